Source: an optimization exercise on an open RTL-to-GDS flow (aim: small area, a short achievable clock period and few clock cycles). Production flows keep margins and buffers that such runs may drop.
Where RTL was checked, it was by simulation tests only, not by an equivalence proof against the original.
Runs are listed by start time; runs that overlapped did not see each other's results, and the first one shown may already differ from the original design.
Some runs may be left out. An edit can pass the tests and still lose a function that they never use.
The RTL of runs 3 to 8, 11, 15, 16, 19 and 22 to 25 was laid out without a check of its function.
The flow treats the clock pin as an ideal source, which a real chip does not have.

[design/flow/config.mk]
export PLATFORM = sky130hd
export DESIGN_NAME = median_fliter
export DESIGN_NICKNAME = median_fliter
export VERILOG_FILES = /design/flow/design.v
export SDC_FILE = /design/flow/constraint.sdc
export NUM_CORES = 4
export LEC_CHECK = 0
export CAP_MARGIN = 20
export CORE_MARGIN = 2
export CORE_UTILIZATION = 40
export SLEW_MARGIN = 20
[design/flow/constraint.sdc]
create_clock -name core_clock -period 10.0 [get_ports {clk}]
set_input_delay 2.0000 -clock core_clock [delete_from_list [all_inputs] [get_ports {clk}]]
set_output_delay 2.0000 -clock core_clock [all_outputs]
set_load 0.01 [all_outputs]
[design/flow/design.v]
module median_fliter(
  input                  clk,
  input                  rst,
  input               enable,
  input  [7:0]     RAM_IMG_Q,
  input  [7:0]     RAM_OUT_Q,
  output          RAM_IMG_OE,
  output          RAM_IMG_WE,
  output [15:0]    RAM_IMG_A,
  output [7:0]     RAM_IMG_D,
  output          RAM_OUT_OE,
  output          RAM_OUT_WE,
  output [15:0]    RAM_OUT_A,
  output [7:0]     RAM_OUT_D,
  output                done
);
  parameter INITIAL  = 2'd0;
  parameter READ     = 2'd1;
  parameter SORT     = 2'd2;
  parameter WRITE    = 2'd3;
  parameter WIDTH    = 8;
  parameter DEPTH    = 515;
  reg  [15:0] p0_addr;
  wire [15:0] p1_addr;
  wire [15:0] p2_addr;
  wire [15:0] p3_addr;
  wire [15:0] p4_addr;
  wire [15:0] p5_addr;
  wire [15:0] p6_addr;
  wire [15:0] p7_addr;
  wire [15:0] p8_addr;
  wire [15:0] p0_addr_cnt_up;
  reg  [7:0]  reg0;
  reg  [7:0]  reg1;
  reg  [7:0]  reg2;
  reg  [7:0]  reg3;
  reg  [7:0]  reg4;
  reg  [7:0]  reg5;
  reg  [7:0]  reg6;
  reg  [7:0]  reg7;
  reg  [7:0]  reg8;
  reg  [7:0]  pad0;
  reg  [7:0]  pad1;
  reg  [7:0]  pad2;
  reg  [7:0]  pad3;
  reg  [7:0]  pad4;
  reg  [7:0]  pad5;
  reg  [7:0]  pad6;
  reg  [7:0]  pad7;
  reg  [7:0]  pad8;
  reg  [7:0]  sortNum1;
  reg  [7:0]  sortNum2;
  reg  [7:0]  sortNum3;
  reg  [7:0]  sortNum4;
  reg  [7:0]  sortNum5;
  reg  [7:0]  sortNum6;
  reg  [7:0]  sortNum7;
  reg  [7:0]  sortNum8;
  reg  [7:0]  sortNum9;
  reg  [7:0]  sort1_o;
  reg  [7:0]  sort2_o;
  reg  [7:0]  sort3_o;
  reg  [7:0]  sort4_o;
  reg  [7:0]  sort5_o;
  reg  [7:0]  sort6_o;
  reg  [7:0]  sort7_o;
  reg  [7:0]  sort8_o;
  reg  [1:0]  cs;
  reg  [1:0]  ns;
  reg  [15:0] RAM_IMG_A_reg;
  reg  [15:0] RAM_OUT_A_reg;
  wire [15:0] RAM_IMG_A_cnt_up;
  wire [15:0] RAM_OUT_A_cnt_up;
  reg         RAM_IMG_OE_reg;
  reg         RAM_OUT_WE_reg;
  reg  [8:0]  column_cnt;
  wire [8:0]  column_cnt_up;
  reg  [8:0]  row_cnt;
  wire [8:0]  row_cnt_up;
  reg  [3:0]  read_cnt;
  wire [3:0]  read_cnt_up;
  wire        read_done;
  reg  [2:0]  sort_cnt;
  wire [2:0]  sort_cnt_up;
  wire        sort_done;
  wire        write_done;
  reg         done_reg;
  assign p1_addr = p0_addr-16'h0101;
  assign p2_addr = p0_addr-16'h0100;
  assign p3_addr = p0_addr-16'h00ff;
  assign p4_addr = p0_addr-16'h0001;
  assign p5_addr = p0_addr+16'h0001;
  assign p6_addr = p0_addr+16'h00ff;
  assign p7_addr = p0_addr+16'h0100;
  assign p8_addr = p0_addr+16'h0101;
  assign RAM_IMG_A = RAM_IMG_A_reg;
  assign RAM_OUT_A = RAM_OUT_A_reg;
  assign RAM_IMG_A_cnt_up = RAM_IMG_A+1'd1;
  assign RAM_OUT_A_cnt_up = RAM_OUT_A+1'd1;
  assign column_cnt_up = column_cnt+1'd1;
  assign row_cnt_up = row_cnt+1'd1;
  assign read_cnt_up = read_cnt+1'd1;
  assign sort_cnt_up = sort_cnt+1'd1;
  assign p0_addr_cnt_up = p0_addr+1'd1;
  assign RAM_IMG_OE = RAM_IMG_OE_reg;
  assign RAM_OUT_WE = RAM_OUT_WE_reg;
  assign RAM_IMG_WE = 1'b0;
  assign RAM_IMG_D  = 8'd0;
  assign RAM_OUT_OE = 1'b0;
  assign RAM_OUT_D = sort5_o;
  assign read_done = (read_cnt==4'd10);
  assign sort_done = (sort_cnt==3'd7);
  assign done = done_reg;
  assign write_done = (RAM_OUT_A==16'd65535);
  always @(posedge clk, posedge rst) begin
    if (rst) begin
      cs <= INITIAL;
    end else cs <= ns;
  end
  always @(*) begin
    ns = cs;
    case (cs)
      INITIAL:
        begin
          if (enable) begin
            ns = READ;
          end
        end
      READ:
        begin
          if (!read_done) begin
            ns = READ;
          end else ns = SORT;
        end
      SORT:
        begin
          if (!sort_done) begin
            ns = SORT;
          end else ns = WRITE;
        end
      WRITE:
        begin
          if (write_done) begin
            ns = INITIAL;
          end else ns = READ;
        end
    endcase
  end
  always @(*) begin
    RAM_IMG_OE_reg=0;
    RAM_OUT_WE_reg=0;
    case (cs)
      INITIAL:
        begin
        end
      READ:
        begin
          RAM_IMG_OE_reg=1;
        end
      SORT:
        begin
        end
      WRITE:
        begin
          RAM_OUT_WE_reg=1;
        end
    endcase
  end
  always @(posedge clk, posedge rst) begin
    if (rst) begin
      column_cnt <= 0;
    end else if (column_cnt!=9'd255 && RAM_OUT_WE) begin
      column_cnt <= column_cnt_up;
    end else if (column_cnt==9'd255 && RAM_OUT_WE) begin
      column_cnt <= 0;
    end
  end
  always @(posedge clk, posedge rst) begin
    if (rst) begin
      row_cnt <= 0;
    end else if (column_cnt==9'd255 && row_cnt==9'd255 && RAM_OUT_WE) begin
      row_cnt <= 0;
    end else if (column_cnt==9'd255 && RAM_OUT_WE) begin
      row_cnt <= row_cnt_up;
    end
  end
  always @(posedge clk, posedge rst) begin
    if (rst) begin
      p0_addr <= 0;
    end else if (RAM_OUT_WE) begin
      p0_addr <= p0_addr_cnt_up;
    end 
  end
  always @(posedge clk, posedge rst) begin
    if (rst) begin
      read_cnt <= 0;
    end else if (!read_done && RAM_IMG_OE) begin
      read_cnt <= read_cnt_up;
    end else if (read_done && RAM_IMG_OE) begin
      read_cnt <= 0;
    end
  end
  always @(posedge clk, posedge rst) begin
    if (rst) begin
      RAM_IMG_A_reg <= 0;
    end else if (RAM_IMG_OE) begin
      case (read_cnt)
        4'd0:
          begin
            RAM_IMG_A_reg <= p1_addr;
          end
        4'd1:
          begin
            RAM_IMG_A_reg <= p2_addr;
          end
        4'd2:
          begin
            RAM_IMG_A_reg <= p3_addr;
          end
        4'd3:
          begin
            RAM_IMG_A_reg <= p4_addr;
          end
        4'd4:
          begin
            RAM_IMG_A_reg <= p0_addr;
          end
        4'd5:
          begin
            RAM_IMG_A_reg <= p5_addr;
          end
        4'd6:
          begin
            RAM_IMG_A_reg <= p6_addr;
          end
        4'd7:
          begin
            RAM_IMG_A_reg <= p7_addr;
          end
        4'd8:
          begin
            RAM_IMG_A_reg <= p8_addr;
          end   
      endcase
    end
  end
  always @(posedge clk, posedge rst) begin
    if (rst) begin
      reg0 <=0;
      reg1 <=0;
      reg2 <=0;
      reg3 <=0;
      reg4 <=0;
      reg5 <=0;
      reg6 <=0;
      reg7 <=0;
      reg8 <=0;
    end else if (RAM_IMG_OE) begin
      case (read_cnt)
        4'd2:
          begin
            reg0 <= RAM_IMG_Q;
          end
        4'd3:
          begin
            reg1 <= RAM_IMG_Q;
          end
        4'd4:
          begin
            reg2 <= RAM_IMG_Q;
          end
        4'd5:
          begin
            reg3 <= RAM_IMG_Q;
          end
        4'd6:
          begin
            reg4 <= RAM_IMG_Q;
          end
        4'd7:
          begin
            reg5 <= RAM_IMG_Q;
          end
        4'd8:
          begin
            reg6 <= RAM_IMG_Q;
          end
        4'd9:
          begin
            reg7 <= RAM_IMG_Q;
          end
        4'd10:
          begin
            reg8 <= RAM_IMG_Q;
          end   
      endcase
    end
  end
  always @(*) begin
    pad0 = reg0;
    pad1 = reg1;
    pad2 = reg2;
    pad3 = reg3;
    pad4 = reg4;
    pad5 = reg5;
    pad6 = reg6;
    pad7 = reg7;
    pad8 = reg8;
    if (cs==SORT) begin
      if (row_cnt!=9'd0 && row_cnt!=9'd255 && column_cnt!=9'd0 && column_cnt!=9'd255) begin
        pad0 = reg0;
        pad1 = reg1;
        pad2 = reg2;
        pad3 = reg3;
        pad4 = reg4;
        pad5 = reg5;
        pad6 = reg6;
        pad7 = reg7;
        pad8 = reg8;
      end else begin
        if (row_cnt==9'd0) begin  
          pad0 = 0;
          pad1 = 0;
          pad2 = 0;
        end
        if (row_cnt==9'd255) begin  
          pad6 = 0;
          pad7 = 0;
          pad8 = 0;
        end
        if (column_cnt==9'd0) begin  
          pad0 = 0;
          pad3 = 0;
          pad6 = 0;
        end 
        if (column_cnt==9'd255) begin  
          pad2 = 0;
          pad5 = 0;
          pad8 = 0;
        end
      end
    end
  end
  always @(*) begin  
    sortNum1 = pad0;
    sortNum2 = pad1;
    sortNum3 = pad2;
    sortNum4 = pad3;
    sortNum5 = pad4;
    sortNum6 = pad5;
    sortNum7 = pad6;
    sortNum8 = pad7;
    sortNum9 = pad8;
    if (cs==SORT) begin
      if (pad0>=pad1 && pad0>=pad2 && pad0>=pad3 && pad0>=pad4 && pad0>=pad5 && pad0>=pad6 && pad0>=pad7 && pad0>=pad8) begin
        sortNum9 = pad0;
        sortNum1 = pad1;
        sortNum2 = pad2;
        sortNum3 = pad3;
        sortNum4 = pad4;
        sortNum5 = pad5;
        sortNum6 = pad6;
        sortNum7 = pad7;
        sortNum8 = pad8;
      end else if (pad1>=pad0 && pad1>=pad2 && pad1>=pad3 && pad1>=pad4 && pad1>=pad5 && pad1>=pad6 && pad1>=pad7 && pad1>=pad8) begin
        sortNum9 = pad1;
        sortNum1 = pad0;
        sortNum2 = pad2;
        sortNum3 = pad3;
        sortNum4 = pad4;
        sortNum5 = pad5;
        sortNum6 = pad6;
        sortNum7 = pad7;
        sortNum8 = pad8;
      end else if (pad2>=pad1 && pad2>=pad0 && pad2>=pad3 && pad2>=pad4 && pad2>=pad5 && pad2>=pad6 && pad2>=pad7 && pad2>=pad8) begin
        sortNum9 = pad2;
        sortNum1 = pad0;
        sortNum2 = pad1;
        sortNum3 = pad3;
        sortNum4 = pad4;
        sortNum5 = pad5;
        sortNum6 = pad6;
        sortNum7 = pad7;
        sortNum8 = pad8;
      end else if (pad3>=pad1 && pad3>=pad2 && pad3>=pad0 && pad3>=pad4 && pad3>=pad5 && pad3>=pad6 && pad3>=pad7 && pad3>=pad8) begin
        sortNum9 = pad3;
        sortNum1 = pad0;
        sortNum2 = pad1;
        sortNum3 = pad2;
        sortNum4 = pad4;
        sortNum5 = pad5;
        sortNum6 = pad6;
        sortNum7 = pad7;
        sortNum8 = pad8;
      end else if (pad4>=pad1 && pad4>=pad2 && pad4>=pad3 && pad4>=pad0 && pad4>=pad5 && pad4>=pad6 && pad4>=pad7 && pad4>=pad8) begin
        sortNum9 = pad4;
        sortNum1 = pad0;
        sortNum2 = pad1;
        sortNum3 = pad2;
        sortNum4 = pad3;
        sortNum5 = pad5;
        sortNum6 = pad6;
        sortNum7 = pad7;
        sortNum8 = pad8;
      end else if (pad5>=pad1 && pad5>=pad2 && pad5>=pad3 && pad5>=pad4 && pad5>=pad0 && pad5>=pad6 && pad5>=pad7 && pad5>=pad8) begin
        sortNum9 = pad5;
        sortNum1 = pad0;
        sortNum2 = pad1;
        sortNum3 = pad2;
        sortNum4 = pad3;
        sortNum5 = pad4;
        sortNum6 = pad6;
        sortNum7 = pad7;
        sortNum8 = pad8;
      end else if (pad6>=pad1 && pad6>=pad2 && pad6>=pad3 && pad6>=pad4 && pad6>=pad5 && pad6>=pad0 && pad6>=pad7 && pad6>=pad8) begin
        sortNum9 = pad6;
        sortNum1 = pad0;
        sortNum2 = pad1;
        sortNum3 = pad2;
        sortNum4 = pad3;
        sortNum5 = pad4;
        sortNum6 = pad5;
        sortNum7 = pad7;
        sortNum8 = pad8;
      end else if (pad7>=pad1 && pad7>=pad2 && pad7>=pad3 && pad7>=pad4 && pad7>=pad5 && pad7>=pad6 && pad7>=pad0 && pad7>=pad8) begin
        sortNum9 = pad7;
        sortNum1 = pad0;
        sortNum2 = pad1;
        sortNum3 = pad2;
        sortNum4 = pad3;
        sortNum5 = pad4;
        sortNum6 = pad5;
        sortNum7 = pad6;
        sortNum8 = pad8;
      end else if (pad8>=pad1 && pad8>=pad2 && pad8>=pad3 && pad8>=pad4 && pad8>=pad5 && pad8>=pad6 && pad8>=pad7 && pad8>=pad0) begin
        sortNum9 = pad8;
        sortNum1 = pad0;
        sortNum2 = pad1;
        sortNum3 = pad2;
        sortNum4 = pad3;
        sortNum5 = pad4;
        sortNum6 = pad5;
        sortNum7 = pad6;
        sortNum8 = pad7;
      end
    end
  end
  always @(posedge clk, posedge rst) begin 
    if (rst) begin
      sort1_o <= 0;
      sort2_o <= 0;
      sort3_o <= 0;
      sort4_o <= 0;
      sort5_o <= 0;
      sort6_o <= 0;
      sort7_o <= 0;
      sort8_o <= 0;
    end else if (cs==SORT) begin
      case (sort_cnt)
        3'd0:
          begin 
            sort1_o <= sortNum1;
            sort2_o <= sortNum2;
            sort3_o <= sortNum3;
            sort4_o <= sortNum4;
            sort5_o <= sortNum5;
            sort6_o <= sortNum6;
            sort7_o <= sortNum7;
            sort8_o <= sortNum8;
          end
        3'd1:  
          begin 
            if (sort1_o>=sort2_o) begin
              sort1_o <= sort2_o;
              sort2_o <= sort1_o;
            end
            if (sort3_o>=sort4_o) begin
              sort3_o <= sort4_o;
              sort4_o <= sort3_o;
            end 
            if (sort5_o>=sort6_o) begin
              sort5_o <= sort6_o;
              sort6_o <= sort5_o;
            end
            if (sort7_o>=sort8_o) begin
              sort7_o <= sort8_o;
              sort8_o <= sort7_o;
            end
          end
        3'd2:  
          begin
            if (sort1_o>=sort4_o) begin
              sort1_o <= sort4_o;
              sort4_o <= sort1_o;
            end
            if (sort2_o>=sort3_o) begin
              sort2_o <= sort3_o;
              sort3_o <= sort2_o;
            end
            if (sort5_o>=sort8_o) begin
              sort5_o <= sort8_o;
              sort8_o <= sort5_o;
            end
            if (sort6_o>=sort7_o) begin
              sort6_o <= sort7_o;
              sort7_o <= sort6_o;
            end
          end
        3'd3:  
          begin 
            if (sort1_o>=sort2_o) begin
              sort1_o <= sort2_o;
              sort2_o <= sort1_o;
            end
            if (sort3_o>=sort4_o) begin
              sort3_o <= sort4_o;
              sort4_o <= sort3_o;
            end 
            if (sort5_o>=sort6_o) begin
              sort5_o <= sort6_o;
              sort6_o <= sort5_o;
            end
            if (sort7_o>=sort8_o) begin
              sort7_o <= sort8_o;
              sort8_o <= sort7_o;
            end
          end
        3'd4:  
          begin 
            if (sort1_o>=sort8_o) begin
              sort1_o <= sort8_o;
              sort8_o <= sort1_o;
            end
            if (sort2_o>=sort7_o) begin
              sort2_o <= sort7_o;
              sort7_o <= sort2_o;
            end 
            if (sort3_o>=sort6_o) begin
              sort3_o <= sort6_o;
              sort6_o <= sort3_o;
            end
            if (sort4_o>=sort5_o) begin
              sort4_o <= sort5_o;
              sort5_o <= sort4_o;
            end
          end
        3'd5:  
          begin 
            if (sort1_o>=sort2_o) begin
              sort1_o <= sort2_o;
              sort2_o <= sort1_o;
            end
            if (sort3_o>=sort4_o) begin
              sort3_o <= sort4_o;
              sort4_o <= sort3_o;
            end 
            if (sort5_o>=sort6_o) begin
              sort5_o <= sort6_o;
              sort6_o <= sort5_o;
            end
            if (sort7_o>=sort8_o) begin
              sort7_o <= sort8_o;
              sort8_o <= sort7_o;
            end
          end
        3'd6:  
          begin 
            if (sort1_o>=sort4_o) begin
              sort1_o <= sort4_o;
              sort4_o <= sort1_o;
            end
            if (sort2_o>=sort3_o) begin
              sort2_o <= sort3_o;
              sort3_o <= sort2_o;
            end
            if (sort5_o>=sort8_o) begin
              sort5_o <= sort8_o;
              sort8_o <= sort5_o;
            end
            if (sort6_o>=sort7_o) begin
              sort6_o <= sort7_o;
              sort7_o <= sort6_o;
            end
          end
        3'd7:  
          begin 
            if (sort1_o>=sort2_o) begin
              sort1_o <= sort2_o;
              sort2_o <= sort1_o;
            end
            if (sort3_o>=sort4_o) begin
              sort3_o <= sort4_o;
              sort4_o <= sort3_o;
            end 
            if (sort5_o>=sort6_o) begin
              sort5_o <= sort6_o;
              sort6_o <= sort5_o;
            end
            if (sort7_o>=sort8_o) begin
              sort7_o <= sort8_o;
              sort8_o <= sort7_o;
            end
          end
      endcase
    end
  end
  always @(posedge clk, posedge rst) begin
    if (rst) begin
      sort_cnt <= 0;
    end else if (!sort_done && cs==SORT) begin
      sort_cnt <= sort_cnt_up; 
    end else if (sort_done && cs==SORT) begin
      sort_cnt <= 0;
    end
  end
  always @(posedge clk, posedge rst) begin
    if (rst) begin
      RAM_OUT_A_reg <= 0;
    end else if (RAM_OUT_WE) begin
      RAM_OUT_A_reg <= RAM_OUT_A_cnt_up;
    end
  end
  always @(posedge clk, posedge rst) begin
    if (rst) begin
      done_reg <= 0;
    end else if (RAM_OUT_WE && write_done) begin
      done_reg <= 1;
    end else if (cs==INITIAL && enable) begin
      done_reg <= 0;
    end
  end
endmodule
[design/flow/run.sh]
#!/bin/bash
# synth_recipe.tcl (not shown) runs the flow's synth.tcl, then flattens the netlist and writes it again
# the make line also repeats each setting of config.mk as NAME=value (left out here)
make -C /OpenROAD-flow-scripts/flow DESIGN_CONFIG=/design/flow/config.mk WORK_HOME=/design/flow/orfs CLKGATE_MAP_FILE= SYNTH_SCRIPT=/design/flow/synth_recipe.tcl finish
==> flow_results.xml, run 1 <==
<?xml version="1.0" encoding="UTF-8"?>
<metrics>
  <group name="clock_tree">
    <metric name="clk_pin_slew_worst_paths" unit="ps">70</metric>
    <metric name="num_cts_buffers" unit="">24</metric>
    <metric name="cts.repair.resized" unit="">0</metric>
    <metric name="clock-sinks" unit="">212</metric>
    <metric name="ctsRootBufferMaster" unit="">clkbuf_16</metric>
    <metric name="h_tree_depth_reported_by_cts" unit="">1</metric>
    <metric name="max_clock_buf_depth" unit="">3</metric>
    <metric name="post_cts_hold_buffer_count" unit="">0</metric>
    <metric name="cts_setup_buffers" unit="">0</metric>
    <metric name="clk-insertion-delay-late" unit="ps">560</metric>
    <metric name="tritoncts" unit="">yes</metric>
  </group>
  <group name="global_route">
    <metric name="grt_overflow_total" unit="">0</metric>
    <metric name="wire_length_of_the_first_global_routing_pass" unit="um">112000</metric>
    <metric name="antenna_violations_before_repair" unit="">1</metric>
    <metric name="grt_util_all_layers" unit="%">25.9</metric>
    <metric name="grt_pass1_vias" unit="">18900</metric>
    <metric name="grt_max_degree" unit="">136</metric>
  </group>
  <group name="synth">
    <metric name="synth_warnings" unit="">1</metric>
    <metric name="synth_cell_types" unit="">81</metric>
    <metric name="synth.avg_cell_area" unit="sq um">8.93</metric>
    <metric name="syn_inst" unit="">2389</metric>
    <metric name="number_of_enable_type_register_cells_in_the_synthesized_netlist" unit="">0</metric>
    <metric name="synth.cell_area" unit="sq um">21300</metric>
    <metric name="yosysSeqAreaShare" unit="%">24.9</metric>
    <metric name="synth_area_leaders" unit="">dfrtp_1, ha_1, mux2_2, a21oi_1, o21ai_0</metric>
    <metric name="async_flop_share" unit="%">100</metric>
    <metric name="share_of_yosys_cell_area_claimed_by_the_top_area_cell_type" unit="%">24.9</metric>
    <metric name="ys_dominant_reg_cell" unit="">dfrtp_1</metric>
    <metric name="synth_seq_cells" unit="">212</metric>
    <metric name="yosys.area.top_type" unit="">dfrtp_1</metric>
  </group>
  <group name="hold_path">
    <metric name="hold_removal_path_class" unit="">reg -&gt; reg</metric>
    <metric name="worstHoldEndpoint" unit="">RAM_IMG_A_reg[12]</metric>
    <metric name="min_path_cells" unit="">2</metric>
    <metric name="holdCritStartpoint" unit="">RAM_IMG_A_reg[12]</metric>
  </group>
  <group name="timing">
    <metric name="rsz0062_at_grt" unit="">no</metric>
    <metric name="min_period_over_period" unit="%">67.9</metric>
    <metric name="setup_total_negative_slack" unit="ps">0</metric>
    <metric name="final_period_minus_worst_setup_slack" unit="ps">6790</metric>
    <metric name="timing_max_transition_violations_final" unit="">0</metric>
    <metric name="fmax" unit="MHz">147</metric>
    <metric name="setup_violations" unit="">0</metric>
    <metric name="finClkSkew" unit="ps">41.1</metric>
    <metric name="timing_worst_slew_pin_value" unit="ps">1130</metric>
    <metric name="max-slew-margin-rel" unit="%">24.3</metric>
    <metric name="final_hold_viol_count" unit="">0</metric>
  </group>
  <group name="layout">
    <metric name="area.growth.synth_to_final" unit="%">9.61</metric>
    <metric name="instances_no_fill" unit="">3116</metric>
    <metric name="final_layout_size_suffix_gt1_share" unit="%">7.96</metric>
    <metric name="final_net_count" unit="">2846</metric>
    <metric name="layout.cells.most_common_list" unit="">ha_1, dfrtp_1, nand2_1</metric>
    <metric name="final_common_cell" unit="">ha_1</metric>
  </group>
  <group name="worst_setup_path">
    <metric name="worst_path_most_repeated_cell" unit="">and3_1</metric>
    <metric name="cp.required" unit="ps">10370</metric>
    <metric name="worst-path-buf-inv" unit="">2</metric>
    <metric name="regToRegEndpoint" unit="">sort8_o[2]</metric>
    <metric name="ff2ff_setup_slack" unit="ps">3210</metric>
    <metric name="ff2ff_path_depth" unit="">20</metric>
    <metric name="crit-reg2reg-launch" unit="">row_cnt[4]</metric>
    <metric name="slowest_delay" unit="ps">840</metric>
    <metric name="worstPathMaxFanout" unit="">33</metric>
    <metric name="setup_cp_type" unit="">reg -&gt; reg</metric>
    <metric name="cp_top_family" unit="">simple AND/OR/NAND/NOR gates</metric>
    <metric name="cp.arrival" unit="ps">7160</metric>
    <metric name="worst_setup_path_end_kind" unit="">register</metric>
    <metric name="crit_path_cell_trace" unit="">and3_1, and3_1, and3_1, ha_1, nand3b_1, and2_1, nand2_1, inv_1, ha_1, nand4_1, nand2b_1, a21oi_1, a2111oi_0, o2111ai_1, nor4_4, nor3_4, buf_4, nand4_1, mux2i_1, a31oi_1</metric>
    <metric name="crit_start_category" unit="">register</metric>
    <metric name="cpMaxStageDelayCell" unit="">nor4_4</metric>
  </group>
  <group name="drt">
    <metric name="postRouteAntennaNets" unit="">0</metric>
    <metric name="via_per_inst" unit="">6.28</metric>
    <metric name="drt_pre_antenna_iters" unit="">12</metric>
    <metric name="postRouteWirelength" unit="um">74300</metric>
    <metric name="drc_errors" unit="">0</metric>
    <metric name="drt-wirelength-per-cell" unit="um">23.8</metric>
    <metric name="initialDrtViolationCount" unit="">2390</metric>
    <metric name="routed-via-count" unit="">19600</metric>
  </group>
  <group name="run">
    <metric name="number_of_maximum_capacitance_violations" unit="">0</metric>
  </group>
  <group name="floorplan">
    <metric name="starting_density_of_the_core" unit="%">40.5</metric>
    <metric name="fp.dieH" unit="um">235</metric>
    <metric name="die_area" unit="sq um">55200</metric>
    <metric name="placement_rows" unit="">84</metric>
    <metric name="placeableCoreArea" unit="sq um">52700</metric>
    <metric name="dieWidth" unit="um">235</metric>
    <metric name="design.portCount" unit="">72</metric>
  </group>
  <group name="place">
    <metric name="place.detailed.hpwl" unit="um">54300</metric>
    <metric name="portBuffers" unit="">53</metric>
    <metric name="numPlacedInstances" unit="">3071</metric>
    <metric name="place_congestion" unit="">0.954</metric>
  </group>
  <group name="status">
    <metric name="run_status" unit="">complete, no violations</metric>
  </group>
</metrics>
-- layer usage --
layer	track usage, %	wire length [um]	vias up
met4	11.2	3590	0
met5	0	0	-
li1	-	-	9052
met3	5.82	6570	189
met2	41.0	33000	827
met1	33.8	31100	9509
-- worst max-delay path by stage --
| stage | start | end | slack (ps) | cells after the start |
|---|---|---|---|---|
| floorplan | rst | RAM_IMG_A_reg[0] | 2210 | 1 |
| global placement | row_cnt[0] | sort8_o[2] | 3530 | 19 |
| detailed placement | row_cnt[0] | sort8_o[2] | 3370 | 20 |
| CTS | row_cnt[4] | sort8_o[2] | 3360 | 20 |
| global route | row_cnt[4] | sort8_o[2] | 2750 | 20 |
| finish | row_cnt[4] | sort8_o[2] | 3210 | 20 |
-- tightest hold or removal path: stages (launching register included) --
cell	delay, ps
dfrtp_1	350
nand2_1	50
nand2_1	50
-- per-stage QoR --
step	setup slack, ps	utilization, %	hold slack [ps]	cell area, sq um
after CTS	3360	44.4	491	23400
after global routing	2750	44.4	515	23400
after detailed placement	3370	42.9	469	22600
after global placement	3530	42.9	463	22600
final	3210	44.4	485	23400
after floorplan	2210	-	472	21400
-- area by class of cell --
class,instances,area [sq um]
tap,688,861
clock buffer,33,674
fill,5067,29300
sequential,212,5310
timing repair buffer,71,666
clock inverter,10,123
inverter,150,571
antenna,2,5.00
multi-input combinational,1950,15200
-- synth_stat cells (all sizes together) (8+ instances only) --
library cell and count:
a222oi 64, nand4 64, dfrtp 212, a21o 76, nand3 29, ha 416, o21ai 178, a21oi 181
o31ai 9, nor2b 35, buf 24, mux2i 36, nor4 11, o211a 9, or3 11, and2 25
nand2b 34, and3 43, nand2 192, a31oi 40, a211oi 20, nor3 22, mux2 107, nor2 109
o21a 14, inv 148, o22ai 14, xor2 16, xnor2 42, o211ai 28, o22a 10, clkbuf 62
nand3b 8
-- kinds of logic (layout without fill, tap and decap cells) --
kind of cell / after synthesis / after routing / share of synthesized area [%]
compound gates: 705 / 705 / 21.6
buf+inv: 236 / 264 / 4.39
simple gates: 615 / 615 / 14.7
flops: 212 / 212 / 24.9
xor+xnor: 58 / 58 / 2.38
other cells: 1 / 12 / 0.0176
mux: 143 / 143 / 7.44
fa+ha+maj: 419 / 419 / 24.6
Testbench counts, summed over its fixed seeds: cycles 5,242,884.
Power of run 1 is not shown: the default activity estimate is doubtful for this run.
==> run 2: changes to the inputs <==
==> design/flow/design.v (replaced) <==
module median_fliter(
  input                  clk,
  input                  rst,
  input               enable,
  input  [7:0]     RAM_IMG_Q,
  input  [7:0]     RAM_OUT_Q,
  output          RAM_IMG_OE,
  output          RAM_IMG_WE,
  output [15:0]    RAM_IMG_A,
  output [7:0]     RAM_IMG_D,
  output          RAM_OUT_OE,
  output          RAM_OUT_WE,
  output [15:0]    RAM_OUT_A,
  output [7:0]     RAM_OUT_D,
  output                done
);
  localparam LK = 3;             
  localparam K  = 1 << LK;       
  localparam L  = K + 2;         
  localparam [3:0] RI_LAST = L - 1;
  reg        running;    
  reg        first;      
  reg        flush;      
  reg  [7:0] rrow;       
  reg  [7:0] rcol;       
  reg  [3:0] ri;         
  reg        done_reg;
  reg  [4:0] vp;         
  wire       busy = |vp;
  wire start    = enable & ~running & ~busy;
  wire ri_last  = (ri == RI_LAST);
  wire row_pad  = ((ri == 4'd0) & (rrow == 8'd255)) | (ri_last & (rrow == 8'd0));
  always @(posedge clk, posedge rst) begin
    if (rst) begin
      running <= 1'b0;
      first   <= 1'b0;
      flush   <= 1'b0;
      rrow    <= 8'd0;
      rcol    <= 8'd0;
      ri      <= 4'd0;
    end else if (start) begin
      running <= 1'b1;
      first   <= 1'b1;
      flush   <= 1'b0;
      rrow    <= 8'd255;
      rcol    <= 8'd0;
      ri      <= 4'd0;
    end else if (running) begin
      if (!ri_last) begin
        ri   <= ri + 4'd1;
        rrow <= rrow + 8'd1;
      end else begin
        ri    <= 4'd0;
        first <= 1'b0;
        rcol  <= rcol + 8'd1;
        if (rcol == 8'd255) begin
          rrow <= rrow - 8'd1;
          if (rrow == 8'd0) flush <= 1'b1;    
        end else begin
          rrow <= rrow - RI_LAST;
        end
        if (flush) running <= 1'b0;
      end
    end
  end
  wire v0 = running & ~first & (ri >= 4'd2);    
  wire mn0 = (rcol == 8'd0);                    
  wire mo0 = (rcol == 8'd1);                    
  reg       pad1;
  reg [1:0] mn, mo;
  always @(posedge clk, posedge rst) begin
    if (rst) vp <= 5'd0;
    else     vp <= {vp[3:0], v0};
  end
  always @(posedge clk) begin
    pad1 <= row_pad;
    mn   <= {mn[0], mn0};
    mo   <= {mo[0], mo0};
  end
  reg [7:0] din;
  reg [7:0] dl [1:2*L];
  integer k;
  always @(posedge clk) begin
    din   <= RAM_IMG_Q & {8{~pad1}};
    dl[1] <= din;
    for (k = 2; k <= 2*L; k = k + 1) dl[k] <= dl[k-1];
  end
  wire [7:0] ta = dl[2*L] & {8{~mo[1]}};    
  wire [7:0] tb = dl[L];                    
  wire [7:0] tc = din & {8{~mn[1]}};        
  wire ab = ta > tb;
  wire bc = tb > tc;
  wire ac = ta > tc;
  wire [7:0] s_lo = (!ab && !ac) ? ta : (ab && !bc) ? tb : tc;
  wire [7:0] s_hi = (ab && ac) ? ta : (!ab && bc) ? tb : tc;
  wire [7:0] s_md = (ab ^ ac) ? ta : (ab ^ bc) ? tc : tb;
  reg [7:0] lo0, md0, hi0, lo1, md1, hi1, lo2, md2, hi2;
  always @(posedge clk) begin
    lo0 <= s_lo; md0 <= s_md; hi0 <= s_hi;
    lo1 <= lo0;  md1 <= md0;  hi1 <= hi0;
    lo2 <= lo1;  md2 <= md1;  hi2 <= hi1;
  end
  function [7:0] max3(input [7:0] a, input [7:0] b, input [7:0] c);
    reg [7:0] m;
    begin
      m = (a > b) ? a : b;
      max3 = (m > c) ? m : c;
    end
  endfunction
  function [7:0] min3(input [7:0] a, input [7:0] b, input [7:0] c);
    reg [7:0] m;
    begin
      m = (a < b) ? a : b;
      min3 = (m < c) ? m : c;
    end
  endfunction
  function [7:0] med3(input [7:0] a, input [7:0] b, input [7:0] c);
    reg x, y, z;
    begin
      x = a > b;
      y = b > c;
      z = a > c;
      med3 = (x ^ z) ? a : (x ^ y) ? c : b;
    end
  endfunction
  reg [7:0] mxlo, mdmd, mnhi, dout;
  always @(posedge clk) begin
    mxlo <= max3(lo0, lo1, lo2);
    mdmd <= med3(md0, md1, md2);
    mnhi <= min3(hi0, hi1, hi2);
    dout <= med3(mxlo, mdmd, mnhi);
  end
  wire we = vp[4];
  reg [15:0] wcnt;    
  always @(posedge clk, posedge rst) begin
    if (rst) begin
      wcnt     <= 16'd0;
      done_reg <= 1'b0;
    end else begin
      if (we) wcnt <= wcnt + 16'd1;
      if (start) done_reg <= 1'b0;
      else if (we && wcnt == 16'hffff) done_reg <= 1'b1;
    end
  end
  assign RAM_IMG_OE = running;
  assign RAM_IMG_WE = 1'b0;
  assign RAM_IMG_A  = {rrow, rcol};
  assign RAM_IMG_D  = 8'd0;
  assign RAM_OUT_OE = 1'b0;
  assign RAM_OUT_WE = we;
  assign RAM_OUT_A  = {wcnt[15:8+LK], wcnt[LK-1:0], wcnt[7+LK:LK]};
  assign RAM_OUT_D  = dout;
  assign done       = done_reg;
endmodule
==> flow_results.xml, run 2 <==
<?xml version="1.0" encoding="UTF-8"?>
<metrics>
  <group name="drt">
    <metric name="via_per_inst" unit="">4.83</metric>
    <metric name="routed-via-count" unit="">7393</metric>
    <metric name="initialDrtViolationCount" unit="">392</metric>
    <metric name="postRouteWirelength" unit="um">21200</metric>
    <metric name="drc_errors" unit="">0</metric>
    <metric name="drt_pre_antenna_iters" unit="">5</metric>
    <metric name="postRouteAntennaNets" unit="">0</metric>
    <metric name="drt-wirelength-per-cell" unit="um">13.9</metric>
  </group>
  <group name="global_route">
    <metric name="grt_pass1_vias" unit="">7388</metric>
    <metric name="grt_max_degree" unit="">46</metric>
    <metric name="wire_length_of_the_first_global_routing_pass" unit="um">35900</metric>
    <metric name="grt_overflow_total" unit="">0</metric>
    <metric name="grt_util_all_layers" unit="%">14.2</metric>
    <metric name="antenna_violations_before_repair" unit="">0</metric>
  </group>
  <group name="clock_tree">
    <metric name="num_cts_buffers" unit="">34</metric>
    <metric name="post_cts_hold_buffer_count" unit="">0</metric>
    <metric name="h_tree_depth_reported_by_cts" unit="">2</metric>
    <metric name="ctsRootBufferMaster" unit="">clkbuf_16</metric>
    <metric name="clk_pin_slew_worst_paths" unit="ps">60</metric>
    <metric name="clock-sinks" unit="">322</metric>
    <metric name="clk-insertion-delay-late" unit="ps">510</metric>
    <metric name="tritoncts" unit="">yes</metric>
    <metric name="max_clock_buf_depth" unit="">3</metric>
    <metric name="cts_setup_buffers" unit="">0</metric>
    <metric name="cts.repair.resized" unit="">0</metric>
  </group>
  <group name="place">
    <metric name="post_place_instance_area" unit="sq um">12700</metric>
    <metric name="numPlacedInstances" unit="">1470</metric>
    <metric name="place_congestion" unit="">0.800</metric>
    <metric name="portBuffers" unit="">53</metric>
    <metric name="place.detailed.hpwl" unit="um">15100</metric>
  </group>
  <group name="layout">
    <metric name="instances_no_fill" unit="">1531</metric>
    <metric name="largest_register" unit="">dl</metric>
    <metric name="largest_register_ffs" unit="">160</metric>
    <metric name="stdcell_area" unit="sq um">13800</metric>
    <metric name="layout.cells.most_common_list" unit="">dfxtp_1, ha_1, inv_1</metric>
    <metric name="final_layout_size_suffix_gt1_share" unit="%">7.32</metric>
    <metric name="area.growth.synth_to_final" unit="%">17.3</metric>
    <metric name="final_net_count" unit="">1258</metric>
    <metric name="post-route-util" unit="%">47.9</metric>
    <metric name="final_common_cell" unit="">dfxtp_1</metric>
    <metric name="num_antenna_cells" unit="">0</metric>
    <metric name="filler_cell_count" unit="">2646</metric>
  </group>
  <group name="timing">
    <metric name="setup_total_negative_slack" unit="ps">0</metric>
    <metric name="final_hold_viol_count" unit="">0</metric>
    <metric name="setup_violations" unit="">0</metric>
    <metric name="rsz0062_at_grt" unit="">no</metric>
    <metric name="finClkSkew" unit="ps">24.2</metric>
    <metric name="max-slew-margin-rel" unit="%">32.8</metric>
    <metric name="timing_max_transition_violations_final" unit="">0</metric>
    <metric name="timing_worst_slew_pin_value" unit="ps">1000</metric>
    <metric name="fmax" unit="MHz">244</metric>
    <metric name="min_period_over_period" unit="%">41.0</metric>
    <metric name="final_period_minus_worst_setup_slack" unit="ps">4100</metric>
  </group>
  <group name="synth">
    <metric name="yosys.area.top_type" unit="">dfxtp_1</metric>
    <metric name="most_frequent_cells_after_synthesis" unit="">dfxtp_1, ha_1, inv_1</metric>
    <metric name="yosysSeqAreaShare" unit="%">56.6</metric>
    <metric name="synth_cell_types" unit="">62</metric>
    <metric name="synth.most_common_cell" unit="">dfxtp_1</metric>
    <metric name="synth_warnings" unit="">2</metric>
    <metric name="async_flop_share" unit="%">14.0</metric>
    <metric name="share_of_yosys_cell_area_claimed_by_the_top_area_cell_type" unit="%">47.1</metric>
    <metric name="synth.avg_cell_area" unit="sq um">11.2</metric>
    <metric name="synth_seq_cells" unit="">322</metric>
    <metric name="ys_dominant_reg_cell" unit="">dfxtp_1</metric>
    <metric name="synth_area_leaders" unit="">dfxtp_1, ha_1, dfrtp_1, inv_1, a21oi_1</metric>
    <metric name="syn_inst" unit="">1055</metric>
    <metric name="synth.cell_area" unit="sq um">11800</metric>
    <metric name="number_of_enable_type_register_cells_in_the_synthesized_netlist" unit="">0</metric>
  </group>
  <group name="floorplan">
    <metric name="placement_rows" unit="">62</metric>
    <metric name="die_area" unit="sq um">30800</metric>
    <metric name="dieWidth" unit="um">176</metric>
    <metric name="starting_density_of_the_core" unit="%">40.8</metric>
    <metric name="fp.dieH" unit="um">176</metric>
    <metric name="placeableCoreArea" unit="sq um">28900</metric>
    <metric name="design.portCount" unit="">72</metric>
  </group>
  <group name="worst_setup_path">
    <metric name="ff2ff_path_depth" unit="">14</metric>
    <metric name="crit-reg2reg-launch" unit="">lo1[3]</metric>
    <metric name="regToRegEndpoint" unit="">mxlo[7]</metric>
    <metric name="ff2ff_setup_slack" unit="ps">5900</metric>
    <metric name="crit_start_category" unit="">register</metric>
    <metric name="setup_cp_type" unit="">reg -&gt; reg</metric>
    <metric name="worstPathMaxFanout" unit="">9</metric>
    <metric name="cp.arrival" unit="ps">4480</metric>
    <metric name="timing.critical_path.from" unit="">lo1[3]</metric>
    <metric name="cp.required" unit="ps">10380</metric>
    <metric name="timing.critical_path.to" unit="">mxlo[7]</metric>
    <metric name="worst_setup_path_end_kind" unit="">register</metric>
  </group>
  <group name="status">
    <metric name="run_status" unit="">complete, no violations</metric>
  </group>
  <group name="run">
    <metric name="number_of_maximum_capacitance_violations" unit="">0</metric>
  </group>
  <group name="hold_path">
    <metric name="hold_removal_path_class" unit="">reg -&gt; reg</metric>
  </group>
</metrics>
## run 2: stage by stage
stage | setup slack, ps | hold slack, ps
2_1_floorplan | 6440 | 310
3_3_place_gp | 5880 | 310
3_5_place_dp | 5880 | 312
4_1_cts | 5860 | 319
5_1_grt | 5540 | 328
6_report | 5900 | 322
## run 2: metal layers
layer / wire length (um) / global-route usage, % / up-vias
li1: - / - / 3764
met1: 10200 / 18.8 / 3456
met2: 9840 / 23.5 / 141
met3: 759 / 2.77 / 32
met4: 452 / 4.65 / 0
met5: 0 / 0 / -
## run 2: cell type report
| class | instances | area, sq um | area share, % |
|---|---|---|---|
| timing repair buffer | 54 | 538 | 3.89 |
| inverter | 105 | 394 | 2.85 |
| sequential | 322 | 6670 | 48.3 |
| clock inverter | 13 | 128 | 0.924 |
| multi-input combinational | 605 | 4580 | 33.1 |
| clock buffer | 48 | 1030 | 7.43 |
| tap | 384 | 480 | 3.48 |
## run 2: cell families after synthesis
group	after synthesis	synth area share, %
AOI/OAI and AO/OA	208	11.7
xor gates and xnor gates	27	2.07
adders and majority gates	117	12.5
buffers and inverters	137	4.79
DFF	322	56.6
muxes	27	2.78
other	1	0.0318
and+or+nand+nor	216	9.53
## run 2: how the worst min path moves through the flow
stage                         start   endpoint  slack, ps  depth (start not counted)
final                      dl[6][3]   dl[7][3]        320                          0
after global routing       dl[9][1]  dl[10][1]        330                          0
after CTS                 dl[16][6]  dl[17][6]        320                          0
after detailed placement   dl[9][1]  dl[10][1]        310                          0
after global placement        mn[0]      mn[1]        310                          0
after floorplan            dl[9][0]  dl[10][0]        310                          0
## run 2: critical path: stages, from the launching register on
cell      delay, ps
dfxtp_1         350
inv_1            50
ha_1            280
and3_1          200
a221o_1         340
a221oi_2        220
a41o_1          370
mux2_1          400
ha_1            290
nor2b_1         120
o21a_1          120
o21a_1          110
o21ai_0          70
a21oi_1         640
mux2_2          440
Testbench counts for the RTL of run 2, summed over its fixed seeds: cycles 327,744.
Power of run 2 is not shown: the default activity estimate is doubtful for this run.
==> run 3: changes to the inputs <==
--- a/design/flow/design.v
+++ b/design/flow/design.v
@@ -27,3 +27,3 @@
   reg        done_reg;
-  reg  [4:0] vp;         
+  reg  [3:0] vp;         
   wire       busy = |vp;
@@ -72,3 +72,3 @@
     if (rst) vp <= 5'd0;
-    else     vp <= {vp[3:0], v0};
+    else     vp <= {vp[2:0], v0};
   end
@@ -90,5 +90,15 @@
   wire [7:0] tc = din & {8{~mn[1]}};        
-  wire ab = ta > tb;
-  wire bc = tb > tc;
-  wire ac = ta > tc;
+  function gt8(input [7:0] a, input [7:0] b);
+    integer i;
+    reg g;
+    begin
+      g = 1'b0;
+      for (i = 0; i < 8; i = i + 1)
+        g = (a[i] & ~b[i]) | (~(a[i] ^ b[i]) & g);
+      gt8 = g;
+    end
+  endfunction
+  wire ab = gt8(ta, tb);
+  wire bc = gt8(tb, tc);
+  wire ac = gt8(ta, tc);
   wire [7:0] s_lo = (!ab && !ac) ? ta : (ab && !bc) ? tb : tc;
@@ -105,4 +115,4 @@
     begin
-      m = (a > b) ? a : b;
-      max3 = (m > c) ? m : c;
+      m = gt8(a, b) ? a : b;
+      max3 = gt8(m, c) ? m : c;
     end
@@ -112,4 +122,4 @@
     begin
-      m = (a < b) ? a : b;
-      min3 = (m < c) ? m : c;
+      m = gt8(b, a) ? a : b;
+      min3 = gt8(c, m) ? m : c;
     end
@@ -119,5 +129,5 @@
     begin
-      x = a > b;
-      y = b > c;
-      z = a > c;
+      x = gt8(a, b);
+      y = gt8(b, c);
+      z = gt8(a, c);
       med3 = (x ^ z) ? a : (x ^ y) ? c : b;
@@ -125,10 +135,6 @@
   endfunction
-  reg [7:0] mxlo, mdmd, mnhi, dout;
-  always @(posedge clk) begin
-    mxlo <= max3(lo0, lo1, lo2);
-    mdmd <= med3(md0, md1, md2);
-    mnhi <= min3(hi0, hi1, hi2);
-    dout <= med3(mxlo, mdmd, mnhi);
-  end
-  wire we = vp[4];
+  reg [7:0] dout;
+  always @(posedge clk)
+    dout <= med3(max3(lo0, lo1, lo2), med3(md0, md1, md2), min3(hi0, hi1, hi2));
+  wire we = vp[3];
   reg [15:0] wcnt;    
==> flow_results.xml, run 3 <==
<?xml version="1.0" encoding="UTF-8"?>
<metrics>
  <group name="layout">
    <metric name="instances_no_fill" unit="">1475</metric>
    <metric name="final_common_cell" unit="">dfxtp_1</metric>
    <metric name="largest_register" unit="">dl</metric>
    <metric name="final_net_count" unit="">1209</metric>
    <metric name="area.growth.synth_to_final" unit="%">17.3</metric>
    <metric name="largest_register_ffs" unit="">160</metric>
    <metric name="num_antenna_cells" unit="">0</metric>
    <metric name="layout.cells.most_common_list" unit="">dfxtp_1, ha_1, inv_1</metric>
    <metric name="final_layout_size_suffix_gt1_share" unit="%">6.98</metric>
  </group>
  <group name="drt">
    <metric name="initialDrtViolationCount" unit="">455</metric>
    <metric name="postRouteAntennaNets" unit="">0</metric>
    <metric name="via_per_inst" unit="">4.80</metric>
    <metric name="drt-wirelength-per-cell" unit="um">13.8</metric>
    <metric name="postRouteWirelength" unit="um">20300</metric>
    <metric name="drt_pre_antenna_iters" unit="">6</metric>
    <metric name="routed-via-count" unit="">7080</metric>
    <metric name="drc_errors" unit="">0</metric>
  </group>
  <group name="synth">
    <metric name="synth_warnings" unit="">2</metric>
    <metric name="synth.avg_cell_area" unit="sq um">10.9</metric>
    <metric name="synth_seq_cells" unit="">297</metric>
    <metric name="async_flop_share" unit="%">14.8</metric>
    <metric name="yosys.area.top_type" unit="">dfxtp_1</metric>
    <metric name="most_frequent_cells_after_synthesis" unit="">dfxtp_1, ha_1, inv_1</metric>
    <metric name="synth.most_common_cell" unit="">dfxtp_1</metric>
    <metric name="share_of_yosys_cell_area_claimed_by_the_top_area_cell_type" unit="%">45.6</metric>
    <metric name="synth_area_leaders" unit="">dfxtp_1, ha_1, dfrtp_1, a21oi_1, inv_1</metric>
    <metric name="yosysSeqAreaShare" unit="%">55.5</metric>
    <metric name="ys_dominant_reg_cell" unit="">dfxtp_1</metric>
    <metric name="syn_inst" unit="">1019</metric>
    <metric name="synth_cell_types" unit="">69</metric>
    <metric name="synth.cell_area" unit="sq um">11100</metric>
    <metric name="number_of_enable_type_register_cells_in_the_synthesized_netlist" unit="">0</metric>
  </group>
  <group name="place">
    <metric name="place_congestion" unit="">0.845</metric>
    <metric name="portBuffers" unit="">53</metric>
    <metric name="numPlacedInstances" unit="">1421</metric>
    <metric name="dp_slack" unit="ps">3100</metric>
    <metric name="place.detailed.hpwl" unit="um">14700</metric>
  </group>
  <group name="worst_setup_path">
    <metric name="cp.arrival" unit="ps">6990</metric>
    <metric name="regToRegEndpoint" unit="">dout[2]</metric>
    <metric name="worstPathMaxFanout" unit="">8</metric>
    <metric name="crit-reg2reg-launch" unit="">lo1[5]</metric>
    <metric name="worst_setup_path_end_kind" unit="">register</metric>
    <metric name="setup_cp_type" unit="">reg -&gt; reg</metric>
    <metric name="ff2ff_path_depth" unit="">21</metric>
    <metric name="crit_start_category" unit="">register</metric>
    <metric name="ff2ff_setup_slack" unit="ps">3410</metric>
    <metric name="cp.required" unit="ps">10390</metric>
  </group>
  <group name="floorplan">
    <metric name="die_area" unit="sq um">29100</metric>
    <metric name="placeableCoreArea" unit="sq um">27100</metric>
    <metric name="starting_density_of_the_core" unit="%">41.0</metric>
    <metric name="design.portCount" unit="">72</metric>
    <metric name="placement_rows" unit="">60</metric>
    <metric name="dieWidth" unit="um">171</metric>
    <metric name="fp.dieH" unit="um">171</metric>
  </group>
  <group name="timing">
    <metric name="max-slew-margin-rel" unit="%">51.8</metric>
    <metric name="final.hold.worst_slack" unit="ps">322</metric>
    <metric name="finClkSkew" unit="ps">9.28</metric>
    <metric name="timing_worst_slew_pin_value" unit="ps">719</metric>
    <metric name="fmax" unit="MHz">152</metric>
    <metric name="min_period_over_period" unit="%">65.9</metric>
    <metric name="final_period_minus_worst_setup_slack" unit="ps">6590</metric>
    <metric name="final_hold_viol_count" unit="">0</metric>
    <metric name="setup_violations" unit="">0</metric>
    <metric name="rsz0062_at_grt" unit="">no</metric>
    <metric name="timing_max_transition_violations_final" unit="">0</metric>
    <metric name="setup_total_negative_slack" unit="ps">0</metric>
    <metric name="setup_slack" unit="ps">3410</metric>
  </group>
  <group name="global_route">
    <metric name="grt_pass1_vias" unit="">6993</metric>
    <metric name="wire_length_of_the_first_global_routing_pass" unit="um">34500</metric>
    <metric name="grt_overflow_total" unit="">0</metric>
    <metric name="grt_max_degree" unit="">45</metric>
    <metric name="grt_util_all_layers" unit="%">14.6</metric>
    <metric name="antenna_violations_before_repair" unit="">0</metric>
  </group>
  <group name="clock_tree">
    <metric name="clk_pin_slew_worst_paths" unit="ps">70</metric>
    <metric name="clock-sinks" unit="">297</metric>
    <metric name="cts.repair.resized" unit="">0</metric>
    <metric name="num_cts_buffers" unit="">29</metric>
    <metric name="post_cts_hold_buffer_count" unit="">0</metric>
    <metric name="max_clock_buf_depth" unit="">3</metric>
    <metric name="ctsRootBufferMaster" unit="">clkbuf_16</metric>
    <metric name="cts_setup_buffers" unit="">0</metric>
    <metric name="clk-insertion-delay-late" unit="ps">550</metric>
    <metric name="h_tree_depth_reported_by_cts" unit="">1</metric>
    <metric name="tritoncts" unit="">yes</metric>
  </group>
  <group name="hold_path">
    <metric name="worstHoldEndpoint" unit="">dl[18][0]</metric>
    <metric name="hold_removal_path_class" unit="">reg -&gt; reg</metric>
    <metric name="min_path_cells" unit="">0</metric>
    <metric name="holdCritStartpoint" unit="">dl[17][0]</metric>
  </group>
  <group name="run">
    <metric name="number_of_maximum_capacitance_violations" unit="">0</metric>
  </group>
  <group name="status">
    <metric name="run_status" unit="">complete, no violations</metric>
  </group>
</metrics>
run 3: how the worst max path moves through the flow:
stage / from / end / slack (ps) / depth (start not counted)
after global placement: hi0[5] / dout[3] / 3240 / 24
after detailed placement: hi0[5] / dout[2] / 3100 / 23
final: lo1[5] / dout[2] / 3410 / 21
after global routing: hi0[5] / dout[2] / 2450 / 24
after floorplan: hi0[5] / dout[1] / 4380 / 26
after CTS: hi0[5] / dout[3] / 3040 / 23
run 3: routing by layer:
metal	track usage, %	part of all wire [%]	vias up
li1	-	-	3635
met1	19.7	48	3274
met2	23.6	45	138
met3	2.68	4.1	33
met4	4.91	2.9	0
met5	0	0	-
run 3: stage by stage:
| step | util, % | instance area (sq um) |
|---|---|---|
| final | 48.0 | 13000 |
| after detailed placement | 44.2 | 12000 |
| after floorplan | - | 11100 |
| after CTS | 48.0 | 13000 |
| after global routing | 48.0 | 13000 |
| after global placement | 44.2 | 12000 |
run 3: final cells by class:
type | instances | area (sq um)
Clock buffer | 38 | 820
Timing Repair Buffer | 55 | 546
Sequential cell | 297 | 6170
Fill cell | 2493 | 14100
Tap cell | 372 | 465
Multi-Input combinational cell | 609 | 4470
Clock inverter | 16 | 221
Inverter | 88 | 330
run 3: cells by family (layout without fill, tap and decap cells):
family | Yosys count | after routing | share of synthesized area (%)
adders and majority gates | 110 | 110 | 12.5
DFF | 297 | 297 | 55.5
xor gates and xnor gates | 32 | 32 | 2.59
and+or+nand+nor | 231 | 231 | 10.1
other | 1 | 10 | 0.0338
muxes | 15 | 15 | 1.43
buffers and inverters | 122 | 197 | 4.51
AOI/OAI and AO/OA | 211 | 211 | 13.3
run 3: critical path, stage by stage, from the launching register on:
cell and delay, ps:
dfxtp_1 350, inv_1 50, ha_1 310, a2111oi_0 520
nand2_1 130, o21a_1 330, mux2_2 360, ha_1 300
a21o_1 180, a211oi_1 290, nand2_1 140, o21ai_1 590
mux2i_1 390, inv_1 140, ha_1 330, a21oi_1 150
o21ai_0 90, a221oi_1 360, o21ai_1 230, or4_1 740
a221oi_1 360, a221oi_1 90
Power of run 3 is not shown: default switching activity piles up to over one toggle a cycle in this logic, so the estimate is an artifact.
==> run 4: changes to the inputs <==
--- a/design/flow/design.v
+++ b/design/flow/design.v
@@ -27,3 +27,3 @@
   reg        done_reg;
-  reg  [3:0] vp;         
+  reg  [4:0] vp;         
   wire       busy = |vp;
@@ -72,3 +72,3 @@
     if (rst) vp <= 5'd0;
-    else     vp <= {vp[2:0], v0};
+    else     vp <= {vp[3:0], v0};
   end
@@ -135,6 +135,10 @@
   endfunction
-  reg [7:0] dout;
-  always @(posedge clk)
-    dout <= med3(max3(lo0, lo1, lo2), med3(md0, md1, md2), min3(hi0, hi1, hi2));
-  wire we = vp[3];
+  reg [7:0] mxlo, mdmd, mnhi, dout;
+  always @(posedge clk) begin
+    mxlo <= max3(lo0, lo1, lo2);
+    mdmd <= med3(md0, md1, md2);
+    mnhi <= min3(hi0, hi1, hi2);
+    dout <= med3(mxlo, mdmd, mnhi);
+  end
+  wire we = vp[4];
   reg [15:0] wcnt;    
==> flow_results.xml, run 4 <==
<?xml version="1.0" encoding="UTF-8"?>
<metrics>
  <group name="floorplan">
    <metric name="design.portCount" unit="">72</metric>
    <metric name="placeableCoreArea" unit="sq um">28000</metric>
    <metric name="fp.dieH" unit="um">173</metric>
    <metric name="placement_rows" unit="">61</metric>
    <metric name="die_area" unit="sq um">30000</metric>
    <metric name="starting_density_of_the_core" unit="%">40.8</metric>
    <metric name="dieWidth" unit="um">173</metric>
  </group>
  <group name="drt">
    <metric name="postRouteAntennaNets" unit="">0</metric>
    <metric name="drt-wirelength-per-cell" unit="um">13.4</metric>
    <metric name="postRouteWirelength" unit="um">19600</metric>
    <metric name="initialDrtViolationCount" unit="">295</metric>
    <metric name="routed-via-count" unit="">6940</metric>
    <metric name="drc_errors" unit="">0</metric>
    <metric name="via_per_inst" unit="">4.72</metric>
    <metric name="drt_pre_antenna_iters" unit="">4</metric>
  </group>
  <group name="clock_tree">
    <metric name="tritoncts" unit="">yes</metric>
    <metric name="post_cts_hold_buffer_count" unit="">0</metric>
    <metric name="clk_pin_slew_worst_paths" unit="ps">60</metric>
    <metric name="ctsRootBufferMaster" unit="">clkbuf_16</metric>
    <metric name="h_tree_depth_reported_by_cts" unit="">2</metric>
    <metric name="clock-sinks" unit="">322</metric>
    <metric name="clk-insertion-delay-late" unit="ps">510</metric>
    <metric name="max_clock_buf_depth" unit="">3</metric>
    <metric name="cts.repair.resized" unit="">0</metric>
    <metric name="num_cts_buffers" unit="">34</metric>
    <metric name="cts_setup_buffers" unit="">0</metric>
  </group>
  <group name="layout">
    <metric name="num_antenna_cells" unit="">0</metric>
    <metric name="layout.cells.most_common_list" unit="">dfxtp_1, ha_1, inv_1</metric>
    <metric name="largest_register" unit="">dl</metric>
    <metric name="area.growth.synth_to_final" unit="%">18.7</metric>
    <metric name="final_common_cell" unit="">dfxtp_1</metric>
    <metric name="largest_register_ffs" unit="">160</metric>
    <metric name="final_layout_size_suffix_gt1_share" unit="%">8.24</metric>
    <metric name="final_net_count" unit="">1195</metric>
  </group>
  <group name="hold_path">
    <metric name="hold_removal_path_class" unit="">reg -&gt; reg</metric>
    <metric name="holdCritStartpoint" unit="">dl[9][4]</metric>
    <metric name="worstHoldEndpoint" unit="">dl[10][4]</metric>
    <metric name="min_path_cells" unit="">0</metric>
  </group>
  <group name="global_route">
    <metric name="antenna_violations_before_repair" unit="">0</metric>
    <metric name="grt_overflow_total" unit="">0</metric>
    <metric name="grt_max_degree" unit="">46</metric>
    <metric name="wire_length_of_the_first_global_routing_pass" unit="um">33200</metric>
    <metric name="grt_pass1_vias" unit="">6868</metric>
    <metric name="grt_util_all_layers" unit="%">13.4</metric>
  </group>
  <group name="synth">
    <metric name="share_of_yosys_cell_area_claimed_by_the_top_area_cell_type" unit="%">48.5</metric>
    <metric name="async_flop_share" unit="%">14.0</metric>
    <metric name="synth_area_leaders" unit="">dfxtp_1, ha_1, dfrtp_1, inv_1, a21oi_1</metric>
    <metric name="synth_warnings" unit="">2</metric>
    <metric name="ys_dominant_reg_cell" unit="">dfxtp_1</metric>
    <metric name="syn_inst" unit="">995</metric>
    <metric name="synth_seq_cells" unit="">322</metric>
    <metric name="synth.most_common_cell" unit="">dfxtp_1</metric>
    <metric name="yosys.area.top_type" unit="">dfxtp_1</metric>
    <metric name="most_frequent_cells_after_synthesis" unit="">dfxtp_1, ha_1, inv_1</metric>
    <metric name="number_of_enable_type_register_cells_in_the_synthesized_netlist" unit="">0</metric>
    <metric name="synth_cell_types" unit="">64</metric>
    <metric name="synth.cell_area" unit="sq um">11400</metric>
    <metric name="yosysSeqAreaShare" unit="%">58.3</metric>
    <metric name="synth.avg_cell_area" unit="sq um">11.5</metric>
  </group>
  <group name="place">
    <metric name="place.detailed.hpwl" unit="um">14100</metric>
    <metric name="place_congestion" unit="">0.775</metric>
    <metric name="portBuffers" unit="">53</metric>
  </group>
  <group name="worst_setup_path">
    <metric name="slowest_delay" unit="ps">740</metric>
    <metric name="cp_top_family" unit="">flip-flops</metric>
    <metric name="cp.required" unit="ps">8000</metric>
    <metric name="worstPathMaxFanout" unit="">19</metric>
    <metric name="crit_start_category" unit="">register</metric>
    <metric name="ff2ff_path_depth" unit="">14</metric>
    <metric name="setup_cp_type" unit="">reg -&gt; out</metric>
    <metric name="regToRegEndpoint" unit="">mnhi[0]</metric>
    <metric name="cp.arrival" unit="ps">1910</metric>
    <metric name="cpMaxStageDelayCell" unit="">dfrtp_1</metric>
    <metric name="worst-path-buf-inv" unit="">1</metric>
    <metric name="ff2ff_setup_slack" unit="ps">6270</metric>
    <metric name="crit-reg2reg-launch" unit="">hi0[5]</metric>
    <metric name="crit_path_cell_trace" unit="">clkdlybuf4s50_1</metric>
    <metric name="worst_setup_path_end_kind" unit="">output port</metric>
  </group>
  <group name="timing">
    <metric name="final_hold_viol_count" unit="">0</metric>
    <metric name="max-slew-margin-rel" unit="%">41.6</metric>
    <metric name="final_period_minus_worst_setup_slack" unit="ps">3910</metric>
    <metric name="min_period_over_period" unit="%">39.1</metric>
    <metric name="finClkSkew" unit="ps">19.4</metric>
    <metric name="timing_max_transition_violations_final" unit="">0</metric>
    <metric name="rsz0062_at_grt" unit="">no</metric>
    <metric name="timing_worst_slew_pin_value" unit="ps">876</metric>
    <metric name="setup_total_negative_slack" unit="ps">0</metric>
    <metric name="fmax" unit="MHz">256</metric>
    <metric name="setup_violations" unit="">0</metric>
  </group>
  <group name="run">
    <metric name="number_of_maximum_capacitance_violations" unit="">0</metric>
  </group>
  <group name="status">
    <metric name="run_status" unit="">complete, no violations</metric>
  </group>
</metrics>
[run 4: cell types whose count changed after synthesis, moves of 9 or more]
cell      previous run  this run
a221oi_1            14         0
a21oi_1             79        61
nor2_1              86        71
o21ai_0             17         8
nand2_1             42        31
nand3_1             25        14
dfxtp_1            253       277
[run 4: cells by family after synthesis]
kind of cell    after synthesis  share of synthesized area (%)
simple gates                215                           9.56
buf+inv                     115                           4.10
flops                       322                           58.3
xor+xnor                     30                           2.30
fa+ha+maj                   110                           12.1
mux                          24                           2.46
compound gates              178                           11.2
other cells                   1                         0.0328
[run 4: per-stage QoR]
stage / std cells / util, % / setup WS [ps] / hold slack, ps / instance area [sq um]
5_1_grt: 1470 / 48.5 / 5890 / 324 / 13600
2_1_floorplan: 1004 / - / 6600 / 310 / 11500
6_report: 1470 / 48.5 / 6090 / 314 / 13600
3_5_place_dp: 1408 / 44.1 / 6200 / 312 / 12300
4_1_cts: 1470 / 48.5 / 6070 / 319 / 13600
3_3_place_gp: 1408 / 44.1 / 6210 / 309 / 12300
[run 4: worst max-delay path by stage]
stage,startpoint,to,slack [ps],cells after the start
after floorplan,hi0[5],mnhi[0],6600,15
after global placement,enable,rcol[7],6210,7
after detailed placement,enable,rcol[7],6200,7
after CTS,running,RAM_IMG_OE,6070,1
after global routing,hi0[5],mnhi[0],5890,14
final,running,RAM_IMG_OE,6090,1
[run 4: layer usage]
layer / GRT usage, % / vias to the layer above / part of all wire [%]
met1: 17.2 / 3242 / 47
met5: 0 / - / 0
li1: - / 3546 / -
met4: 4.94 / 0 / 2.1
met3: 3.06 / 26 / 4.4
met2: 22.1 / 126 / 46
[run 4: layout make-up]
type / instances / area [sq um]
Clock buffer: 44 / 981
Clock inverter: 18 / 259
Fill cell: 2548 / 14400
Inverter: 87 / 327
Multi-Input combinational cell: 567 / 4340
Sequential cell: 322 / 6670
Tap cell: 378 / 473
Timing Repair Buffer: 54 / 538
Power of run 4 is not shown: the default activity estimate is doubtful for this run.
==> run 5: changes to the inputs <==
==> design/flow/design.v (replaced) <==
module median_fliter(
  input                  clk,
  input                  rst,
  input               enable,
  input  [7:0]     RAM_IMG_Q,
  input  [7:0]     RAM_OUT_Q,
  output          RAM_IMG_OE,
  output          RAM_IMG_WE,
  output [15:0]    RAM_IMG_A,
  output [7:0]     RAM_IMG_D,
  output          RAM_OUT_OE,
  output          RAM_OUT_WE,
  output [15:0]    RAM_OUT_A,
  output [7:0]     RAM_OUT_D,
  output                done
);
  localparam LK = 3;             
  localparam K  = 1 << LK;       
  localparam L  = K + 2;         
  localparam [3:0] RI_LAST = L - 1;
  reg        go;         
  reg        running;    
  reg        oe;         
  reg        first;      
  reg        flush;      
  reg  [7:0] rrow;       
  reg  [7:0] rcol;       
  reg  [3:0] ri;         
  reg        done_reg;
  reg  [4:0] vp;         
  wire ri_last  = (ri == RI_LAST);
  wire row_pad  = ((ri == 4'd0) & (rrow == 8'd255)) | (ri_last & (rrow == 8'd0));
  always @(posedge clk, posedge rst) begin
    if (rst) begin
      go      <= 1'b0;
      running <= 1'b0;
      oe      <= 1'b0;
    end else begin
      go <= enable & ~running & ~go;
      if (go) begin
        running <= 1'b1;
        oe      <= 1'b1;
      end else if (ri_last) begin
        if (rcol == 8'd255 && rrow == 8'd0) oe <= 1'b0;    
        if (flush) running <= 1'b0;
      end
    end
  end
  always @(posedge clk) begin
    if (go) begin
      first <= 1'b1;
      flush <= 1'b0;
      rrow  <= 8'd255;
      rcol  <= 8'd0;
      ri    <= 4'd0;
    end else if (!ri_last) begin
      ri   <= ri + 4'd1;
      rrow <= rrow + 8'd1;
    end else begin
      ri    <= 4'd0;
      first <= 1'b0;
      rcol  <= rcol + 8'd1;
      if (rcol == 8'd255) begin
        rrow <= rrow - 8'd1;
        if (rrow == 8'd0) flush <= 1'b1;
      end else begin
        rrow <= rrow - RI_LAST;
      end
    end
  end
  wire v0  = running & ~first & (ri >= 4'd2);   
  wire mn0 = (rcol == 8'd0);                    
  reg       pad1;
  reg [1:0] mn;
  always @(posedge clk, posedge rst) begin
    if (rst) vp <= 5'd0;
    else     vp <= {vp[3:0], v0};
  end
  always @(posedge clk) begin
    pad1 <= row_pad;
    mn   <= {mn[0], mn0};
  end
  reg [7:0] din;
  reg [7:0] dl [1:2*L];
  integer k;
  always @(posedge clk) begin
    din     <= RAM_IMG_Q & {8{~pad1}};
    dl[1]   <= din;
    for (k = 2; k <= 2*L; k = k + 1) dl[k] <= dl[k-1];
    dl[L+1] <= dl[L] & {8{~mn[1]}};
  end
  wire [7:0] ta = dl[2*L];                  
  wire [7:0] tb = dl[L];                    
  wire [7:0] tc = din & {8{~mn[1]}};        
  function gt8(input [7:0] a, input [7:0] b);
    integer i;
    reg g;
    begin
      g = 1'b0;
      for (i = 0; i < 8; i = i + 1)
        g = (a[i] & ~b[i]) | (~(a[i] ^ b[i]) & g);
      gt8 = g;
    end
  endfunction
  function [7:0] max3(input [7:0] a, input [7:0] b, input [7:0] c);
    reg x, y, z;
    begin
      x = gt8(a, b);
      y = gt8(b, c);
      z = gt8(a, c);
      max3 = (x & z) ? a : (~x & y) ? b : c;
    end
  endfunction
  function [7:0] min3(input [7:0] a, input [7:0] b, input [7:0] c);
    reg x, y, z;
    begin
      x = gt8(a, b);
      y = gt8(b, c);
      z = gt8(a, c);
      min3 = (~x & ~z) ? a : (x & ~y) ? b : c;
    end
  endfunction
  function [7:0] med3(input [7:0] a, input [7:0] b, input [7:0] c);
    reg x, y, z;
    begin
      x = gt8(a, b);
      y = gt8(b, c);
      z = gt8(a, c);
      med3 = (x ^ z) ? a : (x ^ y) ? c : b;
    end
  endfunction
  reg [7:0] lo0, md0, hi0, lo1, md1, hi1, lo2, md2, hi2;
  always @(posedge clk) begin
    lo0 <= min3(ta, tb, tc);
    md0 <= med3(ta, tb, tc);
    hi0 <= max3(ta, tb, tc);
    lo1 <= lo0;  md1 <= md0;  hi1 <= hi0;
    lo2 <= lo1;  md2 <= md1;  hi2 <= hi1;
  end
  reg [7:0] mxlo, mdmd, mnhi, dout;
  always @(posedge clk) begin
    mxlo <= max3(lo0, lo1, lo2);
    mdmd <= med3(md0, md1, md2);
    mnhi <= min3(hi0, hi1, hi2);
    dout <= med3(mxlo, mdmd, mnhi);
  end
  wire we = vp[4];
  reg [15:0] wcnt;    
  always @(posedge clk, posedge rst) begin
    if (rst) begin
      wcnt     <= 16'd0;
      done_reg <= 1'b0;
    end else begin
      if (we) wcnt <= wcnt + 16'd1;
      if (enable && !running) done_reg <= 1'b0;
      else if (we && wcnt == 16'hffff) done_reg <= 1'b1;
    end
  end
  assign RAM_IMG_OE = oe;
  assign RAM_IMG_WE = 1'b0;
  assign RAM_IMG_A  = {rrow, rcol};
  assign RAM_IMG_D  = 8'd0;
  assign RAM_OUT_OE = 1'b0;
  assign RAM_OUT_WE = we;
  assign RAM_OUT_A  = {wcnt[15:8+LK], wcnt[LK-1:0], wcnt[7+LK:LK]};
  assign RAM_OUT_D  = dout;
  assign done       = done_reg;
endmodule
==> design/flow/flow/run.sh (new file) <==
#!/bin/bash
# The standard layout (standard.sh, standard synthesis), with the
# ports buffered by a stronger buffer than the default choice.
set -euo pipefail
bash standard.sh BUFFER_PORTS_ARGS="-buffer_cell sky130_fd_sc_hd__buf_4" finish > standard.log 2>&1
==> design/flow/standard.sh (new file) <==
#!/bin/bash
# synth_recipe.tcl (not shown) runs the flow's synth.tcl, then flattens the netlist and writes it again
# the make line also repeats each setting of config.mk as NAME=value (left out here)
make -C /OpenROAD-flow-scripts/flow DESIGN_CONFIG=/design/flow/config.mk WORK_HOME=/design/flow/orfs CLKGATE_MAP_FILE= SYNTH_SCRIPT=/design/flow/synth_recipe.tcl "${@:-finish}"
removed: design/flow/run.sh
==> flow_results.xml, run 5 <==
<?xml version="1.0" encoding="UTF-8"?>
<metrics>
  <group name="drt">
    <metric name="drc_errors" unit="">0</metric>
    <metric name="initialDrtViolationCount" unit="">360</metric>
    <metric name="postRouteWirelength" unit="um">20100</metric>
    <metric name="routed-via-count" unit="">7152</metric>
    <metric name="postRouteAntennaNets" unit="">0</metric>
    <metric name="drt_pre_antenna_iters" unit="">4</metric>
    <metric name="drt-wirelength-per-cell" unit="um">13.6</metric>
    <metric name="via_per_inst" unit="">4.84</metric>
  </group>
  <group name="worst_setup_path">
    <metric name="cp.required" unit="ps">8000</metric>
    <metric name="worst_setup_path_end_kind" unit="">output port</metric>
    <metric name="setup_cp_type" unit="">reg -&gt; out</metric>
    <metric name="cp_top_family" unit="">flip-flops</metric>
    <metric name="cp.arrival" unit="ps">1140</metric>
    <metric name="slowest_delay" unit="ps">480</metric>
    <metric name="worstPathMaxFanout" unit="">7</metric>
    <metric name="worst-path-buf-inv" unit="">1</metric>
    <metric name="crit_path_cell_trace" unit="">buf_4</metric>
    <metric name="cpMaxStageDelayCell" unit="">dfrtp_1</metric>
    <metric name="crit_start_category" unit="">register</metric>
  </group>
  <group name="clock_tree">
    <metric name="ctsRootBufferMaster" unit="">clkbuf_16</metric>
    <metric name="max_clock_buf_depth" unit="">3</metric>
    <metric name="cts.repair.resized" unit="">0</metric>
    <metric name="tritoncts" unit="">yes</metric>
    <metric name="clk_pin_slew_worst_paths" unit="ps">60</metric>
    <metric name="clk-insertion-delay-late" unit="ps">510</metric>
    <metric name="cts_setup_buffers" unit="">0</metric>
    <metric name="post_cts_hold_buffer_count" unit="">0</metric>
    <metric name="h_tree_depth_reported_by_cts" unit="">2</metric>
    <metric name="clock-sinks" unit="">322</metric>
    <metric name="num_cts_buffers" unit="">34</metric>
  </group>
  <group name="floorplan">
    <metric name="starting_density_of_the_core" unit="%">40.9</metric>
    <metric name="fp.dieH" unit="um">173</metric>
    <metric name="design.portCount" unit="">72</metric>
    <metric name="dieWidth" unit="um">173</metric>
    <metric name="placement_rows" unit="">61</metric>
    <metric name="die_area" unit="sq um">29900</metric>
    <metric name="placeableCoreArea" unit="sq um">27900</metric>
  </group>
  <group name="global_route">
    <metric name="grt_overflow_total" unit="">0</metric>
    <metric name="wire_length_of_the_first_global_routing_pass" unit="um">33800</metric>
    <metric name="antenna_violations_before_repair" unit="">0</metric>
    <metric name="grt_pass1_vias" unit="">6978</metric>
    <metric name="grt_util_all_layers" unit="%">13.6</metric>
    <metric name="grt_max_degree" unit="">26</metric>
  </group>
  <group name="synth">
    <metric name="synth.cell_area" unit="sq um">11400</metric>
    <metric name="yosys.area.top_type" unit="">dfxtp_1</metric>
    <metric name="async_flop_share" unit="%">7.76</metric>
    <metric name="synth.avg_cell_area" unit="sq um">11.5</metric>
    <metric name="ys_dominant_reg_cell" unit="">dfxtp_1</metric>
    <metric name="synth_area_leaders" unit="">dfxtp_1, ha_1, dfrtp_1, inv_1, a21oi_1</metric>
    <metric name="synth_cell_types" unit="">72</metric>
    <metric name="synth.most_common_cell" unit="">dfxtp_1</metric>
    <metric name="number_of_enable_type_register_cells_in_the_synthesized_netlist" unit="">0</metric>
    <metric name="most_frequent_cells_after_synthesis" unit="">dfxtp_1, ha_1, inv_1</metric>
    <metric name="share_of_yosys_cell_area_claimed_by_the_top_area_cell_type" unit="%">52.0</metric>
    <metric name="synth_seq_cells" unit="">322</metric>
    <metric name="synth_warnings" unit="">2</metric>
    <metric name="yosysSeqAreaShare" unit="%">57.5</metric>
    <metric name="syn_inst" unit="">996</metric>
  </group>
  <group name="layout">
    <metric name="final_layout_size_suffix_gt1_share" unit="%">12.7</metric>
    <metric name="largest_register_ffs" unit="">160</metric>
    <metric name="layout.cells.most_common_list" unit="">dfxtp_1, ha_1, inv_1</metric>
    <metric name="final_common_cell" unit="">dfxtp_1</metric>
    <metric name="filler_cell_count" unit="">2574</metric>
    <metric name="largest_register" unit="">dl</metric>
    <metric name="num_antenna_cells" unit="">0</metric>
    <metric name="area.growth.synth_to_final" unit="%">16.6</metric>
    <metric name="final_net_count" unit="">1214</metric>
  </group>
  <group name="timing">
    <metric name="setup_violations" unit="">0</metric>
    <metric name="final_hold_viol_count" unit="">0</metric>
    <metric name="final_period_minus_worst_setup_slack" unit="ps">3140</metric>
    <metric name="timing_max_transition_violations_final" unit="">0</metric>
    <metric name="timing_worst_slew_pin_value" unit="ps">1050</metric>
    <metric name="rsz0062_at_grt" unit="">no</metric>
    <metric name="min_period_over_period" unit="%">31.4</metric>
    <metric name="setup_total_negative_slack" unit="ps">0</metric>
    <metric name="fmax" unit="MHz">319</metric>
    <metric name="finClkSkew" unit="ps">22.5</metric>
    <metric name="max-slew-margin-rel" unit="%">29.7</metric>
  </group>
  <group name="run">
    <metric name="number_of_maximum_capacitance_violations" unit="">0</metric>
  </group>
  <group name="status">
    <metric name="run_status" unit="">complete, no violations</metric>
  </group>
  <group name="place">
    <metric name="place.detailed.hpwl" unit="um">14700</metric>
    <metric name="portBuffers" unit="">53</metric>
    <metric name="place_congestion" unit="">0.843</metric>
  </group>
  <group name="hold_path">
    <metric name="hold_removal_path_class" unit="">reg -&gt; reg</metric>
  </group>
</metrics>
[run 5: cell types whose count changed after synthesis, moves of 17 or more]
cell	previous run	this run
a21oi_1	61	42
dfrtp_1	45	25
dfxtp_1	277	297
nor2_1	71	52
nand3_1	14	31
a211oi_1	25	6
a221oi_1	0	23
[run 5: worst register-to-register path, cell delays in order (launching register included)]
cell and delay, ps:
dfxtp_1 470, nand2b_1 360, ha_1 250, or3_1 360, a31o_1 220, a311oi_4 440
and2_1 410, or2_2 260, o21ai_1 80
[run 5: per-stage QoR]
step	util [%]	cell area [sq um]	hold WS, ps	worst slack (ps)	instances
5_1_grt	47.7	13300	320	6790	1478
6_report	47.7	13300	316	6860	1478
4_1_cts	47.7	13300	317	6830	1478
2_1_floorplan	-	11500	310	7430	1005
3_5_place_dp	43.8	12200	312	6880	1418
3_3_place_gp	43.8	12200	310	6940	1418
[run 5: layout make-up]
type | instances | area [sq um] | area share (%)
clock buffer | 45 | 942 | 7.07
clock inverter | 15 | 158 | 1.18
inverter | 94 | 353 | 2.65
multi-input combinational | 571 | 4430 | 33.3
sequential | 322 | 6570 | 49.3
tap | 378 | 473 | 3.55
timing repair buffer | 53 | 398 | 2.99
[run 5: metal layers]
layer | track usage [%] | vias up | part of all wire [%]
met5 | 0 | - | 0
met4 | 4.87 | 0 | 2.6
met3 | 2.29 | 40 | 3.9
met2 | 21.3 | 123 | 43
met1 | 18.9 | 3324 | 50
li1 | - | 3665 | -
[run 5: path summary, 6_finish.rpt]
path	startpoint	end	slack, ps	cells past startpoint
max reg2reg	mn[1]	lo0[1]	7000	8
max	vp[4]	RAM_OUT_WE	6860	1
min	dl[14][4]	dl[15][4]	320	0
min in group asynchronous	rst	wcnt[12]	1680	2
max in group asynchronous	rst	wcnt[0]	7760	2
min reg2reg	dl[14][4]	dl[15][4]	320	0
[run 5: logic make-up (layout without fill, tap and decap cells)]
family / count (synthesis) / in the layout / synth area share, %
flops: 322 / 322 / 57.5
simple gates: 220 / 220 / 9.99
compound gates: 189 / 189 / 12.6
fa+ha+maj: 119 / 119 / 13.1
buf+inv: 112 / 207 / 4.03
xor+xnor: 27 / 27 / 2.07
mux: 6 / 6 / 0.657
other cells: 1 / 10 / 0.0328
Power of run 5 is not shown: the default activity estimate is doubtful for this run.
==> run 6: changes to the inputs <==
==> design/flow/run.sh (new file) <==
#!/bin/bash
# synth_recipe.tcl (not shown) runs the flow's synth.tcl, then flattens the netlist and writes it again
# the make line also repeats each setting of config.mk as NAME=value (left out here)
make -C /OpenROAD-flow-scripts/flow DESIGN_CONFIG=/design/flow/config.mk WORK_HOME=/design/flow/orfs CLKGATE_MAP_FILE= SYNTH_SCRIPT=/design/flow/synth_recipe.tcl finish
removed: design/flow/flow/run.sh
removed: design/flow/standard.sh
==> flow_results.xml, run 6 <==
<?xml version="1.0" encoding="UTF-8"?>
<metrics>
  <group name="status">
    <metric name="run_status" unit="">complete, no violations</metric>
  </group>
  <group name="worst_setup_path">
    <metric name="cp.required" unit="ps">8000</metric>
    <metric name="cpMaxStageDelayCell" unit="">clkdlybuf4s50_1</metric>
    <metric name="worstPathMaxFanout" unit="">7</metric>
    <metric name="worst_setup_path_end_kind" unit="">output port</metric>
    <metric name="setup_cp_type" unit="">reg -&gt; out</metric>
    <metric name="cp.arrival" unit="ps">1610</metric>
    <metric name="crit_start_category" unit="">register</metric>
    <metric name="slowest_delay" unit="ps">590</metric>
    <metric name="cp_top_family" unit="">buffers and inverters</metric>
    <metric name="worst-path-buf-inv" unit="">1</metric>
    <metric name="crit_path_cell_trace" unit="">clkdlybuf4s50_1</metric>
  </group>
  <group name="timing">
    <metric name="max-slew-margin-rel" unit="%">33.3</metric>
    <metric name="timing_worst_slew_pin_value" unit="ps">992</metric>
    <metric name="timing_max_transition_violations_final" unit="">0</metric>
    <metric name="setup_violations" unit="">0</metric>
    <metric name="rsz0062_at_grt" unit="">no</metric>
    <metric name="finClkSkew" unit="ps">13.0</metric>
    <metric name="fmax" unit="MHz">277</metric>
    <metric name="final_period_minus_worst_setup_slack" unit="ps">3610</metric>
    <metric name="setup_total_negative_slack" unit="ps">0</metric>
    <metric name="min_period_over_period" unit="%">36.1</metric>
    <metric name="final_hold_viol_count" unit="">0</metric>
  </group>
  <group name="layout">
    <metric name="num_antenna_cells" unit="">0</metric>
    <metric name="stdcell_area" unit="sq um">13400</metric>
    <metric name="filler_cell_count" unit="">2637</metric>
    <metric name="layout.cells.most_common_list" unit="">dfxtp_1, ha_1, inv_1</metric>
    <metric name="final_common_cell" unit="">dfxtp_1</metric>
    <metric name="largest_register_ffs" unit="">160</metric>
    <metric name="final_net_count" unit="">1211</metric>
    <metric name="largest_register" unit="">dl</metric>
    <metric name="area.growth.synth_to_final" unit="%">17.4</metric>
    <metric name="final_layout_size_suffix_gt1_share" unit="%">7.67</metric>
  </group>
  <group name="floorplan">
    <metric name="placement_rows" unit="">61</metric>
    <metric name="fp.dieH" unit="um">173</metric>
    <metric name="dieWidth" unit="um">173</metric>
    <metric name="die_area" unit="sq um">29900</metric>
    <metric name="placeableCoreArea" unit="sq um">27900</metric>
    <metric name="starting_density_of_the_core" unit="%">40.9</metric>
    <metric name="design.portCount" unit="">72</metric>
  </group>
  <group name="synth">
    <metric name="number_of_enable_type_register_cells_in_the_synthesized_netlist" unit="">0</metric>
    <metric name="combinational_family_with_the_most_area_after_synthesis" unit="">adder cells</metric>
    <metric name="yosysSeqAreaShare" unit="%">57.5</metric>
    <metric name="yosys.area.top_type" unit="">dfxtp_1</metric>
    <metric name="synth.avg_cell_area" unit="sq um">11.5</metric>
    <metric name="synth.most_common_cell" unit="">dfxtp_1</metric>
    <metric name="synth_seq_cells" unit="">322</metric>
    <metric name="syn_inst" unit="">996</metric>
    <metric name="synth_cell_types" unit="">72</metric>
    <metric name="synth.area.mux_share" unit="%">0.657</metric>
    <metric name="synth.cell_area" unit="sq um">11400</metric>
    <metric name="synth-adder-area-share" unit="%">13.1</metric>
    <metric name="synth_compound_gate_area_share" unit="%">12.6</metric>
    <metric name="most_frequent_cells_after_synthesis" unit="">dfxtp_1, ha_1, inv_1</metric>
    <metric name="synth_area_leaders" unit="">dfxtp_1, ha_1, dfrtp_1, inv_1, a21oi_1</metric>
    <metric name="synth_warnings" unit="">2</metric>
    <metric name="synth_simple_gate_area_share" unit="%">9.99</metric>
    <metric name="ys_dominant_reg_cell" unit="">dfxtp_1</metric>
    <metric name="async_flop_share" unit="%">7.76</metric>
    <metric name="share_of_yosys_cell_area_claimed_by_the_top_area_cell_type" unit="%">52.0</metric>
    <metric name="synthesized_area_fraction_occupied_by_xor_and_xnor_cells" unit="%">2.07</metric>
  </group>
  <group name="global_route">
    <metric name="wire_length_of_the_first_global_routing_pass" unit="um">33600</metric>
    <metric name="grt_use_met3" unit="%">2.26</metric>
    <metric name="grt_pass1_vias" unit="">6873</metric>
    <metric name="grt_util_all_layers" unit="%">13.4</metric>
    <metric name="grt_overflow_total" unit="">0</metric>
    <metric name="grt_max_degree" unit="">26</metric>
    <metric name="grt_util_met2" unit="%">20.5</metric>
    <metric name="globalRouteMet1Util" unit="%">19.1</metric>
    <metric name="top_usage_layer" unit="">met2</metric>
    <metric name="antenna_violations_before_repair" unit="">0</metric>
  </group>
  <group name="clock_tree">
    <metric name="max_clock_buf_depth" unit="">3</metric>
    <metric name="clk-insertion-delay-late" unit="ps">540</metric>
    <metric name="cts_setup_buffers" unit="">0</metric>
    <metric name="tritoncts" unit="">yes</metric>
    <metric name="post_cts_hold_buffer_count" unit="">0</metric>
    <metric name="clock-sinks" unit="">322</metric>
    <metric name="clk_pin_slew_worst_paths" unit="ps">60</metric>
    <metric name="num_cts_buffers" unit="">31</metric>
    <metric name="cts.repair.resized" unit="">0</metric>
    <metric name="h_tree_depth_reported_by_cts" unit="">1</metric>
    <metric name="ctsRootBufferMaster" unit="">clkbuf_16</metric>
  </group>
  <group name="place">
    <metric name="place.detailed.hpwl" unit="um">14500</metric>
    <metric name="place_congestion" unit="">0.820</metric>
    <metric name="post_place_instance_area" unit="sq um">12400</metric>
    <metric name="portBuffers" unit="">53</metric>
  </group>
  <group name="drt">
    <metric name="routed-via-count" unit="">7141</metric>
    <metric name="postRouteWirelength" unit="um">19900</metric>
    <metric name="drt_pre_antenna_iters" unit="">5</metric>
    <metric name="via_per_inst" unit="">4.85</metric>
    <metric name="drt-wirelength-per-cell" unit="um">13.5</metric>
    <metric name="initialDrtViolationCount" unit="">381</metric>
    <metric name="drc_errors" unit="">0</metric>
    <metric name="postRouteAntennaNets" unit="">0</metric>
  </group>
  <group name="hold_path">
    <metric name="hold_removal_path_class" unit="">reg -&gt; reg</metric>
  </group>
  <group name="run">
    <metric name="number_of_maximum_capacitance_violations" unit="">0</metric>
  </group>
</metrics>
-- run 6: final cells by class --
class | count | area, sq um | area share, %
Tap cell | 378 | 473 | 3.52
Inverter | 94 | 353 | 2.63
Multi-Input combinational cell | 571 | 4430 | 33.0
Timing Repair Buffer | 53 | 531 | 3.95
Clock buffer | 46 | 953 | 7.11
Clock inverter | 9 | 105 | 0.783
Sequential cell | 322 | 6570 | 49.0
-- run 6: path summary, 6_finish.rpt --
kind                                    to  slack (ps)       from  depth (start not counted)
worst max-delay path            RAM_OUT_WE        6390      vp[4]                          1
worst min-delay path             dl[12][0]         320  dl[11][0]                          0
worst max register to register      md0[7]        6960      mn[1]                          8
worst min register to register   dl[12][0]         320  dl[11][0]                          0
max in group asynchronous          wcnt[7]        7460        rst                          2
min in group asynchronous         wcnt[12]        1960        rst                          2
-- run 6: kinds of logic (layout without fill, tap and decap cells) --
| group | after synthesis | in the layout |
|---|---|---|
| compound gates | 189 | 189 |
| xor+xnor | 27 | 27 |
| fa+ha+maj | 119 | 119 |
| buf+inv | 112 | 202 |
| flops | 322 | 322 |
| mux | 6 | 6 |
| other cells | 1 | 10 |
| simple gates | 220 | 220 |
-- run 6: layer usage --
| layer | vias to the layer above | wire length (um) |
|---|---|---|
| met4 | 0 | 610 |
| met1 | 3332 | 9930 |
| li1 | 3646 | - |
| met2 | 118 | 8690 |
| met3 | 45 | 706 |
| met5 | - | 0 |
-- run 6: metrics by stage --
stage                     setup slack, ps  utilization [%]  hold slack [ps]  std cells
after global placement               6810             44.2              310       1418
final                                6390             48.0              322       1473
after CTS                            6350             48.0              324       1473
after detailed placement             6810             44.2              312       1418
after floorplan                      7430                -              310       1005
after global routing                 6330             48.0              328       1473
Power of run 6 is not shown: the default activity estimate is doubtful for this run.
==> run 7: changes to the inputs <==
==> design/flow/flow/run.sh (new file) <==
#!/bin/bash
set -euo pipefail
bash standard.sh BUFFER_PORTS_ARGS="-buffer_cell sky130_fd_sc_hd__buf_4" SETUP_SLACK_MARGIN=7.2 finish > standard.log 2>&1
==> design/flow/standard.sh (new file) <==
#!/bin/bash
# synth_recipe.tcl (not shown) runs the flow's synth.tcl, then flattens the netlist and writes it again
# the make line also repeats each setting of config.mk as NAME=value (left out here)
make -C /OpenROAD-flow-scripts/flow DESIGN_CONFIG=/design/flow/config.mk WORK_HOME=/design/flow/orfs CLKGATE_MAP_FILE= SYNTH_SCRIPT=/design/flow/synth_recipe.tcl "${@:-finish}"
removed: design/flow/run.sh
==> flow_results.xml, run 7 <==
<?xml version="1.0" encoding="UTF-8"?>
<metrics>
  <group name="worst_setup_path">
    <metric name="crit_start_category" unit="">register</metric>
    <metric name="crit_path_cell_trace" unit="">buf_6</metric>
    <metric name="worst-path-buf-inv" unit="">1</metric>
    <metric name="cp.arrival" unit="ps">1040</metric>
    <metric name="slowest_delay" unit="ps">410</metric>
    <metric name="setup_cp_type" unit="">reg -&gt; out</metric>
    <metric name="cp.required" unit="ps">8000</metric>
    <metric name="worstPathMaxFanout" unit="">3</metric>
    <metric name="cpMaxStageDelayCell" unit="">dfrtp_1</metric>
    <metric name="worst_setup_path_end_kind" unit="">output port</metric>
    <metric name="cp_top_family" unit="">flip-flops</metric>
  </group>
  <group name="clock_tree">
    <metric name="clk-insertion-delay-late" unit="ps">510</metric>
    <metric name="tritoncts" unit="">yes</metric>
    <metric name="h_tree_depth_reported_by_cts" unit="">2</metric>
    <metric name="num_cts_buffers" unit="">34</metric>
    <metric name="clock-sinks" unit="">322</metric>
    <metric name="clk_pin_slew_worst_paths" unit="ps">60</metric>
    <metric name="max_clock_buf_depth" unit="">3</metric>
    <metric name="ctsRootBufferMaster" unit="">clkbuf_16</metric>
    <metric name="post_cts_hold_buffer_count" unit="">0</metric>
  </group>
  <group name="synth">
    <metric name="yosys.area.top_type" unit="">dfxtp_1</metric>
    <metric name="synth.avg_cell_area" unit="sq um">11.5</metric>
    <metric name="ys_dominant_reg_cell" unit="">dfxtp_1</metric>
    <metric name="synth_warnings" unit="">2</metric>
    <metric name="synth.most_common_cell" unit="">dfxtp_1</metric>
    <metric name="most_frequent_cells_after_synthesis" unit="">dfxtp_1, ha_1, inv_1</metric>
    <metric name="synth_area_leaders" unit="">dfxtp_1, ha_1, dfrtp_1, inv_1, a21oi_1</metric>
    <metric name="share_of_yosys_cell_area_claimed_by_the_top_area_cell_type" unit="%">52.0</metric>
    <metric name="synth.cell_area" unit="sq um">11400</metric>
    <metric name="yosysSeqAreaShare" unit="%">57.5</metric>
    <metric name="number_of_enable_type_register_cells_in_the_synthesized_netlist" unit="">0</metric>
    <metric name="async_flop_share" unit="%">7.76</metric>
    <metric name="synth_cell_types" unit="">72</metric>
    <metric name="synth_seq_cells" unit="">322</metric>
    <metric name="syn_inst" unit="">996</metric>
  </group>
  <group name="timing">
    <metric name="setup_violations" unit="">0</metric>
    <metric name="timing_max_transition_violations_final" unit="">0</metric>
    <metric name="setup_total_negative_slack" unit="ps">0</metric>
    <metric name="min_period_over_period" unit="%">30.4</metric>
    <metric name="timing_worst_slew_pin_value" unit="ps">1020</metric>
    <metric name="fmax" unit="MHz">329</metric>
    <metric name="finClkSkew" unit="ps">22.3</metric>
    <metric name="final_hold_viol_count" unit="">0</metric>
    <metric name="final_period_minus_worst_setup_slack" unit="ps">3040</metric>
    <metric name="max-slew-margin-rel" unit="%">31.3</metric>
    <metric name="rsz0062_at_grt" unit="">yes</metric>
  </group>
  <group name="floorplan">
    <metric name="placeableCoreArea" unit="sq um">27900</metric>
    <metric name="dieWidth" unit="um">173</metric>
    <metric name="design.portCount" unit="">72</metric>
    <metric name="placement_rows" unit="">61</metric>
    <metric name="die_area" unit="sq um">29900</metric>
    <metric name="starting_density_of_the_core" unit="%">40.9</metric>
    <metric name="fp.dieH" unit="um">173</metric>
  </group>
  <group name="layout">
    <metric name="largest_register_ffs" unit="">160</metric>
    <metric name="area.growth.synth_to_final" unit="%">22.3</metric>
    <metric name="largest_register" unit="">dl</metric>
    <metric name="final_layout_size_suffix_gt1_share" unit="%">19.7</metric>
    <metric name="final_common_cell" unit="">dfxtp_1</metric>
    <metric name="layout.cells.most_common_list" unit="">dfxtp_1, ha_1, inv_1</metric>
    <metric name="final_net_count" unit="">1263</metric>
    <metric name="num_antenna_cells" unit="">0</metric>
  </group>
  <group name="global_route">
    <metric name="grt_util_all_layers" unit="%">14.0</metric>
    <metric name="grt_overflow_total" unit="">0</metric>
    <metric name="grt_max_degree" unit="">26</metric>
    <metric name="grt_pass1_vias" unit="">7248</metric>
    <metric name="wire_length_of_the_first_global_routing_pass" unit="um">34800</metric>
    <metric name="antenna_violations_before_repair" unit="">0</metric>
  </group>
  <group name="drt">
    <metric name="via_per_inst" unit="">4.85</metric>
    <metric name="drt-wirelength-per-cell" unit="um">13.6</metric>
    <metric name="postRouteAntennaNets" unit="">0</metric>
    <metric name="routed-via-count" unit="">7403</metric>
    <metric name="drt_pre_antenna_iters" unit="">4</metric>
    <metric name="drc_errors" unit="">0</metric>
    <metric name="postRouteWirelength" unit="um">20800</metric>
    <metric name="initialDrtViolationCount" unit="">370</metric>
  </group>
  <group name="place">
    <metric name="place_congestion" unit="">0.843</metric>
    <metric name="portBuffers" unit="">53</metric>
    <metric name="place.detailed.hpwl" unit="um">14700</metric>
  </group>
  <group name="run">
    <metric name="number_of_maximum_capacitance_violations" unit="">0</metric>
  </group>
  <group name="status">
    <metric name="run_status" unit="">complete, no violations</metric>
  </group>
  <group name="hold_path">
    <metric name="hold_removal_path_class" unit="">reg -&gt; reg</metric>
  </group>
</metrics>
-- run 7: cell counts after synthesis --
Identical to the previous run, type by type.
-- run 7: path summary, 6_finish.rpt --
kind,start,to,slack [ps],cells after the start
max,wcnt[4],RAM_OUT_A[1],6960,1
min,dl[14][4],dl[15][4],320,0
max reg2reg,mn[1],md0[4],7330,10
min reg2reg,dl[14][4],dl[15][4],320,0
max in group asynchronous,rst,wcnt[0],7700,2
min in group asynchronous,rst,wcnt[12],1690,2
-- run 7: cell families (layout without fill, tap and decap cells) --
family                     Yosys count  count (layout)  share of synthesized area [%]
AOI/OAI and AO/OA                  189             189                           12.6
xor gates and xnor gates            27              27                           2.07
adders and majority gates          119             119                           13.1
buffers and inverters              112             256                           4.03
DFF                                322             322                           57.5
muxes                                6               6                          0.657
other                                1              10                         0.0328
and+or+nand+nor                    220             220                           9.99
-- run 7: stage by stage --
| stage | area (sq um) | cells | utilization (%) | setup WS, ps | hold WS, ps |
|---|---|---|---|---|---|
| global route | 14000 | 1527 | 50.0 | 6930 | 320 |
| global placement | 12200 | 1418 | 43.8 | 6940 | 310 |
| finish | 14000 | 1527 | 50.0 | 6960 | 316 |
| detailed placement | 12200 | 1418 | 43.8 | 6880 | 312 |
| floorplan | 11500 | 1005 | - | 7430 | 310 |
| CTS | 13800 | 1513 | 49.4 | 6940 | 317 |
-- run 7: final cells by class --
cell class | count | area (sq um)
Fill cell | 2514 | 14000
Sequential cell | 322 | 6620
Multi-Input combinational cell | 571 | 4470
Timing Repair Buffer | 102 | 952
Clock buffer | 45 | 942
Tap cell | 378 | 473
Inverter | 94 | 355
Clock inverter | 15 | 158
-- run 7: routing by layer --
layer / up-vias / track usage, % / wire (um)
met5: - / 0 / 0
li1: 3766 / - / -
met4: 0 / 4.87 / 524
met2: 128 / 22.4 / 9240
met1: 3467 / 19.1 / 10300
met3: 42 / 2.29 / 796
-- run 7: repair_timing --
action / CTS / global route
setup buffers: 35 / 14
pin swaps: 1 / 1
gates resized for setup: 70 / 20
gates cloned: 0 / 0
endpoints found under the setup margin: 66 / 69
Power of run 7 is not shown: the default activity estimate is doubtful for this run.
==> run 8: changes to the inputs <==
--- a/design/flow/design.v
+++ b/design/flow/design.v
@@ -100,3 +100,3 @@
       for (i = 0; i < 8; i = i + 1)
-        g = (a[i] & ~b[i]) | (~(a[i] ^ b[i]) & g);
+        g = (a[i] & ~b[i]) | ((a[i] | ~b[i]) & g);
       gt8 = g;
==> design/flow/flow/run.sh (replaced) <==
#!/bin/bash
# The standard layout (standard.sh, standard synthesis), with the
# ports buffered by a stronger buffer than the default choice.
set -euo pipefail
bash standard.sh BUFFER_PORTS_ARGS="-buffer_cell sky130_fd_sc_hd__buf_4" finish > standard.log 2>&1
--- a/design/flow/config.mk
+++ b/design/flow/config.mk
@@ -10,2 +10,4 @@
 export CORE_UTILIZATION = 40
+export CTS_BUF_LIST = sky130_fd_sc_hd__clkbuf_8
+export CTS_CLUSTER_SIZE = 20
 export SLEW_MARGIN = 20
==> flow_results.xml, run 8 <==
<?xml version="1.0" encoding="UTF-8"?>
<metrics>
  <group name="timing">
    <metric name="finClkSkew" unit="ps">29.2</metric>
    <metric name="final_hold_viol_count" unit="">0</metric>
    <metric name="fmax" unit="MHz">250</metric>
    <metric name="max-slew-margin-rel" unit="%">36.3</metric>
    <metric name="timing_worst_slew_pin_value" unit="ps">948</metric>
    <metric name="min_period_over_period" unit="%">40.0</metric>
    <metric name="final_period_minus_worst_setup_slack" unit="ps">4000</metric>
    <metric name="rsz0062_at_grt" unit="">no</metric>
    <metric name="timing_max_transition_violations_final" unit="">0</metric>
    <metric name="setup_total_negative_slack" unit="ps">0</metric>
    <metric name="setup_violations" unit="">0</metric>
  </group>
  <group name="synth">
    <metric name="synth.avg_cell_area" unit="sq um">11.3</metric>
    <metric name="yosysSeqAreaShare" unit="%">61.0</metric>
    <metric name="number_of_enable_type_register_cells_in_the_synthesized_netlist" unit="">0</metric>
    <metric name="synth.most_common_cell" unit="">dfxtp_1</metric>
    <metric name="synth_area_leaders" unit="">dfxtp_1, dfrtp_1, mux2i_1, inv_1, maj3_1</metric>
    <metric name="synth_warnings" unit="">2</metric>
    <metric name="syn_inst" unit="">954</metric>
    <metric name="yosys.area.top_type" unit="">dfxtp_1</metric>
    <metric name="most_frequent_cells_after_synthesis" unit="">dfxtp_1, inv_1, nor2_1</metric>
    <metric name="async_flop_share" unit="%">7.76</metric>
    <metric name="share_of_yosys_cell_area_claimed_by_the_top_area_cell_type" unit="%">55.2</metric>
    <metric name="synth_cell_types" unit="">70</metric>
    <metric name="synth.cell_area" unit="sq um">10800</metric>
    <metric name="ys_dominant_reg_cell" unit="">dfxtp_1</metric>
    <metric name="synth_seq_cells" unit="">322</metric>
  </group>
  <group name="worst_setup_path">
    <metric name="ff2ff_path_depth" unit="">8</metric>
    <metric name="worstPathMaxFanout" unit="">17</metric>
    <metric name="setup_cp_type" unit="">reg -&gt; reg</metric>
    <metric name="regToRegEndpoint" unit="">md0[4]</metric>
    <metric name="crit_start_category" unit="">register</metric>
    <metric name="ff2ff_setup_slack" unit="ps">6000</metric>
    <metric name="worst_setup_path_end_kind" unit="">register</metric>
    <metric name="crit_path_cell_trace" unit="">inv_1, nand2_1, o21ai_0, a221oi_2, a2111oi_1, nor4_4, xor2_1, a222oi_1</metric>
    <metric name="crit-reg2reg-launch" unit="">mn[1]</metric>
    <metric name="cp.arrival" unit="ps">4380</metric>
    <metric name="cpMaxStageDelayCell" unit="">nor4_4</metric>
    <metric name="slowest_delay" unit="ps">890</metric>
    <metric name="cp.required" unit="ps">10380</metric>
  </group>
  <group name="floorplan">
    <metric name="design.portCount" unit="">72</metric>
    <metric name="starting_density_of_the_core" unit="%">40.4</metric>
    <metric name="fp.dieH" unit="um">168</metric>
    <metric name="placeableCoreArea" unit="sq um">26700</metric>
    <metric name="placement_rows" unit="">60</metric>
    <metric name="dieWidth" unit="um">168</metric>
    <metric name="die_area" unit="sq um">28200</metric>
  </group>
  <group name="drt">
    <metric name="via_per_inst" unit="">4.73</metric>
    <metric name="routed-via-count" unit="">6718</metric>
    <metric name="drc_errors" unit="">0</metric>
    <metric name="postRouteWirelength" unit="um">18500</metric>
    <metric name="drt-wirelength-per-cell" unit="um">13.0</metric>
    <metric name="initialDrtViolationCount" unit="">376</metric>
    <metric name="drt_pre_antenna_iters" unit="">5</metric>
    <metric name="postRouteAntennaNets" unit="">0</metric>
  </group>
  <group name="clock_tree">
    <metric name="cts.repair.resized" unit="">0</metric>
    <metric name="h_tree_depth_reported_by_cts" unit="">2</metric>
    <metric name="cts_setup_buffers" unit="">0</metric>
    <metric name="clock-sinks" unit="">322</metric>
    <metric name="max_clock_buf_depth" unit="">3</metric>
    <metric name="clk-insertion-delay-late" unit="ps">570</metric>
    <metric name="tritoncts" unit="">yes</metric>
    <metric name="post_cts_hold_buffer_count" unit="">0</metric>
    <metric name="ctsRootBufferMaster" unit="">clkbuf_8</metric>
    <metric name="clk_pin_slew_worst_paths" unit="ps">60</metric>
    <metric name="num_cts_buffers" unit="">49</metric>
  </group>
  <group name="layout">
    <metric name="filler_cell_count" unit="">2381</metric>
    <metric name="final_layout_size_suffix_gt1_share" unit="%">14.6</metric>
    <metric name="final_net_count" unit="">1082</metric>
    <metric name="layout.cells.most_common_list" unit="">dfxtp_1, inv_1, nor2_1</metric>
    <metric name="instances_no_fill" unit="">1421</metric>
    <metric name="area.growth.synth_to_final" unit="%">15.7</metric>
    <metric name="stdcell_area" unit="sq um">12500</metric>
    <metric name="final_common_cell" unit="">dfxtp_1</metric>
    <metric name="num_antenna_cells" unit="">0</metric>
    <metric name="largest_register" unit="">dl</metric>
    <metric name="largest_register_ffs" unit="">160</metric>
  </group>
  <group name="place">
    <metric name="post_place_instance_area" unit="sq um">11500</metric>
    <metric name="numPlacedInstances" unit="">1339</metric>
    <metric name="portBuffers" unit="">53</metric>
    <metric name="place.detailed.hpwl" unit="um">12900</metric>
    <metric name="place_congestion" unit="">0.790</metric>
  </group>
  <group name="hold_path">
    <metric name="hold_removal_path_class" unit="">reg -&gt; reg</metric>
    <metric name="min_path_cells" unit="">0</metric>
    <metric name="holdCritStartpoint" unit="">dl[8][3]</metric>
    <metric name="worstHoldEndpoint" unit="">dl[9][3]</metric>
  </group>
  <group name="run">
    <metric name="number_of_maximum_capacitance_violations" unit="">0</metric>
  </group>
  <group name="global_route">
    <metric name="grt_pass1_vias" unit="">6462</metric>
    <metric name="antenna_violations_before_repair" unit="">0</metric>
    <metric name="grt_overflow_total" unit="">0</metric>
    <metric name="grt_util_all_layers" unit="%">13.4</metric>
    <metric name="wire_length_of_the_first_global_routing_pass" unit="um">31200</metric>
    <metric name="grt_max_degree" unit="">26</metric>
  </group>
  <group name="status">
    <metric name="run_status" unit="">complete, no violations</metric>
  </group>
</metrics>
run 8: kinds of logic (layout without fill, tap and decap cells):
logic type	count (synthesis)	count (layout)	share of synthesized area [%]
buf+inv	111	228	4.28
xor+xnor	36	36	3.24
simple gates	232	232	11.1
flops	322	322	61.0
fa+ha+maj	59	59	6.03
compound gates	139	139	9.15
other cells	1	10	0.0348
mux	54	54	5.17
run 8: worst max path at each step:
| stage | from | end | slack [ps] | cells after the start |
|---|---|---|---|---|
| global route | mn[1] | md0[4] | 5620 | 8 |
| global placement | dl[10][0] | md0[4] | 5950 | 9 |
| detailed placement | dl[10][0] | md0[4] | 5980 | 9 |
| CTS | dl[10][0] | md0[4] | 5960 | 9 |
| floorplan | ri[1] | rrow[7] | 6990 | 15 |
| finish | mn[1] | md0[4] | 6000 | 8 |
run 8: per-stage QoR:
| step | worst slack [ps] | util [%] | hold slack, ps |
|---|---|---|---|
| after detailed placement | 5980 | 43.2 | 312 |
| after global placement | 5950 | 43.2 | 310 |
| after floorplan | 6990 | - | 310 |
| final | 6000 | 46.7 | 307 |
| after CTS | 5960 | 46.7 | 306 |
| after global routing | 5620 | 46.7 | 311 |
run 8: area by class of cell:
type	count	area (sq um)	share of cell area, %
Sequential cell	322	6570	52.8
Clock inverter	26	159	1.28
Clock buffer	56	771	6.19
Inverter	91	342	2.74
Multi-Input combinational cell	530	3770	30.3
Tap cell	341	427	3.43
Timing Repair Buffer	55	413	3.32
run 8: routing by layer:
metal / GRT usage, % / vias to the layer above / wire length [um]
li1: - / 3438 / -
met1: 18.0 / 3145 / 9010
met4: 4.24 / 0 / 348
met5: 0 / - / 0
met2: 21.4 / 101 / 8350
met3: 3.15 / 34 / 783
run 8: worst max-delay path: cells and delay by family, from the launching register on:
family / cells / cell delay (ps)
compound gates: 4 / 1170
simple gates: 2 / 1150
buf+inv: 1 / 320
flops: 1 / 760
xor+xnor: 1 / 410
Power of run 8 is not shown: the default activity estimate is doubtful for this run.
==> run 9: changes to the inputs <==
--- a/design/flow/design.v
+++ b/design/flow/design.v
@@ -95,9 +95,18 @@
   function gt8(input [7:0] a, input [7:0] b);
+    reg [7:0] g, p;
+    reg [3:0] g1, p1;
+    reg [1:0] g2, p2;
     integer i;
-    reg g;
     begin
-      g = 1'b0;
-      for (i = 0; i < 8; i = i + 1)
-        g = (a[i] & ~b[i]) | ((a[i] | ~b[i]) & g);
-      gt8 = g;
+      g = a & ~b;
+      p = a | ~b;
+      for (i = 0; i < 4; i = i + 1) begin
+        g1[i] = g[2*i+1] | (p[2*i+1] & g[2*i]);
+        p1[i] = p[2*i+1] & p[2*i];
+      end
+      for (i = 0; i < 2; i = i + 1) begin
+        g2[i] = g1[2*i+1] | (p1[2*i+1] & g1[2*i]);
+        p2[i] = p1[2*i+1] & p1[2*i];
+      end
+      gt8 = g2[1] | (p2[1] & g2[0]);
     end
@@ -147,12 +156,17 @@
   wire we = vp[4];
-  reg [15:0] wcnt;    
+  reg [15:0] wa;      
+  reg        wlast;   
+  always @(posedge clk) begin
+    if (go) begin
+      wa    <= 16'hffff;
+      wlast <= 1'b0;
+    end else if (vp[3]) begin
+      wa    <= wa + 16'd1;
+      wlast <= (wa == 16'hfffe);
+    end
+  end
   always @(posedge clk, posedge rst) begin
-    if (rst) begin
-      wcnt     <= 16'd0;
-      done_reg <= 1'b0;
-    end else begin
-      if (we) wcnt <= wcnt + 16'd1;
-      if (enable && !running) done_reg <= 1'b0;
-      else if (we && wcnt == 16'hffff) done_reg <= 1'b1;
-    end
+    if (rst) done_reg <= 1'b0;
+    else if (enable && !running) done_reg <= 1'b0;
+    else if (we && wlast) done_reg <= 1'b1;
   end
@@ -164,3 +178,3 @@
   assign RAM_OUT_WE = we;
-  assign RAM_OUT_A  = {wcnt[15:8+LK], wcnt[LK-1:0], wcnt[7+LK:LK]};
+  assign RAM_OUT_A  = {wa[15:8+LK], wa[LK-1:0], wa[7+LK:LK]};
   assign RAM_OUT_D  = dout;
--- a/design/flow/config.mk
+++ b/design/flow/config.mk
@@ -10,4 +10,4 @@
 export CORE_UTILIZATION = 40
-export CTS_BUF_LIST = sky130_fd_sc_hd__clkbuf_8
-export CTS_CLUSTER_SIZE = 20
+export CTS_CLUSTER_DIAMETER = 100
+export CTS_CLUSTER_SIZE = 30
 export SLEW_MARGIN = 20
==> flow_results.xml, run 9 <==
<?xml version="1.0" encoding="UTF-8"?>
<metrics>
  <group name="status">
    <metric name="run_status" unit="">complete, no violations</metric>
  </group>
  <group name="synth">
    <metric name="most_frequent_cells_after_synthesis" unit="">dfxtp_1, inv_1, mux2i_1</metric>
    <metric name="yosys.area.top_type" unit="">dfxtp_1</metric>
    <metric name="synth_warnings" unit="">2</metric>
    <metric name="yosysSeqAreaShare" unit="%">59.0</metric>
    <metric name="synth.avg_cell_area" unit="sq um">11.3</metric>
    <metric name="syn_inst" unit="">975</metric>
    <metric name="async_flop_share" unit="%">2.79</metric>
    <metric name="synth_area_leaders" unit="">dfxtp_1, mux2i_1, inv_1, nand2b_1, dfrtp_1</metric>
    <metric name="share_of_yosys_cell_area_claimed_by_the_top_area_cell_type" unit="%">57.0</metric>
    <metric name="number_of_enable_type_register_cells_in_the_synthesized_netlist" unit="">0</metric>
    <metric name="synth.cell_area" unit="sq um">11000</metric>
    <metric name="synth_cell_types" unit="">67</metric>
    <metric name="ys_dominant_reg_cell" unit="">dfxtp_1</metric>
    <metric name="synth_seq_cells" unit="">323</metric>
    <metric name="synth.most_common_cell" unit="">dfxtp_1</metric>
  </group>
  <group name="worst_setup_path">
    <metric name="crit_path_cell_trace" unit="">buf_4</metric>
    <metric name="worst-path-buf-inv" unit="">1</metric>
    <metric name="cp_top_family" unit="">flip-flops</metric>
    <metric name="cp.arrival" unit="ps">1150</metric>
    <metric name="cpMaxStageDelayCell" unit="">dfxtp_1</metric>
    <metric name="crit-reg2reg-launch" unit="">ri[1]</metric>
    <metric name="ff2ff_path_depth" unit="">13</metric>
    <metric name="worst-path-stages" unit="">1</metric>
    <metric name="slowest_delay" unit="ps">470</metric>
    <metric name="regToRegEndpoint" unit="">rrow[6]</metric>
    <metric name="setup_cp_type" unit="">reg -&gt; out</metric>
    <metric name="crit_start_category" unit="">register</metric>
    <metric name="worst_setup_path_end_kind" unit="">output port</metric>
    <metric name="ff2ff_setup_slack" unit="ps">7040</metric>
    <metric name="worstPathMaxFanout" unit="">6</metric>
    <metric name="cp.required" unit="ps">8000</metric>
  </group>
  <group name="timing">
    <metric name="timing_max_transition_violations_final" unit="">0</metric>
    <metric name="rsz0062_at_grt" unit="">no</metric>
    <metric name="max-slew-margin-rel" unit="%">43.4</metric>
    <metric name="min_period_over_period" unit="%">31.5</metric>
    <metric name="final_period_minus_worst_setup_slack" unit="ps">3150</metric>
    <metric name="setup_violations" unit="">0</metric>
    <metric name="finClkSkew" unit="ps">27.4</metric>
    <metric name="fmax" unit="MHz">318</metric>
    <metric name="final_hold_viol_count" unit="">0</metric>
    <metric name="setup_total_negative_slack" unit="ps">0</metric>
    <metric name="timing_worst_slew_pin_value" unit="ps">848</metric>
  </group>
  <group name="place">
    <metric name="place_congestion" unit="">0.854</metric>
    <metric name="place.detailed.hpwl" unit="um">13900</metric>
    <metric name="portBuffers" unit="">53</metric>
  </group>
  <group name="layout">
    <metric name="largest_register" unit="">dl</metric>
    <metric name="filler_cell_count" unit="">2534</metric>
    <metric name="final_common_cell" unit="">dfxtp_1</metric>
    <metric name="num_antenna_cells" unit="">0</metric>
    <metric name="largest_register_ffs" unit="">160</metric>
    <metric name="layout.cells.most_common_list" unit="">dfxtp_1, inv_1, mux2i_1</metric>
    <metric name="final_net_count" unit="">1066</metric>
    <metric name="final_layout_size_suffix_gt1_share" unit="%">12.7</metric>
    <metric name="area.growth.synth_to_final" unit="%">10.6</metric>
  </group>
  <group name="floorplan">
    <metric name="design.portCount" unit="">72</metric>
    <metric name="placement_rows" unit="">60</metric>
    <metric name="die_area" unit="sq um">28900</metric>
    <metric name="dieWidth" unit="um">170</metric>
    <metric name="placeableCoreArea" unit="sq um">27000</metric>
    <metric name="starting_density_of_the_core" unit="%">40.8</metric>
    <metric name="fp.dieH" unit="um">170</metric>
  </group>
  <group name="clock_tree">
    <metric name="max_clock_buf_depth" unit="">3</metric>
    <metric name="clk_pin_slew_worst_paths" unit="ps">110</metric>
    <metric name="post_cts_hold_buffer_count" unit="">0</metric>
    <metric name="clk-insertion-delay-late" unit="ps">510</metric>
    <metric name="ctsRootBufferMaster" unit="">clkbuf_16</metric>
    <metric name="clock-sinks" unit="">323</metric>
    <metric name="cts.repair.resized" unit="">0</metric>
    <metric name="cts_setup_buffers" unit="">0</metric>
    <metric name="h_tree_depth_reported_by_cts" unit="">1</metric>
    <metric name="num_cts_buffers" unit="">15</metric>
    <metric name="tritoncts" unit="">yes</metric>
  </group>
  <group name="global_route">
    <metric name="grt_util_all_layers" unit="%">13.2</metric>
    <metric name="grt_overflow_total" unit="">0</metric>
    <metric name="grt_pass1_vias" unit="">6372</metric>
    <metric name="grt_max_degree" unit="">32</metric>
    <metric name="antenna_violations_before_repair" unit="">0</metric>
    <metric name="wire_length_of_the_first_global_routing_pass" unit="um">31200</metric>
  </group>
  <group name="drt">
    <metric name="via_per_inst" unit="">4.93</metric>
    <metric name="drt_pre_antenna_iters" unit="">6</metric>
    <metric name="postRouteAntennaNets" unit="">0</metric>
    <metric name="routed-via-count" unit="">6781</metric>
    <metric name="drc_errors" unit="">0</metric>
    <metric name="initialDrtViolationCount" unit="">456</metric>
    <metric name="drt-wirelength-per-cell" unit="um">13.9</metric>
    <metric name="postRouteWirelength" unit="um">19200</metric>
  </group>
  <group name="hold_path">
    <metric name="worstHoldEndpoint" unit="">dl[2][7]</metric>
    <metric name="hold_removal_path_class" unit="">reg -&gt; reg</metric>
    <metric name="holdCritStartpoint" unit="">dl[1][7]</metric>
    <metric name="min_path_cells" unit="">0</metric>
  </group>
  <group name="run">
    <metric name="number_of_maximum_capacitance_violations" unit="">0</metric>
  </group>
</metrics>
[run 9: cells by family (layout without fill, tap and decap cells)]
family / after synthesis / count (layout) / synth area share (%)
compound gates: 183 / 183 / 11.9
xor+xnor: 22 / 22 / 2.56
fa+ha+maj: 48 / 48 / 4.89
buf+inv: 114 / 165 / 4.30
flops: 323 / 323 / 59.0
mux: 77 / 77 / 7.16
other cells: 1 / 10 / 0.0340
simple gates: 207 / 207 / 10.1
[run 9: through the flow]
stage	area (sq um)	utilization, %	setup slack, ps	hold slack, ps	cells
4_1_cts	12200	45.1	6830	301	1376
2_1_floorplan	11100	-	7450	310	984
3_5_place_dp	11800	43.5	7020	312	1356
6_report	12200	45.1	6850	302	1376
3_3_place_gp	11800	43.5	7040	309	1356
5_1_grt	12200	45.1	6710	302	1376
[run 9: worst max-delay path by stage]
stage	startpoint	end	slack [ps]
2_1_floorplan	ri[1]	rrow[7]	7450
3_3_place_gp	ri[1]	rrow[6]	7040
3_5_place_dp	ri[1]	rrow[7]	7020
4_1_cts	rrow[0]	RAM_IMG_A[8]	6830
5_1_grt	ri[1]	rrow[6]	6710
6_report	rrow[0]	RAM_IMG_A[8]	6850
[run 9: metal layers]
layer	up-vias	GRT usage, %	wire (um)
met5	-	0	0
met4	0	3.86	386
met3	23	2.07	687
met2	109	21.4	8580
met1	3189	18.2	9500
li1	3460	-	-
[run 9: cell type report]
| class | count | area, sq um | area share, % |
|---|---|---|---|
| sequential | 323 | 6510 | 53.4 |
| timing repair buffer | 54 | 405 | 3.32 |
| inverter | 91 | 342 | 2.80 |
| clock inverter | 3 | 48.8 | 0.400 |
| multi-input combinational | 547 | 4080 | 33.4 |
| tap | 341 | 427 | 3.50 |
| clock buffer | 17 | 383 | 3.14 |
Testbench counts for the RTL of run 9, summed over its fixed seeds: cycles 327,748.
Power of run 9 is not shown: the default activity estimate is doubtful for this run.
==> run 10: changes to the inputs <==
--- a/design/flow/config.mk
+++ b/design/flow/config.mk
@@ -7,2 +7,3 @@
 export LEC_CHECK = 0
+export ABC_AREA = 1
 export CAP_MARGIN = 20
==> flow_results.xml, run 10 <==
<?xml version="1.0" encoding="UTF-8"?>
<metrics>
  <group name="synth">
    <metric name="async_flop_share" unit="%">2.79</metric>
    <metric name="synth_cell_types" unit="">42</metric>
    <metric name="synth.most_common_cell" unit="">nand2_1</metric>
    <metric name="synth_warnings" unit="">2</metric>
    <metric name="syn_inst" unit="">1335</metric>
    <metric name="yosys.area.top_type" unit="">dfxtp_1</metric>
    <metric name="synth.cell_area" unit="sq um">11200</metric>
    <metric name="synth_seq_cells" unit="">323</metric>
    <metric name="most_frequent_cells_after_synthesis" unit="">nand2_1, dfxtp_1, inv_1</metric>
    <metric name="number_of_enable_type_register_cells_in_the_synthesized_netlist" unit="">0</metric>
    <metric name="synth.avg_cell_area" unit="sq um">8.41</metric>
    <metric name="share_of_yosys_cell_area_claimed_by_the_top_area_cell_type" unit="%">56.0</metric>
    <metric name="synth_area_leaders" unit="">dfxtp_1, nand2_1, nand3_1, inv_1, o21ai_0</metric>
    <metric name="ys_dominant_reg_cell" unit="">dfxtp_1</metric>
    <metric name="yosysSeqAreaShare" unit="%">58.0</metric>
  </group>
  <group name="clock_tree">
    <metric name="post_cts_hold_buffer_count" unit="">0</metric>
    <metric name="clk_pin_slew_worst_paths" unit="ps">110</metric>
    <metric name="num_cts_buffers" unit="">14</metric>
    <metric name="max_clock_buf_depth" unit="">3</metric>
    <metric name="cts_setup_buffers" unit="">0</metric>
    <metric name="clock-sinks" unit="">323</metric>
    <metric name="ctsRootBufferMaster" unit="">clkbuf_16</metric>
    <metric name="clk-insertion-delay-late" unit="ps">510</metric>
    <metric name="h_tree_depth_reported_by_cts" unit="">1</metric>
    <metric name="tritoncts" unit="">yes</metric>
    <metric name="cts.repair.resized" unit="">0</metric>
  </group>
  <group name="floorplan">
    <metric name="design.portCount" unit="">72</metric>
    <metric name="starting_density_of_the_core" unit="%">40.5</metric>
    <metric name="placement_rows" unit="">61</metric>
    <metric name="placeableCoreArea" unit="sq um">27700</metric>
    <metric name="fp.dieH" unit="um">172</metric>
    <metric name="dieWidth" unit="um">172</metric>
    <metric name="die_area" unit="sq um">29400</metric>
  </group>
  <group name="worst_setup_path">
    <metric name="regToRegEndpoint" unit="">rrow[6]</metric>
    <metric name="cp.arrival" unit="ps">3560</metric>
    <metric name="ff2ff_path_depth" unit="">14</metric>
    <metric name="timing.critical_path.to" unit="">rrow[6]</metric>
    <metric name="worstPathMaxFanout" unit="">12</metric>
    <metric name="crit-reg2reg-launch" unit="">ri[1]</metric>
    <metric name="ff2ff_setup_slack" unit="ps">6840</metric>
    <metric name="crit_start_category" unit="">register</metric>
    <metric name="worst_setup_path_end_kind" unit="">register</metric>
    <metric name="setup_cp_type" unit="">reg -&gt; reg</metric>
    <metric name="cp.required" unit="ps">10400</metric>
    <metric name="timing.critical_path.from" unit="">ri[1]</metric>
  </group>
  <group name="timing">
    <metric name="finClkSkew" unit="ps">15.6</metric>
    <metric name="final_period_minus_worst_setup_slack" unit="ps">3160</metric>
    <metric name="min_period_over_period" unit="%">31.6</metric>
    <metric name="fmax" unit="MHz">317</metric>
    <metric name="setup_total_negative_slack" unit="ps">0</metric>
    <metric name="rsz0062_at_grt" unit="">no</metric>
    <metric name="timing_max_transition_violations_final" unit="">0</metric>
    <metric name="final_hold_viol_count" unit="">0</metric>
    <metric name="setup_violations" unit="">0</metric>
    <metric name="max-slew-margin-rel" unit="%">40.8</metric>
    <metric name="timing_worst_slew_pin_value" unit="ps">887</metric>
  </group>
  <group name="layout">
    <metric name="regArea" unit="sq um">6510</metric>
    <metric name="layout.cells.most_common_list" unit="">nand2_1, dfxtp_1, inv_1</metric>
    <metric name="filler_cell_count" unit="">2725</metric>
    <metric name="final_common_cell" unit="">nand2_1</metric>
    <metric name="final_layout_size_suffix_gt1_share" unit="%">6.89</metric>
    <metric name="final_net_count" unit="">1425</metric>
    <metric name="num_antenna_cells" unit="">0</metric>
    <metric name="area.growth.synth_to_final" unit="%">10.2</metric>
    <metric name="largest_register" unit="">dl</metric>
    <metric name="instances_no_fill" unit="">1771</metric>
    <metric name="multi_input_area" unit="sq um">3910</metric>
    <metric name="largest_register_ffs" unit="">160</metric>
  </group>
  <group name="run">
    <metric name="number_of_maximum_capacitance_violations" unit="">0</metric>
  </group>
  <group name="global_route">
    <metric name="grt_pass1_vias" unit="">7364</metric>
    <metric name="grt_util_all_layers" unit="%">14.6</metric>
    <metric name="grt_overflow_total" unit="">0</metric>
    <metric name="grt_max_degree" unit="">32</metric>
    <metric name="antenna_violations_before_repair" unit="">0</metric>
    <metric name="wire_length_of_the_first_global_routing_pass" unit="um">35300</metric>
  </group>
  <group name="drt">
    <metric name="postRouteWirelength" unit="um">21600</metric>
    <metric name="initialDrtViolationCount" unit="">490</metric>
    <metric name="drt_pre_antenna_iters" unit="">7</metric>
    <metric name="postRouteAntennaNets" unit="">0</metric>
    <metric name="drc_errors" unit="">0</metric>
    <metric name="via_per_inst" unit="">4.71</metric>
    <metric name="drt-wirelength-per-cell" unit="um">12.2</metric>
    <metric name="routed-via-count" unit="">8349</metric>
  </group>
  <group name="place">
    <metric name="place_congestion" unit="">0.931</metric>
    <metric name="place.detailed.hpwl" unit="um">15700</metric>
    <metric name="portBuffers" unit="">53</metric>
    <metric name="numPlacedInstances" unit="">1753</metric>
  </group>
  <group name="hold_path">
    <metric name="hold_removal_path_class" unit="">reg -&gt; reg</metric>
  </group>
  <group name="status">
    <metric name="run_status" unit="">complete, no violations</metric>
  </group>
</metrics>
-- run 10: cell count changes in the layout (fill, tap and decap cells not counted), sizes merged, moves of 44 or more --
cell	before	now
nor2	34	85
nand3	4	157
inv	94	186
nand2	44	329
mux2i	62	0
nand2b	44	0
-- run 10: per-stage QoR --
stage / area (sq um) / worst slack, ps / hold slack (ps) / utilization (%)
2_1_floorplan: 11300 / 7580 / 310 / -
3_3_place_gp: 12000 / 6940 / 310 / 43.3
3_5_place_dp: 12000 / 6860 / 312 / 43.3
4_1_cts: 12400 / 6830 / 335 / 44.7
5_1_grt: 12400 / 6510 / 341 / 44.7
6_report: 12400 / 6840 / 331 / 44.7
-- run 10: logic make-up after synthesis --
group                    Yosys count  synth area share (%)
AND/OR/NAND/NOR                  601                  23.1
flip-flops                       323                  58.0
buffers and inverters            208                  7.57
AO/OA/AOI/OAI                    179                  9.00
adder cells (fa/ha/maj)           15                  1.74
XOR/XNOR                           8                 0.624
other                              1                0.0334
-- run 10: critical path, stage by stage (launching register included) --
cell and delay [ps]:
dfxtp_1 350, inv_1 100, ha_1 150, nand3_1 360, inv_1 440, and3_1 260
nand3_1 100, nor2_1 160, ha_1 300, a21oi_1 130, o21ai_0 150, a21oi_1 170
o21ai_0 120, a21oi_1 140, o21ai_0 110
-- run 10: how the worst min path moves through the flow --
stage          slack, ps   endpoint      start  cells past startpoint
2_1_floorplan        310  dl[10][0]   dl[9][0]                      0
3_3_place_gp         310   dl[8][2]   dl[7][2]                      0
3_5_place_dp         310  dl[12][6]  dl[11][6]                      0
4_1_cts              330  dl[13][7]  dl[12][7]                      0
5_1_grt              340  dl[16][4]  dl[15][4]                      0
6_report             330  dl[18][5]  dl[17][5]                      0
-- run 10: final cells by class --
type                       count  area share (%)
sequential                   323            52.6
inverter                     186            5.64
multi-input combinational    813            31.6
clock buffer                  16            2.97
tap                          378            3.82
clock inverter                 2           0.192
timing repair buffer          53            3.21
-- run 10: routing by layer --
metal	routed length, um	share of wire [%]	track usage [%]
met5	0	0	0
met3	987	4.6	2.21
met1	10300	48	20.0
met2	9730	45	24.0
met4	545	2.5	4.09
Power of run 10 is not shown: the default activity estimate is doubtful for this run.
==> run 11: changes to the inputs <==
--- a/design/flow/design.v
+++ b/design/flow/design.v
@@ -19,3 +19,2 @@
   localparam L  = K + 2;         
-  localparam [3:0] RI_LAST = L - 1;
   reg        go;         
@@ -27,7 +26,16 @@
   reg  [7:0] rcol;       
-  reg  [3:0] ri;         
+  reg  [4:0] sm1;        
+  reg  [4:0] jc;         
+  reg        col_last;   
+  reg        col_zero;   
+  reg        strip_top;  
+  reg        strip_bot;  
   reg        done_reg;
   reg  [4:0] vp;         
-  wire ri_last  = (ri == RI_LAST);
-  wire row_pad  = ((ri == 4'd0) & (rrow == 8'd255)) | (ri_last & (rrow == 8'd0));
+  wire ri_first = ~jc[0] & ~jc[4];          
+  wire ri_last  = jc[4] & ~jc[3];           
+  wire ri_ge2   = jc[1] | jc[4];            
+  wire row_pad  = (ri_first & strip_top) | (ri_last & strip_bot);
+  wire step_end = ri_last;
+  wire [4:0] sm1_next = col_last ? sm1 + 5'd1 : sm1;
   always @(posedge clk, posedge rst) begin
@@ -42,4 +50,4 @@
         oe      <= 1'b1;
-      end else if (ri_last) begin
-        if (rcol == 8'd255 && rrow == 8'd0) oe <= 1'b0;    
+      end else if (step_end) begin
+        if (col_last && strip_bot) oe <= 1'b0;    
         if (flush) running <= 1'b0;
@@ -49,25 +57,29 @@
   always @(posedge clk) begin
+    jc <= go ? 5'd0 : {jc[3:0], ~jc[4]};
     if (go) begin
-      first <= 1'b1;
-      flush <= 1'b0;
-      rrow  <= 8'd255;
-      rcol  <= 8'd0;
-      ri    <= 4'd0;
-    end else if (!ri_last) begin
-      ri   <= ri + 4'd1;
+      first     <= 1'b1;
+      flush     <= 1'b0;
+      rrow      <= 8'd255;
+      rcol      <= 8'd0;
+      sm1       <= 5'd31;
+      col_last  <= 1'b0;
+      col_zero  <= 1'b1;
+      strip_top <= 1'b1;
+      strip_bot <= 1'b0;
+    end else if (!step_end) begin
       rrow <= rrow + 8'd1;
     end else begin
-      ri    <= 4'd0;
-      first <= 1'b0;
-      rcol  <= rcol + 8'd1;
-      if (rcol == 8'd255) begin
-        rrow <= rrow - 8'd1;
-        if (rrow == 8'd0) flush <= 1'b1;
-      end else begin
-        rrow <= rrow - RI_LAST;
-      end
+      first     <= 1'b0;
+      rcol      <= rcol + 8'd1;
+      col_last  <= (rcol == 8'd254);
+      col_zero  <= col_last;
+      rrow      <= {sm1_next, 3'b111};
+      sm1       <= sm1_next;
+      strip_top <= (sm1_next == 5'd31);
+      strip_bot <= (sm1_next == 5'd30);
+      if (col_last && strip_bot) flush <= 1'b1;
     end
   end
-  wire v0  = running & ~first & (ri >= 4'd2);   
-  wire mn0 = (rcol == 8'd0);                    
+  wire v0  = running & ~first & ri_ge2;   
+  wire mn0 = col_zero;                    
   reg       pad1;
--- a/design/flow/config.mk
+++ b/design/flow/config.mk
@@ -7,3 +7,2 @@
 export LEC_CHECK = 0
-export ABC_AREA = 1
 export CAP_MARGIN = 20
==> flow_results.xml, run 11 <==
<?xml version="1.0" encoding="UTF-8"?>
<metrics>
  <group name="clock_tree">
    <metric name="h_tree_depth_reported_by_cts" unit="">1</metric>
    <metric name="post_cts_hold_buffer_count" unit="">0</metric>
    <metric name="clk_pin_slew_worst_paths" unit="ps">100</metric>
    <metric name="max_clock_buf_depth" unit="">3</metric>
    <metric name="num_cts_buffers" unit="">15</metric>
    <metric name="clk-insertion-delay-late" unit="ps">500</metric>
    <metric name="ctsRootBufferMaster" unit="">clkbuf_16</metric>
    <metric name="tritoncts" unit="">yes</metric>
    <metric name="clock-sinks" unit="">333</metric>
    <metric name="cts_setup_buffers" unit="">0</metric>
    <metric name="cts.repair.resized" unit="">0</metric>
  </group>
  <group name="worst_setup_path">
    <metric name="slowest_delay" unit="ps">470</metric>
    <metric name="worstPathMaxFanout" unit="">6</metric>
    <metric name="cpMaxStageDelayCell" unit="">dfxtp_1</metric>
    <metric name="cp.required" unit="ps">8000</metric>
    <metric name="cp.arrival" unit="ps">1130</metric>
    <metric name="crit_start_category" unit="">register</metric>
    <metric name="worst-path-buf-inv" unit="">1</metric>
    <metric name="setup_cp_type" unit="">reg -&gt; out</metric>
    <metric name="crit_path_cell_trace" unit="">buf_4</metric>
    <metric name="cp_top_family" unit="">flip-flops</metric>
    <metric name="worst_setup_path_end_kind" unit="">output port</metric>
  </group>
  <group name="drt">
    <metric name="initialDrtViolationCount" unit="">474</metric>
    <metric name="postRouteWirelength" unit="um">20300</metric>
    <metric name="drt_pre_antenna_iters" unit="">5</metric>
    <metric name="drt-wirelength-per-cell" unit="um">14.0</metric>
    <metric name="routed-via-count" unit="">7163</metric>
    <metric name="drc_errors" unit="">0</metric>
    <metric name="via_per_inst" unit="">4.95</metric>
    <metric name="postRouteAntennaNets" unit="">0</metric>
  </group>
  <group name="global_route">
    <metric name="grt_util_met2" unit="%">22.8</metric>
    <metric name="wire_length_of_the_first_global_routing_pass" unit="um">33300</metric>
    <metric name="grt_use_met3" unit="%">1.96</metric>
    <metric name="grt_pass1_vias" unit="">6685</metric>
    <metric name="antenna_violations_before_repair" unit="">0</metric>
    <metric name="top_usage_layer" unit="">met2</metric>
    <metric name="grt_max_degree" unit="">34</metric>
    <metric name="grt_overflow_total" unit="">0</metric>
    <metric name="grt_util_all_layers" unit="%">13.9</metric>
    <metric name="globalRouteMet1Util" unit="%">19.4</metric>
  </group>
  <group name="timing">
    <metric name="final_hold_viol_count" unit="">0</metric>
    <metric name="final.hold.worst_slack" unit="ps">322</metric>
    <metric name="setup_total_negative_slack" unit="ps">0</metric>
    <metric name="final_period_minus_worst_setup_slack" unit="ps">3130</metric>
    <metric name="max-slew-margin-rel" unit="%">46.0</metric>
    <metric name="rsz0062_at_grt" unit="">no</metric>
    <metric name="finClkSkew" unit="ps">23.6</metric>
    <metric name="fmax" unit="MHz">319</metric>
    <metric name="min_period_over_period" unit="%">31.3</metric>
    <metric name="setup_violations" unit="">0</metric>
    <metric name="timing_worst_slew_pin_value" unit="ps">805</metric>
    <metric name="timing_max_transition_violations_final" unit="">0</metric>
  </group>
  <group name="place">
    <metric name="place.detailed.hpwl" unit="um">14100</metric>
    <metric name="numPlacedInstances" unit="">1428</metric>
    <metric name="place_congestion" unit="">0.873</metric>
    <metric name="portBuffers" unit="">53</metric>
  </group>
  <group name="run">
    <metric name="number_of_maximum_capacitance_violations" unit="">0</metric>
  </group>
  <group name="layout">
    <metric name="num_antenna_cells" unit="">0</metric>
    <metric name="final_layout_size_suffix_gt1_share" unit="%">10.8</metric>
    <metric name="final_net_count" unit="">1092</metric>
    <metric name="instances_no_fill" unit="">1448</metric>
    <metric name="filler_cell_count" unit="">2577</metric>
    <metric name="final_common_cell" unit="">dfxtp_1</metric>
    <metric name="area.growth.synth_to_final" unit="%">10.5</metric>
    <metric name="largest_register_ffs" unit="">160</metric>
    <metric name="largest_register" unit="">dl</metric>
    <metric name="layout.cells.most_common_list" unit="">dfxtp_1, inv_1, buf_4</metric>
  </group>
  <group name="synth">
    <metric name="yosysSeqAreaShare" unit="%">59.8</metric>
    <metric name="synth_warnings" unit="">2</metric>
    <metric name="synth.most_common_cell" unit="">dfxtp_1</metric>
    <metric name="synth_seq_cells" unit="">333</metric>
    <metric name="number_of_enable_type_register_cells_in_the_synthesized_netlist" unit="">0</metric>
    <metric name="synth_cell_types" unit="">77</metric>
    <metric name="synth.avg_cell_area" unit="sq um">11.1</metric>
    <metric name="most_frequent_cells_after_synthesis" unit="">dfxtp_1, inv_1, mux2i_1</metric>
    <metric name="synth_area_leaders" unit="">dfxtp_1, mux2i_1, inv_1, nand2b_1, nor2b_1</metric>
    <metric name="share_of_yosys_cell_area_claimed_by_the_top_area_cell_type" unit="%">57.8</metric>
    <metric name="syn_inst" unit="">1016</metric>
    <metric name="synth.cell_area" unit="sq um">11200</metric>
    <metric name="ys_dominant_reg_cell" unit="">dfxtp_1</metric>
    <metric name="async_flop_share" unit="%">2.70</metric>
    <metric name="yosys.area.top_type" unit="">dfxtp_1</metric>
  </group>
  <group name="floorplan">
    <metric name="design.portCount" unit="">72</metric>
    <metric name="dieWidth" unit="um">172</metric>
    <metric name="fp.dieH" unit="um">172</metric>
    <metric name="starting_density_of_the_core" unit="%">40.5</metric>
    <metric name="placeableCoreArea" unit="sq um">27700</metric>
    <metric name="placement_rows" unit="">61</metric>
    <metric name="die_area" unit="sq um">29400</metric>
  </group>
  <group name="status">
    <metric name="run_status" unit="">complete, no violations</metric>
  </group>
  <group name="hold_path">
    <metric name="hold_removal_path_class" unit="">reg -&gt; reg</metric>
  </group>
</metrics>
-- run 11: cell count changes in the layout (fill, tap and decap cells not counted), moves of 12 or more --
cell	before	now
o211ai_1	20	2
o21ai_1	3	22
maj3_1	0	17
nor2_1	79	39
nor2b_1	0	37
nand2_1	319	38
a22oi_1	1	23
o21ai_0	77	31
mux2i_1	0	50
xor2_1	5	17
nand3_1	155	17
nand2b_1	0	38
inv_1	180	79
-- run 11: path summary, 6_finish.rpt --
kind / start / to / slack, ps / cells past startpoint
worst min-delay path: dl[8][2] / dl[9][2] / 320 / 0
worst max register to register: mn[1] / md0[7] / 7140 / 7
worst max-delay path: wa[0] / RAM_OUT_A[8] / 6870 / 1
worst min register to register: dl[8][2] / dl[9][2] / 320 / 0
min in group asynchronous: rst / oe / 1450 / 2
max in group asynchronous: rst / vp[2] / 8300 / 2
-- run 11: stage by stage --
step / utilization (%) / instance area [sq um] / setup slack, ps
after floorplan: - / 11300 / 7570
after global placement: 43.3 / 12000 / 7210
after detailed placement: 43.3 / 12000 / 7170
after CTS: 44.8 / 12400 / 6830
after global routing: 44.8 / 12400 / 6780
final: 44.8 / 12400 / 6870
-- run 11: cell families after synthesis --
| kind of cell | count (synthesis) | share of synthesized area (%) |
|---|---|---|
| AO/OA/AOI/OAI | 235 | 14.8 |
| AND/OR/NAND/NOR | 219 | 10.4 |
| multiplexers | 60 | 5.53 |
| buffers and inverters | 113 | 4.22 |
| flip-flops | 333 | 59.8 |
| adder cells (fa/ha/maj) | 27 | 2.58 |
| XOR/XNOR | 28 | 2.65 |
| other | 1 | 0.0334 |
-- run 11: layout make-up --
class,instances,area [sq um],share of cell area [%]
Clock buffer,17,383,3.09
Clock inverter,3,36.3,0.292
Inverter,83,312,2.51
Multi-Input combinational cell,579,4080,32.9
Sequential cell,333,6710,54.1
Tap cell,378,473,3.81
Timing Repair Buffer,55,413,3.33
-- run 11: layer usage --
layer / part of all wire [%] / wire length [um]
met3: 4.5 / 920
met4: 1.4 / 274
met2: 45 / 9150
met5: 0 / 0
met1: 49 / 9930
Power of run 11 is not shown: the default activity estimate is doubtful for this run.
==> run 12: changes to the inputs <==
==> design/flow/design.v: back to that of run 9 <==
==> design/flow/flow/run.sh (replaced) <==
#!/bin/bash
set -euo pipefail
bash standard.sh BUFFER_PORTS_ARGS="-buffer_cell sky130_fd_sc_hd__buf_4" CTS_ARGS="-sink_clustering_enable -repair_clock_nets -sink_clustering_size 30 -sink_clustering_max_diameter 100 -dont_use_dummy_load -sink_clustering_levels 1" finish > standard.log 2>&1
==> flow_results.xml, run 12 <==
<?xml version="1.0" encoding="UTF-8"?>
<metrics>
  <group name="drt">
    <metric name="initialDrtViolationCount" unit="">457</metric>
    <metric name="drt-wirelength-per-cell" unit="um">14.0</metric>
    <metric name="postRouteAntennaNets" unit="">0</metric>
    <metric name="drc_errors" unit="">0</metric>
    <metric name="via_per_inst" unit="">4.96</metric>
    <metric name="postRouteWirelength" unit="um">19200</metric>
    <metric name="routed-via-count" unit="">6801</metric>
    <metric name="drt_pre_antenna_iters" unit="">6</metric>
  </group>
  <group name="worst_setup_path">
    <metric name="cp.arrival" unit="ps">1140</metric>
    <metric name="slowest_delay" unit="ps">460</metric>
    <metric name="worst_setup_path_end_kind" unit="">output port</metric>
    <metric name="crit_start_category" unit="">register</metric>
    <metric name="cpMaxStageDelayCell" unit="">dfxtp_1</metric>
    <metric name="crit_path_cell_trace" unit="">buf_4</metric>
    <metric name="cp.required" unit="ps">8000</metric>
    <metric name="worstPathMaxFanout" unit="">6</metric>
    <metric name="worst-path-buf-inv" unit="">1</metric>
    <metric name="setup_cp_type" unit="">reg -&gt; out</metric>
    <metric name="cp_top_family" unit="">flip-flops</metric>
  </group>
  <group name="clock_tree">
    <metric name="cts_setup_buffers" unit="">0</metric>
    <metric name="cts.repair.resized" unit="">0</metric>
    <metric name="ctsRootBufferMaster" unit="">clkbuf_16</metric>
    <metric name="post_cts_hold_buffer_count" unit="">0</metric>
    <metric name="clock-sinks" unit="">323</metric>
    <metric name="num_cts_buffers" unit="">15</metric>
    <metric name="max_clock_buf_depth" unit="">3</metric>
    <metric name="h_tree_depth_reported_by_cts" unit="">1</metric>
    <metric name="clk-insertion-delay-late" unit="ps">500</metric>
    <metric name="tritoncts" unit="">yes</metric>
    <metric name="clk_pin_slew_worst_paths" unit="ps">110</metric>
  </group>
  <group name="synth">
    <metric name="synth.most_common_cell" unit="">dfxtp_1</metric>
    <metric name="synth.avg_cell_area" unit="sq um">11.3</metric>
    <metric name="syn_inst" unit="">975</metric>
    <metric name="synth_seq_cells" unit="">323</metric>
    <metric name="async_flop_share" unit="%">2.79</metric>
    <metric name="most_frequent_cells_after_synthesis" unit="">dfxtp_1, inv_1, mux2i_1</metric>
    <metric name="synth_warnings" unit="">2</metric>
    <metric name="number_of_enable_type_register_cells_in_the_synthesized_netlist" unit="">0</metric>
    <metric name="synth_area_leaders" unit="">dfxtp_1, mux2i_1, inv_1, nand2b_1, dfrtp_1</metric>
    <metric name="share_of_yosys_cell_area_claimed_by_the_top_area_cell_type" unit="%">57.0</metric>
    <metric name="yosys.area.top_type" unit="">dfxtp_1</metric>
    <metric name="ys_dominant_reg_cell" unit="">dfxtp_1</metric>
    <metric name="synth.cell_area" unit="sq um">11000</metric>
    <metric name="synth_cell_types" unit="">67</metric>
    <metric name="yosysSeqAreaShare" unit="%">59.0</metric>
  </group>
  <group name="floorplan">
    <metric name="starting_density_of_the_core" unit="%">40.8</metric>
    <metric name="placement_rows" unit="">60</metric>
    <metric name="die_area" unit="sq um">28900</metric>
    <metric name="fp.dieH" unit="um">170</metric>
    <metric name="dieWidth" unit="um">170</metric>
    <metric name="design.portCount" unit="">72</metric>
    <metric name="placeableCoreArea" unit="sq um">27000</metric>
  </group>
  <group name="global_route">
    <metric name="wire_length_of_the_first_global_routing_pass" unit="um">31200</metric>
    <metric name="grt_overflow_total" unit="">0</metric>
    <metric name="grt_max_degree" unit="">31</metric>
    <metric name="antenna_violations_before_repair" unit="">0</metric>
    <metric name="grt_util_all_layers" unit="%">13.2</metric>
    <metric name="grt_pass1_vias" unit="">6362</metric>
  </group>
  <group name="timing">
    <metric name="max-slew-margin-rel" unit="%">42.9</metric>
    <metric name="final_hold_viol_count" unit="">0</metric>
    <metric name="final_period_minus_worst_setup_slack" unit="ps">3140</metric>
    <metric name="timing_worst_slew_pin_value" unit="ps">856</metric>
    <metric name="finClkSkew" unit="ps">59.6</metric>
    <metric name="fmax" unit="MHz">318</metric>
    <metric name="timing_max_transition_violations_final" unit="">0</metric>
    <metric name="setup_total_negative_slack" unit="ps">0</metric>
    <metric name="min_period_over_period" unit="%">31.4</metric>
    <metric name="setup_violations" unit="">0</metric>
    <metric name="rsz0062_at_grt" unit="">no</metric>
  </group>
  <group name="layout">
    <metric name="final_common_cell" unit="">dfxtp_1</metric>
    <metric name="final_layout_size_suffix_gt1_share" unit="%">12.4</metric>
    <metric name="area.growth.synth_to_final" unit="%">10.1</metric>
    <metric name="largest_register" unit="">dl</metric>
    <metric name="final_net_count" unit="">1066</metric>
    <metric name="num_antenna_cells" unit="">0</metric>
    <metric name="layout.cells.most_common_list" unit="">dfxtp_1, inv_1, mux2i_1</metric>
    <metric name="largest_register_ffs" unit="">160</metric>
  </group>
  <group name="run">
    <metric name="number_of_maximum_capacitance_violations" unit="">0</metric>
  </group>
  <group name="place">
    <metric name="place_congestion" unit="">0.854</metric>
    <metric name="portBuffers" unit="">53</metric>
    <metric name="place.detailed.hpwl" unit="um">13900</metric>
  </group>
  <group name="status">
    <metric name="run_status" unit="">complete, no violations</metric>
  </group>
  <group name="hold_path">
    <metric name="hold_removal_path_class" unit="">reg -&gt; reg</metric>
  </group>
</metrics>
run 12: cell families after synthesis:
| logic type | share of synthesized area, % |
|---|---|
| buffers and inverters | 4.30 |
| XOR/XNOR | 2.56 |
| adder cells (fa/ha/maj) | 4.89 |
| other | 0.0340 |
| AND/OR/NAND/NOR | 10.1 |
| AO/OA/AOI/OAI | 11.9 |
| flip-flops | 59.0 |
| multiplexers | 7.16 |
run 12: final timing paths:
path / from / endpoint / slack [ps] / cells after the start
setup / recovery: rrow[0] / RAM_IMG_A[8] / 6860 / 1
min in group asynchronous: rst / running / 1440 / 2
hold / removal: dl[1][7] / dl[2][7] / 260 / 0
setup reg to reg: ri[1] / rrow[6] / 7060 / 13
max in group asynchronous: rst / vp[3] / 8300 / 2
hold reg to reg: dl[1][7] / dl[2][7] / 260 / 0
run 12: area by class of cell:
class,instances,area [sq um]
Sequential cell,323,6510
Timing Repair Buffer,54,405
Tap cell,341,427
Inverter,91,342
Clock buffer,15,375
Fill cell,2539,14900
Multi-Input combinational cell,547,4080
run 12: per-stage QoR:
step	setup WS [ps]	area, sq um	hold WS [ps]	utilization (%)	std cells
final	6860	12100	263	44.9	1371
after global routing	6710	12100	265	44.9	1371
after CTS	6830	12100	263	44.9	1371
after detailed placement	7020	11800	312	43.5	1356
after global placement	7040	11800	309	43.5	1356
after floorplan	7450	11100	310	-	984
run 12: routing by layer:
metal  up-vias  wire length (um)  GRT usage (%)  share of wire, %
li1       3450                 -              -                 -
met1      3209              9380           18.2                49
met2       116              8610           21.3                45
met3        26               735           2.05               3.8
met4         0               424           3.90               2.2
met5         -                 0              0                 0
Testbench counts for the RTL of run 12, summed over its fixed seeds: cycles 327,748.
Power of run 12 is not shown: the default activity estimate is doubtful for this run.
==> run 13: changes to the inputs <==
--- a/design/flow/config.mk
+++ b/design/flow/config.mk
@@ -9,5 +9,4 @@
 export CORE_MARGIN = 2
-export CORE_UTILIZATION = 40
-export CTS_CLUSTER_DIAMETER = 100
-export CTS_CLUSTER_SIZE = 30
+export CORE_UTILIZATION = 65
+export PLACE_DENSITY = 0.75
 export SLEW_MARGIN = 20
==> flow_results.xml, run 13 <==
<?xml version="1.0" encoding="UTF-8"?>
<metrics>
  <group name="synth">
    <metric name="most_frequent_cells_after_synthesis" unit="">dfxtp_1, inv_1, mux2i_1</metric>
    <metric name="synth_simple_gate_area_share" unit="%">10.1</metric>
    <metric name="yosysSeqAreaShare" unit="%">59.0</metric>
    <metric name="yosys.area.top_type" unit="">dfxtp_1</metric>
    <metric name="share_of_yosys_cell_area_claimed_by_the_top_area_cell_type" unit="%">57.0</metric>
    <metric name="number_of_enable_type_register_cells_in_the_synthesized_netlist" unit="">0</metric>
    <metric name="async_flop_share" unit="%">2.79</metric>
    <metric name="synth_cell_types" unit="">67</metric>
    <metric name="synth-adder-area-share" unit="%">4.89</metric>
    <metric name="synth_warnings" unit="">2</metric>
    <metric name="synthesized_area_fraction_occupied_by_xor_and_xnor_cells" unit="%">2.56</metric>
    <metric name="synth_seq_cells" unit="">323</metric>
    <metric name="synth.most_common_cell" unit="">dfxtp_1</metric>
    <metric name="ys_dominant_reg_cell" unit="">dfxtp_1</metric>
    <metric name="syn_inst" unit="">975</metric>
    <metric name="combinational_family_with_the_most_area_after_synthesis" unit="">compound AO/OA/AOI/OAI gates</metric>
    <metric name="synth_area_leaders" unit="">dfxtp_1, mux2i_1, inv_1, nand2b_1, dfrtp_1</metric>
    <metric name="synth.area.mux_share" unit="%">7.16</metric>
    <metric name="synth_compound_gate_area_share" unit="%">11.9</metric>
    <metric name="synth.cell_area" unit="sq um">11000</metric>
    <metric name="synth.avg_cell_area" unit="sq um">11.3</metric>
  </group>
  <group name="timing">
    <metric name="fmax" unit="MHz">323</metric>
    <metric name="setup_violations" unit="">0</metric>
    <metric name="max-slew-margin-rel" unit="%">44.7</metric>
    <metric name="final_period_minus_worst_setup_slack" unit="ps">3100</metric>
    <metric name="timing_worst_slew_pin_value" unit="ps">828</metric>
    <metric name="rsz0062_at_grt" unit="">no</metric>
    <metric name="final_hold_viol_count" unit="">0</metric>
    <metric name="min_period_over_period" unit="%">31.0</metric>
    <metric name="finClkSkew" unit="ps">28.6</metric>
    <metric name="setup_total_negative_slack" unit="ps">0</metric>
    <metric name="timing_max_transition_violations_final" unit="">0</metric>
  </group>
  <group name="global_route">
    <metric name="wire_length_of_the_first_global_routing_pass" unit="um">31500</metric>
    <metric name="grt_max_degree" unit="">32</metric>
    <metric name="grt_util_all_layers" unit="%">21.4</metric>
    <metric name="antenna_violations_before_repair" unit="">0</metric>
    <metric name="grt_overflow_total" unit="">0</metric>
    <metric name="grt_pass1_vias" unit="">6554</metric>
  </group>
  <group name="layout">
    <metric name="stdcell_area" unit="sq um">12000</metric>
    <metric name="final_layout_size_suffix_gt1_share" unit="%">12.3</metric>
    <metric name="area.growth.synth_to_final" unit="%">8.45</metric>
    <metric name="layout.cells.most_common_list" unit="">dfxtp_1, inv_1, mux2i_1</metric>
    <metric name="final_common_cell" unit="">dfxtp_1</metric>
    <metric name="final_net_count" unit="">1065</metric>
    <metric name="largest_register" unit="">dl</metric>
    <metric name="largest_register_ffs" unit="">160</metric>
    <metric name="num_antenna_cells" unit="">0</metric>
  </group>
  <group name="drt">
    <metric name="via_per_inst" unit="">5.54</metric>
    <metric name="routed-via-count" unit="">6914</metric>
    <metric name="postRouteAntennaNets" unit="">0</metric>
    <metric name="drt_pre_antenna_iters" unit="">6</metric>
    <metric name="drc_errors" unit="">0</metric>
    <metric name="dr.max_layer_used" unit="">met4</metric>
    <metric name="initialDrtViolationCount" unit="">416</metric>
    <metric name="drt-wirelength-per-cell" unit="um">15.5</metric>
    <metric name="wl_met2" unit="um">9460</metric>
    <metric name="wirelength_met1" unit="um">8850</metric>
    <metric name="postRouteWirelength" unit="um">19400</metric>
    <metric name="met3WireLength" unit="um">688</metric>
  </group>
  <group name="status">
    <metric name="run_status" unit="">complete, no violations</metric>
  </group>
  <group name="clock_tree">
    <metric name="clk-insertion-delay-late" unit="ps">490</metric>
    <metric name="h_tree_depth_reported_by_cts" unit="">1</metric>
    <metric name="max_clock_buf_depth" unit="">3</metric>
    <metric name="tritoncts" unit="">yes</metric>
    <metric name="cts.repair.resized" unit="">0</metric>
    <metric name="clock-sinks" unit="">323</metric>
    <metric name="clk_pin_slew_worst_paths" unit="ps">100</metric>
    <metric name="cts_setup_buffers" unit="">0</metric>
    <metric name="num_cts_buffers" unit="">14</metric>
    <metric name="ctsRootBufferMaster" unit="">clkbuf_16</metric>
    <metric name="post_cts_hold_buffer_count" unit="">0</metric>
  </group>
  <group name="worst_setup_path">
    <metric name="worst_setup_path_end_kind" unit="">output port</metric>
    <metric name="crit-reg2reg-launch" unit="">ri[1]</metric>
    <metric name="cp.required" unit="ps">8000</metric>
    <metric name="worst-path-buf-inv" unit="">1</metric>
    <metric name="slowest_delay" unit="ps">460</metric>
    <metric name="ff2ff_setup_slack" unit="ps">7030</metric>
    <metric name="cpMaxStageDelayCell" unit="">dfxtp_1</metric>
    <metric name="setup_cp_type" unit="">reg -&gt; out</metric>
    <metric name="crit_start_category" unit="">register</metric>
    <metric name="crit_path_cell_trace" unit="">buf_4</metric>
    <metric name="cp.arrival" unit="ps">1100</metric>
    <metric name="ff2ff_path_depth" unit="">13</metric>
    <metric name="cp_top_family" unit="">flip-flops</metric>
    <metric name="worstPathMaxFanout" unit="">6</metric>
    <metric name="regToRegEndpoint" unit="">rrow[6]</metric>
  </group>
  <group name="floorplan">
    <metric name="die_area" unit="sq um">18000</metric>
    <metric name="design.portCount" unit="">72</metric>
    <metric name="placeableCoreArea" unit="sq um">16600</metric>
    <metric name="starting_density_of_the_core" unit="%">66.5</metric>
    <metric name="placement_rows" unit="">47</metric>
    <metric name="dieWidth" unit="um">134</metric>
    <metric name="fp.dieH" unit="um">134</metric>
  </group>
  <group name="hold_path">
    <metric name="hold_removal_path_class" unit="">reg -&gt; reg</metric>
    <metric name="worstHoldEndpoint" unit="">dl[13][3]</metric>
    <metric name="holdCritStartpoint" unit="">dl[12][3]</metric>
    <metric name="min_path_cells" unit="">0</metric>
  </group>
  <group name="run">
    <metric name="number_of_maximum_capacitance_violations" unit="">0</metric>
  </group>
  <group name="place">
    <metric name="place_congestion" unit="">0.959</metric>
    <metric name="portBuffers" unit="">53</metric>
    <metric name="post_place_instance_area" unit="sq um">11600</metric>
    <metric name="place.detailed.hpwl" unit="um">13800</metric>
  </group>
</metrics>
-- run 13: cell count changes in the layout (fill, tap and decap cells not counted), sizes merged --
cell and change:
clkbuf -1
-- run 13: how the worst max path moves through the flow --
stage / slack [ps] / to / from / cells past startpoint
6_report: 6900 / RAM_IMG_A[3] / rcol[3] / 1
5_1_grt: 6760 / rrow[7] / ri[1] / 13
4_1_cts: 6890 / RAM_IMG_A[3] / rcol[3] / 1
3_5_place_dp: 7020 / rrow[6] / ri[1] / 13
3_3_place_gp: 7060 / rrow[6] / ri[1] / 13
2_1_floorplan: 7450 / rrow[7] / ri[1] / 13
-- run 13: stage by stage --
step / setup slack, ps / utilization, % / hold WS, ps / cells
after floorplan: 7450 / - / 310 / 984
after detailed placement: 7020 / 70.0 / 312 / 1235
after global placement: 7060 / 70.0 / 310 / 1235
after global routing: 6760 / 72.1 / 330 / 1249
final: 6900 / 72.1 / 321 / 1249
after CTS: 6890 / 72.1 / 322 / 1249
-- run 13: cells by family (layout without fill, tap and decap cells) --
kind of cell | count (synthesis) | count (layout)
buffers and inverters | 114 | 159
adder cells (fa/ha/maj) | 48 | 48
AND/OR/NAND/NOR | 207 | 207
flip-flops | 323 | 323
multiplexers | 77 | 77
other | 1 | 10
XOR/XNOR | 22 | 22
AO/OA/AOI/OAI | 183 | 183
-- run 13: cell type report --
type                       instances  area, sq um
clock buffer                      14          350
sequential                       323         6510
fill                            1236         4620
inverter                          91          342
multi-input combinational        547         4080
tap                              220          275
timing repair buffer              54          405
-- run 13: layer usage --
layer | vias to the layer above | track usage [%]
li1 | 3450 | -
met1 | 3261 | 28.3
met2 | 161 | 37.3
met3 | 42 | 2.49
met4 | 0 | 5.61
met5 | - | 0
Power of run 13 is not shown: the default activity estimate is doubtful for this run.
==> run 14: changes to the inputs <==
--- a/design/flow/config.mk
+++ b/design/flow/config.mk
@@ -9,4 +9,4 @@
 export CORE_MARGIN = 2
-export CORE_UTILIZATION = 65
-export PLACE_DENSITY = 0.75
+export CORE_UTILIZATION = 55
+export PLACE_DENSITY = 0.65
 export SLEW_MARGIN = 20
==> flow_results.xml, run 14 <==
<?xml version="1.0" encoding="UTF-8"?>
<metrics>
  <group name="status">
    <metric name="run_status" unit="">complete, no violations</metric>
  </group>
  <group name="hold_path">
    <metric name="hold_removal_path_class" unit="">reg -&gt; reg</metric>
    <metric name="min_path_cells" unit="">0</metric>
  </group>
  <group name="place">
    <metric name="place_congestion" unit="">0.883</metric>
    <metric name="dp_slack" unit="ps">7050</metric>
    <metric name="portBuffers" unit="">53</metric>
    <metric name="place.detailed.hpwl" unit="um">13500</metric>
  </group>
  <group name="global_route">
    <metric name="antenna_violations_before_repair" unit="">0</metric>
    <metric name="grt_util_all_layers" unit="%">17.4</metric>
    <metric name="grt_max_degree" unit="">36</metric>
    <metric name="grt_overflow_total" unit="">0</metric>
    <metric name="grt_pass1_vias" unit="">6354</metric>
    <metric name="wire_length_of_the_first_global_routing_pass" unit="um">31100</metric>
  </group>
  <group name="drt">
    <metric name="drt_pre_antenna_iters" unit="">5</metric>
    <metric name="drt-wirelength-per-cell" unit="um">14.6</metric>
    <metric name="initialDrtViolationCount" unit="">407</metric>
    <metric name="postRouteAntennaNets" unit="">0</metric>
    <metric name="via_per_inst" unit="">5.26</metric>
    <metric name="routed-via-count" unit="">6806</metric>
    <metric name="postRouteWirelength" unit="um">18900</metric>
    <metric name="drc_errors" unit="">0</metric>
  </group>
  <group name="synth">
    <metric name="share_of_yosys_cell_area_claimed_by_the_top_area_cell_type" unit="%">57.0</metric>
    <metric name="synth_seq_cells" unit="">323</metric>
    <metric name="synth_area_leaders" unit="">dfxtp_1, mux2i_1, inv_1, nand2b_1, dfrtp_1</metric>
    <metric name="synth.cell_area" unit="sq um">11000</metric>
    <metric name="most_frequent_cells_after_synthesis" unit="">dfxtp_1, inv_1, mux2i_1</metric>
    <metric name="async_flop_share" unit="%">2.79</metric>
    <metric name="yosys.area.top_type" unit="">dfxtp_1</metric>
    <metric name="synth.avg_cell_area" unit="sq um">11.3</metric>
    <metric name="number_of_enable_type_register_cells_in_the_synthesized_netlist" unit="">0</metric>
    <metric name="synth.most_common_cell" unit="">dfxtp_1</metric>
    <metric name="syn_inst" unit="">975</metric>
    <metric name="yosysSeqAreaShare" unit="%">59.0</metric>
    <metric name="ys_dominant_reg_cell" unit="">dfxtp_1</metric>
    <metric name="synth_warnings" unit="">2</metric>
    <metric name="synth_cell_types" unit="">67</metric>
  </group>
  <group name="timing">
    <metric name="timing_max_transition_violations_final" unit="">0</metric>
    <metric name="setup_violations" unit="">0</metric>
    <metric name="rsz0062_at_grt" unit="">no</metric>
    <metric name="final_hold_viol_count" unit="">0</metric>
    <metric name="timing_worst_slew_pin_value" unit="ps">827</metric>
    <metric name="setup_slack" unit="ps">6890</metric>
    <metric name="fmax" unit="MHz">322</metric>
    <metric name="min_period_over_period" unit="%">31.1</metric>
    <metric name="setup_total_negative_slack" unit="ps">0</metric>
    <metric name="max-slew-margin-rel" unit="%">44.8</metric>
    <metric name="final.hold.worst_slack" unit="ps">316</metric>
    <metric name="final_period_minus_worst_setup_slack" unit="ps">3110</metric>
    <metric name="finClkSkew" unit="ps">28.3</metric>
  </group>
  <group name="floorplan">
    <metric name="design.portCount" unit="">72</metric>
    <metric name="placement_rows" unit="">51</metric>
    <metric name="die_area" unit="sq um">21200</metric>
    <metric name="fp.dieH" unit="um">146</metric>
    <metric name="dieWidth" unit="um">146</metric>
    <metric name="placeableCoreArea" unit="sq um">19600</metric>
    <metric name="starting_density_of_the_core" unit="%">56.3</metric>
  </group>
  <group name="clock_tree">
    <metric name="ctsRootBufferMaster" unit="">clkbuf_16</metric>
    <metric name="clk-insertion-delay-late" unit="ps">490</metric>
    <metric name="clock-sinks" unit="">323</metric>
    <metric name="max_clock_buf_depth" unit="">3</metric>
    <metric name="cts.repair.resized" unit="">0</metric>
    <metric name="num_cts_buffers" unit="">14</metric>
    <metric name="tritoncts" unit="">yes</metric>
    <metric name="clk_pin_slew_worst_paths" unit="ps">110</metric>
    <metric name="post_cts_hold_buffer_count" unit="">0</metric>
    <metric name="h_tree_depth_reported_by_cts" unit="">1</metric>
    <metric name="cts_setup_buffers" unit="">0</metric>
  </group>
  <group name="worst_setup_path">
    <metric name="setup_cp_type" unit="">reg -&gt; out</metric>
    <metric name="cp.arrival" unit="ps">1110</metric>
    <metric name="ff2ff_setup_slack" unit="ps">7030</metric>
    <metric name="worst-path-buf-inv" unit="">1</metric>
    <metric name="worst_setup_path_end_kind" unit="">output port</metric>
    <metric name="crit_start_category" unit="">register</metric>
    <metric name="cpMaxStageDelayCell" unit="">dfxtp_1</metric>
    <metric name="cp.required" unit="ps">8000</metric>
    <metric name="slowest_delay" unit="ps">460</metric>
    <metric name="worstPathMaxFanout" unit="">6</metric>
    <metric name="worst-path-stages" unit="">1</metric>
    <metric name="ff2ff_path_depth" unit="">13</metric>
    <metric name="cp_top_family" unit="">flip-flops</metric>
    <metric name="crit_path_cell_trace" unit="">buf_4</metric>
  </group>
  <group name="layout">
    <metric name="final_common_cell" unit="">dfxtp_1</metric>
    <metric name="area.growth.synth_to_final" unit="%">8.96</metric>
    <metric name="final_layout_size_suffix_gt1_share" unit="%">12.3</metric>
    <metric name="layout.cells.most_common_list" unit="">dfxtp_1, inv_1, mux2i_1</metric>
    <metric name="post-route-util" unit="%">61.3</metric>
    <metric name="largest_register" unit="">dl</metric>
    <metric name="largest_register_ffs" unit="">160</metric>
    <metric name="num_antenna_cells" unit="">0</metric>
    <metric name="final_net_count" unit="">1065</metric>
  </group>
  <group name="run">
    <metric name="number_of_maximum_capacitance_violations" unit="">0</metric>
  </group>
</metrics>
## run 14: cell counts in the layout (fill, tap and decap cells not counted)
No cell type changed its count.
## run 14: stage by stage
step,cells,instance area [sq um]
after CTS,1294,12000
after detailed placement,1280,11700
after floorplan,984,11100
after global placement,1280,11700
final,1294,12000
after global routing,1294,12000
## run 14: layout make-up
type,count,area [sq um]
Fill cell,1639,7570
Sequential cell,323,6510
Multi-Input combinational cell,547,4080
Timing Repair Buffer,54,405
Clock buffer,14,350
Inverter,91,342
Tap cell,265,332
## run 14: layer usage
layer	GRT usage (%)	wire length, um
met5	0	0
met4	3.53	245
met3	2.38	683
met2	29.4	8820
met1	24.2	9110
## run 14: kinds of logic (layout without fill, tap and decap cells)
kind of cell | count (synthesis) | count (layout) | share of synthesized area [%]
AOI/OAI and AO/OA | 183 | 183 | 11.9
xor gates and xnor gates | 22 | 22 | 2.56
adders and majority gates | 48 | 48 | 4.89
buffers and inverters | 114 | 159 | 4.30
DFF | 323 | 323 | 59.0
muxes | 77 | 77 | 7.16
other | 1 | 10 | 0.0340
and+or+nand+nor | 207 | 207 | 10.1
## run 14: path summary, 6_finish.rpt
kind | start | end
worst min register to register | dl[4][6] | dl[5][6]
max in group asynchronous | rst | vp[2]
worst max register to register | ri[1] | rrow[6]
min in group asynchronous | rst | vp[0]
worst min-delay path | dl[4][6] | dl[5][6]
worst max-delay path | wa[0] | RAM_OUT_A[8]
Power of run 14 is not shown: the default activity estimate is doubtful for this run.
==> run 15: changes to the inputs <==
--- a/design/flow/design.v
+++ b/design/flow/design.v
@@ -140,9 +140,11 @@
   endfunction
-  reg [7:0] lo0, md0, hi0, lo1, md1, hi1, lo2, md2, hi2;
+  reg [7:0] lo0, md0, hi0, lo1, md1, hi1, md2, lo12, hi12;
   always @(posedge clk) begin
-    lo0 <= min3(ta, tb, tc);
-    md0 <= med3(ta, tb, tc);
-    hi0 <= max3(ta, tb, tc);
-    lo1 <= lo0;  md1 <= md0;  hi1 <= hi0;
-    lo2 <= lo1;  md2 <= md1;  hi2 <= hi1;
+    lo0  <= min3(ta, tb, tc);
+    md0  <= med3(ta, tb, tc);
+    hi0  <= max3(ta, tb, tc);
+    lo1  <= lo0;  md1 <= md0;  hi1 <= hi0;
+    md2  <= md1;
+    lo12 <= gt8(lo0, lo1) ? lo0 : lo1;
+    hi12 <= gt8(hi0, hi1) ? hi1 : hi0;
   end
@@ -150,5 +152,5 @@
   always @(posedge clk) begin
-    mxlo <= max3(lo0, lo1, lo2);
+    mxlo <= gt8(lo12, lo0) ? lo12 : lo0;
     mdmd <= med3(md0, md1, md2);
-    mnhi <= min3(hi0, hi1, hi2);
+    mnhi <= gt8(hi12, hi0) ? hi0 : hi12;
     dout <= med3(mxlo, mdmd, mnhi);
--- a/design/flow/config.mk
+++ b/design/flow/config.mk
@@ -9,4 +9,4 @@
 export CORE_MARGIN = 2
-export CORE_UTILIZATION = 55
-export PLACE_DENSITY = 0.65
+export CORE_UTILIZATION = 65
+export PLACE_DENSITY = 0.75
 export SLEW_MARGIN = 20
==> flow_results.xml, run 15 <==
<?xml version="1.0" encoding="UTF-8"?>
<metrics>
  <group name="layout">
    <metric name="final_net_count" unit="">1056</metric>
    <metric name="num_antenna_cells" unit="">0</metric>
    <metric name="area.growth.synth_to_final" unit="%">8.76</metric>
    <metric name="post-route-util" unit="%">72.1</metric>
    <metric name="layout.cells.most_common_list" unit="">dfxtp_1, inv_1, mux2i_1</metric>
    <metric name="largest_register" unit="">dl</metric>
    <metric name="stdcell_area" unit="sq um">11900</metric>
    <metric name="final_common_cell" unit="">dfxtp_1</metric>
    <metric name="final_layout_size_suffix_gt1_share" unit="%">11.1</metric>
    <metric name="largest_register_ffs" unit="">160</metric>
  </group>
  <group name="place">
    <metric name="post_place_instance_area" unit="sq um">11600</metric>
    <metric name="portBuffers" unit="">53</metric>
    <metric name="place.detailed.hpwl" unit="um">13100</metric>
    <metric name="place_congestion" unit="">0.876</metric>
  </group>
  <group name="clock_tree">
    <metric name="clk_pin_slew_worst_paths" unit="ps">110</metric>
    <metric name="cts_setup_buffers" unit="">0</metric>
    <metric name="tritoncts" unit="">yes</metric>
    <metric name="cts.repair.resized" unit="">0</metric>
    <metric name="ctsRootBufferMaster" unit="">clkbuf_16</metric>
    <metric name="clock-sinks" unit="">323</metric>
    <metric name="post_cts_hold_buffer_count" unit="">0</metric>
    <metric name="clk-insertion-delay-late" unit="ps">490</metric>
    <metric name="num_cts_buffers" unit="">14</metric>
    <metric name="max_clock_buf_depth" unit="">3</metric>
    <metric name="h_tree_depth_reported_by_cts" unit="">1</metric>
  </group>
  <group name="synth">
    <metric name="ys_dominant_reg_cell" unit="">dfxtp_1</metric>
    <metric name="syn_inst" unit="">966</metric>
    <metric name="synth_seq_cells" unit="">323</metric>
    <metric name="yosysSeqAreaShare" unit="%">59.4</metric>
    <metric name="async_flop_share" unit="%">2.79</metric>
    <metric name="synth.most_common_cell" unit="">dfxtp_1</metric>
    <metric name="synth_warnings" unit="">2</metric>
    <metric name="synth.avg_cell_area" unit="sq um">11.3</metric>
    <metric name="number_of_enable_type_register_cells_in_the_synthesized_netlist" unit="">0</metric>
    <metric name="synth.cell_area" unit="sq um">11000</metric>
    <metric name="synth_cell_types" unit="">68</metric>
    <metric name="most_frequent_cells_after_synthesis" unit="">dfxtp_1, inv_1, mux2i_1</metric>
    <metric name="yosys.area.top_type" unit="">dfxtp_1</metric>
    <metric name="share_of_yosys_cell_area_claimed_by_the_top_area_cell_type" unit="%">57.4</metric>
    <metric name="synth_area_leaders" unit="">dfxtp_1, mux2i_1, inv_1, maj3_1, a222oi_1</metric>
  </group>
  <group name="worst_setup_path">
    <metric name="worst-path-stages" unit="">1</metric>
    <metric name="cp.required" unit="ps">8000</metric>
    <metric name="worst-path-buf-inv" unit="">1</metric>
    <metric name="regToRegEndpoint" unit="">rrow[7]</metric>
    <metric name="cpMaxStageDelayCell" unit="">dfxtp_1</metric>
    <metric name="slowest_delay" unit="ps">460</metric>
    <metric name="cp_top_family" unit="">flip-flops</metric>
    <metric name="worst_setup_path_end_kind" unit="">output port</metric>
    <metric name="ff2ff_setup_slack" unit="ps">6900</metric>
    <metric name="crit-reg2reg-launch" unit="">ri[0]</metric>
    <metric name="worstPathMaxFanout" unit="">5</metric>
    <metric name="ff2ff_path_depth" unit="">11</metric>
    <metric name="crit_start_category" unit="">register</metric>
    <metric name="setup_cp_type" unit="">reg -&gt; out</metric>
    <metric name="cp.arrival" unit="ps">1120</metric>
    <metric name="crit_path_cell_trace" unit="">buf_4</metric>
  </group>
  <group name="floorplan">
    <metric name="dieWidth" unit="um">134</metric>
    <metric name="starting_density_of_the_core" unit="%">66.3</metric>
    <metric name="die_area" unit="sq um">17900</metric>
    <metric name="fp.dieH" unit="um">134</metric>
    <metric name="placement_rows" unit="">47</metric>
    <metric name="placeableCoreArea" unit="sq um">16500</metric>
    <metric name="design.portCount" unit="">72</metric>
  </group>
  <group name="hold_path">
    <metric name="holdCritStartpoint" unit="">dl[17][2]</metric>
    <metric name="worstHoldEndpoint" unit="">dl[18][2]</metric>
    <metric name="min_path_cells" unit="">0</metric>
    <metric name="hold_removal_path_class" unit="">reg -&gt; reg</metric>
  </group>
  <group name="global_route">
    <metric name="grt_max_degree" unit="">43</metric>
    <metric name="grt_pass1_vias" unit="">6411</metric>
    <metric name="wire_length_of_the_first_global_routing_pass" unit="um">30600</metric>
    <metric name="grt_overflow_total" unit="">0</metric>
    <metric name="antenna_violations_before_repair" unit="">0</metric>
    <metric name="grt_util_all_layers" unit="%">20.8</metric>
  </group>
  <group name="drt">
    <metric name="drc_errors" unit="">0</metric>
    <metric name="drt-wirelength-per-cell" unit="um">14.8</metric>
    <metric name="initialDrtViolationCount" unit="">441</metric>
    <metric name="postRouteWirelength" unit="um">18400</metric>
    <metric name="via_per_inst" unit="">5.40</metric>
    <metric name="postRouteAntennaNets" unit="">0</metric>
    <metric name="routed-via-count" unit="">6700</metric>
    <metric name="drt_pre_antenna_iters" unit="">5</metric>
  </group>
  <group name="run">
    <metric name="number_of_maximum_capacitance_violations" unit="">0</metric>
  </group>
  <group name="timing">
    <metric name="max-slew-margin-rel" unit="%">55.6</metric>
    <metric name="final_period_minus_worst_setup_slack" unit="ps">3120</metric>
    <metric name="min_period_over_period" unit="%">31.2</metric>
    <metric name="final_hold_viol_count" unit="">0</metric>
    <metric name="finClkSkew" unit="ps">46.2</metric>
    <metric name="fmax" unit="MHz">321</metric>
    <metric name="setup_total_negative_slack" unit="ps">0</metric>
    <metric name="rsz0062_at_grt" unit="">no</metric>
    <metric name="timing_worst_slew_pin_value" unit="ps">661</metric>
    <metric name="timing_max_transition_violations_final" unit="">0</metric>
    <metric name="setup_violations" unit="">0</metric>
  </group>
  <group name="status">
    <metric name="run_status" unit="">complete, no violations</metric>
  </group>
</metrics>
## run 15: final cells by class
cell class | count | area (sq um)
inverters | 101 | 379
repair buffers | 58 | 435
flip-flops and latches | 323 | 6510
clock buffers | 14 | 350
well taps | 220 | 275
multi-input cells | 524 | 3960
fillers | 1213 | 4610
## run 15: per-layer routing
| metal | global-route usage (%) | vias to the layer above | part of all wire (%) |
|---|---|---|---|
| met5 | 0 | - | 0 |
| met4 | 5.26 | 0 | 1.9 |
| met3 | 2.53 | 27 | 3.2 |
| met2 | 37.1 | 126 | 49 |
| met1 | 27.0 | 3157 | 45 |
| li1 | - | 3390 | - |
## run 15: worst max-delay path by stage
stage,startpoint,endpoint,slack (ps)
final,wa[0],RAM_OUT_A[8],6880
after global routing,ri[1],rrow[7],6510
after global placement,ri[0],rrow[6],6920
after floorplan,ri[1],rrow[6],7350
after CTS,ri[0],rrow[7],6840
after detailed placement,ri[0],rrow[7],6860
## run 15: metrics by stage
stage,hold WS (ps),worst slack [ps],cells
after global routing,322,6510,1240
after detailed placement,312,6860,1226
final,319,6880,1240
after CTS,317,6840,1240
after floorplan,310,7350,975
after global placement,310,6920,1226
## run 15: kinds of logic after synthesis
group           count (synthesis)  share of synthesized area [%]
compound gates                153                           9.89
other cells                     1                         0.0342
fa+ha+maj                      50                           5.05
simple gates                  196                           9.79
flops                         323                           59.4
buf+inv                       128                           4.90
xor+xnor                       27                           2.40
mux                            88                           8.49
Power of run 15 is not shown: the default activity estimate is doubtful for this run.
==> run 16: changes to the inputs <==
==> design/flow/flow/run.sh (replaced) <==
#!/bin/bash
# The standard layout (standard.sh, standard synthesis) with: ports
# buffered by buf_4, clock tree sinks clustered by 30 without dummy loads, and
# after CTS the flip-flops that drive output ports given drive strength 2.
set -euo pipefail
bash standard.sh BUFFER_PORTS_ARGS="-buffer_cell sky130_fd_sc_hd__buf_4" \
  CTS_ARGS="-sink_clustering_enable -repair_clock_nets -sink_clustering_size 30 -sink_clustering_max_diameter 100 -dont_use_dummy_load -sink_clustering_levels 1" \
  POST_CTS_TCL="$PWD/flow/post_cts.tcl" finish > standard.log 2>&1
==> design/flow/flow/post_cts.tcl (new file) <==
# Give each flip-flop that drives an output port's buffer a stronger drive.
proc upsize_output_flops {strength} {
  set db [ord::get_db]
  set block [ord::get_db_block]
  set n 0
  foreach bt [$block getBTerms] {
    if {[$bt getIoType] != "OUTPUT"} { continue }
    set net [$bt getNet]
    if {$net == "NULL"} { continue }
    foreach it [$net getITerms] {
      if {![$it isOutputSignal]} { continue }
      set buf [$it getInst]
      foreach bit [$buf getITerms] {
        if {![$bit isInputSignal]} { continue }
        set bnet [$bit getNet]
        if {$bnet == "NULL"} { continue }
        foreach dit [$bnet getITerms] {
          if {![$dit isOutputSignal]} { continue }
          set inst [$dit getInst]
          set master [[$inst getMaster] getName]
          if {[regexp {^(sky130_fd_sc_hd__df\w+)_1$} $master -> base]} {
            set new [$db findMaster ${base}_$strength]
            if {$new != "NULL"} {
              $inst swapMaster $new
              incr n
            }
          }
        }
      }
    }
  }
  puts "upsize: $n output flip-flops to drive $strength"
}

upsize_output_flops 2
==> flow_results.xml, run 16 <==
<?xml version="1.0" encoding="UTF-8"?>
<metrics>
  <group name="floorplan">
    <metric name="design.portCount" unit="">72</metric>
    <metric name="placement_rows" unit="">47</metric>
    <metric name="dieWidth" unit="um">134</metric>
    <metric name="fp.dieH" unit="um">134</metric>
    <metric name="placeableCoreArea" unit="sq um">16500</metric>
    <metric name="starting_density_of_the_core" unit="%">66.3</metric>
    <metric name="die_area" unit="sq um">17900</metric>
  </group>
  <group name="layout">
    <metric name="final_layout_size_suffix_gt1_share" unit="%">15.3</metric>
    <metric name="area.growth.synth_to_final" unit="%">9.25</metric>
    <metric name="layout.cells.most_common_list" unit="">dfxtp_1, inv_1, mux2i_1</metric>
    <metric name="multi_input_area" unit="sq um">3960</metric>
    <metric name="regArea" unit="sq um">6570</metric>
    <metric name="num_antenna_cells" unit="">0</metric>
    <metric name="final_net_count" unit="">1056</metric>
    <metric name="filler_cell_count" unit="">1206</metric>
    <metric name="final_common_cell" unit="">dfxtp_1</metric>
    <metric name="largest_register_ffs" unit="">160</metric>
    <metric name="largest_register" unit="">dl</metric>
  </group>
  <group name="synth">
    <metric name="share_of_yosys_cell_area_claimed_by_the_top_area_cell_type" unit="%">57.4</metric>
    <metric name="synth.cell_area" unit="sq um">11000</metric>
    <metric name="ys_dominant_reg_cell" unit="">dfxtp_1</metric>
    <metric name="synth_warnings" unit="">2</metric>
    <metric name="number_of_enable_type_register_cells_in_the_synthesized_netlist" unit="">0</metric>
    <metric name="synth_seq_cells" unit="">323</metric>
    <metric name="async_flop_share" unit="%">2.79</metric>
    <metric name="yosysSeqAreaShare" unit="%">59.4</metric>
    <metric name="synth_cell_types" unit="">68</metric>
    <metric name="synth.avg_cell_area" unit="sq um">11.3</metric>
    <metric name="syn_inst" unit="">966</metric>
    <metric name="yosys.area.top_type" unit="">dfxtp_1</metric>
    <metric name="synth.most_common_cell" unit="">dfxtp_1</metric>
    <metric name="synth_area_leaders" unit="">dfxtp_1, mux2i_1, inv_1, maj3_1, a222oi_1</metric>
    <metric name="most_frequent_cells_after_synthesis" unit="">dfxtp_1, inv_1, mux2i_1</metric>
  </group>
  <group name="drt">
    <metric name="via_per_inst" unit="">5.43</metric>
    <metric name="postRouteAntennaNets" unit="">0</metric>
    <metric name="drt-wirelength-per-cell" unit="um">14.9</metric>
    <metric name="postRouteWirelength" unit="um">18500</metric>
    <metric name="initialDrtViolationCount" unit="">523</metric>
    <metric name="drc_errors" unit="">0</metric>
    <metric name="routed-via-count" unit="">6729</metric>
    <metric name="drt_pre_antenna_iters" unit="">6</metric>
  </group>
  <group name="worst_setup_path">
    <metric name="cpMaxStageDelayCell" unit="">and3b_1</metric>
    <metric name="crit_start_category" unit="">register</metric>
    <metric name="worst_setup_path_end_kind" unit="">register</metric>
    <metric name="setup_cp_type" unit="">reg -&gt; reg</metric>
    <metric name="worst_path_most_repeated_cell" unit="">ha_1</metric>
    <metric name="cp.arrival" unit="ps">3490</metric>
    <metric name="slowest_delay" unit="ps">550</metric>
    <metric name="worstPathMaxFanout" unit="">14</metric>
    <metric name="cp.required" unit="ps">10400</metric>
    <metric name="crit_path_cell_trace" unit="">ha_1, and3b_1, clkinv_1, nor3_1, ha_1, inv_1, o21bai_1, a21oi_1, o21ai_0, xnor2_1, nand2b_1</metric>
  </group>
  <group name="place">
    <metric name="place_congestion" unit="">0.876</metric>
    <metric name="portBuffers" unit="">53</metric>
    <metric name="place.detailed.hpwl" unit="um">13100</metric>
  </group>
  <group name="run">
    <metric name="number_of_maximum_capacitance_violations" unit="">0</metric>
  </group>
  <group name="timing">
    <metric name="final_hold_viol_count" unit="">0</metric>
    <metric name="max-slew-margin-rel" unit="%">55.9</metric>
    <metric name="final_period_minus_worst_setup_slack" unit="ps">3080</metric>
    <metric name="finClkSkew" unit="ps">46.4</metric>
    <metric name="min_period_over_period" unit="%">30.8</metric>
    <metric name="timing_worst_slew_pin_value" unit="ps">657</metric>
    <metric name="rsz0062_at_grt" unit="">no</metric>
    <metric name="fmax" unit="MHz">324</metric>
    <metric name="setup_total_negative_slack" unit="ps">0</metric>
    <metric name="timing_max_transition_violations_final" unit="">0</metric>
    <metric name="setup_violations" unit="">0</metric>
  </group>
  <group name="global_route">
    <metric name="antenna_violations_before_repair" unit="">0</metric>
    <metric name="wire_length_of_the_first_global_routing_pass" unit="um">30600</metric>
    <metric name="grt_max_degree" unit="">43</metric>
    <metric name="grt_overflow_total" unit="">0</metric>
    <metric name="grt_pass1_vias" unit="">6411</metric>
    <metric name="grt_util_all_layers" unit="%">20.8</metric>
  </group>
  <group name="hold_path">
    <metric name="hold_removal_path_class" unit="">reg -&gt; reg</metric>
  </group>
  <group name="clock_tree">
    <metric name="clk_pin_slew_worst_paths" unit="ps">110</metric>
    <metric name="clock-sinks" unit="">323</metric>
    <metric name="clk-insertion-delay-late" unit="ps">500</metric>
    <metric name="tritoncts" unit="">yes</metric>
  </group>
  <group name="status">
    <metric name="run_status" unit="">complete, no violations</metric>
  </group>
</metrics>
run 16: cell counts after synthesis:
No cell type changed its count.
run 16: cell families (layout without fill, tap and decap cells):
family                   after synthesis  in the layout  share of synthesized area (%)
AND/OR/NAND/NOR                      196            196                           9.79
adder cells (fa/ha/maj)               50             50                           5.05
flip-flops                           323            323                           59.4
AO/OA/AOI/OAI                        153            153                           9.89
other                                  1             10                         0.0342
buffers and inverters                128            173                           4.90
multiplexers                          88             88                           8.49
XOR/XNOR                              27             27                           2.40
run 16: critical path: cells and delay by family, from the launching register on:
kind	cells	cell delay, ps
AND/OR/NAND/NOR	3	960
buffers and inverters	2	500
adder cells (fa/ha/maj)	2	480
AO/OA/AOI/OAI	3	450
flip-flops	1	420
XOR/XNOR	1	180
run 16: layer usage:
layer,up-vias,track usage (%),wire (um)
met2,129,37.1,9110
met4,0,5.26,351
met3,27,2.53,610
li1,3389,-,-
met5,-,0,0
met1,3184,27.0,8430
run 16: final cells by class:
type / count / share of cell area (%)
sequential: 323 / 54.9
multi-input combinational: 524 / 33.1
timing repair buffer: 58 / 3.64
inverter: 101 / 3.17
clock buffer: 14 / 2.93
tap: 220 / 2.30
run 16: final timing paths:
kind                             end  cells past startpoint       from  slack, ps
setup reg to reg             rrow[7]                     11      ri[0]       6920
setup / recovery             rrow[7]                     11      ri[0]       6920
min in group asynchronous         oe                      2        rst       1450
max in group asynchronous   done_reg                      2        rst       8260
hold reg to reg            dl[18][2]                      0  dl[17][2]        320
hold / removal             dl[18][2]                      0  dl[17][2]        320
run 16: through the flow:
| stage | utilization (%) | cells | setup WS [ps] | instance area, sq um | hold slack, ps |
|---|---|---|---|---|---|
| after floorplan | - | 975 | 7350 | 11000 | 310 |
| after global placement | 70.0 | 1226 | 6920 | 11600 | 310 |
| after detailed placement | 70.0 | 1226 | 6860 | 11600 | 312 |
| after global routing | 72.4 | 1240 | 6510 | 12000 | 323 |
| final | 72.4 | 1240 | 6920 | 12000 | 319 |
Power of run 16 is not shown: the default activity estimate is doubtful for this run.
==> run 17: changes to the inputs <==
--- a/design/flow/design.v
+++ b/design/flow/design.v
@@ -28,5 +28,5 @@
   reg  [3:0] ri;         
+  reg        ri_last;    
   reg        done_reg;
   reg  [4:0] vp;         
-  wire ri_last  = (ri == RI_LAST);
   wire row_pad  = ((ri == 4'd0) & (rrow == 8'd255)) | (ri_last & (rrow == 8'd0));
@@ -54,9 +54,12 @@
       rcol  <= 8'd0;
-      ri    <= 4'd0;
+      ri      <= 4'd0;
+      ri_last <= 1'b0;
     end else if (!ri_last) begin
-      ri   <= ri + 4'd1;
+      ri      <= ri + 4'd1;
+      ri_last <= (ri == RI_LAST - 4'd1);
       rrow <= rrow + 8'd1;
     end else begin
-      ri    <= 4'd0;
-      first <= 1'b0;
+      ri      <= 4'd0;
+      ri_last <= 1'b0;
+      first   <= 1'b0;
       rcol  <= rcol + 8'd1;
==> flow_results.xml, run 17 <==
<?xml version="1.0" encoding="UTF-8"?>
<metrics>
  <group name="worst_setup_path">
    <metric name="worst_setup_path_end_kind" unit="">register</metric>
    <metric name="setup_cp_type" unit="">reg -&gt; reg</metric>
    <metric name="timing.critical_path.from" unit="">mn[1]</metric>
    <metric name="crit_start_category" unit="">register</metric>
    <metric name="worst_path_most_repeated_cell" unit="">o22ai_1</metric>
    <metric name="worstPathMaxFanout" unit="">32</metric>
    <metric name="cpMaxStageDelayCell" unit="">dfxtp_1</metric>
    <metric name="worst-path-buf-inv" unit="">0</metric>
    <metric name="crit_path_cell_trace" unit="">nor2b_1, a21boi_0, a2111oi_0, o22ai_1, and2_1, xnor2_1, o22ai_1, a21oi_1</metric>
    <metric name="crit-reg2reg-launch" unit="">mn[1]</metric>
    <metric name="slowest_delay" unit="ps">960</metric>
    <metric name="regToRegEndpoint" unit="">md0[5]</metric>
    <metric name="worst-path-stages" unit="">8</metric>
    <metric name="cp_top_family" unit="">compound AO/OA/AOI/OAI gates</metric>
    <metric name="ff2ff_setup_slack" unit="ps">6680</metric>
    <metric name="timing.critical_path.to" unit="">md0[5]</metric>
    <metric name="cp.arrival" unit="ps">3710</metric>
    <metric name="ff2ff_path_depth" unit="">8</metric>
    <metric name="cp.required" unit="ps">10380</metric>
  </group>
  <group name="drt">
    <metric name="postRouteWirelength" unit="um">17500</metric>
    <metric name="routed-via-count" unit="">6583</metric>
    <metric name="postRouteAntennaNets" unit="">0</metric>
    <metric name="drt-wirelength-per-cell" unit="um">14.3</metric>
    <metric name="drc_errors" unit="">0</metric>
    <metric name="drt_pre_antenna_iters" unit="">5</metric>
    <metric name="via_per_inst" unit="">5.37</metric>
    <metric name="initialDrtViolationCount" unit="">450</metric>
  </group>
  <group name="timing">
    <metric name="final_period_minus_worst_setup_slack" unit="ps">3320</metric>
    <metric name="min_period_over_period" unit="%">33.2</metric>
    <metric name="setup_total_negative_slack" unit="ps">0</metric>
    <metric name="rsz0062_at_grt" unit="">no</metric>
    <metric name="max-slew-margin-rel" unit="%">36.1</metric>
    <metric name="finClkSkew" unit="ps">25.4</metric>
    <metric name="fmax" unit="MHz">301</metric>
    <metric name="timing_worst_slew_pin_value" unit="ps">957</metric>
    <metric name="timing_max_transition_violations_final" unit="">0</metric>
    <metric name="setup_violations" unit="">0</metric>
    <metric name="final_hold_viol_count" unit="">0</metric>
  </group>
  <group name="layout">
    <metric name="instances_no_fill" unit="">1226</metric>
    <metric name="final_layout_size_suffix_gt1_share" unit="%">14.5</metric>
    <metric name="area.growth.synth_to_final" unit="%">9.11</metric>
    <metric name="final_common_cell" unit="">dfxtp_1</metric>
    <metric name="final_net_count" unit="">1045</metric>
    <metric name="layout.cells.most_common_list" unit="">dfxtp_1, inv_1, buf_4</metric>
    <metric name="num_antenna_cells" unit="">0</metric>
    <metric name="filler_cell_count" unit="">1152</metric>
    <metric name="largest_register_ffs" unit="">160</metric>
    <metric name="largest_register" unit="">dl</metric>
  </group>
  <group name="floorplan">
    <metric name="placeableCoreArea" unit="sq um">15900</metric>
    <metric name="dieWidth" unit="um">132</metric>
    <metric name="die_area" unit="sq um">17400</metric>
    <metric name="starting_density_of_the_core" unit="%">66.8</metric>
    <metric name="placement_rows" unit="">46</metric>
    <metric name="design.portCount" unit="">72</metric>
    <metric name="fp.dieH" unit="um">132</metric>
  </group>
  <group name="synth">
    <metric name="synth_cell_types" unit="">72</metric>
    <metric name="synth.most_common_cell" unit="">dfxtp_1</metric>
    <metric name="synth.avg_cell_area" unit="sq um">11.1</metric>
    <metric name="synth_compound_gate_area_share" unit="%">12.3</metric>
    <metric name="yosysSeqAreaShare" unit="%">61.3</metric>
    <metric name="synth-adder-area-share" unit="%">4.94</metric>
    <metric name="syn_inst" unit="">960</metric>
    <metric name="synth_seq_cells" unit="">324</metric>
    <metric name="synth.area.mux_share" unit="%">3.37</metric>
    <metric name="synthesized_area_fraction_occupied_by_xor_and_xnor_cells" unit="%">2.44</metric>
    <metric name="ys_dominant_reg_cell" unit="">dfxtp_1</metric>
    <metric name="synth.cell_area" unit="sq um">10700</metric>
    <metric name="combinational_family_with_the_most_area_after_synthesis" unit="">compound AO/OA/AOI/OAI gates</metric>
    <metric name="share_of_yosys_cell_area_claimed_by_the_top_area_cell_type" unit="%">59.2</metric>
    <metric name="number_of_enable_type_register_cells_in_the_synthesized_netlist" unit="">0</metric>
    <metric name="most_frequent_cells_after_synthesis" unit="">dfxtp_1, inv_1, nand2b_1</metric>
    <metric name="synth_area_leaders" unit="">dfxtp_1, inv_1, nand2b_1, dfrtp_1, maj3_1</metric>
    <metric name="synth_warnings" unit="">2</metric>
    <metric name="synth_simple_gate_area_share" unit="%">11.3</metric>
    <metric name="yosys.area.top_type" unit="">dfxtp_1</metric>
    <metric name="async_flop_share" unit="%">2.78</metric>
  </group>
  <group name="clock_tree">
    <metric name="tritoncts" unit="">yes</metric>
    <metric name="clk_pin_slew_worst_paths" unit="ps">100</metric>
    <metric name="clock-sinks" unit="">324</metric>
    <metric name="clk-insertion-delay-late" unit="ps">480</metric>
  </group>
  <group name="global_route">
    <metric name="grt_use_met3" unit="%">2.77</metric>
    <metric name="globalRouteMet1Util" unit="%">28.1</metric>
    <metric name="antenna_violations_before_repair" unit="">0</metric>
    <metric name="grt_util_all_layers" unit="%">19.7</metric>
    <metric name="grt_overflow_total" unit="">0</metric>
    <metric name="grt_util_met2" unit="%">32.3</metric>
    <metric name="grt_pass1_vias" unit="">6070</metric>
    <metric name="wire_length_of_the_first_global_routing_pass" unit="um">28900</metric>
    <metric name="top_usage_layer" unit="">met2</metric>
    <metric name="grt_max_degree" unit="">44</metric>
  </group>
  <group name="place">
    <metric name="portBuffers" unit="">53</metric>
    <metric name="place_congestion" unit="">0.856</metric>
    <metric name="place.detailed.hpwl" unit="um">12300</metric>
    <metric name="numPlacedInstances" unit="">1212</metric>
  </group>
  <group name="status">
    <metric name="run_status" unit="">complete, no violations</metric>
  </group>
  <group name="hold_path">
    <metric name="hold_removal_path_class" unit="">reg -&gt; reg</metric>
    <metric name="holdCritStartpoint" unit="">dl[17][1]</metric>
  </group>
  <group name="run">
    <metric name="number_of_maximum_capacitance_violations" unit="">0</metric>
  </group>
</metrics>
[run 17: area by class of cell]
cell class | count | area (sq um) | area share [%]
Sequential cell | 324 | 6590 | 56.6
Multi-Input combinational cell | 532 | 3690 | 31.7
Timing Repair Buffer | 55 | 413 | 3.55
Clock buffer | 14 | 350 | 3.01
Inverter | 85 | 319 | 2.74
Tap cell | 216 | 270 | 2.32
[run 17: logic make-up (layout without fill, tap and decap cells)]
kind of cell / count (synthesis) / after routing
flops: 324 / 324
simple gates: 224 / 224
compound gates: 190 / 190
buf+inv: 113 / 154
fa+ha+maj: 47 / 47
mux: 33 / 33
xor+xnor: 28 / 28
other cells: 1 / 10
[run 17: stage by stage]
step,util [%],setup WS [ps],instance area [sq um],hold slack [ps]
global route,72.9,6340,11600,330
global placement,70.4,6870,11200,310
finish,72.9,6680,11600,329
floorplan,-,7520,10700,310
detailed placement,70.4,6830,11200,312
[run 17: worst min path at each step]
stage | end | slack, ps | cells past startpoint
floorplan | dl[10][0] | 310 | 0
detailed placement | dl[12][7] | 310 | 0
global route | dl[15][3] | 330 | 0
global placement | dl[2][5] | 310 | 0
finish | dl[18][1] | 330 | 0
[run 17: layer usage]
metal  part of all wire [%]  up-vias  wire length (um)
met4                    1.5        0               265
met5                      0        -                 0
met3                    3.6       19               632
li1                       -     3366                 -
met1                     49     3069              8500
met2                     46      129              8080
Testbench counts for the RTL of run 17, summed over its fixed seeds: cycles 327,748.
Power of run 17 is not shown: the default activity estimate is doubtful for this run.
==> run 18: changes to the inputs <==
--- a/design/flow/flow/run.sh
+++ b/design/flow/flow/run.sh
@@ -7,2 +7,2 @@
   CTS_ARGS="-sink_clustering_enable -repair_clock_nets -sink_clustering_size 30 -sink_clustering_max_diameter 100 -dont_use_dummy_load -sink_clustering_levels 1" \
-  POST_CTS_TCL="$PWD/flow/post_cts.tcl" finish > standard.log 2>&1
+  SETUP_SLACK_MARGIN=6.95 POST_CTS_TCL="$PWD/flow/post_cts.tcl" finish > standard.log 2>&1
==> flow_results.xml, run 18 <==
<?xml version="1.0" encoding="UTF-8"?>
<metrics>
  <group name="status">
    <metric name="run_status" unit="">complete, no violations</metric>
  </group>
  <group name="floorplan">
    <metric name="die_area" unit="sq um">17400</metric>
    <metric name="placeableCoreArea" unit="sq um">15900</metric>
    <metric name="fp.dieH" unit="um">132</metric>
    <metric name="design.portCount" unit="">72</metric>
    <metric name="placement_rows" unit="">46</metric>
    <metric name="starting_density_of_the_core" unit="%">66.8</metric>
    <metric name="dieWidth" unit="um">132</metric>
  </group>
  <group name="timing">
    <metric name="fmax" unit="MHz">331</metric>
    <metric name="final_hold_viol_count" unit="">0</metric>
    <metric name="timing_max_transition_violations_final" unit="">0</metric>
    <metric name="min_period_over_period" unit="%">30.2</metric>
    <metric name="final_period_minus_worst_setup_slack" unit="ps">3020</metric>
    <metric name="finClkSkew" unit="ps">24.7</metric>
    <metric name="setup_total_negative_slack" unit="ps">0</metric>
    <metric name="max-slew-margin-rel" unit="%">48.8</metric>
    <metric name="setup_violations" unit="">0</metric>
    <metric name="rsz0062_at_grt" unit="">yes</metric>
    <metric name="timing_worst_slew_pin_value" unit="ps">766</metric>
  </group>
  <group name="synth">
    <metric name="async_flop_share" unit="%">2.78</metric>
    <metric name="number_of_enable_type_register_cells_in_the_synthesized_netlist" unit="">0</metric>
    <metric name="share_of_yosys_cell_area_claimed_by_the_top_area_cell_type" unit="%">59.2</metric>
    <metric name="synth_warnings" unit="">2</metric>
    <metric name="ys_dominant_reg_cell" unit="">dfxtp_1</metric>
    <metric name="synth_cell_types" unit="">72</metric>
    <metric name="yosysSeqAreaShare" unit="%">61.3</metric>
    <metric name="synth_seq_cells" unit="">324</metric>
    <metric name="most_frequent_cells_after_synthesis" unit="">dfxtp_1, inv_1, nand2b_1</metric>
    <metric name="syn_inst" unit="">960</metric>
    <metric name="synth.avg_cell_area" unit="sq um">11.1</metric>
    <metric name="synth.cell_area" unit="sq um">10700</metric>
    <metric name="yosys.area.top_type" unit="">dfxtp_1</metric>
    <metric name="synth_area_leaders" unit="">dfxtp_1, inv_1, nand2b_1, dfrtp_1, maj3_1</metric>
    <metric name="synth.most_common_cell" unit="">dfxtp_1</metric>
  </group>
  <group name="hold_path">
    <metric name="holdCritStartpoint" unit="">dl[14][3]</metric>
    <metric name="worstHoldEndpoint" unit="">dl[15][3]</metric>
    <metric name="min_path_cells" unit="">0</metric>
    <metric name="hold_removal_path_class" unit="">reg -&gt; reg</metric>
  </group>
  <group name="drt">
    <metric name="postRouteAntennaNets" unit="">0</metric>
    <metric name="drc_errors" unit="">0</metric>
    <metric name="routed-via-count" unit="">6589</metric>
    <metric name="via_per_inst" unit="">5.37</metric>
    <metric name="drt-wirelength-per-cell" unit="um">14.3</metric>
    <metric name="drt_pre_antenna_iters" unit="">5</metric>
    <metric name="initialDrtViolationCount" unit="">475</metric>
    <metric name="postRouteWirelength" unit="um">17600</metric>
  </group>
  <group name="layout">
    <metric name="filler_cell_count" unit="">1144</metric>
    <metric name="final_net_count" unit="">1046</metric>
    <metric name="final_layout_size_suffix_gt1_share" unit="%">14.7</metric>
    <metric name="final_common_cell" unit="">dfxtp_1</metric>
    <metric name="area.growth.synth_to_final" unit="%">9.44</metric>
    <metric name="largest_register_ffs" unit="">160</metric>
    <metric name="num_antenna_cells" unit="">0</metric>
    <metric name="largest_register" unit="">dl</metric>
    <metric name="layout.cells.most_common_list" unit="">dfxtp_1, inv_1, buf_4</metric>
  </group>
  <group name="run">
    <metric name="number_of_maximum_capacitance_violations" unit="">0</metric>
  </group>
  <group name="worst_setup_path">
    <metric name="crit-reg2reg-launch" unit="">dl[20][2]</metric>
    <metric name="cp_top_family" unit="">flip-flops</metric>
    <metric name="setup_cp_type" unit="">reg -&gt; out</metric>
    <metric name="worstPathMaxFanout" unit="">2</metric>
    <metric name="crit_start_category" unit="">register</metric>
    <metric name="ff2ff_path_depth" unit="">8</metric>
    <metric name="cp.arrival" unit="ps">1020</metric>
    <metric name="slowest_delay" unit="ps">420</metric>
    <metric name="worst-path-stages" unit="">1</metric>
    <metric name="cp.required" unit="ps">8000</metric>
    <metric name="regToRegEndpoint" unit="">hi0[3]</metric>
    <metric name="worst_setup_path_end_kind" unit="">output port</metric>
    <metric name="ff2ff_setup_slack" unit="ps">7200</metric>
    <metric name="worst-path-buf-inv" unit="">1</metric>
    <metric name="cpMaxStageDelayCell" unit="">dfrtp_2</metric>
    <metric name="crit_path_cell_trace" unit="">buf_6</metric>
  </group>
  <group name="place">
    <metric name="place.detailed.hpwl" unit="um">12300</metric>
    <metric name="place_congestion" unit="">0.856</metric>
    <metric name="portBuffers" unit="">53</metric>
  </group>
  <group name="clock_tree">
    <metric name="tritoncts" unit="">yes</metric>
    <metric name="clk-insertion-delay-late" unit="ps">480</metric>
    <metric name="clock-sinks" unit="">324</metric>
    <metric name="clk_pin_slew_worst_paths" unit="ps">100</metric>
  </group>
  <group name="global_route">
    <metric name="antenna_violations_before_repair" unit="">0</metric>
    <metric name="grt_util_all_layers" unit="%">19.8</metric>
    <metric name="grt_max_degree" unit="">44</metric>
    <metric name="grt_overflow_total" unit="">0</metric>
    <metric name="wire_length_of_the_first_global_routing_pass" unit="um">28900</metric>
    <metric name="grt_pass1_vias" unit="">6073</metric>
  </group>
</metrics>
[run 18: per-stage QoR]
step	hold slack (ps)	std cells	util, %	cell area, sq um	worst slack, ps
final	327	1227	73.2	11700	6980
after detailed placement	312	1212	70.4	11200	6830
after global routing	330	1227	73.2	11700	6930
after floorplan	310	969	-	10700	7520
after global placement	310	1212	70.4	11200	6870
[run 18: kinds of logic after synthesis]
| family | synth area share [%] |
|---|---|
| muxes | 3.37 |
| and+or+nand+nor | 11.3 |
| adders and majority gates | 4.94 |
| AOI/OAI and AO/OA | 12.3 |
| buffers and inverters | 4.40 |
| xor gates and xnor gates | 2.44 |
| other | 0.0352 |
| DFF | 61.3 |
[run 18: worst max path at each step]
stage	slack, ps	from	to
5_1_grt	6930	oe	RAM_IMG_OE
6_report	6980	oe	RAM_IMG_OE
3_5_place_dp	6830	mn[1]	md0[5]
3_3_place_gp	6870	mn[1]	md0[5]
2_1_floorplan	7520	mnhi[0]	dout[0]
[run 18: routing by layer]
| layer | wire length (um) | global-route usage (%) |
|---|---|---|
| met5 | 0 | 0 |
| met4 | 311 | 4.65 |
| met3 | 674 | 2.77 |
| met2 | 8110 | 32.3 |
| met1 | 8480 | 28.1 |
[run 18: area by class of cell]
type,instances,area (sq um),area share [%]
Sequential cell,324,6600,56.6
Timing Repair Buffer,56,428,3.67
Inverter,85,319,2.74
Multi-Input combinational cell,532,3700,31.7
Clock buffer,14,350,3.00
Tap cell,216,270,2.32
Power of run 18 is not shown: the default activity estimate is doubtful for this run.
==> run 19: changes to the inputs <==
--- a/design/flow/design.v
+++ b/design/flow/design.v
@@ -144,2 +144,5 @@
   reg [7:0] lo0, md0, hi0, lo1, md1, hi1, md2, lo12, hi12;
+  reg       md12;    
+  wire      md01 = gt8(md0, md1);
+  wire      md02 = gt8(md0, md2);
   always @(posedge clk) begin
@@ -150,2 +153,3 @@
     md2  <= md1;
+    md12 <= md01;
     lo12 <= gt8(lo0, lo1) ? lo0 : lo1;
@@ -156,3 +160,3 @@
     mxlo <= gt8(lo12, lo0) ? lo12 : lo0;
-    mdmd <= med3(md0, md1, md2);
+    mdmd <= (md01 ^ md02) ? md0 : (md01 ^ md12) ? md2 : md1;
     mnhi <= gt8(hi12, hi0) ? hi0 : hi12;
==> flow_results.xml, run 19 <==
<?xml version="1.0" encoding="UTF-8"?>
<metrics>
  <group name="layout">
    <metric name="final_layout_size_suffix_gt1_share" unit="%">16.6</metric>
    <metric name="num_antenna_cells" unit="">0</metric>
    <metric name="area.growth.synth_to_final" unit="%">10.8</metric>
    <metric name="stdcell_area" unit="sq um">12100</metric>
    <metric name="final_net_count" unit="">1106</metric>
    <metric name="final_common_cell" unit="">dfxtp_1</metric>
    <metric name="layout.cells.most_common_list" unit="">dfxtp_1, inv_1, buf_4</metric>
    <metric name="multi_input_area" unit="sq um">3970</metric>
    <metric name="largest_register" unit="">dl</metric>
    <metric name="filler_cell_count" unit="">1191</metric>
    <metric name="largest_register_ffs" unit="">160</metric>
    <metric name="regArea" unit="sq um">6640</metric>
  </group>
  <group name="drt">
    <metric name="via_per_inst" unit="">5.58</metric>
    <metric name="initialDrtViolationCount" unit="">464</metric>
    <metric name="postRouteAntennaNets" unit="">0</metric>
    <metric name="postRouteWirelength" unit="um">19600</metric>
    <metric name="drt_pre_antenna_iters" unit="">5</metric>
    <metric name="routed-via-count" unit="">7209</metric>
    <metric name="drt-wirelength-per-cell" unit="um">15.2</metric>
    <metric name="drc_errors" unit="">0</metric>
  </group>
  <group name="timing">
    <metric name="timing_worst_slew_pin_value" unit="ps">768</metric>
    <metric name="setup_violations" unit="">0</metric>
    <metric name="min_period_over_period" unit="%">30.4</metric>
    <metric name="rsz0062_at_grt" unit="">yes</metric>
    <metric name="final.hold.worst_slack" unit="ps">308</metric>
    <metric name="setup_total_negative_slack" unit="ps">0</metric>
    <metric name="setup_slack" unit="ps">6960</metric>
    <metric name="max-slew-margin-rel" unit="%">48.4</metric>
    <metric name="final_period_minus_worst_setup_slack" unit="ps">3040</metric>
    <metric name="final_hold_viol_count" unit="">0</metric>
    <metric name="timing_max_transition_violations_final" unit="">0</metric>
    <metric name="finClkSkew" unit="ps">41.1</metric>
    <metric name="fmax" unit="MHz">329</metric>
  </group>
  <group name="synth">
    <metric name="synth.most_common_cell" unit="">dfxtp_1</metric>
    <metric name="synth_warnings" unit="">2</metric>
    <metric name="synth_area_leaders" unit="">dfxtp_1, inv_1, mux2i_1, nor2b_1, dfrtp_1</metric>
    <metric name="share_of_yosys_cell_area_claimed_by_the_top_area_cell_type" unit="%">58.0</metric>
    <metric name="yosys.area.top_type" unit="">dfxtp_1</metric>
    <metric name="number_of_enable_type_register_cells_in_the_synthesized_netlist" unit="">0</metric>
    <metric name="synth_cell_types" unit="">69</metric>
    <metric name="yosysSeqAreaShare" unit="%">60.1</metric>
    <metric name="synth.avg_cell_area" unit="sq um">10.8</metric>
    <metric name="most_frequent_cells_after_synthesis" unit="">dfxtp_1, inv_1, nand2_1</metric>
    <metric name="async_flop_share" unit="%">2.77</metric>
    <metric name="synth.cell_area" unit="sq um">10900</metric>
    <metric name="synth_seq_cells" unit="">325</metric>
    <metric name="syn_inst" unit="">1009</metric>
    <metric name="ys_dominant_reg_cell" unit="">dfxtp_1</metric>
  </group>
  <group name="clock_tree">
    <metric name="clk_pin_slew_worst_paths" unit="ps">100</metric>
    <metric name="clock-sinks" unit="">325</metric>
    <metric name="clk-insertion-delay-late" unit="ps">500</metric>
    <metric name="tritoncts" unit="">yes</metric>
  </group>
  <group name="worst_setup_path">
    <metric name="setup_cp_type" unit="">reg -&gt; out</metric>
    <metric name="worstPathMaxFanout" unit="">2</metric>
    <metric name="cp.required" unit="ps">8000</metric>
    <metric name="ff2ff_path_depth" unit="">7</metric>
    <metric name="worst-path-buf-inv" unit="">1</metric>
    <metric name="crit_path_cell_trace" unit="">buf_6</metric>
    <metric name="crit_start_category" unit="">register</metric>
    <metric name="worst_setup_path_end_kind" unit="">output port</metric>
    <metric name="slowest_delay" unit="ps">430</metric>
    <metric name="cp_top_family" unit="">flip-flops</metric>
    <metric name="cpMaxStageDelayCell" unit="">dfrtp_2</metric>
    <metric name="cp.arrival" unit="ps">1040</metric>
    <metric name="worst-path-stages" unit="">1</metric>
  </group>
  <group name="global_route">
    <metric name="globalRouteMet1Util" unit="%">28.8</metric>
    <metric name="grt_pass1_vias" unit="">6518</metric>
    <metric name="top_usage_layer" unit="">met2</metric>
    <metric name="grt_overflow_total" unit="">0</metric>
    <metric name="grt_use_met3" unit="%">2.40</metric>
    <metric name="antenna_violations_before_repair" unit="">0</metric>
    <metric name="grt_util_all_layers" unit="%">21.4</metric>
    <metric name="wire_length_of_the_first_global_routing_pass" unit="um">31500</metric>
    <metric name="grt_max_degree" unit="">31</metric>
    <metric name="grt_util_met2" unit="%">37.3</metric>
  </group>
  <group name="status">
    <metric name="run_status" unit="">complete, no violations</metric>
  </group>
  <group name="run">
    <metric name="number_of_maximum_capacitance_violations" unit="">0</metric>
  </group>
  <group name="floorplan">
    <metric name="die_area" unit="sq um">17800</metric>
    <metric name="placeableCoreArea" unit="sq um">16500</metric>
    <metric name="design.portCount" unit="">72</metric>
    <metric name="starting_density_of_the_core" unit="%">66.3</metric>
    <metric name="fp.dieH" unit="um">134</metric>
    <metric name="dieWidth" unit="um">134</metric>
    <metric name="placement_rows" unit="">47</metric>
  </group>
  <group name="place">
    <metric name="place_congestion" unit="">0.841</metric>
    <metric name="portBuffers" unit="">53</metric>
    <metric name="place.detailed.hpwl" unit="um">13100</metric>
    <metric name="post_place_instance_area" unit="sq um">11500</metric>
    <metric name="dp_slack" unit="ps">6430</metric>
  </group>
  <group name="hold_path">
    <metric name="min_path_cells" unit="">0</metric>
    <metric name="hold_removal_path_class" unit="">reg -&gt; reg</metric>
  </group>
</metrics>
run 19: changes by cell type in the layout (fill, tap and decap cells not counted), sizes merged, moves of 9 or more:
| cell | delta |
|---|---|
| buf | +14 |
| o21ai | -12 |
| nor2 | +13 |
| nand2b | -13 |
| maj3 | -10 |
| nand2 | +19 |
| mux2i | +9 |
run 19: cell type report:
type | instances | area share, %
inverters | 83 | 2.58
well taps | 220 | 2.28
flip-flops and latches | 325 | 54.9
clock buffers | 14 | 2.90
multi-input cells | 579 | 32.8
repair buffers | 70 | 4.47
run 19: logic make-up (layout without fill, tap and decap cells):
group	after synthesis	in the layout	synth area share (%)
other	1	10	0.0344
flip-flops	325	325	60.1
XOR/XNOR	26	26	2.09
AO/OA/AOI/OAI	187	187	12.2
adder cells (fa/ha/maj)	37	37	3.89
AND/OR/NAND/NOR	277	277	13.5
multiplexers	42	42	4.01
buffers and inverters	114	167	4.29
run 19: final timing paths:
check,to,slack [ps],startpoint
worst max register to register,md0[1],7080,dl[10][0]
worst min-delay path,dl[10][7],310,dl[9][7]
worst max-delay path,done,6960,done_reg
min in group asynchronous,vp[3],1440,rst
max in group asynchronous,vp[4],8280,rst
worst min register to register,dl[10][7],310,dl[9][7]
run 19: routing by layer:
metal  part of all wire (%)  vias to the layer above
met1                     46                     3433
met5                      0                        -
met3                    3.7                       25
met4                    1.5                        0
met2                     49                      140
li1                       -                     3611
run 19: stage by stage:
stage          utilization, %  cells
2_1_floorplan               -   1018
3_3_place_gp             69.8   1263
3_5_place_dp             69.8   1263
5_1_grt                  73.4   1291
6_report                 73.4   1291
Power of run 19 is not shown: the default activity estimate is doubtful for this run.
==> run 20: changes to the inputs <==
--- a/design/flow/design.v
+++ b/design/flow/design.v
@@ -144,5 +144,2 @@
   reg [7:0] lo0, md0, hi0, lo1, md1, hi1, md2, lo12, hi12;
-  reg       md12;    
-  wire      md01 = gt8(md0, md1);
-  wire      md02 = gt8(md0, md2);
   always @(posedge clk) begin
@@ -153,3 +150,2 @@
     md2  <= md1;
-    md12 <= md01;
     lo12 <= gt8(lo0, lo1) ? lo0 : lo1;
@@ -160,3 +156,3 @@
     mxlo <= gt8(lo12, lo0) ? lo12 : lo0;
-    mdmd <= (md01 ^ md02) ? md0 : (md01 ^ md12) ? md2 : md1;
+    mdmd <= med3(md0, md1, md2);
     mnhi <= gt8(hi12, hi0) ? hi0 : hi12;
--- a/design/flow/flow/run.sh
+++ b/design/flow/flow/run.sh
@@ -6,3 +6,3 @@
 bash standard.sh BUFFER_PORTS_ARGS="-buffer_cell sky130_fd_sc_hd__buf_4" \
-  CTS_ARGS="-sink_clustering_enable -repair_clock_nets -sink_clustering_size 30 -sink_clustering_max_diameter 100 -dont_use_dummy_load -sink_clustering_levels 1" \
+  CTS_ARGS="-sink_clustering_enable -repair_clock_nets -sink_clustering_size 20 -sink_clustering_max_diameter 100 -dont_use_dummy_load -sink_clustering_levels 1" \
   SETUP_SLACK_MARGIN=6.95 POST_CTS_TCL="$PWD/flow/post_cts.tcl" finish > standard.log 2>&1
==> flow_results.xml, run 20 <==
<?xml version="1.0" encoding="UTF-8"?>
<metrics>
  <group name="status">
    <metric name="run_status" unit="">complete, no violations</metric>
  </group>
  <group name="clock_tree">
    <metric name="clk-insertion-delay-late" unit="ps">510</metric>
    <metric name="clock-sinks" unit="">324</metric>
    <metric name="tritoncts" unit="">yes</metric>
    <metric name="clk_pin_slew_worst_paths" unit="ps">80</metric>
  </group>
  <group name="timing">
    <metric name="final_period_minus_worst_setup_slack" unit="ps">3040</metric>
    <metric name="rsz0062_at_grt" unit="">yes</metric>
    <metric name="min_period_over_period" unit="%">30.4</metric>
    <metric name="max-slew-margin-rel" unit="%">49.3</metric>
    <metric name="finClkSkew" unit="ps">44.9</metric>
    <metric name="timing_worst_slew_pin_value" unit="ps">755</metric>
    <metric name="timing_max_transition_violations_final" unit="">0</metric>
    <metric name="setup_violations" unit="">0</metric>
    <metric name="fmax" unit="MHz">329</metric>
    <metric name="final_hold_viol_count" unit="">0</metric>
    <metric name="setup_total_negative_slack" unit="ps">0</metric>
  </group>
  <group name="global_route">
    <metric name="antenna_violations_before_repair" unit="">0</metric>
    <metric name="grt_util_all_layers" unit="%">20.4</metric>
    <metric name="wire_length_of_the_first_global_routing_pass" unit="um">29800</metric>
    <metric name="grt_overflow_total" unit="">0</metric>
    <metric name="grt_pass1_vias" unit="">6246</metric>
    <metric name="grt_max_degree" unit="">44</metric>
  </group>
  <group name="hold_path">
    <metric name="hold_removal_path_class" unit="">reg -&gt; reg</metric>
    <metric name="min_path_cells" unit="">0</metric>
  </group>
  <group name="drt">
    <metric name="initialDrtViolationCount" unit="">369</metric>
    <metric name="drt-wirelength-per-cell" unit="um">14.5</metric>
    <metric name="postRouteWirelength" unit="um">18000</metric>
    <metric name="routed-via-count" unit="">6652</metric>
    <metric name="drt_pre_antenna_iters" unit="">5</metric>
    <metric name="drc_errors" unit="">0</metric>
    <metric name="postRouteAntennaNets" unit="">0</metric>
    <metric name="via_per_inst" unit="">5.36</metric>
  </group>
  <group name="layout">
    <metric name="final_common_cell" unit="">dfxtp_1</metric>
    <metric name="final_layout_size_suffix_gt1_share" unit="%">15.8</metric>
    <metric name="final_net_count" unit="">1059</metric>
    <metric name="num_antenna_cells" unit="">0</metric>
    <metric name="layout.cells.most_common_list" unit="">dfxtp_1, inv_1, buf_4</metric>
    <metric name="stdcell_area" unit="sq um">11900</metric>
    <metric name="area.growth.synth_to_final" unit="%">11.4</metric>
    <metric name="largest_register" unit="">dl</metric>
    <metric name="largest_register_ffs" unit="">160</metric>
    <metric name="filler_cell_count" unit="">1099</metric>
  </group>
  <group name="synth">
    <metric name="synth.cell_area" unit="sq um">10700</metric>
    <metric name="synth.area.mux_share" unit="%">3.37</metric>
    <metric name="async_flop_share" unit="%">2.78</metric>
    <metric name="number_of_enable_type_register_cells_in_the_synthesized_netlist" unit="">0</metric>
    <metric name="syn_inst" unit="">960</metric>
    <metric name="synth.most_common_cell" unit="">dfxtp_1</metric>
    <metric name="combinational_family_with_the_most_area_after_synthesis" unit="">compound AO/OA/AOI/OAI gates</metric>
    <metric name="yosysSeqAreaShare" unit="%">61.3</metric>
    <metric name="synthesized_area_fraction_occupied_by_xor_and_xnor_cells" unit="%">2.44</metric>
    <metric name="synth_cell_types" unit="">72</metric>
    <metric name="synth_warnings" unit="">2</metric>
    <metric name="most_frequent_cells_after_synthesis" unit="">dfxtp_1, inv_1, nand2b_1</metric>
    <metric name="synth.avg_cell_area" unit="sq um">11.1</metric>
    <metric name="synth_simple_gate_area_share" unit="%">11.3</metric>
    <metric name="ys_dominant_reg_cell" unit="">dfxtp_1</metric>
    <metric name="synth_compound_gate_area_share" unit="%">12.3</metric>
    <metric name="yosys.area.top_type" unit="">dfxtp_1</metric>
    <metric name="synth-adder-area-share" unit="%">4.94</metric>
    <metric name="synth_seq_cells" unit="">324</metric>
    <metric name="share_of_yosys_cell_area_claimed_by_the_top_area_cell_type" unit="%">59.2</metric>
    <metric name="synth_area_leaders" unit="">dfxtp_1, inv_1, nand2b_1, dfrtp_1, maj3_1</metric>
  </group>
  <group name="worst_setup_path">
    <metric name="setup_cp_type" unit="">reg -&gt; out</metric>
    <metric name="cpMaxStageDelayCell" unit="">dfrtp_2</metric>
    <metric name="worst-path-stages" unit="">1</metric>
    <metric name="crit_start_category" unit="">register</metric>
    <metric name="worstPathMaxFanout" unit="">2</metric>
    <metric name="worst_setup_path_end_kind" unit="">output port</metric>
    <metric name="ff2ff_path_depth" unit="">8</metric>
    <metric name="worst-path-buf-inv" unit="">1</metric>
    <metric name="crit_path_cell_trace" unit="">buf_6</metric>
    <metric name="slowest_delay" unit="ps">410</metric>
    <metric name="cp.required" unit="ps">8000</metric>
    <metric name="cp_top_family" unit="">flip-flops</metric>
    <metric name="cp.arrival" unit="ps">1040</metric>
  </group>
  <group name="place">
    <metric name="portBuffers" unit="">53</metric>
    <metric name="place_congestion" unit="">0.856</metric>
    <metric name="place.detailed.hpwl" unit="um">12300</metric>
    <metric name="post_place_instance_area" unit="sq um">11200</metric>
  </group>
  <group name="floorplan">
    <metric name="fp.dieH" unit="um">132</metric>
    <metric name="dieWidth" unit="um">132</metric>
    <metric name="design.portCount" unit="">72</metric>
    <metric name="die_area" unit="sq um">17400</metric>
    <metric name="starting_density_of_the_core" unit="%">66.8</metric>
    <metric name="placement_rows" unit="">46</metric>
    <metric name="placeableCoreArea" unit="sq um">15900</metric>
  </group>
  <group name="run">
    <metric name="number_of_maximum_capacitance_violations" unit="">0</metric>
  </group>
</metrics>
==> run 20: metal layers <==
layer	up-vias	share of wire, %	GRT usage [%]
li1	3398	-	-
met1	3081	47	28.3
met2	135	46	33.5
met3	38	4.1	3.00
met4	0	2.5	6.28
met5	-	0	0
==> run 20: final timing paths <==
kind,from,endpoint,slack (ps)
worst max-delay path,oe,RAM_IMG_OE,6960
worst min-delay path,mn[0],mn[1],270
worst max register to register,dl[20][2],hi0[3],7160
worst min register to register,mn[0],mn[1],270
max in group asynchronous,rst,vp[4],8250
min in group asynchronous,rst,vp[1],1440
==> run 20: logic make-up after synthesis <==
group	Yosys count
XOR/XNOR	28
flip-flops	324
AND/OR/NAND/NOR	224
buffers and inverters	113
AO/OA/AOI/OAI	190
other	1
multiplexers	33
adder cells (fa/ha/maj)	47
==> run 20: through the flow <==
stage	worst slack [ps]	utilization (%)	hold WS, ps	std cells
2_1_floorplan	7520	-	310	969
3_3_place_gp	6870	70.4	310	1212
3_5_place_dp	6830	70.4	312	1212
5_1_grt	6930	74.5	268	1240
6_report	6960	74.5	272	1240
==> run 20: final cells by class <==
class	instances	area, sq um	share of cell area (%)
Sequential cell	324	6600	55.6
Multi-Input combinational cell	532	3700	31.2
Clock buffer	20	500	4.21
Timing Repair Buffer	63	480	4.05
Inverter	85	319	2.69
Tap cell	216	270	2.28
Testbench counts for the RTL of run 20, summed over its fixed seeds: cycles 327,748.
Power of run 20 is not shown: the default activity estimate is doubtful for this run.
==> run 21: changes to the inputs <==
==> design/flow/flow/run.sh (replaced) <==
#!/bin/bash
# The standard layout (standard.sh, standard synthesis) with: ports
# buffered by buf_4, clock tree sinks clustered by 30 without dummy loads, and
# after CTS the flip-flops that drive output ports given drive strength 2.
set -euo pipefail
bash standard.sh BUFFER_PORTS_ARGS="-buffer_cell sky130_fd_sc_hd__buf_2" \
  CTS_ARGS="-sink_clustering_enable -repair_clock_nets -sink_clustering_size 30 -sink_clustering_max_diameter 100 -dont_use_dummy_load -sink_clustering_levels 1" \
  SETUP_SLACK_MARGIN=6.95 POST_CTS_TCL="$PWD/flow/post_cts.tcl" finish > standard.log 2>&1
==> flow_results.xml, run 21 <==
<?xml version="1.0" encoding="UTF-8"?>
<metrics>
  <group name="status">
    <metric name="run_status" unit="">complete, no violations</metric>
  </group>
  <group name="worst_setup_path">
    <metric name="cp.required" unit="ps">8000</metric>
    <metric name="worstPathMaxFanout" unit="">2</metric>
    <metric name="cp.arrival" unit="ps">1040</metric>
    <metric name="slowest_delay" unit="ps">420</metric>
    <metric name="cp_top_family" unit="">flip-flops</metric>
    <metric name="crit_path_cell_trace" unit="">buf_6</metric>
    <metric name="cpMaxStageDelayCell" unit="">dfrtp_2</metric>
    <metric name="setup_cp_type" unit="">reg -&gt; out</metric>
    <metric name="worst-path-buf-inv" unit="">1</metric>
    <metric name="crit_start_category" unit="">register</metric>
    <metric name="worst_setup_path_end_kind" unit="">output port</metric>
  </group>
  <group name="timing">
    <metric name="setup_total_negative_slack" unit="ps">0</metric>
    <metric name="setup_violations" unit="">0</metric>
    <metric name="final_hold_viol_count" unit="">0</metric>
    <metric name="max-slew-margin-rel" unit="%">48.6</metric>
    <metric name="timing_max_transition_violations_final" unit="">0</metric>
    <metric name="finClkSkew" unit="ps">49.1</metric>
    <metric name="fmax" unit="MHz">329</metric>
    <metric name="final_period_minus_worst_setup_slack" unit="ps">3040</metric>
    <metric name="rsz0062_at_grt" unit="">yes</metric>
    <metric name="timing_worst_slew_pin_value" unit="ps">770</metric>
    <metric name="min_period_over_period" unit="%">30.4</metric>
  </group>
  <group name="global_route">
    <metric name="grt_pass1_vias" unit="">6039</metric>
    <metric name="wire_length_of_the_first_global_routing_pass" unit="um">28600</metric>
    <metric name="grt_use_met3" unit="%">2.54</metric>
    <metric name="grt_util_all_layers" unit="%">19.8</metric>
    <metric name="grt_overflow_total" unit="">0</metric>
    <metric name="top_usage_layer" unit="">met2</metric>
    <metric name="grt_max_degree" unit="">33</metric>
    <metric name="antenna_violations_before_repair" unit="">0</metric>
    <metric name="grt_util_met2" unit="%">32.6</metric>
    <metric name="globalRouteMet1Util" unit="%">28.1</metric>
  </group>
  <group name="drt">
    <metric name="postRouteWirelength" unit="um">17500</metric>
    <metric name="drt-wirelength-per-cell" unit="um">14.3</metric>
    <metric name="via_per_inst" unit="">5.34</metric>
    <metric name="drc_errors" unit="">0</metric>
    <metric name="postRouteAntennaNets" unit="">0</metric>
    <metric name="initialDrtViolationCount" unit="">436</metric>
    <metric name="routed-via-count" unit="">6547</metric>
    <metric name="drt_pre_antenna_iters" unit="">5</metric>
  </group>
  <group name="floorplan">
    <metric name="starting_density_of_the_core" unit="%">66.8</metric>
    <metric name="dieWidth" unit="um">132</metric>
    <metric name="die_area" unit="sq um">17400</metric>
    <metric name="fp.dieH" unit="um">132</metric>
    <metric name="placeableCoreArea" unit="sq um">15900</metric>
    <metric name="placement_rows" unit="">46</metric>
    <metric name="design.portCount" unit="">72</metric>
  </group>
  <group name="clock_tree">
    <metric name="clk-insertion-delay-late" unit="ps">500</metric>
    <metric name="clk_pin_slew_worst_paths" unit="ps">100</metric>
    <metric name="tritoncts" unit="">yes</metric>
    <metric name="clock-sinks" unit="">324</metric>
  </group>
  <group name="layout">
    <metric name="area.growth.synth_to_final" unit="%">8.15</metric>
    <metric name="layout.cells.most_common_list" unit="">dfxtp_1, inv_1, buf_2</metric>
    <metric name="filler_cell_count" unit="">1178</metric>
    <metric name="largest_register_ffs" unit="">160</metric>
    <metric name="final_common_cell" unit="">dfxtp_1</metric>
    <metric name="largest_register" unit="">dl</metric>
    <metric name="final_net_count" unit="">1045</metric>
    <metric name="num_antenna_cells" unit="">0</metric>
    <metric name="final_layout_size_suffix_gt1_share" unit="%">14.7</metric>
  </group>
  <group name="synth">
    <metric name="yosys.area.top_type" unit="">dfxtp_1</metric>
    <metric name="synth.avg_cell_area" unit="sq um">11.1</metric>
    <metric name="synth_area_leaders" unit="">dfxtp_1, inv_1, nand2b_1, dfrtp_1, maj3_1</metric>
    <metric name="ys_dominant_reg_cell" unit="">dfxtp_1</metric>
    <metric name="number_of_enable_type_register_cells_in_the_synthesized_netlist" unit="">0</metric>
    <metric name="share_of_yosys_cell_area_claimed_by_the_top_area_cell_type" unit="%">59.2</metric>
    <metric name="most_frequent_cells_after_synthesis" unit="">dfxtp_1, inv_1, nand2b_1</metric>
    <metric name="synth_warnings" unit="">2</metric>
    <metric name="synth_cell_types" unit="">72</metric>
    <metric name="async_flop_share" unit="%">2.78</metric>
    <metric name="synth_seq_cells" unit="">324</metric>
    <metric name="synth.cell_area" unit="sq um">10700</metric>
    <metric name="yosysSeqAreaShare" unit="%">61.3</metric>
    <metric name="synth.most_common_cell" unit="">dfxtp_1</metric>
    <metric name="syn_inst" unit="">960</metric>
  </group>
  <group name="place">
    <metric name="portBuffers" unit="">53</metric>
    <metric name="place.detailed.hpwl" unit="um">12500</metric>
    <metric name="place_congestion" unit="">0.845</metric>
  </group>
  <group name="hold_path">
    <metric name="hold_removal_path_class" unit="">reg -&gt; reg</metric>
  </group>
  <group name="run">
    <metric name="number_of_maximum_capacitance_violations" unit="">0</metric>
  </group>
</metrics>
-- run 21: cell count changes in the layout (fill, tap and decap cells not counted) --
cell	delta
buf_2	+52
a2111oi_1	-1
a2111oi_0	+1
clkbuf_16	-6
buf_4	-59
dfxtp_2	+1
dfxtp_4	-1
buf_6	-1
-- run 21: stage by stage --
| stage | std cells | utilization (%) | worst slack, ps | hold WS [ps] | area, sq um |
|---|---|---|---|---|---|
| after floorplan | 969 | - | 7520 | 310 | 10700 |
| after global placement | 1212 | 69.6 | 6850 | 310 | 11100 |
| after detailed placement | 1212 | 69.6 | 6810 | 312 | 11100 |
| after global routing | 1226 | 72.3 | 6930 | 317 | 11500 |
| final | 1226 | 72.3 | 6960 | 304 | 11500 |
-- run 21: layout make-up --
cell class	count	area, sq um	area share [%]
flip-flops and latches	324	6600	57.3
multi-input cells	532	3700	32.1
clock buffers	14	350	3.04
inverters	85	319	2.77
repair buffers	55	287	2.49
well taps	216	270	2.34
-- run 21: metal layers --
layer  part of all wire, %  wire (um)  up-vias
met5                     0          0        -
met4                   2.0        346        0
li1                      -          -     3358
met3                   4.0        705       22
met2                    45       7950      126
met1                    49       8520     3041
-- run 21: kinds of logic (layout without fill, tap and decap cells) --
logic type / count (synthesis) / count (layout) / synth area share (%)
AOI/OAI and AO/OA: 190 / 190 / 12.3
xor gates and xnor gates: 28 / 28 / 2.44
adders and majority gates: 47 / 47 / 4.94
buffers and inverters: 113 / 154 / 4.40
DFF: 324 / 324 / 61.3
muxes: 33 / 33 / 3.37
other: 1 / 10 / 0.0352
and+or+nand+nor: 224 / 224 / 11.3
-- run 21: final timing paths --
path                           start         end  slack (ps)  cells past startpoint
setup / recovery                  oe  RAM_IMG_OE        6960                      1
hold / removal              dl[3][7]    dl[4][7]         300                      0
setup reg to reg           dl[20][0]      hi0[7]        7180                      8
hold reg to reg             dl[3][7]    dl[4][7]         300                      0
max in group asynchronous        rst       vp[4]        8240                      2
min in group asynchronous        rst     running        1440                      2
-- run 21: worst register-to-register path, delay by kind of cell, from the launching register on --
family	cells	cell delay [ps]
simple gates	3	1200
fa+ha+maj	2	520
compound gates	3	520
flops	1	470
Power of run 21 is not shown: the default activity estimate is doubtful for this run.
==> run 22: changes to the inputs <==
--- a/design/flow/design.v
+++ b/design/flow/design.v
@@ -30,3 +30,3 @@
   reg        done_reg;
-  reg  [4:0] vp;         
+  reg  [3:0] vp;         
   wire row_pad  = ((ri == 4'd0) & (rrow == 8'd255)) | (ri_last & (rrow == 8'd0));
@@ -78,4 +78,4 @@
   always @(posedge clk, posedge rst) begin
-    if (rst) vp <= 5'd0;
-    else     vp <= {vp[3:0], v0};
+    if (rst) vp <= 4'd0;
+    else     vp <= {vp[2:0], v0};
   end
@@ -94,5 +94,2 @@
   end
-  wire [7:0] ta = dl[2*L];                  
-  wire [7:0] tb = dl[L];                    
-  wire [7:0] tc = din & {8{~mn[1]}};        
   function gt8(input [7:0] a, input [7:0] b);
@@ -116,20 +113,2 @@
   endfunction
-  function [7:0] max3(input [7:0] a, input [7:0] b, input [7:0] c);
-    reg x, y, z;
-    begin
-      x = gt8(a, b);
-      y = gt8(b, c);
-      z = gt8(a, c);
-      max3 = (x & z) ? a : (~x & y) ? b : c;
-    end
-  endfunction
-  function [7:0] min3(input [7:0] a, input [7:0] b, input [7:0] c);
-    reg x, y, z;
-    begin
-      x = gt8(a, b);
-      y = gt8(b, c);
-      z = gt8(a, c);
-      min3 = (~x & ~z) ? a : (x & ~y) ? b : c;
-    end
-  endfunction
   function [7:0] med3(input [7:0] a, input [7:0] b, input [7:0] c);
@@ -143,11 +122,21 @@
   endfunction
-  reg [7:0] lo0, md0, hi0, lo1, md1, hi1, md2, lo12, hi12;
+  wire [7:0] ta = dl[2*L];
+  wire [7:0] tb = dl[L];
+  wire [7:0] tc = din & {8{~mn[1]}};
+  wire [7:0] nc = RAM_IMG_Q & {8{~pad1 & ~mn[0]}};    
+  reg        ab, bc, ac;                              
   always @(posedge clk) begin
-    lo0  <= min3(ta, tb, tc);
-    md0  <= med3(ta, tb, tc);
-    hi0  <= max3(ta, tb, tc);
-    lo1  <= lo0;  md1 <= md0;  hi1 <= hi0;
+    ab <= gt8(dl[2*L-1], dl[L-1]);
+    bc <= gt8(dl[L-1], nc);
+    ac <= gt8(dl[2*L-1], nc);
+  end
+  wire [7:0] s_lo = (~ab & ~ac) ? ta : (ab & ~bc) ? tb : tc;
+  wire [7:0] s_md = (ab ^ ac) ? ta : (ab ^ bc) ? tc : tb;
+  wire [7:0] s_hi = (ab & ac) ? ta : (~ab & bc) ? tb : tc;
+  reg [7:0] lo1, md1, hi1, md2, lo12, hi12;
+  always @(posedge clk) begin
+    lo1  <= s_lo;  md1 <= s_md;  hi1 <= s_hi;
     md2  <= md1;
-    lo12 <= gt8(lo0, lo1) ? lo0 : lo1;
-    hi12 <= gt8(hi0, hi1) ? hi1 : hi0;
+    lo12 <= gt8(s_lo, lo1) ? s_lo : lo1;
+    hi12 <= gt8(s_hi, hi1) ? hi1 : s_hi;
   end
@@ -155,8 +144,8 @@
   always @(posedge clk) begin
-    mxlo <= gt8(lo12, lo0) ? lo12 : lo0;
-    mdmd <= med3(md0, md1, md2);
-    mnhi <= gt8(hi12, hi0) ? hi0 : hi12;
+    mxlo <= gt8(lo12, s_lo) ? lo12 : s_lo;
+    mdmd <= med3(s_md, md1, md2);
+    mnhi <= gt8(hi12, s_hi) ? s_hi : hi12;
     dout <= med3(mxlo, mdmd, mnhi);
   end
-  wire we = vp[4];
+  wire we = vp[3];
   reg [15:0] wa;      
@@ -167,3 +156,3 @@
       wlast <= 1'b0;
-    end else if (vp[3]) begin
+    end else if (vp[2]) begin
       wa    <= wa + 16'd1;
==> flow_results.xml, run 22 <==
<?xml version="1.0" encoding="UTF-8"?>
<metrics>
  <group name="clock_tree">
    <metric name="tritoncts" unit="">yes</metric>
    <metric name="clk-insertion-delay-late" unit="ps">490</metric>
    <metric name="clock-sinks" unit="">302</metric>
    <metric name="clk_pin_slew_worst_paths" unit="ps">110</metric>
  </group>
  <group name="synth">
    <metric name="number_of_enable_type_register_cells_in_the_synthesized_netlist" unit="">0</metric>
    <metric name="syn_inst" unit="">1031</metric>
    <metric name="synth_cell_types" unit="">83</metric>
    <metric name="combinational_family_with_the_most_area_after_synthesis" unit="">compound AO/OA/AOI/OAI gates</metric>
    <metric name="async_flop_share" unit="%">2.65</metric>
    <metric name="synth_simple_gate_area_share" unit="%">14.1</metric>
    <metric name="synth-adder-area-share" unit="%">4.71</metric>
    <metric name="synth_seq_cells" unit="">302</metric>
    <metric name="most_frequent_cells_after_synthesis" unit="">dfxtp_1, inv_1, nor2_1</metric>
    <metric name="yosys.area.top_type" unit="">dfxtp_1</metric>
    <metric name="synth.cell_area" unit="sq um">10800</metric>
    <metric name="ys_dominant_reg_cell" unit="">dfxtp_1</metric>
    <metric name="synth_area_leaders" unit="">dfxtp_1, inv_1, nor2_1, a21oi_1, nand2b_1</metric>
    <metric name="share_of_yosys_cell_area_claimed_by_the_top_area_cell_type" unit="%">54.6</metric>
    <metric name="synth_warnings" unit="">2</metric>
    <metric name="synthesized_area_fraction_occupied_by_xor_and_xnor_cells" unit="%">2.18</metric>
    <metric name="synth.most_common_cell" unit="">dfxtp_1</metric>
    <metric name="yosysSeqAreaShare" unit="%">56.4</metric>
    <metric name="synth.area.mux_share" unit="%">3.02</metric>
    <metric name="synth_compound_gate_area_share" unit="%">14.6</metric>
    <metric name="synth.avg_cell_area" unit="sq um">10.5</metric>
  </group>
  <group name="drt">
    <metric name="drc_errors" unit="">0</metric>
    <metric name="initialDrtViolationCount" unit="">403</metric>
    <metric name="drt_pre_antenna_iters" unit="">5</metric>
    <metric name="routed-via-count" unit="">7477</metric>
    <metric name="via_per_inst" unit="">5.58</metric>
    <metric name="postRouteWirelength" unit="um">21200</metric>
    <metric name="drt-wirelength-per-cell" unit="um">15.8</metric>
    <metric name="postRouteAntennaNets" unit="">0</metric>
  </group>
  <group name="hold_path">
    <metric name="holdCritStartpoint" unit="">vp[1]</metric>
    <metric name="hold_removal_path_class" unit="">reg -&gt; reg</metric>
  </group>
  <group name="timing">
    <metric name="rsz0062_at_grt" unit="">yes</metric>
    <metric name="final_hold_viol_count" unit="">0</metric>
    <metric name="final_period_minus_worst_setup_slack" unit="ps">3310</metric>
    <metric name="setup_violations" unit="">0</metric>
    <metric name="min_period_over_period" unit="%">33.1</metric>
    <metric name="final.hold.worst_slack" unit="ps">303</metric>
    <metric name="max-slew-margin-rel" unit="%">44.6</metric>
    <metric name="setup_total_negative_slack" unit="ps">0</metric>
    <metric name="timing_worst_slew_pin_value" unit="ps">823</metric>
    <metric name="timing_max_transition_violations_final" unit="">0</metric>
    <metric name="fmax" unit="MHz">302</metric>
    <metric name="finClkSkew" unit="ps">57.2</metric>
  </group>
  <group name="worst_setup_path">
    <metric name="cp.arrival" unit="ps">3700</metric>
    <metric name="crit-reg2reg-launch" unit="">ab</metric>
    <metric name="worstPathMaxFanout" unit="">4</metric>
    <metric name="slowest_delay" unit="ps">340</metric>
    <metric name="timing.critical_path.from" unit="">RAM_IMG_Q[1]</metric>
    <metric name="setup_cp_type" unit="">in -&gt; reg</metric>
    <metric name="worst_setup_path_end_kind" unit="">register</metric>
    <metric name="ff2ff_setup_slack" unit="ps">6860</metric>
    <metric name="cp.required" unit="ps">10390</metric>
    <metric name="worst_path_most_repeated_cell" unit="">o21ai_1</metric>
    <metric name="crit_path_cell_trace" unit="">buf_6, nor2b_4, o21ai_1, a221o_1, o21ai_2, a21oi_2, maj3_2, a211o_1, a32oi_1, o21ai_1</metric>
    <metric name="cpMaxStageDelayCell" unit="">a221o_1</metric>
    <metric name="crit_start_category" unit="">input port</metric>
  </group>
  <group name="layout">
    <metric name="filler_cell_count" unit="">1160</metric>
    <metric name="largest_register_ffs" unit="">160</metric>
    <metric name="largest_register" unit="">dl</metric>
    <metric name="final_layout_size_suffix_gt1_share" unit="%">22.9</metric>
    <metric name="final_common_cell" unit="">dfxtp_1</metric>
    <metric name="area.growth.synth_to_final" unit="%">15.0</metric>
    <metric name="layout.cells.most_common_list" unit="">dfxtp_1, inv_1, nor2_1</metric>
    <metric name="final_net_count" unit="">1159</metric>
    <metric name="num_antenna_cells" unit="">0</metric>
  </group>
  <group name="floorplan">
    <metric name="design.portCount" unit="">72</metric>
    <metric name="placeableCoreArea" unit="sq um">16400</metric>
    <metric name="fp.dieH" unit="um">133</metric>
    <metric name="starting_density_of_the_core" unit="%">65.7</metric>
    <metric name="dieWidth" unit="um">133</metric>
    <metric name="die_area" unit="sq um">17600</metric>
    <metric name="placement_rows" unit="">47</metric>
  </group>
  <group name="place">
    <metric name="place.detailed.hpwl" unit="um">14100</metric>
    <metric name="portBuffers" unit="">53</metric>
    <metric name="place_congestion" unit="">0.880</metric>
  </group>
  <group name="status">
    <metric name="run_status" unit="">complete, no violations</metric>
  </group>
  <group name="global_route">
    <metric name="grt_pass1_vias" unit="">7002</metric>
    <metric name="grt_overflow_total" unit="">0</metric>
    <metric name="wire_length_of_the_first_global_routing_pass" unit="um">33900</metric>
    <metric name="antenna_violations_before_repair" unit="">0</metric>
    <metric name="grt_max_degree" unit="">33</metric>
    <metric name="grt_util_all_layers" unit="%">23.4</metric>
  </group>
  <group name="run">
    <metric name="number_of_maximum_capacitance_violations" unit="">0</metric>
  </group>
</metrics>
[run 22: worst paths after layout]
| check | cells after the start | endpoint |
|---|---|---|
| setup / recovery | 10 | bc |
| hold / removal | 0 | vp[2] |
| setup reg to reg | 12 | mnhi[3] |
| hold reg to reg | 0 | vp[2] |
| max in group asynchronous | 2 | oe |
| min in group asynchronous | 2 | running |
[run 22: routing by layer]
layer	up-vias	part of all wire, %	global-route usage [%]
li1	3724	-	-
met1	3544	46	31.1
met2	175	47	39.1
met3	34	4.7	3.91
met4	0	2.2	7.89
met5	-	0	0
[run 22: stage by stage]
stage	cell area, sq um	util [%]	setup WS [ps]	cells
5_1_grt	12400	75.6	6640	1340
3_5_place_dp	11200	68.4	6150	1285
3_3_place_gp	11200	68.4	6170	1285
6_report	12400	75.6	6690	1340
2_1_floorplan	10800	-	6380	1040
[run 22: cell type report]
class | instances | area [sq um] | share of cell area [%]
clock buffer | 14 | 350 | 2.82
multi-input combinational | 612 | 4610 | 37.2
sequential | 302 | 6170 | 49.7
tap | 220 | 275 | 2.22
timing repair buffer | 95 | 626 | 5.04
inverter | 97 | 368 | 2.97
[run 22: logic make-up after synthesis]
family,after synthesis
adder cells (fa/ha/maj),44
AO/OA/AOI/OAI,219
buffers and inverters,126
XOR/XNOR,26
flip-flops,302
AND/OR/NAND/NOR,286
other,1
multiplexers,27
[run 22: worst max-delay path: cells and delay by family]
| kind | cells | cell delay (ps) |
|---|---|---|
| AO/OA/AOI/OAI | 7 | 1180 |
| AND/OR/NAND/NOR | 1 | 150 |
| adder cells (fa/ha/maj) | 1 | 310 |
| buffers and inverters | 1 | 60 |
Power of run 22 is not shown: the default activity estimate is doubtful for this run.
==> run 23: changes to the inputs <==
--- a/design/flow/flow/run.sh
+++ b/design/flow/flow/run.sh
@@ -5,3 +5,3 @@
 set -euo pipefail
-bash standard.sh BUFFER_PORTS_ARGS="-buffer_cell sky130_fd_sc_hd__buf_2" \
+bash standard.sh BUFFER_PORTS_ARGS="-buffer_cell sky130_fd_sc_hd__buf_4" \
   CTS_ARGS="-sink_clustering_enable -repair_clock_nets -sink_clustering_size 30 -sink_clustering_max_diameter 100 -dont_use_dummy_load -sink_clustering_levels 1" \
==> flow_results.xml, run 23 <==
<?xml version="1.0" encoding="UTF-8"?>
<metrics>
  <group name="drt">
    <metric name="initialDrtViolationCount" unit="">491</metric>
    <metric name="postRouteAntennaNets" unit="">0</metric>
    <metric name="drc_errors" unit="">0</metric>
    <metric name="postRouteWirelength" unit="um">21000</metric>
    <metric name="drt-wirelength-per-cell" unit="um">15.8</metric>
    <metric name="via_per_inst" unit="">5.57</metric>
    <metric name="drt_pre_antenna_iters" unit="">5</metric>
    <metric name="routed-via-count" unit="">7398</metric>
  </group>
  <group name="synth">
    <metric name="yosysSeqAreaShare" unit="%">56.4</metric>
    <metric name="synth_seq_cells" unit="">302</metric>
    <metric name="synth_cell_types" unit="">83</metric>
    <metric name="async_flop_share" unit="%">2.65</metric>
    <metric name="share_of_yosys_cell_area_claimed_by_the_top_area_cell_type" unit="%">54.6</metric>
    <metric name="yosys.area.top_type" unit="">dfxtp_1</metric>
    <metric name="most_frequent_cells_after_synthesis" unit="">dfxtp_1, inv_1, nor2_1</metric>
    <metric name="number_of_enable_type_register_cells_in_the_synthesized_netlist" unit="">0</metric>
    <metric name="syn_inst" unit="">1031</metric>
    <metric name="synth_warnings" unit="">2</metric>
    <metric name="synth_area_leaders" unit="">dfxtp_1, inv_1, nor2_1, a21oi_1, nand2b_1</metric>
    <metric name="synth.cell_area" unit="sq um">10800</metric>
    <metric name="synth.most_common_cell" unit="">dfxtp_1</metric>
    <metric name="ys_dominant_reg_cell" unit="">dfxtp_1</metric>
    <metric name="synth.avg_cell_area" unit="sq um">10.5</metric>
  </group>
  <group name="layout">
    <metric name="final_net_count" unit="">1147</metric>
    <metric name="largest_register" unit="">dl</metric>
    <metric name="final_layout_size_suffix_gt1_share" unit="%">21.8</metric>
    <metric name="num_antenna_cells" unit="">0</metric>
    <metric name="filler_cell_count" unit="">1111</metric>
    <metric name="area.growth.synth_to_final" unit="%">15.2</metric>
    <metric name="final_common_cell" unit="">dfxtp_1</metric>
    <metric name="stdcell_area" unit="sq um">12400</metric>
    <metric name="layout.cells.most_common_list" unit="">dfxtp_1, inv_1, buf_4</metric>
    <metric name="largest_register_ffs" unit="">160</metric>
  </group>
  <group name="global_route">
    <metric name="wire_length_of_the_first_global_routing_pass" unit="um">34700</metric>
    <metric name="grt_util_all_layers" unit="%">24.0</metric>
    <metric name="grt_max_degree" unit="">33</metric>
    <metric name="antenna_violations_before_repair" unit="">0</metric>
    <metric name="grt_overflow_total" unit="">0</metric>
    <metric name="grt_pass1_vias" unit="">7064</metric>
  </group>
  <group name="timing">
    <metric name="finClkSkew" unit="ps">54.8</metric>
    <metric name="timing_max_transition_violations_final" unit="">0</metric>
    <metric name="max-slew-margin-rel" unit="%">49.1</metric>
    <metric name="final_period_minus_worst_setup_slack" unit="ps">3330</metric>
    <metric name="setup_total_negative_slack" unit="ps">0</metric>
    <metric name="timing_worst_slew_pin_value" unit="ps">762</metric>
    <metric name="rsz0062_at_grt" unit="">yes</metric>
    <metric name="setup_violations" unit="">0</metric>
    <metric name="fmax" unit="MHz">301</metric>
    <metric name="final_hold_viol_count" unit="">0</metric>
    <metric name="min_period_over_period" unit="%">33.3</metric>
  </group>
  <group name="worst_setup_path">
    <metric name="ff2ff_path_depth" unit="">12</metric>
    <metric name="crit_path_cell_trace" unit="">buf_6, nor2b_4, o21ai_1, a221o_1, o21ai_2, a21oi_2, maj3_2, a211o_1, a32oi_1, o21ai_1</metric>
    <metric name="crit-reg2reg-launch" unit="">ab</metric>
    <metric name="crit_start_category" unit="">input port</metric>
    <metric name="cp_top_family" unit="">compound AO/OA/AOI/OAI gates</metric>
    <metric name="ff2ff_setup_slack" unit="ps">6880</metric>
    <metric name="slowest_delay" unit="ps">370</metric>
    <metric name="worst_setup_path_end_kind" unit="">register</metric>
    <metric name="worst_path_most_repeated_cell" unit="">o21ai_1</metric>
    <metric name="setup_cp_type" unit="">in -&gt; reg</metric>
    <metric name="worst-path-buf-inv" unit="">1</metric>
    <metric name="cpMaxStageDelayCell" unit="">a221o_1</metric>
    <metric name="cp.required" unit="ps">10370</metric>
    <metric name="regToRegEndpoint" unit="">mnhi[3]</metric>
    <metric name="worstPathMaxFanout" unit="">3</metric>
    <metric name="cp.arrival" unit="ps">3700</metric>
  </group>
  <group name="hold_path">
    <metric name="min_path_cells" unit="">0</metric>
    <metric name="holdCritStartpoint" unit="">dl[14][4]</metric>
    <metric name="hold_removal_path_class" unit="">reg -&gt; reg</metric>
    <metric name="worstHoldEndpoint" unit="">dl[15][4]</metric>
  </group>
  <group name="floorplan">
    <metric name="placeableCoreArea" unit="sq um">16400</metric>
    <metric name="fp.dieH" unit="um">133</metric>
    <metric name="starting_density_of_the_core" unit="%">65.7</metric>
    <metric name="die_area" unit="sq um">17600</metric>
    <metric name="placement_rows" unit="">47</metric>
    <metric name="design.portCount" unit="">72</metric>
    <metric name="dieWidth" unit="um">133</metric>
  </group>
  <group name="clock_tree">
    <metric name="clock-sinks" unit="">302</metric>
    <metric name="clk-insertion-delay-late" unit="ps">490</metric>
    <metric name="clk_pin_slew_worst_paths" unit="ps">100</metric>
    <metric name="tritoncts" unit="">yes</metric>
  </group>
  <group name="place">
    <metric name="portBuffers" unit="">53</metric>
    <metric name="place.detailed.hpwl" unit="um">14200</metric>
    <metric name="post_place_instance_area" unit="sq um">11400</metric>
    <metric name="place_congestion" unit="">0.873</metric>
  </group>
  <group name="run">
    <metric name="number_of_maximum_capacitance_violations" unit="">0</metric>
  </group>
  <group name="status">
    <metric name="run_status" unit="">complete, no violations</metric>
  </group>
</metrics>
==> run 23: metal layers <==
| layer | wire (um) | GRT usage (%) | vias up | share of wire, % |
|---|---|---|---|---|
| met5 | 0 | 0 | - | 0 |
| met4 | 425 | 6.57 | 0 | 2.0 |
| met3 | 881 | 3.45 | 30 | 4.2 |
| met2 | 10100 | 40.5 | 168 | 48 |
| met1 | 9660 | 32.5 | 3505 | 46 |
| li1 | - | - | 3695 | - |
==> run 23: kinds of logic (layout without fill, tap and decap cells) <==
| group | count (synthesis) | after routing | synth area share (%) |
|---|---|---|---|
| DFF | 302 | 302 | 56.4 |
| and+or+nand+nor | 286 | 286 | 14.1 |
| AOI/OAI and AO/OA | 219 | 219 | 14.6 |
| buffers and inverters | 126 | 194 | 4.88 |
| adders and majority gates | 44 | 44 | 4.71 |
| muxes | 27 | 27 | 3.02 |
| xor gates and xnor gates | 26 | 26 | 2.18 |
| other | 1 | 10 | 0.0348 |
==> run 23: worst reg2reg max path: stages, from the launching register on <==
cell      delay (ps)
dfxtp_2          400
inv_2             80
ha_4             200
or3b_1           370
a21o_1           210
a21oi_1          160
o21ai_1          140
o31ai_2          270
nor2_1            90
maj3_2           330
a221oi_4         310
buf_12           160
mux2_4           290
==> run 23: final cells by class <==
cell class / instances / area, sq um / share of cell area (%)
clock buffer: 14 / 350 / 2.82
timing repair buffer: 83 / 676 / 5.44
inverter: 97 / 370 / 2.98
tap: 220 / 275 / 2.22
sequential: 302 / 6160 / 49.6
multi-input combinational: 612 / 4590 / 37.0
==> run 23: worst max path at each step <==
stage	startpoint	end	slack [ps]	cells past startpoint
after floorplan	RAM_IMG_Q[1]	bc	6380	9
after global placement	RAM_IMG_Q[1]	bc	6180	10
after detailed placement	RAM_IMG_Q[1]	bc	6140	10
after global routing	RAM_IMG_Q[1]	bc	6610	10
final	RAM_IMG_Q[1]	bc	6670	10
==> run 23: per-stage QoR <==
stage,cells,hold WS [ps],setup WS (ps),utilization [%]
detailed placement,1285,312,6140,69.2
finish,1328,277,6670,75.7
floorplan,1040,310,6380,-
global placement,1285,310,6180,69.2
global route,1328,275,6610,75.7
Power of run 23 is not shown: the default activity estimate is doubtful for this run.
==> run 24: changes to the inputs <==
--- a/design/flow/design.v
+++ b/design/flow/design.v
@@ -30,3 +30,3 @@
   reg        done_reg;
-  reg  [3:0] vp;         
+  reg  [4:0] vp;         
   wire row_pad  = ((ri == 4'd0) & (rrow == 8'd255)) | (ri_last & (rrow == 8'd0));
@@ -78,4 +78,4 @@
   always @(posedge clk, posedge rst) begin
-    if (rst) vp <= 4'd0;
-    else     vp <= {vp[2:0], v0};
+    if (rst) vp <= 5'd0;
+    else     vp <= {vp[3:0], v0};
   end
@@ -94,2 +94,5 @@
   end
+  wire [7:0] ta = dl[2*L];                  
+  wire [7:0] tb = dl[L];                    
+  wire [7:0] tc = din & {8{~mn[1]}};        
   function gt8(input [7:0] a, input [7:0] b);
@@ -113,2 +116,20 @@
   endfunction
+  function [7:0] max3(input [7:0] a, input [7:0] b, input [7:0] c);
+    reg x, y, z;
+    begin
+      x = gt8(a, b);
+      y = gt8(b, c);
+      z = gt8(a, c);
+      max3 = (x & z) ? a : (~x & y) ? b : c;
+    end
+  endfunction
+  function [7:0] min3(input [7:0] a, input [7:0] b, input [7:0] c);
+    reg x, y, z;
+    begin
+      x = gt8(a, b);
+      y = gt8(b, c);
+      z = gt8(a, c);
+      min3 = (~x & ~z) ? a : (x & ~y) ? b : c;
+    end
+  endfunction
   function [7:0] med3(input [7:0] a, input [7:0] b, input [7:0] c);
@@ -122,21 +143,11 @@
   endfunction
-  wire [7:0] ta = dl[2*L];
-  wire [7:0] tb = dl[L];
-  wire [7:0] tc = din & {8{~mn[1]}};
-  wire [7:0] nc = RAM_IMG_Q & {8{~pad1 & ~mn[0]}};    
-  reg        ab, bc, ac;                              
+  reg [7:0] lo0, md0, hi0, lo1, md1, hi1, md2, lo12, hi12;
   always @(posedge clk) begin
-    ab <= gt8(dl[2*L-1], dl[L-1]);
-    bc <= gt8(dl[L-1], nc);
-    ac <= gt8(dl[2*L-1], nc);
-  end
-  wire [7:0] s_lo = (~ab & ~ac) ? ta : (ab & ~bc) ? tb : tc;
-  wire [7:0] s_md = (ab ^ ac) ? ta : (ab ^ bc) ? tc : tb;
-  wire [7:0] s_hi = (ab & ac) ? ta : (~ab & bc) ? tb : tc;
-  reg [7:0] lo1, md1, hi1, md2, lo12, hi12;
-  always @(posedge clk) begin
-    lo1  <= s_lo;  md1 <= s_md;  hi1 <= s_hi;
+    lo0  <= min3(ta, tb, tc);
+    md0  <= med3(ta, tb, tc);
+    hi0  <= max3(ta, tb, tc);
+    lo1  <= lo0;  md1 <= md0;  hi1 <= hi0;
     md2  <= md1;
-    lo12 <= gt8(s_lo, lo1) ? s_lo : lo1;
-    hi12 <= gt8(s_hi, hi1) ? hi1 : s_hi;
+    lo12 <= gt8(lo0, lo1) ? lo0 : lo1;
+    hi12 <= gt8(hi0, hi1) ? hi1 : hi0;
   end
@@ -144,18 +155,14 @@
   always @(posedge clk) begin
-    mxlo <= gt8(lo12, s_lo) ? lo12 : s_lo;
-    mdmd <= med3(s_md, md1, md2);
-    mnhi <= gt8(hi12, s_hi) ? s_hi : hi12;
+    mxlo <= gt8(lo12, lo0) ? lo12 : lo0;
+    mdmd <= med3(md0, md1, md2);
+    mnhi <= gt8(hi12, hi0) ? hi0 : hi12;
     dout <= med3(mxlo, mdmd, mnhi);
   end
-  wire we = vp[3];
+  wire we = vp[4];
   reg [15:0] wa;      
-  reg        wlast;   
   always @(posedge clk) begin
-    if (go) begin
-      wa    <= 16'hffff;
-      wlast <= 1'b0;
-    end else if (vp[2]) begin
-      wa    <= wa + 16'd1;
-      wlast <= (wa == 16'hfffe);
-    end
+    if (go)
+      wa <= 16'hffff;
+    else if (vp[3])
+      wa <= wa + 16'd1;
   end
@@ -164,3 +171,3 @@
     else if (enable && !running) done_reg <= 1'b0;
-    else if (we && wlast) done_reg <= 1'b1;
+    else if (we && (&wa)) done_reg <= 1'b1;
   end
--- a/design/flow/flow/run.sh
+++ b/design/flow/flow/run.sh
@@ -5,3 +5,3 @@
 set -euo pipefail
-bash standard.sh BUFFER_PORTS_ARGS="-buffer_cell sky130_fd_sc_hd__buf_4" \
+bash standard.sh BUFFER_PORTS_ARGS="-buffer_cell sky130_fd_sc_hd__buf_2" \
   CTS_ARGS="-sink_clustering_enable -repair_clock_nets -sink_clustering_size 30 -sink_clustering_max_diameter 100 -dont_use_dummy_load -sink_clustering_levels 1" \
==> flow_results.xml, run 24 <==
<?xml version="1.0" encoding="UTF-8"?>
<metrics>
  <group name="status">
    <metric name="run_status" unit="">complete, no violations</metric>
  </group>
  <group name="worst_setup_path">
    <metric name="setup_cp_type" unit="">reg -&gt; out</metric>
    <metric name="cp.arrival" unit="ps">1040</metric>
    <metric name="slowest_delay" unit="ps">430</metric>
    <metric name="ff2ff_setup_slack" unit="ps">7190</metric>
    <metric name="worstPathMaxFanout" unit="">2</metric>
    <metric name="crit_path_cell_trace" unit="">buf_6</metric>
    <metric name="worst-path-buf-inv" unit="">1</metric>
    <metric name="worst_setup_path_end_kind" unit="">output port</metric>
    <metric name="crit_start_category" unit="">register</metric>
    <metric name="cp.required" unit="ps">8000</metric>
    <metric name="cpMaxStageDelayCell" unit="">dfrtp_2</metric>
    <metric name="cp_top_family" unit="">flip-flops</metric>
  </group>
  <group name="synth">
    <metric name="ys_dominant_reg_cell" unit="">dfxtp_1</metric>
    <metric name="synth.avg_cell_area" unit="sq um">11.2</metric>
    <metric name="synth_area_leaders" unit="">dfxtp_1, inv_1, mux2i_1, nand2b_1, nor2b_1</metric>
    <metric name="synth.most_common_cell" unit="">dfxtp_1</metric>
    <metric name="synth.cell_area" unit="sq um">11500</metric>
    <metric name="yosys.area.top_type" unit="">dfxtp_1</metric>
    <metric name="synth_seq_cells" unit="">323</metric>
    <metric name="syn_inst" unit="">1029</metric>
    <metric name="number_of_enable_type_register_cells_in_the_synthesized_netlist" unit="">0</metric>
    <metric name="yosysSeqAreaShare" unit="%">56.4</metric>
    <metric name="synth_cell_types" unit="">80</metric>
    <metric name="async_flop_share" unit="%">2.79</metric>
    <metric name="most_frequent_cells_after_synthesis" unit="">dfxtp_1, inv_1, nand2b_1</metric>
    <metric name="synth_warnings" unit="">2</metric>
    <metric name="share_of_yosys_cell_area_claimed_by_the_top_area_cell_type" unit="%">54.5</metric>
  </group>
  <group name="timing">
    <metric name="max-slew-margin-rel" unit="%">43.8</metric>
    <metric name="rsz0062_at_grt" unit="">yes</metric>
    <metric name="finClkSkew" unit="ps">17.4</metric>
    <metric name="timing_max_transition_violations_final" unit="">0</metric>
    <metric name="timing_worst_slew_pin_value" unit="ps">843</metric>
    <metric name="fmax" unit="MHz">329</metric>
    <metric name="final_hold_viol_count" unit="">0</metric>
    <metric name="final_period_minus_worst_setup_slack" unit="ps">3040</metric>
    <metric name="setup_violations" unit="">0</metric>
    <metric name="min_period_over_period" unit="%">30.4</metric>
    <metric name="setup_total_negative_slack" unit="ps">0</metric>
  </group>
  <group name="layout">
    <metric name="multi_input_area" unit="sq um">4540</metric>
    <metric name="final_common_cell" unit="">dfxtp_1</metric>
    <metric name="area.growth.synth_to_final" unit="%">7.39</metric>
    <metric name="largest_register_ffs" unit="">160</metric>
    <metric name="largest_register" unit="">dl</metric>
    <metric name="regArea" unit="sq um">6590</metric>
    <metric name="num_antenna_cells" unit="">0</metric>
    <metric name="final_net_count" unit="">1106</metric>
    <metric name="layout.cells.most_common_list" unit="">dfxtp_1, inv_1, buf_2</metric>
    <metric name="filler_cell_count" unit="">1309</metric>
    <metric name="final_layout_size_suffix_gt1_share" unit="%">18.1</metric>
  </group>
  <group name="place">
    <metric name="place.detailed.hpwl" unit="um">14000</metric>
    <metric name="place_congestion" unit="">0.865</metric>
    <metric name="portBuffers" unit="">53</metric>
  </group>
  <group name="clock_tree">
    <metric name="clk-insertion-delay-late" unit="ps">490</metric>
    <metric name="tritoncts" unit="">yes</metric>
    <metric name="clock-sinks" unit="">323</metric>
    <metric name="clk_pin_slew_worst_paths" unit="ps">110</metric>
  </group>
  <group name="floorplan">
    <metric name="placement_rows" unit="">48</metric>
    <metric name="placeableCoreArea" unit="sq um">17400</metric>
    <metric name="starting_density_of_the_core" unit="%">66.5</metric>
    <metric name="design.portCount" unit="">72</metric>
    <metric name="dieWidth" unit="um">137</metric>
    <metric name="fp.dieH" unit="um">137</metric>
    <metric name="die_area" unit="sq um">18800</metric>
  </group>
  <group name="drt">
    <metric name="wl_met2" unit="um">9480</metric>
    <metric name="drc_errors" unit="">0</metric>
    <metric name="met3WireLength" unit="um">829</metric>
    <metric name="via_per_inst" unit="">5.78</metric>
    <metric name="dr.max_layer_used" unit="">met4</metric>
    <metric name="postRouteWirelength" unit="um">20300</metric>
    <metric name="drt-wirelength-per-cell" unit="um">15.6</metric>
    <metric name="routed-via-count" unit="">7494</metric>
    <metric name="drt_pre_antenna_iters" unit="">7</metric>
    <metric name="wirelength_met1" unit="um">9470</metric>
    <metric name="postRouteAntennaNets" unit="">0</metric>
    <metric name="initialDrtViolationCount" unit="">645</metric>
  </group>
  <group name="global_route">
    <metric name="grt_pass1_vias" unit="">6678</metric>
    <metric name="grt_util_all_layers" unit="%">21.5</metric>
    <metric name="grt_overflow_total" unit="">0</metric>
    <metric name="antenna_violations_before_repair" unit="">0</metric>
    <metric name="grt_max_degree" unit="">43</metric>
    <metric name="wire_length_of_the_first_global_routing_pass" unit="um">32800</metric>
  </group>
  <group name="run">
    <metric name="number_of_maximum_capacitance_violations" unit="">0</metric>
  </group>
  <group name="hold_path">
    <metric name="hold_removal_path_class" unit="">reg -&gt; reg</metric>
  </group>
</metrics>
run 24: cell types whose count changed in the layout (fill, tap and decap cells not counted), moves of 16 or more:
| cell | delta |
|---|---|
| buf_2 | +50 |
| buf_4 | -73 |
| dfxtp_1 | +22 |
| mux2i_1 | +19 |
| nand2_1 | -16 |
| nor2_1 | -37 |
run 24: area by class of cell:
type	count	area share [%]
Clock buffer	14	2.83
Inverter	86	2.60
Multi-Input combinational cell	593	36.6
Sequential cell	323	53.2
Tap cell	225	2.27
Timing Repair Buffer	56	2.47
run 24: cell families (layout without fill, tap and decap cells):
logic type      Yosys count  count (layout)  share of synthesized area (%)
simple gates            237             237                           11.8
buf+inv                 122             156                           4.66
xor+xnor                 23              23                           2.20
fa+ha+maj                43              43                           4.15
compound gates          218             218                           14.5
other cells               1              10                         0.0325
mux                      62              62                           6.19
flops                   323             323                           56.4
run 24: per-layer routing:
metal / GRT usage, % / up-vias
li1: - / 3725
met5: 0 / -
met4: 6.87 / 0
met2: 35.1 / 198
met1: 30.3 / 3537
met3: 2.17 / 34
run 24: worst paths after layout:
path	from	to	cells after the start
max	vp[4]	RAM_OUT_WE	1
min	dl[17][4]	dl[18][4]	0
max reg2reg	mn[1]	md0[4]	7
min reg2reg	dl[17][4]	dl[18][4]	0
max in group asynchronous	rst	oe	2
min in group asynchronous	rst	vp[4]	2
run 24: stage by stage:
| stage | cells | hold slack (ps) | cell area [sq um] | util (%) | setup WS [ps] |
|---|---|---|---|---|---|
| after detailed placement | 1280 | 312 | 11900 | 68.6 | 6670 |
| after global routing | 1297 | 325 | 12400 | 71.4 | 6930 |
| after global placement | 1280 | 310 | 11900 | 68.6 | 6700 |
| after floorplan | 1038 | 310 | 11600 | - | 7560 |
| final | 1297 | 319 | 12400 | 71.4 | 6960 |
Power of run 24 is not shown: the default activity estimate is doubtful for this run.
==> run 25: changes to the inputs <==
--- a/design/flow/design.v
+++ b/design/flow/design.v
@@ -98,18 +98,9 @@
   function gt8(input [7:0] a, input [7:0] b);
-    reg [7:0] g, p;
-    reg [3:0] g1, p1;
-    reg [1:0] g2, p2;
     integer i;
+    reg g;
     begin
-      g = a & ~b;
-      p = a | ~b;
-      for (i = 0; i < 4; i = i + 1) begin
-        g1[i] = g[2*i+1] | (p[2*i+1] & g[2*i]);
-        p1[i] = p[2*i+1] & p[2*i];
-      end
-      for (i = 0; i < 2; i = i + 1) begin
-        g2[i] = g1[2*i+1] | (p1[2*i+1] & g1[2*i]);
-        p2[i] = p1[2*i+1] & p1[2*i];
-      end
-      gt8 = g2[1] | (p2[1] & g2[0]);
+      g = 1'b0;
+      for (i = 0; i < 8; i = i + 1)
+        g = (a[i] & ~b[i]) | ((a[i] | ~b[i]) & g);
+      gt8 = g;
     end
@@ -162,7 +153,11 @@
   reg [15:0] wa;      
+  reg        wlast;   
   always @(posedge clk) begin
-    if (go)
-      wa <= 16'hffff;
-    else if (vp[3])
-      wa <= wa + 16'd1;
+    if (go) begin
+      wa    <= 16'hffff;
+      wlast <= 1'b0;
+    end else if (vp[3]) begin
+      wa    <= wa + 16'd1;
+      wlast <= (wa == 16'hfffe);
+    end
   end
@@ -171,3 +166,3 @@
     else if (enable && !running) done_reg <= 1'b0;
-    else if (we && (&wa)) done_reg <= 1'b1;
+    else if (we && wlast) done_reg <= 1'b1;
   end
==> flow_results.xml, run 25 <==
<?xml version="1.0" encoding="UTF-8"?>
<metrics>
  <group name="synth">
    <metric name="async_flop_share" unit="%">2.78</metric>
    <metric name="ys_dominant_reg_cell" unit="">dfxtp_1</metric>
    <metric name="synth_area_leaders" unit="">dfxtp_1, inv_1, maj3_1, dfrtp_1, a21oi_1</metric>
    <metric name="share_of_yosys_cell_area_claimed_by_the_top_area_cell_type" unit="%">60.4</metric>
    <metric name="syn_inst" unit="">938</metric>
    <metric name="synth.cell_area" unit="sq um">10400</metric>
    <metric name="yosys.area.top_type" unit="">dfxtp_1</metric>
    <metric name="synth.avg_cell_area" unit="sq um">11.1</metric>
    <metric name="synth_cell_types" unit="">67</metric>
    <metric name="synth_warnings" unit="">2</metric>
    <metric name="synth_seq_cells" unit="">324</metric>
    <metric name="number_of_enable_type_register_cells_in_the_synthesized_netlist" unit="">0</metric>
    <metric name="most_frequent_cells_after_synthesis" unit="">dfxtp_1, inv_1, nor2_1</metric>
    <metric name="synth.most_common_cell" unit="">dfxtp_1</metric>
    <metric name="yosysSeqAreaShare" unit="%">62.5</metric>
  </group>
  <group name="place">
    <metric name="portBuffers" unit="">53</metric>
    <metric name="place.detailed.hpwl" unit="um">11900</metric>
    <metric name="numPlacedInstances" unit="">1191</metric>
    <metric name="place_congestion" unit="">0.907</metric>
  </group>
  <group name="drt">
    <metric name="drt_pre_antenna_iters" unit="">5</metric>
    <metric name="postRouteWirelength" unit="um">17400</metric>
    <metric name="drc_errors" unit="">0</metric>
    <metric name="postRouteAntennaNets" unit="">0</metric>
    <metric name="routed-via-count" unit="">6462</metric>
    <metric name="drt-wirelength-per-cell" unit="um">14.4</metric>
    <metric name="initialDrtViolationCount" unit="">520</metric>
    <metric name="via_per_inst" unit="">5.34</metric>
  </group>
  <group name="layout">
    <metric name="largest_register_ffs" unit="">160</metric>
    <metric name="final_common_cell" unit="">dfxtp_1</metric>
    <metric name="area.growth.synth_to_final" unit="%">10.0</metric>
    <metric name="final_net_count" unit="">1029</metric>
    <metric name="layout.cells.most_common_list" unit="">dfxtp_1, inv_1, buf_2</metric>
    <metric name="num_antenna_cells" unit="">0</metric>
    <metric name="filler_cell_count" unit="">1129</metric>
    <metric name="largest_register" unit="">dl</metric>
    <metric name="final_layout_size_suffix_gt1_share" unit="%">18.0</metric>
    <metric name="instances_no_fill" unit="">1210</metric>
  </group>
  <group name="worst_setup_path">
    <metric name="cp.required" unit="ps">10390</metric>
    <metric name="worst_setup_path_end_kind" unit="">register</metric>
    <metric name="crit-reg2reg-launch" unit="">lo1[0]</metric>
    <metric name="crit_start_category" unit="">register</metric>
    <metric name="setup_cp_type" unit="">reg -&gt; reg</metric>
    <metric name="worstPathMaxFanout" unit="">3</metric>
    <metric name="ff2ff_setup_slack" unit="ps">6900</metric>
    <metric name="cp.arrival" unit="ps">3490</metric>
    <metric name="ff2ff_path_depth" unit="">9</metric>
    <metric name="regToRegEndpoint" unit="">lo12[0]</metric>
  </group>
  <group name="hold_path">
    <metric name="min_path_cells" unit="">0</metric>
    <metric name="worstHoldEndpoint" unit="">dl[16][5]</metric>
    <metric name="holdCritStartpoint" unit="">dl[15][5]</metric>
    <metric name="hold_removal_path_class" unit="">reg -&gt; reg</metric>
  </group>
  <group name="global_route">
    <metric name="grt_pass1_vias" unit="">6113</metric>
    <metric name="globalRouteMet1Util" unit="%">27.5</metric>
    <metric name="grt_util_all_layers" unit="%">20.6</metric>
    <metric name="grt_overflow_total" unit="">0</metric>
    <metric name="wire_length_of_the_first_global_routing_pass" unit="um">28400</metric>
    <metric name="antenna_violations_before_repair" unit="">0</metric>
    <metric name="grt_util_met2" unit="%">36.0</metric>
    <metric name="top_usage_layer" unit="">met2</metric>
    <metric name="grt_max_degree" unit="">31</metric>
    <metric name="grt_use_met3" unit="%">2.36</metric>
  </group>
  <group name="clock_tree">
    <metric name="clk-insertion-delay-late" unit="ps">490</metric>
    <metric name="tritoncts" unit="">yes</metric>
    <metric name="clock-sinks" unit="">324</metric>
    <metric name="clk_pin_slew_worst_paths" unit="ps">100</metric>
  </group>
  <group name="timing">
    <metric name="rsz0062_at_grt" unit="">yes</metric>
    <metric name="fmax" unit="MHz">322</metric>
    <metric name="final_period_minus_worst_setup_slack" unit="ps">3100</metric>
    <metric name="final.hold.worst_slack" unit="ps">317</metric>
    <metric name="timing_max_transition_violations_final" unit="">0</metric>
    <metric name="max-slew-margin-rel" unit="%">47.4</metric>
    <metric name="setup_total_negative_slack" unit="ps">0</metric>
    <metric name="final_hold_viol_count" unit="">0</metric>
    <metric name="timing_worst_slew_pin_value" unit="ps">782</metric>
    <metric name="min_period_over_period" unit="%">31.0</metric>
    <metric name="finClkSkew" unit="ps">27.2</metric>
    <metric name="setup_violations" unit="">0</metric>
  </group>
  <group name="floorplan">
    <metric name="fp.dieH" unit="um">131</metric>
    <metric name="placement_rows" unit="">46</metric>
    <metric name="die_area" unit="sq um">17100</metric>
    <metric name="design.portCount" unit="">72</metric>
    <metric name="starting_density_of_the_core" unit="%">66.2</metric>
    <metric name="placeableCoreArea" unit="sq um">15800</metric>
    <metric name="dieWidth" unit="um">131</metric>
  </group>
  <group name="status">
    <metric name="run_status" unit="">complete, no violations</metric>
  </group>
  <group name="run">
    <metric name="number_of_maximum_capacitance_violations" unit="">0</metric>
  </group>
</metrics>
==> run 25: changes by cell type after synthesis, moves of 15 or more <==
cell	change
mux2_1	+16
nand2_1	+16
nand3_1	-22
mux2_2	-18
mux2i_1	-20
a211o_1	-15
nor2_1	+25
==> run 25: cell families (layout without fill, tap and decap cells) <==
logic type	count (synthesis)	in the layout	synth area share (%)
and+or+nand+nor	219	219	10.7
buffers and inverters	108	155	4.64
DFF	324	324	62.5
other	1	10	0.0359
adders and majority gates	58	58	6.21
xor gates and xnor gates	23	23	1.93
muxes	27	27	2.84
AOI/OAI and AO/OA	178	178	11.1
==> run 25: area by class of cell <==
| class | instances | area [sq um] | area share, % |
|---|---|---|---|
| Timing Repair Buffer | 59 | 333 | 2.90 |
| Multi-Input combinational cell | 515 | 3570 | 31.0 |
| Tap cell | 216 | 270 | 2.35 |
| Sequential cell | 324 | 6620 | 57.6 |
| Inverter | 82 | 349 | 3.04 |
| Clock buffer | 14 | 350 | 3.05 |
==> run 25: layer usage <==
| layer | part of all wire, % | wire [um] | up-vias |
|---|---|---|---|
| met4 | 1.3 | 229 | 0 |
| met3 | 3.4 | 597 | 21 |
| li1 | - | - | 3278 |
| met1 | 46 | 8070 | 3036 |
| met5 | 0 | 0 | - |
| met2 | 49 | 8510 | 127 |
==> run 25: worst max-delay path: stages (launching register included) <==
cell and delay [ps]:
dfxtp_2 340, and2b_1 190, maj3_2 310, maj3_2 310, maj3_2 290, maj3_2 290, maj3_2 300, maj3_2 310
maj3_4 360, mux2_4 300
==> run 25: worst max-delay path by stage <==
stage	endpoint	start	depth (start not counted)
2_1_floorplan	hi12[0]	hi1[0]	9
3_3_place_gp	hi12[0]	hi0[0]	9
3_5_place_dp	hi12[4]	hi0[0]	9
5_1_grt	lo12[0]	lo1[0]	9
6_report	lo12[0]	lo1[0]	9
==> run 25: stage by stage <==
step	utilization [%]	area (sq um)	setup slack, ps
6_report	72.9	11500	6900
5_1_grt	72.9	11500	6830
2_1_floorplan	-	10500	6950
3_3_place_gp	69.0	10900	6790
3_5_place_dp	69.0	10900	6760
Power of run 25 is not shown: the default activity estimate is doubtful for this run.
==> run 26: changes to the inputs <==
--- a/design/flow/design.v
+++ b/design/flow/design.v
@@ -98,9 +98,18 @@
   function gt8(input [7:0] a, input [7:0] b);
+    reg [7:0] g, p;
+    reg [3:0] g1, p1;
+    reg [1:0] g2, p2;
     integer i;
-    reg g;
     begin
-      g = 1'b0;
-      for (i = 0; i < 8; i = i + 1)
-        g = (a[i] & ~b[i]) | ((a[i] | ~b[i]) & g);
-      gt8 = g;
+      g = a & ~b;
+      p = a | ~b;
+      for (i = 0; i < 4; i = i + 1) begin
+        g1[i] = g[2*i+1] | (p[2*i+1] & g[2*i]);
+        p1[i] = p[2*i+1] & p[2*i];
+      end
+      for (i = 0; i < 2; i = i + 1) begin
+        g2[i] = g1[2*i+1] | (p1[2*i+1] & g1[2*i]);
+        p2[i] = p1[2*i+1] & p1[2*i];
+      end
+      gt8 = g2[1] | (p2[1] & g2[0]);
     end
--- a/design/flow/flow/run.sh
+++ b/design/flow/flow/run.sh
@@ -1,5 +1,9 @@
 #!/bin/bash
-# The standard layout (standard.sh, standard synthesis) with: ports
-# buffered by buf_4, clock tree sinks clustered by 30 without dummy loads, and
-# after CTS the flip-flops that drive output ports given drive strength 2.
+# The standard layout (standard.sh, with the standard synthesis), changed
+# only in how hard and with what it optimises:
+#  - ports buffered with buf_2,
+#  - clock tree sinks clustered by up to 30 within 100 um, no dummy loads,
+#  - timing repair aiming for 6.95 ns of setup slack,
+#  - after CTS, the flip-flops that drive output ports get drive strength 2.
+# The tools' full output goes to standard.log here and to orfs/logs/.
 set -euo pipefail
==> flow_results.xml, run 26 <==
<?xml version="1.0" encoding="UTF-8"?>
<metrics>
  <group name="run">
    <metric name="number_of_maximum_capacitance_violations" unit="">0</metric>
  </group>
  <group name="worst_setup_path">
    <metric name="setup_cp_type" unit="">reg -&gt; out</metric>
    <metric name="slowest_delay" unit="ps">420</metric>
    <metric name="regToRegEndpoint" unit="">hi0[7]</metric>
    <metric name="cpMaxStageDelayCell" unit="">dfrtp_2</metric>
    <metric name="worst_setup_path_end_kind" unit="">output port</metric>
    <metric name="ff2ff_path_depth" unit="">8</metric>
    <metric name="timing.critical_path.from" unit="">oe</metric>
    <metric name="ff2ff_setup_slack" unit="ps">7180</metric>
    <metric name="cp.arrival" unit="ps">1040</metric>
    <metric name="timing.critical_path.to" unit="">RAM_IMG_OE</metric>
    <metric name="crit_path_cell_trace" unit="">buf_6</metric>
    <metric name="cp.required" unit="ps">8000</metric>
    <metric name="worst-path-stages" unit="">1</metric>
    <metric name="crit_start_category" unit="">register</metric>
    <metric name="worst-path-buf-inv" unit="">1</metric>
    <metric name="worstPathMaxFanout" unit="">2</metric>
    <metric name="cp_top_family" unit="">flip-flops</metric>
    <metric name="crit-reg2reg-launch" unit="">dl[20][0]</metric>
  </group>
  <group name="synth">
    <metric name="ys_dominant_reg_cell" unit="">dfxtp_1</metric>
    <metric name="synth_warnings" unit="">2</metric>
    <metric name="most_frequent_cells_after_synthesis" unit="">dfxtp_1, inv_1, nand2b_1</metric>
    <metric name="synth.avg_cell_area" unit="sq um">11.1</metric>
    <metric name="async_flop_share" unit="%">2.78</metric>
    <metric name="synth.most_common_cell" unit="">dfxtp_1</metric>
    <metric name="syn_inst" unit="">960</metric>
    <metric name="yosys.area.top_type" unit="">dfxtp_1</metric>
    <metric name="synth_seq_cells" unit="">324</metric>
    <metric name="number_of_enable_type_register_cells_in_the_synthesized_netlist" unit="">0</metric>
    <metric name="synth.cell_area" unit="sq um">10700</metric>
    <metric name="yosysSeqAreaShare" unit="%">61.3</metric>
    <metric name="synth_cell_types" unit="">72</metric>
    <metric name="share_of_yosys_cell_area_claimed_by_the_top_area_cell_type" unit="%">59.2</metric>
    <metric name="synth_area_leaders" unit="">dfxtp_1, inv_1, nand2b_1, dfrtp_1, maj3_1</metric>
  </group>
  <group name="timing">
    <metric name="setup_violations" unit="">0</metric>
    <metric name="min_period_over_period" unit="%">30.4</metric>
    <metric name="max-slew-margin-rel" unit="%">48.6</metric>
    <metric name="final_hold_viol_count" unit="">0</metric>
    <metric name="finClkSkew" unit="ps">49.1</metric>
    <metric name="timing_worst_slew_pin_value" unit="ps">770</metric>
    <metric name="setup_total_negative_slack" unit="ps">0</metric>
    <metric name="final_period_minus_worst_setup_slack" unit="ps">3040</metric>
    <metric name="fmax" unit="MHz">329</metric>
    <metric name="timing_max_transition_violations_final" unit="">0</metric>
    <metric name="rsz0062_at_grt" unit="">yes</metric>
  </group>
  <group name="global_route">
    <metric name="antenna_violations_before_repair" unit="">0</metric>
    <metric name="grt_util_met2" unit="%">32.6</metric>
    <metric name="grt_pass1_vias" unit="">6039</metric>
    <metric name="grt_util_all_layers" unit="%">19.8</metric>
    <metric name="wire_length_of_the_first_global_routing_pass" unit="um">28600</metric>
    <metric name="grt_use_met3" unit="%">2.54</metric>
    <metric name="top_usage_layer" unit="">met2</metric>
    <metric name="grt_max_degree" unit="">33</metric>
    <metric name="globalRouteMet1Util" unit="%">28.1</metric>
    <metric name="grt_overflow_total" unit="">0</metric>
  </group>
  <group name="layout">
    <metric name="area.growth.synth_to_final" unit="%">8.15</metric>
    <metric name="layout.cells.most_common_list" unit="">dfxtp_1, inv_1, buf_2</metric>
    <metric name="largest_register" unit="">dl</metric>
    <metric name="stdcell_area" unit="sq um">11500</metric>
    <metric name="final_net_count" unit="">1045</metric>
    <metric name="final_layout_size_suffix_gt1_share" unit="%">14.7</metric>
    <metric name="final_common_cell" unit="">dfxtp_1</metric>
    <metric name="post-route-util" unit="%">72.3</metric>
    <metric name="num_antenna_cells" unit="">0</metric>
    <metric name="largest_register_ffs" unit="">160</metric>
    <metric name="filler_cell_count" unit="">1178</metric>
  </group>
  <group name="place">
    <metric name="place_congestion" unit="">0.845</metric>
    <metric name="portBuffers" unit="">53</metric>
    <metric name="post_place_instance_area" unit="sq um">11100</metric>
    <metric name="place.detailed.hpwl" unit="um">12500</metric>
  </group>
  <group name="clock_tree">
    <metric name="tritoncts" unit="">yes</metric>
    <metric name="clock-sinks" unit="">324</metric>
    <metric name="clk-insertion-delay-late" unit="ps">500</metric>
    <metric name="clk_pin_slew_worst_paths" unit="ps">100</metric>
  </group>
  <group name="hold_path">
    <metric name="min_path_cells" unit="">0</metric>
    <metric name="hold_removal_path_class" unit="">reg -&gt; reg</metric>
  </group>
  <group name="drt">
    <metric name="postRouteAntennaNets" unit="">0</metric>
    <metric name="drt_pre_antenna_iters" unit="">5</metric>
    <metric name="initialDrtViolationCount" unit="">436</metric>
    <metric name="routed-via-count" unit="">6547</metric>
    <metric name="postRouteWirelength" unit="um">17500</metric>
    <metric name="drc_errors" unit="">0</metric>
    <metric name="drt-wirelength-per-cell" unit="um">14.3</metric>
    <metric name="via_per_inst" unit="">5.34</metric>
  </group>
  <group name="status">
    <metric name="run_status" unit="">complete, no violations</metric>
  </group>
  <group name="floorplan">
    <metric name="starting_density_of_the_core" unit="%">66.8</metric>
    <metric name="die_area" unit="sq um">17400</metric>
    <metric name="dieWidth" unit="um">132</metric>
    <metric name="fp.dieH" unit="um">132</metric>
    <metric name="placeableCoreArea" unit="sq um">15900</metric>
    <metric name="design.portCount" unit="">72</metric>
    <metric name="placement_rows" unit="">46</metric>
  </group>
</metrics>
==> run 26: cell count changes after synthesis, sizes merged, moves of 6 or more <==
cell	previous run	this run
nor2	52	40
nand3	4	10
a22oi	18	11
nand2b	28	48
maj3	44	33
a221o	2	8
nand2	49	35
mux2i	9	19
==> run 26: worst min-delay path by stage <==
stage                   start   endpoint  slack (ps)
floorplan            dl[9][0]  dl[10][0]         310
global placement     dl[7][5]   dl[8][5]         310
detailed placement  dl[12][7]  dl[13][7]         310
global route         dl[3][7]   dl[4][7]         320
finish               dl[3][7]   dl[4][7]         300
==> run 26: per-layer routing <==
layer / wire, um / part of all wire, % / up-vias
li1: - / - / 3358
met1: 8520 / 49 / 3041
met2: 7950 / 45 / 126
met3: 705 / 4.0 / 22
met4: 346 / 2.0 / 0
met5: 0 / 0 / -
==> run 26: logic make-up (layout without fill, tap and decap cells) <==
group,Yosys count,count (layout),synth area share (%)
AOI/OAI and AO/OA,190,190,12.3
xor gates and xnor gates,28,28,2.44
adders and majority gates,47,47,4.94
buffers and inverters,113,154,4.40
DFF,324,324,61.3
muxes,33,33,3.37
other,1,10,0.0352
and+or+nand+nor,224,224,11.3
==> run 26: layout make-up <==
class	instances	area [sq um]	share of cell area, %
repair buffers	55	287	2.49
flip-flops and latches	324	6600	57.3
well taps	216	270	2.34
inverters	85	319	2.77
multi-input cells	532	3700	32.1
clock buffers	14	350	3.04
==> run 26: worst reg2reg max path: stages, from the launching register on <==
cell and delay (ps):
dfxtp_1 470, nor2b_1 180, maj3_1 190, a31oi_1 100
maj3_2 330, a2bb2oi_2 280, nor2b_1 650, or2_1 370
o21ai_1 140
==> run 26: metrics by stage <==
stage,std cells,setup WS [ps],hold slack (ps)
2_1_floorplan,969,7520,310
3_3_place_gp,1212,6850,310
3_5_place_dp,1212,6810,312
5_1_grt,1226,6930,317
6_report,1226,6960,304
Testbench counts for the RTL of run 26, summed over its fixed seeds: cycles 327,748.
Power of run 26 is not shown: the default activity estimate is doubtful for this run.
==> run 27: changes to the inputs <==
--- a/design/flow/flow/run.sh
+++ b/design/flow/flow/run.sh
@@ -11,2 +11,2 @@
   CTS_ARGS="-sink_clustering_enable -repair_clock_nets -sink_clustering_size 30 -sink_clustering_max_diameter 100 -dont_use_dummy_load -sink_clustering_levels 1" \
-  SETUP_SLACK_MARGIN=6.95 POST_CTS_TCL="$PWD/flow/post_cts.tcl" finish > standard.log 2>&1
+  SETUP_SLACK_MARGIN=7.05 POST_CTS_TCL="$PWD/flow/post_cts.tcl" finish > standard.log 2>&1
==> flow_results.xml, run 27 <==
<?xml version="1.0" encoding="UTF-8"?>
<metrics>
  <group name="status">
    <metric name="run_status" unit="">complete, no violations</metric>
  </group>
  <group name="layout">
    <metric name="filler_cell_count" unit="">1098</metric>
    <metric name="final_layout_size_suffix_gt1_share" unit="%">18.0</metric>
    <metric name="layout.cells.most_common_list" unit="">dfxtp_1, inv_1, nand2b_1</metric>
    <metric name="final_net_count" unit="">1084</metric>
    <metric name="largest_register" unit="">dl</metric>
    <metric name="final_common_cell" unit="">dfxtp_1</metric>
    <metric name="num_antenna_cells" unit="">0</metric>
    <metric name="area.growth.synth_to_final" unit="%">12.8</metric>
    <metric name="largest_register_ffs" unit="">160</metric>
  </group>
  <group name="synth">
    <metric name="yosysSeqAreaShare" unit="%">61.3</metric>
    <metric name="async_flop_share" unit="%">2.78</metric>
    <metric name="share_of_yosys_cell_area_claimed_by_the_top_area_cell_type" unit="%">59.2</metric>
    <metric name="syn_inst" unit="">960</metric>
    <metric name="number_of_enable_type_register_cells_in_the_synthesized_netlist" unit="">0</metric>
    <metric name="yosys.area.top_type" unit="">dfxtp_1</metric>
    <metric name="synth.avg_cell_area" unit="sq um">11.1</metric>
    <metric name="most_frequent_cells_after_synthesis" unit="">dfxtp_1, inv_1, nand2b_1</metric>
    <metric name="synth_area_leaders" unit="">dfxtp_1, inv_1, nand2b_1, dfrtp_1, maj3_1</metric>
    <metric name="synth.most_common_cell" unit="">dfxtp_1</metric>
    <metric name="synth_seq_cells" unit="">324</metric>
    <metric name="synth_warnings" unit="">2</metric>
    <metric name="ys_dominant_reg_cell" unit="">dfxtp_1</metric>
    <metric name="synth_cell_types" unit="">72</metric>
    <metric name="synth.cell_area" unit="sq um">10700</metric>
  </group>
  <group name="drt">
    <metric name="wirelength_met1" unit="um">8770</metric>
    <metric name="drt-wirelength-per-cell" unit="um">14.8</metric>
    <metric name="initialDrtViolationCount" unit="">398</metric>
    <metric name="postRouteAntennaNets" unit="">0</metric>
    <metric name="wl_met2" unit="um">8820</metric>
    <metric name="dr.max_layer_used" unit="">met4</metric>
    <metric name="postRouteWirelength" unit="um">18700</metric>
    <metric name="met3WireLength" unit="um">708</metric>
    <metric name="via_per_inst" unit="">5.37</metric>
    <metric name="drc_errors" unit="">0</metric>
    <metric name="drt_pre_antenna_iters" unit="">5</metric>
    <metric name="routed-via-count" unit="">6791</metric>
  </group>
  <group name="timing">
    <metric name="final_hold_viol_count" unit="">0</metric>
    <metric name="max-slew-margin-rel" unit="%">50.3</metric>
    <metric name="min_period_over_period" unit="%">30.3</metric>
    <metric name="setup_total_negative_slack" unit="ps">0</metric>
    <metric name="rsz0062_at_grt" unit="">yes</metric>
    <metric name="fmax" unit="MHz">330</metric>
    <metric name="finClkSkew" unit="ps">48.2</metric>
    <metric name="setup_violations" unit="">0</metric>
    <metric name="final_period_minus_worst_setup_slack" unit="ps">3030</metric>
    <metric name="timing_max_transition_violations_final" unit="">0</metric>
    <metric name="timing_worst_slew_pin_value" unit="ps">740</metric>
  </group>
  <group name="place">
    <metric name="place.detailed.hpwl" unit="um">12500</metric>
    <metric name="place_congestion" unit="">0.845</metric>
    <metric name="portBuffers" unit="">53</metric>
  </group>
  <group name="floorplan">
    <metric name="placement_rows" unit="">46</metric>
    <metric name="starting_density_of_the_core" unit="%">66.8</metric>
    <metric name="placeableCoreArea" unit="sq um">15900</metric>
    <metric name="die_area" unit="sq um">17400</metric>
    <metric name="fp.dieH" unit="um">132</metric>
    <metric name="design.portCount" unit="">72</metric>
    <metric name="dieWidth" unit="um">132</metric>
  </group>
  <group name="worst_setup_path">
    <metric name="cp.required" unit="ps">8000</metric>
    <metric name="cp_top_family" unit="">flip-flops</metric>
    <metric name="crit_path_cell_trace" unit="">buf_6</metric>
    <metric name="cp.arrival" unit="ps">1030</metric>
    <metric name="worst-path-buf-inv" unit="">1</metric>
    <metric name="crit_start_category" unit="">register</metric>
    <metric name="slowest_delay" unit="ps">420</metric>
    <metric name="setup_cp_type" unit="">reg -&gt; out</metric>
    <metric name="worst_setup_path_end_kind" unit="">output port</metric>
    <metric name="worstPathMaxFanout" unit="">2</metric>
    <metric name="cpMaxStageDelayCell" unit="">dfrtp_2</metric>
  </group>
  <group name="run">
    <metric name="number_of_maximum_capacitance_violations" unit="">0</metric>
  </group>
  <group name="global_route">
    <metric name="wire_length_of_the_first_global_routing_pass" unit="um">30500</metric>
    <metric name="grt_pass1_vias" unit="">6380</metric>
    <metric name="grt_overflow_total" unit="">0</metric>
    <metric name="grt_util_all_layers" unit="%">21.1</metric>
    <metric name="grt_max_degree" unit="">33</metric>
    <metric name="antenna_violations_before_repair" unit="">0</metric>
  </group>
  <group name="clock_tree">
    <metric name="clock-sinks" unit="">324</metric>
    <metric name="tritoncts" unit="">yes</metric>
    <metric name="clk_pin_slew_worst_paths" unit="ps">100</metric>
    <metric name="clk-insertion-delay-late" unit="ps">500</metric>
  </group>
  <group name="hold_path">
    <metric name="hold_removal_path_class" unit="">reg -&gt; reg</metric>
  </group>
</metrics>
==> run 27: cell counts after synthesis <==
No cell type changed its count.
==> run 27: final cells by class <==
type	count	area [sq um]	share of cell area [%]
Sequential cell	324	6610	55.0
Multi-Input combinational cell	532	3700	30.8
Timing Repair Buffer	94	767	6.38
Clock buffer	14	350	2.91
Inverter	85	319	2.65
Tap cell	216	270	2.25
==> run 27: layer usage <==
layer	vias up	track usage, %
met4	0	4.59
met3	26	2.65
li1	3438	-
met5	-	0
met2	141	35.9
met1	3186	29.3
==> run 27: cell families (layout without fill, tap and decap cells) <==
kind of cell,after synthesis,count (layout),share of synthesized area [%]
AOI/OAI and AO/OA,190,190,12.3
xor gates and xnor gates,28,28,2.44
adders and majority gates,47,47,4.94
buffers and inverters,113,193,4.40
DFF,324,324,61.3
muxes,33,33,3.37
other,1,10,0.0352
and+or+nand+nor,224,224,11.3
==> run 27: final timing paths <==
path / startpoint / endpoint / slack [ps] / cells after the start
worst min-delay path: dl[3][7] / dl[4][7] / 310 / 0
worst max register to register: mnhi[0] / dout[0] / 7310 / 8
max in group asynchronous: rst / done_reg / 8250 / 2
worst max-delay path: oe / RAM_IMG_OE / 6970 / 1
min in group asynchronous: rst / oe / 1440 / 2
worst min register to register: dl[3][7] / dl[4][7] / 310 / 0
==> run 27: metrics by stage <==
step / hold slack [ps] / worst slack, ps / instances / util, % / cell area (sq um)
6_report: 305 / 6970 / 1265 / 75.4 / 12000
5_1_grt: 317 / 6930 / 1265 / 75.4 / 12000
2_1_floorplan: 310 / 7520 / 969 / - / 10700
3_3_place_gp: 310 / 6850 / 1212 / 69.6 / 11100
3_5_place_dp: 312 / 6810 / 1212 / 69.6 / 11100
Power of run 27 is not shown: the default activity estimate is doubtful for this run.
==> run 28: changes to the inputs <==
--- a/design/flow/flow/run.sh
+++ b/design/flow/flow/run.sh
@@ -10,3 +10,3 @@
 bash standard.sh BUFFER_PORTS_ARGS="-buffer_cell sky130_fd_sc_hd__buf_2" \
-  CTS_ARGS="-sink_clustering_enable -repair_clock_nets -sink_clustering_size 30 -sink_clustering_max_diameter 100 -dont_use_dummy_load -sink_clustering_levels 1" \
-  SETUP_SLACK_MARGIN=7.05 POST_CTS_TCL="$PWD/flow/post_cts.tcl" finish > standard.log 2>&1
+  CTS_ARGS="-sink_clustering_enable -repair_clock_nets -sink_clustering_size 25 -sink_clustering_max_diameter 100 -dont_use_dummy_load -sink_clustering_levels 1" \
+  SETUP_SLACK_MARGIN=6.95 POST_CTS_TCL="$PWD/flow/post_cts.tcl" finish > standard.log 2>&1
==> flow_results.xml, run 28 <==
<?xml version="1.0" encoding="UTF-8"?>
<metrics>
  <group name="clock_tree">
    <metric name="clock-sinks" unit="">324</metric>
    <metric name="tritoncts" unit="">yes</metric>
    <metric name="clk_pin_slew_worst_paths" unit="ps">90</metric>
    <metric name="clk-insertion-delay-late" unit="ps">500</metric>
  </group>
  <group name="worst_setup_path">
    <metric name="timing.critical_path.from" unit="">oe</metric>
    <metric name="worst_setup_path_end_kind" unit="">output port</metric>
    <metric name="cpMaxStageDelayCell" unit="">dfrtp_2</metric>
    <metric name="cp_top_family" unit="">flip-flops</metric>
    <metric name="crit_start_category" unit="">register</metric>
    <metric name="slowest_delay" unit="ps">420</metric>
    <metric name="cp.arrival" unit="ps">1050</metric>
    <metric name="cp.required" unit="ps">8000</metric>
    <metric name="crit_path_cell_trace" unit="">buf_6</metric>
    <metric name="worst-path-buf-inv" unit="">1</metric>
    <metric name="setup_cp_type" unit="">reg -&gt; out</metric>
    <metric name="crit-reg2reg-launch" unit="">dl[20][0]</metric>
    <metric name="worstPathMaxFanout" unit="">2</metric>
  </group>
  <group name="synth">
    <metric name="synth.cell_area" unit="sq um">10700</metric>
    <metric name="synth.most_common_cell" unit="">dfxtp_1</metric>
    <metric name="yosys.area.top_type" unit="">dfxtp_1</metric>
    <metric name="combinational_family_with_the_most_area_after_synthesis" unit="">compound AO/OA/AOI/OAI gates</metric>
    <metric name="synth.area.mux_share" unit="%">3.37</metric>
    <metric name="synth.avg_cell_area" unit="sq um">11.1</metric>
    <metric name="synthesized_area_fraction_occupied_by_xor_and_xnor_cells" unit="%">2.44</metric>
    <metric name="ys_dominant_reg_cell" unit="">dfxtp_1</metric>
    <metric name="syn_inst" unit="">960</metric>
    <metric name="most_frequent_cells_after_synthesis" unit="">dfxtp_1, inv_1, nand2b_1</metric>
    <metric name="synth-adder-area-share" unit="%">4.94</metric>
    <metric name="number_of_enable_type_register_cells_in_the_synthesized_netlist" unit="">0</metric>
    <metric name="yosysSeqAreaShare" unit="%">61.3</metric>
    <metric name="synth_cell_types" unit="">72</metric>
    <metric name="synth_seq_cells" unit="">324</metric>
    <metric name="async_flop_share" unit="%">2.78</metric>
    <metric name="synth_simple_gate_area_share" unit="%">11.3</metric>
    <metric name="synth_compound_gate_area_share" unit="%">12.3</metric>
    <metric name="synth_area_leaders" unit="">dfxtp_1, inv_1, nand2b_1, dfrtp_1, maj3_1</metric>
    <metric name="synth_warnings" unit="">2</metric>
    <metric name="share_of_yosys_cell_area_claimed_by_the_top_area_cell_type" unit="%">59.2</metric>
  </group>
  <group name="floorplan">
    <metric name="design.portCount" unit="">72</metric>
    <metric name="fp.dieH" unit="um">132</metric>
    <metric name="die_area" unit="sq um">17400</metric>
    <metric name="starting_density_of_the_core" unit="%">66.8</metric>
    <metric name="dieWidth" unit="um">132</metric>
    <metric name="placeableCoreArea" unit="sq um">15900</metric>
    <metric name="placement_rows" unit="">46</metric>
  </group>
  <group name="timing">
    <metric name="rsz0062_at_grt" unit="">yes</metric>
    <metric name="finClkSkew" unit="ps">49.5</metric>
    <metric name="timing_worst_slew_pin_value" unit="ps">779</metric>
    <metric name="final_hold_viol_count" unit="">0</metric>
    <metric name="final_period_minus_worst_setup_slack" unit="ps">3050</metric>
    <metric name="setup_total_negative_slack" unit="ps">0</metric>
    <metric name="max-slew-margin-rel" unit="%">48.0</metric>
    <metric name="min_period_over_period" unit="%">30.5</metric>
    <metric name="setup_slack" unit="ps">6950</metric>
    <metric name="fmax" unit="MHz">328</metric>
    <metric name="setup_violations" unit="">0</metric>
    <metric name="timing_max_transition_violations_final" unit="">0</metric>
  </group>
  <group name="place">
    <metric name="place.detailed.hpwl" unit="um">12500</metric>
    <metric name="numPlacedInstances" unit="">1212</metric>
    <metric name="place_congestion" unit="">0.845</metric>
    <metric name="portBuffers" unit="">53</metric>
    <metric name="dp_slack" unit="ps">6810</metric>
  </group>
  <group name="hold_path">
    <metric name="hold_removal_path_class" unit="">reg -&gt; reg</metric>
    <metric name="holdCritStartpoint" unit="">dl[12][5]</metric>
  </group>
  <group name="drt">
    <metric name="via_per_inst" unit="">5.32</metric>
    <metric name="drt_pre_antenna_iters" unit="">7</metric>
    <metric name="drc_errors" unit="">0</metric>
    <metric name="postRouteWirelength" unit="um">17800</metric>
    <metric name="initialDrtViolationCount" unit="">409</metric>
    <metric name="routed-via-count" unit="">6590</metric>
    <metric name="drt-wirelength-per-cell" unit="um">14.4</metric>
    <metric name="postRouteAntennaNets" unit="">0</metric>
  </group>
  <group name="layout">
    <metric name="final_common_cell" unit="">dfxtp_1</metric>
    <metric name="largest_register" unit="">dl</metric>
    <metric name="instances_no_fill" unit="">1238</metric>
    <metric name="num_antenna_cells" unit="">0</metric>
    <metric name="post-route-util" unit="%">73.1</metric>
    <metric name="filler_cell_count" unit="">1149</metric>
    <metric name="area.growth.synth_to_final" unit="%">9.37</metric>
    <metric name="multi_input_area" unit="sq um">3700</metric>
    <metric name="layout.cells.most_common_list" unit="">dfxtp_1, inv_1, buf_2</metric>
    <metric name="final_net_count" unit="">1057</metric>
    <metric name="regArea" unit="sq um">6610</metric>
    <metric name="final_layout_size_suffix_gt1_share" unit="%">15.7</metric>
    <metric name="largest_register_ffs" unit="">160</metric>
  </group>
  <group name="global_route">
    <metric name="grt_max_degree" unit="">33</metric>
    <metric name="wire_length_of_the_first_global_routing_pass" unit="um">29100</metric>
    <metric name="grt_pass1_vias" unit="">6102</metric>
    <metric name="antenna_violations_before_repair" unit="">0</metric>
    <metric name="grt_util_all_layers" unit="%">20.1</metric>
    <metric name="grt_overflow_total" unit="">0</metric>
  </group>
  <group name="status">
    <metric name="run_status" unit="">complete, no violations</metric>
  </group>
  <group name="run">
    <metric name="number_of_maximum_capacitance_violations" unit="">0</metric>
  </group>
</metrics>
-- run 28: path summary, 6_finish.rpt --
path / endpoint / slack, ps / depth (start not counted)
setup reg to reg: hi0[7] / 7120 / 8
setup / recovery: RAM_IMG_OE / 6950 / 1
hold / removal: dl[13][5] / 300 / 0
max in group asynchronous: vp[4] / 8250 / 2
min in group asynchronous: oe / 1430 / 2
hold reg to reg: dl[13][5] / 300 / 0
-- run 28: cell type report --
class / instances / share of cell area, %
multi-input combinational: 532 / 31.7
clock buffer: 16 / 3.43
sequential: 324 / 56.7
inverter: 85 / 2.74
tap: 216 / 2.32
timing repair buffer: 65 / 3.10
-- run 28: logic make-up after synthesis --
logic type                 Yosys count
DFF                                324
and+or+nand+nor                    224
AOI/OAI and AO/OA                  190
buffers and inverters              113
adders and majority gates           47
muxes                               33
xor gates and xnor gates            28
other                                1
-- run 28: through the flow --
step	hold slack (ps)	instance area, sq um
after detailed placement	312	11100
after global placement	310	11100
final	299	11700
after global routing	306	11700
after floorplan	310	10700
-- run 28: layer usage --
metal	GRT usage, %	part of all wire (%)	wire length [um]	up-vias
met5	0	0	0	-
met4	4.83	1.9	345	0
met3	2.88	3.9	696	29
met2	33.2	46	8160	128
met1	28.2	48	8630	3050
li1	-	-	-	3383
Power of run 28 is not shown: the default activity estimate is doubtful for this run.
==> run 29: changes to the inputs <==
--- a/design/flow/flow/run.sh
+++ b/design/flow/flow/run.sh
@@ -10,3 +10,3 @@
 bash standard.sh BUFFER_PORTS_ARGS="-buffer_cell sky130_fd_sc_hd__buf_2" \
-  CTS_ARGS="-sink_clustering_enable -repair_clock_nets -sink_clustering_size 25 -sink_clustering_max_diameter 100 -dont_use_dummy_load -sink_clustering_levels 1" \
-  SETUP_SLACK_MARGIN=6.95 POST_CTS_TCL="$PWD/flow/post_cts.tcl" finish > standard.log 2>&1
+  CTS_ARGS="-sink_clustering_enable -repair_clock_nets -sink_clustering_size 30 -sink_clustering_max_diameter 100 -dont_use_dummy_load -sink_clustering_levels 1" \
+  SETUP_SLACK_MARGIN=6.95 RECOVER_POWER=100 MATCH_CELL_FOOTPRINT=0 POST_CTS_TCL="$PWD/flow/post_cts.tcl" finish > standard.log 2>&1
==> flow_results.xml, run 29 <==
<?xml version="1.0" encoding="UTF-8"?>
<metrics>
  <group name="synth">
    <metric name="synth_warnings" unit="">2</metric>
    <metric name="number_of_enable_type_register_cells_in_the_synthesized_netlist" unit="">0</metric>
    <metric name="synth_seq_cells" unit="">324</metric>
    <metric name="yosysSeqAreaShare" unit="%">61.3</metric>
    <metric name="synth.cell_area" unit="sq um">10700</metric>
    <metric name="synth.most_common_cell" unit="">dfxtp_1</metric>
    <metric name="most_frequent_cells_after_synthesis" unit="">dfxtp_1, inv_1, nand2b_1</metric>
    <metric name="synth_cell_types" unit="">72</metric>
    <metric name="syn_inst" unit="">960</metric>
    <metric name="async_flop_share" unit="%">2.78</metric>
    <metric name="synth.avg_cell_area" unit="sq um">11.1</metric>
    <metric name="synth_area_leaders" unit="">dfxtp_1, inv_1, nand2b_1, dfrtp_1, maj3_1</metric>
    <metric name="share_of_yosys_cell_area_claimed_by_the_top_area_cell_type" unit="%">59.2</metric>
    <metric name="yosys.area.top_type" unit="">dfxtp_1</metric>
    <metric name="ys_dominant_reg_cell" unit="">dfxtp_1</metric>
  </group>
  <group name="layout">
    <metric name="final_common_cell" unit="">dfxtp_1</metric>
    <metric name="layout.cells.most_common_list" unit="">dfxtp_1, inv_1, nand2b_1</metric>
    <metric name="final_net_count" unit="">1045</metric>
    <metric name="final_layout_size_suffix_gt1_share" unit="%">8.22</metric>
    <metric name="regArea" unit="sq um">6540</metric>
    <metric name="largest_register" unit="">dl</metric>
    <metric name="multi_input_area" unit="sq um">3630</metric>
    <metric name="num_antenna_cells" unit="">0</metric>
    <metric name="area.growth.synth_to_final" unit="%">6.73</metric>
    <metric name="largest_register_ffs" unit="">160</metric>
    <metric name="filler_cell_count" unit="">1236</metric>
  </group>
  <group name="worst_setup_path">
    <metric name="cp.required" unit="ps">10350</metric>
    <metric name="cp.arrival" unit="ps">3870</metric>
    <metric name="ff2ff_path_depth" unit="">8</metric>
    <metric name="worstPathMaxFanout" unit="">32</metric>
    <metric name="worst_setup_path_end_kind" unit="">register</metric>
    <metric name="setup_cp_type" unit="">reg -&gt; reg</metric>
    <metric name="ff2ff_setup_slack" unit="ps">6480</metric>
    <metric name="crit_start_category" unit="">register</metric>
  </group>
  <group name="global_route">
    <metric name="wire_length_of_the_first_global_routing_pass" unit="um">28600</metric>
    <metric name="grt_max_degree" unit="">33</metric>
    <metric name="antenna_violations_before_repair" unit="">0</metric>
    <metric name="grt_overflow_total" unit="">0</metric>
    <metric name="grt_pass1_vias" unit="">6039</metric>
    <metric name="grt_util_all_layers" unit="%">19.8</metric>
  </group>
  <group name="status">
    <metric name="run_status" unit="">complete, no violations</metric>
  </group>
  <group name="clock_tree">
    <metric name="clk_pin_slew_worst_paths" unit="ps">100</metric>
    <metric name="tritoncts" unit="">yes</metric>
    <metric name="clock-sinks" unit="">324</metric>
    <metric name="clk-insertion-delay-late" unit="ps">500</metric>
  </group>
  <group name="timing">
    <metric name="final_hold_viol_count" unit="">0</metric>
    <metric name="finClkSkew" unit="ps">48.8</metric>
    <metric name="fmax" unit="MHz">284</metric>
    <metric name="setup_violations" unit="">0</metric>
    <metric name="timing_worst_slew_pin_value" unit="ps">1150</metric>
    <metric name="timing_max_transition_violations_final" unit="">0</metric>
    <metric name="rsz0062_at_grt" unit="">yes</metric>
    <metric name="final_period_minus_worst_setup_slack" unit="ps">3520</metric>
    <metric name="max-slew-margin-rel" unit="%">23.6</metric>
    <metric name="setup_total_negative_slack" unit="ps">0</metric>
    <metric name="min_period_over_period" unit="%">35.2</metric>
  </group>
  <group name="floorplan">
    <metric name="die_area" unit="sq um">17400</metric>
    <metric name="placement_rows" unit="">46</metric>
    <metric name="placeableCoreArea" unit="sq um">15900</metric>
    <metric name="dieWidth" unit="um">132</metric>
    <metric name="fp.dieH" unit="um">132</metric>
    <metric name="starting_density_of_the_core" unit="%">66.8</metric>
    <metric name="design.portCount" unit="">72</metric>
  </group>
  <group name="hold_path">
    <metric name="hold_removal_path_class" unit="">reg -&gt; reg</metric>
    <metric name="min_path_cells" unit="">0</metric>
  </group>
  <group name="place">
    <metric name="portBuffers" unit="">53</metric>
    <metric name="place_congestion" unit="">0.845</metric>
    <metric name="place.detailed.hpwl" unit="um">12500</metric>
  </group>
  <group name="run">
    <metric name="number_of_maximum_capacitance_violations" unit="">0</metric>
  </group>
  <group name="drt">
    <metric name="drt_pre_antenna_iters" unit="">5</metric>
    <metric name="postRouteAntennaNets" unit="">0</metric>
    <metric name="via_per_inst" unit="">5.34</metric>
    <metric name="initialDrtViolationCount" unit="">417</metric>
    <metric name="routed-via-count" unit="">6545</metric>
    <metric name="postRouteWirelength" unit="um">17600</metric>
    <metric name="drt-wirelength-per-cell" unit="um">14.3</metric>
    <metric name="drc_errors" unit="">0</metric>
  </group>
</metrics>
run 29: cell counts after synthesis:
Identical to the previous run, type by type.
run 29: routing by layer:
| layer | routed length (um) | GRT usage [%] | vias up | share of wire (%) |
|---|---|---|---|---|
| met4 | 348 | 4.59 | 0 | 2.0 |
| met5 | 0 | 0 | - | 0 |
| met2 | 7930 | 32.6 | 129 | 45 |
| met3 | 694 | 2.54 | 22 | 3.9 |
| met1 | 8610 | 28.1 | 3037 | 49 |
| li1 | - | - | 3357 | - |
run 29: worst paths after layout:
| path | start | end |
|---|---|---|
| hold / removal | dl[3][7] | dl[4][7] |
| hold reg to reg | dl[3][7] | dl[4][7] |
| max in group asynchronous | rst | vp[4] |
| setup / recovery | mn[1] | hi0[7] |
| setup reg to reg | mn[1] | hi0[7] |
| min in group asynchronous | rst | oe |
run 29: layout make-up:
class / instances / area share (%)
tap: 216 / 2.38
clock buffer: 14 / 3.08
timing repair buffer: 55 / 2.28
multi-input combinational: 532 / 31.9
inverter: 85 / 2.80
sequential: 324 / 57.5
run 29: kinds of logic (layout without fill, tap and decap cells):
group	count (synthesis)	after routing	share of synthesized area, %
compound gates	190	190	12.3
simple gates	224	224	11.3
mux	33	33	3.37
other cells	1	10	0.0352
fa+ha+maj	47	47	4.94
flops	324	324	61.3
buf+inv	113	154	4.40
xor+xnor	28	28	2.44
run 29: critical path, cell delays in order (launching register included):
cell and delay (ps):
dfxtp_1 970, nor2b_1 220, a21boi_0 190, a2111oi_0 280, o22ai_1 140, and2_0 400, nor2_1 550, or2_0 410
o21ai_0 200
run 29: through the flow:
| step | hold WS (ps) | worst slack [ps] | util, % | instances | instance area (sq um) |
|---|---|---|---|---|---|
| finish | 304 | 6480 | 71.3 | 1226 | 11400 |
| global route | 317 | 6040 | 71.3 | 1226 | 11400 |
| detailed placement | 312 | 6810 | 69.6 | 1212 | 11100 |
| global placement | 310 | 6850 | 69.6 | 1212 | 11100 |
| floorplan | 310 | 7520 | - | 969 | 10700 |
Power of run 29 is not shown: the default activity estimate is doubtful for this run.
==> run 30: changes to the inputs <==
--- a/design/flow/flow/run.sh
+++ b/design/flow/flow/run.sh
@@ -11,2 +11,2 @@
   CTS_ARGS="-sink_clustering_enable -repair_clock_nets -sink_clustering_size 30 -sink_clustering_max_diameter 100 -dont_use_dummy_load -sink_clustering_levels 1" \
-  SETUP_SLACK_MARGIN=6.95 RECOVER_POWER=100 MATCH_CELL_FOOTPRINT=0 POST_CTS_TCL="$PWD/flow/post_cts.tcl" finish > standard.log 2>&1
+  SETUP_SLACK_MARGIN=6.95 POST_CTS_TCL="$PWD/flow/post_cts.tcl" finish > standard.log 2>&1
--- a/design/flow/flow/post_cts.tcl
+++ b/design/flow/flow/post_cts.tcl
@@ -35 +35,6 @@
 upsize_output_flops 2
+
+# Downsize gates off the critical paths, keeping the setup margin the flow aims for.
+estimate_parasitics -placement
+repair_timing -recover_power 100 -setup_margin $::env(SETUP_SLACK_MARGIN) -verbose
+detailed_placement
==> flow_results.xml, run 30 <==
<?xml version="1.0" encoding="UTF-8"?>
<metrics>
  <group name="floorplan">
    <metric name="fp.dieH" unit="um">132</metric>
    <metric name="starting_density_of_the_core" unit="%">66.8</metric>
    <metric name="dieWidth" unit="um">132</metric>
    <metric name="placeableCoreArea" unit="sq um">15900</metric>
    <metric name="placement_rows" unit="">46</metric>
    <metric name="design.portCount" unit="">72</metric>
    <metric name="die_area" unit="sq um">17400</metric>
  </group>
  <group name="layout">
    <metric name="final_layout_size_suffix_gt1_share" unit="%">11.9</metric>
    <metric name="filler_cell_count" unit="">1197</metric>
    <metric name="final_net_count" unit="">1045</metric>
    <metric name="num_antenna_cells" unit="">0</metric>
    <metric name="largest_register" unit="">dl</metric>
    <metric name="instances_no_fill" unit="">1226</metric>
    <metric name="final_common_cell" unit="">dfxtp_1</metric>
    <metric name="area.growth.synth_to_final" unit="%">7.65</metric>
    <metric name="layout.cells.most_common_list" unit="">dfxtp_1, inv_1, nand2b_1</metric>
    <metric name="largest_register_ffs" unit="">160</metric>
  </group>
  <group name="worst_setup_path">
    <metric name="crit-reg2reg-launch" unit="">mnhi[0]</metric>
    <metric name="crit_start_category" unit="">register</metric>
    <metric name="timing.critical_path.from" unit="">oe</metric>
    <metric name="cp.required" unit="ps">8000</metric>
    <metric name="cp.arrival" unit="ps">1040</metric>
    <metric name="worstPathMaxFanout" unit="">2</metric>
    <metric name="worst-path-stages" unit="">1</metric>
    <metric name="ff2ff_setup_slack" unit="ps">7160</metric>
    <metric name="cpMaxStageDelayCell" unit="">dfrtp_2</metric>
    <metric name="timing.critical_path.to" unit="">RAM_IMG_OE</metric>
    <metric name="cp_top_family" unit="">flip-flops</metric>
    <metric name="regToRegEndpoint" unit="">dout[0]</metric>
    <metric name="worst_setup_path_end_kind" unit="">output port</metric>
    <metric name="ff2ff_path_depth" unit="">8</metric>
    <metric name="setup_cp_type" unit="">reg -&gt; out</metric>
    <metric name="worst-path-buf-inv" unit="">1</metric>
    <metric name="slowest_delay" unit="ps">420</metric>
    <metric name="crit_path_cell_trace" unit="">buf_6</metric>
  </group>
  <group name="place">
    <metric name="portBuffers" unit="">53</metric>
    <metric name="numPlacedInstances" unit="">1212</metric>
    <metric name="place.detailed.hpwl" unit="um">12500</metric>
    <metric name="place_congestion" unit="">0.845</metric>
  </group>
  <group name="synth">
    <metric name="synth.cell_area" unit="sq um">10700</metric>
    <metric name="most_frequent_cells_after_synthesis" unit="">dfxtp_1, inv_1, nand2b_1</metric>
    <metric name="synth_seq_cells" unit="">324</metric>
    <metric name="synth_area_leaders" unit="">dfxtp_1, inv_1, nand2b_1, dfrtp_1, maj3_1</metric>
    <metric name="async_flop_share" unit="%">2.78</metric>
    <metric name="synth.avg_cell_area" unit="sq um">11.1</metric>
    <metric name="yosysSeqAreaShare" unit="%">61.3</metric>
    <metric name="synth_cell_types" unit="">72</metric>
    <metric name="yosys.area.top_type" unit="">dfxtp_1</metric>
    <metric name="ys_dominant_reg_cell" unit="">dfxtp_1</metric>
    <metric name="syn_inst" unit="">960</metric>
    <metric name="synth.most_common_cell" unit="">dfxtp_1</metric>
    <metric name="share_of_yosys_cell_area_claimed_by_the_top_area_cell_type" unit="%">59.2</metric>
    <metric name="number_of_enable_type_register_cells_in_the_synthesized_netlist" unit="">0</metric>
    <metric name="synth_warnings" unit="">2</metric>
  </group>
  <group name="drt">
    <metric name="postRouteWirelength" unit="um">17500</metric>
    <metric name="drc_errors" unit="">0</metric>
    <metric name="routed-via-count" unit="">6537</metric>
    <metric name="drt-wirelength-per-cell" unit="um">14.3</metric>
    <metric name="via_per_inst" unit="">5.33</metric>
    <metric name="drt_pre_antenna_iters" unit="">5</metric>
    <metric name="initialDrtViolationCount" unit="">415</metric>
    <metric name="postRouteAntennaNets" unit="">0</metric>
  </group>
  <group name="timing">
    <metric name="final_period_minus_worst_setup_slack" unit="ps">3040</metric>
    <metric name="final.hold.worst_slack" unit="ps">304</metric>
    <metric name="rsz0062_at_grt" unit="">yes</metric>
    <metric name="setup_violations" unit="">0</metric>
    <metric name="setup_total_negative_slack" unit="ps">0</metric>
    <metric name="max-slew-margin-rel" unit="%">48.6</metric>
    <metric name="min_period_over_period" unit="%">30.4</metric>
    <metric name="final_hold_viol_count" unit="">0</metric>
    <metric name="finClkSkew" unit="ps">50.2</metric>
    <metric name="timing_max_transition_violations_final" unit="">0</metric>
    <metric name="fmax" unit="MHz">329</metric>
    <metric name="timing_worst_slew_pin_value" unit="ps">769</metric>
  </group>
  <group name="hold_path">
    <metric name="hold_removal_path_class" unit="">reg -&gt; reg</metric>
  </group>
  <group name="status">
    <metric name="run_status" unit="">complete, no violations</metric>
  </group>
  <group name="clock_tree">
    <metric name="tritoncts" unit="">yes</metric>
    <metric name="clock-sinks" unit="">324</metric>
    <metric name="clk_pin_slew_worst_paths" unit="ps">100</metric>
    <metric name="clk-insertion-delay-late" unit="ps">490</metric>
  </group>
  <group name="global_route">
    <metric name="grt_util_all_layers" unit="%">19.7</metric>
    <metric name="grt_max_degree" unit="">33</metric>
    <metric name="antenna_violations_before_repair" unit="">0</metric>
    <metric name="wire_length_of_the_first_global_routing_pass" unit="um">28500</metric>
    <metric name="grt_pass1_vias" unit="">6055</metric>
    <metric name="grt_overflow_total" unit="">0</metric>
  </group>
  <group name="run">
    <metric name="number_of_maximum_capacitance_violations" unit="">0</metric>
  </group>
</metrics>
## run 30: cell count changes in the layout (fill, tap and decap cells not counted), moves of 3 or more
cell	before	now
and2_0	6	3
and2_1	1	4
clkbuf_1	15	12
clkbuf_2	0	3
dfxtp_1	308	281
dfxtp_2	7	28
dfxtp_4	0	6
## run 30: layout make-up
class                   count  area [sq um]  area share [%]
repair buffers             55           269            2.34
clock buffers              14           350            3.05
flip-flops and latches    324          6590            57.5
inverters                  85           319            2.78
well taps                 216           270            2.36
multi-input cells         532          3670            32.0
## run 30: per-layer routing
layer,track usage (%),wire (um),share of wire (%),up-vias
met3,2.54,612,3.5,26
met5,0,0,0,-
met4,4.59,363,2.1,0
met2,32.6,7960,45,115
li1,-,-,-,3360
met1,27.9,8590,49,3036
## run 30: worst min-delay path by stage
stage | from | end | cells past startpoint
after global placement | dl[7][5] | dl[8][5] | 0
final | dl[3][7] | dl[4][7] | 0
after detailed placement | dl[12][7] | dl[13][7] | 0
after floorplan | dl[9][0] | dl[10][0] | 0
after global routing | dl[3][7] | dl[4][7] | 0
## run 30: kinds of logic after synthesis
kind of cell / count (synthesis) / synth area share (%)
other cells: 1 / 0.0352
flops: 324 / 61.3
buf+inv: 113 / 4.40
xor+xnor: 28 / 2.44
simple gates: 224 / 11.3
mux: 33 / 3.37
compound gates: 190 / 12.3
fa+ha+maj: 47 / 4.94
## run 30: metrics by stage
stage / utilization (%) / setup slack (ps) / cell area (sq um)
finish: 72.0 / 6960 / 11500
floorplan: - / 7520 / 10700
global route: 72.0 / 6930 / 11500
global placement: 69.6 / 6850 / 11100
detailed placement: 69.6 / 6810 / 11100
Power of run 30 is not shown: the default activity estimate is doubtful for this run.
==> run 31: changes to the inputs <==
--- a/design/flow/flow/run.sh
+++ b/design/flow/flow/run.sh
@@ -11,2 +11,2 @@
   CTS_ARGS="-sink_clustering_enable -repair_clock_nets -sink_clustering_size 30 -sink_clustering_max_diameter 100 -dont_use_dummy_load -sink_clustering_levels 1" \
-  SETUP_SLACK_MARGIN=6.95 POST_CTS_TCL="$PWD/flow/post_cts.tcl" finish > standard.log 2>&1
+  SETUP_SLACK_MARGIN=6.95 POST_CTS_TCL="$PWD/flow/post_cts.tcl" POST_GLOBAL_ROUTE_TCL="$PWD/flow/post_grt.tcl" finish > standard.log 2>&1
==> design/flow/flow/post_grt.tcl (new file) <==
# Downsize gates off the critical paths again on global-route parasitics,
# keeping the setup margin the flow aims for, and reroute what changed.
global_route -start_incremental
estimate_parasitics -global_routing
repair_timing -recover_power 100 -setup_margin $::env(SETUP_SLACK_MARGIN) -verbose
global_route -end_incremental
==> flow_results.xml, run 31 <==
<?xml version="1.0" encoding="UTF-8"?>
<metrics>
  <group name="synth">
    <metric name="synth_seq_cells" unit="">324</metric>
    <metric name="most_frequent_cells_after_synthesis" unit="">dfxtp_1, inv_1, nand2b_1</metric>
    <metric name="synth_warnings" unit="">2</metric>
    <metric name="synth_area_leaders" unit="">dfxtp_1, inv_1, nand2b_1, dfrtp_1, maj3_1</metric>
    <metric name="yosysSeqAreaShare" unit="%">61.3</metric>
    <metric name="synth_cell_types" unit="">72</metric>
    <metric name="syn_inst" unit="">960</metric>
    <metric name="async_flop_share" unit="%">2.78</metric>
    <metric name="share_of_yosys_cell_area_claimed_by_the_top_area_cell_type" unit="%">59.2</metric>
    <metric name="synth.cell_area" unit="sq um">10700</metric>
    <metric name="ys_dominant_reg_cell" unit="">dfxtp_1</metric>
    <metric name="yosys.area.top_type" unit="">dfxtp_1</metric>
    <metric name="synth.most_common_cell" unit="">dfxtp_1</metric>
    <metric name="number_of_enable_type_register_cells_in_the_synthesized_netlist" unit="">0</metric>
    <metric name="synth.avg_cell_area" unit="sq um">11.1</metric>
  </group>
  <group name="place">
    <metric name="place.detailed.hpwl" unit="um">12500</metric>
    <metric name="numPlacedInstances" unit="">1212</metric>
    <metric name="portBuffers" unit="">53</metric>
    <metric name="place_congestion" unit="">0.845</metric>
  </group>
  <group name="layout">
    <metric name="final_net_count" unit="">1045</metric>
    <metric name="final_layout_size_suffix_gt1_share" unit="%">7.52</metric>
    <metric name="largest_register" unit="">dl</metric>
    <metric name="instances_no_fill" unit="">1226</metric>
    <metric name="area.growth.synth_to_final" unit="%">6.66</metric>
    <metric name="final_common_cell" unit="">dfxtp_1</metric>
    <metric name="num_antenna_cells" unit="">0</metric>
    <metric name="layout.cells.most_common_list" unit="">dfxtp_1, inv_1, nand2b_1</metric>
    <metric name="largest_register_ffs" unit="">160</metric>
    <metric name="post-route-util" unit="%">71.3</metric>
  </group>
  <group name="floorplan">
    <metric name="placement_rows" unit="">46</metric>
    <metric name="design.portCount" unit="">72</metric>
    <metric name="dieWidth" unit="um">132</metric>
    <metric name="starting_density_of_the_core" unit="%">66.8</metric>
    <metric name="placeableCoreArea" unit="sq um">15900</metric>
    <metric name="fp.dieH" unit="um">132</metric>
    <metric name="die_area" unit="sq um">17400</metric>
  </group>
  <group name="worst_setup_path">
    <metric name="cp.arrival" unit="ps">3860</metric>
    <metric name="worst_setup_path_end_kind" unit="">register</metric>
    <metric name="cp.required" unit="ps">10350</metric>
    <metric name="slowest_delay" unit="ps">970</metric>
    <metric name="worstPathMaxFanout" unit="">32</metric>
    <metric name="worst-path-buf-inv" unit="">0</metric>
    <metric name="cpMaxStageDelayCell" unit="">dfxtp_1</metric>
    <metric name="crit_path_cell_trace" unit="">nor2b_1, a21boi_0, a2111oi_0, o22ai_1, and2_0, nor2_1, or2_0, o21ai_0</metric>
    <metric name="setup_cp_type" unit="">reg -&gt; reg</metric>
    <metric name="cp_top_family" unit="">simple AND/OR/NAND/NOR gates</metric>
    <metric name="ff2ff_path_depth" unit="">8</metric>
    <metric name="worst-path-stages" unit="">8</metric>
    <metric name="crit_start_category" unit="">register</metric>
  </group>
  <group name="clock_tree">
    <metric name="clk-insertion-delay-late" unit="ps">500</metric>
    <metric name="clk_pin_slew_worst_paths" unit="ps">100</metric>
    <metric name="tritoncts" unit="">yes</metric>
    <metric name="clock-sinks" unit="">324</metric>
  </group>
  <group name="global_route">
    <metric name="grt_util_all_layers" unit="%">19.7</metric>
    <metric name="antenna_violations_before_repair" unit="">0</metric>
    <metric name="grt_overflow_total" unit="">0</metric>
    <metric name="wire_length_of_the_first_global_routing_pass" unit="um">28500</metric>
    <metric name="grt_max_degree" unit="">33</metric>
    <metric name="grt_pass1_vias" unit="">6055</metric>
  </group>
  <group name="timing">
    <metric name="finClkSkew" unit="ps">51.3</metric>
    <metric name="setup_total_negative_slack" unit="ps">0</metric>
    <metric name="setup_violations" unit="">0</metric>
    <metric name="timing_max_transition_violations_final" unit="">0</metric>
    <metric name="final_period_minus_worst_setup_slack" unit="ps">3510</metric>
    <metric name="final_hold_viol_count" unit="">0</metric>
    <metric name="timing_worst_slew_pin_value" unit="ps">1150</metric>
    <metric name="max-slew-margin-rel" unit="%">23.2</metric>
    <metric name="min_period_over_period" unit="%">35.1</metric>
    <metric name="fmax" unit="MHz">285</metric>
  </group>
  <group name="run">
    <metric name="number_of_maximum_capacitance_violations" unit="">0</metric>
  </group>
  <group name="status">
    <metric name="run_status" unit="">complete, no violations</metric>
  </group>
  <group name="drt">
    <metric name="initialDrtViolationCount" unit="">418</metric>
    <metric name="drt_pre_antenna_iters" unit="">5</metric>
    <metric name="drt-wirelength-per-cell" unit="um">14.3</metric>
    <metric name="postRouteAntennaNets" unit="">0</metric>
    <metric name="routed-via-count" unit="">6602</metric>
    <metric name="drc_errors" unit="">0</metric>
    <metric name="via_per_inst" unit="">5.38</metric>
    <metric name="postRouteWirelength" unit="um">17600</metric>
  </group>
  <group name="hold_path">
    <metric name="hold_removal_path_class" unit="">reg -&gt; reg</metric>
    <metric name="min_path_cells" unit="">0</metric>
  </group>
</metrics>
-- run 31: cell types whose count changed in the layout (fill, tap and decap cells not counted), sizes merged --
| cell | delta |
|---|---|
| clkbuf | +8 |
| buf | -8 |
-- run 31: final timing paths --
path | slack (ps) | endpoint | startpoint
worst max-delay path | 6490 | hi0[7] | mn[1]
min in group asynchronous | 1440 | oe | rst
max in group asynchronous | 8250 | vp[4] | rst
worst max register to register | 6490 | hi0[7] | mn[1]
worst min register to register | 310 | dl[4][7] | dl[3][7]
worst min-delay path | 310 | dl[4][7] | dl[3][7]
-- run 31: kinds of logic after synthesis --
logic type,share of synthesized area [%]
compound gates,12.3
xor+xnor,2.44
fa+ha+maj,4.94
buf+inv,4.40
flops,61.3
mux,3.37
other cells,0.0352
simple gates,11.3
-- run 31: area by class of cell --
type / count / area [sq um]
Sequential cell: 324 / 6540
Inverter: 85 / 319
Fill cell: 1237 / 4580
Multi-Input combinational cell: 532 / 3630
Tap cell: 216 / 270
Timing Repair Buffer: 55 / 249
Clock buffer: 14 / 350
-- run 31: layer usage --
layer / routed length, um / track usage [%] / share of wire (%) / vias to the layer above
li1: - / - / - / 3359
met3: 678 / 2.54 / 3.9 / 32
met5: 0 / 0 / 0 / -
met2: 7920 / 32.6 / 45 / 141
met4: 380 / 4.59 / 2.2 / 0
met1: 8610 / 27.9 / 49 / 3070
-- run 31: stage by stage --
stage               setup WS, ps  hold slack, ps  instance area, sq um
floorplan                   7520             310                 10700
global placement            6850             310                 11100
detailed placement          6810             312                 11100
finish                      6490             305                 11400
Power of run 31 is not shown: the default activity estimate is doubtful for this run.
==> run 32: changes to the inputs <==
--- a/design/flow/flow/run.sh
+++ b/design/flow/flow/run.sh
@@ -6,3 +6,5 @@
 #  - timing repair aiming for 6.95 ns of setup slack,
-#  - after CTS, the flip-flops that drive output ports get drive strength 2.
+#  - after CTS, the flip-flops that drive output ports get drive strength 2,
+#    and gates off the critical paths are downsized (the later repair keeps
+#    the setup margin).
 # The tools' full output goes to standard.log here and to orfs/logs/.
@@ -11,2 +13,2 @@
   CTS_ARGS="-sink_clustering_enable -repair_clock_nets -sink_clustering_size 30 -sink_clustering_max_diameter 100 -dont_use_dummy_load -sink_clustering_levels 1" \
-  SETUP_SLACK_MARGIN=6.95 POST_CTS_TCL="$PWD/flow/post_cts.tcl" POST_GLOBAL_ROUTE_TCL="$PWD/flow/post_grt.tcl" finish > standard.log 2>&1
+  SETUP_SLACK_MARGIN=6.95 POST_CTS_TCL="$PWD/flow/post_cts.tcl" finish > standard.log 2>&1
removed: design/flow/flow/post_grt.tcl
==> flow_results.xml, run 32 <==
<?xml version="1.0" encoding="UTF-8"?>
<metrics>
  <group name="place">
    <metric name="place.detailed.hpwl" unit="um">12500</metric>
    <metric name="portBuffers" unit="">53</metric>
    <metric name="numPlacedInstances" unit="">1212</metric>
    <metric name="place_congestion" unit="">0.845</metric>
    <metric name="post_place_instance_area" unit="sq um">11100</metric>
  </group>
  <group name="clock_tree">
    <metric name="clock-sinks" unit="">324</metric>
    <metric name="clk_pin_slew_worst_paths" unit="ps">100</metric>
    <metric name="tritoncts" unit="">yes</metric>
    <metric name="clk-insertion-delay-late" unit="ps">490</metric>
  </group>
  <group name="synth">
    <metric name="yosys.area.top_type" unit="">dfxtp_1</metric>
    <metric name="synthesized_area_fraction_occupied_by_xor_and_xnor_cells" unit="%">2.44</metric>
    <metric name="synth_warnings" unit="">2</metric>
    <metric name="synth.cell_area" unit="sq um">10700</metric>
    <metric name="ys_dominant_reg_cell" unit="">dfxtp_1</metric>
    <metric name="share_of_yosys_cell_area_claimed_by_the_top_area_cell_type" unit="%">59.2</metric>
    <metric name="synth.area.mux_share" unit="%">3.37</metric>
    <metric name="most_frequent_cells_after_synthesis" unit="">dfxtp_1, inv_1, nand2b_1</metric>
    <metric name="number_of_enable_type_register_cells_in_the_synthesized_netlist" unit="">0</metric>
    <metric name="yosysSeqAreaShare" unit="%">61.3</metric>
    <metric name="combinational_family_with_the_most_area_after_synthesis" unit="">compound AO/OA/AOI/OAI gates</metric>
    <metric name="synth.avg_cell_area" unit="sq um">11.1</metric>
    <metric name="async_flop_share" unit="%">2.78</metric>
    <metric name="syn_inst" unit="">960</metric>
    <metric name="synth_area_leaders" unit="">dfxtp_1, inv_1, nand2b_1, dfrtp_1, maj3_1</metric>
    <metric name="synth_seq_cells" unit="">324</metric>
    <metric name="synth_simple_gate_area_share" unit="%">11.3</metric>
    <metric name="synth.most_common_cell" unit="">dfxtp_1</metric>
    <metric name="synth_compound_gate_area_share" unit="%">12.3</metric>
    <metric name="synth_cell_types" unit="">72</metric>
    <metric name="synth-adder-area-share" unit="%">4.94</metric>
  </group>
  <group name="global_route">
    <metric name="antenna_violations_before_repair" unit="">0</metric>
    <metric name="wire_length_of_the_first_global_routing_pass" unit="um">28500</metric>
    <metric name="grt_pass1_vias" unit="">6055</metric>
    <metric name="grt_max_degree" unit="">33</metric>
    <metric name="grt_overflow_total" unit="">0</metric>
    <metric name="grt_util_all_layers" unit="%">19.7</metric>
  </group>
  <group name="timing">
    <metric name="fmax" unit="MHz">329</metric>
    <metric name="setup_total_negative_slack" unit="ps">0</metric>
    <metric name="final_period_minus_worst_setup_slack" unit="ps">3040</metric>
    <metric name="timing_worst_slew_pin_value" unit="ps">769</metric>
    <metric name="final_hold_viol_count" unit="">0</metric>
    <metric name="finClkSkew" unit="ps">50.2</metric>
    <metric name="timing_max_transition_violations_final" unit="">0</metric>
    <metric name="max-slew-margin-rel" unit="%">48.6</metric>
    <metric name="rsz0062_at_grt" unit="">yes</metric>
    <metric name="setup_violations" unit="">0</metric>
    <metric name="min_period_over_period" unit="%">30.4</metric>
  </group>
  <group name="drt">
    <metric name="initialDrtViolationCount" unit="">415</metric>
    <metric name="drt_pre_antenna_iters" unit="">5</metric>
    <metric name="drt-wirelength-per-cell" unit="um">14.3</metric>
    <metric name="postRouteAntennaNets" unit="">0</metric>
    <metric name="postRouteWirelength" unit="um">17500</metric>
    <metric name="routed-via-count" unit="">6537</metric>
    <metric name="drc_errors" unit="">0</metric>
    <metric name="via_per_inst" unit="">5.33</metric>
  </group>
  <group name="layout">
    <metric name="largest_register" unit="">dl</metric>
    <metric name="num_antenna_cells" unit="">0</metric>
    <metric name="multi_input_area" unit="sq um">3670</metric>
    <metric name="final_common_cell" unit="">dfxtp_1</metric>
    <metric name="largest_register_ffs" unit="">160</metric>
    <metric name="final_layout_size_suffix_gt1_share" unit="%">11.9</metric>
    <metric name="stdcell_area" unit="sq um">11500</metric>
    <metric name="regArea" unit="sq um">6590</metric>
    <metric name="layout.cells.most_common_list" unit="">dfxtp_1, inv_1, nand2b_1</metric>
    <metric name="area.growth.synth_to_final" unit="%">7.65</metric>
    <metric name="instances_no_fill" unit="">1226</metric>
    <metric name="final_net_count" unit="">1045</metric>
    <metric name="filler_cell_count" unit="">1197</metric>
  </group>
  <group name="worst_setup_path">
    <metric name="slowest_delay" unit="ps">420</metric>
    <metric name="crit_path_cell_trace" unit="">buf_6</metric>
    <metric name="worst_setup_path_end_kind" unit="">output port</metric>
    <metric name="cp.arrival" unit="ps">1040</metric>
    <metric name="crit_start_category" unit="">register</metric>
    <metric name="setup_cp_type" unit="">reg -&gt; out</metric>
    <metric name="cp.required" unit="ps">8000</metric>
    <metric name="ff2ff_setup_slack" unit="ps">7160</metric>
    <metric name="worstPathMaxFanout" unit="">2</metric>
    <metric name="cp_top_family" unit="">flip-flops</metric>
    <metric name="cpMaxStageDelayCell" unit="">dfrtp_2</metric>
    <metric name="worst-path-buf-inv" unit="">1</metric>
  </group>
  <group name="status">
    <metric name="run_status" unit="">complete, no violations</metric>
  </group>
  <group name="floorplan">
    <metric name="die_area" unit="sq um">17400</metric>
    <metric name="design.portCount" unit="">72</metric>
    <metric name="fp.dieH" unit="um">132</metric>
    <metric name="placement_rows" unit="">46</metric>
    <metric name="starting_density_of_the_core" unit="%">66.8</metric>
    <metric name="placeableCoreArea" unit="sq um">15900</metric>
    <metric name="dieWidth" unit="um">132</metric>
  </group>
  <group name="hold_path">
    <metric name="hold_removal_path_class" unit="">reg -&gt; reg</metric>
  </group>
  <group name="run">
    <metric name="number_of_maximum_capacitance_violations" unit="">0</metric>
  </group>
</metrics>
-- run 32: cell count changes in the layout (fill, tap and decap cells not counted), sizes merged --
cell / previous run / this run
buf: 32 / 40
clkbuf: 37 / 29
-- run 32: cell families (layout without fill, tap and decap cells) --
family | Yosys count | in the layout
AOI/OAI and AO/OA | 190 | 190
xor gates and xnor gates | 28 | 28
adders and majority gates | 47 | 47
buffers and inverters | 113 | 154
DFF | 324 | 324
muxes | 33 | 33
other | 1 | 10
and+or+nand+nor | 224 | 224
-- run 32: final cells by class --
cell class	count	area share, %
sequential	324	57.5
multi-input combinational	532	32.0
clock buffer	14	3.05
inverter	85	2.78
tap	216	2.36
timing repair buffer	55	2.34
-- run 32: worst paths after layout --
kind / to / start / cells past startpoint
worst max register to register: dout[0] / mnhi[0] / 8
worst min-delay path: dl[4][7] / dl[3][7] / 0
worst max-delay path: RAM_IMG_OE / oe / 1
worst min register to register: dl[4][7] / dl[3][7] / 0
max in group asynchronous: vp[4] / rst / 2
min in group asynchronous: oe / rst / 2
-- run 32: per-stage QoR --
stage                     hold WS (ps)  worst slack (ps)  utilization (%)
final                              304              6960             72.0
after global routing               317              6930             72.0
after detailed placement           312              6810             69.6
after floorplan                    310              7520                -
after global placement             310              6850             69.6
-- run 32: metal layers --
metal | part of all wire, % | track usage, % | routed length [um]
met1 | 49 | 27.9 | 8590
met2 | 45 | 32.6 | 7960
met3 | 3.5 | 2.54 | 612
met4 | 2.1 | 4.59 | 363
met5 | 0 | 0 | 0
Power of run 32 is not shown: the default activity estimate is doubtful for this run.
==> run 33: changes to the inputs <==
--- a/design/flow/flow/run.sh
+++ b/design/flow/flow/run.sh
@@ -13,2 +13,2 @@
   CTS_ARGS="-sink_clustering_enable -repair_clock_nets -sink_clustering_size 30 -sink_clustering_max_diameter 100 -dont_use_dummy_load -sink_clustering_levels 1" \
-  SETUP_SLACK_MARGIN=6.95 POST_CTS_TCL="$PWD/flow/post_cts.tcl" finish > standard.log 2>&1
+  SETUP_SLACK_MARGIN=6.9 POST_CTS_TCL="$PWD/flow/post_cts.tcl" finish > standard.log 2>&1
==> flow_results.xml, run 33 <==
<?xml version="1.0" encoding="UTF-8"?>
<metrics>
  <group name="worst_setup_path">
    <metric name="crit_path_cell_trace" unit="">buf_2</metric>
    <metric name="cp.required" unit="ps">8000</metric>
    <metric name="ff2ff_path_depth" unit="">8</metric>
    <metric name="worstPathMaxFanout" unit="">4</metric>
    <metric name="crit_start_category" unit="">register</metric>
    <metric name="slowest_delay" unit="ps">430</metric>
    <metric name="cp_top_family" unit="">flip-flops</metric>
    <metric name="worst_setup_path_end_kind" unit="">output port</metric>
    <metric name="worst-path-stages" unit="">1</metric>
    <metric name="crit-reg2reg-launch" unit="">mnhi[0]</metric>
    <metric name="timing.critical_path.from" unit="">rcol[7]</metric>
    <metric name="worst-path-buf-inv" unit="">1</metric>
    <metric name="cpMaxStageDelayCell" unit="">dfxtp_1</metric>
    <metric name="setup_cp_type" unit="">reg -&gt; out</metric>
    <metric name="cp.arrival" unit="ps">1080</metric>
  </group>
  <group name="layout">
    <metric name="num_antenna_cells" unit="">0</metric>
    <metric name="final_net_count" unit="">1045</metric>
    <metric name="area.growth.synth_to_final" unit="%">7.27</metric>
    <metric name="multi_input_area" unit="sq um">3670</metric>
    <metric name="regArea" unit="sq um">6560</metric>
    <metric name="final_layout_size_suffix_gt1_share" unit="%">10.1</metric>
    <metric name="filler_cell_count" unit="">1210</metric>
    <metric name="largest_register_ffs" unit="">160</metric>
    <metric name="final_common_cell" unit="">dfxtp_1</metric>
    <metric name="largest_register" unit="">dl</metric>
    <metric name="layout.cells.most_common_list" unit="">dfxtp_1, inv_1, nand2b_1</metric>
  </group>
  <group name="floorplan">
    <metric name="starting_density_of_the_core" unit="%">66.8</metric>
    <metric name="placeableCoreArea" unit="sq um">15900</metric>
    <metric name="design.portCount" unit="">72</metric>
    <metric name="fp.dieH" unit="um">132</metric>
    <metric name="die_area" unit="sq um">17400</metric>
    <metric name="dieWidth" unit="um">132</metric>
    <metric name="placement_rows" unit="">46</metric>
  </group>
  <group name="synth">
    <metric name="number_of_enable_type_register_cells_in_the_synthesized_netlist" unit="">0</metric>
    <metric name="yosysSeqAreaShare" unit="%">61.3</metric>
    <metric name="syn_inst" unit="">960</metric>
    <metric name="synth.avg_cell_area" unit="sq um">11.1</metric>
    <metric name="synth_seq_cells" unit="">324</metric>
    <metric name="ys_dominant_reg_cell" unit="">dfxtp_1</metric>
    <metric name="synth_warnings" unit="">2</metric>
    <metric name="synth.cell_area" unit="sq um">10700</metric>
    <metric name="async_flop_share" unit="%">2.78</metric>
    <metric name="synth.most_common_cell" unit="">dfxtp_1</metric>
    <metric name="synth_area_leaders" unit="">dfxtp_1, inv_1, nand2b_1, dfrtp_1, maj3_1</metric>
    <metric name="yosys.area.top_type" unit="">dfxtp_1</metric>
    <metric name="synth_cell_types" unit="">72</metric>
    <metric name="share_of_yosys_cell_area_claimed_by_the_top_area_cell_type" unit="%">59.2</metric>
    <metric name="most_frequent_cells_after_synthesis" unit="">dfxtp_1, inv_1, nand2b_1</metric>
  </group>
  <group name="hold_path">
    <metric name="hold_removal_path_class" unit="">reg -&gt; reg</metric>
    <metric name="holdCritStartpoint" unit="">dl[3][7]</metric>
    <metric name="min_path_cells" unit="">0</metric>
  </group>
  <group name="timing">
    <metric name="timing_max_transition_violations_final" unit="">0</metric>
    <metric name="final_hold_viol_count" unit="">0</metric>
    <metric name="setup_total_negative_slack" unit="ps">0</metric>
    <metric name="setup_violations" unit="">0</metric>
    <metric name="fmax" unit="MHz">325</metric>
    <metric name="final_period_minus_worst_setup_slack" unit="ps">3080</metric>
    <metric name="finClkSkew" unit="ps">51.0</metric>
    <metric name="max-slew-margin-rel" unit="%">49.2</metric>
    <metric name="rsz0062_at_grt" unit="">no</metric>
    <metric name="timing_worst_slew_pin_value" unit="ps">760</metric>
    <metric name="min_period_over_period" unit="%">30.8</metric>
  </group>
  <group name="global_route">
    <metric name="grt_pass1_vias" unit="">6043</metric>
    <metric name="grt_max_degree" unit="">33</metric>
    <metric name="antenna_violations_before_repair" unit="">0</metric>
    <metric name="grt_overflow_total" unit="">0</metric>
    <metric name="wire_length_of_the_first_global_routing_pass" unit="um">28500</metric>
    <metric name="grt_util_all_layers" unit="%">19.7</metric>
  </group>
  <group name="place">
    <metric name="portBuffers" unit="">53</metric>
    <metric name="place.detailed.hpwl" unit="um">12500</metric>
    <metric name="place_congestion" unit="">0.845</metric>
  </group>
  <group name="clock_tree">
    <metric name="clock-sinks" unit="">324</metric>
    <metric name="clk_pin_slew_worst_paths" unit="ps">100</metric>
    <metric name="tritoncts" unit="">yes</metric>
    <metric name="clk-insertion-delay-late" unit="ps">500</metric>
  </group>
  <group name="drt">
    <metric name="postRouteWirelength" unit="um">17500</metric>
    <metric name="routed-via-count" unit="">6521</metric>
    <metric name="postRouteAntennaNets" unit="">0</metric>
    <metric name="initialDrtViolationCount" unit="">430</metric>
    <metric name="drt-wirelength-per-cell" unit="um">14.2</metric>
    <metric name="drc_errors" unit="">0</metric>
    <metric name="drt_pre_antenna_iters" unit="">5</metric>
    <metric name="via_per_inst" unit="">5.32</metric>
  </group>
  <group name="status">
    <metric name="run_status" unit="">complete, no violations</metric>
  </group>
  <group name="run">
    <metric name="number_of_maximum_capacitance_violations" unit="">0</metric>
  </group>
</metrics>
-- run 33: changes by cell type in the layout (fill, tap and decap cells not counted), sizes merged --
cell    before  now
clkbuf      29   30
buf         40   39
-- run 33: final timing paths --
| kind | endpoint | slack [ps] |
|---|---|---|
| worst max-delay path | RAM_IMG_A[7] | 6920 |
| worst min-delay path | dl[4][7] | 300 |
| worst max register to register | dout[0] | 7160 |
| worst min register to register | dl[4][7] | 300 |
| max in group asynchronous | vp[4] | 8250 |
| min in group asynchronous | oe | 1440 |
-- run 33: routing by layer --
metal  GRT usage (%)  routed length (um)
met5               0                   0
met4            4.59                 349
met3            2.54                 606
met2            32.4                7890
met1            27.9                8620
-- run 33: logic make-up after synthesis --
| kind of cell | after synthesis | share of synthesized area (%) |
|---|---|---|
| XOR/XNOR | 28 | 2.44 |
| AO/OA/AOI/OAI | 190 | 12.3 |
| flip-flops | 324 | 61.3 |
| adder cells (fa/ha/maj) | 47 | 4.94 |
| buffers and inverters | 113 | 4.40 |
| AND/OR/NAND/NOR | 224 | 11.3 |
| other | 1 | 0.0352 |
| multiplexers | 33 | 3.37 |
-- run 33: through the flow --
step / cell area, sq um / instances / hold WS (ps) / setup WS [ps] / utilization (%)
floorplan: 10700 / 969 / 310 / 7520 / -
global placement: 11100 / 1212 / 310 / 6850 / 69.6
detailed placement: 11100 / 1212 / 312 / 6810 / 69.6
global route: 11400 / 1226 / 317 / 6900 / 71.7
finish: 11400 / 1226 / 304 / 6920 / 71.7
-- run 33: final cells by class --
type                       count  area share (%)
multi-input combinational    532            32.1
sequential                   324            57.4
tap                          216            2.36
timing repair buffer          55            2.27
inverter                      85            2.79
clock buffer                  14            3.06
Power of run 33 is not shown: the default activity estimate is doubtful for this run.
==> run 34: changes to the inputs <==
--- a/design/flow/flow/run.sh
+++ b/design/flow/flow/run.sh
@@ -13,2 +13,2 @@
   CTS_ARGS="-sink_clustering_enable -repair_clock_nets -sink_clustering_size 30 -sink_clustering_max_diameter 100 -dont_use_dummy_load -sink_clustering_levels 1" \
-  SETUP_SLACK_MARGIN=6.9 POST_CTS_TCL="$PWD/flow/post_cts.tcl" finish > standard.log 2>&1
+  SETUP_SLACK_MARGIN=6.95 PRE_CTS_TCL="$PWD/flow/pre_cts.tcl" POST_CTS_TCL="$PWD/flow/post_cts.tcl" finish > standard.log 2>&1
==> design/flow/flow/pre_cts.tcl (new file) <==
# Downsize gates off the critical paths after placement.
estimate_parasitics -placement
repair_timing -recover_power 100 -setup_margin $::env(SETUP_SLACK_MARGIN) -verbose
detailed_placement
==> flow_results.xml, run 34 <==
<?xml version="1.0" encoding="UTF-8"?>
<metrics>
  <group name="status">
    <metric name="run_status" unit="">complete, no violations</metric>
  </group>
  <group name="hold_path">
    <metric name="holdCritStartpoint" unit="">dl[4][6]</metric>
    <metric name="worstHoldEndpoint" unit="">dl[5][6]</metric>
    <metric name="min_path_cells" unit="">0</metric>
    <metric name="hold_removal_path_class" unit="">reg -&gt; reg</metric>
  </group>
  <group name="worst_setup_path">
    <metric name="cp.arrival" unit="ps">1030</metric>
    <metric name="crit_path_cell_trace" unit="">buf_6</metric>
    <metric name="cpMaxStageDelayCell" unit="">dfrtp_2</metric>
    <metric name="ff2ff_path_depth" unit="">8</metric>
    <metric name="worstPathMaxFanout" unit="">2</metric>
    <metric name="worst-path-buf-inv" unit="">1</metric>
    <metric name="setup_cp_type" unit="">reg -&gt; out</metric>
    <metric name="cp.required" unit="ps">8000</metric>
    <metric name="regToRegEndpoint" unit="">dout[0]</metric>
    <metric name="ff2ff_setup_slack" unit="ps">7160</metric>
    <metric name="crit_start_category" unit="">register</metric>
    <metric name="worst_setup_path_end_kind" unit="">output port</metric>
    <metric name="slowest_delay" unit="ps">420</metric>
    <metric name="cp_top_family" unit="">flip-flops</metric>
    <metric name="crit-reg2reg-launch" unit="">mnhi[0]</metric>
  </group>
  <group name="layout">
    <metric name="final_net_count" unit="">1045</metric>
    <metric name="num_antenna_cells" unit="">0</metric>
    <metric name="final_layout_size_suffix_gt1_share" unit="%">11.0</metric>
    <metric name="final_common_cell" unit="">dfxtp_1</metric>
    <metric name="area.growth.synth_to_final" unit="%">7.55</metric>
    <metric name="layout.cells.most_common_list" unit="">dfxtp_1, inv_1, nand2b_1</metric>
    <metric name="largest_register_ffs" unit="">160</metric>
    <metric name="instances_no_fill" unit="">1226</metric>
    <metric name="post-route-util" unit="%">71.9</metric>
    <metric name="largest_register" unit="">dl</metric>
  </group>
  <group name="floorplan">
    <metric name="placement_rows" unit="">46</metric>
    <metric name="fp.dieH" unit="um">132</metric>
    <metric name="dieWidth" unit="um">132</metric>
    <metric name="die_area" unit="sq um">17400</metric>
    <metric name="placeableCoreArea" unit="sq um">15900</metric>
    <metric name="starting_density_of_the_core" unit="%">66.8</metric>
    <metric name="design.portCount" unit="">72</metric>
  </group>
  <group name="timing">
    <metric name="max-slew-margin-rel" unit="%">48.8</metric>
    <metric name="final_hold_viol_count" unit="">0</metric>
    <metric name="final.hold.worst_slack" unit="ps">328</metric>
    <metric name="rsz0062_at_grt" unit="">yes</metric>
    <metric name="timing_worst_slew_pin_value" unit="ps">766</metric>
    <metric name="timing_max_transition_violations_final" unit="">0</metric>
    <metric name="fmax" unit="MHz">330</metric>
    <metric name="final_period_minus_worst_setup_slack" unit="ps">3030</metric>
    <metric name="min_period_over_period" unit="%">30.3</metric>
    <metric name="setup_total_negative_slack" unit="ps">0</metric>
    <metric name="setup_violations" unit="">0</metric>
    <metric name="finClkSkew" unit="ps">27.6</metric>
  </group>
  <group name="synth">
    <metric name="synth_simple_gate_area_share" unit="%">11.3</metric>
    <metric name="synth_cell_types" unit="">72</metric>
    <metric name="ys_dominant_reg_cell" unit="">dfxtp_1</metric>
    <metric name="synth.avg_cell_area" unit="sq um">11.1</metric>
    <metric name="synth.area.mux_share" unit="%">3.37</metric>
    <metric name="synth_area_leaders" unit="">dfxtp_1, inv_1, nand2b_1, dfrtp_1, maj3_1</metric>
    <metric name="synthesized_area_fraction_occupied_by_xor_and_xnor_cells" unit="%">2.44</metric>
    <metric name="synth_compound_gate_area_share" unit="%">12.3</metric>
    <metric name="most_frequent_cells_after_synthesis" unit="">dfxtp_1, inv_1, nand2b_1</metric>
    <metric name="synth_seq_cells" unit="">324</metric>
    <metric name="yosys.area.top_type" unit="">dfxtp_1</metric>
    <metric name="combinational_family_with_the_most_area_after_synthesis" unit="">compound AO/OA/AOI/OAI gates</metric>
    <metric name="share_of_yosys_cell_area_claimed_by_the_top_area_cell_type" unit="%">59.2</metric>
    <metric name="async_flop_share" unit="%">2.78</metric>
    <metric name="synth-adder-area-share" unit="%">4.94</metric>
    <metric name="synth_warnings" unit="">2</metric>
    <metric name="syn_inst" unit="">960</metric>
    <metric name="number_of_enable_type_register_cells_in_the_synthesized_netlist" unit="">0</metric>
    <metric name="yosysSeqAreaShare" unit="%">61.3</metric>
    <metric name="synth.cell_area" unit="sq um">10700</metric>
    <metric name="synth.most_common_cell" unit="">dfxtp_1</metric>
  </group>
  <group name="place">
    <metric name="place.detailed.hpwl" unit="um">12500</metric>
    <metric name="portBuffers" unit="">53</metric>
    <metric name="numPlacedInstances" unit="">1212</metric>
    <metric name="place_congestion" unit="">0.845</metric>
  </group>
  <group name="drt">
    <metric name="postRouteAntennaNets" unit="">0</metric>
    <metric name="drt_pre_antenna_iters" unit="">6</metric>
    <metric name="via_per_inst" unit="">5.36</metric>
    <metric name="met3WireLength" unit="um">662</metric>
    <metric name="initialDrtViolationCount" unit="">425</metric>
    <metric name="routed-via-count" unit="">6567</metric>
    <metric name="dr.max_layer_used" unit="">met4</metric>
    <metric name="drt-wirelength-per-cell" unit="um">14.3</metric>
    <metric name="postRouteWirelength" unit="um">17600</metric>
    <metric name="wl_met2" unit="um">7930</metric>
    <metric name="wirelength_met1" unit="um">8530</metric>
    <metric name="drc_errors" unit="">0</metric>
  </group>
  <group name="global_route">
    <metric name="grt_max_degree" unit="">33</metric>
    <metric name="antenna_violations_before_repair" unit="">0</metric>
    <metric name="grt_overflow_total" unit="">0</metric>
    <metric name="grt_util_all_layers" unit="%">19.8</metric>
    <metric name="grt_pass1_vias" unit="">6104</metric>
    <metric name="wire_length_of_the_first_global_routing_pass" unit="um">28700</metric>
  </group>
  <group name="clock_tree">
    <metric name="tritoncts" unit="">yes</metric>
    <metric name="clk-insertion-delay-late" unit="ps">490</metric>
    <metric name="clk_pin_slew_worst_paths" unit="ps">100</metric>
    <metric name="clock-sinks" unit="">324</metric>
  </group>
  <group name="run">
    <metric name="number_of_maximum_capacitance_violations" unit="">0</metric>
  </group>
</metrics>
==> run 34: worst max-delay path by stage <==
stage,from,to,slack [ps],depth (start not counted)
floorplan,mnhi[0],dout[0],7520,8
global placement,mn[1],md0[5],6850,8
detailed placement,mn[1],md0[5],6810,8
global route,oe,RAM_IMG_OE,6940,1
finish,oe,RAM_IMG_OE,6970,1
==> run 34: kinds of logic (layout without fill, tap and decap cells) <==
logic type,Yosys count,in the layout
AO/OA/AOI/OAI,190,190
XOR/XNOR,28,28
adder cells (fa/ha/maj),47,47
buffers and inverters,113,154
flip-flops,324,324
multiplexers,33,33
other,1,10
AND/OR/NAND/NOR,224,224
==> run 34: area by class of cell <==
cell class	count	area, sq um
clock buffer	14	350
fill	1201	4480
inverter	85	319
multi-input combinational	532	3670
sequential	324	6600
tap	216	270
timing repair buffer	55	250
==> run 34: layer usage <==
| metal | track usage (%) | vias up |
|---|---|---|
| met5 | 0 | - |
| met4 | 5.31 | 0 |
| met3 | 2.27 | 26 |
| met2 | 32.8 | 136 |
| met1 | 27.8 | 3046 |
| li1 | - | 3359 |
==> run 34: metrics by stage <==
step,setup slack (ps),cell area (sq um)
2_1_floorplan,7520,10700
5_1_grt,6940,11500
3_5_place_dp,6810,11100
6_report,6970,11500
3_3_place_gp,6850,11100
Power of run 34 is not shown: the default activity estimate is doubtful for this run.
==> run 35: changes to the inputs <==
--- a/design/flow/flow/run.sh
+++ b/design/flow/flow/run.sh
@@ -6,5 +6,5 @@
 #  - timing repair aiming for 6.95 ns of setup slack,
-#  - after CTS, the flip-flops that drive output ports get drive strength 2,
-#    and gates off the critical paths are downsized (the later repair keeps
-#    the setup margin).
+#  - before CTS, and again after it, gates off the critical paths are
+#    downsized (the later repairs keep the setup margin),
+#  - after CTS, the flip-flops that drive output ports get drive strength 2.
 # The tools' full output goes to standard.log here and to orfs/logs/.
==> flow_results.xml, run 35 <==
<?xml version="1.0" encoding="UTF-8"?>
<metrics>
  <group name="clock_tree">
    <metric name="clk-insertion-delay-late" unit="ps">490</metric>
    <metric name="tritoncts" unit="">yes</metric>
    <metric name="clock-sinks" unit="">324</metric>
    <metric name="clk_pin_slew_worst_paths" unit="ps">100</metric>
  </group>
  <group name="worst_setup_path">
    <metric name="setup_cp_type" unit="">reg -&gt; out</metric>
    <metric name="cp.required" unit="ps">8000</metric>
    <metric name="cpMaxStageDelayCell" unit="">dfrtp_2</metric>
    <metric name="timing.critical_path.from" unit="">oe</metric>
    <metric name="crit-reg2reg-launch" unit="">mnhi[0]</metric>
    <metric name="slowest_delay" unit="ps">420</metric>
    <metric name="crit_path_cell_trace" unit="">buf_6</metric>
    <metric name="worstPathMaxFanout" unit="">2</metric>
    <metric name="regToRegEndpoint" unit="">dout[0]</metric>
    <metric name="ff2ff_path_depth" unit="">8</metric>
    <metric name="cp_top_family" unit="">flip-flops</metric>
    <metric name="ff2ff_setup_slack" unit="ps">7160</metric>
    <metric name="worst_setup_path_end_kind" unit="">output port</metric>
    <metric name="crit_start_category" unit="">register</metric>
    <metric name="worst-path-buf-inv" unit="">1</metric>
    <metric name="cp.arrival" unit="ps">1030</metric>
  </group>
  <group name="place">
    <metric name="place_congestion" unit="">0.845</metric>
    <metric name="post_place_instance_area" unit="sq um">11100</metric>
    <metric name="place.detailed.hpwl" unit="um">12500</metric>
    <metric name="portBuffers" unit="">53</metric>
  </group>
  <group name="drt">
    <metric name="drt_pre_antenna_iters" unit="">6</metric>
    <metric name="drc_errors" unit="">0</metric>
    <metric name="postRouteWirelength" unit="um">17600</metric>
    <metric name="routed-via-count" unit="">6567</metric>
    <metric name="postRouteAntennaNets" unit="">0</metric>
    <metric name="drt-wirelength-per-cell" unit="um">14.3</metric>
    <metric name="via_per_inst" unit="">5.36</metric>
    <metric name="initialDrtViolationCount" unit="">425</metric>
  </group>
  <group name="synth">
    <metric name="share_of_yosys_cell_area_claimed_by_the_top_area_cell_type" unit="%">59.2</metric>
    <metric name="most_frequent_cells_after_synthesis" unit="">dfxtp_1, inv_1, nand2b_1</metric>
    <metric name="synth.avg_cell_area" unit="sq um">11.1</metric>
    <metric name="yosysSeqAreaShare" unit="%">61.3</metric>
    <metric name="synth_area_leaders" unit="">dfxtp_1, inv_1, nand2b_1, dfrtp_1, maj3_1</metric>
    <metric name="yosys.area.top_type" unit="">dfxtp_1</metric>
    <metric name="synth.cell_area" unit="sq um">10700</metric>
    <metric name="synth.most_common_cell" unit="">dfxtp_1</metric>
    <metric name="syn_inst" unit="">960</metric>
    <metric name="synth_seq_cells" unit="">324</metric>
    <metric name="synth_warnings" unit="">2</metric>
    <metric name="async_flop_share" unit="%">2.78</metric>
    <metric name="number_of_enable_type_register_cells_in_the_synthesized_netlist" unit="">0</metric>
    <metric name="synth_cell_types" unit="">72</metric>
    <metric name="ys_dominant_reg_cell" unit="">dfxtp_1</metric>
  </group>
  <group name="layout">
    <metric name="multi_input_area" unit="sq um">3670</metric>
    <metric name="stdcell_area" unit="sq um">11500</metric>
    <metric name="regArea" unit="sq um">6600</metric>
    <metric name="largest_register_ffs" unit="">160</metric>
    <metric name="filler_cell_count" unit="">1201</metric>
    <metric name="layout.cells.most_common_list" unit="">dfxtp_1, inv_1, nand2b_1</metric>
    <metric name="area.growth.synth_to_final" unit="%">7.55</metric>
    <metric name="final_layout_size_suffix_gt1_share" unit="%">11.0</metric>
    <metric name="largest_register" unit="">dl</metric>
    <metric name="final_net_count" unit="">1045</metric>
    <metric name="final_common_cell" unit="">dfxtp_1</metric>
    <metric name="num_antenna_cells" unit="">0</metric>
  </group>
  <group name="hold_path">
    <metric name="hold_removal_path_class" unit="">reg -&gt; reg</metric>
    <metric name="holdCritStartpoint" unit="">dl[4][6]</metric>
    <metric name="min_path_cells" unit="">0</metric>
    <metric name="worstHoldEndpoint" unit="">dl[5][6]</metric>
  </group>
  <group name="global_route">
    <metric name="grt_pass1_vias" unit="">6104</metric>
    <metric name="grt_overflow_total" unit="">0</metric>
    <metric name="antenna_violations_before_repair" unit="">0</metric>
    <metric name="wire_length_of_the_first_global_routing_pass" unit="um">28700</metric>
    <metric name="grt_max_degree" unit="">33</metric>
    <metric name="grt_util_all_layers" unit="%">19.8</metric>
  </group>
  <group name="floorplan">
    <metric name="fp.dieH" unit="um">132</metric>
    <metric name="dieWidth" unit="um">132</metric>
    <metric name="placeableCoreArea" unit="sq um">15900</metric>
    <metric name="die_area" unit="sq um">17400</metric>
    <metric name="design.portCount" unit="">72</metric>
    <metric name="starting_density_of_the_core" unit="%">66.8</metric>
    <metric name="placement_rows" unit="">46</metric>
  </group>
  <group name="timing">
    <metric name="rsz0062_at_grt" unit="">yes</metric>
    <metric name="final_period_minus_worst_setup_slack" unit="ps">3030</metric>
    <metric name="final_hold_viol_count" unit="">0</metric>
    <metric name="setup_violations" unit="">0</metric>
    <metric name="finClkSkew" unit="ps">27.6</metric>
    <metric name="timing_worst_slew_pin_value" unit="ps">766</metric>
    <metric name="fmax" unit="MHz">330</metric>
    <metric name="min_period_over_period" unit="%">30.3</metric>
    <metric name="setup_total_negative_slack" unit="ps">0</metric>
    <metric name="max-slew-margin-rel" unit="%">48.8</metric>
    <metric name="timing_max_transition_violations_final" unit="">0</metric>
  </group>
  <group name="run">
    <metric name="number_of_maximum_capacitance_violations" unit="">0</metric>
  </group>
  <group name="status">
    <metric name="run_status" unit="">complete, no violations</metric>
  </group>
</metrics>
[run 35: how the worst max path moves through the flow]
| stage | end | slack, ps | cells after the start |
|---|---|---|---|
| finish | RAM_IMG_OE | 6970 | 1 |
| detailed placement | md0[5] | 6810 | 8 |
| global placement | md0[5] | 6850 | 8 |
| floorplan | dout[0] | 7520 | 8 |
| global route | RAM_IMG_OE | 6940 | 1 |
[run 35: logic make-up (layout without fill, tap and decap cells)]
kind of cell	after synthesis	count (layout)	synth area share, %
compound gates	190	190	12.3
xor+xnor	28	28	2.44
fa+ha+maj	47	47	4.94
buf+inv	113	154	4.40
flops	324	324	61.3
mux	33	33	3.37
other cells	1	10	0.0352
simple gates	224	224	11.3
[run 35: layout make-up]
type,count,share of cell area [%]
multi-input cells,532,32.0
well taps,216,2.36
clock buffers,14,3.06
flip-flops and latches,324,57.6
inverters,85,2.78
repair buffers,55,2.18
[run 35: per-stage QoR]
step	std cells	hold WS (ps)	utilization [%]	worst slack (ps)
after floorplan	969	310	-	7520
after global placement	1212	310	69.6	6850
after detailed placement	1212	312	69.6	6810
after global routing	1226	329	71.9	6940
final	1226	328	71.9	6970
[run 35: metal layers]
metal / vias to the layer above / part of all wire, % / track usage (%)
met5: - / 0 / 0
met4: 0 / 2.4 / 5.31
met3: 26 / 3.8 / 2.27
met2: 136 / 45 / 32.8
met1: 3046 / 49 / 27.8
li1: 3359 / - / -
Power of run 35 is not shown: the default activity estimate is doubtful for this run.
==> run 36: changes to the inputs <==
--- a/design/flow/flow/run.sh
+++ b/design/flow/flow/run.sh
@@ -12,3 +12,3 @@
 bash standard.sh BUFFER_PORTS_ARGS="-buffer_cell sky130_fd_sc_hd__buf_2" \
-  CTS_ARGS="-sink_clustering_enable -repair_clock_nets -sink_clustering_size 30 -sink_clustering_max_diameter 100 -dont_use_dummy_load -sink_clustering_levels 1" \
+  CTS_ARGS="-sink_clustering_enable -repair_clock_nets -sink_clustering_size 33 -sink_clustering_max_diameter 100 -dont_use_dummy_load -sink_clustering_levels 1" \
   SETUP_SLACK_MARGIN=6.95 PRE_CTS_TCL="$PWD/flow/pre_cts.tcl" POST_CTS_TCL="$PWD/flow/post_cts.tcl" finish > standard.log 2>&1
==> flow_results.xml, run 36 <==
<?xml version="1.0" encoding="UTF-8"?>
<metrics>
  <group name="global_route">
    <metric name="grt_overflow_total" unit="">0</metric>
    <metric name="grt_pass1_vias" unit="">6037</metric>
    <metric name="grt_max_degree" unit="">34</metric>
    <metric name="wire_length_of_the_first_global_routing_pass" unit="um">28400</metric>
    <metric name="antenna_violations_before_repair" unit="">0</metric>
    <metric name="grt_util_all_layers" unit="%">19.6</metric>
  </group>
  <group name="worst_setup_path">
    <metric name="worst-path-buf-inv" unit="">1</metric>
    <metric name="slowest_delay" unit="ps">430</metric>
    <metric name="worst_setup_path_end_kind" unit="">output port</metric>
    <metric name="cp.required" unit="ps">8000</metric>
    <metric name="setup_cp_type" unit="">reg -&gt; out</metric>
    <metric name="worstPathMaxFanout" unit="">2</metric>
    <metric name="crit_start_category" unit="">register</metric>
    <metric name="timing.critical_path.from" unit="">oe</metric>
    <metric name="crit-reg2reg-launch" unit="">dl[20][2]</metric>
    <metric name="crit_path_cell_trace" unit="">buf_6</metric>
    <metric name="cp_top_family" unit="">flip-flops</metric>
    <metric name="cp.arrival" unit="ps">1040</metric>
    <metric name="cpMaxStageDelayCell" unit="">dfrtp_2</metric>
  </group>
  <group name="timing">
    <metric name="finClkSkew" unit="ps">31.3</metric>
    <metric name="final_period_minus_worst_setup_slack" unit="ps">3040</metric>
    <metric name="timing_max_transition_violations_final" unit="">0</metric>
    <metric name="max-slew-margin-rel" unit="%">50.3</metric>
    <metric name="rsz0062_at_grt" unit="">yes</metric>
    <metric name="timing_worst_slew_pin_value" unit="ps">744</metric>
    <metric name="fmax" unit="MHz">329</metric>
    <metric name="final_hold_viol_count" unit="">0</metric>
    <metric name="setup_total_negative_slack" unit="ps">0</metric>
    <metric name="min_period_over_period" unit="%">30.4</metric>
    <metric name="setup_violations" unit="">0</metric>
  </group>
  <group name="hold_path">
    <metric name="hold_removal_path_class" unit="">reg -&gt; reg</metric>
    <metric name="holdCritStartpoint" unit="">dl[4][6]</metric>
  </group>
  <group name="floorplan">
    <metric name="die_area" unit="sq um">17400</metric>
    <metric name="placement_rows" unit="">46</metric>
    <metric name="fp.dieH" unit="um">132</metric>
    <metric name="design.portCount" unit="">72</metric>
    <metric name="dieWidth" unit="um">132</metric>
    <metric name="placeableCoreArea" unit="sq um">15900</metric>
    <metric name="starting_density_of_the_core" unit="%">66.8</metric>
  </group>
  <group name="layout">
    <metric name="largest_register_ffs" unit="">160</metric>
    <metric name="final_common_cell" unit="">dfxtp_1</metric>
    <metric name="largest_register" unit="">dl</metric>
    <metric name="final_layout_size_suffix_gt1_share" unit="%">10.9</metric>
    <metric name="filler_cell_count" unit="">1206</metric>
    <metric name="final_net_count" unit="">1044</metric>
    <metric name="num_antenna_cells" unit="">0</metric>
    <metric name="area.growth.synth_to_final" unit="%">7.31</metric>
    <metric name="layout.cells.most_common_list" unit="">dfxtp_1, inv_1, nand2b_1</metric>
  </group>
  <group name="drt">
    <metric name="routed-via-count" unit="">6530</metric>
    <metric name="drc_errors" unit="">0</metric>
    <metric name="postRouteWirelength" unit="um">17400</metric>
    <metric name="initialDrtViolationCount" unit="">495</metric>
    <metric name="drt_pre_antenna_iters" unit="">5</metric>
    <metric name="drt-wirelength-per-cell" unit="um">14.2</metric>
    <metric name="postRouteAntennaNets" unit="">0</metric>
    <metric name="via_per_inst" unit="">5.33</metric>
  </group>
  <group name="synth">
    <metric name="synth_warnings" unit="">2</metric>
    <metric name="ys_dominant_reg_cell" unit="">dfxtp_1</metric>
    <metric name="synth_simple_gate_area_share" unit="%">11.3</metric>
    <metric name="synth_cell_types" unit="">72</metric>
    <metric name="synth.avg_cell_area" unit="sq um">11.1</metric>
    <metric name="most_frequent_cells_after_synthesis" unit="">dfxtp_1, inv_1, nand2b_1</metric>
    <metric name="yosysSeqAreaShare" unit="%">61.3</metric>
    <metric name="synth.cell_area" unit="sq um">10700</metric>
    <metric name="combinational_family_with_the_most_area_after_synthesis" unit="">compound AO/OA/AOI/OAI gates</metric>
    <metric name="synth_seq_cells" unit="">324</metric>
    <metric name="share_of_yosys_cell_area_claimed_by_the_top_area_cell_type" unit="%">59.2</metric>
    <metric name="synth-adder-area-share" unit="%">4.94</metric>
    <metric name="number_of_enable_type_register_cells_in_the_synthesized_netlist" unit="">0</metric>
    <metric name="yosys.area.top_type" unit="">dfxtp_1</metric>
    <metric name="async_flop_share" unit="%">2.78</metric>
    <metric name="syn_inst" unit="">960</metric>
    <metric name="synth.area.mux_share" unit="%">3.37</metric>
    <metric name="synthesized_area_fraction_occupied_by_xor_and_xnor_cells" unit="%">2.44</metric>
    <metric name="synth_compound_gate_area_share" unit="%">12.3</metric>
    <metric name="synth.most_common_cell" unit="">dfxtp_1</metric>
    <metric name="synth_area_leaders" unit="">dfxtp_1, inv_1, nand2b_1, dfrtp_1, maj3_1</metric>
  </group>
  <group name="clock_tree">
    <metric name="clk_pin_slew_worst_paths" unit="ps">110</metric>
    <metric name="clk-insertion-delay-late" unit="ps">490</metric>
    <metric name="clock-sinks" unit="">324</metric>
    <metric name="tritoncts" unit="">yes</metric>
  </group>
  <group name="run">
    <metric name="number_of_maximum_capacitance_violations" unit="">0</metric>
  </group>
  <group name="place">
    <metric name="portBuffers" unit="">53</metric>
    <metric name="place.detailed.hpwl" unit="um">12500</metric>
    <metric name="place_congestion" unit="">0.845</metric>
  </group>
  <group name="status">
    <metric name="run_status" unit="">complete, no violations</metric>
  </group>
</metrics>
## run 36: cell counts after synthesis
No cell type changed its count.
## run 36: cells by family after synthesis
family                   Yosys count
AO/OA/AOI/OAI                    190
other                              1
XOR/XNOR                          28
adder cells (fa/ha/maj)           47
AND/OR/NAND/NOR                  224
flip-flops                       324
multiplexers                      33
buffers and inverters            113
## run 36: routing by layer
layer  track usage [%]  up-vias  wire, um
met1              27.9     3011      8540
met4              5.50        0       439
li1                  -     3355         -
met3              2.00       25       599
met2              32.2      139      7800
met5                 0        -         0
## run 36: stage by stage
stage	setup WS (ps)	cells	area, sq um	utilization, %	hold slack, ps
after floorplan	7520	969	10700	-	310
after detailed placement	6810	1212	11100	69.6	312
final	6960	1225	11400	71.7	324
after global routing	6930	1225	11400	71.7	323
after global placement	6850	1212	11100	69.6	310
## run 36: worst paths after layout
check | slack (ps) | to | cells after the start
worst min-delay path | 320 | dl[5][6] | 0
worst max-delay path | 6960 | RAM_IMG_OE | 1
max in group asynchronous | 8260 | vp[4] | 2
worst max register to register | 7140 | hi0[7] | 8
worst min register to register | 320 | dl[5][6] | 0
min in group asynchronous | 1440 | oe | 2
## run 36: cell type report
type	instances	area [sq um]	share of cell area [%]
timing repair buffer	55	250	2.19
multi-input combinational	532	3670	32.1
inverter	85	319	2.79
tap	216	270	2.36
sequential	324	6600	57.7
clock buffer	13	325	2.84
Power of run 36 is not shown: the default activity estimate is doubtful for this run.
==> run 37: changes to the inputs <==
--- a/design/flow/flow/run.sh
+++ b/design/flow/flow/run.sh
@@ -12,3 +12,3 @@
 bash standard.sh BUFFER_PORTS_ARGS="-buffer_cell sky130_fd_sc_hd__buf_2" \
-  CTS_ARGS="-sink_clustering_enable -repair_clock_nets -sink_clustering_size 33 -sink_clustering_max_diameter 100 -dont_use_dummy_load -sink_clustering_levels 1" \
+  CTS_ARGS="-sink_clustering_enable -repair_clock_nets -sink_clustering_size 30 -sink_clustering_max_diameter 100 -dont_use_dummy_load -sink_clustering_levels 1" \
   SETUP_SLACK_MARGIN=6.95 PRE_CTS_TCL="$PWD/flow/pre_cts.tcl" POST_CTS_TCL="$PWD/flow/post_cts.tcl" finish > standard.log 2>&1
--- a/design/flow/config.mk
+++ b/design/flow/config.mk
@@ -10,2 +10,3 @@
 export CORE_UTILIZATION = 65
+export GPL_TIMING_DRIVEN = 1
 export PLACE_DENSITY = 0.75
==> flow_results.xml, run 37 <==
<?xml version="1.0" encoding="UTF-8"?>
<metrics>
  <group name="status">
    <metric name="run_status" unit="">complete, no violations</metric>
  </group>
  <group name="timing">
    <metric name="timing_worst_slew_pin_value" unit="ps">766</metric>
    <metric name="rsz0062_at_grt" unit="">yes</metric>
    <metric name="timing_max_transition_violations_final" unit="">0</metric>
    <metric name="finClkSkew" unit="ps">27.6</metric>
    <metric name="max-slew-margin-rel" unit="%">48.8</metric>
    <metric name="setup_total_negative_slack" unit="ps">0</metric>
    <metric name="final_hold_viol_count" unit="">0</metric>
    <metric name="fmax" unit="MHz">330</metric>
    <metric name="setup_violations" unit="">0</metric>
    <metric name="min_period_over_period" unit="%">30.3</metric>
    <metric name="final_period_minus_worst_setup_slack" unit="ps">3030</metric>
  </group>
  <group name="synth">
    <metric name="synth_warnings" unit="">2</metric>
    <metric name="synth.avg_cell_area" unit="sq um">11.1</metric>
    <metric name="yosys.area.top_type" unit="">dfxtp_1</metric>
    <metric name="share_of_yosys_cell_area_claimed_by_the_top_area_cell_type" unit="%">59.2</metric>
    <metric name="synth_area_leaders" unit="">dfxtp_1, inv_1, nand2b_1, dfrtp_1, maj3_1</metric>
    <metric name="synth_cell_types" unit="">72</metric>
    <metric name="yosysSeqAreaShare" unit="%">61.3</metric>
    <metric name="number_of_enable_type_register_cells_in_the_synthesized_netlist" unit="">0</metric>
    <metric name="synth_seq_cells" unit="">324</metric>
    <metric name="synth.cell_area" unit="sq um">10700</metric>
    <metric name="synth.most_common_cell" unit="">dfxtp_1</metric>
    <metric name="async_flop_share" unit="%">2.78</metric>
    <metric name="syn_inst" unit="">960</metric>
    <metric name="most_frequent_cells_after_synthesis" unit="">dfxtp_1, inv_1, nand2b_1</metric>
    <metric name="ys_dominant_reg_cell" unit="">dfxtp_1</metric>
  </group>
  <group name="floorplan">
    <metric name="fp.dieH" unit="um">132</metric>
    <metric name="starting_density_of_the_core" unit="%">66.8</metric>
    <metric name="placement_rows" unit="">46</metric>
    <metric name="design.portCount" unit="">72</metric>
    <metric name="placeableCoreArea" unit="sq um">15900</metric>
    <metric name="die_area" unit="sq um">17400</metric>
    <metric name="dieWidth" unit="um">132</metric>
  </group>
  <group name="layout">
    <metric name="final_common_cell" unit="">dfxtp_1</metric>
    <metric name="largest_register_ffs" unit="">160</metric>
    <metric name="layout.cells.most_common_list" unit="">dfxtp_1, inv_1, nand2b_1</metric>
    <metric name="filler_cell_count" unit="">1201</metric>
    <metric name="multi_input_area" unit="sq um">3670</metric>
    <metric name="largest_register" unit="">dl</metric>
    <metric name="final_layout_size_suffix_gt1_share" unit="%">11.0</metric>
    <metric name="num_antenna_cells" unit="">0</metric>
    <metric name="area.growth.synth_to_final" unit="%">7.55</metric>
    <metric name="final_net_count" unit="">1045</metric>
    <metric name="regArea" unit="sq um">6600</metric>
  </group>
  <group name="place">
    <metric name="place.detailed.hpwl" unit="um">12500</metric>
    <metric name="place_congestion" unit="">0.845</metric>
    <metric name="portBuffers" unit="">53</metric>
  </group>
  <group name="worst_setup_path">
    <metric name="cpMaxStageDelayCell" unit="">dfrtp_2</metric>
    <metric name="setup_cp_type" unit="">reg -&gt; out</metric>
    <metric name="worstPathMaxFanout" unit="">2</metric>
    <metric name="crit_path_cell_trace" unit="">buf_6</metric>
    <metric name="cp_top_family" unit="">flip-flops</metric>
    <metric name="crit_start_category" unit="">register</metric>
    <metric name="cp.arrival" unit="ps">1030</metric>
    <metric name="worst-path-buf-inv" unit="">1</metric>
    <metric name="slowest_delay" unit="ps">420</metric>
    <metric name="worst_setup_path_end_kind" unit="">output port</metric>
    <metric name="cp.required" unit="ps">8000</metric>
  </group>
  <group name="global_route">
    <metric name="grt_pass1_vias" unit="">6104</metric>
    <metric name="grt_util_all_layers" unit="%">19.8</metric>
    <metric name="grt_overflow_total" unit="">0</metric>
    <metric name="grt_max_degree" unit="">33</metric>
    <metric name="antenna_violations_before_repair" unit="">0</metric>
    <metric name="wire_length_of_the_first_global_routing_pass" unit="um">28700</metric>
  </group>
  <group name="clock_tree">
    <metric name="tritoncts" unit="">yes</metric>
    <metric name="clk_pin_slew_worst_paths" unit="ps">100</metric>
    <metric name="clk-insertion-delay-late" unit="ps">490</metric>
    <metric name="clock-sinks" unit="">324</metric>
  </group>
  <group name="run">
    <metric name="number_of_maximum_capacitance_violations" unit="">0</metric>
  </group>
  <group name="drt">
    <metric name="drt-wirelength-per-cell" unit="um">14.3</metric>
    <metric name="drt_pre_antenna_iters" unit="">6</metric>
    <metric name="via_per_inst" unit="">5.36</metric>
    <metric name="drc_errors" unit="">0</metric>
    <metric name="postRouteAntennaNets" unit="">0</metric>
    <metric name="postRouteWirelength" unit="um">17600</metric>
    <metric name="routed-via-count" unit="">6567</metric>
    <metric name="initialDrtViolationCount" unit="">425</metric>
  </group>
  <group name="hold_path">
    <metric name="hold_removal_path_class" unit="">reg -&gt; reg</metric>
  </group>
</metrics>
run 37: cell count changes in the layout (fill, tap and decap cells not counted):
cell / delta
clkbuf_16: +1
run 37: logic make-up (layout without fill, tap and decap cells):
logic type                 after synthesis  count (layout)  synth area share [%]
AOI/OAI and AO/OA                      190             190                  12.3
xor gates and xnor gates                28              28                  2.44
adders and majority gates               47              47                  4.94
buffers and inverters                  113             154                  4.40
DFF                                    324             324                  61.3
muxes                                   33              33                  3.37
other                                    1              10                0.0352
and+or+nand+nor                        224             224                  11.3
run 37: area by class of cell:
| cell class | count | share of cell area (%) |
|---|---|---|
| Multi-Input combinational cell | 532 | 32.0 |
| Inverter | 85 | 2.78 |
| Tap cell | 216 | 2.36 |
| Clock buffer | 14 | 3.06 |
| Sequential cell | 324 | 57.6 |
| Timing Repair Buffer | 55 | 2.18 |
run 37: metal layers:
metal | wire [um] | GRT usage, % | up-vias
li1 | - | - | 3359
met1 | 8530 | 27.8 | 3046
met2 | 7930 | 32.8 | 136
met3 | 662 | 2.27 | 26
met4 | 426 | 5.31 | 0
met5 | 0 | 0 | -
run 37: per-stage QoR:
step	hold WS (ps)	utilization (%)	std cells	setup WS (ps)	area, sq um
2_1_floorplan	310	-	969	7520	10700
3_3_place_gp	310	69.6	1212	6850	11100
3_5_place_dp	312	69.6	1212	6810	11100
5_1_grt	329	71.9	1226	6940	11500
6_report	328	71.9	1226	6970	11500
run 37: path summary, 6_finish.rpt:
kind / startpoint / end / slack, ps / cells after the start
setup / recovery: oe / RAM_IMG_OE / 6970 / 1
hold / removal: dl[4][6] / dl[5][6] / 330 / 0
setup reg to reg: mnhi[0] / dout[0] / 7160 / 8
hold reg to reg: dl[4][6] / dl[5][6] / 330 / 0
max in group asynchronous: rst / vp[4] / 8270 / 2
min in group asynchronous: rst / oe / 1450 / 2
Power of run 37 is not shown: the default activity estimate is doubtful for this run.

static timing again, ports no longer ideal:
Ports are ideal in the flow. The routed layouts listed here were re-timed in OpenROAD. Step 1, drivers: a clkbuf_16 drives clk and a buf_2 each remaining input, both assumed. Step 2 moves the port delays by t, midway between the first and last clock arrival at a register: inputs arrive t later, outputs are due t later. That takes back most of the time a late clock gives input paths. a / b / c = no drivers / after step 1 / after step 2; a / b = the first two.
run	t (ns)	setup slack, ns	clock arrival spread, ns
run 1	0.589	3.212 / 3.212 / 3.212	0.041 / 0.041
run 2	0.550	5.898 / 5.898 / 5.898	0.025 / 0.025
run 3	0.593	3.406 / 3.406 / 3.406	0.010 / 0.009
run 4	0.548	6.089 / 6.041 / 6.206	0.020 / 0.021
run 5	0.542	6.860 / 6.814 / 6.997	0.024 / 0.024
run 6	0.585	6.386 / 6.339 / 6.899	0.016 / 0.017
run 7	0.542	6.959 / 6.913 / 7.180	0.023 / 0.023
run 8	0.590	6.001 / 6.001 / 6.001	0.030 / 0.030
run 9	0.540	6.853 / 6.809 / 7.037	0.029 / 0.029
run 10	0.548	6.843 / 6.825 / 6.843	0.024 / 0.024
run 11	0.534	6.870 / 6.822 / 7.144	0.026 / 0.025
run 12	0.520	6.856 / 6.812 / 7.064	0.067 / 0.067
run 13	0.510	6.901 / 6.860 / 7.035	0.031 / 0.032
run 14	0.518	6.893 / 6.848 / 7.027	0.030 / 0.030
run 15	0.514	6.881 / 6.839 / 6.900	0.054 / 0.055
run 16	0.516	6.917 / 6.888 / 6.917	0.059 / 0.058
run 17	0.509	6.678 / 6.678 / 6.678	0.030 / 0.030
run 18	0.508	6.979 / 6.937 / 7.198	0.030 / 0.030
run 19	0.524	6.958 / 6.917 / 7.075	0.043 / 0.042
run 20	0.533	6.959 / 6.916 / 7.160	0.046 / 0.046
run 21	0.516	6.959 / 6.916 / 7.180	0.050 / 0.049
run 22	0.510	6.686 / 6.690 / 6.181	0.063 / 0.063
run 23	0.510	6.674 / 6.676 / 6.166	0.060 / 0.060
run 24	0.526	6.961 / 6.915 / 7.186	0.018 / 0.018
run 25	0.518	6.899 / 6.899 / 6.899	0.035 / 0.035
run 26	0.516	6.959 / 6.916 / 7.180	0.050 / 0.049
run 27	0.518	6.966 / 6.922 / 7.306	0.049 / 0.049
run 28	0.522	6.954 / 6.911 / 7.120	0.052 / 0.052
run 29	0.514	6.478 / 6.478 / 6.478	0.051 / 0.050
run 30	0.513	6.963 / 6.921 / 7.161	0.052 / 0.052
run 31	0.512	6.488 / 6.488 / 6.488	0.051 / 0.052
run 32	0.513	6.963 / 6.921 / 7.161	0.052 / 0.052
run 33	0.514	6.921 / 6.878 / 7.162	0.051 / 0.051
run 34	0.516	6.969 / 6.927 / 7.160	0.028 / 0.028
run 35	0.516	6.969 / 6.927 / 7.160	0.028 / 0.028
run 36	0.514	6.965 / 6.922 / 7.142	0.034 / 0.033
run 37	0.516	6.969 / 6.927 / 7.160	0.028 / 0.028
After both steps setup and hold are still met in every run listed. The setup slack of run 23, which loses most, moves by +0.002 ns with the drivers and by -0.508 ns with both steps. Setup slack includes reset recovery checks.
